What follows belongs to an exercise in optimizing a design on an open flow for small area and a short achievable clock period; a production flow would make more cautious choices. Where RTL was checked, it was by simulation tests only, not by an equivalence proof against the original. The runs stand in the order in which they began. Some may have run side by side, so a run need not build on the results above it, and the first need not be the original design. Not every run is shown, and edits may drop behaviour that the tests do not exercise. No functional check of the RTL was part of runs 2 to 4, 6 to 8, 12, 16, 19, 25, 29, 35, 41 and 42. Power figures rest on the tool's default switching activity, not on a simulated workload.

<file path="flow/config.mk">
export PLATFORM = sky130hd
export DESIGN_NAME = ALU_TOP
export DESIGN_NICKNAME = ALU_TOP
export VERILOG_FILES = /design/flow/design.v
export SDC_FILE = /design/flow/constraint.sdc
export NUM_CORES = 4
export LEC_CHECK = 0
export CAP_MARGIN = 20
export CORE_MARGIN = 2
export CORE_UTILIZATION = 40
export SLEW_MARGIN = 20
</file>
<file path="flow/design.v">
module Decoder(
input       [3:2]            ALU_FUN,
output      reg              Logic_Enable,
output      reg              Shift_Enable,
output      reg              Arith_Enable,
output      reg              CMP_Enable
);
always @(*)               
 begin 
  case (ALU_FUN)
		   2'b00 : 
		   begin 
		    Arith_Enable = 1'b1;
			Shift_Enable = 1'b0;
			Logic_Enable = 1'b0;
			CMP_Enable = 1'b0;
		   end
		   2'b01 :                                       
		   begin 
		    Arith_Enable = 1'b0;
			Shift_Enable = 1'b0;
			Logic_Enable = 1'b1;
			CMP_Enable = 1'b0;
		   end
		   2'b10 :                                       
		   begin 
		    Arith_Enable = 1'b0;
			Shift_Enable = 1'b0;
			Logic_Enable = 1'b0;
			CMP_Enable = 1'b1;
		   end
		   2'b11 :                                       
		   begin 
		    Arith_Enable = 1'b0;
			Shift_Enable = 1'b1;
			Logic_Enable = 1'b0;
			CMP_Enable = 1'b0;
		   end
	endcase 
end 	
endmodule
module Arith_Unit #(parameter Width = 16)
(
input     [Width-1 :0]                 A,
input     [Width-1 :0]                 B,
input                                  CLK,
input                                  RST,
input       [1:0]                      ALU_FUN,
input                                  Arith_Enable,
output      reg[Width-1 :0]            Arith_OUT,
output      reg                        Carry_OUT,
output      reg                        Arith_Flag
);
wire                         High; 
wire                         LOW;
reg   [Width-1 :0]           Arith_OUT_R;
reg                          Arith_Flag_R;
reg                          Carry_OUT_R;
always @(*) 
 begin
  Carry_OUT_R = 1'b0;
  Arith_Flag_R = Arith_Enable;
  if (Arith_Enable)  
   begin 
            Arith_Flag_R = High;
	  case (ALU_FUN)
			   2'b00 :                                       
			   begin 
			   {Carry_OUT_R , Arith_OUT_R} = A + B;
			   end
			   2'b01 :                                      
			   begin 
			   Arith_OUT_R = A - B;
			   end
			   2'b10 :                                      
			   begin
			   Arith_OUT_R = A * B ;
			   end
			   2'b11 :                                     
			   begin
			   Arith_OUT_R = (B == {Width{1'b0}}) ? {Width{1'b1}} : A / B ;
			   end
		endcase 
	end
   else 
    begin
	  Arith_OUT_R= 16'b0;	
	end	
end 	
always @(posedge CLK or negedge RST)                 
 begin 
	 if (!RST)
	  begin
	    Arith_OUT <= 16'b0;
	    Arith_Flag <= 1'b0;
		Carry_OUT <= 1'b0;
	  end
	 else 
	  begin
	    Arith_OUT <= Arith_OUT_R;
 	    Arith_Flag <= Arith_Flag_R;
		Carry_OUT <= Carry_OUT_R;
	  end
 end
assign High = 1'b1;
assign LOW = 1'b0;
endmodule   
module Logic_Unit  #(parameter Width = 16)
(
input       [Width-1 :0]               A,
input       [Width-1 :0]               B,
input                                  CLK,
input       [1:0]                      ALU_FUN,
input                                  RST,
input                                  Logic_Enable,
output      reg                        Logic_Flag,
output      reg[Width-1 :0]            Logic_OUT
);
wire                         High; 
wire                         LOW;
reg    [Width-1 :0]          Logic_OUT_R;
reg                          Logic_Flag_R;
always @(*)               
 begin 
  Logic_Flag_R = Logic_Enable;
  if (Logic_Enable)
   begin
               Logic_Flag_R = High;
	  case (ALU_FUN)
			   2'b00 :                                       
			   begin
			   Logic_OUT_R = A & B;
			   end
			   2'b01 :                                       
			   begin
			   Logic_OUT_R = A | B;
			   end
			   2'b10 :                                       
			   begin
			   Logic_OUT_R = ~(A & B);
			   end
			   2'b11 :                                        
			   begin
			   Logic_OUT_R = ~(A | B);
			   end
		endcase
     end	
	else		
	 begin
	 Logic_OUT_R = 16'b0;
	 end
end 	
always @ (posedge CLK or negedge RST)                 
 begin 
 if (!RST)
  begin
  Logic_OUT <= 16'b0;
  Logic_Flag <= 1'b0;
  end
 else
  begin 
  Logic_OUT <= Logic_OUT_R;
  Logic_Flag <= Logic_Flag_R;
  end
end
assign High = 1'b1;
assign LOW = 1'b0;
endmodule   
module CMP_Unit #(parameter Width = 16)
(
input       [Width-1 :0]               A,
input       [Width-1 :0]               B,
input                                  CLK,
input       [1:0]                      ALU_FUN,
input                                  RST,
input                                  CMP_Enable,
output      reg                        CMP_Flag,
output      reg[Width-1 :0]            CMP_OUT
);
wire                         High; 
wire                         LOW;
reg   [Width-1 :0]           CMP_OUT_R;
reg                          CMP_Flag_R;
always @(*)               
 begin 
  CMP_Flag_R = CMP_Enable;
  CMP_OUT_R = 16'b0;
  if (CMP_Enable)
   begin
               CMP_Flag_R = High;
	  case (ALU_FUN)
			   2'b00 : 
			   begin                                   
				 CMP_OUT_R = 16'b0000;
				 end
			   2'b01 : 
			   begin 
				if (A == B)                                      
				 CMP_OUT_R = 16'b0001;
				 end
			   2'b10 :                                        
			   begin 
				if ( A > B)
				 CMP_OUT_R = 16'b0010;
				 end
			   2'b11 :                                       
			   begin
				if (A < B)
				 CMP_OUT_R = 16'b0011;
				 end
		endcase 
	end
  else
   begin
    CMP_OUT_R = 16'b0;
  end	
end 	
always @ (posedge CLK or negedge RST)                 
begin 
 if (!RST)
  begin
  CMP_OUT <= 16'b0;
  CMP_Flag <= 1'b0;
  end
 else
  begin 
  CMP_OUT <= CMP_OUT_R;
  CMP_Flag <= CMP_Flag_R;
  end
end
assign High = 1'b1;
assign LOW = 1'b0;
endmodule   
module Shift_Unit #(parameter Width = 16)
(
input       [Width-1 :0]                  A,
input       [Width-1 :0]                  B,
input                                     CLK,
input       [1:0]                         ALU_FUN,
input                                     RST,
input                                     Shift_Enable,
output      reg                           Shift_Flag,
output      reg[Width-1 :0]               Shift_OUT
);
wire                         High; 
wire                         LOW;
reg   [Width-1 :0]           Shift_OUT_R;
reg                          Shift_Flag_R;
always @(*)               
 begin 
  Shift_Flag_R = Shift_Enable;
  if (Shift_Enable)
   begin
              Shift_Flag_R = High;
	  case (ALU_FUN)
			   2'b00 :                                        
			   begin 
			   Shift_OUT_R = A >> 16'b0001;
			   end
			   2'b01 :                                        
			   begin
			   Shift_OUT_R = A << 16'b0001;
			   end
			   2'b10 :                                        
			   begin 
			   Shift_OUT_R = B >> 16'b0001;
			   end
			   2'b11 :                                        
			   begin
			   Shift_OUT_R = B << 16'b0001;
			   end
		endcase 
	end
  else
   begin 
     Shift_OUT_R = 16'b0;
  end	 
end 	
always @ (posedge CLK or negedge RST)                 
 begin 
  if (!RST)
   begin 
  Shift_OUT <= 16'b0;
  Shift_Flag <= 1'b0;
   end
  else
   begin  
  Shift_OUT <= Shift_OUT_R;
  Shift_Flag <= Shift_Flag_R;
  end
end
assign High = 1'b1;
assign LOW = 1'b0;
endmodule   
module ALU_TOP #(parameter Width = 16)
( 
input        [Width-1 :0]                                 A,
input        [Width-1 :0]                                 B,
input        [3:0]                                        ALU_FUN,
input                                                     CLK,
input                                                     RST,
output       [Width-1 :0]                                 Arith_OUT,
output                                                    Arith_Flag,
output                                                    Carry_OUT,
output       [Width-1 :0]                                 Logic_Out,
output                                                    Logic_Flag,
output       [Width-1 :0]                                 CMP_OUT,
output                                                    CMP_Flag,
output                                                    Shift_Flag,
output       [Width-1 :0]                                 Shift_OUT
);
wire      Shift_Enable,Logic_Enable,Arith_Enable,CMP_Enable;
Decoder DUT1 (
.ALU_FUN(ALU_FUN[3:2]),
.Logic_Enable(Logic_Enable),
.Shift_Enable(Shift_Enable),
.Arith_Enable(Arith_Enable),
.CMP_Enable(CMP_Enable)
);
Arith_Unit DUT2 (
.A(A),
.B(B),
.CLK(CLK),
.RST(RST),
.ALU_FUN(ALU_FUN[1:0]),
.Arith_Enable(Arith_Enable),
.Arith_OUT(Arith_OUT),
.Carry_OUT(Carry_OUT),
.Arith_Flag(Arith_Flag)
);
Logic_Unit DUT3 (
.A(A),
.B(B),
.CLK(CLK),
.RST(RST),
.ALU_FUN(ALU_FUN[1:0]),
.Logic_Enable(Logic_Enable),
.Logic_Flag(Logic_Flag),
.Logic_OUT(Logic_Out)
);
CMP_Unit DUT4 (
.A(A),
.B(B),
.CLK(CLK),
.RST(RST),
.ALU_FUN(ALU_FUN[1:0]),
.CMP_Enable(CMP_Enable),
.CMP_Flag(CMP_Flag),
.CMP_OUT(CMP_OUT)
);
Shift_Unit DUT5(
.A(A),
.B(B),
.CLK(CLK),
.RST(RST),
.ALU_FUN(ALU_FUN[1:0]),
.Shift_Enable(Shift_Enable),
.Shift_Flag(Shift_Flag),
.Shift_OUT(Shift_OUT)
);
endmodule
</file>
<file path="flow/run.sh">
#!/bin/bash
# synth_recipe.tcl (not shown) runs the flow's synth.tcl, then flattens the netlist and writes it again
# the make line also repeats each setting of config.mk as NAME=value (left out here)
make -C /OpenROAD-flow-scripts/flow DESIGN_CONFIG=/design/flow/config.mk WORK_HOME=/design/flow/orfs CLKGATE_MAP_FILE= SYNTH_SCRIPT=/design/flow/synth_recipe.tcl finish
</file>
<file path="flow/constraint.sdc">
create_clock -name core_clock -period 32.0 [get_ports {CLK}]
set_input_delay 6.4000 -clock core_clock [delete_from_list [all_inputs] [get_ports {CLK}]]
set_output_delay 6.4000 -clock core_clock [all_outputs]
set_load 0.01 [all_outputs]
</file>
==> results of run 1 <==
## report_power, final
group          internal (mW)  switching [mW]  leakage, nW
logic                  0.292           0.363         8.15
registers             0.0750         0.00141        0.740
clock network         0.0449          0.0285       0.0900
## routing by layer
metal | GRT usage, % | vias up
met3 | 4.268 | 162
met5 | 0 | -
met2 | 47.56 | 659
met1 | 38.26 | 7475
li1 | - | 7250
met4 | 11.61 | 0
## layout by cell type, fill, tap and decap left out, types with 21 or more instances in the layout
cell type,n
buf_4,262
ha_1,232
inv_1,185
nor2_1,182
nand2_1,174
a21oi_1,122
xnor2_1,95
fa_1,82
clkdlybuf4s50_1,80
o21ai_0,62
dfrtp_1,55
nor3_1,53
xor2_1,44
nand3_1,40
o21a_1,35
nor2b_1,28
a21o_1,27
a21oi_2,23
o211ai_1,22
or3_1,22
mux2_2,21
## layout make-up
cell class | count | area, um2
multi-input combinational | 1593 | 12980
timing repair buffer | 354 | 2895
sequential | 55 | 1376
clock buffer | 5 | 125.1
fill | 3565 | 17950
inverter | 190 | 713.2
clock inverter | 3 | 67.56
tap | 468 | 585.6
## flip-flops by register name, summed over array words and instances, names as in the netlist
| register | count |
|---|---|
| DUT2.Arith_Flag | 1 |
| DUT2.Carry_OUT | 1 |
| DUT3.Logic_OUT | 16 |
| DUT4.CMP_Flag | 1 |
| DUT5.Shift_OUT | 16 |
| DUT2.Arith_OUT | 16 |
| DUT5.Shift_Flag | 1 |
| DUT4.CMP_OUT | 2 |
| DUT3.Logic_Flag | 1 |
## worst max-delay path by stage
stage                              endpoint  cells past startpoint  start  slack, ps
after global placement    DUT2.Arith_OUT[0]                    119  B[14]       -360
after global routing      DUT2.Arith_OUT[0]                    119   B[0]       -190
after CTS                 DUT2.Arith_OUT[0]                    119  B[14]        0.5
after floorplan           DUT2.Arith_OUT[0]                    120   B[7]         40
after detailed placement  DUT2.Arith_OUT[0]                    119  B[14]       -890
final                     DUT2.Arith_OUT[0]                    117   B[6]       1040
## cell families (layout without fill, tap and decap cells)
family / count (synthesis) / count (layout) / share of synthesized area [%]
buffers and inverters: 285 / 552 / 7.552
DFF: 55 / 55 / 9.220
adders and majority gates: 318 / 318 / 30.78
muxes: 49 / 49 / 4.635
and+or+nand+nor: 607 / 607 / 18.92
xor gates and xnor gates: 140 / 140 / 8.214
AOI/OAI and AO/OA: 465 / 465 / 20.66
other: 1 / 14 / 0.02512
## through the flow
stage	instance area (um2)	worst slack [ps]	total power, mW
after floorplan	15030	43.88	0.5238
after global placement	17930	-356.8	0.7002
after detailed placement	17930	-888.6	0.7075
after CTS	18200	0.4547	0.7888
after global routing	18740	-188.2	0.8769
final	18740	1040	0.8045
## timing repair
item,in CTS,in global routing
resized for setup,14,88
endpoints found under the setup margin,1,2
pin swaps,1,27
setup buffers,0,18
==> results.py, run 1 <==
metrics = {
    "synth": {
        "synth_area_um2": 14930,
        "synth_seq_cells": 55,
        "ys_warn_count": 5,
        "ys.flop_type": "dfrtp_1",
        "yosys.area.top_type": "ha_1",
        "async_flop_share_pct": 100.0,
        "synth_edf_count": 0,
        "yosys.cell_types.count": 84,
        "postSynthCellCount": 1920,
        "synth-seq-area-share_pct": 9.220,
        "synth_common_cells": "ha_1, nor2_1, inv_1",
        "synth_most_common_cell": "ha_1",
        "syn_avg_cell_area_um2": 7.775,
        "yosys.area.top_type_share_pct": 19.78,
        "synth.area.top_cells": "ha_1, fa_1, dfrtp_1, xnor2_1, a21oi_1",
    },
    "clock_network": {
        "numCtsBuffers": 5,
        "cts_hold_buf": 0,
        "cts_max_level": 2,
        "clkTransAtPathRegs_ps": 80,
        "root_buffer": "clkbuf_16",
        "clock_sinks": 55,
        "clk_path_buf_depth": 2,
        "cts_tree": "built",
    },
    "detailed_routing": {
        "wl_um": 56890,
        "drc_errors": 0,
        "drt_pass1_iterations": 6,
        "drt_iter0_drc": 1250,
        "vias": 15550,
        "wl_per_cell_um": 21.32,
        "wl_met3_um": 4516,
        "wl_met1_um": 24210,
        "wl_met2_um": 25750,
        "drtAntennaViolNets": 0,
        "drt-vias-per-instance": 5.827,
        "top_layer_used": "met4",
    },
    "finish": {
        "nNetsFinal": 2555,
        "area_delta_synth_final_pct": 25.56,
        "utilization_pct": 51.07,
        "drive_gt1_share_pct": 19.05,
        "final_cells": 2668,
        "antenna_cells": 0,
    },
    "floorplanning": {
        "pin_count": 107,
        "fp-row-count": 70,
        "die-area_um2": 38880,
        "start_util_pct": 40.68,
        "die_y_um": 197.2,
        "die_w_um": 197.2,
        "coreArea_um2": 36700,
    },
    "global_routing": {
        "antenna_found_initial": 0,
        "grt_first_pass_wirelength_um": 87080,
        "grt_max_degree": 71,
        "grt_pass1_vias": 15300,
        "grt_usage_pct": 28.97,
        "overflow": 0,
    },
    "sta": {
        "max_freq_mhz": 32.30,
        "post-route-min-period_ps": 30960,
        "slew_headroom_pct": 29.23,
        "hold_slack_ps": 6208,
        "max_slew.worst_pin.slew_ps": 1035,
        "tns_ps": 0,
        "finalSetupViolations": 0,
        "fin_crit_sh_pct": 96.75,
        "finalHoldViolCount": 0,
        "drv_slew": 0,
    },
    "status": {
        "status": "complete, no violations",
    },
    "critical_path": {
        "slowest_delay_ps": 600,
        "crit_buf_inv": 12,
        "crit_path_frequent_cell": "ha_1",
        "critPathMaxFanout": 8,
        "critPathLaunchType": "input port",
        "cp.arrival_ps": 31160,
        "required_ps": 32200,
        "crit_slowest_cell": "or4b_2",
        "critPathKind": "input port to flop",
        "end_kind": "flop",
        "cp_top_family": "compound AO/OA/AOI/OAI gates",
    },
    "placement": {
        "place_congestion": 0.9827,
        "dp_hpwl_um": 43430,
        "port_buffers": 92,
        "place_inst": 2642,
    },
    "power": {
        "ir_drop_uv": 65.92,
        "power_density_nw_per_um2": 42.92,
        "leakagePower_nw": 8.981,
    },
    "hold_path": {
        "hp-class": "input port to async pin",
    },
    "run": {
        "maxCapViolations": 0,
    },
}
==> run 2: changes to the inputs <==
==> flow/design.v (replaced) <==
module ALU_TOP #(parameter Width = 16)
(
  input  [Width-1:0] A,
  input  [Width-1:0] B,
  input  [3:0]       ALU_FUN,
  input              CLK,
  input              RST,
  output [Width-1:0] Arith_OUT,
  output             Arith_Flag,
  output             Carry_OUT,
  output [Width-1:0] Logic_Out,
  output             Logic_Flag,
  output [Width-1:0] CMP_OUT,
  output             CMP_Flag,
  output             Shift_Flag,
  output [Width-1:0] Shift_OUT
);
  localparam K = 5;
  wire mul1 = (ALU_FUN == 4'b0010);
  wire div1 = (ALU_FUN == 4'b0011);
  wire [15:0] Bx1 = B ^ {16{div1}};
  wire [16:0] bz;
  assign bz[0] = 1'b1;
  genvar j;
  generate
    for (j = 1; j <= 16; j = j + 1) begin : g_bz
      assign bz[j] = bz[j-1] & ~B[16-j];
    end
  endgenerate
  wire [15:0] r1 [15:K];
  wire [15:K] q1;
  generate
    for (j = 15; j >= K; j = j - 1) begin : g_row1
      localparam W = 16 - j;
      wire a = A[j] & ~mul1;
      wire [W-1:0] t;
      if (j == 15) begin : g_first
        assign t = a;
      end else begin : g_next
        assign t = {r1[j+1][W-2:0], a};
      end
      wire [W:0] s = {1'b0, t} + {1'b0, Bx1[W-1:0]} + div1;
      wire sel = (mul1 & A[j]) | (div1 & bz[j] & s[W]);
      assign q1[j] = sel;
      wire [W-1:0] rr = sel ? s[W-1:0] : t;
      assign r1[j] = {{(16-W){1'b0}}, rr};
    end
  endgenerate
  reg [15:0]   Br;
  reg [K-1:0]  Alo;
  reg [15-K:0] Rr;    
  reg [15:K]   Qr;
  reg [1:0]    Fr;
  reg fA, fL, fC, fS;
  always @(posedge CLK) begin
    Br  <= B;
    Alo <= A[K-1:0];
    Rr  <= r1[K][15-K:0];
    Qr  <= q1;
    Fr  <= ALU_FUN[1:0];
  end
  always @(posedge CLK or negedge RST) begin
    if (!RST) begin
      fA <= 1'b0; fL <= 1'b0; fC <= 1'b0; fS <= 1'b0;
    end else begin
      fA <= (ALU_FUN[3:2] == 2'b00);
      fL <= (ALU_FUN[3:2] == 2'b01);
      fC <= (ALU_FUN[3:2] == 2'b10);
      fS <= (ALU_FUN[3:2] == 2'b11);
    end
  end
  wire add2 = fA & (Fr == 2'b00);
  wire sub2 = fA & (Fr == 2'b01);
  wire mul2 = fA & (Fr == 2'b10);
  wire div2 = fA & (Fr == 2'b11);
  wire sb2  = div2 | sub2;
  wire [15:0] Bx2 = Br ^ {16{sb2}};
  wire [16:0] bz2;
  assign bz2[0] = 1'b1;
  generate
    for (j = 1; j <= 16; j = j + 1) begin : g_bz2
      assign bz2[j] = bz2[j-1] & ~Br[16-j];
    end
  endgenerate
  wire [15:0] r2 [K:0];
  assign r2[K] = {{K{1'b0}}, Rr};
  wire [K-1:0] q2;
  wire c0;
  generate
    for (j = K - 1; j >= 0; j = j - 1) begin : g_row2
      localparam W = 16 - j;
      wire a = Alo[j] & ~mul2;
      wire [W-1:0] t = {r2[j+1][W-2:0], a};
      wire [W:0] s = {1'b0, t} + {1'b0, Bx2[W-1:0]} + sb2;
      wire sel;
      if (j == 0) begin : g_last
        assign sel = (mul2 & Alo[j]) | (div2 & bz2[j] & s[W]) | add2 | sub2;
        assign c0 = s[W];
      end else begin : g_mid
        assign sel = (mul2 & Alo[j]) | (div2 & bz2[j] & s[W]);
      end
      assign q2[j] = sel;
      wire [W-1:0] rr = sel ? s[W-1:0] : t;
      assign r2[j] = {{(16-W){1'b0}}, rr};
    end
  endgenerate
  wire [15:0] Ar = {Rr, Alo};    
  assign Arith_OUT = div2 ? {Qr, q2} : (fA ? r2[0] : 16'b0);
  assign Arith_Flag = fA;
  assign Carry_OUT  = add2 & c0;
  reg [15:0] lo;
  always @(*) begin
    case (Fr)
      2'b00: lo = Ar & Br;
      2'b01: lo = Ar | Br;
      2'b10: lo = ~(Ar & Br);
      default: lo = ~(Ar | Br);
    endcase
  end
  assign Logic_Out  = fL ? lo : 16'b0;
  assign Logic_Flag = fL;
  wire eq = (Ar == Br);
  wire gt = (Ar > Br);
  wire lt = ~eq & ~gt;
  wire [1:0] cmp = (Fr == 2'b01) ? {1'b0, eq} :
                   (Fr == 2'b10) ? {gt, 1'b0} :
                   (Fr == 2'b11) ? {lt, lt} : 2'b00;
  assign CMP_OUT  = {14'b0, fC ? cmp : 2'b00};
  assign CMP_Flag = fC;
  reg [15:0] sh;
  always @(*) begin
    case (Fr)
      2'b00: sh = Ar >> 1;
      2'b01: sh = Ar << 1;
      2'b10: sh = Br >> 1;
      default: sh = Br << 1;
    endcase
  end
  assign Shift_OUT  = fS ? sh : 16'b0;
  assign Shift_Flag = fS;
endmodule
==> run 2 against run 1 <==
Critical path type unchanged. Count of clock-buffer cells in the layout unchanged. Critical endpoint is now Rr[4]. Sequential power decreased by 2%. Non-clock buffer count decreased by 243. Wire length decreased by 35%. Combinational power decreased by 53%.
==> results.py, run 2 <==
metrics = {
    "sta": {
        "post-route-min-period_ps": 27510,
        "fin_crit_sh_pct": 85.98,
        "max_freq_mhz": 36.34,
        "rsz0062_at_grt": "false",
        "finalSetupViolations": 0,
        "tns_ps": 0,
        "finalHoldViolCount": 0,
        "drv_slew": 0,
        "slew_headroom_pct": 20.17,
        "max_slew.worst_pin.slew_ps": 1189,
    },
    "clock_network": {
        "root_buffer": "clkbuf_16",
        "cts_max_level": 2,
        "numCtsBuffers": 5,
        "clk_path_buf_depth": 2,
        "cts_hold_buf": 0,
        "cts_tree": "built",
        "clock_sinks": 49,
        "clkTransAtPathRegs_ps": 70,
        "cts_setup_buffers": 0,
        "cts_resized": 0,
    },
    "floorplanning": {
        "die_y_um": 170.8,
        "fp-row-count": 61,
        "die_w_um": 170.8,
        "die-area_um2": 29160,
        "coreArea_um2": 27550,
        "start_util_pct": 40.38,
        "pin_count": 107,
    },
    "run": {
        "maxCapViolations": 0,
    },
    "power": {
        "power_density_nw_per_um2": 34.90,
        "leakagePower_nw": 5.599,
        "ir_drop_uv": 20.98,
    },
    "critical_path": {
        "critPathLaunchType": "input port",
        "end_kind": "flop",
        "crit_path_frequent_cell": "ha_1",
        "slowest_delay_ps": 770,
        "crit_buf_inv": 11,
        "crit_slowest_cell": "o21ai_1",
        "required_ps": 32180,
        "critPathKind": "input port to flop",
        "cp.arrival_ps": 27690,
        "cp_top_family": "compound AO/OA/AOI/OAI gates",
        "critPathMaxFanout": 17,
    },
    "detailed_routing": {
        "wl_met2_um": 17570,
        "wl_um": 36930,
        "vias": 10860,
        "wl_per_cell_um": 19.56,
        "drtAntennaViolNets": 0,
        "wl_met3_um": 1392,
        "drt_iter0_drc": 660,
        "drt_pass1_iterations": 7,
        "drc_errors": 0,
        "wl_met1_um": 16710,
        "drt-vias-per-instance": 5.752,
        "top_layer_used": "met4",
    },
    "global_routing": {
        "grt_max_degree": 65,
        "grt_pass1_vias": 10280,
        "overflow": 0,
        "antenna_found_initial": 0,
        "grt_first_pass_wirelength_um": 57370,
        "grt_usage_pct": 25.17,
    },
    "synth": {
        "synth.area.top_cells": "ha_1, dfxtp_1, xnor2_1, mux2_2, a21oi_1",
        "ys_warn_count": 1,
        "yosys.area.top_type": "ha_1",
        "synth_seq_cells": 49,
        "synth_most_common_cell": "ha_1",
        "synth_common_cells": "ha_1, a21oi_1, nand2_1",
        "ys.flop_type": "dfxtp_1",
        "async_flop_share_pct": 8.163,
        "synth_area_um2": 11130,
        "synth_edf_count": 0,
        "syn_avg_cell_area_um2": 7.769,
        "postSynthCellCount": 1432,
        "yosys.area.top_type_share_pct": 18.78,
        "synth-seq-area-share_pct": 8.997,
        "yosys.cell_types.count": 86,
    },
    "status": {
        "status": "complete, no violations",
    },
    "finish": {
        "layout_commonest_cell": "ha_1",
        "nNetsFinal": 1729,
        "largest_reg_flops": 16,
        "drive_gt1_share_pct": 7.881,
        "area_delta_synth_final_pct": 13.28,
        "max_flop_register": "Br",
        "fillers": 2769,
        "final_cells": 1888,
        "mostFrequentLayoutCells": "ha_1, a21oi_1, nand2_1",
        "largestRegisters": "Br x16, Qr x11, Rr x11",
        "antenna_cells": 0,
    },
    "placement": {
        "place_congestion": 0.9185,
        "port_buffers": 92,
        "dp_hpwl_um": 29980,
        "place_inst": 1880,
    },
    "hold_path": {
        "hp-class": "input port to async pin",
    },
}
[run 2: cell count changes in the layout (fill, tap and decap cells not counted), moves of 36 or more]
| cell | change |
|---|---|
| nand2_1 | -71 |
| dfrtp_1 | -51 |
| and2_1 | +36 |
| ha_1 | -65 |
| nor2_1 | -81 |
| fa_1 | -67 |
| buf_4 | -243 |
| inv_1 | -94 |
| dfxtp_1 | +43 |
[run 2: cells by family (layout without fill, tap and decap cells)]
logic type | Yosys count | in the layout | synth area share [%]
muxes | 81 | 81 | 9.503
DFF | 49 | 49 | 8.997
xor gates and xnor gates | 127 | 127 | 9.998
AOI/OAI and AO/OA | 418 | 418 | 24.83
adders and majority gates | 182 | 182 | 21.48
other | 1 | 14 | 0.03371
buffers and inverters | 148 | 213 | 5.691
and+or+nand+nor | 426 | 426 | 19.47
[run 2: metal layers]
| metal | GRT usage (%) | vias to the layer above |
|---|---|---|
| li1 | - | 5337 |
| met1 | 33.00 | 5180 |
| met2 | 44.32 | 281 |
| met3 | 0.9484 | 62 |
| met4 | 8.436 | 0 |
| met5 | 0 | - |
[run 2: per-stage QoR]
step | utilization [%] | setup slack [ps] | total power, mW | cell area, um2 | hold WS [ps]
final | 45.74 | 4485 | 0.4399 | 12600 | 6298
after global routing | 45.74 | 2809 | 0.4781 | 12600 | 6296
after CTS | 45.74 | 4636 | 0.4378 | 12600 | 6290
after detailed placement | 45.18 | 4342 | 0.3798 | 12450 | 6612
after global placement | 45.18 | 5034 | 0.3779 | 12450 | 6610
after floorplan | - | 6998 | 0.3030 | 11170 | 6104
[run 2: path summary, 6_finish.rpt]
kind / cells past startpoint / to / start / slack [ps]
worst max-delay path: 83 / Rr[4] / ALU_FUN[3] / 4490
worst min-delay path: 1 / fL / RST / 6300
max in group asynchronous: 1 / fS / RST / 25540
min in group core_clock: 1 / Alo[3] / A[3] / 6550
[run 2: power by group]
| part | internal [mW] | switching [mW] | total (mW) |
|---|---|---|---|
| clock | 0.0300 | 0.0261 | 0.0561 |
| combinational | 0.139 | 0.170 | 0.309 |
| sequential | 0.0650 | 0.00995 | 0.0750 |
[run 2: area by class of cell]
cell class | count | area [um2] | area share [%]
multi-input combinational | 1248 | 9557 | 75.83
timing repair buffer | 111 | 1064 | 8.438
sequential | 49 | 1003 | 7.962
tap | 378 | 473.0 | 3.753
inverter | 94 | 352.8 | 2.800
clock buffer | 5 | 125.1 | 0.9928
clock inverter | 3 | 28.78 | 0.2283
==> run 3: changes to the inputs <==
--- a/flow/design.v
+++ b/flow/design.v
@@ -16,5 +16,5 @@
   output [Width-1:0] Shift_OUT
 );
-  localparam K = 5;
+  localparam K = 8;
   wire mul1 = (ALU_FUN == 4'b0010);
   wire div1 = (ALU_FUN == 4'b0011);
@@ -40,5 +40,6 @@
         assign t = {r1[j+1][W-2:0], a};
       end
-      wire [W:0] s = {1'b0, t} + {1'b0, Bx1[W-1:0]} + div1;
+      wire [W+1:0] s2 = {1'b0, t, 1'b1} + {1'b0, Bx1[W-1:0], div1};
+      wire [W:0] s = s2[W+1:1];
       wire sel = (mul1 & A[j]) | (div1 & bz[j] & s[W]);
       assign q1[j] = sel;
@@ -92,5 +93,6 @@
       wire a = Alo[j] & ~mul2;
       wire [W-1:0] t = {r2[j+1][W-2:0], a};
-      wire [W:0] s = {1'b0, t} + {1'b0, Bx2[W-1:0]} + sb2;
+      wire [W+1:0] s2 = {1'b0, t, 1'b1} + {1'b0, Bx2[W-1:0], sb2};
+      wire [W:0] s = s2[W+1:1];
       wire sel;
       if (j == 0) begin : g_last
==> run 3 against run 2 <==
Utilization grew 0.17 points. Total power increased by 4.7%. Synthesized cell count grew 9.6%. Cell count increased by 7.3%. Final area grew 4.8%.
==> results.py, run 3 <==
metrics = {
    "status": {
        "status": "complete, no violations",
    },
    "clock_network": {
        "root_buffer": "clkbuf_16",
        "cts_setup_buffers": 0,
        "numCtsBuffers": 5,
        "clkTransAtPathRegs_ps": 70,
        "cts_hold_buf": 0,
        "cts_resized": 0,
        "cts_max_level": 2,
        "clk_path_buf_depth": 2,
        "clock_sinks": 46,
        "cts_tree": "built",
    },
    "sta": {
        "max_freq_mhz": 36.86,
        "finalHoldViolCount": 0,
        "drv_slew": 0,
        "rsz0062_at_grt": "false",
        "slew_headroom_pct": 35.51,
        "finalSetupViolations": 0,
        "fin_crit_sh_pct": 84.78,
        "tns_ps": 0,
        "hold_slack_ps": 6307,
        "post-route-min-period_ps": 27130,
        "max_slew.worst_pin.slew_ps": 964.1,
    },
    "detailed_routing": {
        "drtAntennaViolNets": 0,
        "wl_per_cell_um": 19.98,
        "drt_iter0_drc": 799,
        "drt-vias-per-instance": 5.852,
        "drc_errors": 0,
        "drt_pass1_iterations": 5,
        "wl_um": 40480,
        "vias": 11860,
    },
    "global_routing": {
        "antenna_found_initial": 0,
        "grt_first_pass_wirelength_um": 62750,
        "overflow": 0,
        "grt_usage_pct": 25.77,
        "grt_pass1_vias": 11370,
        "grt_max_degree": 73,
    },
    "critical_path": {
        "crit_slowest_cell": "o21ai_1",
        "crit_path_frequent_cell": "ha_1",
        "cp_top_family": "compound AO/OA/AOI/OAI gates",
        "critPathMaxFanout": 72,
        "slowest_delay_ps": 750,
        "critPathKind": "flop to output port",
        "cp.arrival_ps": 20730,
        "required_ps": 25600,
        "critPathLaunchType": "flop",
        "end_kind": "output port",
        "crit_buf_inv": 5,
    },
    "synth": {
        "synth_most_common_cell": "ha_1",
        "syn_avg_cell_area_um2": 7.473,
        "synth.area.top_cells": "ha_1, xnor2_1, dfxtp_1, a21oi_1, nand2_1",
        "postSynthCellCount": 1569,
        "synth-seq-area-share_pct": 8.025,
        "yosys.area.top_type": "ha_1",
        "ys.flop_type": "dfxtp_1",
        "synth_edf_count": 0,
        "yosys.area.top_type_share_pct": 19.64,
        "ys_warn_count": 1,
        "yosys.cell_types.count": 98,
        "synth_seq_cells": 46,
        "async_flop_share_pct": 8.696,
        "synth_area_um2": 11720,
        "synth_common_cells": "ha_1, nand2_1, a21oi_1",
    },
    "finish": {
        "register_area_um2": 943.4,
        "largest_reg_flops": 16,
        "drive_gt1_share_pct": 7.004,
        "layout_commonest_cell": "ha_1",
        "antenna_cells": 0,
        "max_flop_register": "Br",
        "fillers": 2937,
        "nNetsFinal": 1863,
        "area_delta_synth_final_pct": 12.69,
        "mostFrequentLayoutCells": "ha_1, nand2_1, a21oi_1",
        "multi_input_area_um2": 10260,
    },
    "floorplanning": {
        "die_w_um": 175.2,
        "pin_count": 107,
        "fp-row-count": 62,
        "start_util_pct": 40.74,
        "die-area_um2": 30700,
        "coreArea_um2": 28780,
        "die_y_um": 175.2,
    },
    "power": {
        "intPower_uw": 237.7,
        "power_frac_comb_pct": 73.7,
        "ir_drop_uv": 19.57,
        "p_sw_uw": 222.9,
        "leakagePower_nw": 5.848,
        "power_density_nw_per_um2": 34.86,
        "sw_frac_of_total_pct": 48.39,
        "p_clk_share_pct": 11.4,
        "seqPwrFrac_pct": 15.0,
    },
    "run": {
        "maxCapViolations": 0,
    },
    "placement": {
        "dp_hpwl_um": 32950,
        "place_congestion": 0.9676,
        "port_buffers": 92,
    },
    "hold_path": {
        "hp-class": "input port to async pin",
    },
}
## run 3: path summary, 6_finish.rpt
check,startpoint,to,slack [ps],cells after the start
min in group core_clock,A[7],Alo[7],6540,1
max,Fr[0],Arith_OUT[1],4870,68
min,RST,fL,6310,1
max in group asynchronous,RST,fA,25520,1
## run 3: logic make-up (layout without fill, tap and decap cells)
| family | Yosys count | count (layout) | share of synthesized area [%] |
|---|---|---|---|
| DFF | 46 | 46 | 8.025 |
| xor gates and xnor gates | 150 | 150 | 11.20 |
| muxes | 48 | 48 | 5.901 |
| adders and majority gates | 184 | 184 | 19.64 |
| other | 1 | 14 | 0.03198 |
| AOI/OAI and AO/OA | 506 | 506 | 29.11 |
| and+or+nand+nor | 491 | 491 | 20.92 |
| buffers and inverters | 143 | 203 | 5.176 |
## run 3: final cells by class
| cell class | instances | share of cell area, % |
|---|---|---|
| timing repair buffer | 112 | 8.106 |
| multi-input combinational | 1393 | 77.62 |
| tap | 384 | 3.636 |
| clock buffer | 5 | 0.9470 |
| clock inverter | 3 | 0.1894 |
| inverter | 83 | 2.358 |
| sequential | 46 | 7.140 |
## run 3: layer usage
layer / GRT usage [%] / part of all wire, % / up-vias
met5: 0 / 0 / -
met4: 10.63 / 4.3 / 0
met3: 2.089 / 4.6 / 76
met2: 43.75 / 46 / 339
met1: 33.59 / 45 / 5593
li1: - / - / 5848
## run 3: power groups by stage
stage	sequential [mW]	clock (mW)	combinational (mW)
5_1_grt	0.0697	0.0548	0.375
6_report	0.0690	0.0523	0.339
2_1_floorplan	0.0654	0	0.254
3_3_place_gp	0.0700	0	0.332
3_5_place_dp	0.0702	0	0.333
4_1_cts	0.0689	0.0531	0.335
## run 3: per-stage QoR
stage,instance area [um2],utilization [%],setup slack (ps),total power [mW],instances
after global routing,13210,45.91,3321,0.4991,2026
after detailed placement,13060,45.39,5422,0.4028,2018
after CTS,13210,45.91,5050,0.4570,2026
after global placement,13060,45.39,5899,0.4017,2018
final,13210,45.91,4870,0.4606,2026
after floorplan,11770,-,8968,0.3198,1582
==> run 4: changes to the inputs <==
==> flow/design.v (replaced) <==
module ALU_TOP #(parameter Width = 16)
(
  input  [Width-1:0] A,
  input  [Width-1:0] B,
  input  [3:0]       ALU_FUN,
  input              CLK,
  input              RST,
  output [Width-1:0] Arith_OUT,
  output             Arith_Flag,
  output             Carry_OUT,
  output [Width-1:0] Logic_Out,
  output             Logic_Flag,
  output [Width-1:0] CMP_OUT,
  output             CMP_Flag,
  output             Shift_Flag,
  output [Width-1:0] Shift_OUT
);
  wire mul1 = (ALU_FUN == 4'b0010);
  wire div1 = (ALU_FUN == 4'b0011);
  wire [15:0] bx1 = B ^ {16{div1}};
  wire [16:0] bz1;
  assign bz1[0] = 1'b1;
  assign bz1[1] = bz1[0] & ~B[15];
  assign bz1[2] = bz1[1] & ~B[14];
  assign bz1[3] = bz1[2] & ~B[13];
  assign bz1[4] = bz1[3] & ~B[12];
  assign bz1[5] = bz1[4] & ~B[11];
  assign bz1[6] = bz1[5] & ~B[10];
  assign bz1[7] = bz1[6] & ~B[9];
  assign bz1[8] = bz1[7] & ~B[8];
  assign bz1[9] = bz1[8] & ~B[7];
  assign bz1[10] = bz1[9] & ~B[6];
  assign bz1[11] = bz1[10] & ~B[5];
  assign bz1[12] = bz1[11] & ~B[4];
  assign bz1[13] = bz1[12] & ~B[3];
  assign bz1[14] = bz1[13] & ~B[2];
  assign bz1[15] = bz1[14] & ~B[1];
  assign bz1[16] = bz1[15] & ~B[0];
  wire r15_a = A[15] & ~mul1;
  wire [0:0] r15_t = r15_a;
  wire [0:0] r15_p = r15_t ^ bx1[0:0];
  wire [0:0] r15_g = r15_t & bx1[0:0];
  wire r15_G1 = r15_g[0] | (r15_p[0] & div1);
  wire [0:0] r15_s;
  assign r15_s[0] = r15_p[0] ^ div1;
  wire r15_c = r15_G1;
  wire r15_sel = (mul1 & A[15]) | (div1 & bz1[15] & r15_c);
  wire [0:0] r15_r = r15_sel ? r15_s : r15_t;
  wire r14_a = A[14] & ~mul1;
  wire [1:0] r14_t = {r15_r[0:0], r14_a};
  wire [1:0] r14_p = r14_t ^ bx1[1:0];
  wire [1:0] r14_g = r14_t & bx1[1:0];
  wire r14_G1 = r14_g[0] | (r14_p[0] & div1);
  wire r14_G2 = r14_g[1] | (r14_p[1] & r14_G1);
  wire [1:0] r14_s;
  assign r14_s[0] = r14_p[0] ^ div1;
  assign r14_s[1] = r14_p[1] ^ r14_G1;
  wire r14_c = r14_G2;
  wire r14_sel = (mul1 & A[14]) | (div1 & bz1[14] & r14_c);
  wire [1:0] r14_r = r14_sel ? r14_s : r14_t;
  wire r13_a = A[13] & ~mul1;
  wire [2:0] r13_t = {r14_r[1:0], r13_a};
  wire [2:0] r13_p = r13_t ^ bx1[2:0];
  wire [2:0] r13_g = r13_t & bx1[2:0];
  wire r13_G1 = r13_g[0] | (r13_p[0] & div1);
  wire r13_G2 = r13_g[2] | (r13_p[2] & r13_g[1]);
  wire r13_P2 = r13_p[2] & r13_p[1];
  wire r13_G3 = r13_g[1] | (r13_p[1] & r13_G1);
  wire r13_G4 = r13_G2 | (r13_P2 & r13_G1);
  wire [2:0] r13_s;
  assign r13_s[0] = r13_p[0] ^ div1;
  assign r13_s[1] = r13_p[1] ^ r13_G1;
  assign r13_s[2] = r13_p[2] ^ r13_G3;
  wire r13_c = r13_G4;
  wire r13_sel = (mul1 & A[13]) | (div1 & bz1[13] & r13_c);
  wire [2:0] r13_r = r13_sel ? r13_s : r13_t;
  wire r12_a = A[12] & ~mul1;
  wire [3:0] r12_t = {r13_r[2:0], r12_a};
  wire [3:0] r12_p = r12_t ^ bx1[3:0];
  wire [3:0] r12_g = r12_t & bx1[3:0];
  wire r12_G1 = r12_g[0] | (r12_p[0] & div1);
  wire r12_G2 = r12_g[2] | (r12_p[2] & r12_g[1]);
  wire r12_P2 = r12_p[2] & r12_p[1];
  wire r12_G3 = r12_g[1] | (r12_p[1] & r12_G1);
  wire r12_G4 = r12_G2 | (r12_P2 & r12_G1);
  wire r12_G5 = r12_g[3] | (r12_p[3] & r12_G4);
  wire [3:0] r12_s;
  assign r12_s[0] = r12_p[0] ^ div1;
  assign r12_s[1] = r12_p[1] ^ r12_G1;
  assign r12_s[2] = r12_p[2] ^ r12_G3;
  assign r12_s[3] = r12_p[3] ^ r12_G4;
  wire r12_c = r12_G5;
  wire r12_sel = (mul1 & A[12]) | (div1 & bz1[12] & r12_c);
  wire [3:0] r12_r = r12_sel ? r12_s : r12_t;
  wire r11_a = A[11] & ~mul1;
  wire [4:0] r11_t = {r12_r[3:0], r11_a};
  wire [4:0] r11_p = r11_t ^ bx1[4:0];
  wire [4:0] r11_g = r11_t & bx1[4:0];
  wire r11_G1 = r11_g[0] | (r11_p[0] & div1);
  wire r11_G2 = r11_g[2] | (r11_p[2] & r11_g[1]);
  wire r11_P2 = r11_p[2] & r11_p[1];
  wire r11_G3 = r11_g[4] | (r11_p[4] & r11_g[3]);
  wire r11_P3 = r11_p[4] & r11_p[3];
  wire r11_G4 = r11_g[1] | (r11_p[1] & r11_G1);
  wire r11_G5 = r11_G2 | (r11_P2 & r11_G1);
  wire r11_G6 = r11_g[3] | (r11_p[3] & r11_G5);
  wire r11_G7 = r11_G3 | (r11_P3 & r11_G5);
  wire [4:0] r11_s;
  assign r11_s[0] = r11_p[0] ^ div1;
  assign r11_s[1] = r11_p[1] ^ r11_G1;
  assign r11_s[2] = r11_p[2] ^ r11_G4;
  assign r11_s[3] = r11_p[3] ^ r11_G5;
  assign r11_s[4] = r11_p[4] ^ r11_G6;
  wire r11_c = r11_G7;
  wire r11_sel = (mul1 & A[11]) | (div1 & bz1[11] & r11_c);
  wire [4:0] r11_r = r11_sel ? r11_s : r11_t;
  wire r10_a = A[10] & ~mul1;
  wire [5:0] r10_t = {r11_r[4:0], r10_a};
  wire [5:0] r10_p = r10_t ^ bx1[5:0];
  wire [5:0] r10_g = r10_t & bx1[5:0];
  wire r10_G1 = r10_g[0] | (r10_p[0] & div1);
  wire r10_G2 = r10_g[2] | (r10_p[2] & r10_g[1]);
  wire r10_P2 = r10_p[2] & r10_p[1];
  wire r10_G3 = r10_g[4] | (r10_p[4] & r10_g[3]);
  wire r10_P3 = r10_p[4] & r10_p[3];
  wire r10_G4 = r10_g[1] | (r10_p[1] & r10_G1);
  wire r10_G5 = r10_G2 | (r10_P2 & r10_G1);
  wire r10_G6 = r10_g[5] | (r10_p[5] & r10_G3);
  wire r10_P6 = r10_p[5] & r10_P3;
  wire r10_G7 = r10_g[3] | (r10_p[3] & r10_G5);
  wire r10_G8 = r10_G3 | (r10_P3 & r10_G5);
  wire r10_G9 = r10_G6 | (r10_P6 & r10_G5);
  wire [5:0] r10_s;
  assign r10_s[0] = r10_p[0] ^ div1;
  assign r10_s[1] = r10_p[1] ^ r10_G1;
  assign r10_s[2] = r10_p[2] ^ r10_G4;
  assign r10_s[3] = r10_p[3] ^ r10_G5;
  assign r10_s[4] = r10_p[4] ^ r10_G7;
  assign r10_s[5] = r10_p[5] ^ r10_G8;
  wire r10_c = r10_G9;
  wire r10_sel = (mul1 & A[10]) | (div1 & bz1[10] & r10_c);
  wire [5:0] r10_r = r10_sel ? r10_s : r10_t;
  wire r9_a = A[9] & ~mul1;
  wire [6:0] r9_t = {r10_r[5:0], r9_a};
  wire [6:0] r9_p = r9_t ^ bx1[6:0];
  wire [6:0] r9_g = r9_t & bx1[6:0];
  wire r9_G1 = r9_g[0] | (r9_p[0] & div1);
  wire r9_G2 = r9_g[2] | (r9_p[2] & r9_g[1]);
  wire r9_P2 = r9_p[2] & r9_p[1];
  wire r9_G3 = r9_g[4] | (r9_p[4] & r9_g[3]);
  wire r9_P3 = r9_p[4] & r9_p[3];
  wire r9_G4 = r9_g[6] | (r9_p[6] & r9_g[5]);
  wire r9_P4 = r9_p[6] & r9_p[5];
  wire r9_G5 = r9_g[1] | (r9_p[1] & r9_G1);
  wire r9_G6 = r9_G2 | (r9_P2 & r9_G1);
  wire r9_G7 = r9_g[5] | (r9_p[5] & r9_G3);
  wire r9_P7 = r9_p[5] & r9_P3;
  wire r9_G8 = r9_G4 | (r9_P4 & r9_G3);
  wire r9_P8 = r9_P4 & r9_P3;
  wire r9_G9 = r9_g[3] | (r9_p[3] & r9_G6);
  wire r9_G10 = r9_G3 | (r9_P3 & r9_G6);
  wire r9_G11 = r9_G7 | (r9_P7 & r9_G6);
  wire r9_G12 = r9_G8 | (r9_P8 & r9_G6);
  wire [6:0] r9_s;
  assign r9_s[0] = r9_p[0] ^ div1;
  assign r9_s[1] = r9_p[1] ^ r9_G1;
  assign r9_s[2] = r9_p[2] ^ r9_G5;
  assign r9_s[3] = r9_p[3] ^ r9_G6;
  assign r9_s[4] = r9_p[4] ^ r9_G9;
  assign r9_s[5] = r9_p[5] ^ r9_G10;
  assign r9_s[6] = r9_p[6] ^ r9_G11;
  wire r9_c = r9_G12;
  wire r9_sel = (mul1 & A[9]) | (div1 & bz1[9] & r9_c);
  wire [6:0] r9_r = r9_sel ? r9_s : r9_t;
  wire r8_a = A[8] & ~mul1;
  wire [7:0] r8_t = {r9_r[6:0], r8_a};
  wire [7:0] r8_p = r8_t ^ bx1[7:0];
  wire [7:0] r8_g = r8_t & bx1[7:0];
  wire r8_G1 = r8_g[0] | (r8_p[0] & div1);
  wire r8_G2 = r8_g[2] | (r8_p[2] & r8_g[1]);
  wire r8_P2 = r8_p[2] & r8_p[1];
  wire r8_G3 = r8_g[4] | (r8_p[4] & r8_g[3]);
  wire r8_P3 = r8_p[4] & r8_p[3];
  wire r8_G4 = r8_g[6] | (r8_p[6] & r8_g[5]);
  wire r8_P4 = r8_p[6] & r8_p[5];
  wire r8_G5 = r8_g[1] | (r8_p[1] & r8_G1);
  wire r8_G6 = r8_G2 | (r8_P2 & r8_G1);
  wire r8_G7 = r8_g[5] | (r8_p[5] & r8_G3);
  wire r8_P7 = r8_p[5] & r8_P3;
  wire r8_G8 = r8_G4 | (r8_P4 & r8_G3);
  wire r8_P8 = r8_P4 & r8_P3;
  wire r8_G9 = r8_g[3] | (r8_p[3] & r8_G6);
  wire r8_G10 = r8_G3 | (r8_P3 & r8_G6);
  wire r8_G11 = r8_G7 | (r8_P7 & r8_G6);
  wire r8_G12 = r8_G8 | (r8_P8 & r8_G6);
  wire r8_G13 = r8_g[7] | (r8_p[7] & r8_G12);
  wire [7:0] r8_s;
  assign r8_s[0] = r8_p[0] ^ div1;
  assign r8_s[1] = r8_p[1] ^ r8_G1;
  assign r8_s[2] = r8_p[2] ^ r8_G5;
  assign r8_s[3] = r8_p[3] ^ r8_G6;
  assign r8_s[4] = r8_p[4] ^ r8_G9;
  assign r8_s[5] = r8_p[5] ^ r8_G10;
  assign r8_s[6] = r8_p[6] ^ r8_G11;
  assign r8_s[7] = r8_p[7] ^ r8_G12;
  wire r8_c = r8_G13;
  wire r8_sel = (mul1 & A[8]) | (div1 & bz1[8] & r8_c);
  wire [7:0] r8_r = r8_sel ? r8_s : r8_t;
  wire r7_a = A[7] & ~mul1;
  wire [8:0] r7_t = {r8_r[7:0], r7_a};
  wire [8:0] r7_p = r7_t ^ bx1[8:0];
  wire [8:0] r7_g = r7_t & bx1[8:0];
  wire r7_G1 = r7_g[0] | (r7_p[0] & div1);
  wire r7_G2 = r7_g[2] | (r7_p[2] & r7_g[1]);
  wire r7_P2 = r7_p[2] & r7_p[1];
  wire r7_G3 = r7_g[4] | (r7_p[4] & r7_g[3]);
  wire r7_P3 = r7_p[4] & r7_p[3];
  wire r7_G4 = r7_g[6] | (r7_p[6] & r7_g[5]);
  wire r7_P4 = r7_p[6] & r7_p[5];
  wire r7_G5 = r7_g[8] | (r7_p[8] & r7_g[7]);
  wire r7_P5 = r7_p[8] & r7_p[7];
  wire r7_G6 = r7_g[1] | (r7_p[1] & r7_G1);
  wire r7_G7 = r7_G2 | (r7_P2 & r7_G1);
  wire r7_G8 = r7_g[5] | (r7_p[5] & r7_G3);
  wire r7_P8 = r7_p[5] & r7_P3;
  wire r7_G9 = r7_G4 | (r7_P4 & r7_G3);
  wire r7_P9 = r7_P4 & r7_P3;
  wire r7_G10 = r7_g[3] | (r7_p[3] & r7_G7);
  wire r7_G11 = r7_G3 | (r7_P3 & r7_G7);
  wire r7_G12 = r7_G8 | (r7_P8 & r7_G7);
  wire r7_G13 = r7_G9 | (r7_P9 & r7_G7);
  wire r7_G14 = r7_g[7] | (r7_p[7] & r7_G13);
  wire r7_G15 = r7_G5 | (r7_P5 & r7_G13);
  wire [8:0] r7_s;
  assign r7_s[0] = r7_p[0] ^ div1;
  assign r7_s[1] = r7_p[1] ^ r7_G1;
  assign r7_s[2] = r7_p[2] ^ r7_G6;
  assign r7_s[3] = r7_p[3] ^ r7_G7;
  assign r7_s[4] = r7_p[4] ^ r7_G10;
  assign r7_s[5] = r7_p[5] ^ r7_G11;
  assign r7_s[6] = r7_p[6] ^ r7_G12;
  assign r7_s[7] = r7_p[7] ^ r7_G13;
  assign r7_s[8] = r7_p[8] ^ r7_G14;
  wire r7_c = r7_G15;
  wire r7_sel = (mul1 & A[7]) | (div1 & bz1[7] & r7_c);
  wire [8:0] r7_r = r7_sel ? r7_s : r7_t;
  reg [15:0]   Br;
  reg [6:0]  Alo;
  reg [8:0] Rr;    
  reg [15:7]   Qr;
  reg [1:0]    Fr;
  reg fA, fL, fC, fS;
  always @(posedge CLK) begin
    Br  <= B;
    Alo <= A[6:0];
    Rr  <= r7_r;
    Qr  <= {r15_sel, r14_sel, r13_sel, r12_sel, r11_sel, r10_sel, r9_sel, r8_sel, r7_sel};
    Fr  <= ALU_FUN[1:0];
  end
  always @(posedge CLK or negedge RST) begin
    if (!RST) begin
      fA <= 1'b0; fL <= 1'b0; fC <= 1'b0; fS <= 1'b0;
    end else begin
      fA <= (ALU_FUN[3:2] == 2'b00);
      fL <= (ALU_FUN[3:2] == 2'b01);
      fC <= (ALU_FUN[3:2] == 2'b10);
      fS <= (ALU_FUN[3:2] == 2'b11);
    end
  end
  wire add2 = fA & (Fr == 2'b00);
  wire sub2 = fA & (Fr == 2'b01);
  wire mul2 = fA & (Fr == 2'b10);
  wire div2 = fA & (Fr == 2'b11);
  wire sb2  = div2 | sub2;
  wire [15:0] bx2 = Br ^ {16{sb2}};
  wire [16:0] bz2;
  assign bz2[0] = 1'b1;
  assign bz2[1] = bz2[0] & ~Br[15];
  assign bz2[2] = bz2[1] & ~Br[14];
  assign bz2[3] = bz2[2] & ~Br[13];
  assign bz2[4] = bz2[3] & ~Br[12];
  assign bz2[5] = bz2[4] & ~Br[11];
  assign bz2[6] = bz2[5] & ~Br[10];
  assign bz2[7] = bz2[6] & ~Br[9];
  assign bz2[8] = bz2[7] & ~Br[8];
  assign bz2[9] = bz2[8] & ~Br[7];
  assign bz2[10] = bz2[9] & ~Br[6];
  assign bz2[11] = bz2[10] & ~Br[5];
  assign bz2[12] = bz2[11] & ~Br[4];
  assign bz2[13] = bz2[12] & ~Br[3];
  assign bz2[14] = bz2[13] & ~Br[2];
  assign bz2[15] = bz2[14] & ~Br[1];
  assign bz2[16] = bz2[15] & ~Br[0];
  wire [15:0] Alo16 = {9'b0, Alo};
  wire r6_a = Alo16[6] & ~mul2;
  wire [9:0] r6_t = {Rr[8:0], r6_a};
  wire [9:0] r6_p = r6_t ^ bx2[9:0];
  wire [9:0] r6_g = r6_t & bx2[9:0];
  wire r6_G1 = r6_g[0] | (r6_p[0] & sb2);
  wire r6_G2 = r6_g[2] | (r6_p[2] & r6_g[1]);
  wire r6_P2 = r6_p[2] & r6_p[1];
  wire r6_G3 = r6_g[4] | (r6_p[4] & r6_g[3]);
  wire r6_P3 = r6_p[4] & r6_p[3];
  wire r6_G4 = r6_g[6] | (r6_p[6] & r6_g[5]);
  wire r6_P4 = r6_p[6] & r6_p[5];
  wire r6_G5 = r6_g[8] | (r6_p[8] & r6_g[7]);
  wire r6_P5 = r6_p[8] & r6_p[7];
  wire r6_G6 = r6_g[1] | (r6_p[1] & r6_G1);
  wire r6_G7 = r6_G2 | (r6_P2 & r6_G1);
  wire r6_G8 = r6_g[5] | (r6_p[5] & r6_G3);
  wire r6_P8 = r6_p[5] & r6_P3;
  wire r6_G9 = r6_G4 | (r6_P4 & r6_G3);
  wire r6_P9 = r6_P4 & r6_P3;
  wire r6_G10 = r6_g[9] | (r6_p[9] & r6_G5);
  wire r6_P10 = r6_p[9] & r6_P5;
  wire r6_G11 = r6_g[3] | (r6_p[3] & r6_G7);
  wire r6_G12 = r6_G3 | (r6_P3 & r6_G7);
  wire r6_G13 = r6_G8 | (r6_P8 & r6_G7);
  wire r6_G14 = r6_G9 | (r6_P9 & r6_G7);
  wire r6_G15 = r6_g[7] | (r6_p[7] & r6_G14);
  wire r6_G16 = r6_G5 | (r6_P5 & r6_G14);
  wire r6_G17 = r6_G10 | (r6_P10 & r6_G14);
  wire [9:0] r6_s;
  assign r6_s[0] = r6_p[0] ^ sb2;
  assign r6_s[1] = r6_p[1] ^ r6_G1;
  assign r6_s[2] = r6_p[2] ^ r6_G6;
  assign r6_s[3] = r6_p[3] ^ r6_G7;
  assign r6_s[4] = r6_p[4] ^ r6_G11;
  assign r6_s[5] = r6_p[5] ^ r6_G12;
  assign r6_s[6] = r6_p[6] ^ r6_G13;
  assign r6_s[7] = r6_p[7] ^ r6_G14;
  assign r6_s[8] = r6_p[8] ^ r6_G15;
  assign r6_s[9] = r6_p[9] ^ r6_G16;
  wire r6_c = r6_G17;
  wire r6_sel = (mul2 & Alo16[6]) | (div2 & bz2[6] & r6_c);
  wire [9:0] r6_r = r6_sel ? r6_s : r6_t;
  wire r5_a = Alo16[5] & ~mul2;
  wire [10:0] r5_t = {r6_r[9:0], r5_a};
  wire [10:0] r5_p = r5_t ^ bx2[10:0];
  wire [10:0] r5_g = r5_t & bx2[10:0];
  wire r5_G1 = r5_g[0] | (r5_p[0] & sb2);
  wire r5_G2 = r5_g[2] | (r5_p[2] & r5_g[1]);
  wire r5_P2 = r5_p[2] & r5_p[1];
  wire r5_G3 = r5_g[4] | (r5_p[4] & r5_g[3]);
  wire r5_P3 = r5_p[4] & r5_p[3];
  wire r5_G4 = r5_g[6] | (r5_p[6] & r5_g[5]);
  wire r5_P4 = r5_p[6] & r5_p[5];
  wire r5_G5 = r5_g[8] | (r5_p[8] & r5_g[7]);
  wire r5_P5 = r5_p[8] & r5_p[7];
  wire r5_G6 = r5_g[10] | (r5_p[10] & r5_g[9]);
  wire r5_P6 = r5_p[10] & r5_p[9];
  wire r5_G7 = r5_g[1] | (r5_p[1] & r5_G1);
  wire r5_G8 = r5_G2 | (r5_P2 & r5_G1);
  wire r5_G9 = r5_g[5] | (r5_p[5] & r5_G3);
  wire r5_P9 = r5_p[5] & r5_P3;
  wire r5_G10 = r5_G4 | (r5_P4 & r5_G3);
  wire r5_P10 = r5_P4 & r5_P3;
  wire r5_G11 = r5_g[9] | (r5_p[9] & r5_G5);
  wire r5_P11 = r5_p[9] & r5_P5;
  wire r5_G12 = r5_G6 | (r5_P6 & r5_G5);
  wire r5_P12 = r5_P6 & r5_P5;
  wire r5_G13 = r5_g[3] | (r5_p[3] & r5_G8);
  wire r5_G14 = r5_G3 | (r5_P3 & r5_G8);
  wire r5_G15 = r5_G9 | (r5_P9 & r5_G8);
  wire r5_G16 = r5_G10 | (r5_P10 & r5_G8);
  wire r5_G17 = r5_g[7] | (r5_p[7] & r5_G16);
  wire r5_G18 = r5_G5 | (r5_P5 & r5_G16);
  wire r5_G19 = r5_G11 | (r5_P11 & r5_G16);
  wire r5_G20 = r5_G12 | (r5_P12 & r5_G16);
  wire [10:0] r5_s;
  assign r5_s[0] = r5_p[0] ^ sb2;
  assign r5_s[1] = r5_p[1] ^ r5_G1;
  assign r5_s[2] = r5_p[2] ^ r5_G7;
  assign r5_s[3] = r5_p[3] ^ r5_G8;
  assign r5_s[4] = r5_p[4] ^ r5_G13;
  assign r5_s[5] = r5_p[5] ^ r5_G14;
  assign r5_s[6] = r5_p[6] ^ r5_G15;
  assign r5_s[7] = r5_p[7] ^ r5_G16;
  assign r5_s[8] = r5_p[8] ^ r5_G17;
  assign r5_s[9] = r5_p[9] ^ r5_G18;
  assign r5_s[10] = r5_p[10] ^ r5_G19;
  wire r5_c = r5_G20;
  wire r5_sel = (mul2 & Alo16[5]) | (div2 & bz2[5] & r5_c);
  wire [10:0] r5_r = r5_sel ? r5_s : r5_t;
  wire r4_a = Alo16[4] & ~mul2;
  wire [11:0] r4_t = {r5_r[10:0], r4_a};
  wire [11:0] r4_p = r4_t ^ bx2[11:0];
  wire [11:0] r4_g = r4_t & bx2[11:0];
  wire r4_G1 = r4_g[0] | (r4_p[0] & sb2);
  wire r4_G2 = r4_g[2] | (r4_p[2] & r4_g[1]);
  wire r4_P2 = r4_p[2] & r4_p[1];
  wire r4_G3 = r4_g[4] | (r4_p[4] & r4_g[3]);
  wire r4_P3 = r4_p[4] & r4_p[3];
  wire r4_G4 = r4_g[6] | (r4_p[6] & r4_g[5]);
  wire r4_P4 = r4_p[6] & r4_p[5];
  wire r4_G5 = r4_g[8] | (r4_p[8] & r4_g[7]);
  wire r4_P5 = r4_p[8] & r4_p[7];
  wire r4_G6 = r4_g[10] | (r4_p[10] & r4_g[9]);
  wire r4_P6 = r4_p[10] & r4_p[9];
  wire r4_G7 = r4_g[1] | (r4_p[1] & r4_G1);
  wire r4_G8 = r4_G2 | (r4_P2 & r4_G1);
  wire r4_G9 = r4_g[5] | (r4_p[5] & r4_G3);
  wire r4_P9 = r4_p[5] & r4_P3;
  wire r4_G10 = r4_G4 | (r4_P4 & r4_G3);
  wire r4_P10 = r4_P4 & r4_P3;
  wire r4_G11 = r4_g[9] | (r4_p[9] & r4_G5);
  wire r4_P11 = r4_p[9] & r4_P5;
  wire r4_G12 = r4_G6 | (r4_P6 & r4_G5);
  wire r4_P12 = r4_P6 & r4_P5;
  wire r4_G13 = r4_g[3] | (r4_p[3] & r4_G8);
  wire r4_G14 = r4_G3 | (r4_P3 & r4_G8);
  wire r4_G15 = r4_G9 | (r4_P9 & r4_G8);
  wire r4_G16 = r4_G10 | (r4_P10 & r4_G8);
  wire r4_G17 = r4_g[11] | (r4_p[11] & r4_G12);
  wire r4_P17 = r4_p[11] & r4_P12;
  wire r4_G18 = r4_g[7] | (r4_p[7] & r4_G16);
  wire r4_G19 = r4_G5 | (r4_P5 & r4_G16);
  wire r4_G20 = r4_G11 | (r4_P11 & r4_G16);
  wire r4_G21 = r4_G12 | (r4_P12 & r4_G16);
  wire r4_G22 = r4_G17 | (r4_P17 & r4_G16);
  wire [11:0] r4_s;
  assign r4_s[0] = r4_p[0] ^ sb2;
  assign r4_s[1] = r4_p[1] ^ r4_G1;
  assign r4_s[2] = r4_p[2] ^ r4_G7;
  assign r4_s[3] = r4_p[3] ^ r4_G8;
  assign r4_s[4] = r4_p[4] ^ r4_G13;
  assign r4_s[5] = r4_p[5] ^ r4_G14;
  assign r4_s[6] = r4_p[6] ^ r4_G15;
  assign r4_s[7] = r4_p[7] ^ r4_G16;
  assign r4_s[8] = r4_p[8] ^ r4_G18;
  assign r4_s[9] = r4_p[9] ^ r4_G19;
  assign r4_s[10] = r4_p[10] ^ r4_G20;
  assign r4_s[11] = r4_p[11] ^ r4_G21;
  wire r4_c = r4_G22;
  wire r4_sel = (mul2 & Alo16[4]) | (div2 & bz2[4] & r4_c);
  wire [11:0] r4_r = r4_sel ? r4_s : r4_t;
  wire r3_a = Alo16[3] & ~mul2;
  wire [12:0] r3_t = {r4_r[11:0], r3_a};
  wire [12:0] r3_p = r3_t ^ bx2[12:0];
  wire [12:0] r3_g = r3_t & bx2[12:0];
  wire r3_G1 = r3_g[0] | (r3_p[0] & sb2);
  wire r3_G2 = r3_g[2] | (r3_p[2] & r3_g[1]);
  wire r3_P2 = r3_p[2] & r3_p[1];
  wire r3_G3 = r3_g[4] | (r3_p[4] & r3_g[3]);
  wire r3_P3 = r3_p[4] & r3_p[3];
  wire r3_G4 = r3_g[6] | (r3_p[6] & r3_g[5]);
  wire r3_P4 = r3_p[6] & r3_p[5];
  wire r3_G5 = r3_g[8] | (r3_p[8] & r3_g[7]);
  wire r3_P5 = r3_p[8] & r3_p[7];
  wire r3_G6 = r3_g[10] | (r3_p[10] & r3_g[9]);
  wire r3_P6 = r3_p[10] & r3_p[9];
  wire r3_G7 = r3_g[12] | (r3_p[12] & r3_g[11]);
  wire r3_P7 = r3_p[12] & r3_p[11];
  wire r3_G8 = r3_g[1] | (r3_p[1] & r3_G1);
  wire r3_G9 = r3_G2 | (r3_P2 & r3_G1);
  wire r3_G10 = r3_g[5] | (r3_p[5] & r3_G3);
  wire r3_P10 = r3_p[5] & r3_P3;
  wire r3_G11 = r3_G4 | (r3_P4 & r3_G3);
  wire r3_P11 = r3_P4 & r3_P3;
  wire r3_G12 = r3_g[9] | (r3_p[9] & r3_G5);
  wire r3_P12 = r3_p[9] & r3_P5;
  wire r3_G13 = r3_G6 | (r3_P6 & r3_G5);
  wire r3_P13 = r3_P6 & r3_P5;
  wire r3_G14 = r3_g[3] | (r3_p[3] & r3_G9);
  wire r3_G15 = r3_G3 | (r3_P3 & r3_G9);
  wire r3_G16 = r3_G10 | (r3_P10 & r3_G9);
  wire r3_G17 = r3_G11 | (r3_P11 & r3_G9);
  wire r3_G18 = r3_g[11] | (r3_p[11] & r3_G13);
  wire r3_P18 = r3_p[11] & r3_P13;
  wire r3_G19 = r3_G7 | (r3_P7 & r3_G13);
  wire r3_P19 = r3_P7 & r3_P13;
  wire r3_G20 = r3_g[7] | (r3_p[7] & r3_G17);
  wire r3_G21 = r3_G5 | (r3_P5 & r3_G17);
  wire r3_G22 = r3_G12 | (r3_P12 & r3_G17);
  wire r3_G23 = r3_G13 | (r3_P13 & r3_G17);
  wire r3_G24 = r3_G18 | (r3_P18 & r3_G17);
  wire r3_G25 = r3_G19 | (r3_P19 & r3_G17);
  wire [12:0] r3_s;
  assign r3_s[0] = r3_p[0] ^ sb2;
  assign r3_s[1] = r3_p[1] ^ r3_G1;
  assign r3_s[2] = r3_p[2] ^ r3_G8;
  assign r3_s[3] = r3_p[3] ^ r3_G9;
  assign r3_s[4] = r3_p[4] ^ r3_G14;
  assign r3_s[5] = r3_p[5] ^ r3_G15;
  assign r3_s[6] = r3_p[6] ^ r3_G16;
  assign r3_s[7] = r3_p[7] ^ r3_G17;
  assign r3_s[8] = r3_p[8] ^ r3_G20;
  assign r3_s[9] = r3_p[9] ^ r3_G21;
  assign r3_s[10] = r3_p[10] ^ r3_G22;
  assign r3_s[11] = r3_p[11] ^ r3_G23;
  assign r3_s[12] = r3_p[12] ^ r3_G24;
  wire r3_c = r3_G25;
  wire r3_sel = (mul2 & Alo16[3]) | (div2 & bz2[3] & r3_c);
  wire [12:0] r3_r = r3_sel ? r3_s : r3_t;
  wire r2_a = Alo16[2] & ~mul2;
  wire [13:0] r2_t = {r3_r[12:0], r2_a};
  wire [13:0] r2_p = r2_t ^ bx2[13:0];
  wire [13:0] r2_g = r2_t & bx2[13:0];
  wire r2_G1 = r2_g[0] | (r2_p[0] & sb2);
  wire r2_G2 = r2_g[2] | (r2_p[2] & r2_g[1]);
  wire r2_P2 = r2_p[2] & r2_p[1];
  wire r2_G3 = r2_g[4] | (r2_p[4] & r2_g[3]);
  wire r2_P3 = r2_p[4] & r2_p[3];
  wire r2_G4 = r2_g[6] | (r2_p[6] & r2_g[5]);
  wire r2_P4 = r2_p[6] & r2_p[5];
  wire r2_G5 = r2_g[8] | (r2_p[8] & r2_g[7]);
  wire r2_P5 = r2_p[8] & r2_p[7];
  wire r2_G6 = r2_g[10] | (r2_p[10] & r2_g[9]);
  wire r2_P6 = r2_p[10] & r2_p[9];
  wire r2_G7 = r2_g[12] | (r2_p[12] & r2_g[11]);
  wire r2_P7 = r2_p[12] & r2_p[11];
  wire r2_G8 = r2_g[1] | (r2_p[1] & r2_G1);
  wire r2_G9 = r2_G2 | (r2_P2 & r2_G1);
  wire r2_G10 = r2_g[5] | (r2_p[5] & r2_G3);
  wire r2_P10 = r2_p[5] & r2_P3;
  wire r2_G11 = r2_G4 | (r2_P4 & r2_G3);
  wire r2_P11 = r2_P4 & r2_P3;
  wire r2_G12 = r2_g[9] | (r2_p[9] & r2_G5);
  wire r2_P12 = r2_p[9] & r2_P5;
  wire r2_G13 = r2_G6 | (r2_P6 & r2_G5);
  wire r2_P13 = r2_P6 & r2_P5;
  wire r2_G14 = r2_g[13] | (r2_p[13] & r2_G7);
  wire r2_P14 = r2_p[13] & r2_P7;
  wire r2_G15 = r2_g[3] | (r2_p[3] & r2_G9);
  wire r2_G16 = r2_G3 | (r2_P3 & r2_G9);
  wire r2_G17 = r2_G10 | (r2_P10 & r2_G9);
  wire r2_G18 = r2_G11 | (r2_P11 & r2_G9);
  wire r2_G19 = r2_g[11] | (r2_p[11] & r2_G13);
  wire r2_P19 = r2_p[11] & r2_P13;
  wire r2_G20 = r2_G7 | (r2_P7 & r2_G13);
  wire r2_P20 = r2_P7 & r2_P13;
  wire r2_G21 = r2_G14 | (r2_P14 & r2_G13);
  wire r2_P21 = r2_P14 & r2_P13;
  wire r2_G22 = r2_g[7] | (r2_p[7] & r2_G18);
  wire r2_G23 = r2_G5 | (r2_P5 & r2_G18);
  wire r2_G24 = r2_G12 | (r2_P12 & r2_G18);
  wire r2_G25 = r2_G13 | (r2_P13 & r2_G18);
  wire r2_G26 = r2_G19 | (r2_P19 & r2_G18);
  wire r2_G27 = r2_G20 | (r2_P20 & r2_G18);
  wire r2_G28 = r2_G21 | (r2_P21 & r2_G18);
  wire [13:0] r2_s;
  assign r2_s[0] = r2_p[0] ^ sb2;
  assign r2_s[1] = r2_p[1] ^ r2_G1;
  assign r2_s[2] = r2_p[2] ^ r2_G8;
  assign r2_s[3] = r2_p[3] ^ r2_G9;
  assign r2_s[4] = r2_p[4] ^ r2_G15;
  assign r2_s[5] = r2_p[5] ^ r2_G16;
  assign r2_s[6] = r2_p[6] ^ r2_G17;
  assign r2_s[7] = r2_p[7] ^ r2_G18;
  assign r2_s[8] = r2_p[8] ^ r2_G22;
  assign r2_s[9] = r2_p[9] ^ r2_G23;
  assign r2_s[10] = r2_p[10] ^ r2_G24;
  assign r2_s[11] = r2_p[11] ^ r2_G25;
  assign r2_s[12] = r2_p[12] ^ r2_G26;
  assign r2_s[13] = r2_p[13] ^ r2_G27;
  wire r2_c = r2_G28;
  wire r2_sel = (mul2 & Alo16[2]) | (div2 & bz2[2] & r2_c);
  wire [13:0] r2_r = r2_sel ? r2_s : r2_t;
  wire r1_a = Alo16[1] & ~mul2;
  wire [14:0] r1_t = {r2_r[13:0], r1_a};
  wire [14:0] r1_p = r1_t ^ bx2[14:0];
  wire [14:0] r1_g = r1_t & bx2[14:0];
  wire r1_G1 = r1_g[0] | (r1_p[0] & sb2);
  wire r1_G2 = r1_g[2] | (r1_p[2] & r1_g[1]);
  wire r1_P2 = r1_p[2] & r1_p[1];
  wire r1_G3 = r1_g[4] | (r1_p[4] & r1_g[3]);
  wire r1_P3 = r1_p[4] & r1_p[3];
  wire r1_G4 = r1_g[6] | (r1_p[6] & r1_g[5]);
  wire r1_P4 = r1_p[6] & r1_p[5];
  wire r1_G5 = r1_g[8] | (r1_p[8] & r1_g[7]);
  wire r1_P5 = r1_p[8] & r1_p[7];
  wire r1_G6 = r1_g[10] | (r1_p[10] & r1_g[9]);
  wire r1_P6 = r1_p[10] & r1_p[9];
  wire r1_G7 = r1_g[12] | (r1_p[12] & r1_g[11]);
  wire r1_P7 = r1_p[12] & r1_p[11];
  wire r1_G8 = r1_g[14] | (r1_p[14] & r1_g[13]);
  wire r1_P8 = r1_p[14] & r1_p[13];
  wire r1_G9 = r1_g[1] | (r1_p[1] & r1_G1);
  wire r1_G10 = r1_G2 | (r1_P2 & r1_G1);
  wire r1_G11 = r1_g[5] | (r1_p[5] & r1_G3);
  wire r1_P11 = r1_p[5] & r1_P3;
  wire r1_G12 = r1_G4 | (r1_P4 & r1_G3);
  wire r1_P12 = r1_P4 & r1_P3;
  wire r1_G13 = r1_g[9] | (r1_p[9] & r1_G5);
  wire r1_P13 = r1_p[9] & r1_P5;
  wire r1_G14 = r1_G6 | (r1_P6 & r1_G5);
  wire r1_P14 = r1_P6 & r1_P5;
  wire r1_G15 = r1_g[13] | (r1_p[13] & r1_G7);
  wire r1_P15 = r1_p[13] & r1_P7;
  wire r1_G16 = r1_G8 | (r1_P8 & r1_G7);
  wire r1_P16 = r1_P8 & r1_P7;
  wire r1_G17 = r1_g[3] | (r1_p[3] & r1_G10);
  wire r1_G18 = r1_G3 | (r1_P3 & r1_G10);
  wire r1_G19 = r1_G11 | (r1_P11 & r1_G10);
  wire r1_G20 = r1_G12 | (r1_P12 & r1_G10);
  wire r1_G21 = r1_g[11] | (r1_p[11] & r1_G14);
  wire r1_P21 = r1_p[11] & r1_P14;
  wire r1_G22 = r1_G7 | (r1_P7 & r1_G14);
  wire r1_P22 = r1_P7 & r1_P14;
  wire r1_G23 = r1_G15 | (r1_P15 & r1_G14);
  wire r1_P23 = r1_P15 & r1_P14;
  wire r1_G24 = r1_G16 | (r1_P16 & r1_G14);
  wire r1_P24 = r1_P16 & r1_P14;
  wire r1_G25 = r1_g[7] | (r1_p[7] & r1_G20);
  wire r1_G26 = r1_G5 | (r1_P5 & r1_G20);
  wire r1_G27 = r1_G13 | (r1_P13 & r1_G20);
  wire r1_G28 = r1_G14 | (r1_P14 & r1_G20);
  wire r1_G29 = r1_G21 | (r1_P21 & r1_G20);
  wire r1_G30 = r1_G22 | (r1_P22 & r1_G20);
  wire r1_G31 = r1_G23 | (r1_P23 & r1_G20);
  wire r1_G32 = r1_G24 | (r1_P24 & r1_G20);
  wire [14:0] r1_s;
  assign r1_s[0] = r1_p[0] ^ sb2;
  assign r1_s[1] = r1_p[1] ^ r1_G1;
  assign r1_s[2] = r1_p[2] ^ r1_G9;
  assign r1_s[3] = r1_p[3] ^ r1_G10;
  assign r1_s[4] = r1_p[4] ^ r1_G17;
  assign r1_s[5] = r1_p[5] ^ r1_G18;
  assign r1_s[6] = r1_p[6] ^ r1_G19;
  assign r1_s[7] = r1_p[7] ^ r1_G20;
  assign r1_s[8] = r1_p[8] ^ r1_G25;
  assign r1_s[9] = r1_p[9] ^ r1_G26;
  assign r1_s[10] = r1_p[10] ^ r1_G27;
  assign r1_s[11] = r1_p[11] ^ r1_G28;
  assign r1_s[12] = r1_p[12] ^ r1_G29;
  assign r1_s[13] = r1_p[13] ^ r1_G30;
  assign r1_s[14] = r1_p[14] ^ r1_G31;
  wire r1_c = r1_G32;
  wire r1_sel = (mul2 & Alo16[1]) | (div2 & bz2[1] & r1_c);
  wire [14:0] r1_r = r1_sel ? r1_s : r1_t;
  wire r0_a = Alo16[0] & ~mul2;
  wire [15:0] r0_t = {r1_r[14:0], r0_a};
  wire [15:0] r0_p = r0_t ^ bx2[15:0];
  wire [15:0] r0_g = r0_t & bx2[15:0];
  wire r0_G1 = r0_g[0] | (r0_p[0] & sb2);
  wire r0_G2 = r0_g[2] | (r0_p[2] & r0_g[1]);
  wire r0_P2 = r0_p[2] & r0_p[1];
  wire r0_G3 = r0_g[4] | (r0_p[4] & r0_g[3]);
  wire r0_P3 = r0_p[4] & r0_p[3];
  wire r0_G4 = r0_g[6] | (r0_p[6] & r0_g[5]);
  wire r0_P4 = r0_p[6] & r0_p[5];
  wire r0_G5 = r0_g[8] | (r0_p[8] & r0_g[7]);
  wire r0_P5 = r0_p[8] & r0_p[7];
  wire r0_G6 = r0_g[10] | (r0_p[10] & r0_g[9]);
  wire r0_P6 = r0_p[10] & r0_p[9];
  wire r0_G7 = r0_g[12] | (r0_p[12] & r0_g[11]);
  wire r0_P7 = r0_p[12] & r0_p[11];
  wire r0_G8 = r0_g[14] | (r0_p[14] & r0_g[13]);
  wire r0_P8 = r0_p[14] & r0_p[13];
  wire r0_G9 = r0_g[1] | (r0_p[1] & r0_G1);
  wire r0_G10 = r0_G2 | (r0_P2 & r0_G1);
  wire r0_G11 = r0_g[5] | (r0_p[5] & r0_G3);
  wire r0_P11 = r0_p[5] & r0_P3;
  wire r0_G12 = r0_G4 | (r0_P4 & r0_G3);
  wire r0_P12 = r0_P4 & r0_P3;
  wire r0_G13 = r0_g[9] | (r0_p[9] & r0_G5);
  wire r0_P13 = r0_p[9] & r0_P5;
  wire r0_G14 = r0_G6 | (r0_P6 & r0_G5);
  wire r0_P14 = r0_P6 & r0_P5;
  wire r0_G15 = r0_g[13] | (r0_p[13] & r0_G7);
  wire r0_P15 = r0_p[13] & r0_P7;
  wire r0_G16 = r0_G8 | (r0_P8 & r0_G7);
  wire r0_P16 = r0_P8 & r0_P7;
  wire r0_G17 = r0_g[3] | (r0_p[3] & r0_G10);
  wire r0_G18 = r0_G3 | (r0_P3 & r0_G10);
  wire r0_G19 = r0_G11 | (r0_P11 & r0_G10);
  wire r0_G20 = r0_G12 | (r0_P12 & r0_G10);
  wire r0_G21 = r0_g[11] | (r0_p[11] & r0_G14);
  wire r0_P21 = r0_p[11] & r0_P14;
  wire r0_G22 = r0_G7 | (r0_P7 & r0_G14);
  wire r0_P22 = r0_P7 & r0_P14;
  wire r0_G23 = r0_G15 | (r0_P15 & r0_G14);
  wire r0_P23 = r0_P15 & r0_P14;
  wire r0_G24 = r0_G16 | (r0_P16 & r0_G14);
  wire r0_P24 = r0_P16 & r0_P14;
  wire r0_G25 = r0_g[7] | (r0_p[7] & r0_G20);
  wire r0_G26 = r0_G5 | (r0_P5 & r0_G20);
  wire r0_G27 = r0_G13 | (r0_P13 & r0_G20);
  wire r0_G28 = r0_G14 | (r0_P14 & r0_G20);
  wire r0_G29 = r0_G21 | (r0_P21 & r0_G20);
  wire r0_G30 = r0_G22 | (r0_P22 & r0_G20);
  wire r0_G31 = r0_G23 | (r0_P23 & r0_G20);
  wire r0_G32 = r0_G24 | (r0_P24 & r0_G20);
  wire r0_G33 = r0_g[15] | (r0_p[15] & r0_G32);
  wire [15:0] r0_s;
  assign r0_s[0] = r0_p[0] ^ sb2;
  assign r0_s[1] = r0_p[1] ^ r0_G1;
  assign r0_s[2] = r0_p[2] ^ r0_G9;
  assign r0_s[3] = r0_p[3] ^ r0_G10;
  assign r0_s[4] = r0_p[4] ^ r0_G17;
  assign r0_s[5] = r0_p[5] ^ r0_G18;
  assign r0_s[6] = r0_p[6] ^ r0_G19;
  assign r0_s[7] = r0_p[7] ^ r0_G20;
  assign r0_s[8] = r0_p[8] ^ r0_G25;
  assign r0_s[9] = r0_p[9] ^ r0_G26;
  assign r0_s[10] = r0_p[10] ^ r0_G27;
  assign r0_s[11] = r0_p[11] ^ r0_G28;
  assign r0_s[12] = r0_p[12] ^ r0_G29;
  assign r0_s[13] = r0_p[13] ^ r0_G30;
  assign r0_s[14] = r0_p[14] ^ r0_G31;
  assign r0_s[15] = r0_p[15] ^ r0_G32;
  wire r0_c = r0_G33;
  wire r0_sel = (mul2 & Alo16[0]) | (div2 & bz2[0] & r0_c) | add2 | sub2;
  wire [15:0] r0_r = r0_sel ? r0_s : r0_t;
  wire [15:0] Ar = {Rr, Alo};    
  assign Arith_OUT  = div2 ? {Qr, r6_sel, r5_sel, r4_sel, r3_sel, r2_sel, r1_sel, r0_sel} : (fA ? r0_r : 16'b0);
  assign Arith_Flag = fA;
  assign Carry_OUT  = add2 & r0_c;
  reg [15:0] lo;
  always @(*) begin
    case (Fr)
      2'b00: lo = Ar & Br;
      2'b01: lo = Ar | Br;
      2'b10: lo = ~(Ar & Br);
      default: lo = ~(Ar | Br);
    endcase
  end
  assign Logic_Out  = fL ? lo : 16'b0;
  assign Logic_Flag = fL;
  wire eq = (Ar == Br);
  wire gt = (Ar > Br);
  wire lt = ~eq & ~gt;
  wire [1:0] cmp = (Fr == 2'b01) ? {1'b0, eq} :
                   (Fr == 2'b10) ? {gt, 1'b0} :
                   (Fr == 2'b11) ? {lt, lt} : 2'b00;
  assign CMP_OUT  = {14'b0, fC ? cmp : 2'b00};
  assign CMP_Flag = fC;
  reg [15:0] sh;
  always @(*) begin
    case (Fr)
      2'b00: sh = Ar >> 1;
      2'b01: sh = Ar << 1;
      2'b10: sh = Br >> 1;
      default: sh = Br << 1;
    endcase
  end
  assign Shift_OUT  = fS ? sh : 16'b0;
  assign Shift_Flag = fS;
endmodule
--- a/flow/config.mk
+++ b/flow/config.mk
@@ -6,4 +6,5 @@
 export NUM_CORES = 4
 export LEC_CHECK = 0
+export ABC_AREA = 1
 export CAP_MARGIN = 20
 export CORE_MARGIN = 2
==> run 4 against run 3 <==
Count of clock-buffer cells in the layout is the same. Wire length shrank 12%. Area after synthesis shrank 8.4%. Critical path depth grew 22. Critical path type unchanged.
==> results.py, run 4 <==
metrics = {
    "finish": {
        "antenna_cells": 0,
        "largestRegisters": "Br x16, Qr x9, Rr x9",
        "mostFrequentLayoutCells": "nand2_1, inv_1, ha_1",
        "largest_reg_flops": 16,
        "layout_commonest_cell": "nand2_1",
        "area_delta_synth_final_pct": 11.96,
        "drive_gt1_share_pct": 6.170,
        "nNetsFinal": 1957,
        "max_flop_register": "Br",
    },
    "sta": {
        "max_freq_mhz": 41.21,
        "fin_crit_sh_pct": 75.82,
        "slew_headroom_pct": 39.40,
        "setup_slack_ps": 7736,
        "rsz0062_at_grt": "false",
        "finalHoldViolCount": 0,
        "finalSetupViolations": 0,
        "max_slew.worst_pin.slew_ps": 886.0,
        "drv_slew": 0,
        "post-route-min-period_ps": 24260,
        "tns_ps": 0,
    },
    "floorplanning": {
        "coreArea_um2": 26210,
        "fp-row-count": 59,
        "die_y_um": 167.9,
        "die_w_um": 167.9,
        "pin_count": 107,
        "die-area_um2": 28180,
        "start_util_pct": 40.99,
    },
    "detailed_routing": {
        "drc_errors": 0,
        "wl_um": 35650,
        "drt_pass1_iterations": 5,
        "drt-vias-per-instance": 5.351,
        "wl_per_cell_um": 17.37,
        "drtAntennaViolNets": 0,
        "drt_iter0_drc": 843,
        "vias": 10990,
    },
    "global_routing": {
        "grt_max_degree": 46,
        "antenna_found_initial": 0,
        "grt_pass1_vias": 10480,
        "grt_usage_pct": 25.02,
        "overflow": 0,
        "grt_first_pass_wirelength_um": 56270,
    },
    "placement": {
        "place_congestion": 0.9315,
        "port_buffers": 92,
        "place_ws_ps": 8316,
        "dp_hpwl_um": 29780,
    },
    "clock_network": {
        "clk_path_buf_depth": 2,
        "clkTransAtPathRegs_ps": 70,
        "cts_setup_buffers": 0,
        "clock_sinks": 47,
        "root_buffer": "clkbuf_16",
        "cts_hold_buf": 0,
        "cts_resized": 0,
        "cts_max_level": 2,
        "numCtsBuffers": 5,
        "cts_tree": "built",
    },
    "run": {
        "maxCapViolations": 0,
    },
    "power": {
        "ir_drop_uv": 29.20,
        "leakagePower_nw": 6.297,
        "power_density_nw_per_um2": 34.01,
    },
    "critical_path": {
        "crit_start": "Fr[0]",
        "slowest_delay_ps": 780,
        "crit_path_frequent_cell": "nand2_1",
        "critPathKind": "flop to output port",
        "cp.arrival_ps": 17860,
        "crit_slowest_cell": "xor2_1",
        "critPathLaunchType": "flop",
        "end_kind": "output port",
        "required_ps": 25600,
        "critPathMaxFanout": 35,
    },
    "synth": {
        "yosys.cell_types.count": 59,
        "synth_area_um2": 10740,
        "synth_seq_cells": 47,
        "ys.flop_type": "dfxtp_1",
        "ys_warn_count": 1,
        "yosys.area.top_type_share_pct": 19.10,
        "synth_edf_count": 0,
        "async_flop_share_pct": 8.511,
        "synth-seq-area-share_pct": 8.945,
        "yosys.area.top_type": "ha_1",
        "synth_common_cells": "nand2_1, inv_1, ha_1",
        "postSynthCellCount": 1647,
        "syn_avg_cell_area_um2": 6.523,
        "synth.area.top_cells": "ha_1, nand2_1, dfxtp_1, inv_1, fa_1",
        "synth_most_common_cell": "nand2_1",
    },
    "status": {
        "status": "complete, no violations",
    },
    "hold_path": {
        "hp-class": "input port to async pin",
    },
}
-- run 4: cell count changes in the layout (fill, tap and decap cells not counted), sizes merged, moves of 21 or more --
cell	delta
o21a	-24
and2	-34
nand2	+308
nand2b	-21
a21oi	-22
inv	+148
nor2	-57
a21o	-49
xnor2	-73
fa	+38
nand3	+128
-- run 4: through the flow --
stage	power (mW)	utilization [%]	cell area, um2	std cells	hold WS, ps
6_report	0.4091	45.90	12030	2053	6301
5_1_grt	0.4499	45.90	12030	2053	6311
4_1_cts	0.4072	45.88	12020	2052	6303
3_5_place_dp	0.3497	45.29	11870	2044	6620
3_3_place_gp	0.3474	45.28	11870	2044	6622
2_1_floorplan	0.2757	-	10790	1660	6104
-- run 4: worst max-delay path: cells and delay by family (launching register included) --
kind,cells,cell delay [ps]
XOR/XNOR,1,780
AND/OR/NAND/NOR,44,5050
adder cells (fa/ha/maj),9,3250
flip-flops,1,310
buffers and inverters,13,2950
AO/OA/AOI/OAI,23,5220
-- run 4: layer usage --
layer | wire length, um | GRT usage (%)
met4 | 813 | 6.276
met2 | 17140 | 44.39
met1 | 16310 | 33.09
met3 | 1388 | 1.551
met5 | 0 | 0
-- run 4: cells by family after synthesis --
family | Yosys count | synth area share, %
other | 1 | 0.03491
XOR/XNOR | 97 | 7.908
adder cells (fa/ha/maj) | 202 | 26.18
AO/OA/AOI/OAI | 274 | 15.43
buffers and inverters | 280 | 11.03
AND/OR/NAND/NOR | 746 | 30.47
flip-flops | 47 | 8.945
-- run 4: path summary, 6_finish.rpt --
kind                           endpoint  slack (ps)  depth (start not counted)
max                        Arith_OUT[0]        7740                         90
min                                  fS        6300                          1
max in group asynchronous            fL       25530                          1
min in group core_clock          Alo[0]        6540                          1
-- run 4: power by group --
| group | switching (mW) | internal [mW] | total [mW] |
|---|---|---|---|
| combinational | 0.172 | 0.110 | 0.283 |
| sequential | 0.00785 | 0.0621 | 0.0699 |
| clock | 0.0263 | 0.0302 | 0.0565 |
-- run 4: final cells by class --
class                   count  area (um2)
clock buffers               5       125.1
repair buffers             99       970.9
multi-input cells        1333        8648
fillers                  2721       14180
well taps                 335       419.2
clock inverters             3       28.78
flip-flops and latches     47       960.9
inverters                 231       874.6
==> run 5: changes to the inputs <==
--- a/flow/design.v
+++ b/flow/design.v
@@ -245,15 +245,57 @@
   wire r7_sel = (mul1 & A[7]) | (div1 & bz1[7] & r7_c);
   wire [8:0] r7_r = r7_sel ? r7_s : r7_t;
+  wire r6_a = A[6] & ~mul1;
+  wire [9:0] r6_t = {r7_r[8:0], r6_a};
+  wire [9:0] r6_p = r6_t ^ bx1[9:0];
+  wire [9:0] r6_g = r6_t & bx1[9:0];
+  wire r6_G1 = r6_g[0] | (r6_p[0] & div1);
+  wire r6_G2 = r6_g[2] | (r6_p[2] & r6_g[1]);
+  wire r6_P2 = r6_p[2] & r6_p[1];
+  wire r6_G3 = r6_g[4] | (r6_p[4] & r6_g[3]);
+  wire r6_P3 = r6_p[4] & r6_p[3];
+  wire r6_G4 = r6_g[6] | (r6_p[6] & r6_g[5]);
+  wire r6_P4 = r6_p[6] & r6_p[5];
+  wire r6_G5 = r6_g[8] | (r6_p[8] & r6_g[7]);
+  wire r6_P5 = r6_p[8] & r6_p[7];
+  wire r6_G6 = r6_g[1] | (r6_p[1] & r6_G1);
+  wire r6_G7 = r6_G2 | (r6_P2 & r6_G1);
+  wire r6_G8 = r6_g[5] | (r6_p[5] & r6_G3);
+  wire r6_P8 = r6_p[5] & r6_P3;
+  wire r6_G9 = r6_G4 | (r6_P4 & r6_G3);
+  wire r6_P9 = r6_P4 & r6_P3;
+  wire r6_G10 = r6_g[9] | (r6_p[9] & r6_G5);
+  wire r6_P10 = r6_p[9] & r6_P5;
+  wire r6_G11 = r6_g[3] | (r6_p[3] & r6_G7);
+  wire r6_G12 = r6_G3 | (r6_P3 & r6_G7);
+  wire r6_G13 = r6_G8 | (r6_P8 & r6_G7);
+  wire r6_G14 = r6_G9 | (r6_P9 & r6_G7);
+  wire r6_G15 = r6_g[7] | (r6_p[7] & r6_G14);
+  wire r6_G16 = r6_G5 | (r6_P5 & r6_G14);
+  wire r6_G17 = r6_G10 | (r6_P10 & r6_G14);
+  wire [9:0] r6_s;
+  assign r6_s[0] = r6_p[0] ^ div1;
+  assign r6_s[1] = r6_p[1] ^ r6_G1;
+  assign r6_s[2] = r6_p[2] ^ r6_G6;
+  assign r6_s[3] = r6_p[3] ^ r6_G7;
+  assign r6_s[4] = r6_p[4] ^ r6_G11;
+  assign r6_s[5] = r6_p[5] ^ r6_G12;
+  assign r6_s[6] = r6_p[6] ^ r6_G13;
+  assign r6_s[7] = r6_p[7] ^ r6_G14;
+  assign r6_s[8] = r6_p[8] ^ r6_G15;
+  assign r6_s[9] = r6_p[9] ^ r6_G16;
+  wire r6_c = r6_G17;
+  wire r6_sel = (mul1 & A[6]) | (div1 & bz1[6] & r6_c);
+  wire [9:0] r6_r = r6_sel ? r6_s : r6_t;
   reg [15:0]   Br;
-  reg [6:0]  Alo;
-  reg [8:0] Rr;    
-  reg [15:7]   Qr;
+  reg [5:0]  Alo;
+  reg [9:0] Rr;    
+  reg [15:6]   Qr;
   reg [1:0]    Fr;
   reg fA, fL, fC, fS;
   always @(posedge CLK) begin
     Br  <= B;
-    Alo <= A[6:0];
-    Rr  <= r7_r;
-    Qr  <= {r15_sel, r14_sel, r13_sel, r12_sel, r11_sel, r10_sel, r9_sel, r8_sel, r7_sel};
+    Alo <= A[5:0];
+    Rr  <= r6_r;
+    Qr  <= {r15_sel, r14_sel, r13_sel, r12_sel, r11_sel, r10_sel, r9_sel, r8_sel, r7_sel, r6_sel};
     Fr  <= ALU_FUN[1:0];
   end
@@ -292,49 +334,7 @@
   assign bz2[15] = bz2[14] & ~Br[1];
   assign bz2[16] = bz2[15] & ~Br[0];
-  wire [15:0] Alo16 = {9'b0, Alo};
-  wire r6_a = Alo16[6] & ~mul2;
-  wire [9:0] r6_t = {Rr[8:0], r6_a};
-  wire [9:0] r6_p = r6_t ^ bx2[9:0];
-  wire [9:0] r6_g = r6_t & bx2[9:0];
-  wire r6_G1 = r6_g[0] | (r6_p[0] & sb2);
-  wire r6_G2 = r6_g[2] | (r6_p[2] & r6_g[1]);
-  wire r6_P2 = r6_p[2] & r6_p[1];
-  wire r6_G3 = r6_g[4] | (r6_p[4] & r6_g[3]);
-  wire r6_P3 = r6_p[4] & r6_p[3];
-  wire r6_G4 = r6_g[6] | (r6_p[6] & r6_g[5]);
-  wire r6_P4 = r6_p[6] & r6_p[5];
-  wire r6_G5 = r6_g[8] | (r6_p[8] & r6_g[7]);
-  wire r6_P5 = r6_p[8] & r6_p[7];
-  wire r6_G6 = r6_g[1] | (r6_p[1] & r6_G1);
-  wire r6_G7 = r6_G2 | (r6_P2 & r6_G1);
-  wire r6_G8 = r6_g[5] | (r6_p[5] & r6_G3);
-  wire r6_P8 = r6_p[5] & r6_P3;
-  wire r6_G9 = r6_G4 | (r6_P4 & r6_G3);
-  wire r6_P9 = r6_P4 & r6_P3;
-  wire r6_G10 = r6_g[9] | (r6_p[9] & r6_G5);
-  wire r6_P10 = r6_p[9] & r6_P5;
-  wire r6_G11 = r6_g[3] | (r6_p[3] & r6_G7);
-  wire r6_G12 = r6_G3 | (r6_P3 & r6_G7);
-  wire r6_G13 = r6_G8 | (r6_P8 & r6_G7);
-  wire r6_G14 = r6_G9 | (r6_P9 & r6_G7);
-  wire r6_G15 = r6_g[7] | (r6_p[7] & r6_G14);
-  wire r6_G16 = r6_G5 | (r6_P5 & r6_G14);
-  wire r6_G17 = r6_G10 | (r6_P10 & r6_G14);
-  wire [9:0] r6_s;
-  assign r6_s[0] = r6_p[0] ^ sb2;
-  assign r6_s[1] = r6_p[1] ^ r6_G1;
-  assign r6_s[2] = r6_p[2] ^ r6_G6;
-  assign r6_s[3] = r6_p[3] ^ r6_G7;
-  assign r6_s[4] = r6_p[4] ^ r6_G11;
-  assign r6_s[5] = r6_p[5] ^ r6_G12;
-  assign r6_s[6] = r6_p[6] ^ r6_G13;
-  assign r6_s[7] = r6_p[7] ^ r6_G14;
-  assign r6_s[8] = r6_p[8] ^ r6_G15;
-  assign r6_s[9] = r6_p[9] ^ r6_G16;
-  wire r6_c = r6_G17;
-  wire r6_sel = (mul2 & Alo16[6]) | (div2 & bz2[6] & r6_c);
-  wire [9:0] r6_r = r6_sel ? r6_s : r6_t;
+  wire [15:0] Alo16 = {10'b0, Alo};
   wire r5_a = Alo16[5] & ~mul2;
-  wire [10:0] r5_t = {r6_r[9:0], r5_a};
+  wire [10:0] r5_t = {Rr[9:0], r5_a};
   wire [10:0] r5_p = r5_t ^ bx2[10:0];
   wire [10:0] r5_g = r5_t & bx2[10:0];
@@ -704,5 +704,5 @@
   wire [15:0] r0_r = r0_sel ? r0_s : r0_t;
   wire [15:0] Ar = {Rr, Alo};    
-  assign Arith_OUT  = div2 ? {Qr, r6_sel, r5_sel, r4_sel, r3_sel, r2_sel, r1_sel, r0_sel} : (fA ? r0_r : 16'b0);
+  assign Arith_OUT  = div2 ? {Qr, r5_sel, r4_sel, r3_sel, r2_sel, r1_sel, r0_sel} : (fA ? r0_r : 16'b0);
   assign Arith_Flag = fA;
   assign Carry_OUT  = add2 & r0_c;
==> run 5 against run 4 <==
Sequential share of layout area increased by 0.23 points. Critical path type is now input port to flop. Cell count fell by 1.0%. Utilization shrank 0.24 points. Sequential cell count rose by 1. Still clean on timing, DRC and antenna. First-iteration DRC count shrank 1.1%. Worst setup slack improved by 390 ps. Area after synthesis decreased by 0.85%. Non-clock buffer count decreased by 2. Via count is 1.4% lower. Combinational power shrank 2%. Synthesized cell count is 0.91% lower.
==> results.py, run 5 <==
metrics = {
    "status": {
        "status": "complete, no violations",
    },
    "power": {
        "leakagePower_nw": 6.331,
        "finalPower_uw": 407.8,
        "ir_drop_uv": 21.66,
        "power_density_nw_per_um2": 34.18,
    },
    "clock_network": {
        "cts_tree": "built",
        "clock_sinks": 48,
        "numCtsBuffers": 5,
        "cts_resized": 0,
        "root_buffer": "clkbuf_16",
        "clkTransAtPathRegs_ps": 80,
        "cts_hold_buf": 0,
        "clk_path_buf_depth": 2,
        "cts_max_level": 2,
        "cts_setup_buffers": 0,
    },
    "detailed_routing": {
        "wl_met1_um": 15490,
        "drt_pass1_iterations": 16,
        "top_layer_used": "met4",
        "wl_met2_um": 17040,
        "drc_errors": 0,
        "wl_per_cell_um": 17.64,
        "wl_met3_um": 1912,
        "vias": 10840,
        "drt-vias-per-instance": 5.332,
        "wl_um": 35850,
        "drtAntennaViolNets": 0,
        "drt_iter0_drc": 834,
    },
    "synth": {
        "synth_seq_cells": 48,
        "synth_most_common_cell": "nand2_1",
        "synth-seq-area-share_pct": 9.209,
        "synth_area_um2": 10650,
        "yosys.area.top_type_share_pct": 19.26,
        "synth.area.top_cells": "ha_1, nand2_1, dfxtp_1, nand3_1, inv_1",
        "synth_common_cells": "nand2_1, inv_1, ha_1",
        "synth_top_family_by_area": "simple AND/OR/NAND/NOR gates",
        "synth_fa_ha_area_share_pct": 26.41,
        "postSynthCellCount": 1632,
        "synth-simple-area-share_pct": 30.02,
        "yosys.area.top_type": "ha_1",
        "synthMuxAreaShare_pct": 0,
        "synth-xor-area-share_pct": 8.798,
        "ys.flop_type": "dfxtp_1",
        "async_flop_share_pct": 8.333,
        "ys_warn_count": 1,
        "synth_edf_count": 0,
        "yosys.cell_types.count": 58,
        "synth_compound_area_share_pct": 14.66,
        "syn_avg_cell_area_um2": 6.527,
    },
    "floorplanning": {
        "die_y_um": 167.2,
        "coreArea_um2": 26130,
        "start_util_pct": 40.76,
        "fp-row-count": 59,
        "die_w_um": 167.2,
        "pin_count": 107,
        "die-area_um2": 27950,
    },
    "finish": {
        "utilization_pct": 45.66,
        "nNetsFinal": 1936,
        "drive_gt1_share_pct": 5.303,
        "post-route-cell-area_um2": 11930,
        "area_delta_synth_final_pct": 12.02,
        "largest_reg_flops": 16,
        "max_flop_register": "Br",
        "layout_commonest_cell": "nand2_1",
        "mostFrequentLayoutCells": "nand2_1, inv_1, ha_1",
        "antenna_cells": 0,
        "final_cells": 2032,
        "largestRegisters": "Br x16, Qr x10, Rr x10",
    },
    "global_routing": {
        "overflow": 0,
        "grt_first_pass_wirelength_um": 57300,
        "grt_max_degree": 48,
        "antenna_found_initial": 0,
        "grt_pass1_vias": 10780,
        "grt_usage_pct": 25.59,
    },
    "critical_path": {
        "cp.arrival_ps": 24110,
        "required_ps": 32230,
        "slowest_delay_ps": 680,
        "critPathLaunchType": "input port",
        "crit_path_frequent_cell": "nand2_1",
        "crit_slowest_cell": "a21oi_1",
        "end_kind": "flop",
        "critPathKind": "input port to flop",
        "critPathMaxFanout": 21,
    },
    "sta": {
        "finalSetupViolations": 0,
        "max_freq_mhz": 41.89,
        "tns_ps": 0,
        "hold_slack_ps": 6292,
        "rsz0062_at_grt": "false",
        "drv_slew": 0,
        "max_slew.worst_pin.slew_ps": 873.9,
        "finalHoldViolCount": 0,
        "post-route-min-period_ps": 23870,
        "fin_crit_sh_pct": 74.60,
        "setup_slack_ps": 8129,
        "slew_headroom_pct": 41.74,
    },
    "placement": {
        "dp_hpwl_um": 29910,
        "place_ws_ps": 7911,
        "placed_cell_area_um2": 11780,
        "place_congestion": 0.9274,
        "place_inst": 2024,
        "port_buffers": 92,
    },
    "run": {
        "maxCapViolations": 0,
    },
    "hold_path": {
        "hp-class": "input port to async pin",
    },
}
-- run 5: changes by cell type after synthesis, moves of 8 or more --
cell,before,now
nor2_1,61,53
o22ai_1,1,15
nand3_1,148,156
o21ai_0,75,54
xor2_1,67,81
nand2_1,440,431
-- run 5: worst paths after layout --
check | from | end | slack [ps] | cells past startpoint
max | ALU_FUN[3] | Rr[5] | 8130 | 110
min | RST | fA | 6290 | 1
max in group asynchronous | RST | fL | 25540 | 1
min in group core_clock | A[5] | Alo[5] | 6540 | 1
-- run 5: power by group --
| part | switching, mW | internal, mW | leakage [nW] |
|---|---|---|---|
| combinational | 0.168 | 0.109 | 5.83 |
| clock | 0.0267 | 0.0314 | 0.0772 |
| sequential | 0.00890 | 0.0636 | 0.419 |
-- run 5: final cells by class --
class / instances / area, um2
tap: 335 / 419.2
clock inverter: 2 / 13.76
sequential: 48 / 980.9
multi-input combinational: 1316 / 8562
timing repair buffer: 97 / 958.4
fill: 2750 / 14200
clock buffer: 6 / 138.9
inverter: 228 / 858.3
-- run 5: logic make-up (layout without fill, tap and decap cells) --
group           after synthesis  in the layout
fa+ha+maj                   202            202
compound gates              260            260
simple gates                733            733
other cells                   1             14
buf+inv                     281            333
flops                        48             48
xor+xnor                    107            107
-- run 5: critical path: cells and delay by family --
kind	cells	cell delay, ps
fa+ha+maj	11	3450
buf+inv	12	2110
compound gates	25	4970
simple gates	62	7100
-- run 5: metal layers --
layer | up-vias | global-route usage (%)
li1 | 5429 | -
met1 | 4991 | 32.68
met2 | 340 | 44.25
met3 | 75 | 2.505
met4 | 0 | 10.55
met5 | - | 0
## Run 6: large edit since run 5, in outline
flow/design.v: 739 -> 739 lines; modules unchanged: 0
  ALU_TOP: edited, 739 -> 739 lines, shown in part
==> module ALU_TOP, changes in run 6, first 48 of 368 lines <==
@@ -18,5 +18,5 @@
   wire mul1 = (ALU_FUN == 4'b0010);
   wire div1 = (ALU_FUN == 4'b0011);
-  wire [15:0] bx1 = B ^ {16{div1}};
+  wire [15:0] bx1 = B ^ {16{ALU_FUN[0]}};
   wire [16:0] bz1;
   assign bz1[0] = 1'b1;
@@ -41,7 +41,7 @@
   wire [0:0] r15_p = r15_t ^ bx1[0:0];
   wire [0:0] r15_g = r15_t & bx1[0:0];
-  wire r15_G1 = r15_g[0] | (r15_p[0] & div1);
+  wire r15_G1 = r15_g[0] | (r15_p[0] & ALU_FUN[0]);
   wire [0:0] r15_s;
-  assign r15_s[0] = r15_p[0] ^ div1;
+  assign r15_s[0] = r15_p[0] ^ ALU_FUN[0];
   wire r15_c = r15_G1;
   wire r15_sel = (mul1 & A[15]) | (div1 & bz1[15] & r15_c);
@@ -51,8 +51,8 @@
   wire [1:0] r14_p = r14_t ^ bx1[1:0];
   wire [1:0] r14_g = r14_t & bx1[1:0];
-  wire r14_G1 = r14_g[0] | (r14_p[0] & div1);
+  wire r14_G1 = r14_g[0] | (r14_p[0] & ALU_FUN[0]);
   wire r14_G2 = r14_g[1] | (r14_p[1] & r14_G1);
   wire [1:0] r14_s;
-  assign r14_s[0] = r14_p[0] ^ div1;
+  assign r14_s[0] = r14_p[0] ^ ALU_FUN[0];
   assign r14_s[1] = r14_p[1] ^ r14_G1;
   wire r14_c = r14_G2;
@@ -63,5 +63,5 @@
   wire [2:0] r13_p = r13_t ^ bx1[2:0];
   wire [2:0] r13_g = r13_t & bx1[2:0];
-  wire r13_G1 = r13_g[0] | (r13_p[0] & div1);
+  wire r13_G1 = r13_g[0] | (r13_p[0] & ALU_FUN[0]);
   wire r13_G2 = r13_g[2] | (r13_p[2] & r13_g[1]);
   wire r13_P2 = r13_p[2] & r13_p[1];
@@ -69,5 +69,5 @@
   wire r13_G4 = r13_G2 | (r13_P2 & r13_G1);
   wire [2:0] r13_s;
-  assign r13_s[0] = r13_p[0] ^ div1;
+  assign r13_s[0] = r13_p[0] ^ ALU_FUN[0];
   assign r13_s[1] = r13_p[1] ^ r13_G1;
   assign r13_s[2] = r13_p[2] ^ r13_G3;
@@ -79,5 +79,5 @@
   wire [3:0] r12_p = r12_t ^ bx1[3:0];
   wire [3:0] r12_g = r12_t & bx1[3:0];
-  wire r12_G1 = r12_g[0] | (r12_p[0] & div1);
+  wire r12_G1 = r12_g[0] | (r12_p[0] & ALU_FUN[0]);
   wire r12_G2 = r12_g[2] | (r12_p[2] & r12_g[1]);
==> run 6 against run 5 <==
Largest cell class unchanged. Hold slack improved by 7.4 ps. Worst setup slack got worse by 150 ps. Synthesized cell count decreased by 4.5%. Fmax decreased by 0.60%. Total power increased by 2.5%. Still clean on timing, DRC and antenna. Die area decreased by 2.1%.
==> results.py, run 6 <==
metrics = {
    "status": {
        "status": "complete, no violations",
    },
    "floorplanning": {
        "fp-row-count": 59,
        "pin_count": 107,
        "die_y_um": 165.4,
        "die-area_um2": 27370,
        "start_util_pct": 40.34,
        "coreArea_um2": 25840,
        "die_w_um": 165.4,
    },
    "clock_network": {
        "cts_tree": "built",
        "root_buffer": "clkbuf_16",
        "cts_resized": 0,
        "cts_hold_buf": 0,
        "cts_setup_buffers": 0,
        "cts_max_level": 2,
        "clkTransAtPathRegs_ps": 70,
        "clk_path_buf_depth": 2,
        "clock_sinks": 47,
        "numCtsBuffers": 5,
    },
    "global_routing": {
        "grt_pass1_vias": 10060,
        "antenna_found_initial": 0,
        "grt_first_pass_wirelength_um": 52470,
        "grt_usage_pct": 24.60,
        "overflow": 0,
        "grt_max_degree": 57,
    },
    "finish": {
        "drive_gt1_share_pct": 6.785,
        "layout_commonest_cell": "nand2_1",
        "largestRegisters": "BXr x16, Qr x9, Rr x9",
        "mostFrequentLayoutCells": "nand2_1, inv_1, ha_1",
        "area_delta_synth_final_pct": 12.89,
        "register_area_um2": 962.2,
        "antenna_cells": 0,
        "nNetsFinal": 1882,
        "largest_reg_flops": 16,
        "multi_input_area_um2": 8418,
        "fillers": 2714,
        "max_flop_register": "BXr",
    },
    "detailed_routing": {
        "drt-vias-per-instance": 5.226,
        "drt_pass1_iterations": 5,
        "vias": 10300,
        "wl_per_cell_um": 16.53,
        "wl_um": 32570,
        "drt_iter0_drc": 757,
        "drc_errors": 0,
        "drtAntennaViolNets": 0,
    },
    "placement": {
        "port_buffers": 92,
        "dp_hpwl_um": 26940,
        "place_congestion": 0.9205,
    },
    "power": {
        "leakagePower_nw": 6.080,
        "ir_drop_uv": 22.55,
        "finalPower_uw": 418.1,
        "power_density_nw_per_um2": 35.53,
    },
    "sta": {
        "post-route-min-period_ps": 24020,
        "max_freq_mhz": 41.64,
        "max_slew.worst_pin.slew_ps": 988.4,
        "drv_slew": 0,
        "slew_headroom_pct": 33.88,
        "finalHoldViolCount": 0,
        "finalSetupViolations": 0,
        "fin_crit_sh_pct": 75.05,
        "tns_ps": 0,
        "rsz0062_at_grt": "false",
    },
    "critical_path": {
        "end_kind": "output port",
        "critPathLaunchType": "flop",
        "required_ps": 25600,
        "critPathMaxFanout": 48,
        "critPathKind": "flop to output port",
        "crit_path_frequent_cell": "nand2_1",
        "slowest_delay_ps": 590,
        "cp.arrival_ps": 17620,
        "crit_slowest_cell": "a21oi_2",
    },
    "synth": {
        "synth-seq-area-share_pct": 9.219,
        "ys_warn_count": 1,
        "syn_avg_cell_area_um2": 6.686,
        "yosys.cell_types.count": 57,
        "yosys.area.top_type": "ha_1",
        "synth_area_um2": 10420,
        "synth.area.top_cells": "ha_1, nand2_1, fa_1, dfxtp_1, inv_1",
        "yosys.area.top_type_share_pct": 19.69,
        "synth_edf_count": 0,
        "synth_most_common_cell": "nand2_1",
        "synth_seq_cells": 47,
        "postSynthCellCount": 1559,
        "async_flop_share_pct": 8.511,
        "synth_common_cells": "nand2_1, inv_1, ha_1",
        "ys.flop_type": "dfxtp_1",
    },
    "run": {
        "maxCapViolations": 0,
    },
    "hold_path": {
        "hp-class": "input port to async pin",
    },
}
run 6: cell count changes in the layout (fill, tap and decap cells not counted), moves of 8 or more:
cell / previous run / this run
nand2_1: 431 / 393
xor2_1: 81 / 47
nand3_1: 156 / 123
a21oi_1: 115 / 83
nor2_1: 53 / 84
o21ai_0: 54 / 72
xnor2_1: 26 / 43
inv_1: 208 / 195
o211ai_1: 1 / 11
o21ai_1: 16 / 8
run 6: layout make-up:
type	instances	share of cell area [%]
Sequential cell	47	8.177
Inverter	218	6.996
Clock buffer	5	1.063
Timing Repair Buffer	102	8.464
Multi-Input combinational cell	1261	71.54
Tap cell	335	3.562
Clock inverter	3	0.2020
run 6: how the worst max path moves through the flow:
stage	startpoint	endpoint	slack, ps	depth (start not counted)
CTS	Fr[1]	Arith_OUT[15]	8130	107
global placement	Fr[1]	Arith_OUT[15]	9240	107
floorplan	Fr[1]	Arith_OUT[15]	12240	110
finish	Fr[1]	Arith_OUT[15]	7980	107
global route	Fr[1]	Arith_OUT[13]	5800	120
detailed placement	Fr[1]	Arith_OUT[15]	8520	107
run 6: per-layer routing:
layer	part of all wire [%]	GRT usage [%]	vias to the layer above	wire length, um
met4	2.9	7.132	0	934
met3	4.8	2.348	52	1559
met5	0	0	-	0
met1	45	32.15	4741	14510
met2	48	43.03	306	15560
li1	-	-	5202	-
run 6: metrics by stage:
| step | utilization, % | instance area (um2) | instances | hold slack (ps) | worst slack (ps) |
|---|---|---|---|---|---|
| 6_report | 45.54 | 11770 | 1971 | 6299 | 7984 |
| 5_1_grt | 45.54 | 11770 | 1971 | 6302 | 5797 |
| 4_1_cts | 45.54 | 11770 | 1971 | 6298 | 8131 |
| 3_5_place_dp | 44.97 | 11620 | 1963 | 6611 | 8520 |
| 3_3_place_gp | 44.97 | 11620 | 1963 | 6608 | 9243 |
| 2_1_floorplan | - | 10470 | 1572 | 6104 | 12240 |
run 6: kinds of logic after synthesis:
group	after synthesis	share of synthesized area (%)
AOI/OAI and AO/OA	248	14.70
xor gates and xnor gates	90	7.562
adders and majority gates	209	28.33
buffers and inverters	264	10.49
DFF	47	9.219
muxes	1	0.2160
other	1	0.03598
and+or+nand+nor	699	29.44
run 6: critical path, delay by kind of cell, from the launching register on:
kind | cells | cell delay [ps]
AND/OR/NAND/NOR | 61 | 6900
adder cells (fa/ha/maj) | 8 | 2700
AO/OA/AOI/OAI | 23 | 4040
flip-flops | 1 | 550
buffers and inverters | 15 | 3080
run 6: power by group:
group	switching, mW	leakage [nW]	total, mW	internal, mW
Combinational	0.170	5.60	0.289	0.119
Sequential	0.0132	0.411	0.0765	0.0633
Clock	0.0234	0.0664	0.0526	0.0292
==> run 7: changes to the inputs <==
--- a/flow/design.v
+++ b/flow/design.v
@@ -18,5 +18,6 @@
   wire mul1 = (ALU_FUN == 4'b0010);
   wire div1 = (ALU_FUN == 4'b0011);
-  wire [15:0] bx1 = B ^ {16{ALU_FUN[0]}};
+  wire s1 = ALU_FUN[0] | (ALU_FUN[3:2] == 2'b10);
+  wire [15:0] bx1 = B ^ {16{s1}};
   wire [16:0] bz1;
   assign bz1[0] = 1'b1;
@@ -41,7 +42,7 @@
   wire [0:0] r15_p = r15_t ^ bx1[0:0];
   wire [0:0] r15_g = r15_t & bx1[0:0];
-  wire r15_G1 = r15_g[0] | (r15_p[0] & ALU_FUN[0]);
+  wire r15_G1 = r15_g[0] | (r15_p[0] & s1);
   wire [0:0] r15_s;
-  assign r15_s[0] = r15_p[0] ^ ALU_FUN[0];
+  assign r15_s[0] = r15_p[0] ^ s1;
   wire r15_c = r15_G1;
   wire r15_sel = (mul1 & A[15]) | (div1 & bz1[15] & r15_c);
@@ -51,8 +52,8 @@
   wire [1:0] r14_p = r14_t ^ bx1[1:0];
   wire [1:0] r14_g = r14_t & bx1[1:0];
-  wire r14_G1 = r14_g[0] | (r14_p[0] & ALU_FUN[0]);
+  wire r14_G1 = r14_g[0] | (r14_p[0] & s1);
   wire r14_G2 = r14_g[1] | (r14_p[1] & r14_G1);
   wire [1:0] r14_s;
-  assign r14_s[0] = r14_p[0] ^ ALU_FUN[0];
+  assign r14_s[0] = r14_p[0] ^ s1;
   assign r14_s[1] = r14_p[1] ^ r14_G1;
   wire r14_c = r14_G2;
@@ -63,5 +64,5 @@
   wire [2:0] r13_p = r13_t ^ bx1[2:0];
   wire [2:0] r13_g = r13_t & bx1[2:0];
-  wire r13_G1 = r13_g[0] | (r13_p[0] & ALU_FUN[0]);
+  wire r13_G1 = r13_g[0] | (r13_p[0] & s1);
   wire r13_G2 = r13_g[2] | (r13_p[2] & r13_g[1]);
   wire r13_P2 = r13_p[2] & r13_p[1];
@@ -69,5 +70,5 @@
   wire r13_G4 = r13_G2 | (r13_P2 & r13_G1);
   wire [2:0] r13_s;
-  assign r13_s[0] = r13_p[0] ^ ALU_FUN[0];
+  assign r13_s[0] = r13_p[0] ^ s1;
   assign r13_s[1] = r13_p[1] ^ r13_G1;
   assign r13_s[2] = r13_p[2] ^ r13_G3;
@@ -79,5 +80,5 @@
   wire [3:0] r12_p = r12_t ^ bx1[3:0];
   wire [3:0] r12_g = r12_t & bx1[3:0];
-  wire r12_G1 = r12_g[0] | (r12_p[0] & ALU_FUN[0]);
+  wire r12_G1 = r12_g[0] | (r12_p[0] & s1);
   wire r12_G2 = r12_g[2] | (r12_p[2] & r12_g[1]);
   wire r12_P2 = r12_p[2] & r12_p[1];
@@ -86,5 +87,5 @@
   wire r12_G5 = r12_g[3] | (r12_p[3] & r12_G4);
   wire [3:0] r12_s;
-  assign r12_s[0] = r12_p[0] ^ ALU_FUN[0];
+  assign r12_s[0] = r12_p[0] ^ s1;
   assign r12_s[1] = r12_p[1] ^ r12_G1;
   assign r12_s[2] = r12_p[2] ^ r12_G3;
@@ -97,5 +98,5 @@
   wire [4:0] r11_p = r11_t ^ bx1[4:0];
   wire [4:0] r11_g = r11_t & bx1[4:0];
-  wire r11_G1 = r11_g[0] | (r11_p[0] & ALU_FUN[0]);
+  wire r11_G1 = r11_g[0] | (r11_p[0] & s1);
   wire r11_G2 = r11_g[2] | (r11_p[2] & r11_g[1]);
   wire r11_P2 = r11_p[2] & r11_p[1];
@@ -107,5 +108,5 @@
   wire r11_G7 = r11_G3 | (r11_P3 & r11_G5);
   wire [4:0] r11_s;
-  assign r11_s[0] = r11_p[0] ^ ALU_FUN[0];
+  assign r11_s[0] = r11_p[0] ^ s1;
   assign r11_s[1] = r11_p[1] ^ r11_G1;
   assign r11_s[2] = r11_p[2] ^ r11_G4;
@@ -119,5 +120,5 @@
   wire [5:0] r10_p = r10_t ^ bx1[5:0];
   wire [5:0] r10_g = r10_t & bx1[5:0];
-  wire r10_G1 = r10_g[0] | (r10_p[0] & ALU_FUN[0]);
+  wire r10_G1 = r10_g[0] | (r10_p[0] & s1);
   wire r10_G2 = r10_g[2] | (r10_p[2] & r10_g[1]);
   wire r10_P2 = r10_p[2] & r10_p[1];
@@ -132,5 +133,5 @@
   wire r10_G9 = r10_G6 | (r10_P6 & r10_G5);
   wire [5:0] r10_s;
-  assign r10_s[0] = r10_p[0] ^ ALU_FUN[0];
+  assign r10_s[0] = r10_p[0] ^ s1;
   assign r10_s[1] = r10_p[1] ^ r10_G1;
   assign r10_s[2] = r10_p[2] ^ r10_G4;
@@ -145,5 +146,5 @@
   wire [6:0] r9_p = r9_t ^ bx1[6:0];
   wire [6:0] r9_g = r9_t & bx1[6:0];
-  wire r9_G1 = r9_g[0] | (r9_p[0] & ALU_FUN[0]);
+  wire r9_G1 = r9_g[0] | (r9_p[0] & s1);
   wire r9_G2 = r9_g[2] | (r9_p[2] & r9_g[1]);
   wire r9_P2 = r9_p[2] & r9_p[1];
@@ -163,5 +164,5 @@
   wire r9_G12 = r9_G8 | (r9_P8 & r9_G6);
   wire [6:0] r9_s;
-  assign r9_s[0] = r9_p[0] ^ ALU_FUN[0];
+  assign r9_s[0] = r9_p[0] ^ s1;
   assign r9_s[1] = r9_p[1] ^ r9_G1;
   assign r9_s[2] = r9_p[2] ^ r9_G5;
@@ -177,5 +178,5 @@
   wire [7:0] r8_p = r8_t ^ bx1[7:0];
   wire [7:0] r8_g = r8_t & bx1[7:0];
-  wire r8_G1 = r8_g[0] | (r8_p[0] & ALU_FUN[0]);
+  wire r8_G1 = r8_g[0] | (r8_p[0] & s1);
   wire r8_G2 = r8_g[2] | (r8_p[2] & r8_g[1]);
   wire r8_P2 = r8_p[2] & r8_p[1];
@@ -196,5 +197,5 @@
   wire r8_G13 = r8_g[7] | (r8_p[7] & r8_G12);
   wire [7:0] r8_s;
-  assign r8_s[0] = r8_p[0] ^ ALU_FUN[0];
+  assign r8_s[0] = r8_p[0] ^ s1;
   assign r8_s[1] = r8_p[1] ^ r8_G1;
   assign r8_s[2] = r8_p[2] ^ r8_G5;
@@ -211,5 +212,5 @@
   wire [8:0] r7_p = r7_t ^ bx1[8:0];
   wire [8:0] r7_g = r7_t & bx1[8:0];
-  wire r7_G1 = r7_g[0] | (r7_p[0] & ALU_FUN[0]);
+  wire r7_G1 = r7_g[0] | (r7_p[0] & s1);
   wire r7_G2 = r7_g[2] | (r7_p[2] & r7_g[1]);
   wire r7_P2 = r7_p[2] & r7_p[1];
@@ -233,5 +234,5 @@
   wire r7_G15 = r7_G5 | (r7_P5 & r7_G13);
   wire [8:0] r7_s;
-  assign r7_s[0] = r7_p[0] ^ ALU_FUN[0];
+  assign r7_s[0] = r7_p[0] ^ s1;
   assign r7_s[1] = r7_p[1] ^ r7_G1;
   assign r7_s[2] = r7_p[2] ^ r7_G6;
@@ -245,15 +246,57 @@
   wire r7_sel = (mul1 & A[7]) | (div1 & bz1[7] & r7_c);
   wire [8:0] r7_r = r7_sel ? r7_s : r7_t;
+  wire r6_a = A[6] & ~mul1;
+  wire [9:0] r6_t = {r7_r[8:0], r6_a};
+  wire [9:0] r6_p = r6_t ^ bx1[9:0];
+  wire [9:0] r6_g = r6_t & bx1[9:0];
+  wire r6_G1 = r6_g[0] | (r6_p[0] & s1);
+  wire r6_G2 = r6_g[2] | (r6_p[2] & r6_g[1]);
+  wire r6_P2 = r6_p[2] & r6_p[1];
+  wire r6_G3 = r6_g[4] | (r6_p[4] & r6_g[3]);
+  wire r6_P3 = r6_p[4] & r6_p[3];
+  wire r6_G4 = r6_g[6] | (r6_p[6] & r6_g[5]);
+  wire r6_P4 = r6_p[6] & r6_p[5];
+  wire r6_G5 = r6_g[8] | (r6_p[8] & r6_g[7]);
+  wire r6_P5 = r6_p[8] & r6_p[7];
+  wire r6_G6 = r6_g[1] | (r6_p[1] & r6_G1);
+  wire r6_G7 = r6_G2 | (r6_P2 & r6_G1);
+  wire r6_G8 = r6_g[5] | (r6_p[5] & r6_G3);
+  wire r6_P8 = r6_p[5] & r6_P3;
+  wire r6_G9 = r6_G4 | (r6_P4 & r6_G3);
+  wire r6_P9 = r6_P4 & r6_P3;
+  wire r6_G10 = r6_g[9] | (r6_p[9] & r6_G5);
+  wire r6_P10 = r6_p[9] & r6_P5;
+  wire r6_G11 = r6_g[3] | (r6_p[3] & r6_G7);
+  wire r6_G12 = r6_G3 | (r6_P3 & r6_G7);
+  wire r6_G13 = r6_G8 | (r6_P8 & r6_G7);
+  wire r6_G14 = r6_G9 | (r6_P9 & r6_G7);
+  wire r6_G15 = r6_g[7] | (r6_p[7] & r6_G14);
+  wire r6_G16 = r6_G5 | (r6_P5 & r6_G14);
+  wire r6_G17 = r6_G10 | (r6_P10 & r6_G14);
+  wire [9:0] r6_s;
+  assign r6_s[0] = r6_p[0] ^ s1;
+  assign r6_s[1] = r6_p[1] ^ r6_G1;
+  assign r6_s[2] = r6_p[2] ^ r6_G6;
+  assign r6_s[3] = r6_p[3] ^ r6_G7;
+  assign r6_s[4] = r6_p[4] ^ r6_G11;
+  assign r6_s[5] = r6_p[5] ^ r6_G12;
+  assign r6_s[6] = r6_p[6] ^ r6_G13;
+  assign r6_s[7] = r6_p[7] ^ r6_G14;
+  assign r6_s[8] = r6_p[8] ^ r6_G15;
+  assign r6_s[9] = r6_p[9] ^ r6_G16;
+  wire r6_c = r6_G17;
+  wire r6_sel = (mul1 & A[6]) | (div1 & bz1[6] & r6_c);
+  wire [9:0] r6_r = r6_sel ? r6_s : r6_t;
   reg [15:0]   BXr;   
-  reg [6:0]  Alo;
-  reg [8:0] Rr;    
-  reg [15:7]   Qr;
+  reg [5:0]  Alo;
+  reg [9:0] Rr;    
+  reg [15:6]   Qr;
   reg [1:0]    Fr;
   reg fA, fL, fC, fS;
   always @(posedge CLK) begin
     BXr <= bx1;
-    Alo <= A[6:0];
-    Rr  <= r7_r;
-    Qr  <= {r15_sel, r14_sel, r13_sel, r12_sel, r11_sel, r10_sel, r9_sel, r8_sel, r7_sel};
+    Alo <= A[5:0];
+    Rr  <= r6_r;
+    Qr  <= {r15_sel, r14_sel, r13_sel, r12_sel, r11_sel, r10_sel, r9_sel, r8_sel, r7_sel, r6_sel};
     Fr  <= ALU_FUN[1:0];
   end
@@ -272,5 +315,6 @@
   wire mul2 = fA & (Fr == 2'b10);
   wire div2 = fA & (Fr == 2'b11);
-  wire [15:0] Br = BXr ^ {16{Fr[0]}};
+  wire sr = Fr[0] | fC;
+  wire [15:0] Br = BXr ^ {16{sr}};
   wire [16:0] bz2;
   assign bz2[0] = 1'b1;
@@ -291,52 +335,10 @@
   assign bz2[15] = bz2[14] & BXr[1];
   assign bz2[16] = bz2[15] & BXr[0];
-  wire [15:0] Alo16 = {9'b0, Alo};
-  wire r6_a = Alo16[6] & ~mul2;
-  wire [9:0] r6_t = {Rr[8:0], r6_a};
-  wire [9:0] r6_p = r6_t ^ BXr[9:0];
-  wire [9:0] r6_g = r6_t & BXr[9:0];
-  wire r6_G1 = r6_g[0] | (r6_p[0] & Fr[0]);
-  wire r6_G2 = r6_g[2] | (r6_p[2] & r6_g[1]);
-  wire r6_P2 = r6_p[2] & r6_p[1];
-  wire r6_G3 = r6_g[4] | (r6_p[4] & r6_g[3]);
-  wire r6_P3 = r6_p[4] & r6_p[3];
-  wire r6_G4 = r6_g[6] | (r6_p[6] & r6_g[5]);
-  wire r6_P4 = r6_p[6] & r6_p[5];
-  wire r6_G5 = r6_g[8] | (r6_p[8] & r6_g[7]);
-  wire r6_P5 = r6_p[8] & r6_p[7];
-  wire r6_G6 = r6_g[1] | (r6_p[1] & r6_G1);
-  wire r6_G7 = r6_G2 | (r6_P2 & r6_G1);
-  wire r6_G8 = r6_g[5] | (r6_p[5] & r6_G3);
-  wire r6_P8 = r6_p[5] & r6_P3;
-  wire r6_G9 = r6_G4 | (r6_P4 & r6_G3);
-  wire r6_P9 = r6_P4 & r6_P3;
-  wire r6_G10 = r6_g[9] | (r6_p[9] & r6_G5);
-  wire r6_P10 = r6_p[9] & r6_P5;
-  wire r6_G11 = r6_g[3] | (r6_p[3] & r6_G7);
-  wire r6_G12 = r6_G3 | (r6_P3 & r6_G7);
-  wire r6_G13 = r6_G8 | (r6_P8 & r6_G7);
-  wire r6_G14 = r6_G9 | (r6_P9 & r6_G7);
-  wire r6_G15 = r6_g[7] | (r6_p[7] & r6_G14);
-  wire r6_G16 = r6_G5 | (r6_P5 & r6_G14);
-  wire r6_G17 = r6_G10 | (r6_P10 & r6_G14);
-  wire [9:0] r6_s;
-  assign r6_s[0] = r6_p[0] ^ Fr[0];
-  assign r6_s[1] = r6_p[1] ^ r6_G1;
-  assign r6_s[2] = r6_p[2] ^ r6_G6;
-  assign r6_s[3] = r6_p[3] ^ r6_G7;
-  assign r6_s[4] = r6_p[4] ^ r6_G11;
-  assign r6_s[5] = r6_p[5] ^ r6_G12;
-  assign r6_s[6] = r6_p[6] ^ r6_G13;
-  assign r6_s[7] = r6_p[7] ^ r6_G14;
-  assign r6_s[8] = r6_p[8] ^ r6_G15;
-  assign r6_s[9] = r6_p[9] ^ r6_G16;
-  wire r6_c = r6_G17;
-  wire r6_sel = (mul2 & Alo16[6]) | (div2 & bz2[6] & r6_c);
-  wire [9:0] r6_r = r6_sel ? r6_s : r6_t;
+  wire [15:0] Alo16 = {10'b0, Alo};
   wire r5_a = Alo16[5] & ~mul2;
-  wire [10:0] r5_t = {r6_r[9:0], r5_a};
+  wire [10:0] r5_t = {Rr[9:0], r5_a};
   wire [10:0] r5_p = r5_t ^ BXr[10:0];
   wire [10:0] r5_g = r5_t & BXr[10:0];
-  wire r5_G1 = r5_g[0] | (r5_p[0] & Fr[0]);
+  wire r5_G1 = r5_g[0] | (r5_p[0] & sr);
   wire r5_G2 = r5_g[2] | (r5_p[2] & r5_g[1]);
   wire r5_P2 = r5_p[2] & r5_p[1];
@@ -368,5 +370,5 @@
   wire r5_G20 = r5_G12 | (r5_P12 & r5_G16);
   wire [10:0] r5_s;
-  assign r5_s[0] = r5_p[0] ^ Fr[0];
+  assign r5_s[0] = r5_p[0] ^ sr;
   assign r5_s[1] = r5_p[1] ^ r5_G1;
   assign r5_s[2] = r5_p[2] ^ r5_G7;
@@ -386,5 +388,5 @@
   wire [11:0] r4_p = r4_t ^ BXr[11:0];
   wire [11:0] r4_g = r4_t & BXr[11:0];
-  wire r4_G1 = r4_g[0] | (r4_p[0] & Fr[0]);
+  wire r4_G1 = r4_g[0] | (r4_p[0] & sr);
   wire r4_G2 = r4_g[2] | (r4_p[2] & r4_g[1]);
   wire r4_P2 = r4_p[2] & r4_p[1];
@@ -419,5 +421,5 @@
   wire r4_G22 = r4_G17 | (r4_P17 & r4_G16);
   wire [11:0] r4_s;
-  assign r4_s[0] = r4_p[0] ^ Fr[0];
+  assign r4_s[0] = r4_p[0] ^ sr;
   assign r4_s[1] = r4_p[1] ^ r4_G1;
   assign r4_s[2] = r4_p[2] ^ r4_G7;
@@ -438,5 +440,5 @@
   wire [12:0] r3_p = r3_t ^ BXr[12:0];
   wire [12:0] r3_g = r3_t & BXr[12:0];
-  wire r3_G1 = r3_g[0] | (r3_p[0] & Fr[0]);
+  wire r3_G1 = r3_g[0] | (r3_p[0] & sr);
   wire r3_G2 = r3_g[2] | (r3_p[2] & r3_g[1]);
   wire r3_P2 = r3_p[2] & r3_p[1];
@@ -476,5 +478,5 @@
   wire r3_G25 = r3_G19 | (r3_P19 & r3_G17);
   wire [12:0] r3_s;
-  assign r3_s[0] = r3_p[0] ^ Fr[0];
+  assign r3_s[0] = r3_p[0] ^ sr;
   assign r3_s[1] = r3_p[1] ^ r3_G1;
   assign r3_s[2] = r3_p[2] ^ r3_G8;
@@ -496,5 +498,5 @@
   wire [13:0] r2_p = r2_t ^ BXr[13:0];
   wire [13:0] r2_g = r2_t & BXr[13:0];
-  wire r2_G1 = r2_g[0] | (r2_p[0] & Fr[0]);
+  wire r2_G1 = r2_g[0] | (r2_p[0] & sr);
   wire r2_G2 = r2_g[2] | (r2_p[2] & r2_g[1]);
   wire r2_P2 = r2_p[2] & r2_p[1];
@@ -539,5 +541,5 @@
   wire r2_G28 = r2_G21 | (r2_P21 & r2_G18);
   wire [13:0] r2_s;
-  assign r2_s[0] = r2_p[0] ^ Fr[0];
+  assign r2_s[0] = r2_p[0] ^ sr;
   assign r2_s[1] = r2_p[1] ^ r2_G1;
   assign r2_s[2] = r2_p[2] ^ r2_G8;
@@ -560,5 +562,5 @@
   wire [14:0] r1_p = r1_t ^ BXr[14:0];
   wire [14:0] r1_g = r1_t & BXr[14:0];
-  wire r1_G1 = r1_g[0] | (r1_p[0] & Fr[0]);
+  wire r1_G1 = r1_g[0] | (r1_p[0] & sr);
   wire r1_G2 = r1_g[2] | (r1_p[2] & r1_g[1]);
   wire r1_P2 = r1_p[2] & r1_p[1];
@@ -610,5 +612,5 @@
   wire r1_G32 = r1_G24 | (r1_P24 & r1_G20);
   wire [14:0] r1_s;
-  assign r1_s[0] = r1_p[0] ^ Fr[0];
+  assign r1_s[0] = r1_p[0] ^ sr;
   assign r1_s[1] = r1_p[1] ^ r1_G1;
   assign r1_s[2] = r1_p[2] ^ r1_G9;
@@ -632,5 +634,5 @@
   wire [15:0] r0_p = r0_t ^ BXr[15:0];
   wire [15:0] r0_g = r0_t & BXr[15:0];
-  wire r0_G1 = r0_g[0] | (r0_p[0] & Fr[0]);
+  wire r0_G1 = r0_g[0] | (r0_p[0] & sr);
   wire r0_G2 = r0_g[2] | (r0_p[2] & r0_g[1]);
   wire r0_P2 = r0_p[2] & r0_p[1];
@@ -683,5 +685,5 @@
   wire r0_G33 = r0_g[15] | (r0_p[15] & r0_G32);
   wire [15:0] r0_s;
-  assign r0_s[0] = r0_p[0] ^ Fr[0];
+  assign r0_s[0] = r0_p[0] ^ sr;
   assign r0_s[1] = r0_p[1] ^ r0_G1;
   assign r0_s[2] = r0_p[2] ^ r0_G9;
@@ -704,5 +706,5 @@
   wire [15:0] r0_r = r0_rsel ? r0_s : r0_t;
   wire [15:0] Ar = {Rr, Alo};    
-  assign Arith_OUT  = div2 ? {Qr, r6_sel, r5_sel, r4_sel, r3_sel, r2_sel, r1_sel, r0_sel} : (fA ? r0_r : 16'b0);
+  assign Arith_OUT  = div2 ? {Qr, r5_sel, r4_sel, r3_sel, r2_sel, r1_sel, r0_sel} : (fA ? r0_r : 16'b0);
   assign Arith_Flag = fA;
   assign Carry_OUT  = add2 & r0_c;
@@ -718,7 +720,8 @@
   assign Logic_Out  = fL ? lo : 16'b0;
   assign Logic_Flag = fL;
-  wire eq = (Ar == Br);
-  wire gt = (Ar > Br);
-  wire lt = ~eq & ~gt;
+  wire eq = &(r0_t ^ BXr);
+  wire ge = r0_c;
+  wire gt = ge & ~eq;
+  wire lt = ~ge;
   wire [1:0] cmp = (Fr == 2'b01) ? {1'b0, eq} :
                    (Fr == 2'b10) ? {gt, 1'b0} :
==> run 7 against run 6 <==
Worst setup slack got worse by 190 ps. Hold slack improved by 0.51 ps. Sequential share of layout area increased by 0.68 points. Still clean.
==> results.py, run 7 <==
metrics = {
    "sta": {
        "drv_slew": 0,
        "finalHoldViolCount": 0,
        "rsz0062_at_grt": "false",
        "hold_slack_ps": 6299,
        "tns_ps": 0,
        "setup_slack_ps": 7791,
        "finalSetupViolations": 0,
        "slew_headroom_pct": 32.97,
        "max_freq_mhz": 41.31,
        "max_slew.worst_pin.slew_ps": 1004,
        "fin_crit_sh_pct": 75.65,
        "post-route-min-period_ps": 24210,
    },
    "power": {
        "power_density_nw_per_um2": 38.64,
        "leakagePower_nw": 5.690,
        "ir_drop_uv": 25.09,
        "finalPower_uw": 428.0,
    },
    "floorplanning": {
        "coreArea_um2": 24110,
        "die-area_um2": 25670,
        "die_y_um": 160.2,
        "start_util_pct": 40.50,
        "die_w_um": 160.2,
        "fp-row-count": 57,
        "pin_count": 107,
    },
    "critical_path": {
        "critPathKind": "flop to output port",
        "cp.depth": 87,
        "cp.arrival_ps": 17810,
        "slowest_delay_ps": 710,
        "crit_buf_inv": 11,
        "crit_slowest_cell": "nor2_2",
        "end_kind": "output port",
        "cp_top_family": "compound AO/OA/AOI/OAI gates",
        "crit_start": "Fr[0]",
        "critPathMaxFanout": 30,
        "critPathLaunchType": "flop",
        "required_ps": 25600,
        "crit_path_frequent_cell": "nand2_1",
    },
    "global_routing": {
        "grt_pass1_vias": 9583,
        "grt_max_degree": 37,
        "grt_first_pass_wirelength_um": 51740,
        "grt_usage_pct": 25.37,
        "antenna_found_initial": 0,
        "overflow": 0,
    },
    "clock_network": {
        "root_buffer": "clkbuf_16",
        "numCtsBuffers": 5,
        "clock_sinks": 48,
        "cts_setup_buffers": 0,
        "cts_resized": 0,
        "cts_max_level": 2,
        "clkTransAtPathRegs_ps": 60,
        "cts_tree": "built",
        "cts_hold_buf": 0,
        "clk_path_buf_depth": 2,
    },
    "synth": {
        "ys.flop_type": "dfxtp_1",
        "yosys.area.top_type": "nand2_1",
        "yosys.area.top_type_share_pct": 15.22,
        "synth_common_cells": "nand2_1, inv_1, nand3_1",
        "synth_edf_count": 0,
        "ys_warn_count": 1,
        "postSynthCellCount": 1483,
        "synth-seq-area-share_pct": 10.05,
        "yosys.cell_types.count": 55,
        "synth_seq_cells": 48,
        "synth_most_common_cell": "nand2_1",
        "syn_avg_cell_area_um2": 6.583,
        "synth_area_um2": 9763,
        "synth.area.top_cells": "nand2_1, ha_1, dfxtp_1, fa_1, nand3_1",
        "async_flop_share_pct": 8.333,
    },
    "finish": {
        "drive_gt1_share_pct": 7.579,
        "max_flop_register": "BXr",
        "layout_commonest_cell": "nand2_1",
        "antenna_cells": 0,
        "largest_reg_flops": 16,
        "nNetsFinal": 1756,
        "mostFrequentLayoutCells": "nand2_1, inv_1, nand3_1",
        "largestRegisters": "BXr x16, Qr x10, Rr x10",
        "area_delta_synth_final_pct": 13.46,
        "fillers": 2612,
    },
    "placement": {
        "place_congestion": 0.9587,
        "port_buffers": 92,
        "place_ws_ps": 8374,
        "dp_hpwl_um": 27090,
    },
    "detailed_routing": {
        "wl_met1_um": 14110,
        "drt-vias-per-instance": 5.267,
        "wl_met2_um": 15500,
        "drc_errors": 0,
        "drt_iter0_drc": 712,
        "wl_met3_um": 1706,
        "wl_um": 32550,
        "drt_pass1_iterations": 5,
        "top_layer_used": "met4",
        "wl_per_cell_um": 17.30,
        "vias": 9907,
        "drtAntennaViolNets": 0,
    },
    "run": {
        "maxCapViolations": 0,
    },
    "hold_path": {
        "hp-class": "input port to async pin",
    },
    "status": {
        "status": "complete, no violations",
    },
}
-- run 7: cell families after synthesis --
logic type,Yosys count,synth area share (%)
xor gates and xnor gates,102,9.150
buffers and inverters,239,10.38
other,1,0.03841
and+or+nand+nor,676,30.87
AOI/OAI and AO/OA,255,15.37
DFF,48,10.05
adders and majority gates,162,24.14
-- run 7: through the flow --
step | cell area (um2) | cells | utilization [%]
2_1_floorplan | 9812 | 1496 | -
3_3_place_gp | 10930 | 1873 | 45.35
3_5_place_dp | 10930 | 1873 | 45.35
4_1_cts | 11080 | 1881 | 45.95
5_1_grt | 11080 | 1881 | 45.95
6_report | 11080 | 1881 | 45.95
-- run 7: area by class of cell --
cell class                      instances  area [um2]  share of cell area [%]
Timing Repair Buffer                  103        1003                   9.059
Sequential cell                        48       980.9                   8.856
Clock buffer                            6       128.9                   1.163
Tap cell                              324       405.4                   3.660
Clock inverter                          2       16.27                  0.1468
Multi-Input combinational cell       1209        7820                   70.60
Inverter                              189       721.9                   6.518
-- run 7: path summary, 6_finish.rpt --
| kind | to |
|---|---|
| min | fA |
| max in group asynchronous | fL |
| min in group core_clock | Alo[2] |
| max | CMP_OUT[0] |
-- run 7: routing by layer --
metal,GRT usage [%],vias up
li1,-,4969
met1,33.31,4586
met2,43.78,292
met3,1.896,60
met4,9.214,0
met5,0,-
-- run 7: power by group --
group          switching (mW)  total, mW  internal [mW]  leakage [nW]
combinational           0.176      0.298          0.122          5.20
sequential             0.0127     0.0777         0.0650         0.419
clock                  0.0233     0.0524         0.0291        0.0671
==> run 8: changes to the inputs <==
--- a/flow/design.v
+++ b/flow/design.v
@@ -18,5 +18,5 @@
   wire mul1 = (ALU_FUN == 4'b0010);
   wire div1 = (ALU_FUN == 4'b0011);
-  wire s1 = ALU_FUN[0] | (ALU_FUN[3:2] == 2'b10);
+  wire s1 = ~ALU_FUN[2] & (ALU_FUN[0] | ALU_FUN[3]);
   wire [15:0] bx1 = B ^ {16{s1}};
   wire [16:0] bz1;
@@ -246,57 +246,15 @@
   wire r7_sel = (mul1 & A[7]) | (div1 & bz1[7] & r7_c);
   wire [8:0] r7_r = r7_sel ? r7_s : r7_t;
-  wire r6_a = A[6] & ~mul1;
-  wire [9:0] r6_t = {r7_r[8:0], r6_a};
-  wire [9:0] r6_p = r6_t ^ bx1[9:0];
-  wire [9:0] r6_g = r6_t & bx1[9:0];
-  wire r6_G1 = r6_g[0] | (r6_p[0] & s1);
-  wire r6_G2 = r6_g[2] | (r6_p[2] & r6_g[1]);
-  wire r6_P2 = r6_p[2] & r6_p[1];
-  wire r6_G3 = r6_g[4] | (r6_p[4] & r6_g[3]);
-  wire r6_P3 = r6_p[4] & r6_p[3];
-  wire r6_G4 = r6_g[6] | (r6_p[6] & r6_g[5]);
-  wire r6_P4 = r6_p[6] & r6_p[5];
-  wire r6_G5 = r6_g[8] | (r6_p[8] & r6_g[7]);
-  wire r6_P5 = r6_p[8] & r6_p[7];
-  wire r6_G6 = r6_g[1] | (r6_p[1] & r6_G1);
-  wire r6_G7 = r6_G2 | (r6_P2 & r6_G1);
-  wire r6_G8 = r6_g[5] | (r6_p[5] & r6_G3);
-  wire r6_P8 = r6_p[5] & r6_P3;
-  wire r6_G9 = r6_G4 | (r6_P4 & r6_G3);
-  wire r6_P9 = r6_P4 & r6_P3;
-  wire r6_G10 = r6_g[9] | (r6_p[9] & r6_G5);
-  wire r6_P10 = r6_p[9] & r6_P5;
-  wire r6_G11 = r6_g[3] | (r6_p[3] & r6_G7);
-  wire r6_G12 = r6_G3 | (r6_P3 & r6_G7);
-  wire r6_G13 = r6_G8 | (r6_P8 & r6_G7);
-  wire r6_G14 = r6_G9 | (r6_P9 & r6_G7);
-  wire r6_G15 = r6_g[7] | (r6_p[7] & r6_G14);
-  wire r6_G16 = r6_G5 | (r6_P5 & r6_G14);
-  wire r6_G17 = r6_G10 | (r6_P10 & r6_G14);
-  wire [9:0] r6_s;
-  assign r6_s[0] = r6_p[0] ^ s1;
-  assign r6_s[1] = r6_p[1] ^ r6_G1;
-  assign r6_s[2] = r6_p[2] ^ r6_G6;
-  assign r6_s[3] = r6_p[3] ^ r6_G7;
-  assign r6_s[4] = r6_p[4] ^ r6_G11;
-  assign r6_s[5] = r6_p[5] ^ r6_G12;
-  assign r6_s[6] = r6_p[6] ^ r6_G13;
-  assign r6_s[7] = r6_p[7] ^ r6_G14;
-  assign r6_s[8] = r6_p[8] ^ r6_G15;
-  assign r6_s[9] = r6_p[9] ^ r6_G16;
-  wire r6_c = r6_G17;
-  wire r6_sel = (mul1 & A[6]) | (div1 & bz1[6] & r6_c);
-  wire [9:0] r6_r = r6_sel ? r6_s : r6_t;
   reg [15:0]   BXr;   
-  reg [5:0]  Alo;
-  reg [9:0] Rr;    
-  reg [15:6]   Qr;
+  reg [6:0]  Alo;
+  reg [8:0] Rr;    
+  reg [15:7]   Qr;
   reg [1:0]    Fr;
   reg fA, fL, fC, fS;
   always @(posedge CLK) begin
     BXr <= bx1;
-    Alo <= A[5:0];
-    Rr  <= r6_r;
-    Qr  <= {r15_sel, r14_sel, r13_sel, r12_sel, r11_sel, r10_sel, r9_sel, r8_sel, r7_sel, r6_sel};
+    Alo <= A[6:0];
+    Rr  <= r7_r;
+    Qr  <= {r15_sel, r14_sel, r13_sel, r12_sel, r11_sel, r10_sel, r9_sel, r8_sel, r7_sel};
     Fr  <= ALU_FUN[1:0];
   end
@@ -316,5 +274,4 @@
   wire div2 = fA & (Fr == 2'b11);
   wire sr = Fr[0] | fC;
-  wire [15:0] Br = BXr ^ {16{sr}};
   wire [16:0] bz2;
   assign bz2[0] = 1'b1;
@@ -335,7 +292,49 @@
   assign bz2[15] = bz2[14] & BXr[1];
   assign bz2[16] = bz2[15] & BXr[0];
-  wire [15:0] Alo16 = {10'b0, Alo};
+  wire [15:0] Alo16 = {9'b0, Alo};
+  wire r6_a = Alo16[6] & ~mul2;
+  wire [9:0] r6_t = {Rr[8:0], r6_a};
+  wire [9:0] r6_p = r6_t ^ BXr[9:0];
+  wire [9:0] r6_g = r6_t & BXr[9:0];
+  wire r6_G1 = r6_g[0] | (r6_p[0] & sr);
+  wire r6_G2 = r6_g[2] | (r6_p[2] & r6_g[1]);
+  wire r6_P2 = r6_p[2] & r6_p[1];
+  wire r6_G3 = r6_g[4] | (r6_p[4] & r6_g[3]);
+  wire r6_P3 = r6_p[4] & r6_p[3];
+  wire r6_G4 = r6_g[6] | (r6_p[6] & r6_g[5]);
+  wire r6_P4 = r6_p[6] & r6_p[5];
+  wire r6_G5 = r6_g[8] | (r6_p[8] & r6_g[7]);
+  wire r6_P5 = r6_p[8] & r6_p[7];
+  wire r6_G6 = r6_g[1] | (r6_p[1] & r6_G1);
+  wire r6_G7 = r6_G2 | (r6_P2 & r6_G1);
+  wire r6_G8 = r6_g[5] | (r6_p[5] & r6_G3);
+  wire r6_P8 = r6_p[5] & r6_P3;
+  wire r6_G9 = r6_G4 | (r6_P4 & r6_G3);
+  wire r6_P9 = r6_P4 & r6_P3;
+  wire r6_G10 = r6_g[9] | (r6_p[9] & r6_G5);
+  wire r6_P10 = r6_p[9] & r6_P5;
+  wire r6_G11 = r6_g[3] | (r6_p[3] & r6_G7);
+  wire r6_G12 = r6_G3 | (r6_P3 & r6_G7);
+  wire r6_G13 = r6_G8 | (r6_P8 & r6_G7);
+  wire r6_G14 = r6_G9 | (r6_P9 & r6_G7);
+  wire r6_G15 = r6_g[7] | (r6_p[7] & r6_G14);
+  wire r6_G16 = r6_G5 | (r6_P5 & r6_G14);
+  wire r6_G17 = r6_G10 | (r6_P10 & r6_G14);
+  wire [9:0] r6_s;
+  assign r6_s[0] = r6_p[0] ^ sr;
+  assign r6_s[1] = r6_p[1] ^ r6_G1;
+  assign r6_s[2] = r6_p[2] ^ r6_G6;
+  assign r6_s[3] = r6_p[3] ^ r6_G7;
+  assign r6_s[4] = r6_p[4] ^ r6_G11;
+  assign r6_s[5] = r6_p[5] ^ r6_G12;
+  assign r6_s[6] = r6_p[6] ^ r6_G13;
+  assign r6_s[7] = r6_p[7] ^ r6_G14;
+  assign r6_s[8] = r6_p[8] ^ r6_G15;
+  assign r6_s[9] = r6_p[9] ^ r6_G16;
+  wire r6_c = r6_G17;
+  wire r6_sel = (mul2 & Alo16[6]) | (div2 & bz2[6] & r6_c);
+  wire [9:0] r6_r = r6_sel ? r6_s : r6_t;
   wire r5_a = Alo16[5] & ~mul2;
-  wire [10:0] r5_t = {Rr[9:0], r5_a};
+  wire [10:0] r5_t = {r6_r[9:0], r5_a};
   wire [10:0] r5_p = r5_t ^ BXr[10:0];
   wire [10:0] r5_g = r5_t & BXr[10:0];
@@ -706,14 +705,14 @@
   wire [15:0] r0_r = r0_rsel ? r0_s : r0_t;
   wire [15:0] Ar = {Rr, Alo};    
-  assign Arith_OUT  = div2 ? {Qr, r5_sel, r4_sel, r3_sel, r2_sel, r1_sel, r0_sel} : (fA ? r0_r : 16'b0);
+  assign Arith_OUT  = div2 ? {Qr, r6_sel, r5_sel, r4_sel, r3_sel, r2_sel, r1_sel, r0_sel} : (fA ? r0_r : 16'b0);
   assign Arith_Flag = fA;
   assign Carry_OUT  = add2 & r0_c;
-  reg [15:0] lo;
+  reg [15:0] lo;    
   always @(*) begin
     case (Fr)
-      2'b00: lo = Ar & Br;
-      2'b01: lo = Ar | Br;
-      2'b10: lo = ~(Ar & Br);
-      default: lo = ~(Ar | Br);
+      2'b00: lo = Ar & BXr;
+      2'b01: lo = Ar | BXr;
+      2'b10: lo = ~(Ar & BXr);
+      default: lo = ~(Ar | BXr);
     endcase
   end
@@ -734,6 +733,6 @@
       2'b00: sh = Ar >> 1;
       2'b01: sh = Ar << 1;
-      2'b10: sh = Br >> 1;
-      default: sh = Br << 1;
+      2'b10: sh = BXr >> 1;      
+      default: sh = BXr << 1;
     endcase
   end
==> run 8 against run 7 <==
Critical path depth grew 35. Largest power group unchanged. Combinational power is 5% lower. Still clean. Wire length decreased by 3.7%. Highest routed layer unchanged. Area after synthesis down 3.4%. Count of clock-buffer cells in the layout down 1. Via count fell by 2.7%.
==> results.py, run 8 <==
metrics = {
    "status": {
        "status": "complete, no violations",
    },
    "detailed_routing": {
        "wl_per_cell_um": 16.83,
        "wl_um": 31330,
        "drt-vias-per-instance": 5.182,
        "vias": 9643,
        "wl_met2_um": 13690,
        "drtAntennaViolNets": 0,
        "drt_iter0_drc": 846,
        "drc_errors": 0,
        "top_layer_used": "met4",
        "wl_met3_um": 2001,
        "drt_pass1_iterations": 7,
        "wl_met1_um": 14530,
    },
    "finish": {
        "nNetsFinal": 1742,
        "max_flop_register": "BXr",
        "utilization_pct": 46.39,
        "drive_gt1_share_pct": 6.355,
        "largestRegisters": "BXr x16, Qr x9, Rr x9",
        "antenna_cells": 0,
        "fillers": 2403,
        "mostFrequentLayoutCells": "nand2_1, inv_1, nand3_1",
        "area_delta_synth_final_pct": 14.72,
        "post-route-cell-area_um2": 10820,
        "layout_commonest_cell": "nand2_1",
        "final_cells": 1861,
        "largest_reg_flops": 16,
    },
    "sta": {
        "max_freq_mhz": 39.35,
        "finalHoldViolCount": 0,
        "max_slew.worst_pin.slew_ps": 1050,
        "finalSetupViolations": 0,
        "drv_slew": 0,
        "setup_slack_ps": 6588,
        "rsz0062_at_grt": "false",
        "fin_crit_sh_pct": 79.41,
        "post-route-min-period_ps": 25410,
        "tns_ps": 0,
        "slew_headroom_pct": 29.23,
        "hold_slack_ps": 6289,
    },
    "hold_path": {
        "hp-class": "input port to async pin",
    },
    "synth": {
        "synth.area.top_cells": "nand2_1, ha_1, fa_1, dfxtp_1, nand3_1",
        "yosys.area.top_type": "nand2_1",
        "synth_most_common_cell": "nand2_1",
        "synth_edf_count": 0,
        "async_flop_share_pct": 8.511,
        "synth_common_cells": "nand2_1, inv_1, nand3_1",
        "postSynthCellCount": 1463,
        "synth_seq_cells": 47,
        "yosys.cell_types.count": 56,
        "syn_avg_cell_area_um2": 6.448,
        "ys.flop_type": "dfxtp_1",
        "ys_warn_count": 1,
        "yosys.area.top_type_share_pct": 16.19,
        "synth_area_um2": 9434,
        "synth-seq-area-share_pct": 10.19,
    },
    "floorplanning": {
        "coreArea_um2": 23330,
        "die_y_um": 157.6,
        "start_util_pct": 40.43,
        "fp-row-count": 56,
        "die-area_um2": 24830,
        "pin_count": 107,
        "die_w_um": 157.6,
    },
    "placement": {
        "placed_cell_area_um2": 10650,
        "dp_hpwl_um": 25960,
        "place_ws_ps": 7149,
        "port_buffers": 92,
        "place_inst": 1853,
        "place_congestion": 0.9350,
    },
    "critical_path": {
        "required_ps": 25600,
        "crit_path_frequent_cell": "nand2_1",
        "end_kind": "output port",
        "critPathMaxFanout": 44,
        "crit_buf_inv": 14,
        "critPathKind": "flop to output port",
        "crit_slowest_cell": "a21oi_1",
        "critPathLaunchType": "flop",
        "cp_top_family": "simple AND/OR/NAND/NOR gates",
        "cp.arrival_ps": 19010,
        "slowest_delay_ps": 760,
    },
    "clock_network": {
        "numCtsBuffers": 5,
        "cts_tree": "built",
        "clkTransAtPathRegs_ps": 80,
        "cts_resized": 0,
        "cts_hold_buf": 0,
        "clock_sinks": 47,
        "root_buffer": "clkbuf_16",
        "clk_path_buf_depth": 2,
        "cts_max_level": 2,
        "cts_setup_buffers": 0,
    },
    "run": {
        "maxCapViolations": 0,
    },
    "global_routing": {
        "grt_usage_pct": 25.59,
        "overflow": 0,
        "grt_first_pass_wirelength_um": 49110,
        "antenna_found_initial": 0,
        "grt_max_degree": 45,
        "grt_pass1_vias": 9028,
    },
    "power": {
        "finalPower_uw": 420.0,
        "power_density_nw_per_um2": 38.81,
        "leakagePower_nw": 5.549,
        "ir_drop_uv": 32.07,
    },
}
-- run 8: routing by layer --
layer	global-route usage (%)	up-vias
li1	-	4896
met1	36.38	4306
met2	40.82	373
met3	2.518	68
met4	8.009	0
met5	0	-
-- run 8: where the power goes --
group	leakage, nW	total, mW	switching (mW)	internal (mW)
Combinational	5.06	0.284	0.169	0.115
Sequential	0.411	0.0752	0.0117	0.0635
Clock	0.0804	0.0608	0.0237	0.0372
Total	5.55	0.420	0.204	0.216
-- run 8: final cells by class --
cell class,count,area [um2],area share [%]
Clock buffer,5,125.1,1.156
Clock inverter,3,46.29,0.4277
Inverter,194,730.7,6.751
Multi-Input combinational cell,1187,7535,69.62
Sequential cell,47,960.9,8.879
Tap cell,319,399.1,3.688
Timing Repair Buffer,106,1026,9.480
-- run 8: worst max path at each step --
stage | from | endpoint | slack (ps) | cells after the start
2_1_floorplan | Fr[1] | CMP_OUT[0] | 11730 | 117
3_3_place_gp | Fr[1] | Arith_OUT[15] | 7740 | 123
3_5_place_dp | Fr[1] | CMP_OUT[0] | 7150 | 122
4_1_cts | Fr[1] | CMP_OUT[0] | 6780 | 122
5_1_grt | Fr[1] | CMP_OUT[1] | 4150 | 122
6_report | Fr[1] | CMP_OUT[0] | 6590 | 122
-- run 8: cells by family after synthesis --
family	synth area share, %
AO/OA/AOI/OAI	13.67
other	0.03975
AND/OR/NAND/NOR	33.26
adder cells (fa/ha/maj)	25.41
buffers and inverters	10.46
flip-flops	10.19
XOR/XNOR	6.963
==> run 9: changes to the inputs <==
--- a/flow/design.v
+++ b/flow/design.v
@@ -246,15 +246,57 @@
   wire r7_sel = (mul1 & A[7]) | (div1 & bz1[7] & r7_c);
   wire [8:0] r7_r = r7_sel ? r7_s : r7_t;
+  wire r6_a = A[6] & ~mul1;
+  wire [9:0] r6_t = {r7_r[8:0], r6_a};
+  wire [9:0] r6_p = r6_t ^ bx1[9:0];
+  wire [9:0] r6_g = r6_t & bx1[9:0];
+  wire r6_G1 = r6_g[0] | (r6_p[0] & s1);
+  wire r6_G2 = r6_g[2] | (r6_p[2] & r6_g[1]);
+  wire r6_P2 = r6_p[2] & r6_p[1];
+  wire r6_G3 = r6_g[4] | (r6_p[4] & r6_g[3]);
+  wire r6_P3 = r6_p[4] & r6_p[3];
+  wire r6_G4 = r6_g[6] | (r6_p[6] & r6_g[5]);
+  wire r6_P4 = r6_p[6] & r6_p[5];
+  wire r6_G5 = r6_g[8] | (r6_p[8] & r6_g[7]);
+  wire r6_P5 = r6_p[8] & r6_p[7];
+  wire r6_G6 = r6_g[1] | (r6_p[1] & r6_G1);
+  wire r6_G7 = r6_G2 | (r6_P2 & r6_G1);
+  wire r6_G8 = r6_g[5] | (r6_p[5] & r6_G3);
+  wire r6_P8 = r6_p[5] & r6_P3;
+  wire r6_G9 = r6_G4 | (r6_P4 & r6_G3);
+  wire r6_P9 = r6_P4 & r6_P3;
+  wire r6_G10 = r6_g[9] | (r6_p[9] & r6_G5);
+  wire r6_P10 = r6_p[9] & r6_P5;
+  wire r6_G11 = r6_g[3] | (r6_p[3] & r6_G7);
+  wire r6_G12 = r6_G3 | (r6_P3 & r6_G7);
+  wire r6_G13 = r6_G8 | (r6_P8 & r6_G7);
+  wire r6_G14 = r6_G9 | (r6_P9 & r6_G7);
+  wire r6_G15 = r6_g[7] | (r6_p[7] & r6_G14);
+  wire r6_G16 = r6_G5 | (r6_P5 & r6_G14);
+  wire r6_G17 = r6_G10 | (r6_P10 & r6_G14);
+  wire [9:0] r6_s;
+  assign r6_s[0] = r6_p[0] ^ s1;
+  assign r6_s[1] = r6_p[1] ^ r6_G1;
+  assign r6_s[2] = r6_p[2] ^ r6_G6;
+  assign r6_s[3] = r6_p[3] ^ r6_G7;
+  assign r6_s[4] = r6_p[4] ^ r6_G11;
+  assign r6_s[5] = r6_p[5] ^ r6_G12;
+  assign r6_s[6] = r6_p[6] ^ r6_G13;
+  assign r6_s[7] = r6_p[7] ^ r6_G14;
+  assign r6_s[8] = r6_p[8] ^ r6_G15;
+  assign r6_s[9] = r6_p[9] ^ r6_G16;
+  wire r6_c = r6_G17;
+  wire r6_sel = (mul1 & A[6]) | (div1 & bz1[6] & r6_c);
+  wire [9:0] r6_r = r6_sel ? r6_s : r6_t;
   reg [15:0]   BXr;   
-  reg [6:0]  Alo;
-  reg [8:0] Rr;    
-  reg [15:7]   Qr;
+  reg [5:0]  Alo;
+  reg [9:0] Rr;    
+  reg [15:6]   Qr;
   reg [1:0]    Fr;
   reg fA, fL, fC, fS;
   always @(posedge CLK) begin
     BXr <= bx1;
-    Alo <= A[6:0];
-    Rr  <= r7_r;
-    Qr  <= {r15_sel, r14_sel, r13_sel, r12_sel, r11_sel, r10_sel, r9_sel, r8_sel, r7_sel};
+    Alo <= A[5:0];
+    Rr  <= r6_r;
+    Qr  <= {r15_sel, r14_sel, r13_sel, r12_sel, r11_sel, r10_sel, r9_sel, r8_sel, r7_sel, r6_sel};
     Fr  <= ALU_FUN[1:0];
   end
@@ -292,49 +334,7 @@
   assign bz2[15] = bz2[14] & BXr[1];
   assign bz2[16] = bz2[15] & BXr[0];
-  wire [15:0] Alo16 = {9'b0, Alo};
-  wire r6_a = Alo16[6] & ~mul2;
-  wire [9:0] r6_t = {Rr[8:0], r6_a};
-  wire [9:0] r6_p = r6_t ^ BXr[9:0];
-  wire [9:0] r6_g = r6_t & BXr[9:0];
-  wire r6_G1 = r6_g[0] | (r6_p[0] & sr);
-  wire r6_G2 = r6_g[2] | (r6_p[2] & r6_g[1]);
-  wire r6_P2 = r6_p[2] & r6_p[1];
-  wire r6_G3 = r6_g[4] | (r6_p[4] & r6_g[3]);
-  wire r6_P3 = r6_p[4] & r6_p[3];
-  wire r6_G4 = r6_g[6] | (r6_p[6] & r6_g[5]);
-  wire r6_P4 = r6_p[6] & r6_p[5];
-  wire r6_G5 = r6_g[8] | (r6_p[8] & r6_g[7]);
-  wire r6_P5 = r6_p[8] & r6_p[7];
-  wire r6_G6 = r6_g[1] | (r6_p[1] & r6_G1);
-  wire r6_G7 = r6_G2 | (r6_P2 & r6_G1);
-  wire r6_G8 = r6_g[5] | (r6_p[5] & r6_G3);
-  wire r6_P8 = r6_p[5] & r6_P3;
-  wire r6_G9 = r6_G4 | (r6_P4 & r6_G3);
-  wire r6_P9 = r6_P4 & r6_P3;
-  wire r6_G10 = r6_g[9] | (r6_p[9] & r6_G5);
-  wire r6_P10 = r6_p[9] & r6_P5;
-  wire r6_G11 = r6_g[3] | (r6_p[3] & r6_G7);
-  wire r6_G12 = r6_G3 | (r6_P3 & r6_G7);
-  wire r6_G13 = r6_G8 | (r6_P8 & r6_G7);
-  wire r6_G14 = r6_G9 | (r6_P9 & r6_G7);
-  wire r6_G15 = r6_g[7] | (r6_p[7] & r6_G14);
-  wire r6_G16 = r6_G5 | (r6_P5 & r6_G14);
-  wire r6_G17 = r6_G10 | (r6_P10 & r6_G14);
-  wire [9:0] r6_s;
-  assign r6_s[0] = r6_p[0] ^ sr;
-  assign r6_s[1] = r6_p[1] ^ r6_G1;
-  assign r6_s[2] = r6_p[2] ^ r6_G6;
-  assign r6_s[3] = r6_p[3] ^ r6_G7;
-  assign r6_s[4] = r6_p[4] ^ r6_G11;
-  assign r6_s[5] = r6_p[5] ^ r6_G12;
-  assign r6_s[6] = r6_p[6] ^ r6_G13;
-  assign r6_s[7] = r6_p[7] ^ r6_G14;
-  assign r6_s[8] = r6_p[8] ^ r6_G15;
-  assign r6_s[9] = r6_p[9] ^ r6_G16;
-  wire r6_c = r6_G17;
-  wire r6_sel = (mul2 & Alo16[6]) | (div2 & bz2[6] & r6_c);
-  wire [9:0] r6_r = r6_sel ? r6_s : r6_t;
+  wire [15:0] Alo16 = {10'b0, Alo};
   wire r5_a = Alo16[5] & ~mul2;
-  wire [10:0] r5_t = {r6_r[9:0], r5_a};
+  wire [10:0] r5_t = {Rr[9:0], r5_a};
   wire [10:0] r5_p = r5_t ^ BXr[10:0];
   wire [10:0] r5_g = r5_t & BXr[10:0];
@@ -705,5 +705,5 @@
   wire [15:0] r0_r = r0_rsel ? r0_s : r0_t;
   wire [15:0] Ar = {Rr, Alo};    
-  assign Arith_OUT  = div2 ? {Qr, r6_sel, r5_sel, r4_sel, r3_sel, r2_sel, r1_sel, r0_sel} : (fA ? r0_r : 16'b0);
+  assign Arith_OUT  = div2 ? {Qr, r5_sel, r4_sel, r3_sel, r2_sel, r1_sel, r0_sel} : (fA ? r0_r : 16'b0);
   assign Arith_Flag = fA;
   assign Carry_OUT  = add2 & r0_c;
==> run 9 against run 8 <==
Combinational power grew 1%. Worst setup slack better by 1700 ps. Global-route usage up 0.63 points. Wire length up 1.4%. Cell count down 3.3%. Total power rose by 1.7%. Sequential cell count rose by 1. Highest routed layer unchanged. Largest cell class unchanged. Final area fell by 1.1%. Non-clock buffer count shrank 1. Sequential share of layout area grew 0.29 points. Die area down 0.84%. First-iteration DRC count down 12%. Critical path type is now input port to flop.
==> results.py, run 9 <==
metrics = {
    "status": {
        "status": "complete, no violations",
    },
    "critical_path": {
        "crit_buf_inv": 15,
        "slowest_delay_ps": 830,
        "cp.arrival_ps": 23890,
        "cp.depth": 110,
        "cp_top_family": "simple AND/OR/NAND/NOR gates",
        "critPathKind": "input port to flop",
        "end_kind": "flop",
        "critPathLaunchType": "input port",
        "crit_path_frequent_cell": "nand2_1",
        "crit_slowest_cell": "clkdlybuf4s50_1",
        "critPathMaxFanout": 14,
        "required_ps": 32190,
    },
    "sta": {
        "hold_slack_ps": 6306,
        "finalSetupViolations": 0,
        "max_freq_mhz": 42.19,
        "slew_headroom_pct": 48.96,
        "finalHoldViolCount": 0,
        "tns_ps": 0,
        "rsz0062_at_grt": "false",
        "post-route-min-period_ps": 23700,
        "setup_slack_ps": 8298,
        "max_slew.worst_pin.slew_ps": 764.5,
        "fin_crit_sh_pct": 74.07,
        "drv_slew": 0,
    },
    "global_routing": {
        "grt_first_pass_wirelength_um": 50070,
        "overflow": 0,
        "grt_usage_pct": 26.23,
        "grt_pass1_vias": 9246,
        "grt_max_degree": 43,
        "antenna_found_initial": 0,
    },
    "run": {
        "maxCapViolations": 0,
    },
    "placement": {
        "place_ws_ps": 8144,
        "placed_cell_area_um2": 10550,
        "place_congestion": 0.9402,
        "place_inst": 1793,
        "port_buffers": 92,
        "dp_hpwl_um": 25960,
    },
    "finish": {
        "post-route-cell-area_um2": 10700,
        "drive_gt1_share_pct": 7.263,
        "largest_reg_flops": 16,
        "mostFrequentLayoutCells": "nand2_1, inv_1, ha_1",
        "max_flop_register": "BXr",
        "final_cells": 1800,
        "nNetsFinal": 1687,
        "fillers": 2360,
        "utilization_pct": 46.99,
        "area_delta_synth_final_pct": 14.45,
        "largestRegisters": "BXr x16, Qr x10, Rr x10",
        "layout_commonest_cell": "nand2_1",
        "antenna_cells": 0,
    },
    "floorplanning": {
        "fp-row-count": 55,
        "start_util_pct": 41.06,
        "coreArea_um2": 22780,
        "die-area_um2": 24620,
        "pin_count": 107,
        "die_y_um": 156.9,
        "die_w_um": 156.9,
    },
    "detailed_routing": {
        "drt_iter0_drc": 746,
        "wl_per_cell_um": 17.65,
        "vias": 9639,
        "drc_errors": 0,
        "drt-vias-per-instance": 5.355,
        "drt_pass1_iterations": 5,
        "wl_um": 31780,
        "drtAntennaViolNets": 0,
    },
    "power": {
        "finalPower_uw": 427.1,
        "p_clk_share_pct": 14.1,
        "seqPwrFrac_pct": 18.4,
        "intPower_uw": 220.0,
        "p_sw_uw": 207.1,
        "ir_drop_uv": 22.57,
        "power_density_nw_per_um2": 39.90,
        "leakagePower_nw": 5.420,
        "sw_frac_of_total_pct": 48.48,
        "power_frac_comb_pct": 67.5,
    },
    "synth": {
        "synth.area.top_cells": "ha_1, nand2_1, dfxtp_1, fa_1, inv_1",
        "ys_warn_count": 1,
        "postSynthCellCount": 1408,
        "yosys.area.top_type_share_pct": 15.79,
        "synth_common_cells": "nand2_1, inv_1, ha_1",
        "async_flop_share_pct": 8.333,
        "yosys.cell_types.count": 58,
        "yosys.area.top_type": "ha_1",
        "synth_seq_cells": 48,
        "syn_avg_cell_area_um2": 6.643,
        "ys.flop_type": "dfxtp_1",
        "synth_edf_count": 0,
        "synth_area_um2": 9353,
        "synth_most_common_cell": "nand2_1",
        "synth-seq-area-share_pct": 10.49,
    },
    "clock_network": {
        "cts_tree": "built",
        "numCtsBuffers": 5,
        "clk_path_buf_depth": 2,
        "cts_resized": 0,
        "cts_max_level": 2,
        "clkTransAtPathRegs_ps": 70,
        "cts_hold_buf": 0,
        "root_buffer": "clkbuf_16",
        "cts_setup_buffers": 0,
        "clock_sinks": 48,
    },
    "hold_path": {
        "hp-class": "input port to async pin",
    },
}
## run 9: cell types whose count changed in the layout (fill, tap and decap cells not counted), sizes merged, moves of 4 or more
cell    delta
xnor2     +10
inv        -4
nor2      -21
o21ai     +23
nand2     -36
nand3     -42
o22ai      +4
a211oi     -5
a21o       +7
## run 9: layout make-up
cell class / count / area (um2) / share of cell area (%)
Multi-Input combinational cell: 1135 / 7428 / 69.40
Clock buffer: 6 / 128.9 / 1.204
Tap cell: 313 / 391.6 / 3.659
Sequential cell: 48 / 980.9 / 9.164
Clock inverter: 1 / 30.03 / 0.2805
Timing Repair Buffer: 105 / 1018 / 9.515
Inverter: 192 / 725.7 / 6.780
## run 9: cells by family (layout without fill, tap and decap cells)
family	after synthesis	count (layout)	synth area share, %
DFF	48	48	10.49
AOI/OAI and AO/OA	259	259	16.72
and+or+nand+nor	614	614	28.86
xor gates and xnor gates	84	84	7.866
adders and majority gates	164	164	25.42
other	1	14	0.04010
buffers and inverters	238	304	10.61
## run 9: how the worst max path moves through the flow
stage	start	endpoint	slack [ps]
5_1_grt	B[0]	Rr[8]	6710
6_report	B[0]	Rr[8]	8300
3_5_place_dp	B[0]	Rr[5]	8140
2_1_floorplan	ALU_FUN[0]	Rr[7]	11380
3_3_place_gp	B[0]	Rr[5]	8300
4_1_cts	B[0]	Rr[8]	8420
## run 9: power groups by stage
stage          sequential, mW  combinational, mW  clock (mW)
3_3_place_gp           0.0795              0.284           0
2_1_floorplan          0.0736              0.210           0
4_1_cts                0.0779              0.286      0.0619
3_5_place_dp           0.0792              0.285           0
6_report               0.0785              0.288      0.0602
5_1_grt                0.0788              0.327      0.0640
## run 9: per-layer routing
layer  vias up  track usage (%)  wire (um)
met3        75            2.919       2084
met5         -                0          0
met4         0            10.05       1266
li1       4749                -          -
met1      4421            34.70      13660
met2       394            43.84      14770
==> run 10: changes to the inputs <==
==> flow/flow/run.sh (new file) <==
#!/bin/bash
# The standard layout, with the smallest buffer on the ports.
export BUFFER_PORTS_ARGS="-buffer_cell sky130_fd_sc_hd__buf_1"
bash standard.sh > standard.log 2>&1
==> flow/standard.sh (new file) <==
#!/bin/bash
# synth_recipe.tcl (not shown) runs the flow's synth.tcl, then flattens the netlist and writes it again
# the make line also repeats each setting of config.mk as NAME=value (left out here)
make -C /OpenROAD-flow-scripts/flow DESIGN_CONFIG=/design/flow/config.mk WORK_HOME=/design/flow/orfs CLKGATE_MAP_FILE= SYNTH_SCRIPT=/design/flow/synth_recipe.tcl "${@:-finish}"
removed: flow/run.sh
==> run 10 against run 9 <==
Count of clock-buffer cells in the layout is the same. Critical path type unchanged. Die area is the same. Via count shrank 1.2%. Area after synthesis is the same. Largest power group unchanged.
==> results.py, run 10 <==
metrics = {
    "detailed_routing": {
        "wl_um": 31740,
        "drtAntennaViolNets": 0,
        "drt_pass1_iterations": 5,
        "drt-vias-per-instance": 5.272,
        "drc_errors": 0,
        "wl_per_cell_um": 17.58,
        "drt_iter0_drc": 864,
        "vias": 9521,
    },
    "clock_network": {
        "cts_setup_buffers": 0,
        "numCtsBuffers": 5,
        "cts_tree": "built",
        "clock_sinks": 48,
        "cts_max_level": 2,
        "clk_path_buf_depth": 2,
        "cts_hold_buf": 0,
        "cts_resized": 0,
        "clkTransAtPathRegs_ps": 70,
        "root_buffer": "clkbuf_16",
    },
    "synth": {
        "syn_avg_cell_area_um2": 6.643,
        "synth-seq-area-share_pct": 10.49,
        "yosys.area.top_type_share_pct": 15.79,
        "synth_most_common_cell": "nand2_1",
        "postSynthCellCount": 1408,
        "ys_warn_count": 1,
        "yosys.area.top_type": "ha_1",
        "ys.flop_type": "dfxtp_1",
        "synth_edf_count": 0,
        "async_flop_share_pct": 8.333,
        "synth_common_cells": "nand2_1, inv_1, ha_1",
        "synth.area.top_cells": "ha_1, nand2_1, dfxtp_1, fa_1, inv_1",
        "synth_seq_cells": 48,
        "synth_area_um2": 9353,
        "yosys.cell_types.count": 58,
    },
    "placement": {
        "port_buffers": 92,
        "place_ws_ps": 8885,
        "dp_hpwl_um": 26130,
        "place_congestion": 0.9541,
    },
    "finish": {
        "layout_commonest_cell": "nand2_1",
        "utilization_pct": 44.57,
        "area_delta_synth_final_pct": 8.548,
        "largestRegisters": "BXr x16, Qr x10, Rr x10",
        "mostFrequentLayoutCells": "nand2_1, inv_1, ha_1",
        "max_flop_register": "BXr",
        "antenna_cells": 0,
        "nNetsFinal": 1692,
        "largest_reg_flops": 16,
        "drive_gt1_share_pct": 7.636,
    },
    "floorplanning": {
        "die_w_um": 156.9,
        "coreArea_um2": 22780,
        "pin_count": 107,
        "die-area_um2": 24620,
        "fp-row-count": 55,
        "die_y_um": 156.9,
        "start_util_pct": 41.06,
    },
    "sta": {
        "max_slew.worst_pin.slew_ps": 874.1,
        "tns_ps": 0,
        "post-route-min-period_ps": 23000,
        "max_freq_mhz": 43.48,
        "fin_crit_sh_pct": 71.88,
        "rsz0062_at_grt": "false",
        "slew_headroom_pct": 41.19,
        "setup_slack_ps": 8999,
        "finalSetupViolations": 0,
        "drv_slew": 0,
        "finalHoldViolCount": 0,
    },
    "critical_path": {
        "critPathMaxFanout": 22,
        "required_ps": 32220,
        "crit_start": "ALU_FUN[2]",
        "slowest_delay_ps": 450,
        "crit_slowest_cell": "nand2_1",
        "crit_path_frequent_cell": "nand2_1",
        "critPathKind": "input port to flop",
        "end_kind": "flop",
        "cp.arrival_ps": 23220,
        "critPathLaunchType": "input port",
    },
    "power": {
        "leakagePower_nw": 5.205,
        "ir_drop_uv": 23.05,
        "power_density_nw_per_um2": 40.43,
    },
    "global_routing": {
        "grt_first_pass_wirelength_um": 49320,
        "grt_usage_pct": 26.01,
        "grt_max_degree": 43,
        "overflow": 0,
        "grt_pass1_vias": 9140,
        "antenna_found_initial": 0,
    },
    "hold_path": {
        "hp-class": "input port to async pin",
    },
    "run": {
        "maxCapViolations": 0,
    },
    "status": {
        "status": "complete, no violations",
    },
}
[run 10: cell counts after synthesis]
Identical to the previous run, type by type.
[run 10: cell type report]
type / instances / area [um2]
fill: 2442 / 12630
multi-input combinational: 1135 / 7428
sequential: 48 / 980.9
inverter: 192 / 725.7
timing repair buffer: 110 / 480.5
tap: 313 / 391.6
clock buffer: 6 / 128.9
clock inverter: 2 / 16.27
[run 10: worst max-delay path by stage]
stage / to / slack [ps] / cells after the start
3_5_place_dp: Rr[5] / 8880 / 111
2_1_floorplan: Rr[7] / 11380 / 106
6_report: Rr[5] / 9000 / 110
3_3_place_gp: Rr[5] / 9030 / 113
5_1_grt: Rr[5] / 7470 / 111
4_1_cts: Rr[5] / 9140 / 111
[run 10: worst max-delay path: cells and delay by family]
kind | cells | cell delay, ps
adders and majority gates | 11 | 3370
AOI/OAI and AO/OA | 30 | 5270
and+or+nand+nor | 52 | 5560
buffers and inverters | 16 | 2280
xor gates and xnor gates | 1 | 280
[run 10: stage by stage]
stage	cell area, um2	instances	hold slack [ps]	power (mW)
6_report	10150	1806	5919	0.4105
5_1_grt	10150	1806	5922	0.4526
4_1_cts	10150	1806	5920	0.4093
3_5_place_dp	10010	1798	6239	0.3550
3_3_place_gp	10010	1798	6244	0.3526
2_1_floorplan	9402	1421	6104	0.2838
[run 10: cell families (layout without fill, tap and decap cells)]
family                   Yosys count  count (layout)  share of synthesized area (%)
XOR/XNOR                          84              84                          7.866
AO/OA/AOI/OAI                    259             259                          16.72
buffers and inverters            238             310                          10.61
other                              1              14                        0.04010
flip-flops                        48              48                          10.49
AND/OR/NAND/NOR                  614             614                          28.86
adder cells (fa/ha/maj)          164             164                          25.42
[run 10: power by group]
group	switching [mW]	internal (mW)	total [mW]
combinational	0.171	0.110	0.281
clock	0.0240	0.0292	0.0531
sequential	0.0112	0.0650	0.0763
total	0.207	0.204	0.410
[run 10: per-layer routing]
layer	part of all wire (%)	track usage, %
met5	0	0
met4	3.1	8.388
met3	4.9	2.450
met2	48	44.82
met1	44	34.22
==> run 11: changes to the inputs <==
--- a/flow/config.mk
+++ b/flow/config.mk
@@ -9,4 +9,4 @@
 export CAP_MARGIN = 20
 export CORE_MARGIN = 2
-export CORE_UTILIZATION = 40
+export CORE_UTILIZATION = 65
 export SLEW_MARGIN = 20
==> run 11 against run 10 <==
First-iteration DRC count is 2.8% lower. Via count grew 2.4%. Largest power group unchanged. Worst setup slack worse by 190 ps. Still clean on timing, DRC and antenna. Synthesized cell count unchanged. Critical path type is now flop to output port. Highest routed layer unchanged. Utilization increased by 27 points. Sequential share of layout area rose by 0.15 points.
==> results.py, run 11 <==
metrics = {
    "status": {
        "status": "complete, no violations",
    },
    "synth": {
        "synth_area_um2": 9353,
        "synth_top_family_by_area": "simple AND/OR/NAND/NOR gates",
        "yosys.area.top_type_share_pct": 15.79,
        "yosys.cell_types.count": 58,
        "synth_fa_ha_area_share_pct": 25.42,
        "ys.flop_type": "dfxtp_1",
        "postSynthCellCount": 1408,
        "synth_common_cells": "nand2_1, inv_1, ha_1",
        "synth.area.top_cells": "ha_1, nand2_1, dfxtp_1, fa_1, inv_1",
        "synth-seq-area-share_pct": 10.49,
        "yosys.area.top_type": "ha_1",
        "ys_warn_count": 1,
        "synth-xor-area-share_pct": 7.866,
        "syn_avg_cell_area_um2": 6.643,
        "synth_seq_cells": 48,
        "async_flop_share_pct": 8.333,
        "synth_most_common_cell": "nand2_1",
        "synth-simple-area-share_pct": 28.86,
        "synthMuxAreaShare_pct": 0,
        "synth_edf_count": 0,
        "synth_compound_area_share_pct": 16.72,
    },
    "power": {
        "power_frac_comb_pct": 65.2,
        "p_clk_share_pct": 16.7,
        "power_density_nw_per_um2": 42.58,
        "ir_drop_uv": 22.87,
        "leakagePower_nw": 5.207,
        "intPower_uw": 219.1,
        "sw_frac_of_total_pct": 48.52,
        "seqPwrFrac_pct": 18.1,
        "p_sw_uw": 206.5,
    },
    "critical_path": {
        "crit_path_frequent_cell": "nand2_1",
        "critPathMaxFanout": 42,
        "critPathLaunchType": "flop",
        "critPathKind": "flop to output port",
        "required_ps": 25600,
        "cp.arrival_ps": 16790,
        "slowest_delay_ps": 550,
        "crit_slowest_cell": "o21ai_1",
        "end_kind": "output port",
    },
    "sta": {
        "post-route-min-period_ps": 23190,
        "tns_ps": 0,
        "fin_crit_sh_pct": 72.47,
        "slew_headroom_pct": 32.34,
        "max_freq_mhz": 43.12,
        "finalHoldViolCount": 0,
        "hold_slack_ps": 5904,
        "max_slew.worst_pin.slew_ps": 1008,
        "finalSetupViolations": 0,
        "rsz0062_at_grt": "false",
        "drv_slew": 0,
    },
    "floorplanning": {
        "fp-row-count": 43,
        "die_w_um": 124.0,
        "coreArea_um2": 13990,
        "pin_count": 107,
        "start_util_pct": 66.86,
        "die-area_um2": 15360,
        "die_y_um": 124.0,
    },
    "clock_network": {
        "clkTransAtPathRegs_ps": 80,
        "cts_hold_buf": 0,
        "cts_setup_buffers": 0,
        "root_buffer": "clkbuf_16",
        "cts_tree": "built",
        "cts_resized": 0,
        "clk_path_buf_depth": 2,
        "clock_sinks": 48,
        "numCtsBuffers": 5,
        "cts_max_level": 2,
    },
    "detailed_routing": {
        "vias": 9751,
        "drt_pass1_iterations": 6,
        "wl_per_cell_um": 17.53,
        "drc_errors": 0,
        "drt-vias-per-instance": 5.846,
        "drt_iter0_drc": 840,
        "wl_um": 29240,
        "drtAntennaViolNets": 0,
    },
    "finish": {
        "drive_gt1_share_pct": 7.392,
        "nNetsFinal": 1687,
        "antenna_cells": 0,
        "layout_commonest_cell": "nand2_1",
        "area_delta_synth_final_pct": 6.890,
        "max_flop_register": "BXr",
        "mostFrequentLayoutCells": "nand2_1, inv_1, ha_1",
        "fillers": 1323,
        "largestRegisters": "BXr x16, Qr x10, Rr x10",
        "largest_reg_flops": 16,
    },
    "global_routing": {
        "grt_max_degree": 43,
        "overflow": 0,
        "grt_pass1_vias": 8988,
        "grt_first_pass_wirelength_um": 45930,
        "grt_usage_pct": 39.29,
        "antenna_found_initial": 1,
    },
    "hold_path": {
        "hp-class": "input port to async pin",
    },
    "placement": {
        "port_buffers": 92,
        "place_congestion": 1.003,
        "dp_hpwl_um": 23930,
    },
    "run": {
        "maxCapViolations": 0,
    },
}
## run 11: cell counts after synthesis
Identical to the previous run, type by type.
## run 11: per-stage QoR
stage / util [%] / area (um2) / power [mW] / std cells / worst slack, ps
2_1_floorplan: - / 9402 / 0.2838 / 1421 / 11380
3_3_place_gp: 70.08 / 9803 / 0.3447 / 1660 / 9283
3_5_place_dp: 70.08 / 9803 / 0.3488 / 1660 / 9195
4_1_cts: 71.47 / 9997 / 0.4210 / 1668 / 9174
5_1_grt: 71.47 / 9997 / 0.4649 / 1668 / 7322
6_report: 71.47 / 9997 / 0.4257 / 1668 / 8809
## run 11: final timing paths
path / from / endpoint / slack [ps] / cells past startpoint
worst max-delay path: Fr[1] / CMP_OUT[1] / 8810 / 99
min in group core_clock: A[5] / Alo[5] / 6180 / 1
worst min-delay path: RST / fC / 5900 / 1
max in group asynchronous: RST / fL / 25920 / 1
## run 11: cells by family after synthesis
logic type                 count (synthesis)
and+or+nand+nor                          614
adders and majority gates                164
DFF                                       48
xor gates and xnor gates                  84
other                                      1
AOI/OAI and AO/OA                        259
buffers and inverters                    238
## run 11: power groups by stage
stage	combinational (mW)	clock, mW	sequential, mW
after floorplan	0.210	0	0.0736
after global placement	0.267	0	0.0778
after detailed placement	0.271	0	0.0777
after CTS	0.273	0.0715	0.0763
after global routing	0.314	0.0738	0.0773
final	0.277	0.0713	0.0770
## run 11: layout make-up
type	count	area (um2)	area share, %
Inverter	192	725.7	7.259
Tap cell	180	225.2	2.253
Multi-Input combinational cell	1135	7428	74.31
Timing Repair Buffer	105	442.9	4.431
Clock buffer	5	125.1	1.252
Clock inverter	3	68.82	0.6884
Sequential cell	48	980.9	9.812
## run 11: layer usage
metal / global-route usage, % / up-vias / wire [um]
met5: 0 / - / 0
met4: 20.37 / 0 / 1534
met3: 6.273 / 106 / 2873
met2: 63.22 / 509 / 13300
met1: 50.88 / 4388 / 11530
li1: - / 4748 / -
## run 11: critical path, delay by kind of cell, from the launching register on
family / cells / cell delay (ps)
AO/OA/AOI/OAI: 32 / 6050
AND/OR/NAND/NOR: 46 / 4950
buffers and inverters: 14 / 2770
adder cells (fa/ha/maj): 7 / 2260
flip-flops: 1 / 310
==> run 12: changes to the inputs <==
--- a/flow/design.v
+++ b/flow/design.v
@@ -708,13 +708,7 @@
   assign Arith_Flag = fA;
   assign Carry_OUT  = add2 & r0_c;
-  reg [15:0] lo;    
-  always @(*) begin
-    case (Fr)
-      2'b00: lo = Ar & BXr;
-      2'b01: lo = Ar | BXr;
-      2'b10: lo = ~(Ar & BXr);
-      default: lo = ~(Ar | BXr);
-    endcase
-  end
+  wire [15:0] lg = r0_t & BXr;
+  wire [15:0] lp = r0_t ^ BXr;
+  wire [15:0] lo = {16{Fr[1]}} ^ (Fr[0] ? (lg | lp) : lg);
   assign Logic_Out  = fL ? lo : 16'b0;
   assign Logic_Flag = fL;
--- a/flow/config.mk
+++ b/flow/config.mk
@@ -9,4 +9,4 @@
 export CAP_MARGIN = 20
 export CORE_MARGIN = 2
-export CORE_UTILIZATION = 65
+export CORE_UTILIZATION = 40
 export SLEW_MARGIN = 20
==> run 12 against run 11 <==
Still clean on timing, DRC and antenna. Critical path type unchanged. Largest power group unchanged. Utilization down 28 points. Sequential power up 4.7%. Non-clock buffer count down 6. Wire length up 15%. Total power up 5.9%. Fmax up 2.3%. Synthesized cell count up 5.3%. Cell count up 13%. Sequential cell count unchanged. Final area up 6.6%.
==> results.py, run 12 <==
metrics = {
    "sta": {
        "max_freq_mhz": 44.10,
        "tns_ps": 0,
        "fin_crit_sh_pct": 70.86,
        "drv_slew": 0,
        "finalHoldViolCount": 0,
        "finalSetupViolations": 0,
        "slew_headroom_pct": 28.68,
        "rsz0062_at_grt": "false",
        "max_slew.worst_pin.slew_ps": 1066,
        "post-route-min-period_ps": 22680,
    },
    "clock_network": {
        "clock_sinks": 48,
        "cts_setup_buffers": 0,
        "numCtsBuffers": 5,
        "cts_hold_buf": 0,
        "clk_path_buf_depth": 2,
        "clkTransAtPathRegs_ps": 70,
        "cts_tree": "built",
        "cts_resized": 0,
        "cts_max_level": 2,
        "root_buffer": "clkbuf_16",
    },
    "run": {
        "maxCapViolations": 0,
    },
    "finish": {
        "fillers": 2604,
        "largestRegisters": "BXr x16, Qr x10, Rr x10",
        "register_area_um2": 982.2,
        "largest_reg_flops": 16,
        "max_flop_register": "BXr",
        "layout_commonest_cell": "nand2_1",
        "drive_gt1_share_pct": 8.290,
        "multi_input_area_um2": 7869,
        "nNetsFinal": 1771,
        "mostFrequentLayoutCells": "nand2_1, inv_1, ha_1",
        "post-route-cell-area_um2": 10660,
        "final_cells": 1881,
        "area_delta_synth_final_pct": 7.850,
    },
    "detailed_routing": {
        "drt-vias-per-instance": 5.356,
        "drc_errors": 0,
        "drt_iter0_drc": 760,
        "wl_per_cell_um": 17.88,
        "drt_pass1_iterations": 5,
        "vias": 10070,
        "wl_um": 33640,
        "drtAntennaViolNets": 0,
    },
    "synth": {
        "yosys.cell_types.count": 61,
        "synth_top_family_by_area": "simple AND/OR/NAND/NOR gates",
        "synth_seq_cells": 48,
        "synth_edf_count": 0,
        "synth_compound_area_share_pct": 15.38,
        "async_flop_share_pct": 8.333,
        "synth-seq-area-share_pct": 9.927,
        "synth_fa_ha_area_share_pct": 25.88,
        "synth-simple-area-share_pct": 30.48,
        "yosys.area.top_type": "ha_1",
        "synth_most_common_cell": "nand2_1",
        "synth_common_cells": "nand2_1, inv_1, ha_1",
        "ys.flop_type": "dfxtp_1",
        "yosys.area.top_type_share_pct": 16.97,
        "synth_area_um2": 9882,
        "ys_warn_count": 1,
        "synth.area.top_cells": "ha_1, nand2_1, dfxtp_1, fa_1, inv_1",
        "postSynthCellCount": 1482,
        "syn_avg_cell_area_um2": 6.668,
        "synthMuxAreaShare_pct": 0,
        "synth-xor-area-share_pct": 7.356,
    },
    "placement": {
        "place_inst": 1872,
        "place_congestion": 0.9771,
        "dp_hpwl_um": 27980,
        "placed_cell_area_um2": 10460,
        "port_buffers": 92,
    },
    "status": {
        "status": "complete, no violations",
    },
    "critical_path": {
        "crit_end": "Arith_OUT[15]",
        "end_kind": "output port",
        "crit_start": "Fr[1]",
        "crit_path_frequent_cell": "nand2_1",
        "slowest_delay_ps": 700,
        "critPathMaxFanout": 36,
        "critPathLaunchType": "flop",
        "critPathKind": "flop to output port",
        "crit_slowest_cell": "dfxtp_2",
        "required_ps": 25600,
        "cp.arrival_ps": 16280,
    },
    "global_routing": {
        "overflow": 0,
        "grt_usage_pct": 25.81,
        "grt_max_degree": 45,
        "grt_first_pass_wirelength_um": 52330,
        "antenna_found_initial": 2,
        "grt_pass1_vias": 9645,
    },
    "power": {
        "sw_frac_of_total_pct": 50.00,
        "power_density_nw_per_um2": 42.31,
        "finalPower_uw": 450.9,
        "ir_drop_uv": 25.69,
        "intPower_uw": 225.5,
        "seqPwrFrac_pct": 17.9,
        "p_sw_uw": 225.4,
        "p_clk_share_pct": 15.5,
        "power_frac_comb_pct": 66.6,
        "leakagePower_nw": 5.592,
    },
    "floorplanning": {
        "die-area_um2": 25980,
        "start_util_pct": 40.63,
        "die_w_um": 161.2,
        "die_y_um": 161.2,
        "pin_count": 107,
        "coreArea_um2": 24320,
        "fp-row-count": 57,
    },
    "hold_path": {
        "hp-class": "input port to async pin",
    },
}
run 12: power groups by stage:
stage / sequential [mW] / combinational, mW / clock, mW
final: 0.0806 / 0.300 / 0.0701
after global routing: 0.0814 / 0.340 / 0.0730
after CTS: 0.0806 / 0.299 / 0.0706
after detailed placement: 0.0820 / 0.297 / 0
after global placement: 0.0820 / 0.296 / 0
after floorplan: 0.0739 / 0.229 / 0
run 12: cell families (layout without fill, tap and decap cells):
group,Yosys count,in the layout
and+or+nand+nor,672,672
buffers and inverters,257,318
AOI/OAI and AO/OA,243,243
adders and majority gates,178,178
xor gates and xnor gates,83,83
DFF,48,48
other,1,15
run 12: worst min path at each step:
stage | to | slack, ps | cells past startpoint
final | fS | 5930 | 1
after floorplan | fA | 6100 | 0
after CTS | fS | 5930 | 1
after global routing | fS | 5940 | 1
after global placement | fA | 6240 | 1
after detailed placement | fA | 6240 | 1
run 12: critical path, delay by kind of cell (launching register included):
kind | cells | cell delay, ps
compound gates | 26 | 5630
fa+ha+maj | 7 | 2130
buf+inv | 15 | 2220
flops | 1 | 700
simple gates | 50 | 5240
run 12: layer usage:
layer | track usage, % | vias up | wire, um | part of all wire, %
li1 | - | 4946 | - | -
met1 | 32.60 | 4668 | 14200 | 42
met2 | 44.52 | 367 | 15760 | 47
met3 | 2.722 | 91 | 2062 | 6.1
met4 | 11.53 | 2 | 1602 | 4.8
met5 | 0 | - | 15 | 0.045
run 12: per-stage QoR:
step	utilization [%]	worst slack [ps]	hold slack (ps)
floorplan	-	12220	6104
global placement	43.01	9809	6243
detailed placement	43.01	9425	6238
CTS	43.81	9065	5927
global route	43.81	7540	5945
finish	43.82	9323	5930
run 12: cell type report:
type | instances | share of cell area (%)
inverters | 211 | 7.572
clock inverters | 3 | 0.6457
diodes | 1 | 0.02348
multi-input cells | 1190 | 73.83
well taps | 324 | 3.804
clock buffers | 5 | 1.174
flip-flops and latches | 48 | 9.216
repair buffers | 99 | 3.733
==> run 13: changes to the inputs <==
--- a/flow/design.v
+++ b/flow/design.v
@@ -708,7 +708,13 @@
   assign Arith_Flag = fA;
   assign Carry_OUT  = add2 & r0_c;
-  wire [15:0] lg = r0_t & BXr;
-  wire [15:0] lp = r0_t ^ BXr;
-  wire [15:0] lo = {16{Fr[1]}} ^ (Fr[0] ? (lg | lp) : lg);
+  reg [15:0] lo;    
+  always @(*) begin
+    case (Fr)
+      2'b00: lo = Ar & BXr;
+      2'b01: lo = Ar | BXr;
+      2'b10: lo = ~(Ar & BXr);
+      default: lo = ~(Ar | BXr);
+    endcase
+  end
   assign Logic_Out  = fL ? lo : 16'b0;
   assign Logic_Flag = fL;
--- a/flow/config.mk
+++ b/flow/config.mk
@@ -10,3 +10,4 @@
 export CORE_MARGIN = 2
 export CORE_UTILIZATION = 40
+export CTS_BUF_LIST = sky130_fd_sc_hd__clkbuf_8
 export SLEW_MARGIN = 20
==> run 13 against run 12 <==
Utilization is 0.50 points higher. Sequential cell count stayed put. Die area is 5.2% lower. Critical endpoint is now Rr[5].
==> results.py, run 13 <==
metrics = {
    "critical_path": {
        "critPathKind": "input port to flop",
        "slowest_delay_ps": 440,
        "critPathMaxFanout": 22,
        "crit_path_frequent_cell": "nand2_1",
        "end_kind": "flop",
        "critPathLaunchType": "input port",
        "required_ps": 32240,
        "cp.arrival_ps": 23190,
        "crit_slowest_cell": "nand2_1",
    },
    "detailed_routing": {
        "wl_um": 31800,
        "drtAntennaViolNets": 0,
        "drt-vias-per-instance": 5.299,
        "drt_pass1_iterations": 5,
        "vias": 9570,
        "drt_iter0_drc": 857,
        "wl_per_cell_um": 17.61,
        "drc_errors": 0,
    },
    "finish": {
        "layout_commonest_cell": "nand2_1",
        "largestRegisters": "BXr x16, Qr x10, Rr x10",
        "antenna_cells": 0,
        "largest_reg_flops": 16,
        "nNetsFinal": 1692,
        "area_delta_synth_final_pct": 7.946,
        "mostFrequentLayoutCells": "nand2_1, inv_1, ha_1",
        "drive_gt1_share_pct": 7.636,
        "max_flop_register": "BXr",
    },
    "power": {
        "power_density_nw_per_um2": 39.26,
        "leakagePower_nw": 5.184,
        "finalPower_uw": 396.4,
        "ir_drop_uv": 25.83,
    },
    "sta": {
        "tns_ps": 0,
        "max_slew.worst_pin.slew_ps": 896.1,
        "rsz0062_at_grt": "false",
        "drv_slew": 0,
        "finalHoldViolCount": 0,
        "slew_headroom_pct": 39.71,
        "post-route-min-period_ps": 22950,
        "fin_crit_sh_pct": 71.73,
        "finalSetupViolations": 0,
        "max_freq_mhz": 43.57,
    },
    "floorplanning": {
        "pin_count": 107,
        "coreArea_um2": 22780,
        "die_y_um": 156.9,
        "fp-row-count": 55,
        "die_w_um": 156.9,
        "die-area_um2": 24620,
        "start_util_pct": 41.06,
    },
    "clock_network": {
        "clock_sinks": 48,
        "cts_tree": "built",
        "cts_setup_buffers": 0,
        "cts_hold_buf": 0,
        "root_buffer": "clkbuf_8",
        "cts_resized": 0,
        "clkTransAtPathRegs_ps": 100,
        "numCtsBuffers": 5,
        "clk_path_buf_depth": 2,
        "cts_max_level": 2,
    },
    "synth": {
        "synth-seq-area-share_pct": 10.49,
        "synth_edf_count": 0,
        "ys_warn_count": 1,
        "syn_avg_cell_area_um2": 6.643,
        "postSynthCellCount": 1408,
        "async_flop_share_pct": 8.333,
        "synth_most_common_cell": "nand2_1",
        "yosys.cell_types.count": 58,
        "yosys.area.top_type": "ha_1",
        "yosys.area.top_type_share_pct": 15.79,
        "synth_area_um2": 9353,
        "ys.flop_type": "dfxtp_1",
        "synth_common_cells": "nand2_1, inv_1, ha_1",
        "synth_seq_cells": 48,
        "synth.area.top_cells": "ha_1, nand2_1, dfxtp_1, fa_1, inv_1",
    },
    "global_routing": {
        "grt_pass1_vias": 9134,
        "grt_first_pass_wirelength_um": 49340,
        "antenna_found_initial": 0,
        "overflow": 0,
        "grt_usage_pct": 26.01,
        "grt_max_degree": 43,
    },
    "placement": {
        "port_buffers": 92,
        "place_congestion": 0.9541,
        "dp_hpwl_um": 26130,
    },
    "run": {
        "maxCapViolations": 0,
    },
    "hold_path": {
        "hp-class": "input port to async pin",
    },
    "status": {
        "status": "complete, no violations",
    },
}
==> run 13: power by group <==
part           switching [mW]  internal (mW)  leakage, nW  total (mW)
registers              0.0113         0.0650        0.419      0.0762
clock network          0.0231         0.0153       0.0455      0.0384
logic                   0.172          0.110         4.72       0.282
total                   0.206          0.190         5.18       0.396
==> run 13: metal layers <==
metal  part of all wire [%]  global-route usage, %  vias to the layer above
met4                    3.0                  8.475                        0
met5                      0                      0                        -
met3                    5.6                  2.423                       61
li1                       -                      -                     4764
met1                     43                  34.27                     4407
met2                     48                  44.74                      338
==> run 13: per-stage QoR <==
step	std cells	worst slack (ps)	instance area (um2)	utilization (%)	hold slack, ps
6_report	1806	9047	10100	44.32	5888
2_1_floorplan	1421	11380	9402	-	6104
3_3_place_gp	1798	9027	10010	43.93	6244
5_1_grt	1806	7506	10100	44.32	5891
4_1_cts	1806	9171	10100	44.32	5889
3_5_place_dp	1798	8885	10010	43.93	6239
==> run 13: path summary, 6_finish.rpt <==
kind                             from      to
max                        ALU_FUN[2]   Rr[5]
min                               RST      fC
max in group asynchronous         RST      fL
min in group core_clock          A[0]  Alo[0]
==> run 13: cell families after synthesis <==
| family | count (synthesis) | synth area share (%) |
|---|---|---|
| fa+ha+maj | 164 | 25.42 |
| compound gates | 259 | 16.72 |
| simple gates | 614 | 28.86 |
| other cells | 1 | 0.04010 |
| flops | 48 | 10.49 |
| xor+xnor | 84 | 7.866 |
| buf+inv | 238 | 10.61 |
==> run 13: layout make-up <==
cell class,instances,area [um2]
clock buffers,5,68.82
clock inverters,3,20.02
fillers,2443,12680
inverters,192,725.7
multi-input cells,1135,7428
flip-flops and latches,48,980.9
well taps,313,391.6
repair buffers,110,480.5
==> run 13: worst max-delay path, delay by kind of cell <==
kind | cells | cell delay, ps
buf+inv | 16 | 2280
simple gates | 52 | 5560
compound gates | 30 | 5250
fa+ha+maj | 11 | 3370
xor+xnor | 1 | 270
==> run 14: changes to the inputs <==
--- a/flow/config.mk
+++ b/flow/config.mk
@@ -10,4 +10,4 @@
 export CORE_MARGIN = 2
 export CORE_UTILIZATION = 40
-export CTS_BUF_LIST = sky130_fd_sc_hd__clkbuf_8
+export CTS_BUF_LIST = sky130_fd_sc_hd__clkbuf_4 sky130_fd_sc_hd__clkbuf_8
 export SLEW_MARGIN = 20
==> run 14 against run 13 <==
Die area unchanged. Synthesized cell count unchanged. Global-route usage about the same. Total power increased by 0.25%. Cell count unchanged. Wire length increased by 0.13%. Combinational power about the same. Still clean on timing, DRC and antenna. Sequential power about the same. Area after synthesis unchanged. Utilization about the same. Critical endpoint unchanged. Clock power increased by 3%. Final area about the same.
==> results.py, run 14 <==
metrics = {
    "global_routing": {
        "overflow": 0,
        "grt_usage_pct": 26.03,
        "antenna_found_initial": 0,
        "grt_first_pass_wirelength_um": 49380,
        "grt_pass1_vias": 9143,
        "grt_max_degree": 43,
    },
    "clock_network": {
        "clk_path_buf_depth": 2,
        "cts_hold_buf": 0,
        "numCtsBuffers": 5,
        "root_buffer": "clkbuf_8",
        "cts_max_level": 2,
        "cts_resized": 0,
        "cts_setup_buffers": 0,
        "clock_sinks": 48,
        "cts_tree": "built",
        "clkTransAtPathRegs_ps": 100,
    },
    "finish": {
        "nNetsFinal": 1692,
        "mostFrequentLayoutCells": "nand2_1, inv_1, ha_1",
        "layout_commonest_cell": "nand2_1",
        "area_delta_synth_final_pct": 7.987,
        "utilization_pct": 44.34,
        "drive_gt1_share_pct": 7.703,
        "antenna_cells": 0,
        "max_flop_register": "BXr",
        "largest_reg_flops": 16,
        "largestRegisters": "BXr x16, Qr x10, Rr x10",
    },
    "sta": {
        "max_slew.worst_pin.slew_ps": 889.5,
        "max_freq_mhz": 43.55,
        "finalSetupViolations": 0,
        "fin_crit_sh_pct": 71.75,
        "finalHoldViolCount": 0,
        "tns_ps": 0,
        "slew_headroom_pct": 40.16,
        "drv_slew": 0,
        "rsz0062_at_grt": "false",
        "post-route-min-period_ps": 22960,
        "hold_slack_ps": 5890,
    },
    "power": {
        "power_density_nw_per_um2": 39.35,
        "finalPower_uw": 397.4,
        "leakagePower_nw": 5.183,
        "ir_drop_uv": 25.80,
    },
    "synth": {
        "synth_common_cells": "nand2_1, inv_1, ha_1",
        "synth_top_family_by_area": "simple AND/OR/NAND/NOR gates",
        "synthMuxAreaShare_pct": 0,
        "ys.flop_type": "dfxtp_1",
        "synth-xor-area-share_pct": 7.866,
        "synth_fa_ha_area_share_pct": 25.42,
        "ys_warn_count": 1,
        "synth-seq-area-share_pct": 10.49,
        "synth-simple-area-share_pct": 28.86,
        "synth_area_um2": 9353,
        "synth_most_common_cell": "nand2_1",
        "postSynthCellCount": 1408,
        "yosys.area.top_type_share_pct": 15.79,
        "syn_avg_cell_area_um2": 6.643,
        "async_flop_share_pct": 8.333,
        "yosys.area.top_type": "ha_1",
        "synth_edf_count": 0,
        "synth_compound_area_share_pct": 16.72,
        "synth.area.top_cells": "ha_1, nand2_1, dfxtp_1, fa_1, inv_1",
        "synth_seq_cells": 48,
        "yosys.cell_types.count": 58,
    },
    "floorplanning": {
        "die-area_um2": 24620,
        "die_y_um": 156.9,
        "pin_count": 107,
        "start_util_pct": 41.06,
        "coreArea_um2": 22780,
        "fp-row-count": 55,
        "die_w_um": 156.9,
    },
    "detailed_routing": {
        "drt_pass1_iterations": 5,
        "drt_iter0_drc": 905,
        "drc_errors": 0,
        "drtAntennaViolNets": 0,
        "wl_um": 31840,
        "wl_per_cell_um": 17.63,
        "drt-vias-per-instance": 5.310,
        "vias": 9589,
    },
    "hold_path": {
        "hp-class": "input port to async pin",
    },
    "critical_path": {
        "slowest_delay_ps": 450,
        "critPathLaunchType": "input port",
        "crit_path_frequent_cell": "nand2_1",
        "critPathMaxFanout": 22,
        "required_ps": 32240,
        "cp.arrival_ps": 23200,
        "critPathKind": "input port to flop",
        "crit_slowest_cell": "nand2_1",
        "end_kind": "flop",
    },
    "placement": {
        "port_buffers": 92,
        "place_congestion": 0.9541,
        "dp_hpwl_um": 26130,
    },
    "run": {
        "maxCapViolations": 0,
    },
    "status": {
        "status": "complete, no violations",
    },
}
==> run 14: cell counts after synthesis <==
Identical to the previous run, type by type.
==> run 14: where the power goes <==
group          switching [mW]  leakage (nW)  total (mW)  internal (mW)
Clock                  0.0229        0.0448      0.0394         0.0165
Sequential             0.0112         0.419      0.0762         0.0650
Combinational           0.172          4.72       0.282          0.110
Total                   0.206          5.18       0.397          0.191
==> run 14: routing by layer <==
metal	up-vias	track usage (%)	wire length [um]
met2	339	44.80	15330
li1	4762	-	-
met4	0	8.519	997
met5	-	0	0
met3	61	2.478	1709
met1	4427	34.23	13800
==> run 14: critical path: cells and delay by family <==
family / cells / cell delay, ps
compound gates: 30 / 5280
xor+xnor: 1 / 270
fa+ha+maj: 11 / 3370
buf+inv: 16 / 2290
simple gates: 52 / 5600
==> run 14: kinds of logic after synthesis <==
kind of cell             Yosys count
adder cells (fa/ha/maj)          164
AO/OA/AOI/OAI                    259
flip-flops                        48
buffers and inverters            238
other                              1
AND/OR/NAND/NOR                  614
XOR/XNOR                          84
==> run 14: stage by stage <==
stage / cell area (um2) / setup slack (ps) / instances
2_1_floorplan: 9402 / 11380 / 1421
3_3_place_gp: 10010 / 9027 / 1798
3_5_place_dp: 10010 / 8885 / 1798
4_1_cts: 10100 / 9163 / 1806
5_1_grt: 10100 / 7499 / 1806
6_report: 10100 / 9039 / 1806
==> run 14: area by class of cell <==
| cell class | instances | area [um2] |
|---|---|---|
| clock buffers | 6 | 76.32 |
| clock inverters | 2 | 16.27 |
| fillers | 2441 | 12680 |
| inverters | 192 | 725.7 |
| multi-input cells | 1135 | 7428 |
| flip-flops and latches | 48 | 980.9 |
| well taps | 313 | 391.6 |
| repair buffers | 110 | 480.5 |
==> run 14: path summary, 6_finish.rpt <==
check / start / to / slack (ps) / cells after the start
min: RST / fC / 5890 / 1
max in group asynchronous: RST / fL / 25930 / 1
min in group core_clock: A[0] / Alo[0] / 6170 / 1
max: ALU_FUN[2] / Rr[5] / 9040 / 110
==> run 15: changes to the inputs <==
==> flow/flow/run.sh (replaced) <==
#!/bin/bash
# The standard layout, with two changes: synthesis leaves the adders to abc
# (no full/half-adder cells are extracted; registers are untouched), and the
# ports are buffered with the smallest buffer.
export BUFFER_PORTS_ARGS="-buffer_cell sky130_fd_sc_hd__buf_1"
bash standard.sh ADDER_MAP_FILE= finish > standard.log 2>&1
--- a/flow/config.mk
+++ b/flow/config.mk
@@ -10,4 +10,4 @@
 export CORE_MARGIN = 2
 export CORE_UTILIZATION = 40
-export CTS_BUF_LIST = sky130_fd_sc_hd__clkbuf_4 sky130_fd_sc_hd__clkbuf_8
+export CTS_BUF_LIST = sky130_fd_sc_hd__clkbuf_8
 export SLEW_MARGIN = 20
==> run 15 against run 14 <==
Still clean. Cell count is 39% higher. Hold slack better by 12 ps. Final area is 14% higher. Critical path type is now flop to output port. Largest cell class unchanged. Highest routed layer unchanged.
==> results.py, run 15 <==
metrics = {
    "status": {
        "status": "complete, no violations",
    },
    "floorplanning": {
        "die_w_um": 168.6,
        "pin_count": 107,
        "start_util_pct": 40.45,
        "die-area_um2": 28430,
        "fp-row-count": 60,
        "die_y_um": 168.6,
        "coreArea_um2": 26800,
    },
    "placement": {
        "place_ws_ps": 12800,
        "place_congestion": 0.9533,
        "dp_hpwl_um": 32830,
        "place_inst": 2509,
        "placed_cell_area_um2": 11360,
        "port_buffers": 92,
    },
    "power": {
        "leakagePower_nw": 6.530,
        "power_density_nw_per_um2": 37.82,
        "finalPower_uw": 434.1,
        "ir_drop_uv": 23.86,
    },
    "detailed_routing": {
        "drt_pass1_iterations": 6,
        "drtAntennaViolNets": 0,
        "wl_per_cell_um": 15.96,
        "wl_um": 40180,
        "drt_iter0_drc": 1128,
        "drc_errors": 0,
        "vias": 13320,
        "drt-vias-per-instance": 5.293,
    },
    "clock_network": {
        "cts_setup_buffers": 0,
        "root_buffer": "clkbuf_8",
        "cts_tree": "built",
        "cts_hold_buf": 0,
        "clock_sinks": 48,
        "clkTransAtPathRegs_ps": 90,
        "numCtsBuffers": 5,
        "cts_resized": 0,
        "cts_max_level": 2,
        "clk_path_buf_depth": 2,
    },
    "sta": {
        "rsz0062_at_grt": "false",
        "max_freq_mhz": 50.33,
        "fin_crit_sh_pct": 62.09,
        "setup_slack_ps": 12130,
        "max_slew.worst_pin.slew_ps": 1048,
        "finalHoldViolCount": 0,
        "tns_ps": 0,
        "slew_headroom_pct": 30.01,
        "drv_slew": 0,
        "post-route-min-period_ps": 19870,
        "finalSetupViolations": 0,
        "hold_slack_ps": 5902,
    },
    "finish": {
        "antenna_cells": 0,
        "largest_reg_flops": 16,
        "nNetsFinal": 2213,
        "drive_gt1_share_pct": 7.858,
        "max_flop_register": "BXr",
        "area_delta_synth_final_pct": 5.886,
        "mostFrequentLayoutCells": "nand2_1, nand3_1, inv_1",
        "fillers": 3062,
        "post-route-cell-area_um2": 11480,
        "largestRegisters": "BXr x16, Qr x10, Rr x10",
        "layout_commonest_cell": "nand2_1",
        "utilization_pct": 42.83,
        "final_cells": 2517,
    },
    "synth": {
        "synth_most_common_cell": "nand2_1",
        "synth_area_um2": 10840,
        "async_flop_share_pct": 8.333,
        "yosys.area.top_type_share_pct": 27.18,
        "yosys.cell_types.count": 58,
        "synth-seq-area-share_pct": 9.049,
        "synth_seq_cells": 48,
        "synth_edf_count": 0,
        "ys_warn_count": 1,
        "syn_avg_cell_area_um2": 5.125,
        "postSynthCellCount": 2115,
        "ys.flop_type": "dfxtp_1",
        "synth_common_cells": "nand2_1, nand3_1, inv_1",
        "yosys.area.top_type": "nand2_1",
        "synth.area.top_cells": "nand2_1, nand3_1, inv_1, dfxtp_1, xor2_1",
    },
    "critical_path": {
        "end_kind": "output port",
        "required_ps": 25600,
        "slowest_delay_ps": 1020,
        "crit_start": "Fr[1]",
        "cp.arrival_ps": 13470,
        "critPathLaunchType": "flop",
        "critPathKind": "flop to output port",
        "crit_end": "Arith_OUT[0]",
        "crit_path_frequent_cell": "nand2_1",
        "critPathMaxFanout": 36,
        "crit_slowest_cell": "dfxtp_1",
    },
    "global_routing": {
        "grt_first_pass_wirelength_um": 62110,
        "grt_usage_pct": 27.42,
        "grt_max_degree": 38,
        "antenna_found_initial": 0,
        "overflow": 0,
        "grt_pass1_vias": 11900,
    },
    "run": {
        "maxCapViolations": 0,
    },
    "hold_path": {
        "hp-class": "input port to async pin",
    },
}
==> run 15: logic make-up after synthesis <==
| kind of cell | Yosys count | synth area share [%] |
|---|---|---|
| other cells | 1 | 0.03459 |
| xor+xnor | 91 | 7.352 |
| fa+ha+maj | 1 | 0.09234 |
| simple gates | 1359 | 55.36 |
| buf+inv | 355 | 13.93 |
| compound gates | 259 | 14.09 |
| mux | 1 | 0.09234 |
| flops | 48 | 9.049 |
==> run 15: layer usage <==
| layer | vias up | GRT usage, % | routed length (um) |
|---|---|---|---|
| met3 | 100 | 2.572 | 2397 |
| met2 | 459 | 50.03 | 19630 |
| met4 | 0 | 10.79 | 1579 |
| li1 | 6782 | - | - |
| met5 | - | 0 | 0 |
| met1 | 5982 | 33.13 | 16570 |
==> run 15: cell type report <==
type | instances | area, um2 | area share, %
Inverter | 290 | 1096 | 9.549
Multi-Input combinational cell | 1725 | 8411 | 73.27
Timing Repair Buffer | 105 | 442.9 | 3.859
Clock buffer | 6 | 82.58 | 0.7194
Clock inverter | 2 | 38.79 | 0.3379
Sequential cell | 48 | 980.9 | 8.546
Tap cell | 341 | 426.7 | 3.717
==> run 15: how the worst min path moves through the flow <==
stage                     endpoint  slack (ps)  cells past startpoint
after floorplan                 fA        6100                      0
after global placement          fA        6230                      1
after detailed placement        fA        6240                      1
after CTS                       fA        5900                      1
after global routing            fA        5900                      1
final                           fS        5900                      1
==> run 15: critical path, delay by kind of cell (launching register included) <==
family	cells	cell delay [ps]
buf+inv	5	860
compound gates	14	2740
flops	1	1020
simple gates	50	8500
==> run 15: power breakdown <==
group / internal, mW / switching [mW]
Sequential: 0.0648 / 0.0147
Clock: 0.0256 / 0.0218
Combinational: 0.0985 / 0.209
==> run 16: too many edits to list; what changed since run 15 <==
flow/design.v: 741 -> 675 lines; modules unchanged: 0
  ALU_TOP: edited, 741 -> 675 lines, shown in part
==> module ALU_TOP, changes in run 16, first 43 of 819 lines <==
@@ -67,11 +67,11 @@
   wire r13_G2 = r13_g[2] | (r13_p[2] & r13_g[1]);
   wire r13_P2 = r13_p[2] & r13_p[1];
-  wire r13_G3 = r13_g[1] | (r13_p[1] & r13_G1);
-  wire r13_G4 = r13_G2 | (r13_P2 & r13_G1);
+  wire r13_G3 = r13_G2 | (r13_P2 & r13_G1);
+  wire r13_G4 = r13_g[1] | (r13_p[1] & r13_G1);
   wire [2:0] r13_s;
   assign r13_s[0] = r13_p[0] ^ s1;
   assign r13_s[1] = r13_p[1] ^ r13_G1;
-  assign r13_s[2] = r13_p[2] ^ r13_G3;
-  wire r13_c = r13_G4;
+  assign r13_s[2] = r13_p[2] ^ r13_G4;
+  wire r13_c = r13_G3;
   wire r13_sel = (mul1 & A[13]) | (div1 & bz1[13] & r13_c);
   wire [2:0] r13_r = r13_sel ? r13_s : r13_t;
@@ -83,12 +83,12 @@
   wire r12_G2 = r12_g[2] | (r12_p[2] & r12_g[1]);
   wire r12_P2 = r12_p[2] & r12_p[1];
-  wire r12_G3 = r12_g[1] | (r12_p[1] & r12_G1);
-  wire r12_G4 = r12_G2 | (r12_P2 & r12_G1);
-  wire r12_G5 = r12_g[3] | (r12_p[3] & r12_G4);
+  wire r12_G3 = r12_G2 | (r12_P2 & r12_G1);
+  wire r12_G4 = r12_g[1] | (r12_p[1] & r12_G1);
+  wire r12_G5 = r12_g[3] | (r12_p[3] & r12_G3);
   wire [3:0] r12_s;
   assign r12_s[0] = r12_p[0] ^ s1;
   assign r12_s[1] = r12_p[1] ^ r12_G1;
-  assign r12_s[2] = r12_p[2] ^ r12_G3;
-  assign r12_s[3] = r12_p[3] ^ r12_G4;
+  assign r12_s[2] = r12_p[2] ^ r12_G4;
+  assign r12_s[3] = r12_p[3] ^ r12_G3;
   wire r12_c = r12_G5;
   wire r12_sel = (mul1 & A[12]) | (div1 & bz1[12] & r12_c);
@@ -103,15 +103,15 @@
   wire r11_G3 = r11_g[4] | (r11_p[4] & r11_g[3]);
   wire r11_P3 = r11_p[4] & r11_p[3];
-  wire r11_G4 = r11_g[1] | (r11_p[1] & r11_G1);
-  wire r11_G5 = r11_G2 | (r11_P2 & r11_G1);
-  wire r11_G6 = r11_g[3] | (r11_p[3] & r11_G5);
-  wire r11_G7 = r11_G3 | (r11_P3 & r11_G5);
+  wire r11_G4 = r11_G2 | (r11_P2 & r11_G1);
+  wire r11_G5 = r11_G3 | (r11_P3 & r11_G4);
==> run 16 against run 15 <==
Total power down 2.1%. Critical path depth up 28. Via count is 3.9% lower. Critical endpoint is now Carry_OUT.
==> results.py, run 16 <==
metrics = {
    "synth": {
        "ys_warn_count": 1,
        "yosys.area.top_type_share_pct": 28.30,
        "synth_area_um2": 10370,
        "syn_avg_cell_area_um2": 5.162,
        "yosys.cell_types.count": 56,
        "synth-seq-area-share_pct": 9.072,
        "synth.area.top_cells": "nand2_1, nand3_1, dfxtp_1, inv_1, xor2_1",
        "yosys.area.top_type": "nand2_1",
        "synth_most_common_cell": "nand2_1",
        "postSynthCellCount": 2009,
        "synth_edf_count": 0,
        "async_flop_share_pct": 8.696,
        "synth_common_cells": "nand2_1, nand3_1, inv_1",
        "ys.flop_type": "dfxtp_1",
        "synth_seq_cells": 46,
    },
    "floorplanning": {
        "coreArea_um2": 25330,
        "fp-row-count": 58,
        "pin_count": 107,
        "die_w_um": 165.0,
        "die_y_um": 165.0,
        "die-area_um2": 27230,
        "start_util_pct": 40.95,
    },
    "power": {
        "intPower_uw": 183.4,
        "p_clk_share_pct": 11.3,
        "seqPwrFrac_pct": 17.2,
        "power_frac_comb_pct": 71.5,
        "power_density_nw_per_um2": 39.04,
        "sw_frac_of_total_pct": 56.83,
        "p_sw_uw": 241.5,
        "leakagePower_nw": 6.018,
        "ir_drop_uv": 17.42,
    },
    "detailed_routing": {
        "drt_iter0_drc": 1139,
        "wl_met1_um": 16390,
        "drt-vias-per-instance": 5.348,
        "vias": 12800,
        "drt_pass1_iterations": 6,
        "wl_met3_um": 3244,
        "top_layer_used": "met4",
        "drc_errors": 0,
        "wl_met2_um": 17360,
        "wl_per_cell_um": 16.19,
        "drtAntennaViolNets": 0,
        "wl_um": 38770,
    },
    "critical_path": {
        "slowest_delay_ps": 870,
        "critPathLaunchType": "flop",
        "crit_path_frequent_cell": "nand2_1",
        "critPathMaxFanout": 45,
        "end_kind": "output port",
        "critPathKind": "flop to output port",
        "crit_slowest_cell": "dfxtp_2",
        "cp.arrival_ps": 13850,
        "required_ps": 25600,
    },
    "placement": {
        "dp_hpwl_um": 30490,
        "port_buffers": 92,
        "place_congestion": 0.9918,
    },
    "clock_network": {
        "clkTransAtPathRegs_ps": 100,
        "clk_path_buf_depth": 2,
        "clock_sinks": 46,
        "cts_hold_buf": 0,
        "root_buffer": "clkbuf_8",
        "cts_max_level": 2,
        "numCtsBuffers": 5,
        "cts_tree": "built",
        "cts_setup_buffers": 0,
        "cts_resized": 0,
    },
    "sta": {
        "tns_ps": 0,
        "fin_crit_sh_pct": 63.27,
        "rsz0062_at_grt": "false",
        "slew_headroom_pct": 38.30,
        "finalSetupViolations": 0,
        "post-route-min-period_ps": 20250,
        "max_slew.worst_pin.slew_ps": 922.2,
        "hold_slack_ps": 5900,
        "drv_slew": 0,
        "finalHoldViolCount": 0,
        "max_freq_mhz": 49.39,
    },
    "global_routing": {
        "grt_first_pass_wirelength_um": 59740,
        "grt_pass1_vias": 11220,
        "antenna_found_initial": 0,
        "grt_max_degree": 46,
        "overflow": 0,
        "grt_usage_pct": 28.20,
    },
    "finish": {
        "layout_commonest_cell": "nand2_1",
        "area_delta_synth_final_pct": 4.946,
        "largest_reg_flops": 16,
        "max_flop_register": "BXr",
        "mostFrequentLayoutCells": "nand2_1, nand3_1, inv_1",
        "antenna_cells": 0,
        "nNetsFinal": 2101,
        "drive_gt1_share_pct": 7.607,
    },
    "status": {
        "status": "complete, no violations",
    },
    "hold_path": {
        "hp-class": "input port to async pin",
    },
    "run": {
        "maxCapViolations": 0,
    },
}
run 16: layer usage:
metal / vias to the layer above / global-route usage, %
li1: 6483 / -
met1: 5709 / 36.49
met2: 515 / 46.53
met3: 96 / 3.968
met4: 0 / 12.41
met5: - / 0
run 16: worst paths after layout:
kind | start | to | slack, ps | cells after the start
setup / recovery | Fr[0] | Carry_OUT | 11750 | 97
hold / removal | RST | fS | 5900 | 1
max in group asynchronous | RST | fC | 25890 | 1
min in group core_clock | A[5] | Alo[5] | 6160 | 1
run 16: power by group through the flow:
stage	logic, mW	registers (mW)	clock network (mW)
2_1_floorplan	0.238	0.0666	0
3_3_place_gp	0.296	0.0743	0
3_5_place_dp	0.297	0.0743	0
4_1_cts	0.298	0.0730	0.0493
5_1_grt	0.340	0.0737	0.0514
6_report	0.304	0.0731	0.0481
run 16: cell type report:
type	count	area [um2]
Clock buffer	5	68.82
Clock inverter	3	48.80
Fill cell	2867	14440
Inverter	243	917.1
Multi-Input combinational cell	1663	8059
Sequential cell	46	942.2
Tap cell	330	412.9
Timing Repair Buffer	104	435.4
run 16: through the flow:
step                cell area, um2  util (%)  setup WS, ps  cells  power, mW
detailed placement           10770     42.51         12420   2386     0.3712
floorplan                    10420         -         16200   2022     0.3043
global route                 10880     42.98          9961   2394     0.4654
global placement             10770     42.51         12800   2386     0.3700
CTS                          10880     42.98         12020   2394     0.4205
finish                       10880     42.98         11750   2394     0.4249
run 16: logic make-up (layout without fill, tap and decap cells):
group	count (synthesis)	count (layout)	share of synthesized area (%)
adders and majority gates	1	1	0.09652
and+or+nand+nor	1301	1301	54.61
DFF	46	46	9.072
other	1	14	0.03616
buffers and inverters	313	355	13.73
xor gates and xnor gates	100	100	8.445
AOI/OAI and AO/OA	247	247	14.01
run 16: worst max-delay path: cells and delay by family, from the launching register on:
| kind | cells | cell delay, ps |
|---|---|---|
| AOI/OAI and AO/OA | 6 | 1230 |
| xor gates and xnor gates | 1 | 150 |
| buffers and inverters | 4 | 510 |
| DFF | 1 | 870 |
| and+or+nand+nor | 86 | 10780 |
==> run 17: changes to the inputs <==
--- a/flow/design.v
+++ b/flow/design.v
@@ -202,15 +202,51 @@
   wire r8_sel = (mul1 & A[8]) | (div1 & bz1[8] & r8_c);
   wire [7:0] r8_r = r8_sel ? r8_s : r8_t;
+  wire r7_a = A[7] & ~mul1;
+  wire [8:0] r7_t = {r8_r[7:0], r7_a};
+  wire [8:0] r7_p = r7_t ^ bx1[8:0];
+  wire [8:0] r7_g = r7_t & bx1[8:0];
+  wire r7_G1 = r7_g[0] | (r7_p[0] & s1);
+  wire r7_G2 = r7_g[2] | (r7_p[2] & r7_g[1]);
+  wire r7_P2 = r7_p[2] & r7_p[1];
+  wire r7_G3 = r7_g[4] | (r7_p[4] & r7_g[3]);
+  wire r7_P3 = r7_p[4] & r7_p[3];
+  wire r7_G4 = r7_g[6] | (r7_p[6] & r7_g[5]);
+  wire r7_P4 = r7_p[6] & r7_p[5];
+  wire r7_G5 = r7_g[8] | (r7_p[8] & r7_g[7]);
+  wire r7_P5 = r7_p[8] & r7_p[7];
+  wire r7_G6 = r7_G2 | (r7_P2 & r7_G1);
+  wire r7_G7 = r7_G4 | (r7_P4 & r7_G3);
+  wire r7_P7 = r7_P4 & r7_P3;
+  wire r7_G8 = r7_G7 | (r7_P7 & r7_G6);
+  wire r7_G9 = r7_G3 | (r7_P3 & r7_G6);
+  wire r7_G10 = r7_G5 | (r7_P5 & r7_G8);
+  wire r7_G11 = r7_g[1] | (r7_p[1] & r7_G1);
+  wire r7_G12 = r7_g[3] | (r7_p[3] & r7_G6);
+  wire r7_G13 = r7_g[5] | (r7_p[5] & r7_G9);
+  wire r7_G14 = r7_g[7] | (r7_p[7] & r7_G8);
+  wire [8:0] r7_s;
+  assign r7_s[0] = r7_p[0] ^ s1;
+  assign r7_s[1] = r7_p[1] ^ r7_G1;
+  assign r7_s[2] = r7_p[2] ^ r7_G11;
+  assign r7_s[3] = r7_p[3] ^ r7_G6;
+  assign r7_s[4] = r7_p[4] ^ r7_G12;
+  assign r7_s[5] = r7_p[5] ^ r7_G9;
+  assign r7_s[6] = r7_p[6] ^ r7_G13;
+  assign r7_s[7] = r7_p[7] ^ r7_G8;
+  assign r7_s[8] = r7_p[8] ^ r7_G14;
+  wire r7_c = r7_G10;
+  wire r7_sel = (mul1 & A[7]) | (div1 & bz1[7] & r7_c);
+  wire [8:0] r7_r = r7_sel ? r7_s : r7_t;
   reg [15:0]   BXr;   
-  reg [7:0]  Alo;
-  reg [7:0] Rr;    
-  reg [15:8]   Qr;
+  reg [6:0]  Alo;
+  reg [8:0] Rr;    
+  reg [15:7]   Qr;
   reg [1:0]    Fr;
   reg fA, fL, fC, fS;
   always @(posedge CLK) begin
     BXr <= bx1;
-    Alo <= A[7:0];
-    Rr  <= r8_r;
-    Qr  <= {r15_sel, r14_sel, r13_sel, r12_sel, r11_sel, r10_sel, r9_sel, r8_sel};
+    Alo <= A[6:0];
+    Rr  <= r7_r;
+    Qr  <= {r15_sel, r14_sel, r13_sel, r12_sel, r11_sel, r10_sel, r9_sel, r8_sel, r7_sel};
     Fr  <= ALU_FUN[1:0];
   end
@@ -248,43 +284,7 @@
   assign bz2[15] = bz2[14] & BXr[1];
   assign bz2[16] = bz2[15] & BXr[0];
-  wire [15:0] Alo16 = {8'b0, Alo};
-  wire r7_a = Alo16[7] & ~mul2;
-  wire [8:0] r7_t = {Rr[7:0], r7_a};
-  wire [8:0] r7_p = r7_t ^ BXr[8:0];
-  wire [8:0] r7_g = r7_t & BXr[8:0];
-  wire r7_G1 = r7_g[0] | (r7_p[0] & sr);
-  wire r7_G2 = r7_g[2] | (r7_p[2] & r7_g[1]);
-  wire r7_P2 = r7_p[2] & r7_p[1];
-  wire r7_G3 = r7_g[4] | (r7_p[4] & r7_g[3]);
-  wire r7_P3 = r7_p[4] & r7_p[3];
-  wire r7_G4 = r7_g[6] | (r7_p[6] & r7_g[5]);
-  wire r7_P4 = r7_p[6] & r7_p[5];
-  wire r7_G5 = r7_g[8] | (r7_p[8] & r7_g[7]);
-  wire r7_P5 = r7_p[8] & r7_p[7];
-  wire r7_G6 = r7_G2 | (r7_P2 & r7_G1);
-  wire r7_G7 = r7_G4 | (r7_P4 & r7_G3);
-  wire r7_P7 = r7_P4 & r7_P3;
-  wire r7_G8 = r7_G7 | (r7_P7 & r7_G6);
-  wire r7_G9 = r7_G3 | (r7_P3 & r7_G6);
-  wire r7_G10 = r7_G5 | (r7_P5 & r7_G8);
-  wire r7_G11 = r7_g[1] | (r7_p[1] & r7_G1);
-  wire r7_G12 = r7_g[3] | (r7_p[3] & r7_G6);
-  wire r7_G13 = r7_g[5] | (r7_p[5] & r7_G9);
-  wire r7_G14 = r7_g[7] | (r7_p[7] & r7_G8);
-  wire [8:0] r7_s;
-  assign r7_s[0] = r7_p[0] ^ sr;
-  assign r7_s[1] = r7_p[1] ^ r7_G1;
-  assign r7_s[2] = r7_p[2] ^ r7_G11;
-  assign r7_s[3] = r7_p[3] ^ r7_G6;
-  assign r7_s[4] = r7_p[4] ^ r7_G12;
-  assign r7_s[5] = r7_p[5] ^ r7_G9;
-  assign r7_s[6] = r7_p[6] ^ r7_G13;
-  assign r7_s[7] = r7_p[7] ^ r7_G8;
-  assign r7_s[8] = r7_p[8] ^ r7_G14;
-  wire r7_c = r7_G10;
-  wire r7_sel = (mul2 & Alo16[7]) | (div2 & bz2[7] & r7_c);
-  wire [8:0] r7_r = r7_sel ? r7_s : r7_t;
+  wire [15:0] Alo16 = {9'b0, Alo};
   wire r6_a = Alo16[6] & ~mul2;
-  wire [9:0] r6_t = {r7_r[8:0], r6_a};
+  wire [9:0] r6_t = {Rr[8:0], r6_a};
   wire [9:0] r6_p = r6_t ^ BXr[9:0];
   wire [9:0] r6_g = r6_t & BXr[9:0];
@@ -639,5 +639,5 @@
   wire [15:0] r0_r = r0_rsel ? r0_s : r0_t;
   wire [15:0] Ar = {Rr, Alo};    
-  assign Arith_OUT  = div2 ? {Qr, r7_sel, r6_sel, r5_sel, r4_sel, r3_sel, r2_sel, r1_sel, r0_sel} : (fA ? r0_r : 16'b0);
+  assign Arith_OUT  = div2 ? {Qr, r6_sel, r5_sel, r4_sel, r3_sel, r2_sel, r1_sel, r0_sel} : (fA ? r0_r : 16'b0);
   assign Arith_Flag = fA;
   assign Carry_OUT  = add2 & r0_c;
==> run 17 against run 16 <==
Count of clock-buffer cells in the layout rose by 1. Still clean on timing, DRC and antenna. Total power fell by 1.0%. Hold slack got worse by 7.5 ps. Largest cell class unchanged. Clock power fell by 21%. Sequential share of layout area fell by 0.18 points. Cell count rose by 4.6%. Wire length rose by 3.1%.
==> results.py, run 17 <==
metrics = {
    "status": {
        "status": "complete, no violations",
    },
    "synth": {
        "ys.flop_type": "dfxtp_1",
        "synth_seq_cells": 47,
        "synth_area_um2": 10850,
        "async_flop_share_pct": 8.511,
        "synth.area.top_cells": "nand2_1, nand3_1, inv_1, dfxtp_1, xor2_1",
        "synth_most_common_cell": "nand2_1",
        "yosys.area.top_type": "nand2_1",
        "synth-seq-area-share_pct": 8.859,
        "postSynthCellCount": 2103,
        "syn_avg_cell_area_um2": 5.158,
        "synth_edf_count": 0,
        "yosys.area.top_type_share_pct": 27.03,
        "synth_common_cells": "nand2_1, nand3_1, inv_1",
        "ys_warn_count": 1,
        "yosys.cell_types.count": 59,
    },
    "finish": {
        "area_delta_synth_final_pct": 4.476,
        "largestRegisters": "BXr x16, Qr x9, Rr x9",
        "max_flop_register": "BXr",
        "layout_commonest_cell": "nand2_1",
        "nNetsFinal": 2199,
        "largest_reg_flops": 16,
        "drive_gt1_share_pct": 8.237,
        "mostFrequentLayoutCells": "nand2_1, nand3_1, inv_1",
    },
    "clock_network": {
        "cts_resized": 0,
        "clk_path_buf_depth": 2,
        "cts_setup_buffers": 0,
        "cts_hold_buf": 0,
        "cts_max_level": 2,
        "numCtsBuffers": 5,
        "root_buffer": "clkbuf_8",
        "clkTransAtPathRegs_ps": 100,
        "clock_sinks": 47,
        "cts_tree": "built",
    },
    "power": {
        "power_density_nw_per_um2": 37.12,
        "leakagePower_nw": 6.439,
        "ir_drop_uv": 18.14,
        "finalPower_uw": 420.6,
    },
    "placement": {
        "place_congestion": 0.9849,
        "dp_hpwl_um": 32370,
        "place_ws_ps": 13850,
        "port_buffers": 92,
    },
    "critical_path": {
        "end_kind": "output port",
        "crit_slowest_cell": "nor4_2",
        "critPathLaunchType": "flop",
        "slowest_delay_ps": 460,
        "cp_top_family": "simple AND/OR/NAND/NOR gates",
        "critPathKind": "flop to output port",
        "crit_path_frequent_cell": "nand2_1",
        "crit_buf_inv": 4,
        "cp.arrival_ps": 12360,
        "required_ps": 25600,
        "critPathMaxFanout": 43,
    },
    "run": {
        "maxCapViolations": 0,
    },
    "floorplanning": {
        "fp-row-count": 60,
        "start_util_pct": 40.47,
        "die_y_um": 168.7,
        "pin_count": 107,
        "coreArea_um2": 26800,
        "die_w_um": 168.7,
        "die-area_um2": 28450,
    },
    "detailed_routing": {
        "wl_per_cell_um": 15.96,
        "wl_um": 39960,
        "drc_errors": 0,
        "drtAntennaViolNets": 0,
        "drt_pass1_iterations": 6,
        "drt_iter0_drc": 1161,
        "vias": 13240,
        "drt-vias-per-instance": 5.291,
    },
    "sta": {
        "drv_slew": 0,
        "max_freq_mhz": 53.29,
        "finalHoldViolCount": 0,
        "post-route-min-period_ps": 18760,
        "max_slew.worst_pin.slew_ps": 928.1,
        "fin_crit_sh_pct": 58.64,
        "slew_headroom_pct": 38.04,
        "rsz0062_at_grt": "false",
        "tns_ps": 0,
        "finalSetupViolations": 0,
        "setup_slack_ps": 13240,
    },
    "global_routing": {
        "grt_pass1_vias": 11740,
        "grt_first_pass_wirelength_um": 61210,
        "grt_max_degree": 46,
        "overflow": 0,
        "antenna_found_initial": 1,
        "grt_usage_pct": 27.28,
    },
    "hold_path": {
        "hp-class": "input port to async pin",
    },
}
[run 17: cells by family after synthesis]
kind of cell	count (synthesis)	synth area share (%)
AOI/OAI and AO/OA	241	13.00
other	1	0.03457
xor gates and xnor gates	96	7.821
and+or+nand+nor	1373	55.76
buffers and inverters	345	14.52
DFF	47	8.859
[run 17: area by class of cell]
class                   count  area [um2]
diodes                      1       2.502
clock buffers               6       82.58
clock inverters             1       8.758
fillers                  3101       15470
inverters                 278        1049
multi-input cells        1724        8359
flip-flops and latches     47       960.9
well taps                 341       426.7
repair buffers            105       442.9
[run 17: per-layer routing]
metal,GRT usage [%],part of all wire (%),vias to the layer above
li1,-,-,6773
met1,32.53,40,5846
met2,46.65,46,494
met3,4.653,8.5,130
met4,14.92,5.7,0
met5,0,0,-
[run 17: path summary, 6_finish.rpt]
path | slack (ps) | cells after the start | from | end
worst max-delay path | 13240 | 82 | Fr[0] | Carry_OUT
worst min-delay path | 5890 | 1 | RST | fA
max in group asynchronous | 25900 | 1 | RST | fL
min in group core_clock | 6170 | 1 | A[0] | Alo[0]
[run 17: power by group]
part	total, mW	internal [mW]	switching (mW)	leakage, nW
registers	0.0758	0.0633	0.0125	0.411
logic	0.307	0.0989	0.208	5.98
clock network	0.0382	0.0174	0.0208	0.0477
total	0.421	0.180	0.241	6.44
[run 17: metrics by stage]
step | hold WS, ps | util [%] | area [um2] | cells
after detailed placement | 6243 | 41.93 | 11240 | 2495
after global routing | 5891 | 42.27 | 11330 | 2502
after CTS | 5880 | 42.27 | 11330 | 2502
after global placement | 6241 | 41.93 | 11240 | 2495
final | 5892 | 42.28 | 11330 | 2503
after floorplan | 6104 | - | 10900 | 2116
==> run 18: changes to the inputs <==
--- a/flow/config.mk
+++ b/flow/config.mk
@@ -9,5 +9,5 @@
 export CAP_MARGIN = 20
 export CORE_MARGIN = 2
-export CORE_UTILIZATION = 40
+export CORE_UTILIZATION = 55
 export CTS_BUF_LIST = sky130_fd_sc_hd__clkbuf_8
 export SLEW_MARGIN = 20
==> run 18 against run 17 <==
Largest cell class unchanged. Worst setup slack gained 130 ps. Wire length shrank 5.3%. Largest power group unchanged. Via count shrank 0.37%.
==> results.py, run 18 <==
metrics = {
    "detailed_routing": {
        "wl_met2_um": 17210,
        "wl_um": 37830,
        "drt-vias-per-instance": 5.441,
        "wl_per_cell_um": 15.60,
        "wl_met3_um": 3112,
        "drt_pass1_iterations": 6,
        "drc_errors": 0,
        "vias": 13190,
        "top_layer_used": "met4",
        "drt_iter0_drc": 973,
        "drtAntennaViolNets": 0,
        "wl_met1_um": 15230,
    },
    "status": {
        "status": "complete, no violations",
    },
    "floorplanning": {
        "coreArea_um2": 19400,
        "die-area_um2": 20860,
        "start_util_pct": 55.91,
        "die_y_um": 144.4,
        "fp-row-count": 51,
        "pin_count": 107,
        "die_w_um": 144.4,
    },
    "placement": {
        "port_buffers": 92,
        "dp_hpwl_um": 30490,
        "place_congestion": 0.9789,
    },
    "sta": {
        "post-route-min-period_ps": 18630,
        "finalSetupViolations": 0,
        "slew_headroom_pct": 29.77,
        "fin_crit_sh_pct": 58.22,
        "finalHoldViolCount": 0,
        "max_slew.worst_pin.slew_ps": 1050,
        "hold_slack_ps": 5909,
        "max_freq_mhz": 53.68,
        "drv_slew": 0,
        "tns_ps": 0,
        "rsz0062_at_grt": "false",
    },
    "synth": {
        "ys_warn_count": 1,
        "synth-seq-area-share_pct": 8.859,
        "synth_area_um2": 10850,
        "yosys.cell_types.count": 59,
        "ys.flop_type": "dfxtp_1",
        "syn_avg_cell_area_um2": 5.158,
        "yosys.area.top_type_share_pct": 27.03,
        "yosys.area.top_type": "nand2_1",
        "postSynthCellCount": 2103,
        "synth_most_common_cell": "nand2_1",
        "synth_seq_cells": 47,
        "synth_common_cells": "nand2_1, nand3_1, inv_1",
        "synth.area.top_cells": "nand2_1, nand3_1, inv_1, dfxtp_1, xor2_1",
        "synth_edf_count": 0,
        "async_flop_share_pct": 8.511,
    },
    "clock_network": {
        "clock_sinks": 47,
        "cts_hold_buf": 0,
        "cts_resized": 0,
        "numCtsBuffers": 5,
        "clk_path_buf_depth": 2,
        "clkTransAtPathRegs_ps": 90,
        "root_buffer": "clkbuf_8",
        "cts_tree": "built",
        "cts_setup_buffers": 0,
        "cts_max_level": 2,
    },
    "power": {
        "power_density_nw_per_um2": 36.97,
        "leakagePower_nw": 6.431,
        "finalPower_uw": 414.5,
        "ir_drop_uv": 18.19,
    },
    "run": {
        "maxCapViolations": 0,
    },
    "global_routing": {
        "grt_pass1_vias": 11590,
        "grt_first_pass_wirelength_um": 58310,
        "grt_usage_pct": 35.67,
        "antenna_found_initial": 0,
        "overflow": 0,
        "grt_max_degree": 46,
    },
    "finish": {
        "max_flop_register": "BXr",
        "utilization_pct": 57.81,
        "layout_commonest_cell": "nand2_1",
        "multi_input_area_um2": 8359,
        "largestRegisters": "BXr x16, Qr x9, Rr x9",
        "area_delta_synth_final_pct": 3.391,
        "nNetsFinal": 2197,
        "fillers": 2166,
        "register_area_um2": 960.9,
        "largest_reg_flops": 16,
        "mostFrequentLayoutCells": "nand2_1, nand3_1, inv_1",
        "drive_gt1_share_pct": 8.148,
        "antenna_cells": 0,
    },
    "hold_path": {
        "hp-class": "input port to async pin",
    },
    "critical_path": {
        "critPathLaunchType": "flop",
        "cp.arrival_ps": 12230,
        "critPathMaxFanout": 43,
        "slowest_delay_ps": 510,
        "critPathKind": "flop to output port",
        "required_ps": 25600,
        "crit_buf_inv": 7,
        "crit_path_frequent_cell": "nand2_1",
        "cp_top_family": "simple AND/OR/NAND/NOR gates",
        "end_kind": "output port",
        "crit_slowest_cell": "nor4_2",
    },
}
## run 18: kinds of logic (layout without fill, tap and decap cells)
kind of cell / count (synthesis) / in the layout / synth area share, %
simple gates: 1373 / 1373 / 55.76
buf+inv: 345 / 389 / 14.52
compound gates: 241 / 241 / 13.00
other cells: 1 / 14 / 0.03457
flops: 47 / 47 / 8.859
xor+xnor: 96 / 96 / 7.821
## run 18: power by group
part	leakage [nW]	internal [mW]	switching [mW]
combinational	5.97	0.0987	0.206
clock	0.0493	0.0151	0.0194
sequential	0.411	0.0633	0.0124
total	6.43	0.177	0.237
## run 18: path summary, 6_finish.rpt
path,cells after the start,from,endpoint,slack (ps)
max,82,Fr[0],Carry_OUT,13370
min,1,RST,fS,5910
max in group asynchronous,1,RST,fA,25890
min in group core_clock,1,A[4],Alo[4],6190
## run 18: final cells by class
cell class              instances  share of cell area, %
flip-flops and latches         47                  8.569
clock inverters                 3                 0.1562
multi-input cells            1724                  74.54
clock buffers                   5                 0.6136
repair buffers                103                  3.816
well taps                     265                  2.957
inverters                     278                  9.350
## run 18: metrics by stage
stage,area [um2],setup WS (ps),cells
final,11210,13370,2425
after global routing,11210,12040,2425
after CTS,11210,13560,2425
after detailed placement,11130,13920,2417
after global placement,11130,14310,2417
after floorplan,10900,17340,2116
## run 18: routing by layer
| metal | GRT usage, % | vias to the layer above |
|---|---|---|
| met5 | 0 | - |
| met3 | 6.258 | 120 |
| li1 | - | 6765 |
| met2 | 60.91 | 510 |
| met1 | 42.48 | 5799 |
| met4 | 19.26 | 0 |
--- run 19: outline of the changes from run 18 ---
flow/design.v: 675 -> 727 lines; modules unchanged: 0
  ALU_TOP: edited, 675 -> 727 lines, shown in part
==> module ALU_TOP, changes in run 19, first 48 of 395 lines <==
@@ -22,120 +22,140 @@
   wire [16:0] bz1;
   assign bz1[0] = 1'b1;
-  assign bz1[1] = bz1[0] & ~B[15];
-  assign bz1[2] = bz1[1] & ~B[14];
-  assign bz1[3] = bz1[2] & ~B[13];
-  assign bz1[4] = bz1[3] & ~B[12];
-  assign bz1[5] = bz1[4] & ~B[11];
-  assign bz1[6] = bz1[5] & ~B[10];
-  assign bz1[7] = bz1[6] & ~B[9];
-  assign bz1[8] = bz1[7] & ~B[8];
-  assign bz1[9] = bz1[8] & ~B[7];
-  assign bz1[10] = bz1[9] & ~B[6];
-  assign bz1[11] = bz1[10] & ~B[5];
-  assign bz1[12] = bz1[11] & ~B[4];
-  assign bz1[13] = bz1[12] & ~B[3];
-  assign bz1[14] = bz1[13] & ~B[2];
-  assign bz1[15] = bz1[14] & ~B[1];
-  assign bz1[16] = bz1[15] & ~B[0];
+  wire bz1_l0_1 = ~B[14] & ~B[15];
+  wire bz1_l0_3 = ~B[12] & ~B[13];
+  wire bz1_l0_5 = ~B[10] & ~B[11];
+  wire bz1_l0_7 = ~B[8] & ~B[9];
+  wire bz1_l0_9 = ~B[6] & ~B[7];
+  wire bz1_l0_11 = ~B[4] & ~B[5];
+  wire bz1_l0_13 = ~B[2] & ~B[3];
+  wire bz1_l0_15 = ~B[0] & ~B[1];
+  wire bz1_l1_2 = ~B[13] & bz1_l0_1;
+  wire bz1_l1_3 = bz1_l0_3 & bz1_l0_1;
+  wire bz1_l1_6 = ~B[9] & bz1_l0_5;
+  wire bz1_l1_7 = bz1_l0_7 & bz1_l0_5;
+  wire bz1_l1_10 = ~B[5] & bz1_l0_9;
+  wire bz1_l1_11 = bz1_l0_11 & bz1_l0_9;
+  wire bz1_l1_14 = ~B[1] & bz1_l0_13;
+  wire bz1_l1_15 = bz1_l0_15 & bz1_l0_13;
+  wire bz1_l2_4 = ~B[11] & bz1_l1_3;
+  wire bz1_l2_5 = bz1_l0_5 & bz1_l1_3;
+  wire bz1_l2_6 = bz1_l1_6 & bz1_l1_3;
+  wire bz1_l2_7 = bz1_l1_7 & bz1_l1_3;
+  wire bz1_l2_12 = ~B[3] & bz1_l1_11;
+  wire bz1_l2_13 = bz1_l0_13 & bz1_l1_11;
+  wire bz1_l2_14 = bz1_l1_14 & bz1_l1_11;
+  wire bz1_l2_15 = bz1_l1_15 & bz1_l1_11;
+  wire bz1_l3_8 = ~B[7] & bz1_l2_7;
+  wire bz1_l3_9 = bz1_l0_9 & bz1_l2_7;
+  wire bz1_l3_10 = bz1_l1_10 & bz1_l2_7;
+  wire bz1_l3_11 = bz1_l1_11 & bz1_l2_7;
+  wire bz1_l3_12 = bz1_l2_12 & bz1_l2_7;
--- a/flow/config.mk
+++ b/flow/config.mk
@@ -9,5 +9,5 @@
 export CAP_MARGIN = 20
 export CORE_MARGIN = 2
-export CORE_UTILIZATION = 55
+export CORE_UTILIZATION = 40
 export CTS_BUF_LIST = sky130_fd_sc_hd__clkbuf_8
 export SLEW_MARGIN = 20
==> run 19 against run 18 <==
Still clean. Wire length decreased by 1.4%. Clock power increased by 37%. First-iteration DRC count decreased by 2.0%. Via count decreased by 5.3%. Utilization decreased by 15 points. Fmax decreased by 4.5%. Combinational power about the same. Hold slack got worse by 4.0 ps. Sequential cell count increased by 1. Critical path type unchanged.
==> results.py, run 19 <==
metrics = {
    "synth": {
        "synth-seq-area-share_pct": 9.324,
        "ys_warn_count": 1,
        "async_flop_share_pct": 8.333,
        "postSynthCellCount": 1992,
        "synth_edf_count": 0,
        "yosys.area.top_type": "nand2_1",
        "yosys.cell_types.count": 63,
        "synth_seq_cells": 48,
        "synth_area_um2": 10520,
        "ys.flop_type": "dfxtp_1",
        "synth_common_cells": "nand2_1, nand3_1, inv_1",
        "yosys.area.top_type_share_pct": 25.05,
        "synth.area.top_cells": "nand2_1, nand3_1, dfxtp_1, inv_1, xor2_1",
        "synth_most_common_cell": "nand2_1",
        "syn_avg_cell_area_um2": 5.281,
    },
    "sta": {
        "tns_ps": 0,
        "post-route-min-period_ps": 19510,
        "drv_slew": 0,
        "setup_slack_ps": 12490,
        "finalHoldViolCount": 0,
        "fin_crit_sh_pct": 60.97,
        "finalSetupViolations": 0,
        "hold_slack_ps": 5905,
        "slew_headroom_pct": 27.24,
        "rsz0062_at_grt": "false",
        "max_slew.worst_pin.slew_ps": 1088,
        "max_freq_mhz": 51.25,
    },
    "placement": {
        "place_congestion": 0.9700,
        "dp_hpwl_um": 31150,
        "port_buffers": 92,
        "placed_cell_area_um2": 10930,
        "place_ws_ps": 13070,
    },
    "floorplanning": {
        "die_y_um": 166.2,
        "pin_count": 107,
        "die_w_um": 166.2,
        "die-area_um2": 27610,
        "fp-row-count": 59,
        "start_util_pct": 40.60,
        "coreArea_um2": 25910,
    },
    "finish": {
        "area_delta_synth_final_pct": 5.090,
        "utilization_pct": 42.67,
        "drive_gt1_share_pct": 10.88,
        "largestRegisters": "BXr x16, Qr x10, Rr x10",
        "antenna_cells": 0,
        "nNetsFinal": 2087,
        "layout_commonest_cell": "nand2_1",
        "largest_reg_flops": 16,
        "mostFrequentLayoutCells": "nand2_1, nand3_1, inv_1",
        "max_flop_register": "BXr",
        "post-route-cell-area_um2": 11060,
    },
    "power": {
        "p_sw_uw": 239.1,
        "seqPwrFrac_pct": 18.2,
        "ir_drop_uv": 17.08,
        "leakagePower_nw": 6.166,
        "p_clk_share_pct": 11.0,
        "intPower_uw": 190.9,
        "power_density_nw_per_um2": 38.90,
        "power_frac_comb_pct": 70.7,
        "sw_frac_of_total_pct": 55.60,
    },
    "critical_path": {
        "cp_top_family": "simple AND/OR/NAND/NOR gates",
        "crit_path_frequent_cell": "nand2_1",
        "crit_slowest_cell": "nor2_1",
        "required_ps": 25600,
        "crit_buf_inv": 6,
        "cp.arrival_ps": 13110,
        "critPathLaunchType": "flop",
        "slowest_delay_ps": 660,
        "critPathMaxFanout": 39,
        "critPathKind": "flop to output port",
        "end_kind": "output port",
    },
    "global_routing": {
        "grt_usage_pct": 26.11,
        "grt_first_pass_wirelength_um": 58880,
        "antenna_found_initial": 0,
        "grt_pass1_vias": 11230,
        "overflow": 0,
        "grt_max_degree": 44,
    },
    "clock_network": {
        "cts_setup_buffers": 0,
        "clock_sinks": 48,
        "cts_hold_buf": 0,
        "numCtsBuffers": 5,
        "cts_tree": "built",
        "cts_resized": 0,
        "root_buffer": "clkbuf_8",
        "clk_path_buf_depth": 2,
        "cts_max_level": 2,
        "clkTransAtPathRegs_ps": 90,
    },
    "detailed_routing": {
        "drt-vias-per-instance": 5.240,
        "wl_um": 37290,
        "drtAntennaViolNets": 0,
        "vias": 12500,
        "wl_per_cell_um": 15.64,
        "drt_iter0_drc": 954,
        "drt_pass1_iterations": 6,
        "drc_errors": 0,
    },
    "hold_path": {
        "hp-class": "input port to async pin",
    },
    "status": {
        "status": "complete, no violations",
    },
    "run": {
        "maxCapViolations": 0,
    },
}
-- run 19: cell type report --
type | count | area (um2)
Fill cell | 2992 | 14860
Multi-Input combinational cell | 1637 | 8153
Clock buffer | 6 | 82.58
Timing Repair Buffer | 101 | 412.9
Tap cell | 335 | 419.2
Sequential cell | 48 | 980.9
Clock inverter | 2 | 38.79
Inverter | 256 | 968.4
-- run 19: layer usage --
layer / GRT usage, % / part of all wire (%) / routed length, um
met1: 33.13 / 42 / 15700
met2: 46.53 / 49 / 18170
met3: 2.050 / 5.9 / 2214
met4: 8.885 / 3.2 / 1208
met5: 0 / 0 / 0
-- run 19: cell families after synthesis --
logic type | after synthesis | synth area share (%)
simple gates | 1291 | 55.44
xor+xnor | 95 | 8.052
mux | 1 | 0.09515
flops | 48 | 9.324
fa+ha+maj | 2 | 0.1903
buf+inv | 320 | 13.67
other cells | 1 | 0.03565
compound gates | 234 | 13.20
-- run 19: worst paths after layout --
path                        from        end  cells past startpoint  slack [ps]
worst max-delay path       Fr[0]  Carry_OUT                     76       12490
worst min-delay path         RST         fS                      1        5910
min in group core_clock     A[2]     Alo[2]                      1        6160
max in group asynchronous    RST         fL                      1       25910
-- run 19: metrics by stage --
stage                     cells  power, mW
after floorplan            2005     0.3129
after global placement     2377     0.3787
after detailed placement   2377     0.3800
after CTS                  2385     0.4278
after global routing       2385     0.4739
final                      2385     0.4300
-- run 19: power groups by stage --
| stage | clock [mW] | combinational, mW | sequential (mW) |
|---|---|---|---|
| after global routing | 0.0509 | 0.344 | 0.0794 |
| after global placement | 0 | 0.299 | 0.0798 |
| after detailed placement | 0 | 0.300 | 0.0797 |
| after CTS | 0.0482 | 0.301 | 0.0783 |
| final | 0.0473 | 0.304 | 0.0785 |
| after floorplan | 0 | 0.243 | 0.0702 |
==> run 20: changes to the inputs <==
==> flow/design.v: back to that of run 17 <==
--- a/flow/flow/run.sh
+++ b/flow/flow/run.sh
@@ -4,3 +4,3 @@
 # ports are buffered with the smallest buffer.
 export BUFFER_PORTS_ARGS="-buffer_cell sky130_fd_sc_hd__buf_1"
-bash standard.sh ADDER_MAP_FILE= finish > standard.log 2>&1
+bash standard.sh ADDER_MAP_FILE= SETUP_SLACK_MARGIN=14 finish > standard.log 2>&1
==> run 20 against run 19 <==
Combinational power increased by 4%. Critical path depth increased by 2. Sequential share of layout area decreased by 0.59 points. Clock power decreased by about 20%. Global-route usage increased by 1.2 points. Non-clock buffer count increased by 18. First-iteration DRC count increased by 29%. Die area increased by 3.0%. Hold slack got worse by 10 ps. Synthesized cell count increased by 5.6%. Wire length increased by 9.6%.
==> results.py, run 20 <==
metrics = {
    "finish": {
        "layout_commonest_cell": "nand2_1",
        "fillers": 3065,
        "max_flop_register": "BXr",
        "drive_gt1_share_pct": 10.13,
        "largestRegisters": "BXr x16, Qr x9, Rr x9",
        "largest_reg_flops": 16,
        "area_delta_synth_final_pct": 8.167,
        "nNetsFinal": 2219,
        "final_cells": 2523,
        "mostFrequentLayoutCells": "nand2_1, nand3_1, inv_1",
    },
    "detailed_routing": {
        "drt-vias-per-instance": 5.339,
        "vias": 13470,
        "drt_pass1_iterations": 8,
        "wl_per_cell_um": 16.20,
        "drc_errors": 0,
        "drtAntennaViolNets": 0,
        "drt_iter0_drc": 1234,
        "wl_um": 40860,
    },
    "synth": {
        "postSynthCellCount": 2103,
        "ys_warn_count": 1,
        "yosys.area.top_type": "nand2_1",
        "synth_common_cells": "nand2_1, nand3_1, inv_1",
        "yosys.cell_types.count": 59,
        "synth_edf_count": 0,
        "synth_area_um2": 10850,
        "yosys.area.top_type_share_pct": 27.03,
        "syn_avg_cell_area_um2": 5.158,
        "synth_seq_cells": 47,
        "synth_most_common_cell": "nand2_1",
        "synth.area.top_cells": "nand2_1, nand3_1, inv_1, dfxtp_1, xor2_1",
        "async_flop_share_pct": 8.511,
        "ys.flop_type": "dfxtp_1",
        "synth-seq-area-share_pct": 8.859,
    },
    "critical_path": {
        "critPathKind": "flop to output port",
        "cp.arrival_ps": 10830,
        "end_kind": "output port",
        "slowest_delay_ps": 810,
        "critPathMaxFanout": 17,
        "crit_path_frequent_cell": "nand2_1",
        "crit_slowest_cell": "dfxtp_1",
        "critPathLaunchType": "flop",
        "required_ps": 25600,
    },
    "placement": {
        "port_buffers": 92,
        "dp_hpwl_um": 32370,
        "place_congestion": 0.9849,
        "place_inst": 2495,
    },
    "sta": {
        "rsz0062_at_grt": "false",
        "post-route-min-period_ps": 17230,
        "tns_ps": 0,
        "max_slew.worst_pin.slew_ps": 1176,
        "max_freq_mhz": 58.05,
        "drv_slew": 0,
        "finalHoldViolCount": 0,
        "fin_crit_sh_pct": 53.83,
        "finalSetupViolations": 0,
        "slew_headroom_pct": 20.97,
        "hold_slack_ps": 5895,
    },
    "floorplanning": {
        "start_util_pct": 40.47,
        "die_y_um": 168.7,
        "die-area_um2": 28450,
        "die_w_um": 168.7,
        "pin_count": 107,
        "coreArea_um2": 26800,
        "fp-row-count": 60,
    },
    "global_routing": {
        "overflow": 0,
        "antenna_found_initial": 1,
        "grt_pass1_vias": 11730,
        "grt_first_pass_wirelength_um": 61160,
        "grt_usage_pct": 27.27,
        "grt_max_degree": 46,
    },
    "power": {
        "leakagePower_nw": 6.610,
        "ir_drop_uv": 18.10,
        "power_density_nw_per_um2": 36.64,
    },
    "clock_network": {
        "root_buffer": "clkbuf_8",
        "cts_max_level": 2,
        "clock_sinks": 47,
        "cts_tree": "built",
        "clk_path_buf_depth": 2,
        "numCtsBuffers": 5,
        "clkTransAtPathRegs_ps": 90,
    },
    "hold_path": {
        "hp-class": "input port to async pin",
    },
    "run": {
        "maxCapViolations": 0,
    },
    "status": {
        "status": "complete, no violations",
    },
}
[run 20: cell type report]
cell class | count | area (um2) | share of cell area [%]
sequential | 47 | 972.2 | 8.286
multi-input combinational | 1730 | 8597 | 73.28
tap | 341 | 426.7 | 3.637
antenna | 1 | 2.502 | 0.02133
inverter | 278 | 1052 | 8.969
timing repair buffer | 119 | 590.6 | 5.034
clock inverter | 1 | 8.758 | 0.07465
clock buffer | 6 | 82.58 | 0.7038
[run 20: stage by stage]
stage / total power [mW] / setup WS (ps) / utilization (%) / instance area, um2
6_report: 0.4299 / 14770 / 43.78 / 11730
3_5_place_dp: 0.3780 / 13850 / 41.93 / 11240
3_3_place_gp: 0.3762 / 14240 / 41.93 / 11240
2_1_floorplan: 0.3083 / 17340 / - / 10900
5_1_grt: 0.4703 / 13960 / 43.77 / 11730
4_1_cts: 0.4177 / 14000 / 42.37 / 11350
[run 20: critical path, delay by kind of cell, from the launching register on]
kind / cells / cell delay [ps]
AND/OR/NAND/NOR: 65 / 7210
AO/OA/AOI/OAI: 6 / 1290
flip-flops: 1 / 810
buffers and inverters: 7 / 1180
[run 20: how the worst max path moves through the flow]
stage / end / startpoint / slack (ps)
detailed placement: Carry_OUT / Fr[0] / 13850
finish: Arith_OUT[0] / BXr[11] / 14770
global route: Arith_OUT[14] / Fr[1] / 13960
floorplan: Carry_OUT / Fr[0] / 17340
global placement: Carry_OUT / Fr[0] / 14240
CTS: Carry_OUT / Fr[0] / 14000
[run 20: cells by family (layout without fill, tap and decap cells)]
group | after synthesis | in the layout | synth area share (%)
buffers and inverters | 345 | 404 | 14.52
flip-flops | 47 | 47 | 8.859
XOR/XNOR | 96 | 96 | 7.821
AO/OA/AOI/OAI | 241 | 241 | 13.00
AND/OR/NAND/NOR | 1373 | 1379 | 55.76
other | 1 | 15 | 0.03457
[run 20: power breakdown]
part / total (mW) / internal (mW) / switching (mW)
Sequential: 0.0764 / 0.0635 / 0.0128
Combinational: 0.316 / 0.102 / 0.214
Clock: 0.0380 / 0.0174 / 0.0206
[run 20: layer usage]
layer / routed length [um] / vias to the layer above / track usage, %
met3: 3309 / 132 / 4.606
li1: - / 6840 / -
met2: 18760 / 531 / 46.61
met5: 0 / - / 0
met1: 16440 / 5967 / 32.56
met4: 2345 / 0 / 14.92
[run 20: repair_timing]
item | in CTS | in global routing
hold buffers | 0 | 0
setup endpoints to repair | 16 | 19
cloned | 0 | 7
pin swaps | 0 | 10
setup buffers | 0 | 13
gates resized for setup | 4 | 45
==> run 21: changes to the inputs <==
--- a/flow/flow/run.sh
+++ b/flow/flow/run.sh
@@ -4,3 +4,3 @@
 # ports are buffered with the smallest buffer.
 export BUFFER_PORTS_ARGS="-buffer_cell sky130_fd_sc_hd__buf_1"
-bash standard.sh ADDER_MAP_FILE= SETUP_SLACK_MARGIN=14 finish > standard.log 2>&1
+bash standard.sh ADDER_MAP_FILE= SETUP_SLACK_MARGIN=15 finish > standard.log 2>&1
==> run 21 against run 20 <==
First-iteration DRC count unchanged. Largest power group unchanged. Total power up 16%. Still clean on timing, DRC and antenna. Hold slack got worse by 5.0 ps. Cell count increased by 3.9%. Wire length grew 7.5%. Sequential power hardly changed. Synthesized cell count stayed put.
==> results.py, run 21 <==
metrics = {
    "clock_network": {
        "cts_tree": "built",
        "clk_path_buf_depth": 2,
        "clock_sinks": 47,
        "numCtsBuffers": 5,
        "root_buffer": "clkbuf_8",
        "clkTransAtPathRegs_ps": 100,
        "cts_max_level": 2,
    },
    "synth": {
        "synth.area.top_cells": "nand2_1, nand3_1, inv_1, dfxtp_1, xor2_1",
        "async_flop_share_pct": 8.511,
        "ys.flop_type": "dfxtp_1",
        "synth-seq-area-share_pct": 8.859,
        "synth_seq_cells": 47,
        "synth_most_common_cell": "nand2_1",
        "synth_common_cells": "nand2_1, nand3_1, inv_1",
        "yosys.area.top_type_share_pct": 27.03,
        "synth_area_um2": 10850,
        "postSynthCellCount": 2103,
        "yosys.cell_types.count": 59,
        "ys_warn_count": 1,
        "syn_avg_cell_area_um2": 5.158,
        "yosys.area.top_type": "nand2_1",
        "synth_edf_count": 0,
    },
    "global_routing": {
        "grt_first_pass_wirelength_um": 62040,
        "grt_use_met2_pct": 47.27,
        "grt_max_degree": 46,
        "top_usage_layer": "met2",
        "grt_use_met1_pct": 32.81,
        "overflow": 0,
        "grt_pass1_vias": 11910,
        "antenna_found_initial": 1,
        "grt_usage_pct": 27.65,
        "grtUsageMet3_pct": 4.676,
    },
    "sta": {
        "finalHoldViolCount": 0,
        "slew_headroom_pct": 5.488,
        "tns_ps": 0,
        "post-route-min-period_ps": 16770,
        "max_freq_mhz": 59.64,
        "finalSetupViolations": 0,
        "max_slew.worst_pin.slew_ps": 1407,
        "drv_slew": 0,
        "fin_crit_sh_pct": 52.39,
        "rsz0062_at_grt": "true",
    },
    "finish": {
        "max_flop_register": "BXr",
        "utilization_pct": 51.45,
        "nNetsFinal": 2317,
        "fillers": 2861,
        "largestRegisters": "BXr x16, Qr x9, Rr x9",
        "area_delta_synth_final_pct": 27.12,
        "drive_gt1_share_pct": 23.56,
        "layout_commonest_cell": "nand2_1",
        "mostFrequentLayoutCells": "nand2_1, nand3_1, inv_1",
        "largest_reg_flops": 16,
    },
    "critical_path": {
        "critPathLaunchType": "flop",
        "crit_path_frequent_cell": "nand2_2",
        "critPathKind": "flop to output port",
        "critPathMaxFanout": 9,
        "end_kind": "output port",
        "crit_slowest_cell": "dfxtp_1",
        "cp.arrival_ps": 10370,
        "slowest_delay_ps": 820,
        "required_ps": 25600,
    },
    "power": {
        "intPower_uw": 214.7,
        "ir_drop_uv": 17.22,
        "p_clk_share_pct": 7.7,
        "leakagePower_nw": 7.504,
        "power_density_nw_per_um2": 36.05,
        "power_frac_comb_pct": 77.0,
        "sw_frac_of_total_pct": 56.79,
        "seqPwrFrac_pct": 15.3,
        "p_sw_uw": 282.3,
    },
    "floorplanning": {
        "die_w_um": 168.7,
        "pin_count": 107,
        "die-area_um2": 28450,
        "die_y_um": 168.7,
        "fp-row-count": 60,
        "start_util_pct": 40.47,
        "coreArea_um2": 26800,
    },
    "detailed_routing": {
        "vias": 14240,
        "wl_um": 43930,
        "drt_iter0_drc": 1234,
        "drt-vias-per-instance": 5.432,
        "drtAntennaViolNets": 0,
        "wl_per_cell_um": 16.76,
        "drt_pass1_iterations": 10,
        "drc_errors": 0,
    },
    "placement": {
        "port_buffers": 92,
        "place_congestion": 0.9849,
        "dp_hpwl_um": 32370,
    },
    "run": {
        "maxCapViolations": 0,
    },
    "status": {
        "status": "complete, no violations",
    },
    "hold_path": {
        "hp-class": "input port to async pin",
    },
}
run 21: cell counts after synthesis:
Identical to the previous run, type by type.
run 21: logic make-up (layout without fill, tap and decap cells):
kind of cell | Yosys count | count (layout) | synth area share (%)
AO/OA/AOI/OAI | 241 | 241 | 13.00
XOR/XNOR | 96 | 96 | 7.821
buffers and inverters | 345 | 489 | 14.52
flip-flops | 47 | 47 | 8.859
other | 1 | 15 | 0.03457
AND/OR/NAND/NOR | 1373 | 1392 | 55.76
run 21: metrics by stage:
stage	area, um2	power [mW]	worst slack [ps]	cells	hold slack (ps)
after floorplan	10900	0.3083	17340	2116	6104
after global placement	11240	0.3762	14240	2495	6241
after detailed placement	11240	0.3780	13850	2495	6243
after CTS	11620	0.4230	15020	2515	5880
after global routing	13790	0.5381	14770	2620	5887
final	13790	0.4970	15230	2621	5890
run 21: routing by layer:
layer  routed length, um  share of wire, %
met5                   0                 0
met1               16760                38
met4                2629               6.0
met3                3903               8.9
met2               20640                47
run 21: repair_timing:
| action | 4_1_cts | 5_1_grt |
|---|---|---|
| setup endpoints to repair | 19 | 29 |
| hold buffers | 0 | 0 |
| gates resized for setup | 33 | 341 |
| setup buffers | 9 | 86 |
| pin swaps | 8 | 98 |
| gates cloned | 4 | 19 |
run 21: worst paths after layout:
kind,startpoint,endpoint,slack (ps),cells after the start
min,RST,fA,5890,1
max,BXr[11],Carry_OUT,15230,79
min in group core_clock,A[0],Alo[0],6170,1
max in group asynchronous,RST,fC,25900,1
run 21: cell type report:
class | instances | area (um2) | share of cell area (%)
well taps | 341 | 426.7 | 3.094
clock inverters | 1 | 8.758 | 0.06352
flip-flops and latches | 47 | 993.5 | 7.205
clock buffers | 6 | 82.58 | 0.5989
inverters | 278 | 1081 | 7.840
diodes | 1 | 2.502 | 0.01815
multi-input cells | 1743 | 9872 | 71.60
repair buffers | 204 | 1321 | 9.583
run 21: critical path, delay by kind of cell (launching register included):
kind / cells / cell delay, ps
AND/OR/NAND/NOR: 62 / 6730
buffers and inverters: 11 / 1410
AO/OA/AOI/OAI: 5 / 790
flip-flops: 1 / 820
XOR/XNOR: 1 / 250
run 21: power by group through the flow:
stage / sequential, mW / clock, mW / combinational (mW)
final: 0.0762 / 0.0383 / 0.383
after global routing: 0.0762 / 0.0421 / 0.420
after CTS: 0.0758 / 0.0397 / 0.308
after detailed placement: 0.0768 / 0 / 0.301
after global placement: 0.0768 / 0 / 0.299
after floorplan: 0.0682 / 0 / 0.240
==> run 22: changes to the inputs <==
--- a/flow/flow/run.sh
+++ b/flow/flow/run.sh
@@ -4,3 +4,3 @@
 # ports are buffered with the smallest buffer.
 export BUFFER_PORTS_ARGS="-buffer_cell sky130_fd_sc_hd__buf_1"
-bash standard.sh ADDER_MAP_FILE= SETUP_SLACK_MARGIN=15 finish > standard.log 2>&1
+bash standard.sh ADDER_MAP_FILE= SETUP_SLACK_MARGIN=16 finish > standard.log 2>&1
==> run 22 against run 21 <==
Still clean on timing, DRC and antenna. Fmax is 0.12% higher. Worst setup slack gained 20 ps. Hold slack worse by 1.6 ps. Sequential power is 2% lower. Synthesized cell count is the same.
==> results.py, run 22 <==
metrics = {
    "finish": {
        "fillers": 2488,
        "largest_reg_flops": 16,
        "multi_input_area_um2": 10910,
        "register_area_um2": 994.7,
        "max_flop_register": "BXr",
        "nNetsFinal": 2464,
        "largestRegisters": "BXr x16, Qr x9, Rr x9",
        "utilization_pct": 59.80,
        "mostFrequentLayoutCells": "nand2_1, buf_4, inv_1",
        "layout_commonest_cell": "nand2_1",
        "drive_gt1_share_pct": 36.19,
        "area_delta_synth_final_pct": 47.76,
    },
    "synth": {
        "synth-simple-area-share_pct": 55.76,
        "ys.flop_type": "dfxtp_1",
        "synthMuxAreaShare_pct": 0,
        "synth_common_cells": "nand2_1, nand3_1, inv_1",
        "syn_avg_cell_area_um2": 5.158,
        "synth_compound_area_share_pct": 13.00,
        "yosys.cell_types.count": 59,
        "synth_seq_cells": 47,
        "synth-seq-area-share_pct": 8.859,
        "synth.area.top_cells": "nand2_1, nand3_1, inv_1, dfxtp_1, xor2_1",
        "synth_area_um2": 10850,
        "synth_edf_count": 0,
        "synth_fa_ha_area_share_pct": 0,
        "postSynthCellCount": 2103,
        "yosys.area.top_type_share_pct": 27.03,
        "ys_warn_count": 1,
        "synth_most_common_cell": "nand2_1",
        "synth-xor-area-share_pct": 7.821,
        "yosys.area.top_type": "nand2_1",
        "synth_top_family_by_area": "simple AND/OR/NAND/NOR gates",
        "async_flop_share_pct": 8.511,
    },
    "critical_path": {
        "cp.arrival_ps": 10350,
        "end_kind": "output port",
        "crit_buf_inv": 6,
        "crit_slowest_cell": "dfxtp_2",
        "slowest_delay_ps": 480,
        "cp_top_family": "simple AND/OR/NAND/NOR gates",
        "required_ps": 25600,
        "critPathKind": "flop to output port",
        "critPathLaunchType": "flop",
        "crit_path_frequent_cell": "nand2_2",
        "critPathMaxFanout": 8,
    },
    "sta": {
        "max_freq_mhz": 59.72,
        "post-route-min-period_ps": 16750,
        "hold_slack_ps": 5889,
        "slew_headroom_pct": 34.00,
        "tns_ps": 0,
        "drv_slew": 0,
        "max_slew.worst_pin.slew_ps": 987.6,
        "finalHoldViolCount": 0,
        "finalSetupViolations": 0,
        "rsz0062_at_grt": "true",
        "fin_crit_sh_pct": 52.33,
    },
    "power": {
        "ir_drop_uv": 17.74,
        "power_density_nw_per_um2": 36.91,
        "leakagePower_nw": 8.630,
        "finalPower_uw": 591.5,
    },
    "clock_network": {
        "cts_max_level": 2,
        "root_buffer": "clkbuf_8",
        "clk_path_buf_depth": 2,
        "numCtsBuffers": 5,
        "cts_tree": "built",
        "clock_sinks": 47,
        "clkTransAtPathRegs_ps": 90,
        "cts_hold_buf": 0,
    },
    "global_routing": {
        "grt_pass1_vias": 13960,
        "overflow": 0,
        "grt_first_pass_wirelength_um": 71550,
        "grt_usage_pct": 31.74,
        "antenna_found_initial": 2,
        "grt_max_degree": 24,
    },
    "floorplanning": {
        "die-area_um2": 28450,
        "coreArea_um2": 26800,
        "fp-row-count": 60,
        "die_w_um": 168.7,
        "die_y_um": 168.7,
        "pin_count": 107,
        "start_util_pct": 40.47,
    },
    "detailed_routing": {
        "drt-vias-per-instance": 5.646,
        "drt_iter0_drc": 1624,
        "wl_per_cell_um": 18.18,
        "wl_um": 50330,
        "drc_errors": 0,
        "drt_pass1_iterations": 19,
        "drtAntennaViolNets": 0,
        "vias": 15630,
    },
    "hold_path": {
        "hp-class": "input port to async pin",
    },
    "status": {
        "status": "complete, no violations",
    },
    "run": {
        "maxCapViolations": 0,
    },
    "placement": {
        "port_buffers": 92,
        "place_congestion": 0.9849,
        "dp_hpwl_um": 32370,
    },
}
==> run 22: cell types whose count changed in the layout (fill, tap and decap cells not counted), moves of 12 or more <==
cell	change
nand2_1	-91
nand3_1	-43
nand3_2	+33
nor2_1	-12
nand2_4	+45
nand2_2	+47
buf_4	+131
a21oi_1	-12
==> run 22: kinds of logic (layout without fill, tap and decap cells) <==
family	after synthesis	after routing
simple gates	1373	1396
buf+inv	345	632
compound gates	241	241
xor+xnor	96	96
flops	47	47
other cells	1	16
==> run 22: timing repair <==
action                                 in CTS  in global routing
setup endpoints to repair                  29                 29
endpoints found under the hold margin       0                  0
gates cloned                               21                  6
gates resized for setup                   382                280
pin swaps                                 132                129
setup buffers                             171                 67
==> run 22: routing by layer <==
layer  share of wire, %  global-route usage, %
met1                 35                  35.05
met2                 46                  53.99
met3                9.8                  6.780
met4                8.7                  23.05
met5                  0                      0
==> run 22: layout make-up <==
cell class,instances,area share (%)
Multi-Input combinational cell,1747,68.10
Timing Repair Buffer,347,15.59
Inverter,278,6.839
Sequential cell,47,6.207
Tap cell,341,2.662
Clock buffer,6,0.5153
Clock inverter,1,0.05465
Antenna cell,2,0.03123
==> run 22: path summary, 6_finish.rpt <==
| kind | startpoint | end | slack (ps) | depth (start not counted) |
|---|---|---|---|---|
| max in group asynchronous | RST | fA | 25910 | 1 |
| setup / recovery | BXr[13] | Arith_OUT[8] | 15250 | 81 |
| hold / removal | RST | fC | 5890 | 1 |
| min in group core_clock | A[0] | Alo[0] | 6160 | 1 |
==> run 22: stage by stage <==
step	instances	area (um2)	worst slack (ps)
after global routing	2767	16020	14780
after floorplan	2116	10900	17340
after CTS	2694	14420	15870
after detailed placement	2495	11240	13850
final	2769	16030	15250
after global placement	2495	11240	14240
==> run 22: where the power goes <==
group	internal, mW	leakage, nW	switching [mW]
Combinational	0.181	8.17	0.298
Clock	0.0174	0.0477	0.0213
Sequential	0.0636	0.412	0.0109
==> run 23: changes to the inputs <==
--- a/flow/flow/run.sh
+++ b/flow/flow/run.sh
@@ -4,3 +4,3 @@
 # ports are buffered with the smallest buffer.
 export BUFFER_PORTS_ARGS="-buffer_cell sky130_fd_sc_hd__buf_1"
-bash standard.sh ADDER_MAP_FILE= SETUP_SLACK_MARGIN=16 finish > standard.log 2>&1
+bash standard.sh ADDER_MAP_FILE= SETUP_SLACK_MARGIN=15 finish > standard.log 2>&1
--- a/flow/config.mk
+++ b/flow/config.mk
@@ -12,2 +12,3 @@
 export CTS_BUF_LIST = sky130_fd_sc_hd__clkbuf_8
 export SLEW_MARGIN = 20
+export TNS_END_PERCENT = 0
==> run 23 against run 22 <==
The layout now fails its checks (capacitance limit, slew limit). Sequential share of layout area is 1.2 points higher. Synthesized cell count stayed put. Worst setup slack worse by 110 ps. Count of clock-buffer cells in the layout stayed put. First-iteration DRC count is 11% lower. Clock power hardly changed. Critical path depth is 1 higher. Hold slack better by 0.94 ps. Non-clock buffer count is 164 lower. Area after synthesis stayed put. Wire length is 14% lower. Utilization is 10 points lower. Critical path type unchanged. Critical endpoint is now Carry_OUT. Largest cell class unchanged. Largest power group unchanged.
==> results.py, run 23 <==
metrics = {
    "status": {
        "status": "finished with violations",
        "violations": "capacitance limit, slew limit",
    },
    "synth": {
        "synth_common_cells": "nand2_1, nand3_1, inv_1",
        "synth_top_family_by_area": "simple AND/OR/NAND/NOR gates",
        "synth-seq-area-share_pct": 8.859,
        "synthMuxAreaShare_pct": 0,
        "synth_fa_ha_area_share_pct": 0,
        "async_flop_share_pct": 8.511,
        "postSynthCellCount": 2103,
        "yosys.area.top_type": "nand2_1",
        "synth_compound_area_share_pct": 13.00,
        "yosys.cell_types.count": 59,
        "yosys.area.top_type_share_pct": 27.03,
        "synth-simple-area-share_pct": 55.76,
        "synth_edf_count": 0,
        "synth-xor-area-share_pct": 7.821,
        "synth_area_um2": 10850,
        "ys_warn_count": 1,
        "syn_avg_cell_area_um2": 5.158,
        "synth_seq_cells": 47,
        "synth_most_common_cell": "nand2_1",
        "synth.area.top_cells": "nand2_1, nand3_1, inv_1, dfxtp_1, xor2_1",
        "ys.flop_type": "dfxtp_1",
    },
    "global_routing": {
        "antenna_found_initial": 1,
        "grt_usage_pct": 27.65,
        "grt_first_pass_wirelength_um": 62040,
        "grt_pass1_vias": 11910,
        "grt_max_degree": 46,
        "overflow": 0,
    },
    "sta": {
        "fin_crit_sh_pct": 52.69,
        "rsz0062_at_grt": "true",
        "slew_headroom_pct": -0.1869,
        "finalSetupViolations": 0,
        "hold_slack_ps": 5890,
        "drv_slew": 1,
        "post-route-min-period_ps": 16860,
        "max_freq_mhz": 59.31,
        "finalHoldViolCount": 0,
        "max_slew.worst_pin.slew_ps": 1491,
        "tns_ps": 0,
    },
    "clock_network": {
        "root_buffer": "clkbuf_8",
        "numCtsBuffers": 5,
        "clk_path_buf_depth": 2,
        "cts_hold_buf": 0,
        "clkTransAtPathRegs_ps": 100,
        "cts_tree": "built",
        "clock_sinks": 47,
        "cts_max_level": 2,
    },
    "floorplanning": {
        "die-area_um2": 28450,
        "pin_count": 107,
        "fp-row-count": 60,
        "die_w_um": 168.7,
        "start_util_pct": 40.47,
        "die_y_um": 168.7,
        "coreArea_um2": 26800,
    },
    "detailed_routing": {
        "vias": 14010,
        "wl_met2_um": 20390,
        "wl_met3_um": 3763,
        "drt_pass1_iterations": 10,
        "wl_met1_um": 16840,
        "drt_iter0_drc": 1443,
        "drc_errors": 0,
        "drt-vias-per-instance": 5.387,
        "wl_um": 43400,
        "top_layer_used": "met4",
        "drtAntennaViolNets": 0,
        "wl_per_cell_um": 16.68,
    },
    "finish": {
        "largestRegisters": "BXr x16, Qr x9, Rr x9",
        "post-route-cell-area_um2": 13320,
        "largest_reg_flops": 16,
        "mostFrequentLayoutCells": "nand2_1, nand3_1, inv_1",
        "max_flop_register": "BXr",
        "layout_commonest_cell": "nand2_1",
        "utilization_pct": 49.71,
        "area_delta_synth_final_pct": 22.83,
        "nNetsFinal": 2296,
        "drive_gt1_share_pct": 20.95,
    },
    "critical_path": {
        "critPathLaunchType": "flop",
        "crit_path_frequent_cell": "nand2_2",
        "end_kind": "output port",
        "cp.arrival_ps": 10460,
        "critPathMaxFanout": 9,
        "crit_slowest_cell": "dfxtp_1",
        "required_ps": 25600,
        "critPathKind": "flop to output port",
        "slowest_delay_ps": 830,
    },
    "power": {
        "leakagePower_nw": 7.307,
        "finalPower_uw": 479.6,
        "ir_drop_uv": 17.11,
        "power_density_nw_per_um2": 36.00,
    },
    "run": {
        "maxCapViolations": 1,
    },
    "placement": {
        "dp_hpwl_um": 32370,
        "place_congestion": 0.9849,
        "port_buffers": 92,
        "placed_cell_area_um2": 11240,
    },
    "hold_path": {
        "hp-class": "input port to async pin",
    },
}
## run 23: changes by cell type in the layout (fill, tap and decap cells not counted), sizes merged
cell,change
clkinvlp,-1
clkbuf,+3
buf,-164
clkinv,+1
bufbuf,-3
nand2,-4
## run 23: logic make-up (layout without fill, tap and decap cells)
family | after synthesis | count (layout)
xor+xnor | 96 | 96
simple gates | 1373 | 1392
other cells | 1 | 16
compound gates | 241 | 241
buf+inv | 345 | 468
flops | 47 | 47
## run 23: final timing paths
| check | slack [ps] | from | to |
|---|---|---|---|
| min in group core_clock | 6170 | A[0] | Alo[0] |
| min | 5890 | RST | fC |
| max in group asynchronous | 25900 | RST | fA |
| max | 15140 | BXr[11] | Carry_OUT |
## run 23: stage by stage
stage	cells	setup WS (ps)
finish	2601	15140
floorplan	2116	17340
CTS	2515	15020
detailed placement	2495	13850
global placement	2495	14240
global route	2599	14650
## run 23: layout make-up
| cell class | count | area [um2] |
|---|---|---|
| repair buffers | 183 | 1141 |
| fillers | 2916 | 13480 |
| inverters | 278 | 1076 |
| diodes | 2 | 5.005 |
| clock inverters | 1 | 8.758 |
| flip-flops and latches | 47 | 992.2 |
| clock buffers | 6 | 82.58 |
| multi-input cells | 1743 | 9590 |
| well taps | 341 | 426.7 |
## run 23: per-layer routing
layer  up-vias  track usage (%)
met1      6260            32.81
met4         0            15.59
met3       153            4.676
li1       7011                -
met5         -                0
met2       587            47.27
## run 23: repair_timing
| item | 4_1_cts | 5_1_grt |
|---|---|---|
| resized for setup | 33 | 268 |
| setup buffers | 9 | 66 |
| endpoints found under the setup margin | 19 | 29 |
| pin swaps | 8 | 76 |
| gates cloned | 4 | 18 |
## run 23: worst max-delay path: cells and delay by family, from the launching register on
kind,cells,cell delay [ps]
flip-flops,1,830
AO/OA/AOI/OAI,3,280
buffers and inverters,9,1300
AND/OR/NAND/NOR,69,7500
XOR/XNOR,1,210
## run 23: where the power goes
part / switching [mW] / leakage [nW] / internal, mW / total [mW]
Combinational: 0.240 / 6.85 / 0.125 / 0.365
Sequential: 0.0123 / 0.412 / 0.0636 / 0.0758
Clock: 0.0211 / 0.0477 / 0.0174 / 0.0385
==> run 24: changes to the inputs <==
==> flow/flow/run.sh (replaced) <==
#!/bin/bash
# The standard layout (standard.sh, all ORFS steps), with three changes:
# - synthesis leaves the adders to abc (ADDER_MAP_FILE empty: no full/half
#   adder cells are extracted; registers are untouched);
# - the ports are buffered with the smallest buffer (buf_1);
# - repair_timing aims for 14 ns of setup slack, which makes it size up the
#   critical paths although the 32 ns clock is met.
# All of the tools' output goes to standard.log; ORFS's own logs stay under
# orfs/logs.
export BUFFER_PORTS_ARGS="-buffer_cell sky130_fd_sc_hd__buf_1"
bash standard.sh ADDER_MAP_FILE= SETUP_SLACK_MARGIN=14 finish > standard.log 2>&1
--- a/flow/config.mk
+++ b/flow/config.mk
@@ -12,3 +12,2 @@
 export CTS_BUF_LIST = sky130_fd_sc_hd__clkbuf_8
 export SLEW_MARGIN = 20
-export TNS_END_PERCENT = 0
==> run 24 against run 23 <==
Now clean on timing, DRC and antenna. Clock power down 1%. Largest cell class unchanged. Area after synthesis is the same. First-iteration DRC count decreased by 14%. Largest power group unchanged. Wire length decreased by 5.8%. Critical path type unchanged.
==> results.py, run 24 <==
metrics = {
    "sta": {
        "finalHoldViolCount": 0,
        "max_freq_mhz": 58.05,
        "rsz0062_at_grt": "false",
        "tns_ps": 0,
        "drv_slew": 0,
        "post-route-min-period_ps": 17230,
        "fin_crit_sh_pct": 53.83,
        "slew_headroom_pct": 20.97,
        "max_slew.worst_pin.slew_ps": 1176,
        "hold_slack_ps": 5895,
        "setup_slack_ps": 14770,
        "finalSetupViolations": 0,
    },
    "finish": {
        "final_cells": 2523,
        "fillers": 3065,
        "post-route-cell-area_um2": 11730,
        "utilization_pct": 43.78,
        "drive_gt1_share_pct": 10.13,
        "max_flop_register": "BXr",
        "area_delta_synth_final_pct": 8.167,
        "largest_reg_flops": 16,
        "mostFrequentLayoutCells": "nand2_1, nand3_1, inv_1",
        "layout_commonest_cell": "nand2_1",
        "largestRegisters": "BXr x16, Qr x9, Rr x9",
        "nNetsFinal": 2219,
    },
    "global_routing": {
        "overflow": 0,
        "grt_max_degree": 46,
        "grt_usage_pct": 27.27,
        "grt_pass1_vias": 11730,
        "grt_first_pass_wirelength_um": 61160,
        "antenna_found_initial": 1,
    },
    "clock_network": {
        "clkTransAtPathRegs_ps": 90,
        "cts_tree": "built",
        "clock_sinks": 47,
        "cts_hold_buf": 0,
        "root_buffer": "clkbuf_8",
        "clk_path_buf_depth": 2,
        "numCtsBuffers": 5,
        "cts_max_level": 2,
    },
    "power": {
        "leakagePower_nw": 6.610,
        "ir_drop_uv": 18.10,
        "power_density_nw_per_um2": 36.64,
        "finalPower_uw": 429.9,
    },
    "synth": {
        "synth_seq_cells": 47,
        "yosys.cell_types.count": 59,
        "synth_common_cells": "nand2_1, nand3_1, inv_1",
        "yosys.area.top_type_share_pct": 27.03,
        "synth_most_common_cell": "nand2_1",
        "synth_area_um2": 10850,
        "ys.flop_type": "dfxtp_1",
        "ys_warn_count": 1,
        "yosys.area.top_type": "nand2_1",
        "synth.area.top_cells": "nand2_1, nand3_1, inv_1, dfxtp_1, xor2_1",
        "synth-seq-area-share_pct": 8.859,
        "synth_edf_count": 0,
        "postSynthCellCount": 2103,
        "syn_avg_cell_area_um2": 5.158,
        "async_flop_share_pct": 8.511,
    },
    "critical_path": {
        "end_kind": "output port",
        "critPathLaunchType": "flop",
        "required_ps": 25600,
        "critPathKind": "flop to output port",
        "cp.arrival_ps": 10830,
        "crit_path_frequent_cell": "nand2_1",
        "slowest_delay_ps": 810,
        "cp_top_family": "simple AND/OR/NAND/NOR gates",
        "critPathMaxFanout": 17,
        "crit_slowest_cell": "dfxtp_1",
        "crit_buf_inv": 7,
    },
    "status": {
        "status": "complete, no violations",
    },
    "floorplanning": {
        "die_y_um": 168.7,
        "die_w_um": 168.7,
        "pin_count": 107,
        "coreArea_um2": 26800,
        "die-area_um2": 28450,
        "start_util_pct": 40.47,
        "fp-row-count": 60,
    },
    "detailed_routing": {
        "drtAntennaViolNets": 0,
        "drt_pass1_iterations": 8,
        "vias": 13470,
        "wl_um": 40860,
        "drt_iter0_drc": 1234,
        "wl_per_cell_um": 16.20,
        "drt-vias-per-instance": 5.339,
        "drc_errors": 0,
    },
    "run": {
        "maxCapViolations": 0,
    },
    "placement": {
        "dp_hpwl_um": 32370,
        "place_ws_ps": 13850,
        "place_congestion": 0.9849,
        "place_inst": 2495,
        "placed_cell_area_um2": 11240,
        "port_buffers": 92,
    },
    "hold_path": {
        "hp-class": "input port to async pin",
    },
}
run 24: worst paths after layout:
path,startpoint,to,depth (start not counted)
worst max-delay path,BXr[11],Arith_OUT[0],78
worst min-delay path,RST,fA,1
max in group asynchronous,RST,fL,1
min in group core_clock,A[0],Alo[0],1
run 24: kinds of logic (layout without fill, tap and decap cells):
| logic type | Yosys count | in the layout | synth area share [%] |
|---|---|---|---|
| buffers and inverters | 345 | 404 | 14.52 |
| AOI/OAI and AO/OA | 241 | 241 | 13.00 |
| other | 1 | 15 | 0.03457 |
| DFF | 47 | 47 | 8.859 |
| and+or+nand+nor | 1373 | 1379 | 55.76 |
| xor gates and xnor gates | 96 | 96 | 7.821 |
run 24: power by group:
| group | total, mW | switching, mW | internal (mW) |
|---|---|---|---|
| registers | 0.0764 | 0.0128 | 0.0635 |
| clock network | 0.0380 | 0.0206 | 0.0174 |
| logic | 0.316 | 0.214 | 0.102 |
| total | 0.430 | 0.247 | 0.183 |
run 24: area by class of cell:
class | instances | area (um2) | share of cell area [%]
diodes | 1 | 2.502 | 0.02133
clock buffers | 6 | 82.58 | 0.7038
clock inverters | 1 | 8.758 | 0.07465
inverters | 278 | 1052 | 8.969
multi-input cells | 1730 | 8597 | 73.28
flip-flops and latches | 47 | 972.2 | 8.286
well taps | 341 | 426.7 | 3.637
repair buffers | 119 | 590.6 | 5.034
run 24: metal layers:
metal / GRT usage, % / vias to the layer above / share of wire, % / routed length [um]
met5: 0 / - / 0 / 0
met4: 14.92 / 0 / 5.7 / 2345
li1: - / 6840 / - / -
met3: 4.606 / 132 / 8.1 / 3309
met2: 46.61 / 531 / 46 / 18760
met1: 32.56 / 5967 / 40 / 16440
run 24: what timing repair did:
action,in CTS,in global routing
setup endpoints to repair,16,19
resized for setup,4,45
buffers inserted,0,13
gates cloned,0,7
pin swaps,0,10
==> run 25: changes to the inputs <==
--- a/flow/design.v
+++ b/flow/design.v
@@ -238,15 +238,53 @@
   wire r7_sel = (mul1 & A[7]) | (div1 & bz1[7] & r7_c);
   wire [8:0] r7_r = r7_sel ? r7_s : r7_t;
+  wire r6_a = A[6] & ~mul1;
+  wire [9:0] r6_t = {r7_r[8:0], r6_a};
+  wire [9:0] r6_p = r6_t ^ bx1[9:0];
+  wire [9:0] r6_g = r6_t & bx1[9:0];
+  wire r6_G1 = r6_g[0] | (r6_p[0] & s1);
+  wire r6_G2 = r6_g[2] | (r6_p[2] & r6_g[1]);
+  wire r6_P2 = r6_p[2] & r6_p[1];
+  wire r6_G3 = r6_g[4] | (r6_p[4] & r6_g[3]);
+  wire r6_P3 = r6_p[4] & r6_p[3];
+  wire r6_G4 = r6_g[6] | (r6_p[6] & r6_g[5]);
+  wire r6_P4 = r6_p[6] & r6_p[5];
+  wire r6_G5 = r6_g[8] | (r6_p[8] & r6_g[7]);
+  wire r6_P5 = r6_p[8] & r6_p[7];
+  wire r6_G6 = r6_G2 | (r6_P2 & r6_G1);
+  wire r6_G7 = r6_G4 | (r6_P4 & r6_G3);
+  wire r6_P7 = r6_P4 & r6_P3;
+  wire r6_G8 = r6_G7 | (r6_P7 & r6_G6);
+  wire r6_G9 = r6_G3 | (r6_P3 & r6_G6);
+  wire r6_G10 = r6_G5 | (r6_P5 & r6_G8);
+  wire r6_G11 = r6_g[1] | (r6_p[1] & r6_G1);
+  wire r6_G12 = r6_g[3] | (r6_p[3] & r6_G6);
+  wire r6_G13 = r6_g[5] | (r6_p[5] & r6_G9);
+  wire r6_G14 = r6_g[7] | (r6_p[7] & r6_G8);
+  wire r6_G15 = r6_g[9] | (r6_p[9] & r6_G10);
+  wire [9:0] r6_s;
+  assign r6_s[0] = r6_p[0] ^ s1;
+  assign r6_s[1] = r6_p[1] ^ r6_G1;
+  assign r6_s[2] = r6_p[2] ^ r6_G11;
+  assign r6_s[3] = r6_p[3] ^ r6_G6;
+  assign r6_s[4] = r6_p[4] ^ r6_G12;
+  assign r6_s[5] = r6_p[5] ^ r6_G9;
+  assign r6_s[6] = r6_p[6] ^ r6_G13;
+  assign r6_s[7] = r6_p[7] ^ r6_G8;
+  assign r6_s[8] = r6_p[8] ^ r6_G14;
+  assign r6_s[9] = r6_p[9] ^ r6_G10;
+  wire r6_c = r6_G15;
+  wire r6_sel = (mul1 & A[6]) | (div1 & bz1[6] & r6_c);
+  wire [9:0] r6_r = r6_sel ? r6_s : r6_t;
   reg [15:0]   BXr;   
-  reg [6:0]  Alo;
-  reg [8:0] Rr;    
-  reg [15:7]   Qr;
+  reg [5:0]  Alo;
+  reg [9:0] Rr;    
+  reg [15:6]   Qr;
   reg [1:0]    Fr;
   reg fA, fL, fC, fS;
   always @(posedge CLK) begin
     BXr <= bx1;
-    Alo <= A[6:0];
-    Rr  <= r7_r;
-    Qr  <= {r15_sel, r14_sel, r13_sel, r12_sel, r11_sel, r10_sel, r9_sel, r8_sel, r7_sel};
+    Alo <= A[5:0];
+    Rr  <= r6_r;
+    Qr  <= {r15_sel, r14_sel, r13_sel, r12_sel, r11_sel, r10_sel, r9_sel, r8_sel, r7_sel, r6_sel};
     Fr  <= ALU_FUN[1:0];
   end
@@ -284,45 +322,7 @@
   assign bz2[15] = bz2[14] & BXr[1];
   assign bz2[16] = bz2[15] & BXr[0];
-  wire [15:0] Alo16 = {9'b0, Alo};
-  wire r6_a = Alo16[6] & ~mul2;
-  wire [9:0] r6_t = {Rr[8:0], r6_a};
-  wire [9:0] r6_p = r6_t ^ BXr[9:0];
-  wire [9:0] r6_g = r6_t & BXr[9:0];
-  wire r6_G1 = r6_g[0] | (r6_p[0] & sr);
-  wire r6_G2 = r6_g[2] | (r6_p[2] & r6_g[1]);
-  wire r6_P2 = r6_p[2] & r6_p[1];
-  wire r6_G3 = r6_g[4] | (r6_p[4] & r6_g[3]);
-  wire r6_P3 = r6_p[4] & r6_p[3];
-  wire r6_G4 = r6_g[6] | (r6_p[6] & r6_g[5]);
-  wire r6_P4 = r6_p[6] & r6_p[5];
-  wire r6_G5 = r6_g[8] | (r6_p[8] & r6_g[7]);
-  wire r6_P5 = r6_p[8] & r6_p[7];
-  wire r6_G6 = r6_G2 | (r6_P2 & r6_G1);
-  wire r6_G7 = r6_G4 | (r6_P4 & r6_G3);
-  wire r6_P7 = r6_P4 & r6_P3;
-  wire r6_G8 = r6_G7 | (r6_P7 & r6_G6);
-  wire r6_G9 = r6_G3 | (r6_P3 & r6_G6);
-  wire r6_G10 = r6_G5 | (r6_P5 & r6_G8);
-  wire r6_G11 = r6_g[1] | (r6_p[1] & r6_G1);
-  wire r6_G12 = r6_g[3] | (r6_p[3] & r6_G6);
-  wire r6_G13 = r6_g[5] | (r6_p[5] & r6_G9);
-  wire r6_G14 = r6_g[7] | (r6_p[7] & r6_G8);
-  wire r6_G15 = r6_g[9] | (r6_p[9] & r6_G10);
-  wire [9:0] r6_s;
-  assign r6_s[0] = r6_p[0] ^ sr;
-  assign r6_s[1] = r6_p[1] ^ r6_G1;
-  assign r6_s[2] = r6_p[2] ^ r6_G11;
-  assign r6_s[3] = r6_p[3] ^ r6_G6;
-  assign r6_s[4] = r6_p[4] ^ r6_G12;
-  assign r6_s[5] = r6_p[5] ^ r6_G9;
-  assign r6_s[6] = r6_p[6] ^ r6_G13;
-  assign r6_s[7] = r6_p[7] ^ r6_G8;
-  assign r6_s[8] = r6_p[8] ^ r6_G14;
-  assign r6_s[9] = r6_p[9] ^ r6_G10;
-  wire r6_c = r6_G15;
-  wire r6_sel = (mul2 & Alo16[6]) | (div2 & bz2[6] & r6_c);
-  wire [9:0] r6_r = r6_sel ? r6_s : r6_t;
+  wire [15:0] Alo16 = {10'b0, Alo};
   wire r5_a = Alo16[5] & ~mul2;
-  wire [10:0] r5_t = {r6_r[9:0], r5_a};
+  wire [10:0] r5_t = {Rr[9:0], r5_a};
   wire [10:0] r5_p = r5_t ^ BXr[10:0];
   wire [10:0] r5_g = r5_t & BXr[10:0];
@@ -639,5 +639,5 @@
   wire [15:0] r0_r = r0_rsel ? r0_s : r0_t;
   wire [15:0] Ar = {Rr, Alo};    
-  assign Arith_OUT  = div2 ? {Qr, r6_sel, r5_sel, r4_sel, r3_sel, r2_sel, r1_sel, r0_sel} : (fA ? r0_r : 16'b0);
+  assign Arith_OUT  = div2 ? {Qr, r5_sel, r4_sel, r3_sel, r2_sel, r1_sel, r0_sel} : (fA ? r0_r : 16'b0);
   assign Arith_Flag = fA;
   assign Carry_OUT  = add2 & r0_c;
--- a/flow/config.mk
+++ b/flow/config.mk
@@ -10,4 +10,3 @@
 export CORE_MARGIN = 2
 export CORE_UTILIZATION = 40
-export CTS_BUF_LIST = sky130_fd_sc_hd__clkbuf_8
 export SLEW_MARGIN = 20
==> run 25 against run 24 <==
Largest cell class unchanged. Sequential share of layout area barely moved. Largest power group unchanged. Still clean. First-iteration DRC count is 13% lower. Total power rose by 7.1%. Worst setup slack got worse by 100 ps. Utilization is 2.5 points higher. Wire length shrank 1.4%. Sequential cell count up 1. Area after synthesis decreased by 3.6%. Final area increased by 1.9%.
==> results.py, run 25 <==
metrics = {
    "synth": {
        "yosys.area.top_type": "nand2_1",
        "synth_area_um2": 10460,
        "synth-seq-area-share_pct": 9.382,
        "yosys.area.top_type_share_pct": 25.31,
        "yosys.cell_types.count": 60,
        "ys.flop_type": "dfxtp_1",
        "synth_most_common_cell": "nand2_1",
        "syn_avg_cell_area_um2": 5.235,
        "postSynthCellCount": 1997,
        "synth_seq_cells": 48,
        "synth_edf_count": 0,
        "async_flop_share_pct": 8.333,
        "synth_common_cells": "nand2_1, nand3_1, inv_1",
        "synth.area.top_cells": "nand2_1, nand3_1, inv_1, dfxtp_1, xor2_1",
        "ys_warn_count": 1,
    },
    "clock_network": {
        "root_buffer": "clkbuf_16",
        "clk_path_buf_depth": 2,
        "numCtsBuffers": 5,
        "cts_hold_buf": 0,
        "cts_tree": "built",
        "clock_sinks": 48,
        "cts_max_level": 2,
        "clkTransAtPathRegs_ps": 70,
    },
    "finish": {
        "mostFrequentLayoutCells": "nand2_1, nand3_1, inv_1",
        "largest_reg_flops": 16,
        "largestRegisters": "BXr x16, Qr x10, Rr x10",
        "fillers": 2867,
        "drive_gt1_share_pct": 14.16,
        "register_area_um2": 984.7,
        "post-route-cell-area_um2": 11950,
        "final_cells": 2432,
        "layout_commonest_cell": "nand2_1",
        "multi_input_area_um2": 8603,
        "nNetsFinal": 2134,
        "max_flop_register": "BXr",
        "antenna_cells": 0,
        "area_delta_synth_final_pct": 14.30,
    },
    "sta": {
        "hold_slack_ps": 5927,
        "drv_slew": 0,
        "finalHoldViolCount": 0,
        "slew_headroom_pct": 30.20,
        "fin_crit_sh_pct": 54.15,
        "finalSetupViolations": 0,
        "rsz0062_at_grt": "true",
        "max_freq_mhz": 57.71,
        "tns_ps": 0,
        "post-route-min-period_ps": 17330,
        "max_slew.worst_pin.slew_ps": 1045,
    },
    "detailed_routing": {
        "drt_iter0_drc": 1077,
        "drc_errors": 0,
        "wl_per_cell_um": 16.57,
        "vias": 13050,
        "wl_met3_um": 2602,
        "wl_um": 40300,
        "wl_met2_um": 19320,
        "drtAntennaViolNets": 0,
        "drt_pass1_iterations": 5,
        "top_layer_used": "met4",
        "wl_met1_um": 16310,
        "drt-vias-per-instance": 5.367,
    },
    "critical_path": {
        "crit_slowest_cell": "dfxtp_4",
        "critPathMaxFanout": 11,
        "critPathKind": "flop to output port",
        "slowest_delay_ps": 360,
        "cp.arrival_ps": 10930,
        "critPathLaunchType": "flop",
        "end_kind": "output port",
        "required_ps": 25600,
        "crit_path_frequent_cell": "nand2_1",
    },
    "global_routing": {
        "grt_max_degree": 44,
        "overflow": 0,
        "grt_first_pass_wirelength_um": 60620,
        "grt_pass1_vias": 11800,
        "grt_usage_pct": 27.13,
        "antenna_found_initial": 0,
    },
    "floorplanning": {
        "die_y_um": 165.7,
        "start_util_pct": 40.46,
        "fp-row-count": 59,
        "coreArea_um2": 25840,
        "die-area_um2": 27450,
        "die_w_um": 165.7,
        "pin_count": 107,
    },
    "placement": {
        "place_inst": 2386,
        "place_congestion": 0.9604,
        "dp_hpwl_um": 31440,
        "placed_cell_area_um2": 10950,
        "port_buffers": 92,
    },
    "status": {
        "status": "complete, no violations",
    },
    "power": {
        "finalPower_uw": 460.2,
        "leakagePower_nw": 6.610,
        "power_density_nw_per_um2": 38.51,
        "ir_drop_uv": 19.84,
    },
    "hold_path": {
        "hp-class": "input port to async pin",
    },
    "run": {
        "maxCapViolations": 0,
    },
}
## run 25: path summary, 6_finish.rpt
kind,from,end,slack [ps]
min in group core_clock,A[5],Alo[5],6190
max in group asynchronous,RST,fL,25880
max,Fr[1],Arith_OUT[0],14670
min,RST,fC,5930
## run 25: metrics by stage
step,util [%],setup WS [ps]
6_report,46.25,14670
5_1_grt,46.25,13800
4_1_cts,43.58,14010
3_5_place_dp,42.39,13040
3_3_place_gp,42.39,13230
2_1_floorplan,-,17070
## run 25: repair_timing
action,in CTS,in global routing
pin swaps,2,26
resized for setup,13,112
endpoints found under the setup margin,19,30
gates cloned,1,8
buffers inserted,5,24
## run 25: layout make-up
class | count | area share, %
Inverter | 267 | 8.481
Multi-Input combinational cell | 1639 | 71.99
Sequential cell | 48 | 8.240
Timing Repair Buffer | 135 | 6.198
Clock buffer | 6 | 1.078
Tap cell | 335 | 3.507
Clock inverter | 2 | 0.5026
## run 25: power by group
part | switching, mW | internal [mW]
registers | 0.0136 | 0.0648
clock network | 0.0229 | 0.0448
logic | 0.209 | 0.105
total | 0.246 | 0.214
## run 25: cell families after synthesis
logic type,after synthesis,synth area share [%]
compound gates,241,13.45
simple gates,1271,54.52
mux,3,0.2872
xor+xnor,103,8.700
other cells,1,0.03587
buf+inv,330,13.62
flops,48,9.382
## run 25: metal layers
metal / track usage, % / up-vias
li1: - / 6519
met1: 33.19 / 5898
met2: 48.71 / 506
met3: 2.581 / 129
met4: 10.93 / 0
met5: 0 / -
## run 25: worst max-delay path, delay by kind of cell, from the launching register on
| family | cells | cell delay (ps) |
|---|---|---|
| and+or+nand+nor | 77 | 7670 |
| buffers and inverters | 11 | 1080 |
| AOI/OAI and AO/OA | 10 | 1480 |
| DFF | 1 | 360 |
==> run 26: changes to the inputs <==
==> flow/design.v: back to that of run 17 <==
==> run 26 against run 25 <==
Non-clock buffer count down 16. Utilization is 2.3 points lower. Count of clock-buffer cells in the layout did not move. Synthesized cell count rose by 5.3%.
==> results.py, run 26 <==
metrics = {
    "detailed_routing": {
        "drt_iter0_drc": 1246,
        "vias": 13380,
        "drtAntennaViolNets": 0,
        "drt_pass1_iterations": 6,
        "wl_per_cell_um": 16.17,
        "drt-vias-per-instance": 5.302,
        "drc_errors": 0,
        "wl_um": 40810,
    },
    "finish": {
        "final_cells": 2523,
        "max_flop_register": "BXr",
        "largest_reg_flops": 16,
        "drive_gt1_share_pct": 10.04,
        "post-route-cell-area_um2": 11780,
        "largestRegisters": "BXr x16, Qr x9, Rr x9",
        "nNetsFinal": 2219,
        "layout_commonest_cell": "nand2_1",
        "area_delta_synth_final_pct": 8.629,
        "mostFrequentLayoutCells": "nand2_1, nand3_1, inv_1",
    },
    "floorplanning": {
        "die_w_um": 168.7,
        "coreArea_um2": 26800,
        "start_util_pct": 40.47,
        "die_y_um": 168.7,
        "die-area_um2": 28450,
        "fp-row-count": 60,
        "pin_count": 107,
    },
    "global_routing": {
        "grt_first_pass_wirelength_um": 61200,
        "grt_pass1_vias": 11700,
        "antenna_found_initial": 1,
        "overflow": 0,
        "grt_usage_pct": 27.25,
        "grt_max_degree": 46,
    },
    "clock_network": {
        "cts_max_level": 2,
        "clk_path_buf_depth": 2,
        "cts_tree": "built",
        "cts_hold_buf": 0,
        "root_buffer": "clkbuf_16",
        "clock_sinks": 47,
        "clkTransAtPathRegs_ps": 70,
        "numCtsBuffers": 5,
    },
    "critical_path": {
        "crit_path_frequent_cell": "nand2_1",
        "slowest_delay_ps": 760,
        "crit_slowest_cell": "dfxtp_1",
        "crit_start": "BXr[11]",
        "cp.arrival_ps": 10970,
        "required_ps": 25600,
        "end_kind": "output port",
        "critPathLaunchType": "flop",
        "critPathMaxFanout": 17,
        "critPathKind": "flop to output port",
    },
    "run": {
        "maxCapViolations": 0,
    },
    "sta": {
        "rsz0062_at_grt": "false",
        "post-route-min-period_ps": 17370,
        "fin_crit_sh_pct": 54.28,
        "max_slew.worst_pin.slew_ps": 1214,
        "finalHoldViolCount": 0,
        "slew_headroom_pct": 18.46,
        "finalSetupViolations": 0,
        "tns_ps": 0,
        "max_freq_mhz": 57.57,
        "drv_slew": 0,
    },
    "synth": {
        "syn_avg_cell_area_um2": 5.158,
        "synth_common_cells": "nand2_1, nand3_1, inv_1",
        "async_flop_share_pct": 8.511,
        "synth_area_um2": 10850,
        "ys.flop_type": "dfxtp_1",
        "synth_seq_cells": 47,
        "ys_warn_count": 1,
        "yosys.area.top_type_share_pct": 27.03,
        "synth_edf_count": 0,
        "yosys.area.top_type": "nand2_1",
        "synth-seq-area-share_pct": 8.859,
        "yosys.cell_types.count": 59,
        "synth.area.top_cells": "nand2_1, nand3_1, inv_1, dfxtp_1, xor2_1",
        "synth_most_common_cell": "nand2_1",
        "postSynthCellCount": 2103,
    },
    "placement": {
        "placed_cell_area_um2": 11240,
        "place_inst": 2495,
        "port_buffers": 92,
        "dp_hpwl_um": 32370,
        "place_congestion": 0.9849,
    },
    "power": {
        "power_density_nw_per_um2": 37.76,
        "ir_drop_uv": 19.83,
        "leakagePower_nw": 6.637,
    },
    "hold_path": {
        "hp-class": "input port to async pin",
    },
    "status": {
        "status": "complete, no violations",
    },
}
==> run 26: cell count changes in the layout (fill, tap and decap cells not counted), moves of 7 or more <==
| cell | before | now |
|---|---|---|
| nand3_2 | 27 | 19 |
| nand2_1 | 664 | 777 |
| dfxtp_1 | 43 | 36 |
| buf_4 | 37 | 24 |
| nor2_1 | 145 | 155 |
| xor2_1 | 81 | 69 |
| nand2_2 | 93 | 58 |
| nand2_4 | 34 | 13 |
| nand3_1 | 241 | 288 |
| inv_2 | 18 | 33 |
==> run 26: cell type report <==
class                   instances  area, um2
flip-flops and latches         47      972.2
clock buffers                   6      138.9
inverters                     278       1049
clock inverters                 1      8.758
multi-input cells            1730       8594
fillers                      3067      15020
well taps                     341      426.7
diodes                          1      2.502
repair buffers                119      590.6
==> run 26: power breakdown <==
| part | switching, mW | internal (mW) | total (mW) |
|---|---|---|---|
| Sequential | 0.0128 | 0.0636 | 0.0764 |
| Combinational | 0.213 | 0.102 | 0.315 |
| Clock | 0.0228 | 0.0309 | 0.0538 |
==> run 26: worst paths after layout <==
kind                           endpoint  slack, ps
worst max-delay path       Arith_OUT[0]      14630
worst min-delay path                 fA       5920
max in group asynchronous            fL      25880
min in group core_clock          Alo[0]       6190
==> run 26: timing repair <==
action | in CTS | in global routing
pin swaps | 0 | 10
gates resized for setup | 4 | 43
buffers inserted | 0 | 13
endpoints found under the setup margin | 16 | 19
cloned | 0 | 7
==> run 26: kinds of logic (layout without fill, tap and decap cells) <==
logic type | count (synthesis) | count (layout) | synth area share (%)
other | 1 | 15 | 0.03457
xor gates and xnor gates | 96 | 96 | 7.821
buffers and inverters | 345 | 404 | 14.52
DFF | 47 | 47 | 8.859
AOI/OAI and AO/OA | 241 | 241 | 13.00
and+or+nand+nor | 1373 | 1379 | 55.76
==> run 26: per-layer routing <==
layer | share of wire [%] | global-route usage, % | vias up
met3 | 8.0 | 4.489 | 131
met1 | 40 | 32.76 | 5899
met4 | 5.5 | 13.46 | 0
li1 | - | - | 6829
met2 | 46 | 47.04 | 517
met5 | 0 | 0 | -
==> run 26: stage by stage <==
stage / hold WS (ps) / total power [mW] / worst slack [ps] / util (%)
final: 5921 / 0.4450 / 14630 / 43.96
after global routing: 5935 / 0.4851 / 13970 / 43.95
after CTS: 5923 / 0.4328 / 14050 / 42.58
after detailed placement: 6243 / 0.3780 / 13850 / 41.93
after global placement: 6241 / 0.3762 / 14240 / 41.93
after floorplan: 6104 / 0.3083 / 17340 / -
==> run 26: worst max-delay path: cells and delay by family, from the launching register on <==
family	cells	cell delay [ps]
compound gates	5	1100
buf+inv	7	1330
flops	1	760
simple gates	69	7440
==> run 27: changes to the inputs <==
--- a/flow/flow/run.sh
+++ b/flow/flow/run.sh
@@ -9,3 +9,3 @@
 # orfs/logs.
 export BUFFER_PORTS_ARGS="-buffer_cell sky130_fd_sc_hd__buf_1"
-bash standard.sh ADDER_MAP_FILE= SETUP_SLACK_MARGIN=14 finish > standard.log 2>&1
+bash standard.sh ADDER_MAP_FILE= SETUP_SLACK_MARGIN=13 finish > standard.log 2>&1
--- a/flow/config.mk
+++ b/flow/config.mk
@@ -10,3 +10,4 @@
 export CORE_MARGIN = 2
 export CORE_UTILIZATION = 40
+export CTS_BUF_LIST = sky130_fd_sc_hd__clkbuf_8
 export SLEW_MARGIN = 20
==> run 27 against run 26 <==
Combinational power down 3%. Still clean. Utilization down 1.4 points. Sequential share of layout area up 0.21 points.
==> results.py, run 27 <==
metrics = {
    "finish": {
        "max_flop_register": "BXr",
        "nNetsFinal": 2200,
        "register_area_um2": 964.7,
        "area_delta_synth_final_pct": 5.110,
        "fillers": 3101,
        "drive_gt1_share_pct": 8.464,
        "multi_input_area_um2": 8406,
        "mostFrequentLayoutCells": "nand2_1, nand3_1, inv_1",
        "largest_reg_flops": 16,
        "layout_commonest_cell": "nand2_1",
        "largestRegisters": "BXr x16, Qr x9, Rr x9",
        "utilization_pct": 42.54,
    },
    "synth": {
        "synth.area.top_cells": "nand2_1, nand3_1, inv_1, dfxtp_1, xor2_1",
        "synth_common_cells": "nand2_1, nand3_1, inv_1",
        "synth_most_common_cell": "nand2_1",
        "synth_edf_count": 0,
        "synth_seq_cells": 47,
        "syn_avg_cell_area_um2": 5.158,
        "ys.flop_type": "dfxtp_1",
        "async_flop_share_pct": 8.511,
        "postSynthCellCount": 2103,
        "synth-seq-area-share_pct": 8.859,
        "yosys.area.top_type": "nand2_1",
        "synth_area_um2": 10850,
        "yosys.area.top_type_share_pct": 27.03,
        "yosys.cell_types.count": 59,
        "ys_warn_count": 1,
    },
    "global_routing": {
        "overflow": 0,
        "grt_usage_pct": 27.28,
        "antenna_found_initial": 1,
        "grt_pass1_vias": 11740,
        "grt_max_degree": 46,
        "grt_first_pass_wirelength_um": 61210,
    },
    "clock_network": {
        "cts_tree": "built",
        "cts_hold_buf": 0,
        "cts_max_level": 2,
        "clkTransAtPathRegs_ps": 100,
        "root_buffer": "clkbuf_8",
        "clk_path_buf_depth": 2,
        "clock_sinks": 47,
        "numCtsBuffers": 5,
    },
    "sta": {
        "drv_slew": 0,
        "slew_headroom_pct": 47.40,
        "fin_crit_sh_pct": 55.93,
        "max_freq_mhz": 55.87,
        "finalHoldViolCount": 0,
        "tns_ps": 0,
        "max_slew.worst_pin.slew_ps": 787.1,
        "finalSetupViolations": 0,
        "rsz0062_at_grt": "false",
        "post-route-min-period_ps": 17900,
    },
    "placement": {
        "dp_hpwl_um": 32370,
        "port_buffers": 92,
        "place_congestion": 0.9849,
    },
    "detailed_routing": {
        "wl_um": 39890,
        "drc_errors": 0,
        "drt_iter0_drc": 1086,
        "drtAntennaViolNets": 0,
        "vias": 13190,
        "drt-vias-per-instance": 5.267,
        "wl_per_cell_um": 15.93,
        "drt_pass1_iterations": 7,
    },
    "hold_path": {
        "hp-class": "input port to async pin",
    },
    "critical_path": {
        "critPathLaunchType": "flop",
        "cp.arrival_ps": 11500,
        "critPathMaxFanout": 23,
        "crit_path_frequent_cell": "nand2_1",
        "required_ps": 25600,
        "slowest_delay_ps": 760,
        "crit_slowest_cell": "dfxtp_1",
        "critPathKind": "flop to output port",
        "end_kind": "output port",
    },
    "power": {
        "ir_drop_uv": 18.14,
        "power_density_nw_per_um2": 36.95,
        "leakagePower_nw": 6.464,
    },
    "floorplanning": {
        "die-area_um2": 28450,
        "fp-row-count": 60,
        "start_util_pct": 40.47,
        "coreArea_um2": 26800,
        "die_y_um": 168.7,
        "die_w_um": 168.7,
        "pin_count": 107,
    },
    "run": {
        "maxCapViolations": 0,
    },
    "status": {
        "status": "complete, no violations",
    },
}
run 27: cell counts after synthesis:
No cell type changed its count.
run 27: power by group:
part           internal [mW]  leakage (nW)  switching, mW
Combinational         0.0992          6.01          0.208
Sequential            0.0634         0.411         0.0126
Clock                 0.0174        0.0477         0.0207
Total                  0.180          6.46          0.241
run 27: final timing paths:
kind,from,endpoint,depth (start not counted)
setup / recovery,BXr[11],Carry_OUT,77
hold / removal,RST,fA,1
max in group asynchronous,RST,fL,1
min in group core_clock,A[0],Alo[0],1
run 27: timing repair:
item,CTS,global route
hold endpoints to repair,0,0
setup endpoints to repair,0,19
buffers inserted,0,1
resized for setup,0,13
run 27: worst max-delay path, delay by kind of cell, from the launching register on:
kind / cells / cell delay (ps)
AND/OR/NAND/NOR: 70 / 8470
buffers and inverters: 3 / 960
AO/OA/AOI/OAI: 4 / 920
flip-flops: 1 / 760
run 27: area by class of cell:
class | count | area share [%]
Antenna cell | 1 | 0.02195
Clock buffer | 6 | 0.7243
Clock inverter | 1 | 0.07682
Inverter | 278 | 9.197
Multi-Input combinational cell | 1724 | 73.73
Sequential cell | 47 | 8.461
Tap cell | 341 | 3.742
Timing Repair Buffer | 106 | 4.050
run 27: routing by layer:
| layer | vias to the layer above | wire length (um) | global-route usage [%] |
|---|---|---|---|
| met2 | 444 | 18300 | 46.65 |
| met4 | 0 | 2292 | 14.92 |
| met5 | - | 0 | 0 |
| met3 | 130 | 3196 | 4.653 |
| li1 | 6789 | - | - |
| met1 | 5826 | 16090 | 32.53 |
run 27: cell families after synthesis:
kind of cell	Yosys count	share of synthesized area (%)
AOI/OAI and AO/OA	241	13.00
xor gates and xnor gates	96	7.821
buffers and inverters	345	14.52
DFF	47	8.859
other	1	0.03457
and+or+nand+nor	1373	55.76
run 27: per-stage QoR:
step           hold WS [ps]  total power [mW]  worst slack [ps]  area (um2)  instances
2_1_floorplan          6104            0.3083             17340       10900       2116
3_3_place_gp           6241            0.3762             14240       11240       2495
3_5_place_dp           6243            0.3780             13850       11240       2495
4_1_cts                5880            0.4174             13480       11330       2502
5_1_grt                5891            0.4628             13040       11400       2503
6_report               5894            0.4213             14100       11400       2504
==> run 28: changes to the inputs <==
--- a/flow/flow/run.sh
+++ b/flow/flow/run.sh
@@ -9,3 +9,3 @@
 # orfs/logs.
 export BUFFER_PORTS_ARGS="-buffer_cell sky130_fd_sc_hd__buf_1"
-bash standard.sh ADDER_MAP_FILE= SETUP_SLACK_MARGIN=13 finish > standard.log 2>&1
+bash standard.sh ADDER_MAP_FILE= SETUP_SLACK_MARGIN=14.5 finish > standard.log 2>&1
==> run 28 against run 27 <==
Critical path depth is 9 higher. Area after synthesis is the same. Worst setup slack improved by 990 ps. Still clean. Sequential cell count unchanged. Sequential share of layout area down 0.48 points. Critical path type unchanged. Hold slack hardly changed. Wire length grew 4.5%. Die area did not move. Fmax is 5.8% higher. Count of clock-buffer cells in the layout unchanged. Highest routed layer unchanged. Critical endpoint is now Arith_OUT[14].
==> results.py, run 28 <==
metrics = {
    "hold_path": {
        "hp-class": "input port to async pin",
    },
    "global_routing": {
        "overflow": 0,
        "grt_usage_pct": 27.33,
        "antenna_found_initial": 2,
        "grt_pass1_vias": 11780,
        "grt_first_pass_wirelength_um": 61340,
        "grt_max_degree": 46,
    },
    "synth": {
        "synth_edf_count": 0,
        "yosys.area.top_type": "nand2_1",
        "synth_seq_cells": 47,
        "synth_most_common_cell": "nand2_1",
        "yosys.area.top_type_share_pct": 27.03,
        "synth.area.top_cells": "nand2_1, nand3_1, inv_1, dfxtp_1, xor2_1",
        "async_flop_share_pct": 8.511,
        "synth_common_cells": "nand2_1, nand3_1, inv_1",
        "postSynthCellCount": 2103,
        "ys_warn_count": 1,
        "syn_avg_cell_area_um2": 5.158,
        "yosys.cell_types.count": 59,
        "synth-seq-area-share_pct": 8.859,
        "synth_area_um2": 10850,
        "ys.flop_type": "dfxtp_1",
    },
    "placement": {
        "place_congestion": 0.9849,
        "dp_hpwl_um": 32370,
        "place_ws_ps": 13850,
        "port_buffers": 92,
    },
    "detailed_routing": {
        "wl_per_cell_um": 16.32,
        "drt_iter0_drc": 1204,
        "wl_um": 41680,
        "drt_pass1_iterations": 7,
        "drt-vias-per-instance": 5.358,
        "drc_errors": 0,
        "vias": 13680,
        "drtAntennaViolNets": 0,
    },
    "critical_path": {
        "critPathLaunchType": "flop",
        "end_kind": "output port",
        "crit_path_frequent_cell": "nand2_1",
        "critPathMaxFanout": 12,
        "critPathKind": "flop to output port",
        "cp.arrival_ps": 10510,
        "required_ps": 25600,
        "crit_slowest_cell": "dfxtp_1",
        "slowest_delay_ps": 570,
    },
    "floorplanning": {
        "die-area_um2": 28450,
        "die_w_um": 168.7,
        "fp-row-count": 60,
        "coreArea_um2": 26800,
        "start_util_pct": 40.47,
        "pin_count": 107,
        "die_y_um": 168.7,
    },
    "sta": {
        "drv_slew": 0,
        "max_slew.worst_pin.slew_ps": 1411,
        "setup_slack_ps": 15090,
        "slew_headroom_pct": 5.237,
        "finalHoldViolCount": 0,
        "post-route-min-period_ps": 16910,
        "tns_ps": 0,
        "fin_crit_sh_pct": 52.85,
        "finalSetupViolations": 0,
        "rsz0062_at_grt": "true",
        "max_freq_mhz": 59.12,
    },
    "power": {
        "ir_drop_uv": 16.77,
        "power_frac_comb_pct": 74.3,
        "intPower_uw": 189.7,
        "p_sw_uw": 255.2,
        "sw_frac_of_total_pct": 57.36,
        "power_density_nw_per_um2": 36.06,
        "leakagePower_nw": 6.852,
        "seqPwrFrac_pct": 17.1,
        "p_clk_share_pct": 8.5,
        "finalPower_uw": 444.8,
    },
    "finish": {
        "largest_reg_flops": 16,
        "utilization_pct": 46.02,
        "mostFrequentLayoutCells": "nand2_1, nand3_1, inv_1",
        "drive_gt1_share_pct": 13.98,
        "register_area_um2": 984.7,
        "multi_input_area_um2": 8965,
        "max_flop_register": "BXr",
        "nNetsFinal": 2248,
        "fillers": 3004,
        "layout_commonest_cell": "nand2_1",
        "largestRegisters": "BXr x16, Qr x9, Rr x9",
        "area_delta_synth_final_pct": 13.72,
    },
    "clock_network": {
        "cts_tree": "built",
        "clock_sinks": 47,
        "cts_max_level": 2,
        "clk_path_buf_depth": 2,
        "clkTransAtPathRegs_ps": 90,
        "numCtsBuffers": 5,
        "root_buffer": "clkbuf_8",
    },
    "status": {
        "status": "complete, no violations",
    },
    "run": {
        "maxCapViolations": 0,
    },
}
-- run 28: cell counts after synthesis --
No cell type changed its count.
-- run 28: repair_timing --
| action | in CTS | in global routing |
|---|---|---|
| pin swaps | 2 | 25 |
| resized for setup | 18 | 116 |
| hold buffers | 0 | 0 |
| buffers inserted | 1 | 32 |
| cloned | 1 | 15 |
| endpoints found under the hold margin | 0 | 0 |
| endpoints found under the setup margin | 19 | 29 |
-- run 28: logic make-up (layout without fill, tap and decap cells) --
kind of cell,Yosys count,in the layout,share of synthesized area [%]
xor+xnor,96,96,7.821
compound gates,241,241,13.00
buf+inv,345,426,14.52
other cells,1,16,0.03457
flops,47,47,8.859
simple gates,1373,1386,55.76
-- run 28: final cells by class --
class	instances	area share, %
diodes	2	0.04058
clock buffers	6	0.6695
clock inverters	1	0.07101
inverters	278	8.633
multi-input cells	1737	72.68
flip-flops and latches	47	7.983
well taps	341	3.459
repair buffers	141	6.462
-- run 28: through the flow --
stage / cells / area, um2 / hold slack, ps
4_1_cts: 2504 / 11430 / 5880
5_1_grt: 2551 / 12330 / 5889
3_3_place_gp: 2495 / 11240 / 6241
3_5_place_dp: 2495 / 11240 / 6243
6_report: 2553 / 12330 / 5894
2_1_floorplan: 2116 / 10900 / 6104
-- run 28: per-layer routing --
metal	up-vias	wire length (um)	track usage (%)	share of wire [%]
met2	499	19360	46.86	46
met3	140	3231	4.957	7.8
met1	6136	16640	32.36	40
li1	6903	-	-	-
met5	-	0	0	0
met4	0	2444	14.81	5.9
-- run 28: power by group through the flow --
stage,sequential [mW],combinational [mW],clock (mW)
after floorplan,0.0682,0.240,0
after global placement,0.0768,0.299,0
after detailed placement,0.0768,0.301,0
after CTS,0.0756,0.303,0.0397
after global routing,0.0763,0.367,0.0420
final,0.0762,0.331,0.0380
-- run 28: worst max-delay path by stage --
stage                       start  slack, ps             to  depth (start not counted)
after floorplan             Fr[0]      17340      Carry_OUT                         95
after global placement      Fr[0]      14240      Carry_OUT                         82
after detailed placement    Fr[0]      13850      Carry_OUT                         82
after CTS                   Fr[1]      14510      Carry_OUT                         82
after global routing       BXr[8]      14370  Arith_OUT[14]                         94
final                     BXr[13]      15090  Arith_OUT[14]                         86
-- run 28: critical path: cells and delay by family (launching register included) --
kind | cells | cell delay [ps]
buf+inv | 8 | 1110
flops | 1 | 570
simple gates | 74 | 7400
compound gates | 4 | 1040
==> run 29: changes to the inputs <==
==> flow/design.v: back to that of run 19 <==
--- a/flow/flow/run.sh
+++ b/flow/flow/run.sh
@@ -9,3 +9,3 @@
 # orfs/logs.
 export BUFFER_PORTS_ARGS="-buffer_cell sky130_fd_sc_hd__buf_1"
-bash standard.sh ADDER_MAP_FILE= SETUP_SLACK_MARGIN=14.5 finish > standard.log 2>&1
+bash standard.sh ADDER_MAP_FILE= SETUP_SLACK_MARGIN=14 finish > standard.log 2>&1
==> run 29 against run 28 <==
Still clean on timing, DRC and antenna. Cell count fell by 4.7%. Synthesized cell count fell by 5.3%. Sequential cell count rose by 1. First-iteration DRC count fell by 20%. Hold slack improved by 7.9 ps. Via count fell by 4.9%. Largest power group unchanged.
==> results.py, run 29 <==
metrics = {
    "global_routing": {
        "overflow": 0,
        "antenna_found_initial": 0,
        "grt_max_degree": 44,
        "grt_usage_pct": 26.26,
        "grt_first_pass_wirelength_um": 59170,
        "grt_pass1_vias": 11250,
    },
    "synth": {
        "synth.area.top_cells": "nand2_1, nand3_1, dfxtp_1, inv_1, xor2_1",
        "yosys.area.top_type": "nand2_1",
        "postSynthCellCount": 1992,
        "synth_seq_cells": 48,
        "async_flop_share_pct": 8.333,
        "synth_area_um2": 10520,
        "synth_most_common_cell": "nand2_1",
        "yosys.cell_types.count": 63,
        "ys_warn_count": 1,
        "yosys.area.top_type_share_pct": 25.05,
        "synth_edf_count": 0,
        "synth_common_cells": "nand2_1, nand3_1, inv_1",
        "syn_avg_cell_area_um2": 5.281,
        "synth-seq-area-share_pct": 9.324,
        "ys.flop_type": "dfxtp_1",
    },
    "detailed_routing": {
        "wl_um": 39480,
        "drc_errors": 0,
        "wl_per_cell_um": 16.23,
        "drtAntennaViolNets": 0,
        "drt_iter0_drc": 962,
        "drt-vias-per-instance": 5.350,
        "vias": 13010,
        "drt_pass1_iterations": 5,
    },
    "sta": {
        "finalSetupViolations": 0,
        "fin_crit_sh_pct": 53.91,
        "max_slew.worst_pin.slew_ps": 1039,
        "tns_ps": 0,
        "slew_headroom_pct": 30.52,
        "setup_slack_ps": 14750,
        "post-route-min-period_ps": 17250,
        "max_freq_mhz": 57.96,
        "rsz0062_at_grt": "false",
        "finalHoldViolCount": 0,
        "drv_slew": 0,
    },
    "clock_network": {
        "cts_max_level": 2,
        "clk_path_buf_depth": 2,
        "cts_tree": "built",
        "numCtsBuffers": 5,
        "root_buffer": "clkbuf_8",
        "clock_sinks": 48,
        "clkTransAtPathRegs_ps": 90,
    },
    "power": {
        "p_sw_uw": 252.9,
        "sw_frac_of_total_pct": 55.74,
        "leakagePower_nw": 6.564,
        "intPower_uw": 200.8,
        "seqPwrFrac_pct": 17.4,
        "p_clk_share_pct": 10.4,
        "finalPower_uw": 453.7,
        "power_frac_comb_pct": 72.1,
        "power_density_nw_per_um2": 38.03,
        "ir_drop_uv": 16.94,
    },
    "floorplanning": {
        "start_util_pct": 40.60,
        "die_w_um": 166.2,
        "pin_count": 107,
        "fp-row-count": 59,
        "die-area_um2": 27610,
        "coreArea_um2": 25910,
        "die_y_um": 166.2,
    },
    "hold_path": {
        "hp-class": "input port to async pin",
    },
    "critical_path": {
        "cp.depth": 83,
        "crit_buf_inv": 8,
        "end_kind": "output port",
        "critPathKind": "flop to output port",
        "cp.arrival_ps": 10850,
        "critPathLaunchType": "flop",
        "crit_path_frequent_cell": "nand2_1",
        "crit_slowest_cell": "nor2_2",
        "required_ps": 25600,
        "critPathMaxFanout": 20,
        "slowest_delay_ps": 400,
        "cp_top_family": "simple AND/OR/NAND/NOR gates",
    },
    "finish": {
        "max_flop_register": "BXr",
        "nNetsFinal": 2134,
        "utilization_pct": 46.04,
        "register_area_um2": 989.7,
        "drive_gt1_share_pct": 16.12,
        "mostFrequentLayoutCells": "nand2_1, nand3_1, inv_1",
        "antenna_cells": 0,
        "fillers": 2915,
        "multi_input_area_um2": 8607,
        "largestRegisters": "BXr x16, Qr x10, Rr x10",
        "area_delta_synth_final_pct": 13.40,
        "layout_commonest_cell": "nand2_1",
        "largest_reg_flops": 16,
    },
    "run": {
        "maxCapViolations": 0,
    },
    "status": {
        "status": "complete, no violations",
    },
    "placement": {
        "place_congestion": 0.9700,
        "dp_hpwl_um": 31150,
        "place_ws_ps": 13070,
        "port_buffers": 92,
    },
}
## run 29: power by group through the flow
stage | clock network, mW | registers (mW) | logic (mW)
3_3_place_gp | 0 | 0.0798 | 0.299
3_5_place_dp | 0 | 0.0797 | 0.300
4_1_cts | 0.0482 | 0.0783 | 0.304
2_1_floorplan | 0 | 0.0702 | 0.243
6_report | 0.0474 | 0.0790 | 0.327
5_1_grt | 0.0511 | 0.0798 | 0.366
## run 29: path summary, 6_finish.rpt
check,startpoint,endpoint,slack [ps]
min,RST,fS,5900
max in group asynchronous,RST,fL,25910
min in group core_clock,A[2],Alo[2],6170
max,Fr[0],Arith_OUT[14],14750
## run 29: cell type report
cell class	instances	area share [%]
multi-input combinational	1645	72.14
sequential	48	8.296
inverter	256	8.222
timing repair buffer	140	6.806
tap	335	3.513
clock buffer	6	0.6922
clock inverter	2	0.3251
## run 29: cell families (layout without fill, tap and decap cells)
family,Yosys count,after routing,synth area share [%]
AOI/OAI and AO/OA,234,234,13.20
xor gates and xnor gates,95,95,8.052
adders and majority gates,2,2,0.1903
buffers and inverters,320,404,13.67
DFF,48,48,9.324
muxes,1,1,0.09515
other,1,14,0.03565
and+or+nand+nor,1291,1299,55.44
## run 29: through the flow
stage / cells / area (um2) / hold WS [ps]
floorplan: 2005 / 10570 / 6104
global placement: 2377 / 10930 / 6235
detailed placement: 2377 / 10930 / 6244
CTS: 2387 / 11130 / 5899
global route: 2432 / 11930 / 5899
finish: 2432 / 11930 / 5902
## run 29: what timing repair did
item	4_1_cts	5_1_grt
endpoints found under the setup margin	19	30
pin swaps	2	24
hold buffers	0	0
gates cloned	1	10
setup buffers	1	35
gates resized for setup	17	95
## run 29: layer usage
metal / GRT usage (%) / part of all wire, %
met1: 33.27 / 41
met2: 46.89 / 49
met5: 0 / 0
met4: 8.960 / 3.9
met3: 1.978 / 5.7
==> run 30: changes to the inputs <==
==> flow/design.v: back to that of run 17 <==
--- a/flow/flow/run.sh
+++ b/flow/flow/run.sh
@@ -9,3 +9,3 @@
 # orfs/logs.
 export BUFFER_PORTS_ARGS="-buffer_cell sky130_fd_sc_hd__buf_1"
-bash standard.sh ADDER_MAP_FILE= SETUP_SLACK_MARGIN=14 finish > standard.log 2>&1
+bash standard.sh ADDER_MAP_FILE= SETUP_SLACK_MARGIN=14 RECOVER_POWER=100 finish > standard.log 2>&1
==> run 30 against run 29 <==
Now fails the layout checks on capacitance limit, slew limit. Count of clock-buffer cells in the layout did not move. Critical path depth fell by 1. Clock power fell by about 20%. Hold slack got worse by 5.9 ps. Sequential power fell by 3.3%. Die area rose by 3.0%. Global-route usage rose by 1.0 points. Sequential share of layout area rose by 0.18 points. Wire length rose by 3.4%. Synthesized cell count rose by 5.6%. Area after synthesis rose by 3.1%. Critical endpoint is now Arith_OUT[0]. Largest cell class unchanged.
==> results.py, run 30 <==
metrics = {
    "sta": {
        "hold_slack_ps": 5896,
        "tns_ps": 0,
        "slew_headroom_pct": -12.68,
        "post-route-min-period_ps": 22170,
        "max_slew.worst_pin.slew_ps": 1690,
        "finalSetupViolations": 0,
        "finalHoldViolCount": 0,
        "setup_slack_ps": 9831,
        "drv_slew": 46,
        "fin_crit_sh_pct": 69.28,
        "max_freq_mhz": 45.11,
        "rsz0062_at_grt": "false",
    },
    "power": {
        "seqPwrFrac_pct": 18.0,
        "intPower_uw": 181.0,
        "leakagePower_nw": 6.531,
        "power_frac_comb_pct": 73.1,
        "ir_drop_uv": 18.13,
        "power_density_nw_per_um2": 37.10,
        "finalPower_uw": 425.5,
        "p_sw_uw": 244.4,
        "sw_frac_of_total_pct": 57.45,
        "p_clk_share_pct": 8.9,
    },
    "placement": {
        "port_buffers": 92,
        "place_congestion": 0.9849,
        "place_ws_ps": 13850,
        "place_inst": 2495,
        "dp_hpwl_um": 32370,
        "placed_cell_area_um2": 11240,
    },
    "synth": {
        "async_flop_share_pct": 8.511,
        "syn_avg_cell_area_um2": 5.158,
        "ys.flop_type": "dfxtp_1",
        "synth_edf_count": 0,
        "ys_warn_count": 1,
        "synth_area_um2": 10850,
        "yosys.cell_types.count": 59,
        "synth_seq_cells": 47,
        "synth-seq-area-share_pct": 8.859,
        "yosys.area.top_type_share_pct": 27.03,
        "synth_most_common_cell": "nand2_1",
        "synth.area.top_cells": "nand2_1, nand3_1, inv_1, dfxtp_1, xor2_1",
        "postSynthCellCount": 2103,
        "yosys.area.top_type": "nand2_1",
        "synth_common_cells": "nand2_1, nand3_1, inv_1",
    },
    "global_routing": {
        "grt_first_pass_wirelength_um": 61160,
        "grt_use_met2_pct": 46.61,
        "grt_usage_pct": 27.27,
        "grt_max_degree": 46,
        "grt_use_met1_pct": 32.56,
        "antenna_found_initial": 1,
        "grtUsageMet3_pct": 4.606,
        "top_usage_layer": "met2",
        "overflow": 0,
        "grt_pass1_vias": 11730,
    },
    "detailed_routing": {
        "drc_errors": 0,
        "wl_per_cell_um": 16.18,
        "vias": 13430,
        "drt_iter0_drc": 1367,
        "drt-vias-per-instance": 5.321,
        "drt_pass1_iterations": 8,
        "drtAntennaViolNets": 0,
        "wl_um": 40830,
    },
    "floorplanning": {
        "fp-row-count": 60,
        "die_w_um": 168.7,
        "pin_count": 107,
        "die_y_um": 168.7,
        "die-area_um2": 28450,
        "start_util_pct": 40.47,
        "coreArea_um2": 26800,
    },
    "critical_path": {
        "critPathLaunchType": "flop",
        "crit_slowest_cell": "clkbuf_1",
        "crit_path_frequent_cell": "nand2_1",
        "critPathKind": "flop to output port",
        "slowest_delay_ps": 1210,
        "end_kind": "output port",
        "cp.arrival_ps": 15770,
        "required_ps": 25600,
        "critPathMaxFanout": 45,
    },
    "finish": {
        "largestRegisters": "BXr x16, Qr x9, Rr x9",
        "utilization_pct": 42.79,
        "layout_commonest_cell": "nand2_1",
        "largest_reg_flops": 16,
        "final_cells": 2524,
        "drive_gt1_share_pct": 8.253,
        "fillers": 3102,
        "post-route-cell-area_um2": 11470,
        "register_area_um2": 972.2,
        "nNetsFinal": 2219,
        "area_delta_synth_final_pct": 5.721,
        "mostFrequentLayoutCells": "nand2_1, nand3_1, inv_1",
        "max_flop_register": "BXr",
        "multi_input_area_um2": 8368,
    },
    "clock_network": {
        "clock_sinks": 47,
        "root_buffer": "clkbuf_8",
        "numCtsBuffers": 5,
        "cts_tree": "built",
        "clkTransAtPathRegs_ps": 90,
        "cts_max_level": 2,
        "cts_hold_buf": 0,
        "clk_path_buf_depth": 2,
    },
    "status": {
        "violations": "capacitance limit, slew limit",
        "status": "finished with violations",
    },
    "run": {
        "maxCapViolations": 1,
    },
    "hold_path": {
        "hp-class": "input port to async pin",
    },
}
run 30: changes by cell type in the layout (fill, tap and decap cells not counted), sizes merged, moves of 8 or more:
cell / delta
buf: -24
inv: +25
nand2: +31
nand3: +40
nor2: +18
o21ai: +9
or2: -14
xnor2: +9
xor2: -8
run 30: logic make-up (layout without fill, tap and decap cells):
family	count (synthesis)	in the layout	share of synthesized area [%]
AO/OA/AOI/OAI	241	241	13.00
XOR/XNOR	96	96	7.821
buffers and inverters	345	404	14.52
flip-flops	47	47	8.859
other	1	16	0.03457
AND/OR/NAND/NOR	1373	1379	55.76
run 30: layer usage:
layer	routed length, um	up-vias
met1	16390	5956
met3	3447	142
met5	0	-
met4	2420	0
met2	18580	504
li1	-	6829
run 30: final timing paths:
path	startpoint	to	cells after the start
setup / recovery	Fr[1]	Arith_OUT[0]	82
hold / removal	RST	fA	1
max in group asynchronous	RST	fL	1
min in group core_clock	A[0]	Alo[0]	1
run 30: cell type report:
type | instances | share of cell area (%)
multi-input combinational | 1730 | 72.97
antenna | 2 | 0.04364
clock buffer | 6 | 0.7201
tap | 341 | 3.721
sequential | 47 | 8.478
inverter | 278 | 9.176
timing repair buffer | 119 | 4.812
clock inverter | 1 | 0.07638
run 30: power groups by stage:
stage	registers [mW]	clock network (mW)	logic (mW)
final	0.0764	0.0379	0.311
after floorplan	0.0682	0	0.240
after global routing	0.0765	0.0419	0.348
after global placement	0.0768	0	0.299
after detailed placement	0.0768	0	0.301
after CTS	0.0754	0.0397	0.303
run 30: what timing repair did:
item | in CTS | in global routing
resized for setup | 4 | 45
gates cloned | 0 | 7
setup buffers | 0 | 13
setup endpoints to repair | 16 | 19
pin swaps | 0 | 10
run 30: worst max-delay path: cells and delay by family, from the launching register on:
kind / cells / cell delay [ps]
AND/OR/NAND/NOR: 69 / 11250
flip-flops: 1 / 320
buffers and inverters: 7 / 2060
AO/OA/AOI/OAI: 6 / 1800
==> run 31: changes to the inputs <==
--- a/flow/flow/run.sh
+++ b/flow/flow/run.sh
@@ -9,3 +9,3 @@
 # orfs/logs.
 export BUFFER_PORTS_ARGS="-buffer_cell sky130_fd_sc_hd__buf_1"
-bash standard.sh ADDER_MAP_FILE= SETUP_SLACK_MARGIN=14 RECOVER_POWER=100 finish > standard.log 2>&1
+bash standard.sh ADDER_MAP_FILE= SETUP_SLACK_MARGIN=14 finish > standard.log 2>&1
--- a/flow/config.mk
+++ b/flow/config.mk
@@ -7,7 +7,7 @@
 export LEC_CHECK = 0
 export ABC_AREA = 1
-export CAP_MARGIN = 20
+export CAP_MARGIN = 0
 export CORE_MARGIN = 2
-export CORE_UTILIZATION = 40
+export CORE_UTILIZATION = 55
 export CTS_BUF_LIST = sky130_fd_sc_hd__clkbuf_8
-export SLEW_MARGIN = 20
+export SLEW_MARGIN = 0
==> run 31 against run 30 <==
The run now finishes clean. Cell count decreased by 2.9%. Wire length is 4.6% lower. Highest routed layer unchanged. Final area rose by 1.8%. Critical path depth increased by 2. Critical endpoint is now Carry_OUT. Sequential share of layout area shrank 0.19 points.
==> results.py, run 31 <==
metrics = {
    "sta": {
        "rsz0062_at_grt": "false",
        "post-route-min-period_ps": 17100,
        "slew_headroom_pct": 7.585,
        "hold_slack_ps": 5909,
        "drv_slew": 0,
        "fin_crit_sh_pct": 53.43,
        "tns_ps": 0,
        "max_freq_mhz": 58.49,
        "finalSetupViolations": 0,
        "max_slew.worst_pin.slew_ps": 1376,
        "finalHoldViolCount": 0,
    },
    "status": {
        "status": "complete, no violations",
    },
    "global_routing": {
        "grt_usage_pct": 35.67,
        "grt_pass1_vias": 11600,
        "grt_max_degree": 46,
        "grt_first_pass_wirelength_um": 58310,
        "antenna_found_initial": 0,
        "overflow": 0,
    },
    "synth": {
        "ys_warn_count": 1,
        "yosys.area.top_type_share_pct": 27.03,
        "synth_seq_cells": 47,
        "ys.flop_type": "dfxtp_1",
        "async_flop_share_pct": 8.511,
        "synth-seq-area-share_pct": 8.859,
        "syn_avg_cell_area_um2": 5.158,
        "yosys.area.top_type": "nand2_1",
        "synth_most_common_cell": "nand2_1",
        "synth_area_um2": 10850,
        "synth_edf_count": 0,
        "synth_common_cells": "nand2_1, nand3_1, inv_1",
        "postSynthCellCount": 2103,
        "yosys.cell_types.count": 59,
        "synth.area.top_cells": "nand2_1, nand3_1, inv_1, dfxtp_1, xor2_1",
    },
    "power": {
        "ir_drop_uv": 18.12,
        "leakagePower_nw": 6.644,
        "power_density_nw_per_um2": 36.45,
    },
    "clock_network": {
        "clock_sinks": 47,
        "cts_max_level": 2,
        "root_buffer": "clkbuf_8",
        "clk_path_buf_depth": 2,
        "numCtsBuffers": 5,
        "cts_hold_buf": 0,
        "clkTransAtPathRegs_ps": 90,
        "cts_tree": "built",
    },
    "floorplanning": {
        "die_w_um": 144.4,
        "pin_count": 107,
        "fp-row-count": 51,
        "die_y_um": 144.4,
        "start_util_pct": 55.91,
        "die-area_um2": 20860,
        "coreArea_um2": 19400,
    },
    "finish": {
        "antenna_cells": 0,
        "max_flop_register": "BXr",
        "drive_gt1_share_pct": 10.16,
        "area_delta_synth_final_pct": 7.602,
        "mostFrequentLayoutCells": "nand2_1, nand3_1, inv_1",
        "fillers": 2128,
        "largest_reg_flops": 16,
        "nNetsFinal": 2222,
        "layout_commonest_cell": "nand2_1",
        "largestRegisters": "BXr x16, Qr x9, Rr x9",
    },
    "detailed_routing": {
        "drt_iter0_drc": 1047,
        "drt_pass1_iterations": 6,
        "drc_errors": 0,
        "drt-vias-per-instance": 5.477,
        "wl_um": 38940,
        "vias": 13420,
        "wl_per_cell_um": 15.89,
        "drtAntennaViolNets": 0,
    },
    "critical_path": {
        "critPathKind": "flop to output port",
        "crit_end": "Carry_OUT",
        "crit_start": "Fr[1]",
        "critPathMaxFanout": 45,
        "required_ps": 25600,
        "critPathLaunchType": "flop",
        "crit_slowest_cell": "dfxtp_1",
        "crit_path_frequent_cell": "nand2_1",
        "slowest_delay_ps": 360,
        "cp.arrival_ps": 10700,
        "end_kind": "output port",
    },
    "hold_path": {
        "hp-class": "input port to async pin",
    },
    "placement": {
        "dp_hpwl_um": 30490,
        "place_congestion": 0.9789,
        "port_buffers": 92,
    },
    "run": {
        "maxCapViolations": 0,
    },
}
## run 31: what timing repair did
item,4_1_cts,5_1_grt
setup endpoints to repair,17,19
gates resized for setup,4,47
buffers inserted,0,18
cloned,0,7
pin swaps,0,9
## run 31: stage by stage
step | instance area (um2) | util [%] | instances | total power [mW] | setup slack, ps
after CTS | 11230 | 57.91 | 2425 | 0.4102 | 14080
after detailed placement | 11130 | 57.37 | 2417 | 0.3740 | 13920
after floorplan | 10900 | - | 2116 | 0.3083 | 17340
after global routing | 11670 | 60.17 | 2450 | 0.4670 | 13930
final | 11670 | 60.17 | 2450 | 0.4254 | 14900
after global placement | 11130 | 57.37 | 2417 | 0.3723 | 14310
## run 31: area by class of cell
cell class / instances / area (um2) / share of cell area, %
Clock buffer: 5 / 68.82 / 0.5896
Clock inverter: 3 / 17.52 / 0.1501
Inverter: 278 / 1057 / 9.059
Multi-Input combinational cell: 1730 / 8616 / 73.82
Sequential cell: 47 / 967.2 / 8.287
Tap cell: 265 / 331.6 / 2.841
Timing Repair Buffer: 122 / 613.1 / 5.253
## run 31: how the worst min path moves through the flow
stage          endpoint  slack (ps)  cells past startpoint
5_1_grt              fC        5920                      1
2_1_floorplan        fA        6100                      0
6_report             fS        5910                      1
3_3_place_gp         fS        6250                      1
4_1_cts              fS        5910                      1
3_5_place_dp         fS        6240                      1
## run 31: kinds of logic (layout without fill, tap and decap cells)
kind of cell              Yosys count  count (layout)  synth area share, %
AOI/OAI and AO/OA                 241             241                13.00
DFF                                47              47                8.859
xor gates and xnor gates           96              96                7.821
buffers and inverters             345             408                14.52
other                               1              14              0.03457
and+or+nand+nor                  1373            1379                55.76
## run 31: routing by layer
metal  vias to the layer above  GRT usage (%)  share of wire [%]
met5                         -              0                  0
met4                         0          19.01                5.7
met3                       137          6.225                9.0
met2                       557          61.11                 46
met1                      5901          42.44                 39
li1                       6823              -                  -
## run 31: power breakdown
group | total [mW] | internal, mW | switching, mW
combinational | 0.315 | 0.103 | 0.212
clock | 0.0345 | 0.0151 | 0.0194
sequential | 0.0762 | 0.0635 | 0.0127
## run 31: worst max-delay path, delay by kind of cell, from the launching register on
family	cells	cell delay (ps)
and+or+nand+nor	69	7730
AOI/OAI and AO/OA	7	1450
buffers and inverters	8	840
DFF	1	360
==> run 32: changes to the inputs <==
--- a/flow/config.mk
+++ b/flow/config.mk
@@ -9,5 +9,5 @@
 export CAP_MARGIN = 0
 export CORE_MARGIN = 2
-export CORE_UTILIZATION = 55
+export CORE_UTILIZATION = 40
 export CTS_BUF_LIST = sky130_fd_sc_hd__clkbuf_8
 export SLEW_MARGIN = 0
==> run 32 against run 31 <==
Still clean on timing, DRC and antenna. Area after synthesis unchanged. Global-route usage down 8.4 points. Sequential power is essentially flat. Sequential cell count is the same. Die area increased by 36%. Utilization shrank 16 points. Via count rose by 0.39%. Critical endpoint is now Arith_OUT[0]. Largest cell class unchanged.
==> results.py, run 32 <==
metrics = {
    "status": {
        "status": "complete, no violations",
    },
    "detailed_routing": {
        "wl_per_cell_um": 16.20,
        "drt-vias-per-instance": 5.339,
        "drt_iter0_drc": 1234,
        "drc_errors": 0,
        "drt_pass1_iterations": 8,
        "vias": 13470,
        "drtAntennaViolNets": 0,
        "wl_um": 40860,
    },
    "synth": {
        "yosys.area.top_type": "nand2_1",
        "synth_edf_count": 0,
        "synth_most_common_cell": "nand2_1",
        "ys.flop_type": "dfxtp_1",
        "postSynthCellCount": 2103,
        "synth_seq_cells": 47,
        "synth_area_um2": 10850,
        "yosys.area.top_type_share_pct": 27.03,
        "synth-seq-area-share_pct": 8.859,
        "ys_warn_count": 1,
        "yosys.cell_types.count": 59,
        "syn_avg_cell_area_um2": 5.158,
        "async_flop_share_pct": 8.511,
        "synth_common_cells": "nand2_1, nand3_1, inv_1",
        "synth.area.top_cells": "nand2_1, nand3_1, inv_1, dfxtp_1, xor2_1",
    },
    "power": {
        "leakagePower_nw": 6.610,
        "ir_drop_uv": 18.10,
        "power_density_nw_per_um2": 36.64,
    },
    "critical_path": {
        "end_kind": "output port",
        "critPathMaxFanout": 17,
        "crit_slowest_cell": "dfxtp_1",
        "cp.arrival_ps": 10830,
        "critPathKind": "flop to output port",
        "critPathLaunchType": "flop",
        "crit_path_frequent_cell": "nand2_1",
        "required_ps": 25600,
        "slowest_delay_ps": 810,
    },
    "floorplanning": {
        "pin_count": 107,
        "die_y_um": 168.7,
        "die-area_um2": 28450,
        "coreArea_um2": 26800,
        "start_util_pct": 40.47,
        "die_w_um": 168.7,
        "fp-row-count": 60,
    },
    "sta": {
        "finalHoldViolCount": 0,
        "slew_headroom_pct": 20.97,
        "finalSetupViolations": 0,
        "max_slew.worst_pin.slew_ps": 1176,
        "tns_ps": 0,
        "drv_slew": 0,
        "fin_crit_sh_pct": 53.83,
        "post-route-min-period_ps": 17230,
        "hold_slack_ps": 5895,
        "rsz0062_at_grt": "false",
        "max_freq_mhz": 58.05,
    },
    "clock_network": {
        "numCtsBuffers": 5,
        "cts_tree": "built",
        "clk_path_buf_depth": 2,
        "root_buffer": "clkbuf_8",
        "clkTransAtPathRegs_ps": 90,
        "clock_sinks": 47,
        "cts_max_level": 2,
    },
    "global_routing": {
        "grt_first_pass_wirelength_um": 61160,
        "grt_pass1_vias": 11730,
        "grt_usage_pct": 27.27,
        "grt_max_degree": 46,
        "overflow": 0,
        "antenna_found_initial": 1,
    },
    "finish": {
        "nNetsFinal": 2219,
        "post-route-cell-area_um2": 11730,
        "layout_commonest_cell": "nand2_1",
        "drive_gt1_share_pct": 10.13,
        "largest_reg_flops": 16,
        "largestRegisters": "BXr x16, Qr x9, Rr x9",
        "mostFrequentLayoutCells": "nand2_1, nand3_1, inv_1",
        "area_delta_synth_final_pct": 8.167,
        "max_flop_register": "BXr",
    },
    "run": {
        "maxCapViolations": 0,
    },
    "placement": {
        "place_congestion": 0.9849,
        "port_buffers": 92,
        "dp_hpwl_um": 32370,
        "placed_cell_area_um2": 11240,
    },
    "hold_path": {
        "hp-class": "input port to async pin",
    },
}
run 32: cell counts after synthesis:
Identical to the previous run, type by type.
run 32: what timing repair did:
| item | 4_1_cts | 5_1_grt |
|---|---|---|
| buffers inserted | 0 | 13 |
| hold buffers | 0 | 0 |
| pin swaps | 0 | 10 |
| gates resized for setup | 4 | 45 |
| setup endpoints to repair | 16 | 19 |
| cloned | 0 | 7 |
run 32: cell families after synthesis:
kind of cell | after synthesis | synth area share [%]
compound gates | 241 | 13.00
xor+xnor | 96 | 7.821
buf+inv | 345 | 14.52
flops | 47 | 8.859
other cells | 1 | 0.03457
simple gates | 1373 | 55.76
run 32: final timing paths:
check | slack, ps | from | endpoint
max | 14770 | BXr[11] | Arith_OUT[0]
min | 5900 | RST | fA
max in group asynchronous | 25900 | RST | fL
min in group core_clock | 6170 | A[0] | Alo[0]
run 32: per-layer routing:
| layer | GRT usage, % | routed length [um] | up-vias |
|---|---|---|---|
| met4 | 14.92 | 2345 | 0 |
| met5 | 0 | 0 | - |
| li1 | - | - | 6840 |
| met3 | 4.606 | 3309 | 132 |
| met1 | 32.56 | 16440 | 5967 |
| met2 | 46.61 | 18760 | 531 |
run 32: power by group:
| group | leakage (nW) | internal [mW] | switching [mW] |
|---|---|---|---|
| sequential | 0.412 | 0.0635 | 0.0128 |
| clock | 0.0477 | 0.0174 | 0.0206 |
| combinational | 6.15 | 0.102 | 0.214 |
run 32: final cells by class:
| type | count | area, um2 |
|---|---|---|
| flip-flops and latches | 47 | 972.2 |
| clock buffers | 6 | 82.58 |
| well taps | 341 | 426.7 |
| multi-input cells | 1730 | 8597 |
| clock inverters | 1 | 8.758 |
| fillers | 3065 | 15070 |
| inverters | 278 | 1052 |
| diodes | 1 | 2.502 |
| repair buffers | 119 | 590.6 |
run 32: critical path, delay by kind of cell (launching register included):
kind | cells | cell delay (ps)
simple gates | 65 | 7210
flops | 1 | 810
buf+inv | 7 | 1180
compound gates | 6 | 1290
run 32: metrics by stage:
step	setup slack, ps	instances	power (mW)	utilization [%]
2_1_floorplan	17340	2116	0.3083	-
3_3_place_gp	14240	2495	0.3762	41.93
3_5_place_dp	13850	2495	0.3780	41.93
4_1_cts	14000	2502	0.4177	42.37
5_1_grt	13960	2522	0.4703	43.77
6_report	14770	2523	0.4299	43.78
==> run 33: changes to the inputs <==
--- a/flow/config.mk
+++ b/flow/config.mk
@@ -7,7 +7,8 @@
 export LEC_CHECK = 0
 export ABC_AREA = 1
-export CAP_MARGIN = 0
+export CAP_MARGIN = 20
 export CORE_MARGIN = 2
 export CORE_UTILIZATION = 40
 export CTS_BUF_LIST = sky130_fd_sc_hd__clkbuf_8
-export SLEW_MARGIN = 0
+export SLEW_MARGIN = 20
+export TNS_END_PERCENT = 10
==> run 33 against run 32 <==
Non-clock buffer count unchanged. Count of clock-buffer cells in the layout unchanged. Sequential cell count unchanged. Global-route usage unchanged. Combinational power about the same. Sequential share of layout area unchanged. Hold slack unchanged. Die area unchanged. Fmax unchanged. Final area unchanged. Largest cell class unchanged. Critical path type unchanged. Via count unchanged.
==> results.py, run 33 <==
metrics = {
    "critical_path": {
        "critPathKind": "flop to output port",
        "crit_slowest_cell": "dfxtp_1",
        "required_ps": 25600,
        "critPathLaunchType": "flop",
        "slowest_delay_ps": 810,
        "cp.arrival_ps": 10830,
        "crit_start": "BXr[11]",
        "critPathMaxFanout": 17,
        "end_kind": "output port",
        "crit_path_frequent_cell": "nand2_1",
    },
    "finish": {
        "area_delta_synth_final_pct": 8.167,
        "drive_gt1_share_pct": 10.13,
        "nNetsFinal": 2219,
        "layout_commonest_cell": "nand2_1",
        "final_cells": 2523,
        "largestRegisters": "BXr x16, Qr x9, Rr x9",
        "mostFrequentLayoutCells": "nand2_1, nand3_1, inv_1",
        "max_flop_register": "BXr",
        "largest_reg_flops": 16,
        "fillers": 3065,
    },
    "synth": {
        "yosys.cell_types.count": 59,
        "synth_top_family_by_area": "simple AND/OR/NAND/NOR gates",
        "synth.area.top_cells": "nand2_1, nand3_1, inv_1, dfxtp_1, xor2_1",
        "synth-seq-area-share_pct": 8.859,
        "synth_seq_cells": 47,
        "synth_common_cells": "nand2_1, nand3_1, inv_1",
        "synth_fa_ha_area_share_pct": 0,
        "synth_compound_area_share_pct": 13.00,
        "synth-xor-area-share_pct": 7.821,
        "synthMuxAreaShare_pct": 0,
        "yosys.area.top_type": "nand2_1",
        "synth_edf_count": 0,
        "synth-simple-area-share_pct": 55.76,
        "synth_most_common_cell": "nand2_1",
        "ys.flop_type": "dfxtp_1",
        "yosys.area.top_type_share_pct": 27.03,
        "synth_area_um2": 10850,
        "postSynthCellCount": 2103,
        "async_flop_share_pct": 8.511,
        "ys_warn_count": 1,
        "syn_avg_cell_area_um2": 5.158,
    },
    "detailed_routing": {
        "drt-vias-per-instance": 5.339,
        "wl_per_cell_um": 16.20,
        "drt_pass1_iterations": 8,
        "drtAntennaViolNets": 0,
        "drt_iter0_drc": 1234,
        "wl_um": 40860,
        "drc_errors": 0,
        "vias": 13470,
    },
    "global_routing": {
        "overflow": 0,
        "grt_first_pass_wirelength_um": 61160,
        "grt_max_degree": 46,
        "grt_usage_pct": 27.27,
        "antenna_found_initial": 1,
        "grt_pass1_vias": 11730,
    },
    "sta": {
        "finalSetupViolations": 0,
        "post-route-min-period_ps": 17230,
        "max_slew.worst_pin.slew_ps": 1176,
        "max_freq_mhz": 58.05,
        "drv_slew": 0,
        "tns_ps": 0,
        "slew_headroom_pct": 20.97,
        "rsz0062_at_grt": "false",
        "fin_crit_sh_pct": 53.83,
        "finalHoldViolCount": 0,
    },
    "clock_network": {
        "clkTransAtPathRegs_ps": 90,
        "clk_path_buf_depth": 2,
        "cts_hold_buf": 0,
        "clock_sinks": 47,
        "numCtsBuffers": 5,
        "cts_tree": "built",
        "root_buffer": "clkbuf_8",
        "cts_max_level": 2,
    },
    "power": {
        "power_frac_comb_pct": 73.4,
        "power_density_nw_per_um2": 36.64,
        "leakagePower_nw": 6.610,
        "p_clk_share_pct": 8.8,
        "seqPwrFrac_pct": 17.8,
        "ir_drop_uv": 18.10,
        "finalPower_uw": 429.9,
        "intPower_uw": 182.9,
        "p_sw_uw": 247.0,
        "sw_frac_of_total_pct": 57.45,
    },
    "run": {
        "maxCapViolations": 0,
    },
    "placement": {
        "place_congestion": 0.9849,
        "port_buffers": 92,
        "dp_hpwl_um": 32370,
        "place_inst": 2495,
    },
    "floorplanning": {
        "die-area_um2": 28450,
        "fp-row-count": 60,
        "start_util_pct": 40.47,
        "die_y_um": 168.7,
        "coreArea_um2": 26800,
        "pin_count": 107,
        "die_w_um": 168.7,
    },
    "hold_path": {
        "hp-class": "input port to async pin",
    },
    "status": {
        "status": "complete, no violations",
    },
}
run 33: cell counts in the layout (fill, tap and decap cells not counted):
Identical to the previous run, type by type.
run 33: stage by stage:
stage / hold WS (ps) / setup slack (ps) / instance area (um2) / util, %
2_1_floorplan: 6104 / 17340 / 10900 / -
3_3_place_gp: 6241 / 14240 / 11240 / 41.93
3_5_place_dp: 6243 / 13850 / 11240 / 41.93
4_1_cts: 5880 / 14000 / 11350 / 42.37
5_1_grt: 5891 / 13960 / 11730 / 43.77
6_report: 5895 / 14770 / 11730 / 43.78
run 33: power by group through the flow:
stage | clock (mW) | sequential [mW] | combinational [mW]
2_1_floorplan | 0 | 0.0682 | 0.240
3_3_place_gp | 0 | 0.0768 | 0.299
3_5_place_dp | 0 | 0.0768 | 0.301
4_1_cts | 0.0397 | 0.0754 | 0.303
5_1_grt | 0.0419 | 0.0765 | 0.352
6_report | 0.0380 | 0.0764 | 0.316
run 33: logic make-up (layout without fill, tap and decap cells):
family	Yosys count	in the layout
simple gates	1373	1379
compound gates	241	241
xor+xnor	96	96
other cells	1	15
buf+inv	345	404
flops	47	47
run 33: worst paths after layout:
check / end / slack, ps / cells after the start
worst max-delay path: Arith_OUT[0] / 14770 / 78
worst min-delay path: fA / 5900 / 1
max in group asynchronous: fL / 25900 / 1
min in group core_clock: Alo[0] / 6170 / 1
run 33: final cells by class:
cell class | count | area [um2] | share of cell area, %
Sequential cell | 47 | 972.2 | 8.286
Inverter | 278 | 1052 | 8.969
Timing Repair Buffer | 119 | 590.6 | 5.034
Clock inverter | 1 | 8.758 | 0.07465
Multi-Input combinational cell | 1730 | 8597 | 73.28
Tap cell | 341 | 426.7 | 3.637
Clock buffer | 6 | 82.58 | 0.7038
Antenna cell | 1 | 2.502 | 0.02133
run 33: critical path, delay by kind of cell, from the launching register on:
kind	cells	cell delay (ps)
and+or+nand+nor	65	7210
buffers and inverters	7	1180
DFF	1	810
AOI/OAI and AO/OA	6	1290
run 33: layer usage:
| metal | track usage (%) | part of all wire (%) | routed length (um) |
|---|---|---|---|
| met5 | 0 | 0 | 0 |
| met4 | 14.92 | 5.7 | 2345 |
| met3 | 4.606 | 8.1 | 3309 |
| met2 | 46.61 | 46 | 18760 |
| met1 | 32.56 | 40 | 16440 |
run 33: what timing repair did:
item                                    4_1_cts  5_1_grt
cloned                                        0        7
resized for setup                             4       45
pin swaps                                     0       10
buffers inserted                              0       13
endpoints found under the hold margin         0        0
endpoints found under the setup margin       16       19
==> run 34: changes to the inputs <==
--- a/flow/flow/run.sh
+++ b/flow/flow/run.sh
@@ -9,3 +9,3 @@
 # orfs/logs.
 export BUFFER_PORTS_ARGS="-buffer_cell sky130_fd_sc_hd__buf_1"
-bash standard.sh ADDER_MAP_FILE= SETUP_SLACK_MARGIN=14 finish > standard.log 2>&1
+bash standard.sh ADDER_MAP_FILE= SETUP_SLACK_MARGIN=14.4 finish > standard.log 2>&1
--- a/flow/config.mk
+++ b/flow/config.mk
@@ -10,5 +10,3 @@
 export CORE_MARGIN = 2
 export CORE_UTILIZATION = 40
-export CTS_BUF_LIST = sky130_fd_sc_hd__clkbuf_8
 export SLEW_MARGIN = 20
-export TNS_END_PERCENT = 10
==> run 34 against run 33 <==
Count of clock-buffer cells in the layout is the same. Sequential share of layout area decreased by 0.22 points. Sequential cell count unchanged. Die area is the same. Worst setup slack improved by 340 ps. Highest routed layer unchanged. Fmax is 2.0% higher.
==> results.py, run 34 <==
metrics = {
    "floorplanning": {
        "pin_count": 107,
        "start_util_pct": 40.47,
        "fp-row-count": 60,
        "die_y_um": 168.7,
        "die-area_um2": 28450,
        "coreArea_um2": 26800,
        "die_w_um": 168.7,
    },
    "placement": {
        "place_inst": 2495,
        "placed_cell_area_um2": 11240,
        "place_congestion": 0.9849,
        "port_buffers": 92,
        "dp_hpwl_um": 32370,
        "place_ws_ps": 13850,
    },
    "synth": {
        "ys_warn_count": 1,
        "postSynthCellCount": 2103,
        "syn_avg_cell_area_um2": 5.158,
        "synth_most_common_cell": "nand2_1",
        "synth.area.top_cells": "nand2_1, nand3_1, inv_1, dfxtp_1, xor2_1",
        "synth-seq-area-share_pct": 8.859,
        "yosys.area.top_type_share_pct": 27.03,
        "async_flop_share_pct": 8.511,
        "synth-simple-area-share_pct": 55.76,
        "yosys.area.top_type": "nand2_1",
        "synth_area_um2": 10850,
        "synth_seq_cells": 47,
        "synth_top_family_by_area": "simple AND/OR/NAND/NOR gates",
        "synth_fa_ha_area_share_pct": 0,
        "synth_edf_count": 0,
        "ys.flop_type": "dfxtp_1",
        "synth_compound_area_share_pct": 13.00,
        "synth_common_cells": "nand2_1, nand3_1, inv_1",
        "yosys.cell_types.count": 59,
        "synth-xor-area-share_pct": 7.821,
        "synthMuxAreaShare_pct": 0,
    },
    "finish": {
        "fillers": 3026,
        "nNetsFinal": 2237,
        "utilization_pct": 45.40,
        "largest_reg_flops": 16,
        "post-route-cell-area_um2": 12170,
        "layout_commonest_cell": "nand2_1",
        "mostFrequentLayoutCells": "nand2_1, nand3_1, inv_1",
        "drive_gt1_share_pct": 12.60,
        "final_cells": 2541,
        "largestRegisters": "BXr x16, Qr x9, Rr x9",
        "area_delta_synth_final_pct": 12.17,
        "max_flop_register": "BXr",
    },
    "critical_path": {
        "crit_path_frequent_cell": "nand2_1",
        "cp.arrival_ps": 10480,
        "crit_slowest_cell": "dfxtp_2",
        "required_ps": 25600,
        "slowest_delay_ps": 390,
        "end_kind": "output port",
        "crit_start": "Fr[1]",
        "critPathKind": "flop to output port",
        "crit_end": "Arith_OUT[0]",
        "critPathLaunchType": "flop",
        "critPathMaxFanout": 23,
    },
    "sta": {
        "post-route-min-period_ps": 16880,
        "rsz0062_at_grt": "false",
        "max_slew.worst_pin.slew_ps": 1384,
        "slew_headroom_pct": 7.053,
        "finalHoldViolCount": 0,
        "drv_slew": 0,
        "setup_slack_ps": 15120,
        "fin_crit_sh_pct": 52.76,
        "tns_ps": 0,
        "max_freq_mhz": 59.23,
        "finalSetupViolations": 0,
    },
    "detailed_routing": {
        "drtAntennaViolNets": 0,
        "drc_errors": 0,
        "drt_iter0_drc": 1134,
        "drt-vias-per-instance": 5.331,
        "vias": 13550,
        "drt_pass1_iterations": 7,
        "wl_um": 41390,
        "wl_per_cell_um": 16.29,
    },
    "status": {
        "status": "complete, no violations",
    },
    "clock_network": {
        "cts_hold_buf": 0,
        "cts_tree": "built",
        "root_buffer": "clkbuf_16",
        "cts_max_level": 2,
        "clk_path_buf_depth": 2,
        "clock_sinks": 47,
        "numCtsBuffers": 5,
        "clkTransAtPathRegs_ps": 70,
    },
    "power": {
        "ir_drop_uv": 19.78,
        "power_density_nw_per_um2": 37.33,
        "leakagePower_nw": 6.781,
    },
    "global_routing": {
        "antenna_found_initial": 1,
        "grt_first_pass_wirelength_um": 61310,
        "grt_usage_pct": 27.28,
        "grt_max_degree": 46,
        "grt_pass1_vias": 11730,
        "overflow": 0,
    },
    "run": {
        "maxCapViolations": 0,
    },
    "hold_path": {
        "hp-class": "input port to async pin",
    },
}
run 34: cell counts after synthesis:
No cell type changed its count.
run 34: critical path, delay by kind of cell, from the launching register on:
family / cells / cell delay, ps
AOI/OAI and AO/OA: 6 / 1070
DFF: 1 / 390
buffers and inverters: 7 / 760
and+or+nand+nor: 73 / 7950
run 34: logic make-up after synthesis:
| family | count (synthesis) |
|---|---|
| buffers and inverters | 345 |
| other | 1 |
| flip-flops | 47 |
| AND/OR/NAND/NOR | 1373 |
| AO/OA/AOI/OAI | 241 |
| XOR/XNOR | 96 |
run 34: final cells by class:
type	count	area (um2)	share of cell area, %
diodes	1	2.502	0.02057
clock buffers	6	138.9	1.142
clock inverters	1	8.758	0.07199
inverters	278	1061	8.721
multi-input cells	1735	8822	72.51
flip-flops and latches	47	980.9	8.063
well taps	341	426.7	3.507
repair buffers	132	725.7	5.965
run 34: worst min-delay path by stage:
stage	from	to	slack (ps)
after floorplan	RST	fA	6100
after global placement	RST	fC	6240
after detailed placement	RST	fA	6240
after CTS	RST	fA	5920
after global routing	RST	fA	5940
final	RST	fA	5920
run 34: power by group:
part | switching [mW] | internal [mW] | leakage, nW
registers | 0.0132 | 0.0636 | 0.413
logic | 0.218 | 0.106 | 6.29
clock network | 0.0228 | 0.0309 | 0.0733
total | 0.254 | 0.201 | 6.78
run 34: per-stage QoR:
| step | hold WS [ps] | power, mW |
|---|---|---|
| after global routing | 5935 | 0.4948 |
| after floorplan | 6104 | 0.3083 |
| final | 5923 | 0.4542 |
| after CTS | 5923 | 0.4334 |
| after detailed placement | 6243 | 0.3780 |
| after global placement | 6241 | 0.3762 |
run 34: what timing repair did:
| action | in CTS | in global routing |
|---|---|---|
| buffers inserted | 0 | 24 |
| gates cloned | 1 | 13 |
| endpoints found under the setup margin | 19 | 29 |
| pin swaps | 1 | 17 |
| hold endpoints to repair | 0 | 0 |
| gates resized for setup | 12 | 87 |
run 34: routing by layer:
layer | wire length [um] | track usage [%]
met2 | 19130 | 47.10
met3 | 3617 | 4.232
met1 | 16280 | 32.89
met4 | 2360 | 13.68
met5 | 0 | 0
==> run 35: changes to the inputs <==
==> flow/design.v: back to that of run 25 <==
--- a/flow/flow/run.sh
+++ b/flow/flow/run.sh
@@ -9,3 +9,3 @@
 # orfs/logs.
 export BUFFER_PORTS_ARGS="-buffer_cell sky130_fd_sc_hd__buf_1"
-bash standard.sh ADDER_MAP_FILE= SETUP_SLACK_MARGIN=14.4 finish > standard.log 2>&1
+bash standard.sh ADDER_MAP_FILE= SETUP_SLACK_MARGIN=14 finish > standard.log 2>&1
--- a/flow/config.mk
+++ b/flow/config.mk
@@ -10,3 +10,4 @@
 export CORE_MARGIN = 2
 export CORE_UTILIZATION = 40
+export CTS_BUF_LIST = sky130_fd_sc_hd__clkbuf_8
 export SLEW_MARGIN = 20
==> run 35 against run 34 <==
Total power fell by 1.2%. Die area down 3.5%. Sequential power up 2%. Via count down 3.3%. Critical path depth rose by 7. First-iteration DRC count is 1.7% lower. Utilization up 1.2 points. Cell count down 4.0%. Global-route usage fell by 0.24 points. Non-clock buffer count up 10. Largest power group unchanged.
==> results.py, run 35 <==
metrics = {
    "global_routing": {
        "grt_max_degree": 44,
        "grt_first_pass_wirelength_um": 60570,
        "overflow": 0,
        "grt_usage_pct": 27.04,
        "antenna_found_initial": 0,
        "grt_pass1_vias": 11830,
    },
    "clock_network": {
        "cts_max_level": 2,
        "cts_tree": "built",
        "cts_hold_buf": 0,
        "root_buffer": "clkbuf_8",
        "clock_sinks": 48,
        "clkTransAtPathRegs_ps": 90,
        "numCtsBuffers": 5,
        "clk_path_buf_depth": 2,
    },
    "detailed_routing": {
        "drt-vias-per-instance": 5.370,
        "drt_iter0_drc": 1115,
        "vias": 13100,
        "drc_errors": 0,
        "drtAntennaViolNets": 0,
        "wl_per_cell_um": 16.59,
        "wl_um": 40480,
        "drt_pass1_iterations": 6,
    },
    "finish": {
        "nNetsFinal": 2142,
        "largest_reg_flops": 16,
        "mostFrequentLayoutCells": "nand2_1, nand3_1, inv_1",
        "layout_commonest_cell": "nand2_1",
        "largestRegisters": "BXr x16, Qr x10, Rr x10",
        "max_flop_register": "BXr",
        "area_delta_synth_final_pct": 15.25,
        "final_cells": 2440,
        "drive_gt1_share_pct": 15.39,
        "antenna_cells": 0,
    },
    "placement": {
        "dp_hpwl_um": 31440,
        "place_inst": 2386,
        "place_congestion": 0.9604,
        "port_buffers": 92,
        "place_ws_ps": 13040,
    },
    "floorplanning": {
        "fp-row-count": 59,
        "coreArea_um2": 25840,
        "die-area_um2": 27450,
        "pin_count": 107,
        "start_util_pct": 40.46,
        "die_y_um": 165.7,
        "die_w_um": 165.7,
    },
    "sta": {
        "drv_slew": 0,
        "max_slew.worst_pin.slew_ps": 1047,
        "max_freq_mhz": 57.74,
        "post-route-min-period_ps": 17320,
        "fin_crit_sh_pct": 54.12,
        "setup_slack_ps": 14680,
        "slew_headroom_pct": 30.01,
        "rsz0062_at_grt": "true",
        "tns_ps": 0,
        "finalHoldViolCount": 0,
        "hold_slack_ps": 5909,
        "finalSetupViolations": 0,
    },
    "critical_path": {
        "end_kind": "output port",
        "cp_top_family": "simple AND/OR/NAND/NOR gates",
        "slowest_delay_ps": 360,
        "cp.arrival_ps": 10920,
        "critPathLaunchType": "flop",
        "critPathMaxFanout": 11,
        "critPathKind": "flop to output port",
        "crit_slowest_cell": "dfxtp_4",
        "crit_buf_inv": 13,
        "crit_path_frequent_cell": "nand2_1",
        "required_ps": 25600,
    },
    "power": {
        "power_frac_comb_pct": 71.0,
        "ir_drop_uv": 20.71,
        "leakagePower_nw": 6.656,
        "seqPwrFrac_pct": 17.5,
        "intPower_uw": 203.1,
        "p_clk_share_pct": 11.5,
        "power_density_nw_per_um2": 37.25,
        "sw_frac_of_total_pct": 54.76,
        "finalPower_uw": 448.9,
        "p_sw_uw": 245.8,
    },
    "synth": {
        "synth.area.top_cells": "nand2_1, nand3_1, inv_1, dfxtp_1, xor2_1",
        "ys_warn_count": 1,
        "yosys.cell_types.count": 60,
        "synth_seq_cells": 48,
        "yosys.area.top_type_share_pct": 25.31,
        "synth-seq-area-share_pct": 9.382,
        "synth_common_cells": "nand2_1, nand3_1, inv_1",
        "postSynthCellCount": 1997,
        "synth_most_common_cell": "nand2_1",
        "synth_edf_count": 0,
        "ys.flop_type": "dfxtp_1",
        "async_flop_share_pct": 8.333,
        "synth_area_um2": 10460,
        "syn_avg_cell_area_um2": 5.235,
        "yosys.area.top_type": "nand2_1",
    },
    "hold_path": {
        "hp-class": "input port to async pin",
    },
    "status": {
        "status": "complete, no violations",
    },
    "run": {
        "maxCapViolations": 0,
    },
}
==> run 35: cell families (layout without fill, tap and decap cells) <==
logic type	Yosys count	count (layout)	share of synthesized area [%]
other	1	14	0.03587
buffers and inverters	330	417	13.62
AO/OA/AOI/OAI	241	241	13.45
XOR/XNOR	103	103	8.700
AND/OR/NAND/NOR	1271	1279	54.52
flip-flops	48	48	9.382
multiplexers	3	3	0.2872
==> run 35: power by group through the flow <==
stage / combinational, mW / clock (mW) / sequential (mW)
2_1_floorplan: 0.229 / 0 / 0.0696
3_3_place_gp: 0.285 / 0 / 0.0790
3_5_place_dp: 0.286 / 0 / 0.0791
4_1_cts: 0.289 / 0.0524 / 0.0777
5_1_grt: 0.355 / 0.0553 / 0.0792
6_report: 0.319 / 0.0515 / 0.0786
==> run 35: cell type report <==
class | count | area (um2)
clock buffer | 5 | 68.82
inverter | 267 | 1016
multi-input combinational | 1640 | 8692
clock inverter | 3 | 63.81
fill | 2868 | 13790
sequential | 48 | 984.7
timing repair buffer | 142 | 804.5
tap | 335 | 419.2
==> run 35: per-layer routing <==
metal	up-vias	GRT usage, %	wire length [um]
li1	6541	-	-
met1	5943	33.09	16370
met2	495	48.75	19670
met3	125	2.581	2487
met4	0	10.47	1953
met5	-	0	0
==> run 35: final timing paths <==
kind | from | end | slack, ps | cells after the start
max in group asynchronous | RST | fL | 25900 | 1
min in group core_clock | A[5] | Alo[5] | 6180 | 1
worst max-delay path | Fr[1] | Carry_OUT | 14680 | 93
worst min-delay path | RST | fC | 5910 | 1
==> run 35: per-stage QoR <==
step	utilization [%]	instance area, um2
3_5_place_dp	42.39	10950
3_3_place_gp	42.39	10950
5_1_grt	46.63	12050
4_1_cts	43.35	11200
2_1_floorplan	-	10500
6_report	46.63	12050
==> run 35: timing repair <==
action,4_1_cts,5_1_grt
gates cloned,1,9
buffers inserted,4,32
pin swaps,2,39
endpoints found under the setup margin,19,30
resized for setup,14,138
==> run 36: changes to the inputs <==
==> flow/design.v: back to that of run 17 <==
--- a/flow/flow/run.sh
+++ b/flow/flow/run.sh
@@ -9,3 +9,3 @@
 # orfs/logs.
 export BUFFER_PORTS_ARGS="-buffer_cell sky130_fd_sc_hd__buf_1"
-bash standard.sh ADDER_MAP_FILE= SETUP_SLACK_MARGIN=14 finish > standard.log 2>&1
+bash standard.sh ADDER_MAP_FILE= SETUP_SLACK_MARGIN=13.5 finish > standard.log 2>&1
==> run 36 against run 35 <==
Largest cell class unchanged. Critical endpoint is now Arith_OUT[0]. Count of clock-buffer cells in the layout grew 1. Die area grew 3.7%. Combinational power shrank 3%. First-iteration DRC count grew 9.2%. Utilization shrank 3.7 points. Sequential cell count shrank 1. Fmax shrank 1.6%. Still clean on timing, DRC and antenna. Wire length shrank 0.64%. Non-clock buffer count shrank 35. Area after synthesis grew 3.7%. Highest routed layer unchanged. Sequential power shrank 3.3%. Critical path depth shrank 16. Largest power group unchanged.
==> results.py, run 36 <==
metrics = {
    "sta": {
        "tns_ps": 0,
        "slew_headroom_pct": 42.41,
        "fin_crit_sh_pct": 55.00,
        "finalHoldViolCount": 0,
        "max_freq_mhz": 56.82,
        "rsz0062_at_grt": "false",
        "finalSetupViolations": 0,
        "post-route-min-period_ps": 17600,
        "hold_slack_ps": 5893,
        "max_slew.worst_pin.slew_ps": 861.8,
        "drv_slew": 0,
    },
    "finish": {
        "fillers": 3089,
        "layout_commonest_cell": "nand2_1",
        "area_delta_synth_final_pct": 6.068,
        "largestRegisters": "BXr x16, Qr x9, Rr x9",
        "largest_reg_flops": 16,
        "drive_gt1_share_pct": 8.684,
        "max_flop_register": "BXr",
        "post-route-cell-area_um2": 11500,
        "register_area_um2": 965.9,
        "multi_input_area_um2": 8492,
        "utilization_pct": 42.93,
        "nNetsFinal": 2203,
        "mostFrequentLayoutCells": "nand2_1, nand3_1, inv_1",
    },
    "critical_path": {
        "critPathMaxFanout": 22,
        "critPathLaunchType": "flop",
        "slowest_delay_ps": 760,
        "critPathKind": "flop to output port",
        "required_ps": 25600,
        "cp.arrival_ps": 11200,
        "crit_path_frequent_cell": "nand2_1",
        "crit_slowest_cell": "dfxtp_1",
        "end_kind": "output port",
    },
    "synth": {
        "synth_most_common_cell": "nand2_1",
        "ys.flop_type": "dfxtp_1",
        "synth_seq_cells": 47,
        "synth-seq-area-share_pct": 8.859,
        "yosys.area.top_type_share_pct": 27.03,
        "syn_avg_cell_area_um2": 5.158,
        "postSynthCellCount": 2103,
        "yosys.cell_types.count": 59,
        "async_flop_share_pct": 8.511,
        "synth_area_um2": 10850,
        "synth.area.top_cells": "nand2_1, nand3_1, inv_1, dfxtp_1, xor2_1",
        "synth_common_cells": "nand2_1, nand3_1, inv_1",
        "yosys.area.top_type": "nand2_1",
        "ys_warn_count": 1,
        "synth_edf_count": 0,
    },
    "global_routing": {
        "overflow": 0,
        "grt_max_degree": 46,
        "grt_first_pass_wirelength_um": 61210,
        "antenna_found_initial": 1,
        "grt_pass1_vias": 11740,
        "grt_usage_pct": 27.28,
    },
    "clock_network": {
        "root_buffer": "clkbuf_8",
        "cts_tree": "built",
        "clock_sinks": 47,
        "clk_path_buf_depth": 2,
        "clkTransAtPathRegs_ps": 100,
        "cts_max_level": 2,
        "numCtsBuffers": 5,
    },
    "floorplanning": {
        "pin_count": 107,
        "start_util_pct": 40.47,
        "die-area_um2": 28450,
        "coreArea_um2": 26800,
        "die_w_um": 168.7,
        "fp-row-count": 60,
        "die_y_um": 168.7,
    },
    "detailed_routing": {
        "drc_errors": 0,
        "wl_um": 40220,
        "vias": 13280,
        "drt-vias-per-instance": 5.297,
        "wl_per_cell_um": 16.04,
        "drt_pass1_iterations": 6,
        "drtAntennaViolNets": 0,
        "drt_iter0_drc": 1218,
    },
    "power": {
        "ir_drop_uv": 18.22,
        "finalPower_uw": 423.4,
        "power_density_nw_per_um2": 36.80,
        "leakagePower_nw": 6.502,
    },
    "placement": {
        "place_congestion": 0.9849,
        "port_buffers": 92,
        "placed_cell_area_um2": 11240,
        "dp_hpwl_um": 32370,
    },
    "status": {
        "status": "complete, no violations",
    },
    "hold_path": {
        "hp-class": "input port to async pin",
    },
    "run": {
        "maxCapViolations": 0,
    },
}
run 36: cell families after synthesis:
kind of cell / Yosys count / share of synthesized area [%]
AOI/OAI and AO/OA: 241 / 13.00
xor gates and xnor gates: 96 / 7.821
and+or+nand+nor: 1373 / 55.76
buffers and inverters: 345 / 14.52
DFF: 47 / 8.859
other: 1 / 0.03457
run 36: worst max-delay path by stage:
stage	startpoint	end	slack (ps)	cells after the start
CTS	Fr[0]	Carry_OUT	13620	82
floorplan	Fr[0]	Carry_OUT	17340	95
global route	Fr[0]	Arith_OUT[14]	13490	95
finish	BXr[11]	Arith_OUT[0]	14400	77
detailed placement	Fr[0]	Carry_OUT	13850	82
global placement	Fr[0]	Carry_OUT	14240	82
run 36: critical path, delay by kind of cell, from the launching register on:
kind / cells / cell delay, ps
simple gates: 68 / 7960
compound gates: 5 / 1070
buf+inv: 4 / 1030
flops: 1 / 760
run 36: area by class of cell:
cell class,instances,area share (%)
inverter,278,9.114
timing repair buffer,107,4.154
antenna,1,0.02175
sequential,47,8.396
multi-input combinational,1726,73.81
clock inverter,1,0.07613
tap,341,3.709
clock buffer,6,0.7178
run 36: stage by stage:
step,instances,worst slack [ps]
after floorplan,2116,17340
after global placement,2495,14240
after detailed placement,2495,13850
after CTS,2502,13620
after global routing,2506,13490
final,2507,14400
run 36: metal layers:
metal	track usage (%)	wire length, um
met1	32.53	16140
met2	46.65	18430
met4	14.92	2281
met5	0	0
met3	4.653	3375
run 36: power breakdown:
group / internal, mW / total, mW / switching [mW]
combinational: 0.100 / 0.309 / 0.209
sequential: 0.0635 / 0.0760 / 0.0126
clock: 0.0174 / 0.0381 / 0.0207
run 36: repair_timing:
| item | CTS | global route |
|---|---|---|
| setup endpoints to repair | 1 | 19 |
| pin swaps | 0 | 3 |
| cloned | 0 | 2 |
| setup buffers | 0 | 2 |
| hold buffers | 0 | 0 |
| resized for setup | 1 | 24 |
==> run 37: changes to the inputs <==
==> flow/flow/run.sh (replaced) <==
#!/bin/bash
export BUFFER_PORTS_ARGS="-buffer_cell sky130_fd_sc_hd__buf_1"
cp -r "$FLOW_HOME/scripts" ./scripts_abc
printf 'strash\ndc2\ndch\nmap -B 0.9\ntopo\nstime -c\nbuffer -c\nupsize -c\ndnsize -c\n' > scripts_abc/abc_area.script
bash standard.sh SCRIPTS_DIR=$PWD/scripts_abc ADDER_MAP_FILE= SETUP_SLACK_MARGIN=13.5 finish > standard.log 2>&1
==> run 37 against run 36 <==
Critical path depth grew 46. Worst setup slack lost 2200 ps. Critical path type unchanged. Cell count shrank 8.0%. Die area shrank 12%. Wire length grew 7.8%. Highest routed layer unchanged.
==> results.py, run 37 <==
metrics = {
    "clock_network": {
        "clkTransAtPathRegs_ps": 90,
        "root_buffer": "clkbuf_8",
        "clock_sinks": 47,
        "numCtsBuffers": 5,
        "cts_tree": "built",
        "clk_path_buf_depth": 2,
        "cts_max_level": 2,
    },
    "floorplanning": {
        "die_w_um": 158.4,
        "die-area_um2": 25080,
        "start_util_pct": 40.73,
        "coreArea_um2": 23400,
        "pin_count": 107,
        "fp-row-count": 56,
        "die_y_um": 158.4,
    },
    "critical_path": {
        "crit_slowest_cell": "nand2_1",
        "required_ps": 25600,
        "critPathLaunchType": "flop",
        "slowest_delay_ps": 500,
        "cp.arrival_ps": 13430,
        "critPathMaxFanout": 7,
        "crit_path_frequent_cell": "nand2_2",
        "critPathKind": "flop to output port",
        "end_kind": "output port",
    },
    "finish": {
        "utilization_pct": 61.50,
        "largestRegisters": "BXr x16, Qr x9, Rr x9",
        "layout_commonest_cell": "nand2_1",
        "nNetsFinal": 2025,
        "drive_gt1_share_pct": 43.61,
        "max_flop_register": "BXr",
        "largest_reg_flops": 16,
        "antenna_cells": 0,
        "area_delta_synth_final_pct": 51.00,
        "fillers": 2075,
        "mostFrequentLayoutCells": "nand2_1, buf_4, inv_1",
    },
    "sta": {
        "post-route-min-period_ps": 19830,
        "max_slew.worst_pin.slew_ps": 944.0,
        "setup_slack_ps": 12170,
        "fin_crit_sh_pct": 61.98,
        "tns_ps": 0,
        "max_freq_mhz": 50.42,
        "slew_headroom_pct": 36.98,
        "rsz0062_at_grt": "true",
        "finalSetupViolations": 0,
        "drv_slew": 0,
        "finalHoldViolCount": 0,
    },
    "placement": {
        "place_ws_ps": 10830,
        "place_congestion": 1.008,
        "dp_hpwl_um": 26910,
        "port_buffers": 92,
    },
    "synth": {
        "yosys.cell_types.count": 64,
        "synth_fa_ha_area_share_pct": 1.273,
        "synth-seq-area-share_pct": 10.08,
        "synth_compound_area_share_pct": 19.02,
        "synthMuxAreaShare_pct": 0.3676,
        "synth_most_common_cell": "nand2_1",
        "synth_seq_cells": 47,
        "async_flop_share_pct": 8.511,
        "syn_avg_cell_area_um2": 5.968,
        "synth_edf_count": 0,
        "synth_top_family_by_area": "simple AND/OR/NAND/NOR gates",
        "yosys.area.top_type_share_pct": 20.08,
        "synth_common_cells": "nand2_1, inv_1, nand3_1",
        "synth-simple-area-share_pct": 48.23,
        "ys.flop_type": "dfxtp_1",
        "ys_warn_count": 1,
        "postSynthCellCount": 1597,
        "yosys.area.top_type": "nand2_1",
        "synth-xor-area-share_pct": 7.522,
        "synth_area_um2": 9532,
        "synth.area.top_cells": "nand2_1, dfxtp_1, nand3_2, inv_1, nand3_1",
    },
    "run": {
        "maxCapViolations": 0,
    },
    "global_routing": {
        "grt_usage_pct": 30.42,
        "grt_pass1_vias": 11260,
        "grt_first_pass_wirelength_um": 59420,
        "overflow": 0,
        "grt_max_degree": 35,
        "antenna_found_initial": 0,
    },
    "detailed_routing": {
        "wl_per_cell_um": 18.79,
        "drc_errors": 0,
        "drt_iter0_drc": 1265,
        "wl_um": 43350,
        "drtAntennaViolNets": 0,
        "drt-vias-per-instance": 5.566,
        "drt_pass1_iterations": 6,
        "vias": 12840,
    },
    "hold_path": {
        "hp-class": "input port to async pin",
    },
    "power": {
        "power_density_nw_per_um2": 37.82,
        "leakagePower_nw": 7.041,
        "ir_drop_uv": 18.66,
    },
    "status": {
        "status": "complete, no violations",
    },
}
## run 37: cell count changes after synthesis, sizes merged, moves of 12 or more
cell / previous run / this run
a21oi: 97 / 71
inv: 271 / 186
nand2: 850 / 581
nand3: 308 / 202
nor2: 168 / 58
o21ai: 99 / 154
o22ai: 1 / 13
or2: 7 / 35
## run 37: stage by stage
stage | hold WS (ps) | power, mW | instances | area [um2]
floorplan | 6104 | 0.2781 | 1610 | 9580
global placement | 6238 | 0.3288 | 1966 | 9853
detailed placement | 6236 | 0.3309 | 1966 | 9853
CTS | 5895 | 0.4534 | 2199 | 12290
global route | 5894 | 0.5775 | 2307 | 14390
finish | 5888 | 0.5444 | 2307 | 14390
## run 37: what timing repair did
| action | CTS | global route |
|---|---|---|
| setup endpoints to repair | 29 | 29 |
| buffers inserted | 215 | 106 |
| pin swaps | 68 | 149 |
| hold buffers | 0 | 0 |
| gates resized for setup | 155 | 293 |
| gates cloned | 10 | 2 |
## run 37: cell type report
cell class	instances	area, um2	share of cell area (%)
Clock buffer	5	68.82	0.4781
Clock inverter	3	43.79	0.3043
Inverter	196	778.2	5.407
Multi-Input combinational cell	1314	9106	63.27
Sequential cell	47	978.4	6.798
Tap cell	319	399.1	2.773
Timing Repair Buffer	422	3002	20.86
Timing Repair inverter	1	16.27	0.1130
## run 37: cell families after synthesis
kind of cell	Yosys count
AO/OA/AOI/OAI	292
XOR/XNOR	81
adder cells (fa/ha/maj)	11
buffers and inverters	260
flip-flops	47
multiplexers	3
other	1
AND/OR/NAND/NOR	902
## run 37: worst max-delay path, delay by kind of cell (launching register included)
kind | cells | cell delay (ps)
buffers and inverters | 26 | 2930
flip-flops | 1 | 410
AND/OR/NAND/NOR | 84 | 7880
AO/OA/AOI/OAI | 13 | 1830
## run 37: worst max path at each step
stage | start | end
final | Fr[0] | Arith_OUT[6]
after detailed placement | Fr[0] | CMP_OUT[1]
after CTS | Fr[0] | Carry_OUT
after global placement | Fr[0] | CMP_OUT[1]
after floorplan | Fr[0] | Arith_OUT[0]
after global routing | fA | Carry_OUT
## run 37: report_power, final
part	switching (mW)	internal [mW]	leakage, nW
clock network	0.0211	0.0233	0.0581
logic	0.244	0.181	6.57
registers	0.0118	0.0636	0.410
## run 37: per-layer routing
metal  vias to the layer above  part of all wire, %  global-route usage [%]
met5                         -                    0                       0
met4                         0                  7.2                   18.19
met3                       259                  9.8                   5.308
met2                       707                   47                   51.78
met1                      5880                   36                   35.74
li1                       5994                    -                       -
==> run 38: changes to the inputs <==
==> flow/flow/run.sh (replaced) <==
#!/bin/bash
export BUFFER_PORTS_ARGS="-buffer_cell sky130_fd_sc_hd__buf_1"
cp -r "$FLOW_HOME/scripts" ./scripts_abc
printf 'strash\ndc2\ndch\nmap -B 0.9\ntopo\nstime -c\nbuffer -c\nupsize -c\ndnsize -c\n' > scripts_abc/abc_area.script
bash standard.sh SCRIPTS_DIR=$PWD/scripts_abc ADDER_MAP_FILE= SETUP_SLACK_MARGIN=12.5 finish > standard.log 2>&1
==> run 38 against run 37 <==
First-iteration DRC count shrank 34%. Fmax grew 2.1%. Sequential cell count is the same. Count of clock-buffer cells in the layout is the same. Hold slack gained 6.4 ps. Sequential power shrank 0.7%. Combinational power shrank 25%. Non-clock buffer count shrank 209. Sequential share of layout area grew 1.5 points. Final area shrank 18%. Critical path type unchanged. Largest power group unchanged.
==> results.py, run 38 <==
metrics = {
    "finish": {
        "max_flop_register": "BXr",
        "antenna_cells": 0,
        "largest_reg_flops": 16,
        "largestRegisters": "BXr x16, Qr x9, Rr x9",
        "nNetsFinal": 1814,
        "layout_commonest_cell": "nand2_1",
        "mostFrequentLayoutCells": "nand2_1, inv_1, buf_4",
        "drive_gt1_share_pct": 30.39,
        "area_delta_synth_final_pct": 24.11,
    },
    "synth": {
        "postSynthCellCount": 1597,
        "ys_warn_count": 1,
        "synth_common_cells": "nand2_1, inv_1, nand3_1",
        "synth_most_common_cell": "nand2_1",
        "synth-seq-area-share_pct": 10.08,
        "synth.area.top_cells": "nand2_1, dfxtp_1, nand3_2, inv_1, nand3_1",
        "async_flop_share_pct": 8.511,
        "yosys.area.top_type_share_pct": 20.08,
        "synth_edf_count": 0,
        "ys.flop_type": "dfxtp_1",
        "synth_area_um2": 9532,
        "syn_avg_cell_area_um2": 5.968,
        "yosys.area.top_type": "nand2_1",
        "yosys.cell_types.count": 64,
        "synth_seq_cells": 47,
    },
    "global_routing": {
        "grt_pass1_vias": 9847,
        "grt_max_degree": 35,
        "grt_usage_pct": 27.55,
        "antenna_found_initial": 0,
        "grt_first_pass_wirelength_um": 53110,
        "overflow": 0,
    },
    "critical_path": {
        "critPathLaunchType": "flop",
        "required_ps": 25600,
        "cp_top_family": "simple AND/OR/NAND/NOR gates",
        "end_kind": "output port",
        "critPathMaxFanout": 10,
        "crit_buf_inv": 8,
        "crit_path_frequent_cell": "nand3_4",
        "critPathKind": "flop to output port",
        "slowest_delay_ps": 450,
        "cp.arrival_ps": 13030,
        "crit_slowest_cell": "dfrtp_2",
    },
    "clock_network": {
        "cts_hold_buf": 0,
        "clock_sinks": 47,
        "cts_tree": "built",
        "numCtsBuffers": 5,
        "clkTransAtPathRegs_ps": 90,
        "root_buffer": "clkbuf_8",
        "cts_max_level": 2,
        "clk_path_buf_depth": 2,
    },
    "floorplanning": {
        "pin_count": 107,
        "die_w_um": 158.4,
        "coreArea_um2": 23400,
        "start_util_pct": 40.73,
        "die-area_um2": 25080,
        "fp-row-count": 56,
        "die_y_um": 158.4,
    },
    "placement": {
        "dp_hpwl_um": 26910,
        "port_buffers": 92,
        "place_ws_ps": 10830,
        "place_congestion": 1.008,
    },
    "detailed_routing": {
        "drt_iter0_drc": 829,
        "vias": 11320,
        "wl_per_cell_um": 17.51,
        "drtAntennaViolNets": 0,
        "drt-vias-per-instance": 5.402,
        "drc_errors": 0,
        "drt_pass1_iterations": 6,
        "wl_um": 36710,
    },
    "sta": {
        "finalHoldViolCount": 0,
        "max_slew.worst_pin.slew_ps": 929.2,
        "finalSetupViolations": 0,
        "drv_slew": 0,
        "setup_slack_ps": 12570,
        "post-route-min-period_ps": 19430,
        "tns_ps": 0,
        "max_freq_mhz": 51.47,
        "fin_crit_sh_pct": 60.71,
        "slew_headroom_pct": 37.82,
        "rsz0062_at_grt": "true",
        "hold_slack_ps": 5894,
    },
    "status": {
        "status": "complete, no violations",
    },
    "power": {
        "power_density_nw_per_um2": 37.07,
        "leakagePower_nw": 5.804,
        "ir_drop_uv": 15.52,
    },
    "hold_path": {
        "hp-class": "input port to async pin",
    },
    "run": {
        "maxCapViolations": 0,
    },
}
==> run 38: cell counts after synthesis <==
No cell type changed its count.
==> run 38: routing by layer <==
metal  vias up  share of wire (%)  track usage (%)
met5         -                  0                0
met4         0                6.1            15.14
met3       136                8.0            4.845
met2       453                 47            45.92
met1      5162                 39            33.63
li1       5571                  -                -
==> run 38: cells by family (layout without fill, tap and decap cells) <==
logic type	Yosys count	count (layout)	synth area share, %
buffers and inverters	260	417	13.47
multiplexers	3	3	0.3675
AND/OR/NAND/NOR	902	902	48.23
XOR/XNOR	81	81	7.522
AO/OA/AOI/OAI	292	302	19.02
other	1	14	0.03934
flip-flops	47	47	10.08
adder cells (fa/ha/maj)	11	11	1.273
==> run 38: cell type report <==
| type | instances | area [um2] |
|---|---|---|
| Clock buffer | 5 | 68.82 |
| Clock inverter | 3 | 43.79 |
| Fill cell | 2467 | 11570 |
| Inverter | 196 | 769.5 |
| Multi-Input combinational cell | 1313 | 8288 |
| Sequential cell | 47 | 977.2 |
| Tap cell | 319 | 399.1 |
| Timing Repair Buffer | 213 | 1284 |
==> run 38: path summary, 6_finish.rpt <==
| check | from | slack (ps) | endpoint | cells past startpoint |
|---|---|---|---|---|
| setup / recovery | fC | 12570 | Arith_OUT[0] | 120 |
| hold / removal | RST | 5890 | fS | 1 |
| max in group asynchronous | RST | 25900 | fC | 1 |
| min in group core_clock | A[6] | 6170 | Alo[6] | 1 |
==> run 38: metrics by stage <==
| step | utilization [%] | cells | total power, mW | cell area, um2 |
|---|---|---|---|---|
| 5_1_grt | 50.55 | 2096 | 0.4708 | 11830 |
| 2_1_floorplan | - | 1610 | 0.2781 | 9580 |
| 3_3_place_gp | 42.10 | 1966 | 0.3288 | 9853 |
| 4_1_cts | 45.15 | 2023 | 0.3862 | 10570 |
| 3_5_place_dp | 42.10 | 1966 | 0.3309 | 9853 |
| 6_report | 50.55 | 2096 | 0.4385 | 11830 |
==> run 38: what timing repair did <==
action | in CTS | in global routing
endpoints found under the setup margin | 19 | 28
buffers inserted | 39 | 73
pin swaps | 19 | 72
cloned | 10 | 0
resized for setup | 52 | 172
==> run 38: report_power, final <==
| part | internal [mW] | switching, mW |
|---|---|---|
| sequential | 0.0636 | 0.0114 |
| combinational | 0.118 | 0.202 |
| clock | 0.0233 | 0.0207 |
==> run 39: changes to the inputs <==
==> flow/flow/run.sh (replaced) <==
#!/bin/bash
# The standard layout (standard.sh, all ORFS steps), with three changes:
# - synthesis leaves the adders to abc (ADDER_MAP_FILE empty: no full/half
#   adder cells are extracted; registers are untouched);
# - the ports are buffered with the smallest buffer (buf_1);
# - repair_timing aims for 14 ns of setup slack, which makes it size up the
#   critical paths although the 32 ns clock is met.
# All of the tools' output goes to standard.log; ORFS's own logs stay under
# orfs/logs.
export BUFFER_PORTS_ARGS="-buffer_cell sky130_fd_sc_hd__buf_1"
bash standard.sh ADDER_MAP_FILE= SETUP_SLACK_MARGIN=14 finish > standard.log 2>&1
--- a/flow/config.mk
+++ b/flow/config.mk
@@ -10,4 +10,4 @@
 export CORE_MARGIN = 2
 export CORE_UTILIZATION = 40
-export CTS_BUF_LIST = sky130_fd_sc_hd__clkbuf_8
+export CTS_BUF_LIST = sky130_fd_sc_hd__clkbuf_16
 export SLEW_MARGIN = 20
==> run 39 against run 38 <==
Hold slack gained 27 ps. Via count grew 18%. Highest routed layer unchanged. Final area shrank 0.49%. Fmax grew 12%. Total power grew 0.89%. Sequential power grew 2%. Global-route usage shrank 0.31 points. Synthesized cell count grew 32%.
==> results.py, run 39 <==
metrics = {
    "status": {
        "status": "complete, no violations",
    },
    "detailed_routing": {
        "drt-vias-per-instance": 5.302,
        "drt_pass1_iterations": 8,
        "drc_errors": 0,
        "wl_per_cell_um": 16.17,
        "drt_iter0_drc": 1283,
        "drtAntennaViolNets": 0,
        "vias": 13380,
        "wl_um": 40810,
    },
    "finish": {
        "largestRegisters": "BXr x16, Qr x9, Rr x9",
        "largest_reg_flops": 16,
        "register_area_um2": 972.2,
        "multi_input_area_um2": 8594,
        "area_delta_synth_final_pct": 8.536,
        "layout_commonest_cell": "nand2_1",
        "drive_gt1_share_pct": 9.995,
        "fillers": 3068,
        "mostFrequentLayoutCells": "nand2_1, nand3_1, inv_1",
        "utilization_pct": 43.93,
        "nNetsFinal": 2219,
        "max_flop_register": "BXr",
    },
    "power": {
        "leakagePower_nw": 6.632,
        "ir_drop_uv": 19.84,
        "power_density_nw_per_um2": 37.58,
    },
    "placement": {
        "dp_hpwl_um": 32370,
        "port_buffers": 92,
        "place_congestion": 0.9849,
        "place_ws_ps": 13850,
    },
    "clock_network": {
        "clock_sinks": 47,
        "clk_path_buf_depth": 2,
        "cts_tree": "built",
        "numCtsBuffers": 5,
        "clkTransAtPathRegs_ps": 70,
        "root_buffer": "clkbuf_16",
        "cts_max_level": 2,
    },
    "global_routing": {
        "grt_first_pass_wirelength_um": 61180,
        "overflow": 0,
        "grt_pass1_vias": 11710,
        "grt_max_degree": 46,
        "grt_usage_pct": 27.24,
        "antenna_found_initial": 1,
    },
    "sta": {
        "post-route-min-period_ps": 17410,
        "finalSetupViolations": 0,
        "rsz0062_at_grt": "false",
        "drv_slew": 0,
        "slew_headroom_pct": 21.39,
        "max_slew.worst_pin.slew_ps": 1170,
        "finalHoldViolCount": 0,
        "fin_crit_sh_pct": 54.40,
        "max_freq_mhz": 57.45,
        "tns_ps": 0,
        "setup_slack_ps": 14590,
    },
    "synth": {
        "synth_most_common_cell": "nand2_1",
        "synth_common_cells": "nand2_1, nand3_1, inv_1",
        "synth_area_um2": 10850,
        "synth_seq_cells": 47,
        "synth.area.top_cells": "nand2_1, nand3_1, inv_1, dfxtp_1, xor2_1",
        "ys.flop_type": "dfxtp_1",
        "synth_edf_count": 0,
        "ys_warn_count": 1,
        "yosys.cell_types.count": 59,
        "synth-seq-area-share_pct": 8.859,
        "async_flop_share_pct": 8.511,
        "yosys.area.top_type": "nand2_1",
        "yosys.area.top_type_share_pct": 27.03,
        "postSynthCellCount": 2103,
        "syn_avg_cell_area_um2": 5.158,
    },
    "critical_path": {
        "cp.arrival_ps": 11010,
        "crit_slowest_cell": "dfxtp_1",
        "crit_path_frequent_cell": "nand2_1",
        "critPathMaxFanout": 17,
        "required_ps": 25600,
        "critPathLaunchType": "flop",
        "critPathKind": "flop to output port",
        "slowest_delay_ps": 780,
        "end_kind": "output port",
    },
    "floorplanning": {
        "die_y_um": 168.7,
        "die_w_um": 168.7,
        "start_util_pct": 40.47,
        "coreArea_um2": 26800,
        "pin_count": 107,
        "fp-row-count": 60,
        "die-area_um2": 28450,
    },
    "hold_path": {
        "hp-class": "input port to async pin",
    },
    "run": {
        "maxCapViolations": 0,
    },
}
[run 39: cell count changes after synthesis, sizes merged, moves of 11 or more]
cell / previous run / this run
a211oi: 12 / 1
a21oi: 71 / 97
inv: 186 / 271
maj3: 11 / 0
nand2: 581 / 850
nand3: 202 / 308
nor2: 58 / 168
o21ai: 154 / 99
o22ai: 13 / 1
or2: 35 / 7
xor2: 59 / 70
[run 39: critical path, delay by kind of cell, from the launching register on]
family,cells,cell delay [ps]
buf+inv,7,1340
flops,1,780
compound gates,6,1310
simple gates,66,7250
[run 39: repair_timing]
item,in CTS,in global routing
cloned,0,7
endpoints found under the setup margin,16,19
resized for setup,4,43
buffers inserted,0,13
pin swaps,0,10
hold buffers,0,0
[run 39: path summary, 6_finish.rpt]
path	start	end	slack, ps	cells after the start
worst max-delay path	BXr[11]	Arith_OUT[0]	14590	79
worst min-delay path	RST	fA	5920	1
max in group asynchronous	RST	fL	25880	1
min in group core_clock	A[0]	Alo[0]	6190	1
[run 39: cell type report]
| class | count | share of cell area, % |
|---|---|---|
| antenna | 1 | 0.02126 |
| timing repair buffer | 119 | 5.016 |
| sequential | 47 | 8.258 |
| tap | 341 | 3.624 |
| inverter | 278 | 8.906 |
| clock inverter | 2 | 0.1063 |
| clock buffer | 5 | 1.063 |
| multi-input combinational | 1730 | 73.00 |
[run 39: through the flow]
step	cells	total power, mW	hold WS, ps	instance area [um2]
CTS	2502	0.4303	5923	11400
detailed placement	2495	0.3780	6243	11240
global route	2522	0.4824	5935	11770
finish	2523	0.4424	5921	11770
floorplan	2116	0.3083	6104	10900
global placement	2495	0.3762	6241	11240
[run 39: power by group]
part	leakage [nW]	total, mW	internal (mW)	switching (mW)
sequential	0.412	0.0764	0.0636	0.0128
clock	0.0677	0.0514	0.0285	0.0228
combinational	6.15	0.315	0.102	0.213
total	6.63	0.442	0.194	0.248
[run 39: kinds of logic after synthesis]
logic type / synth area share [%]
AO/OA/AOI/OAI: 13.00
flip-flops: 8.859
buffers and inverters: 14.52
other: 0.03457
XOR/XNOR: 7.821
AND/OR/NAND/NOR: 55.76
[run 39: metal layers]
| layer | share of wire (%) | wire length (um) | GRT usage, % |
|---|---|---|---|
| met5 | 0 | 0 | 0 |
| met4 | 5.4 | 2214 | 13.46 |
| met3 | 8.4 | 3437 | 4.489 |
| met2 | 46 | 18860 | 47.04 |
| met1 | 40 | 16300 | 32.75 |
==> run 40: changes to the inputs <==
--- a/flow/flow/run.sh
+++ b/flow/flow/run.sh
@@ -9,3 +9,3 @@
 # orfs/logs.
 export BUFFER_PORTS_ARGS="-buffer_cell sky130_fd_sc_hd__buf_1"
-bash standard.sh ADDER_MAP_FILE= SETUP_SLACK_MARGIN=14 finish > standard.log 2>&1
+bash standard.sh ADDER_MAP_FILE= SETUP_SLACK_MARGIN=14.5 finish > standard.log 2>&1
==> run 40 against run 39 <==
Count of clock-buffer cells in the layout unchanged. Area after synthesis unchanged. Sequential power increased by 0.8%. Largest cell class unchanged.
==> results.py, run 40 <==
metrics = {
    "status": {
        "status": "complete, no violations",
    },
    "detailed_routing": {
        "drt_iter0_drc": 1155,
        "drc_errors": 0,
        "wl_met1_um": 16540,
        "vias": 13620,
        "drtAntennaViolNets": 0,
        "wl_um": 41710,
        "drt-vias-per-instance": 5.347,
        "drt_pass1_iterations": 5,
        "wl_met3_um": 3516,
        "wl_met2_um": 19500,
        "top_layer_used": "met4",
        "wl_per_cell_um": 16.37,
    },
    "critical_path": {
        "critPathKind": "flop to output port",
        "crit_slowest_cell": "dfxtp_1",
        "crit_buf_inv": 9,
        "critPathLaunchType": "flop",
        "cp_top_family": "simple AND/OR/NAND/NOR gates",
        "end_kind": "output port",
        "crit_path_frequent_cell": "nand2_1",
        "required_ps": 25600,
        "critPathMaxFanout": 12,
        "slowest_delay_ps": 790,
        "cp.arrival_ps": 10580,
    },
    "floorplanning": {
        "coreArea_um2": 26800,
        "start_util_pct": 40.47,
        "die-area_um2": 28450,
        "die_y_um": 168.7,
        "pin_count": 107,
        "die_w_um": 168.7,
        "fp-row-count": 60,
    },
    "synth": {
        "synth_common_cells": "nand2_1, nand3_1, inv_1",
        "ys_warn_count": 1,
        "async_flop_share_pct": 8.511,
        "postSynthCellCount": 2103,
        "yosys.area.top_type_share_pct": 27.03,
        "synth_edf_count": 0,
        "synth_area_um2": 10850,
        "syn_avg_cell_area_um2": 5.158,
        "ys.flop_type": "dfxtp_1",
        "yosys.cell_types.count": 59,
        "synth_seq_cells": 47,
        "synth_most_common_cell": "nand2_1",
        "synth-seq-area-share_pct": 8.859,
        "synth.area.top_cells": "nand2_1, nand3_1, inv_1, dfxtp_1, xor2_1",
        "yosys.area.top_type": "nand2_1",
    },
    "clock_network": {
        "cts_hold_buf": 0,
        "clock_sinks": 47,
        "clkTransAtPathRegs_ps": 70,
        "clk_path_buf_depth": 2,
        "cts_tree": "built",
        "root_buffer": "clkbuf_16",
        "numCtsBuffers": 5,
        "cts_max_level": 2,
    },
    "global_routing": {
        "overflow": 0,
        "grt_pass1_vias": 11760,
        "antenna_found_initial": 2,
        "grt_usage_pct": 27.30,
        "grt_max_degree": 46,
        "grt_first_pass_wirelength_um": 61350,
    },
    "sta": {
        "tns_ps": 0,
        "rsz0062_at_grt": "true",
        "max_freq_mhz": 58.88,
        "fin_crit_sh_pct": 53.07,
        "post-route-min-period_ps": 16980,
        "finalHoldViolCount": 0,
        "drv_slew": 0,
        "finalSetupViolations": 0,
        "max_slew.worst_pin.slew_ps": 1418,
        "slew_headroom_pct": 4.758,
    },
    "power": {
        "ir_drop_uv": 20.26,
        "leakagePower_nw": 6.838,
        "power_density_nw_per_um2": 37.02,
        "finalPower_uw": 456.0,
    },
    "finish": {
        "layout_commonest_cell": "nand2_1",
        "area_delta_synth_final_pct": 13.57,
        "mostFrequentLayoutCells": "nand2_1, nand3_1, inv_1",
        "largestRegisters": "BXr x16, Qr x9, Rr x9",
        "nNetsFinal": 2243,
        "fillers": 3020,
        "drive_gt1_share_pct": 13.51,
        "max_flop_register": "BXr",
        "largest_reg_flops": 16,
    },
    "placement": {
        "port_buffers": 92,
        "dp_hpwl_um": 32370,
        "place_congestion": 0.9849,
    },
    "hold_path": {
        "hp-class": "input port to async pin",
    },
    "run": {
        "maxCapViolations": 0,
    },
}
## run 40: cell types whose count changed in the layout (fill, tap and decap cells not counted), sizes merged
cell      previous run  this run
clkinv               8         7
clkinvlp             0         2
buf                118       131
nand2              856       863
clkbuf               6        10
inv                272       271
diode                1         2
## run 40: logic make-up (layout without fill, tap and decap cells)
| group | count (synthesis) | count (layout) | synth area share, % |
|---|---|---|---|
| compound gates | 241 | 241 | 13.00 |
| xor+xnor | 96 | 96 | 7.821 |
| buf+inv | 345 | 421 | 14.52 |
| flops | 47 | 47 | 8.859 |
| other cells | 1 | 16 | 0.03457 |
| simple gates | 1373 | 1386 | 55.76 |
## run 40: layer usage
layer	GRT usage (%)	vias up
met5	0	-
met4	13.46	0
met3	4.910	129
met2	47.20	548
met1	32.53	6059
li1	-	6887
## run 40: final timing paths
path / to / slack [ps] / start / depth (start not counted)
max in group asynchronous: fL / 25880 / RST / 1
min: fA / 5920 / RST / 1
min in group core_clock: Alo[0] / 6190 / A[0] / 1
max: Arith_OUT[0] / 15020 / BXr[11] / 79
## run 40: power by group
group	total (mW)	internal (mW)	switching, mW
registers	0.0770	0.0636	0.0134
clock network	0.0515	0.0286	0.0230
logic	0.328	0.107	0.220
## run 40: final cells by class
class / count / area, um2 / area share [%]
timing repair buffer: 136 / 759.5 / 6.166
tap: 341 / 426.7 / 3.464
multi-input combinational: 1737 / 8945 / 72.62
clock inverter: 2 / 12.51 / 0.1016
antenna: 2 / 5.005 / 0.04063
inverter: 278 / 1061 / 8.614
sequential: 47 / 983.4 / 7.984
clock buffer: 5 / 125.1 / 1.016
## run 40: repair_timing
action | in CTS | in global routing
resized for setup | 16 | 109
buffers inserted | 1 | 27
endpoints found under the setup margin | 19 | 29
pin swaps | 2 | 21
hold endpoints to repair | 0 | 0
cloned | 1 | 15
## run 40: stage by stage
stage	utilization, %	setup WS, ps	instance area [um2]	hold WS [ps]	cells
2_1_floorplan	-	17340	10900	6104	2116
3_3_place_gp	41.93	14240	11240	6241	2495
3_5_place_dp	41.93	13850	11240	6243	2495
4_1_cts	42.78	14510	11460	5923	2504
5_1_grt	45.94	14370	12310	5935	2546
6_report	45.96	15020	12320	5921	2548
==> run 41: changes to the inputs <==
--- a/flow/design.v
+++ b/flow/design.v
@@ -22,20 +22,52 @@
   wire [16:0] bz1;
   assign bz1[0] = 1'b1;
-  assign bz1[1] = bz1[0] & ~B[15];
-  assign bz1[2] = bz1[1] & ~B[14];
-  assign bz1[3] = bz1[2] & ~B[13];
-  assign bz1[4] = bz1[3] & ~B[12];
-  assign bz1[5] = bz1[4] & ~B[11];
-  assign bz1[6] = bz1[5] & ~B[10];
-  assign bz1[7] = bz1[6] & ~B[9];
-  assign bz1[8] = bz1[7] & ~B[8];
-  assign bz1[9] = bz1[8] & ~B[7];
-  assign bz1[10] = bz1[9] & ~B[6];
-  assign bz1[11] = bz1[10] & ~B[5];
-  assign bz1[12] = bz1[11] & ~B[4];
-  assign bz1[13] = bz1[12] & ~B[3];
-  assign bz1[14] = bz1[13] & ~B[2];
-  assign bz1[15] = bz1[14] & ~B[1];
-  assign bz1[16] = bz1[15] & ~B[0];
+  wire bz1_l0_1 = ~B[14] & ~B[15];
+  wire bz1_l0_3 = ~B[12] & ~B[13];
+  wire bz1_l0_5 = ~B[10] & ~B[11];
+  wire bz1_l0_7 = ~B[8] & ~B[9];
+  wire bz1_l0_9 = ~B[6] & ~B[7];
+  wire bz1_l0_11 = ~B[4] & ~B[5];
+  wire bz1_l0_13 = ~B[2] & ~B[3];
+  wire bz1_l0_15 = ~B[0] & ~B[1];
+  wire bz1_l1_2 = ~B[13] & bz1_l0_1;
+  wire bz1_l1_3 = bz1_l0_3 & bz1_l0_1;
+  wire bz1_l1_6 = ~B[9] & bz1_l0_5;
+  wire bz1_l1_7 = bz1_l0_7 & bz1_l0_5;
+  wire bz1_l1_10 = ~B[5] & bz1_l0_9;
+  wire bz1_l1_11 = bz1_l0_11 & bz1_l0_9;
+  wire bz1_l1_14 = ~B[1] & bz1_l0_13;
+  wire bz1_l1_15 = bz1_l0_15 & bz1_l0_13;
+  wire bz1_l2_4 = ~B[11] & bz1_l1_3;
+  wire bz1_l2_5 = bz1_l0_5 & bz1_l1_3;
+  wire bz1_l2_6 = bz1_l1_6 & bz1_l1_3;
+  wire bz1_l2_7 = bz1_l1_7 & bz1_l1_3;
+  wire bz1_l2_12 = ~B[3] & bz1_l1_11;
+  wire bz1_l2_13 = bz1_l0_13 & bz1_l1_11;
+  wire bz1_l2_14 = bz1_l1_14 & bz1_l1_11;
+  wire bz1_l2_15 = bz1_l1_15 & bz1_l1_11;
+  wire bz1_l3_8 = ~B[7] & bz1_l2_7;
+  wire bz1_l3_9 = bz1_l0_9 & bz1_l2_7;
+  wire bz1_l3_10 = bz1_l1_10 & bz1_l2_7;
+  wire bz1_l3_11 = bz1_l1_11 & bz1_l2_7;
+  wire bz1_l3_12 = bz1_l2_12 & bz1_l2_7;
+  wire bz1_l3_13 = bz1_l2_13 & bz1_l2_7;
+  wire bz1_l3_14 = bz1_l2_14 & bz1_l2_7;
+  wire bz1_l3_15 = bz1_l2_15 & bz1_l2_7;
+  assign bz1[1] = ~B[15];
+  assign bz1[2] = bz1_l0_1;
+  assign bz1[3] = bz1_l1_2;
+  assign bz1[4] = bz1_l1_3;
+  assign bz1[5] = bz1_l2_4;
+  assign bz1[6] = bz1_l2_5;
+  assign bz1[7] = bz1_l2_6;
+  assign bz1[8] = bz1_l2_7;
+  assign bz1[9] = bz1_l3_8;
+  assign bz1[10] = bz1_l3_9;
+  assign bz1[11] = bz1_l3_10;
+  assign bz1[12] = bz1_l3_11;
+  assign bz1[13] = bz1_l3_12;
+  assign bz1[14] = bz1_l3_13;
+  assign bz1[15] = bz1_l3_14;
+  assign bz1[16] = bz1_l3_15;
   wire r15_a = A[15] & ~mul1;
   wire [0:0] r15_t = r15_a;
@@ -268,20 +300,52 @@
   wire [16:0] bz2;
   assign bz2[0] = 1'b1;
-  assign bz2[1] = bz2[0] & BXr[15];
-  assign bz2[2] = bz2[1] & BXr[14];
-  assign bz2[3] = bz2[2] & BXr[13];
-  assign bz2[4] = bz2[3] & BXr[12];
-  assign bz2[5] = bz2[4] & BXr[11];
-  assign bz2[6] = bz2[5] & BXr[10];
-  assign bz2[7] = bz2[6] & BXr[9];
-  assign bz2[8] = bz2[7] & BXr[8];
-  assign bz2[9] = bz2[8] & BXr[7];
-  assign bz2[10] = bz2[9] & BXr[6];
-  assign bz2[11] = bz2[10] & BXr[5];
-  assign bz2[12] = bz2[11] & BXr[4];
-  assign bz2[13] = bz2[12] & BXr[3];
-  assign bz2[14] = bz2[13] & BXr[2];
-  assign bz2[15] = bz2[14] & BXr[1];
-  assign bz2[16] = bz2[15] & BXr[0];
+  wire bz2_l0_1 = BXr[14] & BXr[15];
+  wire bz2_l0_3 = BXr[12] & BXr[13];
+  wire bz2_l0_5 = BXr[10] & BXr[11];
+  wire bz2_l0_7 = BXr[8] & BXr[9];
+  wire bz2_l0_9 = BXr[6] & BXr[7];
+  wire bz2_l0_11 = BXr[4] & BXr[5];
+  wire bz2_l0_13 = BXr[2] & BXr[3];
+  wire bz2_l0_15 = BXr[0] & BXr[1];
+  wire bz2_l1_2 = BXr[13] & bz2_l0_1;
+  wire bz2_l1_3 = bz2_l0_3 & bz2_l0_1;
+  wire bz2_l1_6 = BXr[9] & bz2_l0_5;
+  wire bz2_l1_7 = bz2_l0_7 & bz2_l0_5;
+  wire bz2_l1_10 = BXr[5] & bz2_l0_9;
+  wire bz2_l1_11 = bz2_l0_11 & bz2_l0_9;
+  wire bz2_l1_14 = BXr[1] & bz2_l0_13;
+  wire bz2_l1_15 = bz2_l0_15 & bz2_l0_13;
+  wire bz2_l2_4 = BXr[11] & bz2_l1_3;
+  wire bz2_l2_5 = bz2_l0_5 & bz2_l1_3;
+  wire bz2_l2_6 = bz2_l1_6 & bz2_l1_3;
+  wire bz2_l2_7 = bz2_l1_7 & bz2_l1_3;
+  wire bz2_l2_12 = BXr[3] & bz2_l1_11;
+  wire bz2_l2_13 = bz2_l0_13 & bz2_l1_11;
+  wire bz2_l2_14 = bz2_l1_14 & bz2_l1_11;
+  wire bz2_l2_15 = bz2_l1_15 & bz2_l1_11;
+  wire bz2_l3_8 = BXr[7] & bz2_l2_7;
+  wire bz2_l3_9 = bz2_l0_9 & bz2_l2_7;
+  wire bz2_l3_10 = bz2_l1_10 & bz2_l2_7;
+  wire bz2_l3_11 = bz2_l1_11 & bz2_l2_7;
+  wire bz2_l3_12 = bz2_l2_12 & bz2_l2_7;
+  wire bz2_l3_13 = bz2_l2_13 & bz2_l2_7;
+  wire bz2_l3_14 = bz2_l2_14 & bz2_l2_7;
+  wire bz2_l3_15 = bz2_l2_15 & bz2_l2_7;
+  assign bz2[1] = BXr[15];
+  assign bz2[2] = bz2_l0_1;
+  assign bz2[3] = bz2_l1_2;
+  assign bz2[4] = bz2_l1_3;
+  assign bz2[5] = bz2_l2_4;
+  assign bz2[6] = bz2_l2_5;
+  assign bz2[7] = bz2_l2_6;
+  assign bz2[8] = bz2_l2_7;
+  assign bz2[9] = bz2_l3_8;
+  assign bz2[10] = bz2_l3_9;
+  assign bz2[11] = bz2_l3_10;
+  assign bz2[12] = bz2_l3_11;
+  assign bz2[13] = bz2_l3_12;
+  assign bz2[14] = bz2_l3_13;
+  assign bz2[15] = bz2_l3_14;
+  assign bz2[16] = bz2_l3_15;
   wire [15:0] Alo16 = {9'b0, Alo};
   wire r6_a = Alo16[6] & ~mul2;
@@ -642,13 +706,7 @@
   assign Arith_Flag = fA;
   assign Carry_OUT  = add2 & r0_c;
-  reg [15:0] lo;    
-  always @(*) begin
-    case (Fr)
-      2'b00: lo = Ar & BXr;
-      2'b01: lo = Ar | BXr;
-      2'b10: lo = ~(Ar & BXr);
-      default: lo = ~(Ar | BXr);
-    endcase
-  end
+  wire [15:0] lg = r0_t & BXr;
+  wire [15:0] lp = r0_t ^ BXr;
+  wire [15:0] lo = {16{Fr[1]}} ^ (Fr[0] ? (lg | lp) : lg);
   assign Logic_Out  = fL ? lo : 16'b0;
   assign Logic_Flag = fL;
--- a/flow/flow/run.sh
+++ b/flow/flow/run.sh
@@ -9,3 +9,3 @@
 # orfs/logs.
 export BUFFER_PORTS_ARGS="-buffer_cell sky130_fd_sc_hd__buf_1"
-bash standard.sh ADDER_MAP_FILE= SETUP_SLACK_MARGIN=14.5 finish > standard.log 2>&1
+bash standard.sh ADDER_MAP_FILE= SETUP_SLACK_MARGIN=13.5 finish > standard.log 2>&1
--- a/flow/config.mk
+++ b/flow/config.mk
@@ -10,4 +10,4 @@
 export CORE_MARGIN = 2
 export CORE_UTILIZATION = 40
-export CTS_BUF_LIST = sky130_fd_sc_hd__clkbuf_16
+export CTS_BUF_LIST = sky130_fd_sc_hd__clkbuf_8
 export SLEW_MARGIN = 20
==> run 41 against run 40 <==
Still clean on timing, DRC and antenna. Combinational power shrank 6.4%. Area after synthesis fell by 2.2%. Via count shrank 0.91%. Utilization down 1.6 points. Sequential power up 4.2%. Global-route usage is 0.81 points higher. Cell count is 1.0% lower. Wire length is 1.1% lower. Critical path type unchanged. Largest power group unchanged.
==> results.py, run 41 <==
metrics = {
    "status": {
        "status": "complete, no violations",
    },
    "floorplanning": {
        "start_util_pct": 40.69,
        "die_w_um": 166.8,
        "pin_count": 107,
        "fp-row-count": 59,
        "die-area_um2": 27830,
        "coreArea_um2": 26060,
        "die_y_um": 166.8,
    },
    "synth": {
        "syn_avg_cell_area_um2": 5.025,
        "synth-seq-area-share_pct": 9.063,
        "ys_warn_count": 1,
        "synth_seq_cells": 47,
        "synth_common_cells": "nand2_1, nand3_1, inv_1",
        "postSynthCellCount": 2110,
        "synth_edf_count": 0,
        "ys.flop_type": "dfxtp_1",
        "yosys.area.top_type": "nand2_1",
        "synth_area_um2": 10600,
        "synth_most_common_cell": "nand2_1",
        "synth.area.top_cells": "nand2_1, nand3_1, inv_1, dfxtp_1, xor2_1",
        "yosys.cell_types.count": 52,
        "async_flop_share_pct": 8.511,
        "yosys.area.top_type_share_pct": 30.30,
    },
    "clock_network": {
        "clkTransAtPathRegs_ps": 100,
        "cts_tree": "built",
        "root_buffer": "clkbuf_8",
        "clk_path_buf_depth": 2,
        "numCtsBuffers": 5,
        "clock_sinks": 47,
        "cts_max_level": 2,
        "cts_hold_buf": 0,
    },
    "critical_path": {
        "critPathKind": "flop to output port",
        "end_kind": "output port",
        "slowest_delay_ps": 820,
        "cp_top_family": "simple AND/OR/NAND/NOR gates",
        "crit_buf_inv": 6,
        "critPathMaxFanout": 19,
        "crit_path_frequent_cell": "nand2_1",
        "critPathLaunchType": "flop",
        "required_ps": 25600,
        "crit_slowest_cell": "dfxtp_1",
        "cp.arrival_ps": 11210,
    },
    "placement": {
        "place_inst": 2492,
        "dp_hpwl_um": 32750,
        "placed_cell_area_um2": 11050,
        "port_buffers": 92,
        "place_congestion": 0.9957,
        "place_ws_ps": 13190,
    },
    "finish": {
        "final_cells": 2522,
        "utilization_pct": 44.34,
        "nNetsFinal": 2224,
        "antenna_cells": 0,
        "drive_gt1_share_pct": 8.962,
        "post-route-cell-area_um2": 11550,
        "area_delta_synth_final_pct": 8.980,
        "max_flop_register": "BXr",
        "largestRegisters": "BXr x16, Qr x9, Rr x9",
        "mostFrequentLayoutCells": "nand2_1, nand3_1, inv_1",
        "layout_commonest_cell": "nand2_1",
        "largest_reg_flops": 16,
    },
    "sta": {
        "fin_crit_sh_pct": 55.03,
        "hold_slack_ps": 5887,
        "rsz0062_at_grt": "false",
        "finalHoldViolCount": 0,
        "setup_slack_ps": 14390,
        "max_slew.worst_pin.slew_ps": 1087,
        "slew_headroom_pct": 27.29,
        "drv_slew": 0,
        "finalSetupViolations": 0,
        "tns_ps": 0,
        "max_freq_mhz": 56.79,
        "post-route-min-period_ps": 17610,
    },
    "global_routing": {
        "grt_pass1_vias": 11820,
        "grt_max_degree": 31,
        "antenna_found_initial": 0,
        "overflow": 0,
        "grt_first_pass_wirelength_um": 62760,
        "grt_usage_pct": 28.11,
    },
    "detailed_routing": {
        "drt-vias-per-instance": 5.352,
        "wl_per_cell_um": 16.36,
        "drc_errors": 0,
        "drt_pass1_iterations": 7,
        "wl_um": 41270,
        "drtAntennaViolNets": 0,
        "vias": 13500,
        "drt_iter0_drc": 1380,
    },
    "hold_path": {
        "hp-class": "input port to async pin",
    },
    "run": {
        "maxCapViolations": 0,
    },
    "power": {
        "finalPower_uw": 443.0,
        "ir_drop_uv": 17.80,
        "leakagePower_nw": 6.671,
        "power_density_nw_per_um2": 38.34,
    },
}
==> run 41: repair_timing <==
action,in CTS,in global routing
setup endpoints to repair,18,34
pin swaps,1,8
setup buffers,0,18
gates cloned,0,4
gates resized for setup,10,31
==> run 41: final cells by class <==
cell class / instances / area (um2)
Fill cell: 2984 / 14500
Timing Repair Buffer: 117 / 561.8
Clock buffer: 5 / 68.82
Inverter: 285 / 1085
Clock inverter: 3 / 71.32
Tap cell: 335 / 419.2
Multi-Input combinational cell: 1730 / 8378
Sequential cell: 47 / 970.9
==> run 41: power by group <==
part,switching [mW],internal [mW]
logic,0.206,0.101
clock network,0.0243,0.0318
registers,0.0166,0.0636
==> run 41: worst max-delay path by stage <==
stage           start            end  slack [ps]  cells past startpoint
2_1_floorplan   Fr[0]      Carry_OUT       17360                    101
3_3_place_gp    Fr[0]  Arith_OUT[10]       13430                     82
3_5_place_dp    Fr[0]  Arith_OUT[10]       13190                     82
4_1_cts         Fr[0]  Arith_OUT[10]       13590                     91
5_1_grt        BXr[6]  Arith_OUT[10]       13450                     98
6_report       BXr[9]     CMP_OUT[0]       14390                     78
==> run 41: cell families after synthesis <==
group	synth area share, %
AOI/OAI and AO/OA	11.97
xor gates and xnor gates	7.600
buffers and inverters	14.14
DFF	9.063
other	0.03537
and+or+nand+nor	57.20
==> run 41: metal layers <==
layer / vias to the layer above / GRT usage, % / wire [um]
li1: 6791 / - / -
met1: 6096 / 35.43 / 17460
met2: 515 / 48.24 / 18970
met3: 97 / 4.016 / 3088
met4: 0 / 11.21 / 1750
met5: - / 0 / 0
==> run 42: changes to the inputs <==
--- a/flow/flow/run.sh
+++ b/flow/flow/run.sh
@@ -9,3 +9,3 @@
 # orfs/logs.
 export BUFFER_PORTS_ARGS="-buffer_cell sky130_fd_sc_hd__buf_1"
-bash standard.sh ADDER_MAP_FILE= SETUP_SLACK_MARGIN=13.5 finish > standard.log 2>&1
+bash standard.sh ADDER_MAP_FILE= SETUP_SLACK_MARGIN=14 finish > standard.log 2>&1
==> run 42 against run 41 <==
Still clean on timing, DRC and antenna. Area after synthesis unchanged. Via count increased by 1.0%. Largest cell class unchanged. Non-clock buffer count increased by 14. Highest routed layer unchanged.
==> results.py, run 42 <==
metrics = {
    "status": {
        "status": "complete, no violations",
    },
    "finish": {
        "max_flop_register": "BXr",
        "drive_gt1_share_pct": 10.87,
        "area_delta_synth_final_pct": 11.51,
        "layout_commonest_cell": "nand2_1",
        "nNetsFinal": 2244,
        "final_cells": 2542,
        "mostFrequentLayoutCells": "nand2_1, nand3_1, inv_1",
        "largest_reg_flops": 16,
        "antenna_cells": 0,
        "largestRegisters": "BXr x16, Qr x9, Rr x9",
    },
    "critical_path": {
        "critPathLaunchType": "flop",
        "cp_top_family": "simple AND/OR/NAND/NOR gates",
        "cp.arrival_ps": 10780,
        "required_ps": 25600,
        "crit_slowest_cell": "dfxtp_1",
        "crit_path_frequent_cell": "nand2_1",
        "crit_buf_inv": 5,
        "critPathKind": "flop to output port",
        "end_kind": "output port",
        "critPathMaxFanout": 15,
        "slowest_delay_ps": 620,
    },
    "hold_path": {
        "hp-class": "input port to async pin",
    },
    "floorplanning": {
        "pin_count": 107,
        "fp-row-count": 59,
        "start_util_pct": 40.69,
        "die_y_um": 166.8,
        "die-area_um2": 27830,
        "coreArea_um2": 26060,
        "die_w_um": 166.8,
    },
    "synth": {
        "synth_common_cells": "nand2_1, nand3_1, inv_1",
        "yosys.area.top_type_share_pct": 30.30,
        "synth_area_um2": 10600,
        "synth-seq-area-share_pct": 9.063,
        "async_flop_share_pct": 8.511,
        "postSynthCellCount": 2110,
        "synth_most_common_cell": "nand2_1",
        "synth_edf_count": 0,
        "yosys.area.top_type": "nand2_1",
        "ys.flop_type": "dfxtp_1",
        "syn_avg_cell_area_um2": 5.025,
        "synth_seq_cells": 47,
        "synth.area.top_cells": "nand2_1, nand3_1, inv_1, dfxtp_1, xor2_1",
        "yosys.cell_types.count": 52,
        "ys_warn_count": 1,
    },
    "sta": {
        "finalSetupViolations": 0,
        "hold_slack_ps": 5888,
        "slew_headroom_pct": 25.05,
        "tns_ps": 0,
        "max_freq_mhz": 58.20,
        "drv_slew": 0,
        "fin_crit_sh_pct": 53.70,
        "rsz0062_at_grt": "false",
        "post-route-min-period_ps": 17180,
        "finalHoldViolCount": 0,
        "max_slew.worst_pin.slew_ps": 1120,
    },
    "detailed_routing": {
        "drt-vias-per-instance": 5.366,
        "vias": 13640,
        "drc_errors": 0,
        "drt_iter0_drc": 1189,
        "drtAntennaViolNets": 0,
        "wl_per_cell_um": 16.47,
        "drt_pass1_iterations": 6,
        "wl_um": 41870,
    },
    "clock_network": {
        "cts_hold_buf": 0,
        "clk_path_buf_depth": 2,
        "numCtsBuffers": 5,
        "clock_sinks": 47,
        "cts_tree": "built",
        "cts_max_level": 2,
        "root_buffer": "clkbuf_8",
        "clkTransAtPathRegs_ps": 100,
    },
    "global_routing": {
        "overflow": 0,
        "grt_first_pass_wirelength_um": 63030,
        "grt_usage_pct": 28.24,
        "grt_max_degree": 31,
        "antenna_found_initial": 0,
        "grt_pass1_vias": 11830,
    },
    "placement": {
        "port_buffers": 92,
        "dp_hpwl_um": 32750,
        "place_congestion": 0.9957,
        "place_inst": 2492,
    },
    "power": {
        "leakagePower_nw": 6.789,
        "power_density_nw_per_um2": 37.91,
        "ir_drop_uv": 17.88,
    },
    "run": {
        "maxCapViolations": 0,
    },
}
run 42: timing repair:
| item | 4_1_cts | 5_1_grt |
|---|---|---|
| pin swaps | 3 | 11 |
| gates resized for setup | 15 | 60 |
| gates cloned | 1 | 9 |
| endpoints found under the setup margin | 34 | 34 |
| buffers inserted | 3 | 29 |
run 42: report_power, final:
part	switching [mW]	internal (mW)	leakage [nW]
Combinational	0.210	0.103	6.31
Sequential	0.0156	0.0637	0.412
Clock	0.0241	0.0318	0.0703
Total	0.250	0.199	6.79
run 42: cell type report:
cell class / instances / area (um2)
clock inverter: 3 / 71.32
inverter: 285 / 1094
tap: 335 / 419.2
timing repair buffer: 131 / 659.4
sequential: 47 / 978.4
clock buffer: 5 / 68.82
multi-input combinational: 1736 / 8532
fill: 2957 / 14240
run 42: worst paths after layout:
check	from	end	slack (ps)	cells past startpoint
setup / recovery	BXr[11]	Arith_OUT[10]	14820	81
hold / removal	RST	fS	5890	1
max in group asynchronous	RST	fA	25930	1
min in group core_clock	A[5]	Alo[5]	6150	1
run 42: cells by family after synthesis:
logic type                count (synthesis)  share of synthesized area, %
AOI/OAI and AO/OA                       215                         11.97
xor gates and xnor gates                 92                         7.600
and+or+nand+nor                        1405                         57.20
buffers and inverters                   350                         14.14
DFF                                      47                         9.063
other                                     1                       0.03537
run 42: through the flow:
stage	cell area [um2]	total power [mW]	worst slack [ps]	utilization, %
6_report	11820	0.4482	14820	45.37
5_1_grt	11820	0.4874	13970	45.37
4_1_cts	11270	0.4317	14010	43.25
3_5_place_dp	11050	0.3740	13190	42.40
3_3_place_gp	11050	0.3730	13430	42.40
2_1_floorplan	10650	0.3049	17360	-
run 42: routing by layer:
| layer | vias to the layer above | part of all wire (%) | global-route usage [%] | routed length, um |
|---|---|---|---|---|
| met3 | 105 | 7.5 | 3.327 | 3126 |
| met1 | 6160 | 42 | 35.76 | 17480 |
| met2 | 532 | 46 | 48.67 | 19360 |
| met4 | 0 | 4.6 | 11.51 | 1909 |
| li1 | 6843 | - | - | - |
| met5 | - | 0 | 0 | 0 |

## port drivers added, routing unchanged
Ports are ideal in the flow. The routed layouts listed here were re-timed in OpenROAD. Step 1, drivers: a clkbuf_16 drives CLK and a buf_2 each remaining input, both assumed. Step 2 moves the port delays by t, midway between the first and last clock arrival at a register: inputs arrive t later, outputs are due t later. That takes back most of the time a late clock gives input paths. Slacks: no drivers / after step 1 / after step 2; pairs: no drivers / after step 1.
| run | t, ns | setup slack, ns | worst setup path at the end | worst slew at a driven data input, ns | pins driven straight from the clock port |
|---|---|---|---|---|---|
| run 1 | 0.363 | 1.040 / 1.059 / 0.696 | input to register | 0.03 | 1 |
| run 2 | 0.328 | 4.485 / 4.496 / 4.169 | input to register | 0.05 | 1 |
| run 3 | 0.325 | 4.870 / 4.836 / 5.161 | register to output | 0.05 | 1 |
| run 4 | 0.337 | 7.736 / 7.696 / 8.033 | register to output | 0.04 | 1 |
| run 5 | 0.340 | 8.129 / 8.145 / 7.805 | input to register | 0.05 | 1 |
| run 6 | 0.327 | 7.984 / 7.945 / 8.271 | register to output | 0.04 | 1 |
| run 7 | 0.328 | 7.791 / 7.755 / 8.083 | register to output | 0.04 | 1 |
| run 8 | 0.327 | 6.588 / 6.549 / 6.876 | register to output | 0.06 | 1 |
| run 9 | 0.334 | 8.298 / 8.311 / 7.977 | input to register | 0.04 | 1 |
| run 10 | 0.336 | 8.999 / 9.022 / 8.687 | input to register | 0.05 | 1 |
| run 11 | 0.346 | 8.809 / 8.765 / 8.912 | input to register | 0.05 | 1 |
| run 12 | 0.332 | 9.323 / 9.283 / 9.614 | register to output | 0.04 | 1 |
| run 13 | 0.352 | 9.047 / 9.069 / 8.717 | input to register | 0.05 | 1 |
| run 14 | 0.351 | 9.039 / 9.060 / 8.709 | input to register | 0.05 | 1 |
| run 15 | 0.340 | 12.130 / 12.097 / 12.436 | register to output | 0.04 | 1 |
| run 16 | 0.357 | 11.754 / 11.715 / 12.072 | register to output | 0.05 | 1 |
| run 17 | 0.348 | 13.236 / 13.202 / 13.550 | register to output | 0.09 | 1 |
| run 18 | 0.331 | 13.371 / 13.338 / 13.668 | register to output | 0.04 | 1 |
| run 19 | 0.346 | 12.489 / 12.452 / 12.798 | register to output | 0.05 | 1 |
| run 20 | 0.348 | 14.775 / 14.741 / 15.088 | register to output | 0.09 | 1 |
| run 21 | 0.350 | 15.234 / 15.199 / 15.549 | register to output | 0.09 | 1 |
| run 22 | 0.353 | 15.254 / 15.218 / 15.571 | register to output | 0.08 | 1 |
| run 23 | 0.350 | 15.140 / 15.105 / 15.456 | register to output | 0.09 | 1 |
| run 24 | 0.348 | 14.775 / 14.741 / 15.088 | register to output | 0.09 | 1 |
| run 25 | 0.336 | 14.673 / 14.631 / 14.966 | register to output | 0.03 | 1 |
| run 26 | 0.334 | 14.630 / 14.590 / 14.924 | register to output | 0.09 | 1 |
| run 27 | 0.348 | 14.101 / 14.067 / 14.414 | register to output | 0.09 | 1 |
| run 28 | 0.347 | 15.086 / 15.052 / 15.399 | register to output | 0.09 | 1 |
| run 29 | 0.344 | 14.748 / 14.712 / 15.055 | register to output | 0.05 | 1 |
| run 30 | 0.347 | 9.831 / 9.797 / 10.143 | register to output | 0.09 | 1 |
| run 31 | 0.332 | 14.904 / 14.871 / 15.203 | register to output | 0.04 | 1 |
| run 32 | 0.348 | 14.775 / 14.741 / 15.088 | register to output | 0.09 | 1 |
| run 33 | 0.348 | 14.775 / 14.741 / 15.088 | register to output | 0.09 | 1 |
| run 34 | 0.334 | 15.117 / 15.077 / 15.411 | register to output | 0.09 | 1 |
| run 35 | 0.342 | 14.682 / 14.646 / 14.988 | register to output | 0.04 | 1 |
| run 36 | 0.348 | 14.401 / 14.367 / 14.715 | register to output | 0.09 | 1 |
| run 37 | 0.344 | 12.165 / 12.132 / 12.476 | register to output | 0.04 | 1 |
| run 38 | 0.338 | 12.571 / 12.537 / 12.875 | register to output | 0.04 | 1 |
| run 39 | 0.333 | 14.593 / 14.553 / 14.886 | register to output | 0.09 | 1 |
| run 40 | 0.336 | 15.016 / 14.975 / 15.311 | register to output | 0.09 | 1 |
| run 41 | 0.357 | 14.390 / 14.353 / 14.710 | register to output | 0.04 | 1 |
| run 42 | 0.353 | 14.817 / 14.780 / 15.133 | register to output | 0.04 | 1 |
For run 1, which loses most, drivers alone change the setup slack by +0.019 ns; drivers and shift together by -0.344 ns.
